This is an optimization exercise on Yosys and OpenROAD, whose aim is small area, a short achievable clock period and few clock cycles per item, not a production implementation. RTL that was checked went through simulation tests only; none was proved equivalent to the original. The runs stand in the order in which they began. Some may have run side by side, so a run need not build on the results above it, and the first need not be the original design. Not every run is shown, and edits may drop behaviour that the tests do not exercise. For runs 2 to 8, 18, 19, 21, 22, 26, 30 to 37, 39, 40 and 44 to 47, only the layout was checked, not whether the RTL still works. Power figures rest on the tool's default switching activity, not on a simulated workload.

File: flow/config.mk
export PLATFORM = sky130hd
export DESIGN_NAME = divider
export DESIGN_NICKNAME = divider
export VERILOG_FILES = /design/flow/design.v
export SDC_FILE = /design/flow/constraint.sdc
export NUM_CORES = 4
export LEC_CHECK = 0
export CAP_MARGIN = 20
export CORE_MARGIN = 2
export CORE_UTILIZATION = 40
export PLACE_DENSITY = 0.6
export SLEW_MARGIN = 20
File: flow/constraint.sdc
create_clock -name core_clock -period 5.0 [get_ports {clk}]
set_input_delay 1.0000 -clock core_clock [delete_from_list [all_inputs] [get_ports {clk}]]
set_output_delay 1.0000 -clock core_clock [all_outputs]
set_load 0.01 [all_outputs]
File: flow/design.v
`timescale 1ns / 1ps
module divider(quotient, remainder, done, divisor, dividend, start, clk, rst);
    parameter WORD_SIZE     = 32;
    parameter COUNTER_SIZE  = 6;     
    parameter INIT          = 2'h0;
    parameter SHIFT_LEFT    = 2'h1;
    parameter LOAD          = 2'h2;
    parameter DONE          = 2'h3;
    output reg [WORD_SIZE - 1:0] quotient, remainder;
    input [WORD_SIZE - 1:0] divisor, dividend;
    input start, clk, rst;
    output done;                         
    reg [1:0] state, nextState;          
    reg [WORD_SIZE - 1:0] D;             
    reg [WORD_SIZE - 1:0] count;             
    reg initReg;                        
    wire N_GTE_D;                        
    reg shiftQuotient;                  
    reg enShiftLeft;                    
    reg enLoad;                         
    reg selDifference;                  
    wire cntDone;                        
    wire [WORD_SIZE - 1:0] T;            
    wire [WORD_SIZE - 1:0] difference;   
    always_ff @(posedge clk, negedge rst) begin
        if (~rst)
            state <= DONE;
        else
            state <= nextState;
    end
    always_ff @(posedge clk, negedge rst) begin
        if (~rst)
            D <= 0;
        else if (initReg)
            D <= divisor;
    end
    always_ff @(posedge clk, negedge rst) begin
        if (~rst)
            quotient <= 0;
        else if (initReg)
            quotient <= dividend;
        else if (shiftQuotient)
            quotient <= {quotient[WORD_SIZE - 2:0], N_GTE_D};
        else
            quotient <= quotient;
    end
    always_ff @(posedge clk, negedge rst) begin
        if (~rst)
            remainder <= 0;
        else if (enLoad) begin
            if (selDifference)
                remainder <= difference;
            else  
                remainder <= 0;
        end
        else if (enShiftLeft)
            remainder <= {remainder[WORD_SIZE - 2:0], quotient[WORD_SIZE - 1]};
        else
            remainder <= remainder;
    end
    always_ff @(posedge clk, negedge rst) begin
        if (~rst)
            count <= 0;
        else if (initReg)
            count <= WORD_SIZE;
        else if (count > 0)
            count <= count - 1;
    end
    assign cntDone = (count == 0)?1'b1:1'b0;
    assign done = (state == DONE);
    assign T = ~D + 1;
    assign {N_GTE_D, difference} = {remainder[WORD_SIZE - 2:0], quotient[WORD_SIZE - 1]} + T;
    always @(state, start, N_GTE_D, cntDone) begin
        case (state)
            INIT: begin
                if (!start && !N_GTE_D)     nextState = SHIFT_LEFT;
                else if (!start && N_GTE_D) nextState = LOAD;
                else                        nextState = INIT;
            end
            SHIFT_LEFT: begin
                if (!N_GTE_D && !cntDone)      nextState = SHIFT_LEFT;
                else if (!N_GTE_D && cntDone)  nextState = DONE;
                else if (N_GTE_D && !cntDone)  nextState = LOAD;
                else if (N_GTE_D && cntDone)   nextState = DONE;
                else                        nextState = DONE;
            end
            LOAD: begin
                if (!N_GTE_D && !cntDone)      nextState = SHIFT_LEFT;
                else if (!N_GTE_D && cntDone)  nextState = DONE;
                else if (N_GTE_D && !cntDone)  nextState = LOAD;
                else if (N_GTE_D && cntDone)   nextState = DONE;
                else                        nextState = DONE;
            end
            DONE: begin
                if (start)                  nextState = INIT;
                else             nextState = DONE;
            end
        endcase
    end
    always @ (nextState) begin
        case (nextState)
            INIT:       begin initReg = 1'b1; enShiftLeft = 1'b0;
                        enLoad = 1'b1; selDifference = 1'b0; shiftQuotient = 1'b0; end
            SHIFT_LEFT: begin initReg = 1'b0; enShiftLeft = 1'b1;
                        enLoad = 1'b0; selDifference = 1'b0; shiftQuotient = 1'b1; end
            LOAD:       begin initReg = 1'b0; enShiftLeft = 1'b0;
                        enLoad = 1'b1; selDifference = 1'b1; shiftQuotient = 1'b1; end
            DONE:       begin initReg = 1'b0; enShiftLeft = 1'b0;
                        enLoad = 1'b0; selDifference = 1'b0; shiftQuotient = 1'b0; end
        endcase
    end
endmodule
File: flow/run.sh
#!/bin/bash
# synth_recipe.tcl (not shown) runs the flow's synth.tcl, then flattens the netlist and writes it again
# the make line also repeats each setting of config.mk as NAME=value (left out here)
make -C /OpenROAD-flow-scripts/flow DESIGN_CONFIG=/design/flow/config.mk WORK_HOME=/design/flow/orfs CLKGATE_MAP_FILE= SYNTH_SCRIPT=/design/flow/synth_recipe.tcl finish
==> results of run 1 <==
[where the power goes]
group          internal, mW  switching, mW
combinational          1.14           1.28
sequential             1.40          0.350
clock                 0.733          0.483
total                  3.27           2.11
[per-stage QoR]
stage	setup WS (ns)	hold slack, ns	cell area (µm²)	util, %	std cells
6_report	0.301	0.523	10000	51.8	1281
5_1_grt	0.0187	0.562	10000	51.8	1281
4_1_cts	0.0686	0.525	10000	51.7	1281
3_5_place_dp	0.118	0.516	9470	48.8	1249
3_3_place_gp	0.268	0.510	9470	48.8	1249
2_1_floorplan	0.429	0.501	7890	-	880
[critical path, delay by kind of cell (launching register included)]
kind / cells / cell delay [ns]
AOI/OAI and AO/OA: 6 / 1.22
xor gates and xnor gates: 1 / 0.15
adders and majority gates: 1 / 0.33
DFF: 1 / 0.42
and+or+nand+nor: 7 / 2.43
[sequential cells by signal, summed over array words and instances (netlist names)]
signal     count
D             32
count         32
quotient      32
remainder     32
state          2
[cell type report]
class                   instances  area share, %
clock inverters                13           1.37
multi-input cells             691           43.9
repair buffers                142           13.9
clock buffers                  19           4.31
flip-flops and latches        130           32.4
inverters                      21          0.785
well taps                     265           3.30
[synthesized netlist by cell type, drive strengths merged, types with 15 or more instances]
cell | n | area share (%)
o31ai | 15 | 1.4
o21ai | 36 | 2.3
nor3 | 34 | 2.2
nor2 | 109 | 5.2
dfrtp | 128 | 41
xor2 | 29 | 3.2
a31oi | 36 | 2.9
nand2 | 129 | 6.1
xnor2 | 54 | 6.0
inv | 21 | 1.0
mux2 | 30 | 4.4
clkbuf | 25 | 1.2
ha | 36 | 5.7
a21oi | 39 | 2.5
[final timing paths]
path	startpoint	endpoint	slack, ns
min reg2reg	count[19]$_DFFE_PN0P_	count[19]$_DFFE_PN0P_	0.52
min in group asynchronous	rst	count[19]$_DFFE_PN0P_	0.67
max in group asynchronous	rst	remainder[12]$_DFFE_PN0P_	3.34
max reg2reg	D[8]$_DFFE_PN0N_	remainder[24]$_DFFE_PN0P_	0.30
max	D[8]$_DFFE_PN0N_	remainder[24]$_DFFE_PN0P_	0.30
min	count[19]$_DFFE_PN0P_	count[19]$_DFFE_PN0P_	0.52
[kinds of logic after synthesis]
family / after synthesis / share of synthesized area [%]
fa+ha+maj: 37 / 5.96
compound gates: 191 / 15.8
xor+xnor: 83 / 9.21
mux: 34 / 4.88
flops: 130 / 41.2
simple gates: 346 / 19.7
buf+inv: 59 / 3.20
[layer usage]
| metal | global-route usage, % | vias to the layer above | wire length, µm |
|---|---|---|---|
| li1 | - | 3390 | - |
| met1 | 28.3 | 3182 | 10000 |
| met2 | 31.6 | 131 | 9190 |
| met3 | 4.17 | 15 | 769 |
| met4 | 5.06 | 0 | 170 |
| met5 | 0 | - | 0 |
==> impl_results.md, run 1 <==
* Critical path launch point type: register
* TNS Setup at 0 ns
* Total power draw at 5.38 mW
* Sequential cell area at 3260 µm²
* Worst-path cell chain: or4_1 > or4_1 > or3_1 > or2_2 > nor3_1 > xnor2_1 > ha_1 > a21oi_1 > o21bai_1 > a21oi_1 > a2bb2oi_1 > o211a_1 > or2_1 > nor3_1 > a221o_1
* Footprint of the multi-input gates at 4420 µm²
* Final setup violation count at 0
* Initial Util at 40.7%
* Arrival time worst endpoint at 5.00 ns
* H-Tree Depth at 4
* Yosys reg bits at 130
* Inserted Clock Buffers at 17
* Skew-Pair Late Insertion Delay at 0.42 ns
* Crit-path max cell delay at 0.58 ns
* Min Tclk post-route at 4.70 ns
* Outcome: finished clean
* Most frequent cells in the layout: clkdlybuf4s50_1 (130), dfrtp_1 (128), nand2_1 (128), nor2_1 (107), xnor2_1 (54)
* Pwr Density at 536 nW/µm²
* DRT antenna net count at 0
* CTS tree: done
* Clk slew on worst S/H paths at 0.06 ns
* Slew Limit Fails at 0
* Period utilization at 94.0%
* R2r worst-path depth at 15
* Area grow syn2layout at 27.3%
* # DRC at 0
* Leak pwr at 4.33 nW
* PortBufs at 131
* Total gr overflow at 0
* Unrepaired setup endpoints after global routing: false
* Antenna cell count at 0
* Final Hold Vio Count at 0
* FP Rows at 51
* Share of layout cells above drive strength 1 at 8.86%
* Max_cap viols at 0
* Iteration-0 DRC Markers at 366
* Drt pass-1 iters at 4
* Antenna violations before repair at 0
* Hold Crit Depth at 2
* First-pass GRT wire length at 32900 µm
* Largest net degree at the start of global routing at 96
* Worst Clk Skew at 0.00864 ns
* Ys async rst share at 100%
* Sequential area share after synthesis at 41.2%
* Cells after Synth at 880
* Die W at 144 µm
* YS warnings at 1
* CTS Sinks at 130
* Kind of critical path: reg -> reg
* Vias in the first global route at 6416
* Mapped cell area at 7890 µm²
* Vert. Die Dim at 144 µm
* Yosys cell types at 60
* Leading cell type in the layout, fill and taps excluded: clkdlybuf4s50_1
* Final WL at 20200 µm
* Post-cts hold buffer count at 0
* Worst min path class: reg -> reg
* Final-layout fill cell count at 1884
* Total GRT Usage at 20.1%
* Tightest Pin Transition at 1.01 ns
* Ys flop type: dfrtp_1
* Post-CTS setup buffers at 0
* Die area at 20900 µm²
* Syn_nets at 984
* Ports at 132
* Vias at 6718
* CP Capture Type: register
* Detailed placer's ending HPWL at 14500 µm
* CTS max path bufs at 2
* Core area at 19400 µm²
* Fmax achieved at 0.213 GHz
* Avg Cell Area, Syn at 8.97 µm²
* Root buf cell: clkbuf_16
* Gpl congestion at 0.898
* Final #Nets at 1107
* Critical Path RT at 5.30 ns
* Post-CTS Resized at 0
* Max VDD drop at 0.273 mV
* Wire per inst at 15.7 µm
* Max-slew headroom at the worst pin at 32.5%
* EDFF count, synth at 0
* Crit path max fanout at 7
* Critical-path top delay cell: or4_1
* Drt via density at 5.24
Testbench counts, summed over its fixed seeds: cycles 69,632, items 2,048.
==> inputs of run 2 (changes only) <==
==> flow/design.v (replaced) <==
module divider(quotient, remainder, done, divisor, dividend, start, clk, rst);
    output reg [31:0] quotient, remainder;
    input [31:0] divisor, dividend;
    input start, clk, rst;
    output done;
    reg        busy;
    reg [31:0] B;        
    reg [4:0]  cnt;      
    function [5:0] clz;
        input [31:0] x;
        integer i;
        begin
            clz = 6'd32;
            for (i = 0; i < 32; i = i + 1)
                if (x[i]) clz = 6'd31 - i;
        end
    endfunction
    wire [5:0] za = clz(dividend);
    wire [5:0] zb = clz(divisor);
    wire [6:0] sd = {1'b0, zb} - {1'b0, za};
    wire       quick = sd[6] | zb[5];          
    wire [4:0] s = sd[4:0];
    wire [32:0] diff = {1'b0, remainder} - {1'b0, B};
    wire        qbit = ~diff[32];
    assign done = ~busy;
    always_ff @(posedge clk, negedge rst) begin
        if (~rst)
            busy <= 1'b0;
        else if (busy)
            busy <= (cnt != 5'd0);
        else
            busy <= start & ~quick;
    end
    always_ff @(posedge clk) begin
        if (busy) begin
            B <= B >> 1;
            cnt <= cnt - 5'd1;
            quotient <= {quotient[30:0], qbit};
            if (qbit) remainder <= diff[31:0];
        end else begin
            B <= divisor << s;
            cnt <= s;
            if (start) begin
                quotient <= 32'd0;
                remainder <= dividend;
            end
        end
    end
endmodule
==> run 2 against run 1 <==
  * Maximum frequency shrank 1.2%
  * Routed wire length grew 11%
  * Critical path type is now in -> reg
  * Worst hold slack lost 0.063 ns
  * Critical path depth grew 3
  * First-iteration DRC count grew 21%
  * Critical endpoint is now B[29]$_DFF_P_
  * Via count grew 7.3%
  * Largest cell class unchanged
  * Still clean on timing, DRC and antenna
  * Cell count grew 2.4%
  * Design area grew 4.7%
  * Clock power shrank about 40%
==> impl_results.md, run 2 <==
* Outcome: finished clean
* PortBufs at 131
* Yosys cell types at 67
* Largest net degree at the start of global routing at 82
* Avg Cell Area, Syn at 8.85 µm²
* CP Launch Point: dividend[5]
* Vias at 7208
* Max_cap viols at 0
* Switching power total at 3.02 mW
* CP Capture Type: register
* Ys flop type: edfxtp_1
* Gpl congestion at 0.898
* Die W at 142 µm
* Leading area contributor after synthesis: edfxtp_1
* Antenna violations before repair at 0
* Post-synth top area share at 25.2%
* Iteration-0 DRC Markers at 444
* Crit-path max cell delay at 0.60 ns
* Yosys reg bits at 102
* Core area at 18700 µm²
* Period utilization at 95.1%
* Power share of the clock group at 10.2%
* Final Util at 56.2%
* Worst Clk Skew at 0.0111 ns
* Critical-path top delay cell: fa_1
* Hold path startpoint: B[6]$_DFF_P_
* YS warnings at 1
* Vert. Die Dim at 142 µm
* Hold Crit Depth at 2
* Clk slew on worst S/H paths at 0.08 ns
* Tightest Pin Transition at 0.877 ns
* Slew Limit Fails at 0
* P_int at 4.16 mW
* Syn_nets at 970
* Kind of critical path: in -> reg
* Leading cell type in the layout, fill and taps excluded: clkdlybuf4s50_1
* Critical Path RT at 5.22 ns
* EDFF count, synth at 64
* TNS Setup at 0 ns
* Largest registers: B (32), quotient (32), remainder (32)
* Drt via density at 5.49
* Worst min path class: reg -> reg
* Most common cell on crit path: a21oi_1
* Critical R2R Launch: remainder[15]$_DFFE_PP_
* Max-slew headroom at the worst pin at 41.5%
* Final Hold Vio Count at 0
* WHS Endpoint: B[5]$_DFF_P_
* Pwr Density at 683 nW/µm²
* Final WL at 22500 µm
* H-Tree Depth at 3
* Sequential area share after synthesis at 35.3%
* Die area at 20200 µm²
* First-pass GRT wire length at 35400 µm
* Final setup violation count at 0
* Switching part of the total at 42.1%
* R2r worst-path depth at 11
* Max VDD drop at 0.391 mV
* DRT antenna net count at 0
* Reg2reg end: remainder[16]$_DFFE_PP_
* Worst-path cell chain: clkdlybuf4s50_1 > buf_4 > a21oi_1 > o21ai_0 > a21oi_1 > nor3_1 > o311ai_1 > a21oi_1 > nor3_2 > ha_2 > inv_1 > fa_1 > buf_6 > mux4_2 > mux2i_4 > mux2i_1 > a211oi_1 > a21oi_1
* Final-layout fill cell count at 1713
* Inserted Clock Buffers at 9
* Min Tclk post-route at 4.76 ns
* Worst R2R Setup Slack at 1.07 ns
* Vias in the first global route at 6854
* Top post-synthesis cells by area: edfxtp_1 (25%), dfxtp_1 (9.7%), ha_1 (6.6%)
* Sequential share of power at 25.3%
* Total GRT Usage at 22.3%
* CP endpoint: B[29]$_DFF_P_
* Detailed placer's ending HPWL at 17300 µm
* Ports at 132
* Cells after Synth at 861
* Crit path max fanout at 6
* Total gr overflow at 0
* Mapped cell area at 7620 µm²
* Initial Util at 40.8%
* Wire per inst at 17.1 µm
* Fmax achieved at 0.210 GHz
* Root buf cell: clkbuf_16
* # DRC at 0
* Final #Nets at 1182
* CTS Sinks at 102
* Area grow syn2layout at 38.0%
* Most frequent cells in the layout: clkdlybuf4s50_1 (124), buf_4 (98), nand2_1 (75), a21oi_1 (69), edfxtp_1 (64)
* CTS tree: done
* Combinational power share at 64.5%
* Antenna cell count at 0
* CTS max path bufs at 2
* FP Rows at 50
* Ys async rst share at 0.980%
* Min Hold Slack at 0.460 ns
* Post-synth top cells: a21oi_1 (75), nand2_1 (75), edfxtp_1 (64)
* Critical path launch point type: input port
* Leak pwr at 4.28 nW
* Arrival time worst endpoint at 4.98 ns
* Drt pass-1 iters at 6
* Skew-Pair Late Insertion Delay at 0.37 ns
* Share of layout cells above drive strength 1 at 18.9%
==> run 2: cell count changes after synthesis, sizes merged, moves of 35 or more <==
cell,before,now
a21oi,39,77
mux2i,4,42
inv,21,61
nor2,109,63
dfrtp,128,1
dfxtp,0,37
edfxtp,0,64
nand2,129,76
a211oi,6,41
==> run 2: power groups by stage <==
stage / sequential (mW) / combinational (mW) / clock (mW)
5_1_grt: 1.87 / 5.12 / 0.780
3_3_place_gp: 1.84 / 4.46 / 0
4_1_cts: 1.82 / 4.55 / 0.748
2_1_floorplan: 1.91 / 2.93 / 0
3_5_place_dp: 1.84 / 4.51 / 0
6_report: 1.82 / 4.64 / 0.734
==> run 2: worst max-delay path: cells and delay by family <==
kind	cells	cell delay, ns
AO/OA/AOI/OAI	7	1.12
multiplexers	3	0.92
buffers and inverters	4	0.86
adder cells (fa/ha/maj)	2	0.80
AND/OR/NAND/NOR	2	0.28
==> run 2: kinds of logic after synthesis <==
kind of cell / count (synthesis) / share of synthesized area (%)
multiplexers: 73 / 11.0
AO/OA/AOI/OAI: 261 / 22.0
adder cells (fa/ha/maj): 42 / 7.09
flip-flops: 102 / 35.3
AND/OR/NAND/NOR: 254 / 16.2
XOR/XNOR: 31 / 3.56
buffers and inverters: 98 / 4.91
==> run 2: metrics by stage <==
stage | worst slack (ns) | cell area [µm²] | instances | power (mW)
5_1_grt | -0.0237 | 10500 | 1312 | 7.77
2_1_floorplan | 0.593 | 7620 | 861 | 4.84
6_report | 0.244 | 10500 | 1312 | 7.19
3_5_place_dp | -0.542 | 9940 | 1290 | 6.35
3_3_place_gp | -0.405 | 9940 | 1290 | 6.30
4_1_cts | 0.0303 | 10300 | 1306 | 7.12
==> run 2: area by class of cell <==
class	count	area, µm²	share of cell area [%]
Multi-Input combinational cell	661	4770	45.4
Sequential cell	102	2690	25.6
Timing Repair Buffer	238	2220	21.1
Tap cell	234	293	2.78
Inverter	61	229	2.18
Clock buffer	9	225	2.14
Clock inverter	7	86.3	0.821
==> run 2: layer usage <==
metal	track usage (%)	share of wire [%]
met5	0	0
met1	29.9	46
met3	3.63	5.3
met4	6.05	1.4
met2	37.3	48
==> run 2: repair_timing <==
item / CTS / global route
cloned: 0 / 2
resized for setup: 4 / 51
setup endpoints to repair: 17 / 33
buffers inserted: 0 / 4
pin swaps: 0 / 22
hold buffers: 0 / 0
==> inputs of run 3 (changes only) <==
--- a/flow/config.mk
+++ b/flow/config.mk
@@ -10,3 +10,4 @@
 export CORE_UTILIZATION = 40
 export PLACE_DENSITY = 0.6
+export SETUP_SLACK_MARGIN = 1.0
 export SLEW_MARGIN = 20
==> run 3 against run 2 <==
  * Sequential share of layout area decreased by 1.4 points
  * Register-to-register slack improved by 0.21 ns
  * Synthesized cell count unchanged
  * Critical path type unchanged
  * Core utilization increased by 3.1 points
  * Sequential power about the same
  * Maximum frequency increased by 3.8%
==> impl_results.md, run 3 <==
* CTS Sinks at 102
* Die area at 20200 µm²
* Unrepaired setup endpoints after global routing: true
* Drt pass-1 iters at 5
* CTS tree: done
* Yosys reg bits at 102
* Reg2reg end: remainder[17]$_DFFE_PP_
* Ys async rst share at 0.980%
* Crit-path max cell delay at 0.50 ns
* Hold Crit Depth at 2
* YS warnings at 1
* Max VDD drop at 0.458 mV
* Cell Count, Final, Fillers Out at 1325
* Inserted Clock Buffers at 9
* Kind of critical path: in -> reg
* Die W at 142 µm
* Post-synth top cells: a21oi_1 (75), nand2_1 (75), edfxtp_1 (64)
* Total gr overflow at 0
* Final setup violation count at 0
* Pwr Density at 667 nW/µm²
* EDFF count, synth at 64
* Area grow syn2layout at 45.7%
* # DRC at 0
* Syn_nets at 970
* Avg Cell Area, Syn at 8.85 µm²
* Leading area contributor after synthesis: edfxtp_1
* Clk slew on worst S/H paths at 0.08 ns
* Max_cap viols at 0
* Detailed placer's ending HPWL at 17000 µm
* PortBufs at 131
* Skew-Pair Late Insertion Delay at 0.36 ns
* Initial Util at 40.8%
* Final Hold Vio Count at 0
* Critical Path RT at 5.22 ns
* Leading cell type in the layout, fill and taps excluded: clkdlybuf4s50_1
* Fmax achieved at 0.218 GHz
* Root buf cell: clkbuf_16
* Slew Limit Fails at 0
* Share of layout cells above drive strength 1 at 25.7%
* Total power draw at 7.41 mW
* Core area at 18700 µm²
* WHS Endpoint: B[7]$_DFF_P_
* Min Hold Slack at 0.456 ns
* Final #Nets at 1195
* Ys flop type: edfxtp_1
* Tightest Pin Transition at 1.01 ns
* Worst R2R Setup Slack at 1.28 ns
* Critical R2R Launch: remainder[15]$_DFFE_PP_
* Hold path startpoint: B[8]$_DFF_P_
* Dpl ws at -0.607 ns
* H-Tree Depth at 3
* Vert. Die Dim at 142 µm
* Antenna violations before repair at 0
* Worst-path cell chain: buf_6 > nor2_4 > o31ai_4 > buf_4 > a211oi_2 > o31ai_2 > buf_4 > a211oi_2 > o31ai_2 > a211oi_2 > nor3_2 > o31ai_2 > buf_4 > fa_2 > buf_6 > buf_6 > buf_6 > mux4_2 > buf_6 > mux2i_4 > a211oi_2 > a211oi_2 > a21oi_1
* Mapped cell area at 7620 µm²
* CTS max path bufs at 2
* Min Tclk post-route at 4.58 ns
* Dpl cells at 1283
* Crit path max fanout at 5
* Wire per inst at 17.3 µm
* Yosys cell types at 67
* CP Capture Type: register
* Outcome: finished clean
* Largest registers: B (32), quotient (32), remainder (32)
* Arrival time worst endpoint at 4.80 ns
* CP Launch Point: dividend[5]
* Top post-synthesis cells by area: edfxtp_1 (25%), dfxtp_1 (9.7%), ha_1 (6.6%)
* DRT antenna net count at 0
* Largest net degree at the start of global routing at 58
* Critical path launch point type: input port
* Max-slew headroom at the worst pin at 31.8%
* Ports at 132
* R2r worst-path depth at 11
* Sequential area share after synthesis at 35.3%
* Post-cts hold buffer count at 0
* Final WL at 22900 µm
* Critical-path top delay cell: fa_2
* FP Rows at 50
* Gpl congestion at 0.918
* Final worst setup slack at 0.420 ns
* Post-synth top area share at 25.2%
* Leak pwr at 4.44 nW
* Cells after Synth at 861
* First-pass GRT wire length at 36200 µm
* Vias at 7324
* Worst min path class: reg -> reg
* Antenna cell count at 0
* Iteration-0 DRC Markers at 462
* Dpl cell area at 9950 µm²
* Period utilization at 91.6%
* Vias in the first global route at 7089
* Most frequent cells in the layout: clkdlybuf4s50_1 (110), buf_4 (98), nand2_1 (73), edfxtp_1 (64), a21oi_1 (61)
* Drt via density at 5.53
* Final instance area at 11100 µm²
* Total GRT Usage at 22.6%
* Worst Clk Skew at 0.00629 ns
==> run 3: through the flow <==
step,setup TNS [ns],util (%)
floorplan,0,-
detailed placement,-10.62,53.2
finish,0,59.4
global placement,-11.59,53.2
global route,0,59.4
CTS,0,57.4
==> run 3: what timing repair did <==
action / in CTS / in global routing
buffers inserted: 17 / 5
pin swaps: 34 / 23
hold endpoints to repair: 0 / 0
cloned: 3 / 1
resized for setup: 118 / 78
endpoints found under the setup margin: 37 / 69
==> run 3: per-layer routing <==
layer,vias to the layer above,track usage (%),wire length (µm)
met5,-,0,0
met3,34,3.63,1140
met4,0,6.16,441
met1,3451,30.0,10200
met2,210,38.2,11000
li1,3629,-,-
==> run 3: logic make-up (layout without fill, tap and decap cells) <==
logic type | after synthesis | after routing | share of synthesized area (%)
simple gates | 254 | 254 | 16.2
compound gates | 261 | 261 | 22.0
xor+xnor | 31 | 31 | 3.56
fa+ha+maj | 42 | 42 | 7.09
buf+inv | 98 | 328 | 4.91
flops | 102 | 102 | 35.3
mux | 73 | 73 | 11.0
==> run 3: layout make-up <==
| type | instances | area (µm²) |
|---|---|---|
| timing repair inverter | 1 | 8.76 |
| clock inverter | 7 | 97.6 |
| clock buffer | 9 | 225 |
| sequential | 102 | 2690 |
| timing repair buffer | 250 | 2390 |
| multi-input combinational | 661 | 5160 |
| inverter | 61 | 241 |
| fill | 1665 | 7600 |
| tap | 234 | 293 |
==> run 3: how the worst max path moves through the flow <==
stage,to,slack (ns)
after floorplan,B[27]$_DFF_P_,0.83
after global placement,B[27]$_DFF_P_,-0.62
after detailed placement,B[27]$_DFF_P_,-0.61
after CTS,B[29]$_DFF_P_,0.31
after global routing,B[21]$_DFF_P_,0.19
final,B[27]$_DFF_P_,0.42
==> run 3: where the power goes <==
group | internal (mW) | switching (mW) | total [mW]
Clock | 0.406 | 0.364 | 0.771
Sequential | 1.60 | 0.248 | 1.85
Combinational | 2.32 | 2.47 | 4.79
Total | 4.32 | 3.08 | 7.40
==> run 3: critical path, delay by kind of cell <==
kind                       cells  cell delay (ns)
muxes                          2             0.48
and+or+nand+nor                2             0.21
buffers and inverters          8             1.08
adders and majority gates      1             0.50
AOI/OAI and AO/OA             10             1.55
==> inputs of run 4 (changes only) <==
--- a/flow/config.mk
+++ b/flow/config.mk
@@ -10,4 +10,4 @@
 export CORE_UTILIZATION = 40
 export PLACE_DENSITY = 0.6
-export SETUP_SLACK_MARGIN = 1.0
+export SETUP_SLACK_MARGIN = 2.0
 export SLEW_MARGIN = 20
==> run 4 against run 3 <==
  * Count of clock-buffer cells in the layout unchanged
  * Routed wire length up 9.4%
  * Sequential share of layout area down 1.8 points
  * Sequential cell count unchanged
  * Total power up 14%
  * Cell count up 5.2%
  * Via count up 4.6%
  * Highest routed layer unchanged
  * Critical path depth up 1
  * Maximum frequency up 0.64%
  * Clock power down about 10%
  * Largest cell class unchanged
  * Die area unchanged
  * Worst hold slack better by 0.015 ns
==> impl_results.md, run 4 <==
* Period utilization at 91.0%
* Die area at 20200 µm²
* Yosys cell types at 67
* Worst Clk Skew at 0.0132 ns
* Multiplexer area fraction after synthesis at 11.0%
* Ys async rst share at 0.980%
* Syn_nets at 970
* Antenna cell count at 0
* First-pass GRT wire length at 38400 µm
* Max_cap viols at 0
* CTS Sinks at 102
* YS warnings at 1
* Simple-gate share of the synthesized area at 16.2%
* Post-synthesis xor/xnor area fraction at 3.56%
* Initial Util at 40.8%
* Drt via density at 5.49
* Area grow syn2layout at 57.5%
* Drt pass-1 iters at 5
* DRT antenna net count at 0
* Final Util at 64.2%
* Kind of critical path: in -> reg
* Unrepaired setup endpoints after global routing: true
* Ys flop type: edfxtp_1
* PortBufs at 131
* CTS max path bufs at 2
* Total GRT Usage at 24.2%
* Critical path launch point type: input port
* CP Capture Type: register
* Tightest Pin Transition at 0.692 ns
* Total power draw at 8.44 mW
* Final instance area at 12000 µm²
* Leak pwr at 4.88 nW
* Crit path max fanout at 10
* Share of layout cells above drive strength 1 at 34.2%
* Leading cell type in the layout, fill and taps excluded: buf_4
* # DRC at 0
* Worst min path class: reg -> reg
* Post-synth top cells: a21oi_1 (75), nand2_1 (75), edfxtp_1 (64)
* Critical Path RT at 5.27 ns
* Skew-Pair Late Insertion Delay at 0.35 ns
* Root buf cell: clkbuf_16
* Final #Nets at 1264
* Gpl congestion at 0.892
* Arrival time worst endpoint at 4.83 ns
* Largest registers: B (32), quotient (32), remainder (32)
* Min Tclk post-route at 4.55 ns
* H-Tree Depth at 3
* EDFF count, synth at 64
* Max-slew headroom at the worst pin at 53.9%
* Clk slew on worst S/H paths at 0.07 ns
* Dpl ws at -0.492 ns
* Post-synth top area share at 25.2%
* Vias in the first global route at 7312
* Largest family of logic cells by synthesized area: compound AO/OA/AOI/OAI gates
* Outcome: finished clean
* Most frequent cells in the layout: buf_4 (159), clkdlybuf4s50_1 (109), nand2_1 (70), edfxtp_1 (64), inv_1 (57)
* Cell Count, Final, Fillers Out at 1394
* Pwr Density at 703 nW/µm²
* Vert. Die Dim at 142 µm
* Antenna violations before repair at 0
* Compound-gate portion of the synthesized area at 22.0%
* Iteration-0 DRC Markers at 469
* Vias at 7658
* CTS tree: done
* Post-cts hold buffer count at 0
* Final WL at 25000 µm
* Top post-synthesis cells by area: edfxtp_1 (25%), dfxtp_1 (9.7%), ha_1 (6.6%)
* Min Hold Slack at 0.471 ns
* Total gr overflow at 0
* Core area at 18700 µm²
* Post-Synth Adder-Cell Area at 7.09%
* Ports at 132
* Wire per inst at 17.9 µm
* Final setup violation count at 0
* Mapped cell area at 7620 µm²
* Leading area contributor after synthesis: edfxtp_1
* Yosys reg bits at 102
* Max VDD drop at 0.408 mV
* Dpl cell area at 10300 µm²
* Die W at 142 µm
* Slew Limit Fails at 0
* Sequential area share after synthesis at 35.3%
* TNS Setup at 0 ns
* Final Hold Vio Count at 0
* Inserted Clock Buffers at 9
* Dpl cells at 1309
* Cells after Synth at 861
* Avg Cell Area, Syn at 8.85 µm²
* Final worst setup slack at 0.449 ns
* Detailed placer's ending HPWL at 17700 µm
* Fmax achieved at 0.220 GHz
* Largest net degree at the start of global routing at 57
* FP Rows at 50
==> run 4: cell counts after synthesis <==
Identical to the previous run, type by type.
==> run 4: cell type report <==
class                           count  area, µm²
Tap cell                          234        293
Fill cell                        1529       6700
Multi-Input combinational cell    661       5500
Clock buffer                        9        225
Clock inverter                      7       62.6
Inverter                           61        236
Timing Repair Buffer              320       3000
Sequential cell                   102       2690
==> run 4: kinds of logic after synthesis <==
logic type,count (synthesis)
compound gates,261
simple gates,254
mux,73
xor+xnor,31
fa+ha+maj,42
flops,102
buf+inv,98
==> run 4: routing by layer <==
metal  GRT usage (%)  routed length (µm)  vias to the layer above  part of all wire [%]
met2            40.6               12200                      240                    49
met3            3.60                1350                       30                   5.4
met5               0                   0                        -                     0
met1            32.8               11000                     3633                    44
li1                -                   -                     3755                     -
met4            5.95                 490                        0                   2.0
==> run 4: what timing repair did <==
action	in CTS	in global routing
endpoints found under the hold margin	0	0
pin swaps	50	63
cloned	5	0
endpoints found under the setup margin	73	85
resized for setup	117	115
buffers inserted	41	23
==> run 4: where the power goes <==
group / internal, mW / switching, mW / leakage [nW] / total (mW)
Sequential: 1.60 / 0.263 / 1.00 / 1.86
Clock: 0.349 / 0.343 / 0.133 / 0.692
Combinational: 3.02 / 2.87 / 3.74 / 5.89
Total: 4.97 / 3.47 / 4.88 / 8.44
==> run 4: path summary, 6_finish.rpt <==
check / start / endpoint / slack (ns) / cells after the start
min in group asynchronous: rst / busy$_DFF_PN0_ / 0.79 / 1
worst min register to register: B[6]$_DFF_P_ / B[5]$_DFF_P_ / 0.47 / 2
worst max register to register: remainder[13]$_DFFE_PP_ / remainder[29]$_DFFE_PP_ / 1.57 / 13
worst min-delay path: B[6]$_DFF_P_ / B[5]$_DFF_P_ / 0.47 / 2
worst max-delay path: dividend[4] / B[23]$_DFF_P_ / 0.45 / 24
max in group asynchronous: rst / busy$_DFF_PN0_ / 4.10 / 1
==> run 4: critical path, stage by stage <==
cell and delay [ns]:
clkbuf_2 0.11, nor2_4 0.13, o31ai_1 0.09, buf_4 0.15
a211oi_4 0.28, o31ai_4 0.08, buf_6 0.14, a211oi_4 0.19
o31ai_2 0.09, a211oi_2 0.22, nor3_2 0.06, o31ai_2 0.21
buf_4 0.17, fa_2 0.48, buf_6 0.18, inv_8 0.08
nor2_1 0.05, a21oi_1 0.22, a21oi_1 0.10, buf_4 0.15
mux2_4 0.27, o22ai_2 0.16, nor2_1 0.05, a21oi_1 0.14
==> inputs of run 5 (changes only) <==
==> flow/design.v (replaced) <==
module divider(quotient, remainder, done, divisor, dividend, start, clk, rst);
    output reg [31:0] quotient, remainder;
    input [31:0] divisor, dividend;
    input start, clk, rst;
    output done;
    reg        busy, align;
    reg [4:0]  sh;       
    reg [31:0] B;        
    function [5:0] clz;
        input [31:0] x;
        integer i;
        begin
            clz = 6'd32;
            for (i = 0; i < 32; i = i + 1)
                if (x[i]) clz = 6'd31 - i;
        end
    endfunction
    wire [5:0] za = clz(dividend);
    wire [5:0] zb = clz(divisor);
    wire [6:0] sd = {1'b0, zb} - {1'b0, za};
    wire       quick = sd[6] | zb[5];          
    wire [32:0] diff = {1'b0, remainder} - {1'b0, B};
    wire        qbit = ~diff[32];
    assign done = ~busy;
    always_ff @(posedge clk, negedge rst) begin
        if (~rst) begin
            busy <= 1'b0;
            align <= 1'b0;
        end else if (busy) begin
            align <= 1'b0;
            busy <= align | (sh != 5'd0);
        end else begin
            busy <= start & ~quick;
            align <= start & ~quick;
        end
    end
    always_ff @(posedge clk) begin
        if (busy) begin
            if (align) begin
                B <= B << sh;
            end else begin
                B <= B >> 1;
                sh <= sh - 5'd1;
                quotient <= {quotient[30:0], qbit};
                if (qbit) remainder <= diff[31:0];
            end
        end else begin
            B <= divisor;
            sh <= sd[4:0];
            if (start) begin
                quotient <= 32'd0;
                remainder <= dividend;
            end
        end
    end
endmodule
--- a/flow/config.mk
+++ b/flow/config.mk
@@ -10,4 +10,3 @@
 export CORE_UTILIZATION = 40
 export PLACE_DENSITY = 0.6
-export SETUP_SLACK_MARGIN = 2.0
 export SLEW_MARGIN = 20
==> run 5 against run 4 <==
  * Sequential share of layout area increased by 5.2 points
  * Design area decreased by 16%
  * Core utilization decreased by 14 points
  * Register-to-register slack about the same
  * Sequential cell count increased by 1
  * Worst setup slack improved by 0.56 ns
  * Worst hold slack improved by 0.085 ns
  * Maximum frequency increased by 14%
  * Critical path depth decreased by 6
  * Critical path type unchanged
==> impl_results.md, run 5 <==
* Post-synthesis xor/xnor area fraction at 2.67%
* Top post-synthesis cells by area: edfxtp_1 (26%), dfxtp_1 (7.3%), ha_1 (6.1%)
* Critical Path RT at 5.26 ns
* FP Rows at 52
* Vias at 7507
* Root buf cell: clkbuf_16
* Yosys reg bits at 103
* Mapped cell area at 8190 µm²
* Leading area contributor after synthesis: edfxtp_1
* Period utilization at 79.7%
* Total gr overflow at 0
* Skew-Pair Late Insertion Delay at 0.37 ns
* Most frequent cells in the layout: clkdlybuf4s50_1 (131), nand2_1 (92), nor2_1 (75), edfxtp_1 (71), a21oi_1 (68)
* Most numerous cell in the Yosys netlist: nand2_1
* Crit path max fanout at 4
* Share of layout cells above drive strength 1 at 9.34%
* Inserted Clock Buffers at 9
* Post-CTS setup buffers at 0
* Outcome: finished clean
* CP endpoint: busy$_DFF_PN0_
* Drt via density at 5.77
* Compound-gate portion of the synthesized area at 21.4%
* Worst-path cell chain: clkdlybuf4s50_1 > nor2b_1 > o21bai_1 > a21oi_1 > o21ai_0 > a21oi_1 > o31a_1 > o21ai_0 > a221oi_1 > ha_1 > fa_1 > inv_1 > a21o_1 > a21oi_1 > o21bai_1 > a21oi_1 > nor3_1 > or2_1
* Clk slew on worst S/H paths at 0.09 ns
* Final #Nets at 1132
* Core area at 20200 µm²
* Worst min path class: reg -> reg
* DRT antenna net count at 0
* Final instance area at 10100 µm²
* Vias in the first global route at 7314
* Iteration-0 DRC Markers at 689
* Critical path launch point type: input port
* Post-synth top area share at 26.0%
* Largest registers: B (32), quotient (32), remainder (32)
* Area grow syn2layout at 23.2%
* Ys async rst share at 1.94%
* Sequential area share after synthesis at 34.0%
* TNS Setup at 0 ns
* Final WL at 25600 µm
* CTS max path bufs at 2
* Ys flop type: edfxtp_1
* Ports at 132
* Wire per inst at 19.7 µm
* Multiplexer area fraction after synthesis at 13.3%
* Drt pass-1 iters at 5
* Vert. Die Dim at 147 µm
* Slew Limit Fails at 0
* Tightest Pin Transition at 0.977 ns
* Most common cell on crit path: a21oi_1
* Die W at 147 µm
* First-pass GRT wire length at 40100 µm
* Largest net degree at the start of global routing at 68
* Post-CTS Resized at 0
* Dpl cell area at 9780 µm²
* Max-slew headroom at the worst pin at 34.9%
* Worst Clk Skew at 0.0136 ns
* EDFF count, synth at 71
* PortBufs at 131
* CP top delay family: compound AO/OA/AOI/OAI gates
* Avg Cell Area, Syn at 8.99 µm²
* CTS tree: done
* Simple-gate share of the synthesized area at 16.7%
* CP Launch Point: dividend[0]
* Fmax achieved at 0.251 GHz
* H-Tree Depth at 3
* Max_cap viols at 0
* Arrival time worst endpoint at 4.24 ns
* Crit path depth at 18
* Post-synth top cells: nand2_1 (92), nor2_1 (75), edfxtp_1 (71)
* Worst R2R Setup Slack at 1.57 ns
* Worst path bufs/invs at 2
* Initial Util at 40.6%
* Unrepaired setup endpoints after global routing: false
* R2r worst-path depth at 7
* Post-Synth Adder-Cell Area at 6.60%
* Final setup violation count at 0
* Critical R2R Launch: busy$_DFF_PN0_
* Detailed placer's ending HPWL at 19700 µm
* Largest family of logic cells by synthesized area: compound AO/OA/AOI/OAI gates
* CTS Sinks at 103
* # DRC at 0
* YS warnings at 1
* Critical-path top delay cell: clkdlybuf4s50_1
* Gpl congestion at 0.897
* Die area at 21600 µm²
* Total GRT Usage at 23.8%
* Cells after Synth at 911
* Antenna violations before repair at 2
* Final-layout fill cell count at 1964
* Post-cts hold buffer count at 0
* Kind of critical path: in -> reg
* Crit-path max cell delay at 0.53 ns
* CP Capture Type: register
* Reg2reg end: remainder[14]$_DFFE_PP_
* Syn_nets at 1020
* Min Tclk post-route at 3.99 ns
* Final Hold Vio Count at 0
* Yosys cell types at 73
* Leading cell type in the layout, fill and taps excluded: clkdlybuf4s50_1
-- run 5: cell types whose count changed after synthesis, sizes merged, moves of 7 or more --
cell / change
dfxtp: -7
o21ai: -9
nor2: +12
inv: +8
nand2: +16
o211ai: +22
mux2i: -11
o221ai: +9
mux4: +13
o21a: +8
a211oi: -25
edfxtp: +7
a21oi: -9
-- run 5: worst min-delay path by stage --
stage	start	end	slack, ns	cells past startpoint
after floorplan	B[11]$_DFF_P_	B[10]$_DFF_P_	0.50	2
after CTS	B[11]$_DFF_P_	B[10]$_DFF_P_	0.55	2
final	quotient[10]$_SDFFCE_PN0P_	quotient[11]$_SDFFCE_PN0P_	0.56	1
after global routing	quotient[4]$_SDFFCE_PN0P_	quotient[5]$_SDFFCE_PN0P_	0.57	1
after detailed placement	quotient[10]$_SDFFCE_PN0P_	quotient[11]$_SDFFCE_PN0P_	0.54	1
after global placement	quotient[10]$_SDFFCE_PN0P_	quotient[11]$_SDFFCE_PN0P_	0.53	1
-- run 5: per-stage QoR --
| stage | hold WS, ns | utilization (%) | worst slack (ns) | std cells |
|---|---|---|---|---|
| after CTS | 0.554 | 50.0 | 1.03 | 1298 |
| final | 0.556 | 50.0 | 1.01 | 1300 |
| after detailed placement | 0.542 | 48.5 | 0.663 | 1282 |
| after global routing | 0.570 | 50.0 | 0.726 | 1300 |
| after global placement | 0.533 | 48.5 | 0.718 | 1282 |
| after floorplan | 0.497 | - | 0.408 | 911 |
-- run 5: area by class of cell --
class | count | area [µm²] | area share (%)
Antenna cell | 2 | 5.00 | 0.0496
Clock buffer | 9 | 225 | 2.23
Clock inverter | 7 | 81.3 | 0.806
Inverter | 70 | 263 | 2.60
Multi-Input combinational cell | 695 | 4980 | 49.4
Sequential cell | 103 | 2790 | 27.6
Tap cell | 270 | 338 | 3.35
Timing Repair Buffer | 144 | 1410 | 14.0
-- run 5: kinds of logic after synthesis --
family / count (synthesis)
compound gates: 261
xor+xnor: 25
fa+ha+maj: 42
buf+inv: 113
flops: 103
mux: 81
simple gates: 286
-- run 5: layer usage --
layer	part of all wire, %	global-route usage [%]
met1	45	32.7
met4	2.9	9.04
met5	0	0
met3	5.7	3.42
met2	47	38.1
Power of run 5 is not shown: the default activity estimate is doubtful for this run.
==> inputs of run 6 (changes only) <==
--- a/flow/config.mk
+++ b/flow/config.mk
@@ -6,4 +6,5 @@
 export NUM_CORES = 4
 export LEC_CHECK = 0
+export ABC_CLOCK_PERIOD_IN_PS = 2500
 export CAP_MARGIN = 20
 export CORE_MARGIN = 2
==> run 6 against run 5 <==
  * Still clean
  * Die area did not move
  * Clock skew did not move
  * Worst setup slack unchanged
==> impl_results.md, run 6 <==
* Outcome: finished clean
* Post-synth top cells: nand2_1 (92), nor2_1 (75), edfxtp_1 (71)
* Die W at 147 µm
* Total gr overflow at 0
* Crit path depth at 18
* Critical Path RT at 5.26 ns
* Final setup violation count at 0
* Post-synth top area share at 26.0%
* Worst Clk Skew at 0.0136 ns
* Worst path bufs/invs at 2
* Total GRT Usage at 23.8%
* Skew-Pair Late Insertion Delay at 0.37 ns
* Inserted Clock Buffers at 9
* Top post-synthesis cells by area: edfxtp_1 (26%), dfxtp_1 (7.3%), ha_1 (6.1%)
* Clk slew on worst S/H paths at 0.09 ns
* # DRC at 0
* Crit-path max cell delay at 0.53 ns
* Tightest Pin Transition at 0.977 ns
* CTS tree: done
* Ports at 132
* Antenna violations before repair at 2
* Worst min path class: reg -> reg
* Die area at 21600 µm²
* Vias in the first global route at 7314
* Final #Nets at 1132
* Wire per inst at 19.7 µm
* Ys flop type: edfxtp_1
* Ys async rst share at 1.94%
* Yosys cell types at 73
* Avg Cell Area, Syn at 8.99 µm²
* Drt pass-1 iters at 5
* Critical R2R Launch: busy$_DFF_PN0_
* EDFF count, synth at 71
* First-pass GRT wire length at 40100 µm
* Vias at 7507
* Post-cts hold buffer count at 0
* CP top delay family: compound AO/OA/AOI/OAI gates
* Fmax achieved at 0.251 GHz
* CTS max path bufs at 2
* Min Tclk post-route at 3.99 ns
* Largest registers: B (32), quotient (32), remainder (32)
* Slew Limit Fails at 0
* Worst R2R Setup Slack at 1.57 ns
* Cells after Synth at 911
* Final Hold Vio Count at 0
* Max-slew headroom at the worst pin at 34.9%
* CP endpoint: busy$_DFF_PN0_
* Final-layout fill cell count at 1964
* YS warnings at 1
* CP Capture Type: register
* Detailed placer's ending HPWL at 19700 µm
* R2r worst-path depth at 7
* Post-CTS Resized at 0
* Dpl cells at 1282
* Unrepaired setup endpoints after global routing: false
* DRT antenna net count at 0
* Mapped cell area at 8190 µm²
* Yosys reg bits at 103
* FP Rows at 52
* Core area at 20200 µm²
* Area grow syn2layout at 23.2%
* CP Launch Point: dividend[0]
* Leading area contributor after synthesis: edfxtp_1
* Worst-path cell chain: clkdlybuf4s50_1 > nor2b_1 > o21bai_1 > a21oi_1 > o21ai_0 > a21oi_1 > o31a_1 > o21ai_0 > a221oi_1 > ha_1 > fa_1 > inv_1 > a21o_1 > a21oi_1 > o21bai_1 > a21oi_1 > nor3_1 > or2_1
* Arrival time worst endpoint at 4.24 ns
* Sequential area share after synthesis at 34.0%
* Largest net degree at the start of global routing at 68
* Vert. Die Dim at 147 µm
* TNS Setup at 0 ns
* Most frequent cells in the layout: clkdlybuf4s50_1 (131), nand2_1 (92), nor2_1 (75), edfxtp_1 (71), a21oi_1 (68)
* Reg2reg end: remainder[14]$_DFFE_PP_
* Leading cell type in the layout, fill and taps excluded: clkdlybuf4s50_1
* Critical path launch point type: input port
* Gpl congestion at 0.897
* Most numerous cell in the Yosys netlist: nand2_1
* Syn_nets at 1020
* Drt via density at 5.77
* H-Tree Depth at 3
* Share of layout cells above drive strength 1 at 9.34%
* Cell Count, Final, Fillers Out at 1300
* Final WL at 25600 µm
* Crit path max fanout at 4
* Iteration-0 DRC Markers at 689
* Critical-path top delay cell: clkdlybuf4s50_1
* Max_cap viols at 0
* Initial Util at 40.6%
* CTS Sinks at 103
* Period utilization at 79.7%
* Post-CTS setup buffers at 0
* Kind of critical path: in -> reg
* Root buf cell: clkbuf_16
* Most common cell on crit path: a21oi_1
* PortBufs at 131
-- run 6: cell counts after synthesis --
Identical to the previous run, type by type.
-- run 6: layout make-up --
class / instances / area (µm²) / area share, %
multi-input combinational: 695 / 4980 / 49.4
sequential: 103 / 2790 / 27.6
clock buffer: 9 / 225 / 2.23
clock inverter: 7 / 81.3 / 0.806
timing repair buffer: 144 / 1410 / 14.0
inverter: 70 / 263 / 2.60
tap: 270 / 338 / 3.35
antenna: 2 / 5.00 / 0.0496
-- run 6: cells by family after synthesis --
logic type	synth area share [%]
AND/OR/NAND/NOR	16.7
multiplexers	13.3
adder cells (fa/ha/maj)	6.60
AO/OA/AOI/OAI	21.4
XOR/XNOR	2.67
buffers and inverters	5.41
flip-flops	34.0
-- run 6: worst min path at each step --
stage,from,endpoint,cells past startpoint
after floorplan,B[11]$_DFF_P_,B[10]$_DFF_P_,2
after global placement,quotient[10]$_SDFFCE_PN0P_,quotient[11]$_SDFFCE_PN0P_,1
after detailed placement,quotient[10]$_SDFFCE_PN0P_,quotient[11]$_SDFFCE_PN0P_,1
after CTS,B[11]$_DFF_P_,B[10]$_DFF_P_,2
after global routing,quotient[4]$_SDFFCE_PN0P_,quotient[5]$_SDFFCE_PN0P_,1
final,quotient[10]$_SDFFCE_PN0P_,quotient[11]$_SDFFCE_PN0P_,1
-- run 6: per-stage QoR --
step | util, % | setup WS, ns | area [µm²] | hold slack (ns)
after floorplan | - | 0.408 | 8190 | 0.497
after global placement | 48.5 | 0.718 | 9780 | 0.533
after detailed placement | 48.5 | 0.663 | 9780 | 0.542
after CTS | 50.0 | 1.03 | 10100 | 0.554
after global routing | 50.0 | 0.726 | 10100 | 0.570
final | 50.0 | 1.01 | 10100 | 0.556
-- run 6: layer usage --
layer  GRT usage (%)  vias up  share of wire, %
met5               0        -                 0
met4            9.04        0               2.9
met3            3.42       47               5.7
met2            38.1      251                47
met1            32.7     3593                45
li1                -     3616                 -
Power of run 6 is not shown: the default activity estimate is doubtful for this run.
==> inputs of run 7 (changes only) <==
--- a/flow/config.mk
+++ b/flow/config.mk
@@ -11,3 +11,4 @@
 export CORE_UTILIZATION = 40
 export PLACE_DENSITY = 0.6
+export SETUP_SLACK_MARGIN = 1.5
 export SLEW_MARGIN = 20
==> run 7 against run 6 <==
  * Die area is the same
  * Critical path depth shrank 3
  * Register-to-register slack gained 0.18 ns
  * Synthesized cell count is the same
  * Largest cell class unchanged
==> impl_results.md, run 7 <==
* Core area at 20200 µm²
* Reg2reg end: remainder[17]$_DFFE_PP_
* Share of layout cells above drive strength 1 at 14.3%
* Drt via density at 5.77
* Multiplexer area fraction after synthesis at 13.3%
* Worst min path class: reg -> reg
* Unrepaired setup endpoints after global routing: true
* Total gr overflow at 0
* Root buf cell: clkbuf_16
* Min Tclk post-route at 3.57 ns
* EDFF count, synth at 71
* Leading cell type in the layout, fill and taps excluded: clkdlybuf4s50_1
* Most frequent cells in the layout: clkdlybuf4s50_1 (102), nand2_1 (92), edfxtp_1 (71), nor2_1 (69), inv_1 (66)
* Kind of critical path: in -> reg
* Mapped cell area at 8190 µm²
* Iteration-0 DRC Markers at 691
* Critical Path RT at 5.07 ns
* Final WL at 25700 µm
* Critical-path top delay cell: clkdlybuf4s50_1
* CP endpoint: sh[4]$_DFFE_PP_
* DRT antenna net count at 0
* Die W at 147 µm
* Die area at 21600 µm²
* Drt pass-1 iters at 5
* FP Rows at 52
* Top post-synthesis cells by area: edfxtp_1 (26%), dfxtp_1 (7.3%), ha_1 (6.1%)
* Slew Limit Fails at 0
* Area grow syn2layout at 26.0%
* Inserted Clock Buffers at 9
* Largest family of logic cells by synthesized area: compound AO/OA/AOI/OAI gates
* Critical R2R Launch: B[2]$_DFF_P_
* Largest net degree at the start of global routing at 107
* CP top delay family: compound AO/OA/AOI/OAI gates
* Crit path max fanout at 5
* Crit path depth at 15
* Skew-Pair Late Insertion Delay at 0.37 ns
* Initial Util at 40.6%
* CTS Sinks at 103
* Post-synth top area share at 26.0%
* Ys flop type: edfxtp_1
* Sequential area share after synthesis at 34.0%
* Post-Synth Adder-Cell Area at 6.60%
* Antenna violations before repair at 0
* Period utilization at 71.4%
* Ports at 132
* Leading area contributor after synthesis: edfxtp_1
* Final worst setup slack at 1.43 ns
* CP Capture Type: register
* Outcome: finished clean
* Final Util at 51.1%
* Detailed placer's ending HPWL at 19200 µm
* First-pass GRT wire length at 39000 µm
* CTS max path bufs at 2
* CTS tree: done
* Yosys reg bits at 103
* Arrival time worst endpoint at 3.64 ns
* Avg Cell Area, Syn at 8.99 µm²
* Wire per inst at 19.7 µm
* Gpl congestion at 0.961
* Post-synthesis xor/xnor area fraction at 2.67%
* Fmax achieved at 0.280 GHz
* Simple-gate share of the synthesized area at 16.7%
* Vias at 7535
* Post-synth top cells: nand2_1 (92), nor2_1 (75), edfxtp_1 (71)
* Dpl ws at 0.651 ns
* CP Launch Point: divisor[26]
* Crit-path max cell delay at 0.53 ns
* YS warnings at 1
* Final Hold Vio Count at 0
* Final-layout fill cell count at 1940
* Final #Nets at 1141
* Total GRT Usage at 23.2%
* # DRC at 0
* Ys async rst share at 1.94%
* Post-cts hold buffer count at 0
* Worst path bufs/invs at 3
* Tightest Pin Transition at 1.07 ns
* H-Tree Depth at 3
* Max_cap viols at 0
* Max-slew headroom at the worst pin at 28.5%
* Vert. Die Dim at 147 µm
* Yosys cell types at 73
* Syn_nets at 1020
* Worst Clk Skew at 0.0166 ns
* Critical path launch point type: input port
* Antenna cell count at 0
* Worst R2R Setup Slack at 1.75 ns
* Worst-path cell chain: clkdlybuf4s50_1 > nor3_2 > o221ai_1 > o221ai_1 > a21oi_1 > o311ai_1 > ha_2 > fa_2 > inv_2 > a21o_1 > a21oi_2 > buf_4 > xnor2_2 > nor2_1 > a21oi_1
* Vias in the first global route at 7092
* PortBufs at 131
* Largest registers: B (32), quotient (32), remainder (32)
* Most numerous cell in the Yosys netlist: nand2_1
* Compound-gate portion of the synthesized area at 21.4%
* Clk slew on worst S/H paths at 0.09 ns
* R2r worst-path depth at 12
* TNS Setup at 0 ns
* Final setup violation count at 0
* Cells after Synth at 911
==> run 7: cell type report <==
| type | count | area [µm²] | area share (%) |
|---|---|---|---|
| well taps | 270 | 338 | 3.28 |
| multi-input cells | 696 | 5150 | 50.0 |
| clock buffers | 9 | 225 | 2.18 |
| repair buffers | 152 | 1470 | 14.2 |
| flip-flops and latches | 103 | 2790 | 27.0 |
| inverters | 70 | 263 | 2.55 |
| clock inverters | 7 | 81.3 | 0.789 |
==> run 7: logic make-up (layout without fill, tap and decap cells) <==
family                     after synthesis  in the layout
AOI/OAI and AO/OA                      261            262
DFF                                    103            103
and+or+nand+nor                        286            286
muxes                                   81             81
buffers and inverters                  113            238
adders and majority gates               42             42
xor gates and xnor gates                25             25
==> run 7: timing repair <==
item	in CTS	in global routing
setup endpoints to repair	18	22
setup buffers	8	2
resized for setup	65	46
gates cloned	1	0
pin swaps	32	21
==> run 7: metal layers <==
metal / GRT usage, % / share of wire (%)
met5: 0 / 0
met4: 8.27 / 2.5
met3: 2.20 / 5.2
met2: 38.0 / 48
met1: 32.1 / 44
==> run 7: how the worst min path moves through the flow <==
stage	end	startpoint	slack (ns)	cells past startpoint
after CTS	quotient[26]$_SDFFCE_PN0P_	quotient[25]$_SDFFCE_PN0P_	0.56	1
after floorplan	B[10]$_DFF_P_	B[11]$_DFF_P_	0.50	2
after global routing	quotient[10]$_SDFFCE_PN0P_	quotient[9]$_SDFFCE_PN0P_	0.58	1
after detailed placement	quotient[26]$_SDFFCE_PN0P_	quotient[25]$_SDFFCE_PN0P_	0.54	1
final	quotient[5]$_SDFFCE_PN0P_	quotient[4]$_SDFFCE_PN0P_	0.56	1
after global placement	quotient[23]$_SDFFCE_PN0P_	quotient[22]$_SDFFCE_PN0P_	0.53	1
==> run 7: stage by stage <==
step           std cells  instance area [µm²]  hold WS [ns]
6_report            1307                10300         0.559
5_1_grt             1307                10300         0.581
2_1_floorplan        911                 8200         0.497
3_3_place_gp        1280                 9760         0.535
3_5_place_dp        1280                 9760         0.543
4_1_cts             1305                10200         0.564
Power of run 7 is not shown: the default activity estimate is doubtful for this run.
==> inputs of run 8 (changes only) <==
--- a/flow/config.mk
+++ b/flow/config.mk
@@ -6,9 +6,8 @@
 export NUM_CORES = 4
 export LEC_CHECK = 0
-export ABC_CLOCK_PERIOD_IN_PS = 2500
 export CAP_MARGIN = 20
 export CORE_MARGIN = 2
 export CORE_UTILIZATION = 40
+export GPL_TIMING_DRIVEN = 0
 export PLACE_DENSITY = 0.6
-export SETUP_SLACK_MARGIN = 1.5
 export SLEW_MARGIN = 20
==> run 8 against run 7 <==
  * Via count grew 3.6%
  * Cell count rose by 1.8%
  * Critical path depth increased by 1
  * Die area stayed put
==> impl_results.md, run 8 <==
* Total GRT Usage at 26.3%
* CTS Sinks at 103
* Post-cts hold buffer count at 0
* Top post-synthesis cells by area: edfxtp_1 (26%), dfxtp_1 (7.3%), ha_1 (6.1%)
* Gpl congestion at 0.953
* Detailed placer's ending HPWL at 22800 µm
* Met2 WL at 13400 µm
* First-pass GRT wire length at 43600 µm
* CTS max path bufs at 2
* Largest registers: B (32), quotient (32), remainder (32)
* Unrepaired setup endpoints after global routing: false
* CTS tree: done
* Arrival time worst endpoint at 4.30 ns
* Ys flop type: edfxtp_1
* Post-CTS Resized at 0
* EDFF count, synth at 71
* Inserted Clock Buffers at 9
* Yosys reg bits at 103
* CP Capture Type: register
* Vias at 7807
* Tightest Pin Transition at 0.821 ns
* Root buf cell: clkbuf_16
* PortBufs at 131
* Vias in the first global route at 7463
* Max-slew headroom at the worst pin at 45.3%
* Top sig layer: met4
* Clk slew on worst S/H paths at 0.08 ns
* Initial Util at 40.6%
* Skew-Pair Late Insertion Delay at 0.37 ns
* Mapped cell area at 8190 µm²
* Core area at 20200 µm²
* Wire per inst at 21.3 µm
* Vert. Die Dim at 147 µm
* Ys async rst share at 1.94%
* Drt pass-1 iters at 5
* Leading area contributor after synthesis: edfxtp_1
* Leading cell type in the layout, fill and taps excluded: clkdlybuf4s50_1
* Worst Clk Skew at 0.0171 ns
* YS warnings at 1
* Iteration-0 DRC Markers at 607
* Post-synth top area share at 26.0%
* Post-CTS setup buffers at 0
* Sequential area share after synthesis at 34.0%
* Critical path launch point type: input port
* Drt via density at 5.87
* Share of layout cells above drive strength 1 at 8.49%
* Max_cap viols at 0
* Fmax achieved at 0.238 GHz
* Avg Cell Area, Syn at 8.99 µm²
* DRT antenna net count at 0
* Antenna violations before repair at 0
* Final #Nets at 1164
* Most frequent cells in the layout: clkdlybuf4s50_1 (131), nand2_1 (92), nor2_1 (75), edfxtp_1 (71), a21oi_1 (68)
* # DRC at 0
* Syn_nets at 1020
* Antenna cell count at 0
* Final WL at 28400 µm
* Slew Limit Fails at 0
* Final Util at 50.7%
* H-Tree Depth at 3
* Crit path max fanout at 4
* Total gr overflow at 0
* Ports at 132
* Die area at 21600 µm²
* Most numerous cell in the Yosys netlist: nand2_1
* Die W at 147 µm
* FP Rows at 52
* Yosys cell types at 73
* Worst min path class: reg -> reg
* Min Tclk post-route at 4.21 ns
* Final setup violation count at 0
* Post-synth top cells: nand2_1 (92), nor2_1 (75), edfxtp_1 (71)
* Cells after Synth at 911
* WL met1 at 12400 µm
* Critical Path RT at 5.09 ns
* Kind of critical path: in -> reg
* Area grow syn2layout at 24.9%
* Largest net degree at the start of global routing at 23
* Outcome: finished clean
* Period utilization at 84.1%
* Met3 wire length at 1840 µm
* Final Hold Vio Count at 0
-- run 8: cell counts after synthesis --
No cell type changed its count.
-- run 8: area by class of cell --
| type | instances | area (µm²) |
|---|---|---|
| Buffer | 43 | 180 |
| Clock buffer | 9 | 225 |
| Clock inverter | 7 | 83.8 |
| Fill cell | 1943 | 9940 |
| Inverter | 70 | 263 |
| Multi-Input combinational cell | 695 | 4990 |
| Sequential cell | 103 | 2780 |
| Tap cell | 270 | 338 |
| Timing Repair Buffer | 133 | 1370 |
-- run 8: worst max-delay path, stage by stage --
cell,delay (ns)
clkdlybuf4s50_1,0.53
nor2_1,0.07
o31ai_1,0.28
a211oi_1,0.15
nor3_1,0.22
o31ai_1,0.11
a311oi_1,0.44
o31ai_1,0.16
a31o_2,0.28
fa_1,0.45
inv_1,0.07
a21o_1,0.10
a21oi_1,0.09
xnor2_1,0.14
nor2_1,0.12
a21oi_1,0.07
-- run 8: path summary, 6_finish.rpt --
check | from | end | slack (ns) | cells after the start
worst max-delay path | divisor[1] | sh[4]$_DFFE_PP_ | 0.79 | 16
max in group asynchronous | rst | align$_DFF_PN0_ | 3.98 | 1
worst min register to register | quotient[28]$_SDFFCE_PN0P_ | quotient[29]$_SDFFCE_PN0P_ | 0.56 | 1
min in group asynchronous | rst | busy$_DFF_PN0_ | 0.84 | 1
worst max register to register | remainder[0]$_DFFE_PP_ | remainder[13]$_DFFE_PP_ | 1.57 | 12
worst min-delay path | quotient[28]$_SDFFCE_PN0P_ | quotient[29]$_SDFFCE_PN0P_ | 0.56 | 1
-- run 8: through the flow --
step / setup TNS [ns] / hold WS (ns) / instance area, µm² / cells / setup slack [ns]
floorplan: 0 / 0.497 / 8190 / 911 / 0.408
detailed placement: 0 / 0.543 / 9920 / 1314 / 0.406
global placement: -56.97 / 0.535 / 9840 / 1312 / -1.78
finish: 0 / 0.559 / 10200 / 1330 / 0.794
global route: 0 / 0.587 / 10200 / 1330 / 0.600
CTS: 0 / 0.563 / 10200 / 1330 / 0.785
-- run 8: cells by family (layout without fill, tap and decap cells) --
logic type / Yosys count / after routing / synth area share [%]
fa+ha+maj: 42 / 42 / 6.60
buf+inv: 113 / 262 / 5.41
mux: 81 / 81 / 13.3
flops: 103 / 103 / 34.0
compound gates: 261 / 261 / 21.4
xor+xnor: 25 / 25 / 2.67
simple gates: 286 / 286 / 16.7
-- run 8: per-layer routing --
metal	global-route usage [%]	up-vias
li1	-	3665
met1	36.5	3777
met2	43.3	319
met3	2.76	46
met4	8.37	0
met5	0	-
Power of run 8 is not shown: the default activity estimate is doubtful for this run.
==> inputs of run 9 (changes only) <==
--- a/flow/design.v
+++ b/flow/design.v
@@ -7,17 +7,43 @@
     reg [4:0]  sh;       
     reg [31:0] B;        
-    function [5:0] clz;
+    function [4:0] lzc;
+        input [31:0] x;
+        reg [15:0] v0; reg [15:0] z0;
+        reg [7:0]  v1; reg [15:0] z1;
+        reg [3:0]  v2; reg [11:0] z2;
+        reg [1:0]  v3; reg [7:0]  z3;
+        integer i;
+        begin
+            for (i = 0; i < 16; i = i + 1) begin
+                v0[i] = x[2*i+1] | x[2*i];
+                z0[i] = ~x[2*i+1];
+            end
+            for (i = 0; i < 8; i = i + 1) begin
+                v1[i] = v0[2*i+1] | v0[2*i];
+                z1[2*i +: 2] = v0[2*i+1] ? {1'b0, z0[2*i+1]} : {1'b1, z0[2*i]};
+            end
+            for (i = 0; i < 4; i = i + 1) begin
+                v2[i] = v1[2*i+1] | v1[2*i];
+                z2[3*i +: 3] = v1[2*i+1] ? {1'b0, z1[4*i+2 +: 2]} : {1'b1, z1[4*i +: 2]};
+            end
+            for (i = 0; i < 2; i = i + 1) begin
+                v3[i] = v2[2*i+1] | v2[2*i];
+                z3[4*i +: 4] = v2[2*i+1] ? {1'b0, z2[6*i+3 +: 3]} : {1'b1, z2[6*i +: 3]};
+            end
+            lzc = v3[1] ? {1'b0, z3[7:4]} : {1'b1, z3[3:0]};
+        end
+    endfunction
+    function [31:0] smear;
         input [31:0] x;
         integer i;
         begin
-            clz = 6'd32;
-            for (i = 0; i < 32; i = i + 1)
-                if (x[i]) clz = 6'd31 - i;
+            smear = x;
+            for (i = 1; i < 32; i = i * 2)
+                smear = smear | (smear >> i);
         end
     endfunction
-    wire [5:0] za = clz(dividend);
-    wire [5:0] zb = clz(divisor);
-    wire [6:0] sd = {1'b0, zb} - {1'b0, za};
-    wire       quick = sd[6] | zb[5];          
+    wire [4:0] za = lzc(dividend);
+    wire [4:0] zb = lzc(divisor);
+    wire       quick = (|(divisor & ~smear(dividend))) | ~(|divisor);
     wire [32:0] diff = {1'b0, remainder} - {1'b0, B};
     wire        qbit = ~diff[32];
@@ -47,5 +73,5 @@
         end else begin
             B <= divisor;
-            sh <= sd[4:0];
+            sh <= zb - za;
             if (start) begin
                 quotient <= 32'd0;
--- a/flow/config.mk
+++ b/flow/config.mk
@@ -9,5 +9,4 @@
 export CORE_MARGIN = 2
 export CORE_UTILIZATION = 40
-export GPL_TIMING_DRIVEN = 0
 export PLACE_DENSITY = 0.6
 export SLEW_MARGIN = 20
==> run 9 against run 8 <==
  * Still clean
  * Sequential cell count is the same
  * Maximum frequency grew 2.4%
  * Cell count down 1.3%
  * Routed wire length down 4.5%
  * Global-route usage is 1.5 points lower
  * Area after synthesis decreased by 0.86%
  * Synthesized cell count up 1.8%
  * Die area fell by 0.83%
  * Critical path type unchanged
  * Critical endpoint unchanged
==> impl_results.md, run 9 <==
* Skew-Pair Late Insertion Delay at 0.37 ns
* CP Capture Type: register
* Met3 wire length at 1660 µm
* Vert. Die Dim at 146 µm
* R2r worst-path depth at 13
* Met2 WL at 11700 µm
* Multiplexer area fraction after synthesis at 10.9%
* Top post-synthesis cells by area: edfxtp_1 (26%), dfxtp_1 (7.4%), ha_1 (5.9%)
* Gpl congestion at 0.943
* Largest family of logic cells by synthesized area: compound AO/OA/AOI/OAI gates
* Vias at 7812
* Worst Clk Skew at 0.0147 ns
* Area grow syn2layout at 23.4%
* Fmax achieved at 0.243 GHz
* Reg2reg end: remainder[5]$_DFFE_PP_
* Clk slew on worst S/H paths at 0.08 ns
* Core area at 20100 µm²
* Yosys reg bits at 103
* Total gr overflow at 0
* Die area at 21500 µm²
* Crit path max fanout at 5
* Max_cap viols at 0
* Most numerous cell in the Yosys netlist: nand2_1
* Cells after Synth at 927
* First-pass GRT wire length at 41600 µm
* Post-synth top cells: nand2_1 (89), nor2_1 (82), a21oi_1 (78)
* Wire per inst at 20.6 µm
* Vias in the first global route at 7317
* Top sig layer: met4
* Sequential area share after synthesis at 34.3%
* YS warnings at 1
* Slew Limit Fails at 0
* Antenna cell count at 0
* Die W at 146 µm
* Largest registers: B (32), quotient (32), remainder (32)
* Kind of critical path: in -> reg
* Post-synthesis xor/xnor area fraction at 3.24%
* CP endpoint: sh[4]$_DFFE_PP_
* Critical R2R Launch: remainder[0]$_DFFE_PP_
* Drt pass-1 iters at 5
* Post-synth top area share at 26.3%
* Ports at 132
* Inserted Clock Buffers at 9
* Compound-gate portion of the synthesized area at 23.3%
* Share of layout cells above drive strength 1 at 8.34%
* Min Tclk post-route at 4.11 ns
* Drt via density at 5.95
* Critical-path top delay cell: clkdlybuf4s50_1
* Crit-path max cell delay at 0.48 ns
* Largest net degree at the start of global routing at 107
* Initial Util at 40.4%
* Worst R2R Setup Slack at 1.16 ns
* Arrival time worst endpoint at 4.22 ns
* Leading area contributor after synthesis: edfxtp_1
* Final-layout fill cell count at 1916
* Final setup violation count at 0
* Period utilization at 82.2%
* Yosys cell types at 70
* EDFF count, synth at 71
* Worst-path cell chain: clkdlybuf4s50_1 > nor4_1 > nor3b_1 > nand3_1 > o31ai_1 > ha_1 > inv_1 > fa_1 > a21o_1 > a21oi_1 > xor2_1 > xnor2_1 > o21ai_0
* Outcome: finished clean
* Worst min path class: reg -> reg
* FP Rows at 52
* Syn_nets at 1034
* TNS Setup at 0 ns
* DRT antenna net count at 0
* Total GRT Usage at 24.8%
* Root buf cell: clkbuf_16
* Post-CTS Resized at 0
* Detailed placer's ending HPWL at 21000 µm
* Mapped cell area at 8120 µm²
* Final #Nets at 1145
* WL met1 at 12900 µm
* CTS Sinks at 103
* Tightest Pin Transition at 1.02 ns
* Unrepaired setup endpoints after global routing: false
* PortBufs at 131
* Simple-gate share of the synthesized area at 16.8%
* H-Tree Depth at 3
* Final WL at 27100 µm
* Most frequent cells in the layout: clkdlybuf4s50_1 (131), nand2_1 (89), nor2_1 (82), a21oi_1 (78), edfxtp_1 (71)
* Antenna violations before repair at 0
* Ys flop type: edfxtp_1
* Ys async rst share at 1.94%
* CTS max path bufs at 2
* Critical Path RT at 5.11 ns
* Final Hold Vio Count at 0
* Post-Synth Adder-Cell Area at 6.35%
* Max-slew headroom at the worst pin at 31.9%
* Avg Cell Area, Syn at 8.76 µm²
* Critical path launch point type: input port
* Leading cell type in the layout, fill and taps excluded: clkdlybuf4s50_1
* Post-CTS setup buffers at 0
* CTS tree: done
* Post-cts hold buffer count at 0
* Iteration-0 DRC Markers at 839
* # DRC at 0
* CP Launch Point: dividend[23]
* Hold path startpoint: B[30]$_DFFE_PP_
==> run 9: worst min path at each step <==
stage | cells past startpoint | endpoint | slack [ns]
floorplan | 2 | B[29]$_DFF_P_ | 0.50
global placement | 2 | B[29]$_DFF_P_ | 0.51
detailed placement | 1 | quotient[2]$_SDFFCE_PN0P_ | 0.54
CTS | 2 | B[29]$_DFF_P_ | 0.55
global route | 1 | quotient[10]$_SDFFCE_PN0P_ | 0.58
finish | 2 | B[29]$_DFF_P_ | 0.55
==> run 9: layer usage <==
layer	track usage, %	up-vias
met5	0	-
met2	37.0	321
met4	8.69	0
li1	-	3666
met3	3.81	49
met1	36.7	3776
==> run 9: logic make-up after synthesis <==
family,after synthesis
flops,103
simple gates,291
fa+ha+maj,40
xor+xnor,30
compound gates,291
mux,63
buf+inv,109
==> run 9: critical path, delay by kind of cell <==
family / cells / cell delay, ns
simple gates: 3 / 1.06
compound gates: 4 / 0.68
fa+ha+maj: 2 / 0.59
buf+inv: 2 / 0.54
xor+xnor: 2 / 0.33
==> run 9: area by class of cell <==
class | instances | area (µm²) | share of cell area [%]
Tap cell | 270 | 338 | 3.37
Multi-Input combinational cell | 715 | 4920 | 49.2
Inverter | 67 | 251 | 2.51
Clock buffer | 9 | 225 | 2.25
Timing Repair Buffer | 142 | 1410 | 14.0
Clock inverter | 7 | 86.3 | 0.862
Sequential cell | 103 | 2790 | 27.8
==> run 9: stage by stage <==
step                setup slack [ns]  std cells  instance area [µm²]  hold WS, ns  util (%)
floorplan                       1.25        927                 8120        0.499         -
global placement               0.587       1297                 9700        0.511      48.3
detailed placement             0.537       1297                 9700        0.539      48.3
CTS                            0.930       1313                10000        0.552      49.8
global route                   0.561       1313                10000        0.576      49.8
finish                         0.892       1313                10000        0.549      49.8
Testbench counts for the RTL of run 9, summed over its fixed seeds: cycles 15,180, items 2,048.
Power of run 9 is not shown: the default activity estimate is doubtful for this run.
==> inputs of run 10 (changes only) <==
--- a/flow/config.mk
+++ b/flow/config.mk
@@ -10,3 +10,4 @@
 export CORE_UTILIZATION = 40
 export PLACE_DENSITY = 0.6
+export SETUP_SLACK_MARGIN = 1.5
 export SLEW_MARGIN = 20
==> run 10 against run 9 <==
  * Critical path depth rose by 1
  * Routed wire length rose by 2.2%
  * Sequential share of layout area fell by 1.3 points
  * Register-to-register slack improved by 0.48 ns
  * Cell count rose by 2.3%
  * Highest routed layer unchanged
  * Die area did not move
  * Non-clock buffer count rose by 28
  * Still clean
==> impl_results.md, run 10 <==
* Outcome: finished clean
* Worst-path cell chain: dlygate4sd2_1 > nor4_4 > nand2b_4 > a21oi_4 > a2111oi_2 > a21oi_1 > ha_2 > inv_2 > fa_2 > a21o_1 > a21oi_2 > xor2_1 > xnor2_1 > o21ai_1
* Final setup violation count at 0
* Antenna cell count at 0
* Crit path max fanout at 4
* CTS max path bufs at 2
* # DRC at 0
* Worst min path class: reg -> reg
* Final WL at 27700 µm
* Total GRT Usage at 25.1%
* Ys flop type: edfxtp_1
* Leading cell type in the layout, fill and taps excluded: nand2_1
* Kind of critical path: in -> reg
* Die W at 146 µm
* Worst Clk Skew at 0.0110 ns
* DRT antenna net count at 0
* CTS tree: done
* Ports at 132
* Critical-path top delay cell: fa_2
* Critical path launch point type: input port
* Post-synth top cells: nand2_1 (89), nor2_1 (82), a21oi_1 (78)
* CTS Sinks at 103
* Yosys reg bits at 103
* Critical Path RT at 5.10 ns
* Leading area contributor after synthesis: edfxtp_1
* Gpl congestion at 0.948
* Largest registers: B (32), quotient (32), remainder (32)
* Yosys cell types at 70
* Skew-Pair Late Insertion Delay at 0.37 ns
* Unrepaired setup endpoints after global routing: true
* Root buf cell: clkbuf_16
* Clk slew on worst S/H paths at 0.09 ns
* Vias at 8018
* Core area at 20100 µm²
* H-Tree Depth at 3
* Antenna violations before repair at 0
* Post-synth top area share at 26.3%
* Avg Cell Area, Syn at 8.76 µm²
* TNS Setup at 0 ns
* Min Tclk post-route at 3.43 ns
* Sequential area share after synthesis at 34.3%
* Most numerous cell in the Yosys netlist: nand2_1
* Arrival time worst endpoint at 3.53 ns
* EDFF count, synth at 71
* Area grow syn2layout at 29.4%
* Vias in the first global route at 7350
* Period utilization at 68.6%
* Mapped cell area at 8120 µm²
* Iteration-0 DRC Markers at 839
* Tightest Pin Transition at 1.05 ns
* Inserted Clock Buffers at 9
* Final #Nets at 1175
* Drt pass-1 iters at 5
* Drt via density at 5.97
* Syn_nets at 1034
* Crit-path max cell delay at 0.39 ns
* Vert. Die Dim at 146 µm
* Detailed placer's ending HPWL at 20400 µm
* Fmax achieved at 0.292 GHz
* Most frequent cells in the layout: nand2_1 (87), nor2_1 (77), clkdlybuf4s50_1 (75), a21oi_1 (74), edfxtp_1 (71)
* Ys async rst share at 1.94%
* Top post-synthesis cells by area: edfxtp_1 (26%), dfxtp_1 (7.4%), ha_1 (5.9%)
* Total gr overflow at 0
* Slew Limit Fails at 0
* Share of layout cells above drive strength 1 at 16.6%
* Wire per inst at 20.6 µm
* Initial Util at 40.4%
* Final Hold Vio Count at 0
* Die area at 21500 µm²
* CP Capture Type: register
* YS warnings at 1
* Max-slew headroom at the worst pin at 29.8%
* Largest net degree at the start of global routing at 76
* First-pass GRT wire length at 42000 µm
* PortBufs at 131
* FP Rows at 52
* Max_cap viols at 0
* Cells after Synth at 927
[run 10: cell counts after synthesis]
Identical to the previous run, type by type.
[run 10: metal layers]
| layer | vias up | share of wire (%) | track usage, % | routed length [µm] |
|---|---|---|---|---|
| li1 | 3741 | - | - | - |
| met1 | 3816 | 44 | 36.8 | 12200 |
| met2 | 412 | 45 | 39.6 | 12600 |
| met3 | 49 | 8.3 | 3.00 | 2300 |
| met4 | 0 | 2.2 | 6.41 | 605 |
| met5 | - | 0 | 0 | 0 |
[run 10: path summary, 6_finish.rpt]
path,slack (ns),start,cells after the start,endpoint
hold reg to reg,0.56,quotient[14]$_SDFFCE_PN0P_,1,quotient[15]$_SDFFCE_PN0P_
max in group asynchronous,4.08,rst,1,busy$_DFF_PN0_
setup / recovery,1.57,divisor[24],14,sh[4]$_DFFE_PP_
setup reg to reg,1.64,remainder[0]$_DFFE_PP_,14,remainder[22]$_DFFE_PP_
min in group asynchronous,0.79,rst,1,busy$_DFF_PN0_
hold / removal,0.56,quotient[14]$_SDFFCE_PN0P_,1,quotient[15]$_SDFFCE_PN0P_
[run 10: cell type report]
type,count,area [µm²]
clock buffers,9,225
repair buffers,170,1610
clock inverters,7,86.3
well taps,270,338
multi-input cells,717,5200
inverters,67,255
fillers,1916,9600
flip-flops and latches,103,2790
[run 10: critical path, delay by kind of cell]
family / cells / cell delay, ns
adder cells (fa/ha/maj): 2 / 0.58
buffers and inverters: 2 / 0.35
XOR/XNOR: 2 / 0.32
AO/OA/AOI/OAI: 6 / 0.77
AND/OR/NAND/NOR: 2 / 0.50
[run 10: metrics by stage]
step / cell area, µm² / hold WS, ns / cells / util [%] / worst slack [ns]
floorplan: 8140 / 0.499 / 927 / - / 1.43
global placement: 9690 / 0.533 / 1295 / 48.2 / 0.596
detailed placement: 9690 / 0.544 / 1295 / 48.2 / 0.558
CTS: 10300 / 0.565 / 1328 / 51.1 / 1.43
global route: 10500 / 0.581 / 1343 / 52.2 / 1.40
finish: 10500 / 0.558 / 1343 / 52.2 / 1.57
[run 10: cells by family (layout without fill, tap and decap cells)]
kind of cell | after synthesis | in the layout | synth area share [%]
buf+inv | 109 | 253 | 5.13
flops | 103 | 103 | 34.3
xor+xnor | 30 | 30 | 3.24
compound gates | 291 | 293 | 23.3
fa+ha+maj | 40 | 40 | 6.35
simple gates | 291 | 291 | 16.8
mux | 63 | 63 | 10.9
[run 10: what timing repair did]
item	in CTS	in global routing
gates resized for setup	72	95
hold buffers	0	0
setup buffers	15	15
pin swaps	17	29
cloned	2	0
setup endpoints to repair	36	38
Power of run 10 is not shown: the default activity estimate is doubtful for this run.
==> inputs of run 11 (changes only) <==
--- a/flow/config.mk
+++ b/flow/config.mk
@@ -10,4 +10,4 @@
 export CORE_UTILIZATION = 40
 export PLACE_DENSITY = 0.6
-export SETUP_SLACK_MARGIN = 1.5
+export SETUP_SLACK_MARGIN = 2.5
 export SLEW_MARGIN = 20
==> run 11 against run 10 <==
  * Count of clock-buffer cells in the layout unchanged
  * Global-route usage up 2.0 points
  * Critical path depth rose by 4
  * Critical endpoint unchanged
==> impl_results.md, run 11 <==
* CTS max path bufs at 2
* Unrepaired setup endpoints after global routing: true
* Post-synth top area share at 26.3%
* Wire per inst at 21.3 µm
* Final Hold Vio Count at 0
* Final setup violation count at 0
* Vias at 8371
* Final instance area at 11900 µm²
* Antenna violations before repair at 0
* Fmax achieved at 0.296 GHz
* Gpl congestion at 0.927
* Final worst setup slack at 1.62 ns
* Antenna cell count at 0
* Detailed placer's ending HPWL at 20600 µm
* DRT antenna net count at 0
* Total gr overflow at 0
* Final-layout fill cell count at 1783
* Worst R2R Setup Slack at 1.91 ns
* Mapped cell area at 8120 µm²
* Post-cts hold buffer count at 0
* WHS Endpoint: quotient[12]$_SDFFCE_PN0P_
* # DRC at 0
* Inserted Clock Buffers at 9
* Dpl cell area at 9910 µm²
* Ys flop type: edfxtp_1
* Critical Path RT at 5.11 ns
* Tightest Pin Transition at 0.776 ns
* Hold Crit Depth at 1
* Avg Cell Area, Syn at 8.76 µm²
* Period utilization at 67.7%
* Initial Util at 40.4%
* Arrival time worst endpoint at 3.49 ns
* Vert. Die Dim at 146 µm
* Dpl ws at 0.542 ns
* Max_cap viols at 0
* Final #Nets at 1248
* Skew-Pair Late Insertion Delay at 0.38 ns
* Total GRT Usage at 27.2%
* Share of layout cells above drive strength 1 at 33.4%
* Critical R2R Launch: remainder[0]$_DFFE_PP_
* Footprint of the multi-input gates at 5930 µm²
* Outcome: finished clean
* Worst min path class: reg -> reg
* Yosys cell types at 70
* Slew Limit Fails at 0
* R2r worst-path depth at 14
* Most numerous cell in the Yosys netlist: nand2_1
* Top post-synthesis cells by area: edfxtp_1 (26%), dfxtp_1 (7.4%), ha_1 (5.9%)
* Max-slew headroom at the worst pin at 48.2%
* Ys async rst share at 1.94%
* CP Capture Type: register
* Iteration-0 DRC Markers at 828
* Root buf cell: clkbuf_16
* H-Tree Depth at 3
* Die W at 146 µm
* Largest registers: B (32), quotient (32), remainder (32)
* Crit path max fanout at 5
* Core area at 20100 µm²
* Critical path launch point type: input port
* Min Tclk post-route at 3.38 ns
* Most frequent cells in the layout: buf_4 (91), nand2_1 (85), nor2_1 (72), edfxtp_1 (71), clkdlybuf4s50_1 (63)
* Sequential cell area at 2820 µm²
* Post-synth top cells: nand2_1 (89), nor2_1 (82), a21oi_1 (78)
* Leading area contributor after synthesis: edfxtp_1
* Worst Clk Skew at 0.0127 ns
* Leading cell type in the layout, fill and taps excluded: buf_4
* Yosys reg bits at 103
* Kind of critical path: in -> reg
* FP Rows at 52
* First-pass GRT wire length at 45200 µm
* Hold path startpoint: quotient[11]$_SDFFCE_PN0P_
* Final Util at 59.1%
* EDFF count, synth at 71
* Reg2reg end: remainder[5]$_DFFE_PP_
* CTS tree: done
* Cells after Synth at 927
* PortBufs at 131
* Final WL at 30100 µm
* TNS Setup at 0 ns
* Largest net degree at the start of global routing at 79
* Drt via density at 5.91
* Area grow syn2layout at 46.4%
* Drt pass-1 iters at 5
* CTS Sinks at 103
* Vias in the first global route at 7890
* Clk slew on worst S/H paths at 0.08 ns
* Syn_nets at 1034
* YS warnings at 1
* Sequential area share after synthesis at 34.3%
* Die area at 21500 µm²
* Ports at 132
## run 11: cell counts after synthesis
Identical to the previous run, type by type.
## run 11: area by class of cell
cell class	count	share of cell area (%)
Clock inverter	7	0.726
Tap cell	270	2.84
Sequential cell	103	23.7
Timing Repair Buffer	241	18.7
Timing Repair inverter	2	0.105
Multi-Input combinational cell	717	49.9
Inverter	67	2.18
Clock buffer	9	1.89
## run 11: logic make-up after synthesis
kind of cell / after synthesis / share of synthesized area [%]
AO/OA/AOI/OAI: 291 / 23.3
XOR/XNOR: 30 / 3.24
flip-flops: 103 / 34.3
AND/OR/NAND/NOR: 291 / 16.8
buffers and inverters: 109 / 5.13
multiplexers: 63 / 10.9
adder cells (fa/ha/maj): 40 / 6.35
## run 11: layer usage
layer | wire, µm | global-route usage [%] | up-vias
met5 | 0 | 0 | -
met4 | 922 | 10.1 | 0
met3 | 2150 | 3.66 | 62
met2 | 13800 | 42.7 | 377
met1 | 13300 | 38.4 | 4057
li1 | - | - | 3875
## run 11: worst max-delay path by stage
stage	slack, ns	from	end	cells after the start
floorplan	1.50	dividend[30]	sh[4]$_DFFE_PP_	13
global placement	0.61	dividend[30]	sh[4]$_DFFE_PP_	14
detailed placement	0.54	dividend[30]	sh[4]$_DFFE_PP_	14
CTS	1.65	dividend[30]	sh[4]$_DFFE_PP_	14
global route	1.42	dividend[2]	sh[4]$_DFFE_PP_	18
finish	1.62	dividend[17]	sh[4]$_DFFE_PP_	18
## run 11: metrics by stage
step           hold WS, ns  cells
2_1_floorplan        0.499    927
3_3_place_gp         0.533   1294
3_5_place_dp         0.545   1294
4_1_cts              0.564   1387
5_1_grt              0.581   1416
6_report             0.559   1416
## run 11: repair_timing
| action | 4_1_cts | 5_1_grt |
|---|---|---|
| cloned | 5 | 0 |
| buffers inserted | 72 | 29 |
| endpoints found under the setup margin | 125 | 84 |
| resized for setup | 316 | 86 |
| pin swaps | 71 | 58 |
## run 11: worst max-delay path, stage by stage
cell           delay [ns]
dlygate4sd2_1        0.30
inv_1                0.07
a21oi_1              0.05
nor2_1               0.09
nor2_1               0.05
nor2_1               0.10
nor2_1               0.07
o21ai_2              0.12
o211ai_1             0.15
o31ai_2              0.10
ha_2                 0.23
inv_2                0.05
fa_2                 0.33
a21o_1               0.19
a21oi_2              0.14
xor2_1               0.19
xnor2_1              0.16
o21ai_1              0.07
Power of run 11 is not shown: the default activity estimate is doubtful for this run.
==> inputs of run 12 (changes only) <==
==> flow/flow/run.sh (new file) <==
#!/bin/bash
# Own layout flow: the standard synthesis unchanged, then the standard ORFS
# steps with a few extra ORFS settings (flow/extra.mk) appended to config.mk
# after synthesis, so that synthesis is exactly the standard flow's.
set -euo pipefail
here="$(pwd)"
bash standard.sh synth > "$here/log_synth.txt" 2>&1
cat flow/extra.mk >> config.mk
bash standard.sh > "$here/log_layout.txt" 2>&1
==> flow/flow/extra.mk (new file) <==
export BUFFER_PORTS_ARGS = -buffer_cell sky130_fd_sc_hd__buf_2
==> flow/standard.sh (new file) <==
#!/bin/bash
# synth_recipe.tcl (not shown) runs the flow's synth.tcl, then flattens the netlist and writes it again
# the make line also repeats each setting of config.mk as NAME=value (left out here)
make -C /OpenROAD-flow-scripts/flow DESIGN_CONFIG=/design/flow/config.mk WORK_HOME=/design/flow/orfs CLKGATE_MAP_FILE= SYNTH_SCRIPT=/design/flow/synth_recipe.tcl "${@:-finish}"
--- a/flow/config.mk
+++ b/flow/config.mk
@@ -10,4 +10,5 @@
 export CORE_UTILIZATION = 40
 export PLACE_DENSITY = 0.6
-export SETUP_SLACK_MARGIN = 2.5
+export SETUP_SLACK_MARGIN = 1.5
 export SLEW_MARGIN = 20
+export BUFFER_PORTS_ARGS = -buffer_cell sky130_fd_sc_hd__buf_2
removed: flow/run.sh
==> run 12 against run 11 <==
  * Global-route usage decreased by 2.7 points
  * Worst setup slack got worse by 0.015 ns
  * Highest routed layer unchanged
  * Routed wire length decreased by 11%
  * Critical path depth unchanged
  * Worst hold slack got worse by 0.16 ns
  * Still clean
  * Synthesized cell count unchanged
  * Sequential cell count unchanged
  * Cell count decreased by 6.3%
  * Clock skew increased by 0.0025 ns
  * Area after synthesis unchanged
  * Register-to-register slack got worse by 0.29 ns
==> impl_results.md, run 12 <==
* Unrepaired setup endpoints after global routing: true
* Antenna violations before repair at 0
* TNS Setup at 0 ns
* Total GRT Usage at 24.5%
* YS warnings at 1
* Kind of critical path: in -> reg
* Post-synth top area share at 26.3%
* Final #Nets at 1159
* Grt met2 use at 37.5%
* Clk slew on worst S/H paths at 0.09 ns
* Drt via density at 5.91
* H-Tree Depth at 3
* Critical Path RT at 5.10 ns
* Final setup violation count at 0
* Cells after Synth at 927
* Wire per inst at 20.2 µm
* Final Hold Vio Count at 0
* Detailed placer's ending HPWL at 19600 µm
* GRT Max-Usage Layer: met2
* Worst min path class: in -> async
* Final-layout fill cell count at 1956
* Crit path max fanout at 4
* PortBufs at 131
* Initial Util at 40.4%
* Ys async rst share at 1.94%
* Met1 usage at 34.9%
* Grt met3 use at 3.88%
* Mapped cell area at 8120 µm²
* Ys flop type: edfxtp_1
* CP Capture Type: register
* Syn_nets at 1034
* Vias in the first global route at 7265
* Max-slew headroom at the worst pin at 31.4%
* Crit-path max cell delay at 0.35 ns
* CTS max path bufs at 2
* Most common cell on crit path: a21oi_2
* CTS tree: done
* Fmax achieved at 0.294 GHz
* Yosys reg bits at 103
* Root buf cell: clkbuf_16
* # DRC at 0
* Arrival time worst endpoint at 3.50 ns
* Largest net degree at the start of global routing at 95
* DRT antenna net count at 0
* Skew-Pair Late Insertion Delay at 0.37 ns
* Worst R2R Setup Slack at 1.62 ns
* Final WL at 26800 µm
* Sequential area share after synthesis at 34.3%
* Min Tclk post-route at 3.40 ns
* CP top delay family: compound AO/OA/AOI/OAI gates
* Avg Cell Area, Syn at 8.76 µm²
* Vert. Die Dim at 146 µm
* Core area at 20100 µm²
* Most frequent cells in the layout: buf_2 (129), nand2_1 (88), nor2_1 (81), a21oi_1 (73), edfxtp_1 (71)
* R2r worst-path depth at 14
* Slew Limit Fails at 0
* Critical path launch point type: input port
* Period utilization at 67.9%
* Share of layout cells above drive strength 1 at 24.4%
* Gpl congestion at 0.956
* Yosys cell types at 70
* Antenna cell count at 0
* Ports at 132
* Total gr overflow at 0
* Leading area contributor after synthesis: edfxtp_1
* Worst Clk Skew at 0.0153 ns
* FP Rows at 52
* Leading cell type in the layout, fill and taps excluded: buf_2
* Reg2reg end: remainder[12]$_DFFE_PP_
* Outcome: finished clean
* First-pass GRT wire length at 41200 µm
* Iteration-0 DRC Markers at 735
* Critical-path top delay cell: fa_2
* Die W at 146 µm
* Critical R2R Launch: remainder[0]$_DFFE_PP_
* Most numerous cell in the Yosys netlist: nand2_1
* Inserted Clock Buffers at 9
* Die area at 21500 µm²
* Area grow syn2layout at 19.9%
* Worst-path cell chain: buf_8 > nand2b_4 > a21oi_2 > o21bai_1 > a21oi_2 > o21bai_1 > a21oi_1 > nor2_1 > nor2_2 > o31ai_2 > ha_2 > inv_2 > fa_2 > a21o_1 > a21oi_2 > xor2_1 > xnor2_1 > o21ai_1
* Largest registers: B (32), quotient (32), remainder (32)
* Crit path depth at 18
* EDFF count, synth at 71
* Top post-synthesis cells by area: edfxtp_1 (26%), dfxtp_1 (7.4%), ha_1 (5.9%)
* Tightest Pin Transition at 1.03 ns
* Worst path bufs/invs at 2
* Drt pass-1 iters at 5
* Post-synth top cells: nand2_1 (89), nor2_1 (82), a21oi_1 (78)
* CTS Sinks at 103
* Max_cap viols at 0
* Vias at 7839
## run 12: cell counts after synthesis
Identical to the previous run, type by type.
## run 12: layer usage
metal  part of all wire [%]  vias to the layer above
met1                     44                     3720
li1                       -                     3697
met3                    7.3                       64
met4                    3.2                        0
met5                      0                        -
met2                     45                      358
## run 12: stage by stage
step | utilization (%) | setup slack [ns] | std cells | instance area (µm²) | hold WS (ns)
after floorplan | - | 1.43 | 927 | 8140 | 0.499
after global placement | 44.9 | 0.940 | 1294 | 9030 | 0.528
after detailed placement | 44.9 | 0.882 | 1294 | 9030 | 0.534
after CTS | 47.4 | 1.52 | 1321 | 9540 | 0.394
after global routing | 48.4 | 1.42 | 1327 | 9740 | 0.386
final | 48.4 | 1.60 | 1327 | 9740 | 0.399
## run 12: logic make-up after synthesis
| group | synth area share (%) |
|---|---|
| fa+ha+maj | 6.35 |
| mux | 10.9 |
| compound gates | 23.3 |
| simple gates | 16.8 |
| xor+xnor | 3.24 |
| flops | 34.3 |
| buf+inv | 5.13 |
## run 12: what timing repair did
item / 4_1_cts / 5_1_grt
pin swaps: 5 / 15
cloned: 2 / 0
setup buffers: 9 / 5
hold buffers: 0 / 0
endpoints found under the setup margin: 33 / 34
gates resized for setup: 11 / 30
## run 12: cell type report
type | count | area [µm²] | area share, %
Multi-Input combinational cell | 717 | 5160 | 53.0
Clock inverter | 7 | 86.3 | 0.887
Inverter | 67 | 251 | 2.58
Timing Repair Buffer | 154 | 886 | 9.10
Tap cell | 270 | 338 | 3.47
Clock buffer | 9 | 225 | 2.31
Sequential cell | 103 | 2790 | 28.6
## run 12: how the worst max path moves through the flow
stage / endpoint / startpoint
floorplan: sh[4]$_DFFE_PP_ / dividend[30]
global placement: sh[4]$_DFFE_PP_ / dividend[30]
detailed placement: sh[4]$_DFFE_PP_ / dividend[30]
CTS: sh[4]$_DFFE_PP_ / dividend[31]
global route: sh[4]$_DFFE_PP_ / dividend[2]
finish: sh[4]$_DFFE_PP_ / dividend[2]
## run 12: worst reg2reg max path: cells and delay by family, from the launching register on
kind,cells,cell delay [ns]
compound gates,8,1.56
fa+ha+maj,2,0.60
buf+inv,3,0.36
flops,1,0.34
simple gates,1,0.21
Power of run 12 is not shown: the default activity estimate is doubtful for this run.
==> inputs of run 13 (changes only) <==
==> flow/flow/extra.mk (replaced) <==
export BUFFER_PORTS_ARGS = -buffer_cell sky130_fd_sc_hd__buf_1
--- a/flow/config.mk
+++ b/flow/config.mk
@@ -12,3 +12,3 @@
 export SETUP_SLACK_MARGIN = 1.5
 export SLEW_MARGIN = 20
-export BUFFER_PORTS_ARGS = -buffer_cell sky130_fd_sc_hd__buf_2
+export BUFFER_PORTS_ARGS = -buffer_cell sky130_fd_sc_hd__buf_1
==> run 13 against run 12 <==
  * Global-route usage shrank 0.34 points
  * Cell count is essentially flat
  * Non-clock buffer count shrank 2
  * Count of clock-buffer cells in the layout is the same
  * Via count shrank 0.22%
  * Area after synthesis is the same
  * Worst setup slack lost 0.059 ns
  * Routed wire length shrank 1.7%
  * Maximum frequency shrank 1.7%
  * Critical path type unchanged
  * Critical endpoint unchanged
  * Highest routed layer unchanged
==> impl_results.md, run 13 <==
* Min Tclk post-route at 3.46 ns
* Avg Cell Area, Syn at 8.76 µm²
* Critical path launch point type: input port
* TNS Setup at 0 ns
* Outcome: finished clean
* Skew-Pair Late Insertion Delay at 0.37 ns
* Most frequent cells in the layout: buf_1 (124), nand2_1 (88), nor2_1 (81), a21oi_1 (76), edfxtp_1 (71)
* Final Hold Vio Count at 0
* Final Util at 47.2%
* Vias at 7822
* CTS tree: done
* Critical R2R Launch: remainder[0]$_DFFE_PP_
* DRT antenna net count at 0
* Final setup violation count at 0
* PortBufs at 131
* Initial Util at 40.4%
* Ys async rst share at 1.94%
* Antenna violations before repair at 1
* Worst Clk Skew at 0.0145 ns
* Total GRT Usage at 24.1%
* Mapped cell area at 8120 µm²
* Largest net degree at the start of global routing at 94
* EDFF count, synth at 71
* First-pass GRT wire length at 40300 µm
* Grt met3 use at 3.22%
* Inserted Clock Buffers at 9
* Leading cell type in the layout, fill and taps excluded: buf_1
* Crit path max fanout at 6
* Gpl congestion at 0.919
* Kind of critical path: in -> reg
* Leading area contributor after synthesis: edfxtp_1
* Post-synth top cells: nand2_1 (89), nor2_1 (82), a21oi_1 (78)
* YS warnings at 1
* Max_cap viols at 0
* H-Tree Depth at 3
* Top post-synthesis cells by area: edfxtp_1 (26%), dfxtp_1 (7.4%), ha_1 (5.9%)
* Worst-path cell chain: buf_4 > nor4_4 > nand2_2 > nor3_4 > nand3_2 > o31ai_2 > ha_2 > inv_2 > fa_2 > a21o_1 > a21oi_2 > xor2_1 > xnor2_1 > o21ai_1
* Yosys cell types at 70
* Largest registers: B (32), quotient (32), remainder (32)
* Area grow syn2layout at 16.9%
* Crit-path max cell delay at 0.35 ns
* CP top delay family: simple AND/OR/NAND/NOR gates
* Wire per inst at 19.8 µm
* Total gr overflow at 0
* Root buf cell: clkbuf_16
* R2r worst-path depth at 14
* Unrepaired setup endpoints after global routing: false
* Iteration-0 DRC Markers at 842
* Detailed placer's ending HPWL at 19500 µm
* Post-cts hold buffer count at 0
* Final #Nets at 1157
* CTS Sinks at 103
* CTS max path bufs at 2
* Arrival time worst endpoint at 3.55 ns
* CP Capture Type: register
* Grt met2 use at 37.8%
* Critical-path top delay cell: fa_2
* CP Launch Point: dividend[30]
* GRT Max-Usage Layer: met2
* Final WL at 26300 µm
* Die area at 21500 µm²
* Period utilization at 69.1%
* Tightest Pin Transition at 1.22 ns
* Reg2reg end: remainder[22]$_DFFE_PP_
* Critical Path RT at 5.10 ns
* Worst R2R Setup Slack at 1.69 ns
* Post-synth top area share at 26.3%
* Syn_nets at 1034
* Ys flop type: edfxtp_1
* Vias in the first global route at 7144
* Slew Limit Fails at 0
* Yosys reg bits at 103
* # DRC at 0
* Die W at 146 µm
* Most numerous cell in the Yosys netlist: nand2_1
* Max-slew headroom at the worst pin at 16.5%
* Worst min path class: in -> async
* Sequential area share after synthesis at 34.3%
* Drt via density at 5.90
* FP Rows at 52
* Drt pass-1 iters at 6
* Fmax achieved at 0.289 GHz
* Clk slew on worst S/H paths at 0.09 ns
* Cells after Synth at 927
* Core area at 20100 µm²
* Worst path bufs/invs at 2
* Ports at 132
* Met1 usage at 34.2%
* Share of layout cells above drive strength 1 at 12.0%
* Vert. Die Dim at 146 µm
==> run 13: worst max path at each step <==
stage | endpoint | slack (ns) | cells past startpoint
finish | sh[4]$_DFFE_PP_ | 1.54 | 14
global placement | sh[4]$_DFFE_PP_ | 0.93 | 14
detailed placement | sh[4]$_DFFE_PP_ | 0.89 | 14
CTS | sh[4]$_DFFE_PP_ | 1.50 | 14
floorplan | sh[4]$_DFFE_PP_ | 1.43 | 13
global route | sh[4]$_DFFE_PP_ | 1.39 | 14
==> run 13: layout make-up <==
type | instances | area [µm²]
diodes | 1 | 2.50
multi-input cells | 717 | 5100
repair buffers | 152 | 708
clock buffers | 9 | 225
well taps | 270 | 338
flip-flops and latches | 103 | 2790
fillers | 1982 | 10600
inverters | 67 | 251
clock inverters | 7 | 83.8
==> run 13: per-stage QoR <==
step / std cells / hold WS, ns / worst slack, ns / instance area (µm²)
6_report: 1326 / 0.397 / 1.54 / 9490
2_1_floorplan: 927 / 0.499 / 1.43 / 8140
3_5_place_dp: 1294 / 0.541 / 0.893 / 8870
3_3_place_gp: 1294 / 0.530 / 0.930 / 8870
4_1_cts: 1316 / 0.394 / 1.50 / 9340
5_1_grt: 1326 / 0.391 / 1.39 / 9490
==> run 13: timing repair <==
item                                    in CTS  in global routing
cloned                                       2                  0
endpoints found under the hold margin        0                  0
pin swaps                                    3                 20
buffers inserted                             4                  8
gates resized for setup                     12                 27
endpoints found under the setup margin      33                 34
==> run 13: cell families after synthesis <==
logic type | count (synthesis) | share of synthesized area (%)
AO/OA/AOI/OAI | 291 | 23.3
XOR/XNOR | 30 | 3.24
adder cells (fa/ha/maj) | 40 | 6.35
buffers and inverters | 109 | 5.13
flip-flops | 103 | 34.3
multiplexers | 63 | 10.9
AND/OR/NAND/NOR | 291 | 16.8
==> run 13: per-layer routing <==
layer / vias to the layer above / part of all wire, %
met2: 349 / 45
met1: 3719 / 45
met4: 0 / 3.2
li1: 3699 / -
met5: - / 0
met3: 55 / 7.2
Power of run 13 is not shown: the default activity estimate is doubtful for this run.
==> inputs of run 14 (changes only) <==
--- a/flow/config.mk
+++ b/flow/config.mk
@@ -10,5 +10,5 @@
 export CORE_UTILIZATION = 40
 export PLACE_DENSITY = 0.6
-export SETUP_SLACK_MARGIN = 1.5
+export SETUP_SLACK_MARGIN = 2.0
 export SLEW_MARGIN = 20
 export BUFFER_PORTS_ARGS = -buffer_cell sky130_fd_sc_hd__buf_1
==> run 14 against run 13 <==
  * Critical path type unchanged
  * Design area increased by 5.4%
  * Critical endpoint unchanged
  * Cell count increased by 1.2%
  * Die area unchanged
  * Via count increased by 1.6%
  * Critical path depth unchanged
  * Sequential share of layout area decreased by 1.3 points
  * Clock skew increased by 0.0023 ns
==> impl_results.md, run 14 <==
* Outcome: finished clean
* TNS Setup at 0 ns
* Post-cts hold buffer count at 0
* Detailed placer's ending HPWL at 19700 µm
* Sequential area share after synthesis at 34.3%
* Crit path max fanout at 4
* Simple-gate share of the synthesized area at 16.8%
* Period utilization at 66.4%
* Area grow syn2layout at 23.3%
* Critical path launch point type: input port
* Critical-path top delay cell: nor4_4
* CTS max path bufs at 2
* H-Tree Depth at 3
* Post-synth top cells: nand2_1 (89), nor2_1 (82), a21oi_1 (78)
* Arrival time worst endpoint at 3.43 ns
* Max_cap viols at 0
* # DRC at 0
* Unrepaired setup endpoints after global routing: true
* Ys flop type: edfxtp_1
* First-pass GRT wire length at 41800 µm
* Fmax achieved at 0.301 GHz
* Die W at 146 µm
* Iteration-0 DRC Markers at 800
* Worst R2R Setup Slack at 1.85 ns
* Largest net degree at the start of global routing at 89
* Post-synth top area share at 26.3%
* CP Capture Type: register
* Largest family of logic cells by synthesized area: compound AO/OA/AOI/OAI gates
* Post-synthesis xor/xnor area fraction at 3.24%
* Largest registers: B (32), quotient (32), remainder (32)
* Vert. Die Dim at 146 µm
* Root buf cell: clkbuf_16
* Inserted Clock Buffers at 9
* Clk slew on worst S/H paths at 0.09 ns
* Antenna violations before repair at 0
* YS warnings at 1
* FP Rows at 52
* Ys async rst share at 1.94%
* Post-Synth Adder-Cell Area at 6.35%
* Min Tclk post-route at 3.32 ns
* Critical Path RT at 5.11 ns
* Worst min path class: in -> async
* Drt pass-1 iters at 7
* Share of layout cells above drive strength 1 at 19.8%
* DRT antenna net count at 0
* Final-layout fill cell count at 1886
* Leading cell type in the layout, fill and taps excluded: buf_1
* Total gr overflow at 0
* Leading area contributor after synthesis: edfxtp_1
* Worst path bufs/invs at 2
* Vias in the first global route at 7471
* Tightest Pin Transition at 0.817 ns
* Total GRT Usage at 24.9%
* Slew Limit Fails at 0
* CTS tree: done
* Vias at 7945
* Ports at 132
* Antenna cell count at 0
* Skew-Pair Late Insertion Delay at 0.37 ns
* Yosys reg bits at 103
* Core area at 20100 µm²
* Most frequent cells in the layout: buf_1 (102), nand2_1 (87), nor2_1 (80), edfxtp_1 (71), a21oi_1 (70)
* Initial Util at 40.4%
* Final #Nets at 1174
* Gpl congestion at 0.929
* Crit-path max cell delay at 0.35 ns
* Avg Cell Area, Syn at 8.76 µm²
* Max-slew headroom at the worst pin at 45.5%
* Drt via density at 5.92
* Most numerous cell in the Yosys netlist: nand2_1
* Yosys cell types at 70
* CTS Sinks at 103
* CP top delay family: compound AO/OA/AOI/OAI gates
* Compound-gate portion of the synthesized area at 23.3%
* Mapped cell area at 8120 µm²
* Cells after Synth at 927
* Top post-synthesis cells by area: edfxtp_1 (26%), dfxtp_1 (7.4%), ha_1 (5.9%)
* Die area at 21500 µm²
* Final Hold Vio Count at 0
* Worst-path cell chain: buf_1 > nor4_4 > o21ai_1 > a21oi_2 > a2111oi_4 > a21oi_1 > ha_2 > inv_2 > fa_2 > a21o_1 > a21oi_2 > xor2_1 > xnor2_1 > o21ai_1
* Syn_nets at 1034
* Multiplexer area fraction after synthesis at 10.9%
* Wire per inst at 20.4 µm
* PortBufs at 131
* Kind of critical path: in -> reg
* Final setup violation count at 0
* EDFF count, synth at 71
* Worst Clk Skew at 0.0169 ns
* Final WL at 27300 µm
run 14: worst register-to-register path, cell delays in order, from the launching register on:
cell	delay, ns
dfxtp_2	0.40
inv_1	0.08
ha_1	0.40
o21ai_1	0.14
nor4_1	0.24
a21bo_2	0.29
a21oi_4	0.17
o21ai_4	0.09
o21ai_4	0.20
a21oi_4	0.10
o31ai_4	0.28
buf_6	0.18
a22o_4	0.16
buf_12	0.15
run 14: worst paths after layout:
kind	from	endpoint	cells past startpoint
min reg2reg	quotient[15]$_SDFFCE_PN0P_	quotient[16]$_SDFFCE_PN0P_	1
min in group core_clock	quotient[15]$_SDFFCE_PN0P_	quotient[16]$_SDFFCE_PN0P_	1
max	divisor[20]	sh[4]$_DFFE_PP_	14
min	rst	align$_DFF_PN0_	1
max in group asynchronous	rst	busy$_DFF_PN0_	1
max reg2reg	B[7]$_DFF_P_	remainder[20]$_DFFE_PP_	13
run 14: kinds of logic after synthesis:
logic type                 after synthesis
xor gates and xnor gates                30
adders and majority gates               40
and+or+nand+nor                        291
DFF                                    103
AOI/OAI and AO/OA                      291
buffers and inverters                  109
muxes                                   63
run 14: metrics by stage:
stage	utilization, %	cells	hold WS (ns)	worst slack, ns	cell area, µm²
final	49.8	1342	0.401	1.68	10000
after global routing	49.8	1342	0.390	1.50	10000
after CTS	48.7	1337	0.393	1.69	9780
after detailed placement	44.3	1293	0.539	0.917	8910
after global placement	44.3	1293	0.533	0.969	8910
after floorplan	-	927	0.499	1.50	8190
run 14: cell type report:
cell class / count / area [µm²] / area share, %
timing repair buffer: 168 / 916 / 9.15
multi-input combinational: 717 / 5370 / 53.6
timing repair inverter: 1 / 7.51 / 0.0750
clock buffer: 9 / 225 / 2.25
clock inverter: 7 / 88.8 / 0.888
inverter: 67 / 259 / 2.59
sequential: 103 / 2800 / 28.0
tap: 270 / 338 / 3.38
run 14: routing by layer:
metal / wire length, µm / vias to the layer above / part of all wire, % / global-route usage, %
li1: - / 3735 / - / -
met3: 1840 / 65 / 6.7 / 3.41
met1: 12100 / 3782 / 44 / 34.8
met4: 1020 / 0 / 3.7 / 10.1
met2: 12400 / 363 / 45 / 39.1
met5: 0 / - / 0 / 0
run 14: timing repair:
action | 4_1_cts | 5_1_grt
resized for setup | 90 | 60
pin swaps | 32 | 32
cloned | 2 | 1
endpoints found under the setup margin | 41 | 59
buffers inserted | 26 | 4
Power of run 14 is not shown: the default activity estimate is doubtful for this run.
==> inputs of run 15 (changes only) <==
==> flow/flow/extra.mk (replaced) <==
export BUFFER_PORTS_ARGS = -buffer_cell sky130_fd_sc_hd__buf_1
export RECOVER_POWER = 100
--- a/flow/config.mk
+++ b/flow/config.mk
@@ -10,5 +10,6 @@
 export CORE_UTILIZATION = 40
 export PLACE_DENSITY = 0.6
-export SETUP_SLACK_MARGIN = 2.0
+export SETUP_SLACK_MARGIN = 1.5
 export SLEW_MARGIN = 20
 export BUFFER_PORTS_ARGS = -buffer_cell sky130_fd_sc_hd__buf_1
+export RECOVER_POWER = 100
==> run 15 against run 14 <==
  * Now fails the layout checks on capacitance limit, slew limit
  * Count of clock-buffer cells in the layout unchanged
  * Core utilization shrank 2.8 points
  * Die area unchanged
  * Sequential cell count is the same
  * Via count shrank 2.1%
  * Non-clock buffer count down 16
  * Design area down 5.6%
  * Global-route usage decreased by 0.79 points
  * Largest cell class unchanged
==> impl_results.md, run 15 <==
* Yosys reg bits at 103
* Max-slew headroom at the worst pin at -14.9%
* Total GRT Usage at 24.1%
* # DRC at 0
* Met2 WL at 11900 µm
* CTS max path bufs at 2
* Final Hold Vio Count at 0
* Cells after Synth at 927
* Drt via density at 5.87
* YS warnings at 1
* CTS tree: done
* Skew-Pair Late Insertion Delay at 0.37 ns
* Gpl congestion at 0.919
* Drt pass-1 iters at 5
* Ports at 132
* Met3 wire length at 1760 µm
* First-pass GRT wire length at 40300 µm
* Sequential area share after synthesis at 34.3%
* Grt met3 use at 3.22%
* Arrival time worst endpoint at 4.15 ns
* Share of layout cells above drive strength 1 at 11.1%
* Grt met2 use at 37.8%
* Syn_nets at 1034
* Post-synth top area share at 26.3%
* Core area at 20100 µm²
* Total gr overflow at 0
* Most numerous cell in the Yosys netlist: nand2_1
* Avg Cell Area, Syn at 8.76 µm²
* Dpl cells at 1294
* FP Rows at 52
* Top post-synthesis cells by area: edfxtp_1 (26%), dfxtp_1 (7.4%), ha_1 (5.9%)
* Vias in the first global route at 7144
* WL met1 at 11900 µm
* Vert. Die Dim at 146 µm
* Antenna violations before repair at 1
* Die W at 146 µm
* Leading area contributor after synthesis: edfxtp_1
* Inserted Clock Buffers at 9
* Vias at 7779
* Iteration-0 DRC Markers at 851
* GRT Max-Usage Layer: met2
* Leading cell type in the layout, fill and taps excluded: buf_1
* Yosys cell types at 70
* Max_cap viols at 2
* TNS Setup at 0 ns
* EDFF count, synth at 71
* Top sig layer: met4
* Critical path launch point type: register
* H-Tree Depth at 3
* PortBufs at 131
* Clk slew on worst S/H paths at 0.09 ns
* Final WL at 26400 µm
* Final #Nets at 1157
* Period utilization at 81.1%
* Cell Count, Final, Fillers Out at 1326
* Ys flop type: edfxtp_1
* Most frequent cells in the layout: buf_1 (124), nand2_1 (88), nor2_1 (81), a21oi_1 (78), edfxtp_1 (71)
* Worst min path class: in -> async
* Violated checks: capacitance limit, slew limit
* Initial Util at 40.4%
* Final worst setup slack at 0.946 ns
* Worst Clk Skew at 0.0164 ns
* Area grow syn2layout at 16.3%
* Unrepaired setup endpoints after global routing: false
* Detailed placer's ending HPWL at 19500 µm
* Tightest Pin Transition at 1.72 ns
* Mapped cell area at 8120 µm²
* Largest registers: B (32), quotient (32), remainder (32)
* CP Capture Type: register
* Die area at 21500 µm²
* Dpl ws at 0.893 ns
* DRT antenna net count at 0
* Fmax achieved at 0.247 GHz
* Kind of critical path: reg -> reg
* Final-layout fill cell count at 1995
* Critical Path RT at 5.09 ns
* Met1 usage at 34.2%
* Outcome: finished with violations
* Post-synth top cells: nand2_1 (89), nor2_1 (82), a21oi_1 (78)
* Min Hold Slack at 0.398 ns
* Ys async rst share at 1.94%
* Slew Limit Fails at 127
* Root buf cell: clkbuf_16
* Min Tclk post-route at 4.05 ns
* CTS Sinks at 103
* Wire per inst at 19.9 µm
* Final setup violation count at 0
* Largest net degree at the start of global routing at 94
* Crit path max fanout at 10
## run 15: changes by cell type in the layout (fill, tap and decap cells not counted), sizes merged
cell,change
buf,-15
clkbuf,-1
clkinvlp,-3
diode,+1
inv,+2
## run 15: cells by family (layout without fill, tap and decap cells)
kind of cell             after synthesis  count (layout)  share of synthesized area (%)
AO/OA/AOI/OAI                        291             293                           23.3
adder cells (fa/ha/maj)               40              40                           6.35
buffers and inverters                109             235                           5.13
other                                  0               1                              0
XOR/XNOR                              30              30                           3.24
flip-flops                           103             103                           34.3
AND/OR/NAND/NOR                      291             291                           16.8
multiplexers                          63              63                           10.9
## run 15: final cells by class
type / instances / area [µm²] / share of cell area [%]
Multi-Input combinational cell: 717 / 5060 / 53.6
Sequential cell: 103 / 2780 / 29.5
Timing Repair Buffer: 152 / 702 / 7.43
Tap cell: 270 / 338 / 3.58
Inverter: 67 / 251 / 2.66
Clock buffer: 9 / 225 / 2.39
Clock inverter: 7 / 83.8 / 0.888
Antenna cell: 1 / 2.50 / 0.0265
## run 15: final timing paths
kind                                             from                    endpoint  slack [ns]  cells after the start
hold / removal                                    rst              busy$_DFF_PN0_        0.40                      1
setup reg to reg               remainder[0]$_DFFE_PP_     remainder[22]$_DFFE_PP_        0.95                     14
min in group core_clock    quotient[15]$_SDFFCE_PN0P_  quotient[16]$_SDFFCE_PN0P_        0.56                      1
max in group asynchronous                         rst             align$_DFF_PN0_        4.48                      1
setup / recovery               remainder[0]$_DFFE_PP_     remainder[22]$_DFFE_PP_        0.95                     14
hold reg to reg            quotient[15]$_SDFFCE_PN0P_  quotient[16]$_SDFFCE_PN0P_        0.56                      1
## run 15: critical path, stage by stage, from the launching register on
cell and delay (ns):
edfxtp_1 0.36, inv_1 0.05, ha_1 0.21, fa_1 0.42, nand2b_1 0.22, a21o_1 0.21
a21bo_2 0.21, a21oi_1 0.23, o21ai_0 0.20, o21ai_0 0.67, a21oi_1 0.27, o31ai_4 0.28
buf_12 0.16, a22o_4 0.15, buf_12 0.14
## run 15: through the flow
stage	utilization [%]	cell area (µm²)
final	47.0	9440
after global routing	47.0	9440
after CTS	46.4	9340
after detailed placement	44.1	8870
after global placement	44.1	8870
after floorplan	-	8140
## run 15: timing repair
action / CTS / global route
pin swaps: 3 / 20
hold buffers: 0 / 0
buffers inserted: 4 / 8
gates cloned: 2 / 0
endpoints found under the setup margin: 33 / 34
gates resized for setup: 12 / 27
Power of run 15 is not shown: the default activity estimate is doubtful for this run.
==> inputs of run 16 (changes only) <==
--- a/flow/design.v
+++ b/flow/design.v
@@ -5,4 +5,5 @@
     output done;
     reg        busy, align;
+    reg [4:0]  za_r;     
     reg [4:0]  sh;       
     reg [31:0] B;        
@@ -43,7 +44,11 @@
         end
     endfunction
-    wire [4:0] za = lzc(dividend);
-    wire [4:0] zb = lzc(divisor);
-    wire       quick = (|(divisor & ~smear(dividend))) | ~(|divisor);
+    wire quick = (|(divisor & ~smear(dividend))) | ~(|divisor);
+    wire [4:0] s = sh - za_r;
+    wire [31:0] B1 = s[0] ? {B[30:0], 1'b0} : B;
+    wire [31:0] B2 = s[1] ? {B1[29:0], 2'b0} : B1;
+    wire [31:0] B4 = s[2] ? {B2[27:0], 4'b0} : B2;
+    wire [31:0] B8 = s[3] ? {B4[23:0], 8'b0} : B4;
+    wire [31:0] Ba = s[4] ? {B8[15:0], 16'b0} : B8;
     wire [32:0] diff = {1'b0, remainder} - {1'b0, B};
     wire        qbit = ~diff[32];
@@ -64,5 +69,6 @@
         if (busy) begin
             if (align) begin
-                B <= B << sh;
+                B <= Ba;
+                sh <= s;
             end else begin
                 B <= B >> 1;
@@ -73,5 +79,6 @@
         end else begin
             B <= divisor;
-            sh <= zb - za;
+            sh <= lzc(divisor);
+            za_r <= lzc(dividend);
             if (start) begin
                 quotient <= 32'd0;
==> flow/flow/extra.mk (replaced) <==
export BUFFER_PORTS_ARGS = -buffer_cell sky130_fd_sc_hd__buf_1
--- a/flow/config.mk
+++ b/flow/config.mk
@@ -6,10 +6,10 @@
 export NUM_CORES = 4
 export LEC_CHECK = 0
+export ABC_AREA = 1
 export CAP_MARGIN = 20
 export CORE_MARGIN = 2
 export CORE_UTILIZATION = 40
 export PLACE_DENSITY = 0.6
-export SETUP_SLACK_MARGIN = 1.5
+export SETUP_SLACK_MARGIN = 2.2
 export SLEW_MARGIN = 20
 export BUFFER_PORTS_ARGS = -buffer_cell sky130_fd_sc_hd__buf_1
-export RECOVER_POWER = 100
==> run 16 against run 15 <==
  * Now clean on timing, DRC and antenna
  * Count of clock-buffer cells in the layout rose by 1
  * Area after synthesis increased by 13%
  * Worst hold slack improved by 0.0076 ns
  * Synthesized cell count grew 49%
  * Maximum frequency rose by 46%
  * Cell count rose by 34%
  * Global-route usage grew 4.0 points
  * Clock skew is 0.0048 ns lower
  * First-iteration DRC count rose by 100%
  * Register-to-register slack better by 1.3 ns
  * Worst setup slack better by 1.3 ns
==> impl_results.md, run 16 <==
* Mapped cell area at 9190 µm²
* Critical path launch point type: register
* Total GRT Usage at 28.1%
* Ys async rst share at 1.85%
* Final WL at 34800 µm
* Max-slew headroom at the worst pin at 36.2%
* Met2 WL at 15600 µm
* Antenna cell count at 0
* CTS max path bufs at 2
* Die W at 156 µm
* TNS Setup at 0 ns
* R2r worst-path depth at 10
* Total gr overflow at 0
* Area grow syn2layout at 11.6%
* Post-synth top cells: nand2_1 (391), inv_1 (205), nand3_1 (107)
* Min Tclk post-route at 2.77 ns
* Yosys cell types at 50
* Max_cap viols at 0
* CTS tree: done
* FP Rows at 55
* Worst Clk Skew at 0.0116 ns
* Arrival time worst endpoint at 3.09 ns
* Skew-Pair Late Insertion Delay at 0.37 ns
* Crit-path max cell delay at 0.40 ns
* Met3 wire length at 3200 µm
* CP Capture Type: register
* Largest net degree at the start of global routing at 85
* Worst-path cell chain: inv_1 > ha_1 > buf_6 > inv_2 > o21ai_0 > or2_1 > nand2_1 > nor2_1 > o211ai_1 > nand3b_1
* Tightest Pin Transition at 0.957 ns
* Outcome: finished clean
* Drt pass-1 iters at 12
* GRT Max-Usage Layer: met2
* Unrepaired setup endpoints after global routing: true
* Kind of critical path: reg -> reg
* Period utilization at 55.4%
* Drt via density at 5.65
* Detailed placer's ending HPWL at 26900 µm
* First-pass GRT wire length at 51800 µm
* Share of layout cells above drive strength 1 at 4.54%
* Top sig layer: met4
* Sequential area share after synthesis at 31.4%
* Ys flop type: edfxtp_1
* # DRC at 0
* Vias at 10100
* Clk slew on worst S/H paths at 0.09 ns
* Crit path max fanout at 60
* PortBufs at 131
* Vert. Die Dim at 156 µm
* Most frequent cells in the layout: nand2_1 (389), inv_1 (204), buf_1 (131), nand3_1 (107), nor2_1 (101)
* Antenna violations before repair at 0
* Critical Path RT at 5.31 ns
* Top post-synthesis cells by area: edfxtp_1 (23%), nand2_1 (16%), inv_1 (8.4%)
* Post-cts hold buffer count at 0
* Post-synth top area share at 23.2%
* Gpl congestion at 0.981
* Inserted Clock Buffers at 9
* EDFF count, synth at 71
* Avg Cell Area, Syn at 6.66 µm²
* Die area at 24200 µm²
* Wire per inst at 19.5 µm
* Yosys reg bits at 108
* Grt met2 use at 44.9%
* Root buf cell: clkbuf_16
* Post-CTS setup buffers at 0
* Post-CTS Resized at 3
* Final-layout fill cell count at 2406
* Grt met3 use at 3.89%
* Largest registers: B (32), quotient (32), remainder (32)
* Final Hold Vio Count at 0
* Critical-path top delay cell: o21ai_0
* Core area at 22600 µm²
* Leading area contributor after synthesis: edfxtp_1
* Vias in the first global route at 9343
* YS warnings at 1
* Slew Limit Fails at 0
* H-Tree Depth at 3
* Fmax achieved at 0.361 GHz
* Ports at 132
* Worst min path class: in -> async
* Final #Nets at 1600
* WL met1 at 14300 µm
* Syn_nets at 1488
* Critical R2R Launch: sh[0]$_DFF_P_
* Most numerous cell in the Yosys netlist: nand2_1
* Reg2reg end: B[27]$_DFF_P_
* DRT antenna net count at 0
* Cells after Synth at 1381
* Leading cell type in the layout, fill and taps excluded: nand2_1
* Initial Util at 40.7%
* CTS Sinks at 108
* Iteration-0 DRC Markers at 1718
* Met1 usage at 38.2%
* Worst R2R Setup Slack at 2.23 ns
* Final setup violation count at 0
## run 16: cell count changes in the layout (fill, tap and decap cells not counted), sizes merged, moves of 19 or more
cell / before / now
and2: 34 / 1
a21oi: 79 / 60
nand3: 9 / 107
mux2: 23 / 0
nor2: 82 / 107
nand2: 89 / 396
o211ai: 11 / 43
o21ai: 74 / 122
inv: 69 / 214
a21o: 23 / 1
## run 16: cell families (layout without fill, tap and decap cells)
| group | count (synthesis) | in the layout | share of synthesized area (%) |
|---|---|---|---|
| simple gates | 675 | 677 | 31.4 |
| flops | 108 | 108 | 31.4 |
| buf+inv | 259 | 374 | 11.6 |
| fa+ha+maj | 40 | 40 | 5.61 |
| mux | 11 | 11 | 1.20 |
| xor+xnor | 15 | 15 | 1.59 |
| compound gates | 273 | 273 | 17.3 |
## run 16: worst max-delay path: cells and delay by family (launching register included)
kind	cells	cell delay, ns
AO/OA/AOI/OAI	2	0.65
adder cells (fa/ha/maj)	1	0.30
buffers and inverters	3	0.66
flip-flops	1	0.31
AND/OR/NAND/NOR	4	0.78
## run 16: worst max-delay path by stage
stage                                       from                 endpoint
after detailed placement  remainder[0]$_DFFE_PP_  remainder[27]$_DFFE_PP_
after floorplan           remainder[0]$_DFFE_PP_   remainder[0]$_DFFE_PP_
final                              sh[0]$_DFF_P_            B[27]$_DFF_P_
after CTS                          sh[0]$_DFF_P_            B[27]$_DFF_P_
after global routing               sh[0]$_DFF_P_            B[27]$_DFF_P_
after global placement             sh[0]$_DFF_P_          B[31]$_DFFE_PP_
## run 16: area by class of cell
type | instances | area (µm²) | area share, %
flip-flops and latches | 108 | 2880 | 28.1
inverters | 212 | 807 | 7.87
multi-input cells | 1016 | 5310 | 51.7
repair inverters | 1 | 7.51 | 0.0732
clock inverters | 6 | 55.1 | 0.537
clock buffers | 10 | 229 | 2.23
well taps | 285 | 357 | 3.48
repair buffers | 145 | 614 | 5.99
## run 16: stage by stage
stage | util (%) | hold WS, ns | cell area [µm²] | instances | setup slack [ns]
3_3_place_gp | 43.6 | 0.484 | 9840 | 1758 | 2.09
5_1_grt | 45.4 | 0.415 | 10300 | 1783 | 2.16
6_report | 45.4 | 0.405 | 10300 | 1783 | 2.23
3_5_place_dp | 43.6 | 0.474 | 9840 | 1758 | 2.04
2_1_floorplan | - | 0.442 | 9200 | 1381 | 2.46
4_1_cts | 44.9 | 0.420 | 10100 | 1774 | 2.24
Testbench counts for the RTL of run 16, summed over its fixed seeds: cycles 15,180, items 2,048.
Power of run 16 is not shown: the default activity estimate is doubtful for this run.
==> inputs of run 17 (changes only) <==
--- a/flow/config.mk
+++ b/flow/config.mk
@@ -11,5 +11,5 @@
 export CORE_UTILIZATION = 40
 export PLACE_DENSITY = 0.6
-export SETUP_SLACK_MARGIN = 2.2
+export SETUP_SLACK_MARGIN = 3.0
 export SLEW_MARGIN = 20
 export BUFFER_PORTS_ARGS = -buffer_cell sky130_fd_sc_hd__buf_1
==> run 17 against run 16 <==
  * Routed wire length rose by 17%
  * Clock skew fell by 0.00086 ns
  * Synthesized cell count did not move
  * Worst hold slack improved by 0.013 ns
  * Design area rose by 29%
  * Via count rose by 10%
==> impl_results.md, run 17 <==
* Worst-path cell chain: inv_4 > ha_4 > inv_2 > fa_2 > buf_12 > inv_12 > mux2i_4 > buf_4 > o211ai_1 > nand3_1 > nand3b_1
* Tightest Pin Transition at 0.671 ns
* CP top delay family: adder cells
* FP Rows at 55
* Fmax achieved at 0.427 GHz
* Final WL at 40600 µm
* Worst path bufs/invs at 5
* Reg2reg end: B[26]$_DFF_P_
* CTS tree: done
* Largest net degree at the start of global routing at 85
* Largest registers: B (32), quotient (32), remainder (32)
* CTS Sinks at 108
* Detailed placer's ending HPWL at 27300 µm
* Arrival time worst endpoint at 2.65 ns
* Min Tclk post-route at 2.34 ns
* Leading cell type in the layout, fill and taps excluded: nand2_1
* Syn_nets at 1488
* Period utilization at 46.9%
* Drt via density at 5.85
* Critical-path top delay cell: fa_2
* Ys async rst share at 1.85%
* Antenna violations before repair at 0
* Mapped cell area at 9190 µm²
* CP Capture Type: register
* Root buf cell: clkbuf_16
* Yosys cell types at 50
* DRT antenna net count at 0
* Antenna cell count at 0
* Skew-Pair Late Insertion Delay at 0.37 ns
* Crit path max fanout at 7
* Cells after Synth at 1381
* Share of layout cells above drive strength 1 at 31.6%
* Post-synth top cells: nand2_1 (391), inv_1 (205), nand3_1 (107)
* CTS max path bufs at 2
* Area grow syn2layout at 43.5%
* Critical R2R Launch: sh[0]$_DFF_P_
* Ys flop type: edfxtp_1
* TNS Setup at 0 ns
* Final Hold Vio Count at 0
* Max_cap viols at 0
* Avg Cell Area, Syn at 6.66 µm²
* Iteration-0 DRC Markers at 1453
* First-pass GRT wire length at 56800 µm
* Worst R2R Setup Slack at 2.66 ns
* Initial Util at 40.7%
* Most numerous cell in the Yosys netlist: nand2_1
* Die area at 24200 µm²
* Vias in the first global route at 10000
* Drt pass-1 iters at 7
* EDFF count, synth at 71
* H-Tree Depth at 3
* PortBufs at 131
* Gpl congestion at 1.00
* Leading area contributor after synthesis: edfxtp_1
* Critical Path RT at 5.31 ns
* Sequential area share after synthesis at 31.4%
* Final #Nets at 1720
* Total GRT Usage at 30.8%
* Wire per inst at 21.3 µm
* Post-synth top area share at 23.2%
* Die W at 156 µm
* Most frequent cells in the layout: nand2_1 (318), inv_1 (170), buf_1 (99), buf_4 (83), nand3_1 (78)
* Worst min path class: in -> async
* Crit-path max cell delay at 0.58 ns
* # DRC at 0
* Inserted Clock Buffers at 9
* Slew Limit Fails at 0
* Unrepaired setup endpoints after global routing: true
* Outcome: finished clean
* Kind of critical path: reg -> reg
* Min Hold Slack at 0.418 ns
* Core area at 22600 µm²
* Yosys reg bits at 108
* Vert. Die Dim at 156 µm
* YS warnings at 1
* Post-cts hold buffer count at 0
* Top post-synthesis cells by area: edfxtp_1 (23%), nand2_1 (16%), inv_1 (8.4%)
* Vias at 11100
* Worst Clk Skew at 0.0107 ns
* Ports at 132
* Total gr overflow at 0
* R2r worst-path depth at 11
* Critical path launch point type: register
* Clk slew on worst S/H paths at 0.08 ns
* Max-slew headroom at the worst pin at 54.9%
* Final setup violation count at 0
==> run 17: cell counts after synthesis <==
No cell type changed its count.
==> run 17: logic make-up after synthesis <==
family	count (synthesis)	share of synthesized area (%)
and+or+nand+nor	675	31.4
buffers and inverters	259	11.6
DFF	108	31.4
muxes	11	1.20
xor gates and xnor gates	15	1.59
adders and majority gates	40	5.61
AOI/OAI and AO/OA	273	17.3
==> run 17: final cells by class <==
class / count / area [µm²]
flip-flops and latches: 108 / 2900
repair inverters: 9 / 85.1
clock buffers: 10 / 229
clock inverters: 5 / 45.0
repair buffers: 256 / 1850
well taps: 285 / 357
multi-input cells: 1017 / 6880
inverters: 212 / 850
fillers: 2067 / 9380
==> run 17: repair_timing <==
item / CTS / global route
cloned: 10 / 4
setup endpoints to repair: 133 / 155
resized for setup: 218 / 309
pin swaps: 61 / 104
buffers inserted: 61 / 56
==> run 17: metrics by stage <==
stage / cell area, µm² / cells / utilization (%) / worst slack [ns]
2_1_floorplan: 9300 / 1381 / - / 2.75
3_3_place_gp: 9910 / 1756 / 43.9 / 2.15
3_5_place_dp: 9910 / 1756 / 43.9 / 2.19
4_1_cts: 11700 / 1842 / 51.9 / 2.71
5_1_grt: 13200 / 1902 / 58.5 / 2.57
6_report: 13200 / 1902 / 58.5 / 2.66
==> run 17: worst max-delay path by stage <==
stage                      startpoint               to  depth (start not counted)
floorplan               sh[0]$_DFF_P_  B[30]$_DFFE_PP_                         12
global placement        sh[0]$_DFF_P_     B[6]$_DFF_P_                         10
detailed placement      sh[0]$_DFF_P_     B[6]$_DFF_P_                         10
CTS                 za_r[0]$_DFFE_PN_  B[30]$_DFFE_PP_                         10
global route        za_r[0]$_DFFE_PN_  B[31]$_DFFE_PP_                         11
finish                  sh[0]$_DFF_P_    B[26]$_DFF_P_                         11
==> run 17: layer usage <==
metal	global-route usage (%)	wire length (µm)	vias up
met3	6.14	3830	186
li1	-	-	5075
met5	0	0	-
met2	49.8	18600	647
met1	40.6	15800	5215
met4	12.1	2330	0
Power of run 17 is left out: the tool's default activity adds up to more than one toggle a clock period on the data nets, which glitch-free logic cannot reach.
==> inputs of run 18 (changes only) <==
--- a/flow/design.v
+++ b/flow/design.v
@@ -35,14 +35,17 @@
         end
     endfunction
-    function [31:0] smear;
-        input [31:0] x;
+    wire [4:0] za = lzc(dividend);
+    wire [4:0] zb = lzc(divisor);
+    function gt5;
+        input [4:0] x, y;
+        reg [4:0] g, e;
         integer i;
         begin
-            smear = x;
-            for (i = 1; i < 32; i = i * 2)
-                smear = smear | (smear >> i);
+            g = x & ~y;
+            e = ~(x ^ y);
+            gt5 = g[4] | (e[4] & (g[3] | (e[3] & (g[2] | (e[2] & (g[1] | (e[1] & g[0])))))));
         end
     endfunction
-    wire quick = (|(divisor & ~smear(dividend))) | ~(|divisor);
+    wire quick = gt5(za, zb) | ~(|divisor);
     wire [4:0] s = sh - za_r;
     wire [31:0] B1 = s[0] ? {B[30:0], 1'b0} : B;
@@ -79,6 +82,6 @@
         end else begin
             B <= divisor;
-            sh <= lzc(divisor);
-            za_r <= lzc(dividend);
+            sh <= zb;
+            za_r <= za;
             if (start) begin
                 quotient <= 32'd0;
--- a/flow/config.mk
+++ b/flow/config.mk
@@ -11,5 +11,5 @@
 export CORE_UTILIZATION = 40
 export PLACE_DENSITY = 0.6
-export SETUP_SLACK_MARGIN = 3.0
+export SETUP_SLACK_MARGIN = 2.2
 export SLEW_MARGIN = 20
 export BUFFER_PORTS_ARGS = -buffer_cell sky130_fd_sc_hd__buf_1
==> run 18 against run 17 <==
  * Die area is 7.5% lower
  * Via count is 22% lower
  * Worst setup slack worse by 0.32 ns
  * Critical endpoint is now B[9]$_DFF_P_
  * Worst hold slack worse by 0.015 ns
  * Sequential cell count stayed put
==> impl_results.md, run 18 <==
* Outcome: finished clean
* H-Tree Depth at 3
* Drt via density at 5.39
* Syn_nets at 1316
* Final #Nets at 1439
* Max-slew headroom at the worst pin at 53.8%
* Final instance area at 9860 µm²
* Wire per inst at 18.3 µm
* Area grow syn2layout at 16.2%
* Worst path bufs/invs at 3
* Largest registers: B (32), quotient (32), remainder (32)
* Iteration-0 DRC Markers at 755
* Final worst setup slack at 2.33 ns
* YS warnings at 1
* DRT antenna net count at 0
* Ys flop type: edfxtp_1
* TNS Setup at 0 ns
* Slew Limit Fails at 0
* Final Util at 47.2%
* Vias in the first global route at 8078
* Vert. Die Dim at 150 µm
* Cells after Synth at 1205
* Period utilization at 53.3%
* Most numerous cell in the Yosys netlist: nand2_1
* Crit-path max cell delay at 0.71 ns
* Clk slew on worst S/H paths at 0.08 ns
* CP Capture Type: register
* CTS tree: done
* Crit path max fanout at 14
* Arrival time worst endpoint at 2.93 ns
* Critical Path RT at 5.26 ns
* Mapped cell area at 8490 µm²
* Antenna violations before repair at 0
* Skew-Pair Late Insertion Delay at 0.38 ns
* CP top delay family: adder cells
* Avg Cell Area, Syn at 7.04 µm²
* Die area at 22400 µm²
* Kind of critical path: reg -> reg
* Gpl congestion at 0.943
* Min Tclk post-route at 2.67 ns
* Fmax achieved at 0.375 GHz
* # DRC at 0
* Leading area contributor after synthesis: edfxtp_1
* Core area at 20900 µm²
* Worst-path cell chain: inv_2 > ha_1 > inv_1 > fa_2 > buf_12 > nand2_1 > o21ai_1 > mux2i_1 > o21ai_1 > o22ai_1 > mux2_2
* Detailed placer's ending HPWL at 21900 µm
* Initial Util at 40.6%
* Worst Clk Skew at 0.0133 ns
* Dpl ws at 1.64 ns
* Most frequent cells in the layout: nand2_1 (312), inv_1 (155), buf_1 (130), nor2_1 (98), o21ai_1 (93)
* Ys async rst share at 1.85%
* Post-synth top area share at 25.1%
* FP Rows at 53
* Unrepaired setup endpoints after global routing: true
* Drt pass-1 iters at 5
* Max_cap viols at 0
* Total GRT Usage at 26.2%
* Share of layout cells above drive strength 1 at 8.70%
* Final setup violation count at 0
* Post-cts hold buffer count at 0
* EDFF count, synth at 71
* Post-synth top cells: nand2_1 (314), inv_1 (156), nor2_1 (100)
* Antenna cell count at 0
* Leading cell type in the layout, fill and taps excluded: nand2_1
* Worst min path class: in -> async
* Largest net degree at the start of global routing at 86
* First-pass GRT wire length at 45100 µm
* Critical-path top delay cell: fa_2
* Root buf cell: clkbuf_16
* Inserted Clock Buffers at 9
* Dpl cell area at 9180 µm²
* Die W at 150 µm
* CTS max path bufs at 2
* Most common cell on crit path: o21ai_1
* Vias at 8665
* Tightest Pin Transition at 0.693 ns
* Yosys cell types at 56
* CTS Sinks at 108
* Yosys reg bits at 108
* Total gr overflow at 0
* Final WL at 29400 µm
* Top post-synthesis cells by area: edfxtp_1 (25%), nand2_1 (14%), dfxtp_1 (8.3%)
* PortBufs at 131
* Sequential area share after synthesis at 34.0%
* Critical path launch point type: register
* Final Hold Vio Count at 0
* Ports at 132
[run 18: cell types whose count changed in the layout (fill, tap and decap cells not counted), sizes merged, moves of 13 or more]
cell	change
xor2	+13
o21bai	+13
nand4	-15
o211ai	-34
o21ai	+29
inv	-43
buf	-90
nand2	-80
nand3	-57
[run 18: worst paths after layout]
check                                    from  slack, ns               to  cells past startpoint
worst max-delay path            sh[0]$_DFF_P_       2.33     B[9]$_DFF_P_                     11
min in group core_clock         B[22]$_DFF_P_       0.53    B[21]$_DFF_P_                      2
worst max register to register  sh[0]$_DFF_P_       2.33     B[9]$_DFF_P_                     11
worst min register to register  B[22]$_DFF_P_       0.53    B[21]$_DFF_P_                      2
worst min-delay path                      rst       0.40  align$_DFF_PN0_                      1
max in group asynchronous                 rst       4.46   busy$_DFF_PN0_                      1
[run 18: cell families (layout without fill, tap and decap cells)]
kind of cell	Yosys count	count (layout)	synth area share [%]
AO/OA/AOI/OAI	296	297	20.6
XOR/XNOR	19	19	1.96
flip-flops	108	108	34.0
adder cells (fa/ha/maj)	44	44	6.66
multiplexers	15	15	1.78
buffers and inverters	217	344	10.2
AND/OR/NAND/NOR	506	506	24.8
[run 18: metrics by stage]
step / hold WS, ns / cells
after floorplan: 0.462 / 1205
after global placement: 0.494 / 1573
after detailed placement: 0.494 / 1573
after CTS: 0.395 / 1595
after global routing: 0.407 / 1608
final: 0.404 / 1608
[run 18: what timing repair did]
item,CTS,global route
gates resized for setup,7,49
pin swaps,2,7
setup endpoints to repair,36,54
cloned,1,3
setup buffers,5,10
[run 18: per-layer routing]
| layer | global-route usage (%) | vias to the layer above | routed length (µm) |
|---|---|---|---|
| met5 | 0 | - | 0 |
| met4 | 8.73 | 0 | 761 |
| met3 | 4.63 | 47 | 2000 |
| met2 | 40.9 | 327 | 13300 |
| met1 | 36.7 | 4024 | 13300 |
| li1 | - | 4267 | - |
[run 18: worst register-to-register path, delay by kind of cell (launching register included)]
kind / cells / cell delay [ns]
adder cells (fa/ha/maj): 2 / 0.87
multiplexers: 2 / 0.42
AND/OR/NAND/NOR: 1 / 0.06
buffers and inverters: 3 / 0.34
AO/OA/AOI/OAI: 3 / 0.56
flip-flops: 1 / 0.32
[run 18: cell type report]
class | count | area, µm²
clock buffers | 9 | 225
clock inverters | 7 | 57.6
fillers | 2170 | 11000
inverters | 172 | 653
multi-input cells | 881 | 4940
flip-flops and latches | 108 | 2880
well taps | 275 | 344
repair buffers | 154 | 748
repair inverters | 2 | 11.3
Power of run 18 is left out for the same reason.
==> inputs of run 19 (changes only) <==
--- a/flow/config.mk
+++ b/flow/config.mk
@@ -11,5 +11,5 @@
 export CORE_UTILIZATION = 40
 export PLACE_DENSITY = 0.6
-export SETUP_SLACK_MARGIN = 2.2
+export SETUP_SLACK_MARGIN = 2.6
 export SLEW_MARGIN = 20
 export BUFFER_PORTS_ARGS = -buffer_cell sky130_fd_sc_hd__buf_1
==> run 19 against run 18 <==
  * Clock skew down 0.0016 ns
  * Cell count grew 5.0%
  * Sequential share of layout area down 4.3 points
  * Design area grew 18%
  * Maximum frequency up 3.9%
  * Synthesized cell count unchanged
  * Register-to-register slack improved by 0.099 ns
  * Via count increased by 6.1%
  * Non-clock buffer count grew 81
  * Critical path type unchanged
  * Critical endpoint is now B[15]$_DFF_P_
  * Largest cell class unchanged
  * Highest routed layer unchanged
==> impl_results.md, run 19 <==
* Vias in the first global route at 8688
* Final-layout fill cell count at 1997
* Worst min path class: in -> async
* Ports at 132
* Yosys cell types at 56
* Final WL at 31500 µm
* Vert. Die Dim at 150 µm
* First-pass GRT wire length at 48000 µm
* Antenna violations before repair at 0
* CTS max path bufs at 2
* Min Tclk post-route at 2.57 ns
* Final #Nets at 1520
* Critical path launch point type: register
* CP top delay family: adder cells
* Final Hold Vio Count at 0
* EDFF count, synth at 71
* Post-synth top area share at 25.1%
* Vias at 9197
* Final setup violation count at 0
* Tightest Pin Transition at 0.708 ns
* Skew-Pair Late Insertion Delay at 0.38 ns
* Total GRT Usage at 28.0%
* Worst-path cell chain: ha_4 > inv_2 > fa_2 > buf_12 > buf_12 > o21a_1 > nand2_1 > nand2_1 > mux2i_1 > buf_4 > nor2_2 > a21oi_2 > o21ai_1
* Area grow syn2layout at 37.0%
* Sequential area share after synthesis at 34.0%
* Critical-path top delay cell: fa_2
* Leading cell type in the layout, fill and taps excluded: nand2_1
* Arrival time worst endpoint at 2.82 ns
* Root buf cell: clkbuf_16
* Initial Util at 40.6%
* Clk slew on worst S/H paths at 0.09 ns
* Crit-path max cell delay at 0.52 ns
* Outcome: finished clean
* Largest registers: B (32), quotient (32), remainder (32)
* Total gr overflow at 0
* Period utilization at 51.3%
* TNS Setup at 0 ns
* Largest net degree at the start of global routing at 86
* Cells after Synth at 1205
* Post-synth top cells: nand2_1 (314), inv_1 (156), nor2_1 (100)
* Antenna cell count at 0
* # DRC at 0
* Footprint of the multi-input gates at 5860 µm²
* Most numerous cell in the Yosys netlist: nand2_1
* Max-slew headroom at the worst pin at 52.8%
* CTS Sinks at 108
* Yosys reg bits at 108
* Syn_nets at 1316
* Ys flop type: edfxtp_1
* Kind of critical path: reg -> reg
* Worst path bufs/invs at 4
* Top post-synthesis cells by area: edfxtp_1 (25%), nand2_1 (14%), dfxtp_1 (8.3%)
* Avg Cell Area, Syn at 7.04 µm²
* DRT antenna net count at 0
* Mapped cell area at 8490 µm²
* Wire per inst at 18.7 µm
* Core area at 20900 µm²
* Iteration-0 DRC Markers at 906
* PortBufs at 131
* Die area at 22400 µm²
* Leading area contributor after synthesis: edfxtp_1
* Post-cts hold buffer count at 0
* CP Capture Type: register
* Share of layout cells above drive strength 1 at 26.5%
* Fmax achieved at 0.390 GHz
* Die W at 150 µm
* Drt pass-1 iters at 5
* Critical Path RT at 5.25 ns
* Crit path max fanout at 7
* Worst Clk Skew at 0.0117 ns
* Sequential cell area at 2900 µm²
* FP Rows at 53
* Ys async rst share at 1.85%
* Drt via density at 5.45
* Slew Limit Fails at 0
* YS warnings at 1
* Unrepaired setup endpoints after global routing: true
* H-Tree Depth at 3
* Most frequent cells in the layout: nand2_1 (279), inv_1 (138), buf_1 (117), nor2_1 (81)
* Max_cap viols at 0
* Detailed placer's ending HPWL at 22300 µm
* Gpl congestion at 0.928
* CTS tree: done
* Inserted Clock Buffers at 9
[run 19: cell counts after synthesis]
Identical to the previous run, type by type.
[run 19: logic make-up after synthesis]
group	synth area share, %
compound gates	20.6
xor+xnor	1.96
fa+ha+maj	6.66
buf+inv	10.2
flops	34.0
mux	1.78
simple gates	24.8
[run 19: final timing paths]
| check | start | depth (start not counted) | slack (ns) | end |
|---|---|---|---|---|
| min | rst | 1 | 0.42 | align$_DFF_PN0_ |
| max reg2reg | za_r[0]$_DFFE_PN_ | 13 | 2.43 | B[15]$_DFF_P_ |
| max | za_r[0]$_DFFE_PN_ | 13 | 2.43 | B[15]$_DFF_P_ |
| min reg2reg | B[19]$_DFF_P_ | 2 | 0.51 | B[18]$_DFF_P_ |
| min in group core_clock | B[19]$_DFF_P_ | 2 | 0.51 | B[18]$_DFF_P_ |
| max in group asynchronous | rst | 1 | 4.42 | busy$_DFF_PN0_ |
[run 19: final cells by class]
| class | instances | share of cell area (%) |
|---|---|---|
| inverters | 172 | 5.80 |
| repair inverters | 2 | 0.151 |
| well taps | 275 | 2.96 |
| repair buffers | 235 | 13.2 |
| clock inverters | 7 | 0.657 |
| flip-flops and latches | 108 | 25.0 |
| clock buffers | 9 | 1.94 |
| multi-input cells | 881 | 50.4 |
[run 19: repair_timing]
| item | 4_1_cts | 5_1_grt |
|---|---|---|
| pin swaps | 35 | 53 |
| cloned | 4 | 1 |
| resized for setup | 141 | 173 |
| setup buffers | 53 | 41 |
| hold endpoints to repair | 0 | 0 |
| endpoints found under the setup margin | 80 | 113 |
[run 19: metal layers]
metal	track usage, %	vias up	part of all wire [%]
met5	0	-	0
met4	10.2	0	3.1
met3	3.78	72	6.4
met2	44.9	388	47
met1	38.5	4293	44
li1	-	4444	-
[run 19: metrics by stage]
| step | cells | hold WS, ns | setup slack (ns) | instance area (µm²) | utilization (%) |
|---|---|---|---|---|---|
| CTS | 1647 | 0.430 | 2.47 | 10700 | 51.1 |
| global placement | 1574 | 0.484 | 1.82 | 9240 | 44.2 |
| finish | 1689 | 0.420 | 2.43 | 11600 | 55.7 |
| global route | 1689 | 0.436 | 2.34 | 11600 | 55.7 |
| floorplan | 1205 | 0.462 | 2.32 | 8550 | - |
| detailed placement | 1574 | 0.513 | 1.73 | 9240 | 44.2 |
Power of run 19 is left out for the same reason.
==> inputs of run 20 (changes only) <==
--- a/flow/design.v
+++ b/flow/design.v
@@ -35,17 +35,14 @@
         end
     endfunction
-    wire [4:0] za = lzc(dividend);
-    wire [4:0] zb = lzc(divisor);
-    function gt5;
-        input [4:0] x, y;
-        reg [4:0] g, e;
+    function [31:0] smear;
+        input [31:0] x;
         integer i;
         begin
-            g = x & ~y;
-            e = ~(x ^ y);
-            gt5 = g[4] | (e[4] & (g[3] | (e[3] & (g[2] | (e[2] & (g[1] | (e[1] & g[0])))))));
+            smear = x;
+            for (i = 1; i < 32; i = i * 2)
+                smear = smear | (smear >> i);
         end
     endfunction
-    wire quick = gt5(za, zb) | ~(|divisor);
+    wire quick = (|(divisor & ~smear(dividend))) | ~(|divisor);
     wire [4:0] s = sh - za_r;
     wire [31:0] B1 = s[0] ? {B[30:0], 1'b0} : B;
@@ -82,6 +79,6 @@
         end else begin
             B <= divisor;
-            sh <= zb;
-            za_r <= za;
+            sh <= lzc(divisor);
+            za_r <= lzc(dividend);
             if (start) begin
                 quotient <= 32'd0;
==> run 20 against run 19 <==
  * Design area fell by 6.0%
  * Still clean
  * Clock skew up 0.0020 ns
  * Critical endpoint is now B[30]$_DFFE_PP_
  * Synthesized cell count grew 15%
  * Sequential cell count is the same
  * First-iteration DRC count up 56%
  * Via count increased by 11%
  * Sequential share of layout area is 1.5 points higher
  * Cell count grew 6.9%
  * Core utilization down 7.2 points
  * Register-to-register slack better by 0.21 ns
==> impl_results.md, run 20 <==
* Leading cell type in the layout, fill and taps excluded: nand2_1
* Skew-Pair Late Insertion Delay at 0.38 ns
* Largest net degree at the start of global routing at 83
* Ports at 132
* Dpl cell area at 9850 µm²
* Period utilization at 47.2%
* Area grow syn2layout at 18.8%
* Syn_nets at 1488
* YS warnings at 1
* Share of layout cells above drive strength 1 at 10.2%
* Detailed placer's ending HPWL at 27100 µm
* Sequential area share after synthesis at 31.4%
* Final setup violation count at 0
* Drt pass-1 iters at 6
* R2r worst-path depth at 11
* Crit path depth at 11
* EDFF count, synth at 71
* Inserted Clock Buffers at 9
* Leading area contributor after synthesis: edfxtp_1
* PortBufs at 131
* CTS Sinks at 108
* Mapped cell area at 9190 µm²
* Vias in the first global route at 9245
* Antenna violations before repair at 0
* FP Rows at 55
* Iteration-0 DRC Markers at 1414
* Crit path max fanout at 14
* Most numerous cell in the Yosys netlist: nand2_1
* Worst path bufs/invs at 4
* Vias at 10200
* Core area at 22600 µm²
* H-Tree Depth at 3
* Top post-synthesis cells by area: edfxtp_1 (23%), nand2_1 (16%), inv_1 (8.4%)
* Clk slew on worst S/H paths at 0.09 ns
* Final #Nets at 1622
* Critical path launch point type: register
* Arrival time worst endpoint at 2.50 ns
* Worst min path class: in -> async
* Final Hold Vio Count at 0
* Min Tclk post-route at 2.36 ns
* Critical Path RT at 5.13 ns
* Yosys reg bits at 108
* Wire per inst at 19.7 µm
* Vert. Die Dim at 156 µm
* TNS Setup at 0 ns
* Initial Util at 40.7%
* Post-cts hold buffer count at 0
* Final instance area at 10900 µm²
* Ys flop type: edfxtp_1
* Yosys cell types at 50
* Total gr overflow at 0
* DRT antenna net count at 0
* Unrepaired setup endpoints after global routing: true
* Crit-path max cell delay at 0.60 ns
* Drt via density at 5.68
* Final WL at 35600 µm
* Avg Cell Area, Syn at 6.66 µm²
* CP top delay family: adder cells
* CTS max path bufs at 2
* Tightest Pin Transition at 1.01 ns
* Die area at 24200 µm²
* Ys async rst share at 1.85%
* Max-slew headroom at the worst pin at 32.8%
* Critical-path top delay cell: fa_2
* CP Capture Type: register
* First-pass GRT wire length at 52700 µm
* Post-synth top cells: nand2_1 (391), inv_1 (205), nand3_1 (107)
* Total GRT Usage at 28.7%
* CTS tree: done
* Worst Clk Skew at 0.0137 ns
* Largest registers: B (32), quotient (32), remainder (32)
* Root buf cell: clkbuf_16
* Slew Limit Fails at 0
* Cells after Synth at 1381
* Gpl congestion at 0.975
* Worst R2R Setup Slack at 2.64 ns
* Kind of critical path: reg -> reg
* Max_cap viols at 0
* Antenna cell count at 0
* Worst-path cell chain: inv_2 > ha_2 > inv_2 > fa_2 > buf_6 > inv_8 > or2_2 > o211ai_1 > o211ai_1 > nand3_1 > nand3b_1
* Outcome: finished clean
* Fmax achieved at 0.424 GHz
* Die W at 156 µm
* Most frequent cells in the layout: nand2_1 (381), inv_1 (200), buf_1 (131), nand3_1 (105), nor2_1 (95)
* Post-synth top area share at 23.2%
* # DRC at 0
run 20: changes by cell type in the layout (fill, tap and decap cells not counted), moves of 13 or more:
cell	delta
inv_2	-23
inv_1	+62
o21ai_0	+42
a21oi_1	+26
nor2_1	+14
buf_6	-13
nand2_1	+102
buf_1	+14
nand4_1	+15
nand3_1	+65
o21ai_1	-52
o211ai_1	+33
buf_4	-52
nand2_2	-25
run 20: worst register-to-register path, stage by stage (launching register included):
cell	delay, ns
dfxtp_1	0.31
inv_2	0.06
ha_2	0.16
inv_2	0.04
fa_2	0.60
buf_6	0.14
inv_8	0.07
or2_2	0.32
o211ai_1	0.11
o211ai_1	0.14
nand3_1	0.10
nand3b_1	0.09
run 20: repair_timing:
action / 4_1_cts / 5_1_grt
pin swaps: 10 / 21
endpoints found under the setup margin: 68 / 77
cloned: 5 / 0
gates resized for setup: 44 / 88
setup buffers: 10 / 15
run 20: layout make-up:
cell class | count | area, µm²
multi-input cells | 1017 | 5740
clock buffers | 9 | 225
well taps | 285 | 357
inverters | 212 | 823
fillers | 2356 | 11600
flip-flops and latches | 108 | 2890
clock inverters | 7 | 67.6
repair inverters | 2 | 23.8
repair buffers | 165 | 805
run 20: final timing paths:
path                               start              end
min reg2reg                B[12]$_DFF_P_    B[11]$_DFF_P_
min                                  rst  align$_DFF_PN0_
max reg2reg                sh[0]$_DFF_P_  B[30]$_DFFE_PP_
min in group core_clock    B[12]$_DFF_P_    B[11]$_DFF_P_
max                        sh[0]$_DFF_P_  B[30]$_DFFE_PP_
max in group asynchronous            rst   busy$_DFF_PN0_
run 20: kinds of logic (layout without fill, tap and decap cells):
group / Yosys count / count (layout) / share of synthesized area, %
buffers and inverters: 259 / 395 / 11.6
xor gates and xnor gates: 15 / 15 / 1.59
adders and majority gates: 40 / 40 / 5.61
DFF: 108 / 108 / 31.4
and+or+nand+nor: 675 / 678 / 31.4
AOI/OAI and AO/OA: 273 / 273 / 17.3
muxes: 11 / 11 / 1.20
run 20: routing by layer:
layer,global-route usage (%),up-vias,part of all wire (%)
li1,-,4880,-
met1,39.8,4723,42
met2,45.2,535,45
met5,0,-,0
met3,2.56,107,8.0
met4,13.8,0,4.8
run 20: metrics by stage:
stage	hold slack, ns	setup slack (ns)	cells	util, %
floorplan	0.442	2.63	1381	-
global placement	0.478	2.13	1759	43.6
detailed placement	0.475	2.13	1759	43.6
CTS	0.391	2.55	1790	46.5
global route	0.403	2.54	1805	48.4
finish	0.393	2.64	1805	48.4
Testbench counts for the RTL of run 20, summed over its fixed seeds: cycles 15,180, items 2,048.
Power of run 20 is not shown: the default activity estimate is doubtful for this run.
==> inputs of run 21 (changes only) <==
--- a/flow/design.v
+++ b/flow/design.v
@@ -35,14 +35,17 @@
         end
     endfunction
-    function [31:0] smear;
-        input [31:0] x;
+    wire [4:0] za = lzc(dividend);
+    wire [4:0] zb = lzc(divisor);
+    function gt5;
+        input [4:0] x, y;
+        reg [4:0] g, e;
         integer i;
         begin
-            smear = x;
-            for (i = 1; i < 32; i = i * 2)
-                smear = smear | (smear >> i);
+            g = x & ~y;
+            e = ~(x ^ y);
+            gt5 = g[4] | (e[4] & (g[3] | (e[3] & (g[2] | (e[2] & (g[1] | (e[1] & g[0])))))));
         end
     endfunction
-    wire quick = (|(divisor & ~smear(dividend))) | ~(|divisor);
+    wire quick = gt5(za, zb) | ~(|divisor);
     wire [4:0] s = sh - za_r;
     wire [31:0] B1 = s[0] ? {B[30:0], 1'b0} : B;
@@ -79,6 +82,6 @@
         end else begin
             B <= divisor;
-            sh <= lzc(divisor);
-            za_r <= lzc(dividend);
+            sh <= zb;
+            za_r <= za;
             if (start) begin
                 quotient <= 32'd0;
--- a/flow/config.mk
+++ b/flow/config.mk
@@ -11,5 +11,5 @@
 export CORE_UTILIZATION = 40
 export PLACE_DENSITY = 0.6
-export SETUP_SLACK_MARGIN = 2.6
+export SETUP_SLACK_MARGIN = 2.4
 export SLEW_MARGIN = 20
 export BUFFER_PORTS_ARGS = -buffer_cell sky130_fd_sc_hd__buf_1
==> run 21 against run 20 <==
  * Area after synthesis fell by 7.7%
  * Register-to-register slack got worse by 0.24 ns
  * Worst hold slack improved by 0.032 ns
  * Count of clock-buffer cells in the layout did not move
  * First-iteration DRC count fell by 43%
  * Clock skew fell by 0.0070 ns
  * Cell count fell by 9.4%
  * Core utilization rose by 2.3 points
==> impl_results.md, run 21 <==
* Outcome: finished clean
* Critical R2R Launch: B[13]$_DFF_P_
* Vias at 8858
* Inserted Clock Buffers at 9
* Gpl congestion at 0.960
* Antenna cell count at 0
* Post-cts hold buffer count at 0
* Max_cap viols at 0
* Period utilization at 51.9%
* Root buf cell: clkbuf_16
* CP Capture Type: register
* Final-layout fill cell count at 2126
* Max-slew headroom at the worst pin at 52.0%
* Yosys cell types at 56
* Worst Clk Skew at 0.00673 ns
* Avg Cell Area, Syn at 7.04 µm²
* Met1 usage at 36.1%
* Largest registers: B (32), quotient (32), remainder (32)
* Slew Limit Fails at 0
* Min Hold Slack at 0.425 ns
* GRT Max-Usage Layer: met2
* Grt met2 use at 41.0%
* Sequential cell area at 2890 µm²
* Leading area contributor after synthesis: edfxtp_1
* Core area at 20900 µm²
* Post-synth top cells: nand2_1 (314), inv_1 (156), nor2_1 (100)
* Grt met3 use at 3.90%
* Worst R2R Setup Slack at 2.40 ns
* Min Tclk post-route at 2.60 ns
* Yosys reg bits at 108
* Ports at 132
* Clk slew on worst S/H paths at 0.08 ns
* Die W at 150 µm
* Area grow syn2layout at 24.8%
* PortBufs at 131
* Skew-Pair Late Insertion Delay at 0.37 ns
* Top sig layer: met4
* Total GRT Usage at 26.3%
* Drt via density at 5.41
* Antenna violations before repair at 0
* Iteration-0 DRC Markers at 806
* CTS Sinks at 108
* EDFF count, synth at 71
* Wire per inst at 18.4 µm
* Final setup violation count at 0
* Sequential area share after synthesis at 34.0%
* Leading cell type in the layout, fill and taps excluded: nand2_1
* Final Hold Vio Count at 0
* Final #Nets at 1467
* Reg2reg end: remainder[29]$_DFFE_PP_
* Post-synth top area share at 25.1%
* Kind of critical path: reg -> reg
* Drt pass-1 iters at 5
* # DRC at 0
* First-pass GRT wire length at 45200 µm
* Ys async rst share at 1.85%
* DRT antenna net count at 0
* FP Rows at 53
* Largest net degree at the start of global routing at 86
* YS warnings at 1
* Total gr overflow at 0
* Ys flop type: edfxtp_1
* Syn_nets at 1316
* Worst min path class: in -> async
* Mapped cell area at 8490 µm²
* Footprint of the multi-input gates at 5290 µm²
* WL met1 at 13300 µm
* Most frequent cells in the layout: nand2_1 (303), inv_1 (145), buf_1 (126), nor2_1 (91), o21ai_1 (88)
* Initial Util at 40.6%
* Tightest Pin Transition at 0.720 ns
* H-Tree Depth at 3
* Fmax achieved at 0.385 GHz
* Critical Path RT at 5.08 ns
* CTS max path bufs at 2
* R2r worst-path depth at 14
* Top post-synthesis cells by area: edfxtp_1 (25%), nand2_1 (14%), dfxtp_1 (8.3%)
* Detailed placer's ending HPWL at 22000 µm
* Crit path max fanout at 4
* Share of layout cells above drive strength 1 at 15.1%
* TNS Setup at 0 ns
* Most numerous cell in the Yosys netlist: nand2_1
* CTS tree: done
* Critical path launch point type: register
* Die area at 22400 µm²
* Final WL at 30100 µm
* Vias in the first global route at 8250
* Cells after Synth at 1205
* Met2 WL at 13500 µm
* Met3 wire length at 2010 µm
* Arrival time worst endpoint at 2.68 ns
* Vert. Die Dim at 150 µm
* Unrepaired setup endpoints after global routing: true
## run 21: cell types whose count changed in the layout (fill, tap and decap cells not counted), moves of 11 or more
cell | previous run | this run
nand2_1 | 381 | 303
o21ai_1 | 28 | 88
xor2_1 | 0 | 12
o211ai_1 | 42 | 9
inv_1 | 200 | 145
nand3b_1 | 15 | 4
o21ai_0 | 88 | 49
nand4_1 | 16 | 1
o21bai_1 | 1 | 12
inv_2 | 6 | 23
nand3_1 | 105 | 46
## run 21: kinds of logic (layout without fill, tap and decap cells)
logic type      after synthesis  in the layout  share of synthesized area (%)
compound gates              296            297                           20.6
xor+xnor                     19             19                           1.96
fa+ha+maj                    44             44                           6.66
buf+inv                     217            372                           10.2
flops                       108            108                           34.0
mux                          15             15                           1.78
simple gates                506            506                           24.8
## run 21: repair_timing
action,in CTS,in global routing
buffers inserted,17,24
gates resized for setup,58,75
setup endpoints to repair,68,65
gates cloned,4,2
pin swaps,12,34
## run 21: per-stage QoR
step	setup WS, ns	instances	area, µm²	util [%]
floorplan	2.32	1205	8530	-
global placement	1.81	1573	9210	44.1
detailed placement	1.74	1573	9210	44.1
CTS	2.40	1610	10100	48.3
global route	2.31	1636	10600	50.7
finish	2.40	1636	10600	50.7
## run 21: worst max path at each step
stage / from / endpoint / slack [ns] / cells after the start
after floorplan: remainder[0]$_DFFE_PP_ / remainder[0]$_DFFE_PP_ / 2.32 / 12
after global placement: B[13]$_DFF_P_ / remainder[8]$_DFFE_PP_ / 1.81 / 12
after detailed placement: B[12]$_DFF_P_ / remainder[9]$_DFFE_PP_ / 1.74 / 12
after CTS: sh[0]$_DFF_P_ / B[31]$_DFFE_PP_ / 2.40 / 13
after global routing: B[15]$_DFF_P_ / remainder[25]$_DFFE_PP_ / 2.31 / 14
final: B[13]$_DFF_P_ / remainder[29]$_DFFE_PP_ / 2.40 / 14
## run 21: final cells by class
type                    instances  share of cell area, %
repair inverters                1                  0.106
flip-flops and latches        108                   27.3
multi-input cells             881                   49.9
clock buffers                   9                   2.13
inverters                     172                   6.42
repair buffers                183                   10.3
well taps                     275                   3.25
clock inverters                 7                  0.543
## run 21: worst max-delay path, stage by stage, from the launching register on
cell and delay (ns):
dfxtp_1 0.36, inv_1 0.11, ha_4 0.31, nand4_1 0.14, nor3_2 0.25, nand3_1 0.12
nand3_2 0.12, nand2_2 0.07, nand2_2 0.08, nand2_2 0.06, nand2_2 0.09, a21boi_4 0.08
buf_12 0.14, o21ai_4 0.20, buf_4 0.19
Power of run 21 is not shown: default switching activity piles up to over one toggle a cycle in this logic, so the estimate is an artifact.
==> inputs of run 22 (changes only) <==
--- a/flow/config.mk
+++ b/flow/config.mk
@@ -11,5 +11,5 @@
 export CORE_UTILIZATION = 40
 export PLACE_DENSITY = 0.6
-export SETUP_SLACK_MARGIN = 2.4
+export SETUP_SLACK_MARGIN = 2.5
 export SLEW_MARGIN = 20
 export BUFFER_PORTS_ARGS = -buffer_cell sky130_fd_sc_hd__buf_1
==> run 22 against run 21 <==
  * Sequential share of layout area down 1.3 points
  * Largest cell class unchanged
  * Critical path depth stayed put
  * Design area grew 5.2%
  * Worst setup slack worse by 0.0074 ns
  * Routed wire length rose by 2.8%
  * First-iteration DRC count rose by 14%
  * Maximum frequency decreased by 0.28%
  * Die area unchanged
  * Sequential cell count is the same
  * Area after synthesis did not move
==> impl_results.md, run 22 <==
* Total gr overflow at 0
* Skew-Pair Late Insertion Delay at 0.38 ns
* Leading area contributor after synthesis: edfxtp_1
* Min Tclk post-route at 2.60 ns
* Post-synth top cells: nand2_1 (314), inv_1 (156), nor2_1 (100)
* TNS Setup at 0 ns
* Largest registers: B (32), quotient (32), remainder (32)
* Clk slew on worst S/H paths at 0.09 ns
* Initial Util at 40.6%
* Final Hold Vio Count at 0
* Crit path max fanout at 6
* H-Tree Depth at 3
* Area grow syn2layout at 31.3%
* Wire per inst at 18.6 µm
* Yosys reg bits at 108
* Cells after Synth at 1205
* Tightest Pin Transition at 0.688 ns
* Kind of critical path: reg -> reg
* Arrival time worst endpoint at 2.71 ns
* PortBufs at 131
* Yosys cell types at 56
* Max_cap viols at 0
* Unrepaired setup endpoints after global routing: true
* Ports at 132
* CP Capture Type: register
* Ys flop type: edfxtp_1
* Max-slew headroom at the worst pin at 54.1%
* Vias at 9024
* Iteration-0 DRC Markers at 916
* Final #Nets at 1491
* # DRC at 0
* Post-cts hold buffer count at 0
* CTS max path bufs at 2
* Critical Path RT at 5.10 ns
* Sequential area share after synthesis at 34.0%
* Antenna violations before repair at 0
* Outcome: finished clean
* Vias in the first global route at 8507
* Drt via density at 5.44
* Top post-synthesis cells by area: edfxtp_1 (25%), nand2_1 (14%), dfxtp_1 (8.3%)
* DRT antenna net count at 0
* Worst Clk Skew at 0.0114 ns
* EDFF count, synth at 71
* Period utilization at 52.1%
* Crit-path max cell delay at 0.46 ns
* Post-synth top area share at 25.1%
* Leading cell type in the layout, fill and taps excluded: nand2_1
* Mapped cell area at 8490 µm²
* Total GRT Usage at 27.6%
* Critical-path top delay cell: edfxtp_1
* Core area at 20900 µm²
* Final WL at 30900 µm
* Drt pass-1 iters at 5
* Die area at 22400 µm²
* First-pass GRT wire length at 47200 µm
* Final setup violation count at 0
* Avg Cell Area, Syn at 7.04 µm²
* FP Rows at 53
* Die W at 150 µm
* Largest net degree at the start of global routing at 86
* Most numerous cell in the Yosys netlist: nand2_1
* YS warnings at 1
* Slew Limit Fails at 0
* Fmax achieved at 0.384 GHz
* CTS tree: done
* Detailed placer's ending HPWL at 22300 µm
* Worst-path cell chain: ha_4 > nand4_1 > nor3_2 > nand3_2 > nand3_2 > nand2_1 > nand2_2 > nand2_2 > nand2_4 > a21boi_4 > buf_6 > o21ai_4 > buf_6 > buf_16
* Share of layout cells above drive strength 1 at 21.6%
* Syn_nets at 1316
* CP top delay family: simple AND/OR/NAND/NOR gates
* Worst path bufs/invs at 3
* Gpl congestion at 0.928
* Critical path launch point type: register
* CTS Sinks at 108
* Most frequent cells in the layout: nand2_1 (293), inv_1 (141), buf_1 (120), nor2_1 (84), o21ai_1 (81)
* Root buf cell: clkbuf_16
* Ys async rst share at 1.85%
* Antenna cell count at 0
* Vert. Die Dim at 150 µm
* Worst min path class: in -> async
* Inserted Clock Buffers at 9
==> run 22: cell counts after synthesis <==
No cell type changed its count.
==> run 22: cell type report <==
type,instances,area (µm²)
Tap cell,275,344
Fill cell,2059,9750
Clock inverter,7,76.3
Clock buffer,9,225
Timing Repair Buffer,206,1310
Multi-Input combinational cell,881,5610
Timing Repair inverter,2,15.0
Inverter,172,667
Sequential cell,108,2900
==> run 22: metrics by stage <==
| stage | util [%] | std cells | cell area (µm²) | hold slack, ns | setup WS (ns) |
|---|---|---|---|---|---|
| floorplan | - | 1205 | 8550 | 0.462 | 2.32 |
| global placement | 44.2 | 1574 | 9240 | 0.484 | 1.82 |
| detailed placement | 44.2 | 1574 | 9240 | 0.513 | 1.73 |
| CTS | 50.1 | 1637 | 10500 | 0.430 | 2.46 |
| global route | 53.3 | 1660 | 11100 | 0.434 | 2.34 |
| finish | 53.3 | 1660 | 11100 | 0.421 | 2.40 |
==> run 22: cells by family after synthesis <==
logic type	synth area share, %
and+or+nand+nor	24.8
DFF	34.0
buffers and inverters	10.2
xor gates and xnor gates	1.96
muxes	1.78
adders and majority gates	6.66
AOI/OAI and AO/OA	20.6
==> run 22: layer usage <==
layer / part of all wire (%) / global-route usage [%] / vias to the layer above
li1: - / - / 4380
met1: 45 / 38.3 / 4216
met2: 46 / 44.1 / 361
met3: 6.2 / 3.60 / 67
met4: 2.8 / 9.86 / 0
met5: 0 / 0 / -
==> run 22: worst paths after layout <==
| kind | from | to | cells past startpoint | slack (ns) |
|---|---|---|---|---|
| worst max-delay path | remainder[13]$_DFFE_PP_ | remainder[12]$_DFFE_PP_ | 14 | 2.40 |
| worst min-delay path | rst | align$_DFF_PN0_ | 1 | 0.42 |
| worst max register to register | remainder[13]$_DFFE_PP_ | remainder[12]$_DFFE_PP_ | 14 | 2.40 |
| worst min register to register | B[22]$_DFF_P_ | B[21]$_DFF_P_ | 2 | 0.53 |
| max in group asynchronous | rst | busy$_DFF_PN0_ | 1 | 4.42 |
| min in group core_clock | B[22]$_DFF_P_ | B[21]$_DFF_P_ | 2 | 0.53 |
==> run 22: timing repair <==
item,4_1_cts,5_1_grt
setup buffers,42,22
endpoints found under the setup margin,74,70
cloned,5,1
pin swaps,15,62
gates resized for setup,104,135
Power of run 22 is left out for the same reason.
==> inputs of run 23 (changes only) <==
--- a/flow/design.v
+++ b/flow/design.v
@@ -35,17 +35,14 @@
         end
     endfunction
-    wire [4:0] za = lzc(dividend);
-    wire [4:0] zb = lzc(divisor);
-    function gt5;
-        input [4:0] x, y;
-        reg [4:0] g, e;
+    function [31:0] smear;
+        input [31:0] x;
         integer i;
         begin
-            g = x & ~y;
-            e = ~(x ^ y);
-            gt5 = g[4] | (e[4] & (g[3] | (e[3] & (g[2] | (e[2] & (g[1] | (e[1] & g[0])))))));
+            smear = x;
+            for (i = 1; i < 32; i = i * 2)
+                smear = smear | (smear >> i);
         end
     endfunction
-    wire quick = gt5(za, zb) | ~(|divisor);
+    wire quick = (|(divisor & ~smear(dividend))) | ~(|divisor);
     wire [4:0] s = sh - za_r;
     wire [31:0] B1 = s[0] ? {B[30:0], 1'b0} : B;
@@ -82,6 +79,6 @@
         end else begin
             B <= divisor;
-            sh <= zb;
-            za_r <= za;
+            sh <= lzc(divisor);
+            za_r <= lzc(dividend);
             if (start) begin
                 quotient <= 32'd0;
--- a/flow/config.mk
+++ b/flow/config.mk
@@ -11,5 +11,5 @@
 export CORE_UTILIZATION = 40
 export PLACE_DENSITY = 0.6
-export SETUP_SLACK_MARGIN = 2.5
+export SETUP_SLACK_MARGIN = 2.4
 export SLEW_MARGIN = 20
 export BUFFER_PORTS_ARGS = -buffer_cell sky130_fd_sc_hd__buf_1
==> run 23 against run 22 <==
  * Cell count up 7.5%
  * Register-to-register slack better by 0.03 ns
  * Critical path depth fell by 2
  * Sequential share of layout area rose by 1.6 points
  * Routed wire length is 13% higher
  * Synthesized cell count is 15% higher
  * Worst hold slack got worse by 0.011 ns
==> impl_results.md, run 23 <==
* Tightest Pin Transition at 0.952 ns
* Avg Cell Area, Syn at 6.66 µm²
* Unrepaired setup endpoints after global routing: true
* Drt pass-1 iters at 7
* Max-slew headroom at the worst pin at 36.6%
* Cells after Synth at 1381
* Vert. Die Dim at 156 µm
* Antenna cell count at 0
* DRT antenna net count at 0
* Drt via density at 5.64
* Total GRT Usage at 28.3%
* Worst-path cell chain: inv_1 > ha_1 > a21oi_1 > o21ai_4 > buf_4 > nand2_1 > nand2_1 > nand2_1 > nand2_1 > or2_2 > nand3_1 > o21ai_0
* Reg2reg end: remainder[14]$_DFFE_PP_
* Worst path bufs/invs at 2
* Antenna violations before repair at 0
* Period utilization at 51.5%
* Largest registers: B (32), quotient (32), remainder (32)
* Final Hold Vio Count at 0
* # DRC at 0
* Gpl congestion at 0.981
* Critical R2R Launch: B[3]$_DFF_P_
* Fmax achieved at 0.389 GHz
* CTS Sinks at 108
* Ports at 132
* Final-layout fill cell count at 2395
* Leading cell type in the layout, fill and taps excluded: nand2_1
* Final WL at 34800 µm
* Vias in the first global route at 9372
* Critical Path RT at 5.09 ns
* Final #Nets at 1602
* Kind of critical path: reg -> reg
* TNS Setup at 0 ns
* Leading area contributor after synthesis: edfxtp_1
* Final instance area at 10500 µm²
* Critical path launch point type: register
* First-pass GRT wire length at 52000 µm
* Worst Clk Skew at 0.00878 ns
* Worst R2R Setup Slack at 2.43 ns
* FP Rows at 55
* Most frequent cells in the layout: nand2_1 (389), inv_1 (202), buf_1 (131), nand3_1 (107), nor2_1 (99)
* EDFF count, synth at 71
* Outcome: finished clean
* Vias at 10100
* Skew-Pair Late Insertion Delay at 0.37 ns
* Largest net degree at the start of global routing at 85
* Yosys cell types at 50
* CTS max path bufs at 2
* Iteration-0 DRC Markers at 1513
* Ys flop type: edfxtp_1
* Post-synth top area share at 23.2%
* PortBufs at 131
* Top post-synthesis cells by area: edfxtp_1 (23%), nand2_1 (16%), inv_1 (8.4%)
* Detailed placer's ending HPWL at 26900 µm
* Slew Limit Fails at 0
* Ys async rst share at 1.85%
* Min Hold Slack at 0.411 ns
* CP top delay family: simple AND/OR/NAND/NOR gates
* YS warnings at 1
* Area grow syn2layout at 13.7%
* Die W at 156 µm
* Final setup violation count at 0
* Core area at 22600 µm²
* Most common cell on crit path: nand2_1
* Clk slew on worst S/H paths at 0.08 ns
* Inserted Clock Buffers at 9
* Mapped cell area at 9190 µm²
* Post-synth top cells: nand2_1 (391), inv_1 (205), nand3_1 (107)
* Dpl cell area at 9840 µm²
* Crit-path max cell delay at 0.39 ns
* Root buf cell: clkbuf_16
* Total gr overflow at 0
* Arrival time worst endpoint at 2.66 ns
* Most numerous cell in the Yosys netlist: nand2_1
* Wire per inst at 19.5 µm
* Share of layout cells above drive strength 1 at 6.07%
* Post-cts hold buffer count at 0
* Yosys reg bits at 108
* Die area at 24200 µm²
* Initial Util at 40.7%
* Max_cap viols at 0
* Sequential area share after synthesis at 31.4%
* Worst min path class: in -> async
* Critical-path top delay cell: ha_1
* Crit path max fanout at 5
* CTS tree: done
* R2r worst-path depth at 12
* CP Capture Type: register
* Min Tclk post-route at 2.57 ns
* H-Tree Depth at 3
* Syn_nets at 1488
## run 23: changes by cell type after synthesis, sizes merged, moves of 13 or more
| cell | delta |
|---|---|
| o211ai | +34 |
| xor2 | -13 |
| nand3 | +57 |
| o21bai | -13 |
| inv | +39 |
| o21ai | -28 |
| nand4 | +15 |
| nand2 | +77 |
## run 23: kinds of logic (layout without fill, tap and decap cells)
kind of cell    Yosys count  after routing  share of synthesized area, %
buf+inv                 259            377                          11.6
mux                      11             11                          1.20
flops                   108            108                          31.4
compound gates          273            273                          17.3
xor+xnor                 15             15                          1.59
fa+ha+maj                40             40                          5.61
simple gates            675            676                          31.4
## run 23: repair_timing
item | 4_1_cts | 5_1_grt
setup endpoints to repair | 64 | 65
pin swaps | 1 | 2
resized for setup | 12 | 35
gates cloned | 2 | 0
buffers inserted | 3 | 6
## run 23: how the worst max path moves through the flow
stage | start | endpoint | slack, ns | cells past startpoint
after floorplan | remainder[0]$_DFFE_PP_ | remainder[0]$_DFFE_PP_ | 2.46 | 12
after global placement | sh[0]$_DFF_P_ | B[31]$_DFFE_PP_ | 2.09 | 12
after detailed placement | remainder[0]$_DFFE_PP_ | remainder[27]$_DFFE_PP_ | 2.04 | 12
after CTS | remainder[0]$_DFFE_PP_ | remainder[26]$_DFFE_PP_ | 2.40 | 13
after global routing | B[3]$_DFF_P_ | remainder[14]$_DFFE_PP_ | 2.30 | 12
final | B[3]$_DFF_P_ | remainder[14]$_DFFE_PP_ | 2.43 | 12
## run 23: through the flow
| stage | cells | setup slack [ns] | utilization (%) |
|---|---|---|---|
| CTS | 1779 | 2.40 | 45.3 |
| global route | 1785 | 2.30 | 46.3 |
| detailed placement | 1758 | 2.04 | 43.6 |
| global placement | 1758 | 2.09 | 43.6 |
| floorplan | 1381 | 2.46 | - |
| finish | 1785 | 2.43 | 46.3 |
## run 23: routing by layer
layer	routed length, µm	vias up	GRT usage, %
met5	0	-	0
met4	1620	0	12.0
met3	2710	103	3.81
met2	15700	475	45.3
met1	14800	4659	38.4
li1	-	4823	-
## run 23: area by class of cell
cell class,instances,area [µm²],share of cell area [%]
clock buffer,10,229,2.19
clock inverter,6,55.1,0.526
inverter,212,817,7.81
multi-input combinational,1015,5450,52.2
sequential,108,2890,27.6
tap,285,357,3.41
timing repair buffer,148,653,6.25
timing repair inverter,1,7.51,0.0718
Testbench counts for the RTL of run 23, summed over its fixed seeds: cycles 15,180, items 2,048.
Power of run 23 is not shown: the default activity estimate is doubtful for this run.
==> inputs of run 24 (changes only) <==
--- a/flow/config.mk
+++ b/flow/config.mk
@@ -11,5 +11,5 @@
 export CORE_UTILIZATION = 40
 export PLACE_DENSITY = 0.6
-export SETUP_SLACK_MARGIN = 2.4
+export SETUP_SLACK_MARGIN = 2.5
 export SLEW_MARGIN = 20
 export BUFFER_PORTS_ARGS = -buffer_cell sky130_fd_sc_hd__buf_1
==> run 24 against run 23 <==
  * Critical path depth rose by 1
  * Routed wire length grew 2.1%
  * Highest routed layer unchanged
  * First-iteration DRC count is 4.5% lower
  * Cell count grew 0.73%
  * Still clean on timing, DRC and antenna
  * Sequential cell count unchanged
  * Area after synthesis is the same
  * Worst hold slack worse by 0.020 ns
  * Worst setup slack better by 0.081 ns
  * Non-clock buffer count increased by 11
==> impl_results.md, run 24 <==
* Total gr overflow at 0
* Area grow syn2layout at 16.5%
* Worst Clk Skew at 0.0137 ns
* Antenna violations before repair at 0
* Drt pass-1 iters at 6
* Reg2reg end: B[31]$_DFFE_PP_
* Yosys cell types at 50
* Cell Count, Final, Fillers Out at 1798
* Min Tclk post-route at 2.49 ns
* Ys async rst share at 1.85%
* Unrepaired setup endpoints after global routing: true
* Final Hold Vio Count at 0
* Grt met3 use at 2.83%
* Iteration-0 DRC Markers at 1445
* TNS Setup at 0 ns
* Skew-Pair Late Insertion Delay at 0.38 ns
* Crit path max fanout at 7
* Die area at 24200 µm²
* H-Tree Depth at 3
* Root buf cell: clkbuf_16
* YS warnings at 1
* Final Util at 47.5%
* Footprint of the multi-input gates at 5550 µm²
* Critical path launch point type: register
* Vias at 10200
* Ports at 132
* First-pass GRT wire length at 51900 µm
* Vert. Die Dim at 156 µm
* Tightest Pin Transition at 0.975 ns
* Clk slew on worst S/H paths at 0.09 ns
* Final #Nets at 1615
* Final setup violation count at 0
* Kind of critical path: reg -> reg
* Worst R2R Setup Slack at 2.51 ns
* EDFF count, synth at 71
* Top post-synthesis cells by area: edfxtp_1 (23%), nand2_1 (16%), inv_1 (8.4%)
* Arrival time worst endpoint at 2.64 ns
* Gpl congestion at 0.975
* Met1 usage at 39.4%
* PortBufs at 131
* Worst min path class: in -> async
* Ys flop type: edfxtp_1
* Antenna cell count at 0
* Grt met2 use at 44.7%
* Max_cap viols at 0
* Final WL at 35500 µm
* Post-synth top cells: nand2_1 (391), inv_1 (205), nand3_1 (107)
* Sequential area share after synthesis at 31.4%
* Slew Limit Fails at 0
* Outcome: finished clean
* Largest registers: B (32), quotient (32), remainder (32)
* Post-synth top area share at 23.2%
* Avg Cell Area, Syn at 6.66 µm²
* Total GRT Usage at 28.3%
* DRT antenna net count at 0
* Initial Util at 40.7%
* Leading cell type in the layout, fill and taps excluded: nand2_1
* Yosys reg bits at 108
* Die W at 156 µm
* Wire per inst at 19.8 µm
* Most numerous cell in the Yosys netlist: nand2_1
* Most frequent cells in the layout: nand2_1 (384), inv_1 (202), buf_1 (131), nand3_1 (105), nor2_1 (100)
* R2r worst-path depth at 13
* FP Rows at 55
* Post-cts hold buffer count at 0
* Mapped cell area at 9190 µm²
* Core area at 22600 µm²
* Syn_nets at 1488
* Fmax achieved at 0.401 GHz
* Detailed placer's ending HPWL at 27100 µm
* Max-slew headroom at the worst pin at 35.0%
* Critical Path RT at 5.15 ns
* CTS max path bufs at 2
* Inserted Clock Buffers at 9
* Sequential cell area at 2890 µm²
* Largest net degree at the start of global routing at 83
* # DRC at 0
* Vias in the first global route at 9172
* Leading area contributor after synthesis: edfxtp_1
* CP Capture Type: register
* Final-layout fill cell count at 2377
* Period utilization at 49.8%
* Dpl cells at 1759
* CTS Sinks at 108
* Drt via density at 5.67
* CP Launch Point: za_r[0]$_DFFE_PN_
* Cells after Synth at 1381
* GRT Max-Usage Layer: met2
* Share of layout cells above drive strength 1 at 8.00%
* Critical R2R Launch: za_r[0]$_DFFE_PN_
* CTS tree: done
## run 24: cell counts after synthesis
Identical to the previous run, type by type.
## run 24: timing repair
| action | CTS | global route |
|---|---|---|
| pin swaps | 2 | 13 |
| gates cloned | 3 | 2 |
| setup buffers | 4 | 14 |
| gates resized for setup | 17 | 69 |
| setup endpoints to repair | 67 | 68 |
## run 24: worst max-delay path by stage
stage,cells after the start,to,slack [ns]
after floorplan,12,B[30]$_DFFE_PP_,2.63
after global placement,11,B[27]$_DFF_P_,2.13
after detailed placement,12,B[31]$_DFFE_PP_,2.13
after CTS,10,B[25]$_DFF_P_,2.44
after global routing,13,B[31]$_DFFE_PP_,2.45
final,13,B[31]$_DFFE_PP_,2.51
## run 24: cell families (layout without fill, tap and decap cells)
| group | count (synthesis) | count (layout) | share of synthesized area [%] |
|---|---|---|---|
| compound gates | 273 | 273 | 17.3 |
| xor+xnor | 15 | 15 | 1.59 |
| fa+ha+maj | 40 | 40 | 5.61 |
| buf+inv | 259 | 389 | 11.6 |
| flops | 108 | 108 | 31.4 |
| mux | 11 | 11 | 1.20 |
| simple gates | 675 | 677 | 31.4 |
## run 24: layer usage
metal  routed length, µm  share of wire [%]
met1               14900                 42
met2               16100                 45
met3                2970                8.4
met4                1590                4.5
met5                   0                  0
## run 24: critical path, stage by stage, from the launching register on
cell,delay (ns)
edfxtp_1,0.43
ha_4,0.18
inv_2,0.05
fa_2,0.52
buf_6,0.17
buf_6,0.12
buf_12,0.14
or2_4,0.23
nand3_2,0.07
nand2_2,0.06
nand2_2,0.06
nand3b_1,0.08
nand3_1,0.08
nand2_1,0.05
## run 24: area by class of cell
type	instances	area share, %
flip-flops and latches	108	27.0
repair buffers	159	7.31
inverters	212	7.68
clock inverters	7	0.631
repair inverters	2	0.152
multi-input cells	1016	51.8
clock buffers	9	2.10
well taps	285	3.33
## run 24: stage by stage
step / instance area, µm² / setup WS, ns / hold WS, ns
2_1_floorplan: 9200 / 2.63 / 0.442
3_3_place_gp: 9850 / 2.13 / 0.478
3_5_place_dp: 9850 / 2.13 / 0.475
4_1_cts: 10300 / 2.44 / 0.391
5_1_grt: 10700 / 2.45 / 0.402
6_report: 10700 / 2.51 / 0.391
Power of run 24 is not shown: the default activity estimate is doubtful for this run.
==> inputs of run 25 (changes only) <==
--- a/flow/config.mk
+++ b/flow/config.mk
@@ -9,7 +9,8 @@
 export CAP_MARGIN = 20
 export CORE_MARGIN = 2
-export CORE_UTILIZATION = 40
-export PLACE_DENSITY = 0.6
-export SETUP_SLACK_MARGIN = 2.5
+export CORE_UTILIZATION = 60
+export CTS_BUF_LIST = sky130_fd_sc_hd__clkbuf_8
+export PLACE_DENSITY = 0.7
+export SETUP_SLACK_MARGIN = 2.6
 export SLEW_MARGIN = 20
 export BUFFER_PORTS_ARGS = -buffer_cell sky130_fd_sc_hd__buf_1
==> run 25 against run 24 <==
  * Design area is 0.98% higher
  * Non-clock buffer count increased by 7
  * Synthesized cell count stayed put
  * Global-route usage grew 12 points
  * Sequential share of layout area is 0.23 points lower
  * Register-to-register slack improved by 0.07 ns
  * Die area down 33%
  * Clock skew rose by 0.0055 ns
  * Highest routed layer unchanged
==> impl_results.md, run 25 <==
* Core area at 15100 µm²
* Footprint of the multi-input gates at 5770 µm²
* Ys async rst share at 1.85%
* Crit-path max cell delay at 0.75 ns
* Drt via density at 6.18
* Initial Util at 60.9%
* Unrepaired setup endpoints after global routing: true
* Vias at 10600
* Crit path depth at 10
* Yosys cell types at 50
* Period utilization at 48.4%
* Gpl congestion at 1.01
* Final setup violation count at 0
* Critical-path top delay cell: fa_2
* Mapped cell area at 9190 µm²
* TNS Setup at 0 ns
* Sequential area share after synthesis at 31.4%
* EDFF count, synth at 71
* Tightest Pin Transition at 0.843 ns
* Final Hold Vio Count at 0
* CTS max path bufs at 2
* Most common cell on crit path: inv_2
* Crit path max fanout at 7
* Post-synth top area share at 23.2%
* Worst-path cell chain: inv_2 > ha_4 > inv_2 > fa_2 > inv_4 > mux2i_2 > or2_2 > o211ai_1 > nand3_1 > nand3b_1
* Ys flop type: edfxtp_1
* CP Capture Type: register
* Top post-synthesis cells by area: edfxtp_1 (23%), nand2_1 (16%), inv_1 (8.4%)
* Area grow syn2layout at 17.6%
* Syn_nets at 1488
* Leading cell type in the layout, fill and taps excluded: nand2_1
* YS warnings at 1
* Final-layout fill cell count at 1290
* Iteration-0 DRC Markers at 1509
* CP top delay family: adder cells
* Min Tclk post-route at 2.42 ns
* Share of layout cells above drive strength 1 at 11.0%
* FP Rows at 45
* Avg Cell Area, Syn at 6.66 µm²
* Wire per inst at 20.0 µm
* Cells after Synth at 1381
* Most numerous cell in the Yosys netlist: nand2_1
* Vias in the first global route at 9568
* Antenna cell count at 0
* Final WL at 34100 µm
* Post-synth top cells: nand2_1 (391), inv_1 (205), nand3_1 (107)
* Critical path launch point type: register
* Kind of critical path: reg -> reg
* H-Tree Depth at 3
* Antenna violations before repair at 0
* Max-slew headroom at the worst pin at 43.3%
* Inserted Clock Buffers at 9
* First-pass GRT wire length at 50500 µm
* Die W at 128 µm
* Final #Nets at 1624
* Leading area contributor after synthesis: edfxtp_1
* CTS tree: done
* Clk slew on worst S/H paths at 0.12 ns
* Critical Path RT at 5.36 ns
* Worst min path class: in -> async
* R2r worst-path depth at 10
* # DRC at 0
* Most frequent cells in the layout: nand2_1 (380), inv_1 (197), buf_1 (131), nand3_1 (99), nor2_1 (95)
* DRT antenna net count at 0
* Worst path bufs/invs at 3
* CTS Sinks at 108
* Drt pass-1 iters at 6
* Vert. Die Dim at 128 µm
* Total gr overflow at 0
* Worst Clk Skew at 0.0192 ns
* Max_cap viols at 0
* Fmax achieved at 0.413 GHz
* Root buf cell: clkbuf_8
* Dpl ws at 2.13 ns
* Post-cts hold buffer count at 0
* Skew-Pair Late Insertion Delay at 0.41 ns
* Total GRT Usage at 40.5%
* Outcome: finished clean
* Die area at 16300 µm²
* Sequential cell area at 2890 µm²
* Slew Limit Fails at 0
* Largest net degree at the start of global routing at 85
* Ports at 132
* Arrival time worst endpoint at 2.78 ns
* Final worst setup slack at 2.58 ns
* PortBufs at 131
* Largest registers: B (32), quotient (32), remainder (32)
* Yosys reg bits at 108
* Detailed placer's ending HPWL at 25000 µm
## run 25: worst register-to-register path: stages (launching register included)
cell	delay (ns)
dfxtp_2	0.33
inv_2	0.07
ha_4	0.13
inv_2	0.04
fa_2	0.75
inv_4	0.13
mux2i_2	0.19
or2_2	0.31
o211ai_1	0.11
nand3_1	0.19
nand3b_1	0.14
## run 25: what timing repair did
action,CTS,global route
setup endpoints to repair,70,93
cloned,7,2
endpoints found under the hold margin,0,0
pin swaps,4,25
setup buffers,15,8
resized for setup,36,105
## run 25: cell families (layout without fill, tap and decap cells)
logic type                 count (synthesis)  after routing  share of synthesized area, %
DFF                                      108            108                          31.4
xor gates and xnor gates                  15             15                          1.59
adders and majority gates                 40             40                          5.61
buffers and inverters                    259            397                          11.6
and+or+nand+nor                          675            678                          31.4
muxes                                     11             11                          1.20
AOI/OAI and AO/OA                        273            273                          17.3
## run 25: path summary, 6_finish.rpt
| path | from | to | slack, ns |
|---|---|---|---|
| worst min register to register | B[11]$_DFF_P_ | B[10]$_DFF_P_ | 0.51 |
| worst max-delay path | sh[0]$_DFF_P_ | B[26]$_DFF_P_ | 2.58 |
| min in group core_clock | B[11]$_DFF_P_ | B[10]$_DFF_P_ | 0.51 |
| worst min-delay path | rst | busy$_DFF_PN0_ | 0.38 |
| max in group asynchronous | rst | busy$_DFF_PN0_ | 4.43 |
| worst max register to register | sh[0]$_DFF_P_ | B[26]$_DFF_P_ | 2.58 |
## run 25: cell type report
cell class	instances	share of cell area (%)
clock inverters	7	0.717
clock buffers	9	1.15
repair inverters	3	0.208
flip-flops and latches	108	26.7
repair buffers	166	8.12
inverters	212	7.60
well taps	188	2.17
multi-input cells	1017	53.3
## run 25: metrics by stage
stage                     std cells  area, µm²  hold WS [ns]  util, %
after floorplan                1381       9200         0.442        -
after global routing           1710      10800         0.393     71.7
after detailed placement       1662       9730         0.471     64.5
final                          1710      10800         0.385     71.7
after global placement         1662       9730         0.450     64.5
after CTS                      1700      10300         0.394     68.0
## run 25: metal layers
metal / wire, µm / up-vias / part of all wire, % / GRT usage (%)
met5: 0 / - / 0 / 0
li1: - / 4875 / - / -
met2: 15500 / 699 / 45 / 66.7
met4: 2140 / 0 / 6.3 / 20.4
met1: 13000 / 4835 / 38 / 52.4
met3: 3490 / 155 / 10 / 5.47
Power of run 25 is left out: the tool's default activity adds up to more than one toggle a clock period on the data nets, which glitch-free logic cannot reach.
==> inputs of run 26 (changes only) <==
--- a/flow/design.v
+++ b/flow/design.v
@@ -4,8 +4,8 @@
     input start, clk, rst;
     output done;
-    reg        busy, align;
+    reg        busy, idle, align;
     reg [4:0]  za_r;     
     reg [4:0]  sh;       
-    reg [31:0] B;        
+    reg [31:0] NB;       
     function [4:0] lzc;
         input [31:0] x;
@@ -35,33 +35,67 @@
         end
     endfunction
-    function [31:0] smear;
-        input [31:0] x;
-        integer i;
+    function longer4;
+        input [31:0] x, y;       
+        reg [7:0] nx, ny;
+        reg above;               
+        integer j;
         begin
-            smear = x;
-            for (i = 1; i < 32; i = i * 2)
-                smear = smear | (smear >> i);
+            for (j = 0; j < 8; j = j + 1) begin
+                nx[j] = |x[4*j +: 4];
+                ny[j] = |y[4*j +: 4];
+            end
+            longer4 = 1'b0;
+            above = 1'b0;
+            for (j = 7; j >= 0; j = j - 1) begin
+                above = above | nx[j];
+                longer4 = longer4 | (ny[j] & ~above);
+            end
         end
     endfunction
-    wire quick = (|(divisor & ~smear(dividend))) | ~(|divisor);
-    wire [4:0] s = sh - za_r;
-    wire [31:0] B1 = s[0] ? {B[30:0], 1'b0} : B;
-    wire [31:0] B2 = s[1] ? {B1[29:0], 2'b0} : B1;
-    wire [31:0] B4 = s[2] ? {B2[27:0], 4'b0} : B2;
-    wire [31:0] B8 = s[3] ? {B4[23:0], 8'b0} : B4;
-    wire [31:0] Ba = s[4] ? {B8[15:0], 16'b0} : B8;
-    wire [32:0] diff = {1'b0, remainder} - {1'b0, B};
-    wire        qbit = ~diff[32];
-    assign done = ~busy;
+    wire quick = longer4(dividend, divisor) | ~(|divisor);
+    wire [5:0] s = {1'b0, sh} - {1'b0, za_r};
+    wire [31:0] B1 = s[0] ? {NB[30:0], 1'b1} : NB;
+    wire [31:0] B2 = s[1] ? {B1[29:0], 2'b11} : B1;
+    wire [31:0] B4 = s[2] ? {B2[27:0], 4'hf} : B2;
+    wire [31:0] B8 = s[3] ? {B4[23:0], 8'hff} : B4;
+    wire [31:0] Ba = s[4] ? {B8[15:0], 16'hffff} : B8;
+    function [32:0] sub32;
+        input [31:0] x, ny;
+        reg [31:0] g, p, G, P, Gn, Pn;
+        integer i, d;
+        begin
+            g = x & ny;
+            p = x | ny;
+            g[0] = p[0];                     
+            G = g; P = p;
+            for (d = 1; d < 32; d = d * 2) begin
+                Gn = G; Pn = P;
+                for (i = 0; i < 32; i = i + 1)
+                    if (i % (2*d) >= d) begin
+                        Gn[i] = G[i] | (P[i] & G[i - (i % d) - 1]);
+                        Pn[i] = P[i] & P[i - (i % d) - 1];
+                    end
+                G = Gn; P = Pn;
+            end
+            sub32[32] = G[31];
+            sub32[0] = ~(x[0] ^ ny[0]);
+            for (i = 1; i < 32; i = i + 1)
+                sub32[i] = x[i] ^ ny[i] ^ G[i-1];
+        end
+    endfunction
+    wire [32:0] s32 = sub32(remainder, NB);
+    wire [31:0] diff = s32[31:0];
+    wire        qbit = s32[32];
+    wire busy_n = busy ? (align ? ~s[5] : (sh != 5'd0)) : (start & ~quick);
+    assign done = idle;
     always_ff @(posedge clk, negedge rst) begin
         if (~rst) begin
             busy <= 1'b0;
+            idle <= 1'b1;
             align <= 1'b0;
-        end else if (busy) begin
-            align <= 1'b0;
-            busy <= align | (sh != 5'd0);
         end else begin
-            busy <= start & ~quick;
-            align <= start & ~quick;
+            busy <= busy_n;
+            idle <= ~busy_n;
+            align <= ~busy & start & ~quick;
         end
     end
@@ -69,8 +103,8 @@
         if (busy) begin
             if (align) begin
-                B <= Ba;
-                sh <= s;
+                NB <= Ba;
+                sh <= s[4:0];
             end else begin
-                B <= B >> 1;
+                NB <= {1'b1, NB[31:1]};
                 sh <= sh - 5'd1;
                 quotient <= {quotient[30:0], qbit};
@@ -78,5 +112,5 @@
             end
         end else begin
-            B <= divisor;
+            NB <= ~divisor;
             sh <= lzc(divisor);
             za_r <= lzc(dividend);
--- a/flow/config.mk
+++ b/flow/config.mk
@@ -9,7 +9,7 @@
 export CAP_MARGIN = 20
 export CORE_MARGIN = 2
-export CORE_UTILIZATION = 60
+export CORE_UTILIZATION = 40
 export CTS_BUF_LIST = sky130_fd_sc_hd__clkbuf_8
-export PLACE_DENSITY = 0.7
+export PLACE_DENSITY = 0.6
 export SETUP_SLACK_MARGIN = 2.6
 export SLEW_MARGIN = 20
==> run 26 against run 25 <==
  * Critical path type unchanged
  * Area after synthesis shrank 3.2%
  * Critical endpoint is now NB[13]$_DFF_P_
  * Clock skew shrank 0.00092 ns
  * Count of clock-buffer cells in the layout is the same
  * Critical path depth grew 6
  * Still clean
  * First-iteration DRC count shrank 41%
  * Via count shrank 12%
  * Worst setup slack lost 0.051 ns
==> impl_results.md, run 26 <==
* Drt pass-1 iters at 6
* Area grow syn2layout at 20.7%
* Drt via density at 5.33
* Crit path max fanout at 6
* CP Capture Type: register
* Yosys reg bits at 109
* Leading cell type in the layout, fill and taps excluded: nand2_1
* Core area at 21800 µm²
* Iteration-0 DRC Markers at 890
* Most frequent cells in the layout: nand2_1 (344), inv_1 (215), buf_1 (131), o21ai_0 (84), nand3_1 (82)
* Final WL at 29800 µm
* Clk slew on worst S/H paths at 0.11 ns
* CTS tree: done
* Syn_nets at 1461
* Vias at 9263
* Mapped cell area at 8900 µm²
* Final Util at 49.2%
* Final-layout fill cell count at 2260
* Root buf cell: clkbuf_8
* Skew-Pair Late Insertion Delay at 0.41 ns
* PortBufs at 131
* FP Rows at 54
* Critical Path RT at 5.26 ns
* Final setup violation count at 0
* Wire per inst at 17.1 µm
* First-pass GRT wire length at 45900 µm
* Largest net degree at the start of global routing at 102
* Largest registers: NB (32), quotient (32), remainder (32)
* Sequential area share after synthesis at 32.7%
* Initial Util at 40.8%
* Antenna cell count at 0
* Leading area contributor after synthesis: edfxtp_1
* Worst min path class: in -> async
* Ports at 132
* Share of layout cells above drive strength 1 at 12.8%
* Min Hold Slack at 0.384 ns
* Critical path launch point type: register
* Detailed placer's ending HPWL at 21400 µm
* Ys async rst share at 2.75%
* Total GRT Usage at 24.7%
* CTS max path bufs at 2
* Tightest Pin Transition at 0.797 ns
* Vias in the first global route at 8608
* Post-cts hold buffer count at 0
* Min Tclk post-route at 2.47 ns
* Final #Nets at 1592
* # DRC at 0
* Max_cap viols at 0
* Worst-path cell chain: ha_4 > inv_2 > fa_2 > buf_12 > clkinvlp_4 > buf_8 > buf_6 > nand2_1 > nand2_1 > nand2_1 > nand2_1 > nand2_1 > nand2_1 > nand2_1 > nand2_1 > o21ai_1
* Most common cell on crit path: nand2_1
* Dpl cells at 1689
* Most numerous cell in the Yosys netlist: nand2_1
* Unrepaired setup endpoints after global routing: true
* Gpl congestion at 0.947
* Avg Cell Area, Syn at 6.74 µm²
* Total gr overflow at 0
* Slew Limit Fails at 0
* Arrival time worst endpoint at 2.74 ns
* Ys flop type: edfxtp_1
* Crit-path max cell delay at 0.46 ns
* Inserted Clock Buffers at 9
* Kind of critical path: reg -> reg
* Cells after Synth at 1321
* Final Hold Vio Count at 0
* Period utilization at 49.5%
* YS warnings at 1
* Die area at 23500 µm²
* Fmax achieved at 0.404 GHz
* Critical-path top delay cell: fa_2
* EDFF count, synth at 71
* Yosys cell types at 44
* Die W at 153 µm
* DRT antenna net count at 0
* Vert. Die Dim at 153 µm
* Antenna violations before repair at 0
* CTS Sinks at 109
* Post-synth top cells: nand2_1 (397), inv_1 (221), o21ai_0 (107)
* Outcome: finished clean
* Post-synth top area share at 23.9%
* H-Tree Depth at 3
* Cell Count, Final, Fillers Out at 1737
* TNS Setup at 0 ns
* Max-slew headroom at the worst pin at 46.8%
* Worst Clk Skew at 0.0183 ns
* Top post-synthesis cells by area: edfxtp_1 (24%), nand2_1 (17%), ha_1 (9.4%)
[run 26: cell types whose count changed after synthesis, moves of 10 or more]
cell,before,now
o211ai_1,42,18
nand3_1,107,97
ha_1,38,67
o21ai_1,20,3
nor2_1,102,75
nand4_1,16,6
inv_1,205,221
[run 26: cell type report]
cell class              count  area (µm²)  share of cell area (%)
repair inverters            3        22.5                   0.210
inverters                 224         857                    7.98
multi-input cells         940        5450                    50.7
clock buffers               9         124                    1.15
clock inverters             7        98.8                   0.920
repair buffers            165         926                    8.62
flip-flops and latches    109        2910                    27.1
well taps                 280         350                    3.26
[run 26: critical path, delay by kind of cell (launching register included)]
family	cells	cell delay (ns)
AO/OA/AOI/OAI	1	0.05
adder cells (fa/ha/maj)	2	0.64
buffers and inverters	5	0.57
flip-flops	1	0.43
AND/OR/NAND/NOR	8	0.64
[run 26: through the flow]
step	worst slack (ns)	area, µm²
floorplan	2.59	8930
global placement	1.91	9600
global route	2.43	10700
CTS	2.51	10300
finish	2.53	10700
detailed placement	1.87	9600
[run 26: kinds of logic (layout without fill, tap and decap cells)]
family | Yosys count | after routing | share of synthesized area (%)
flip-flops | 109 | 109 | 32.7
adder cells (fa/ha/maj) | 73 | 73 | 10.8
AND/OR/NAND/NOR | 616 | 617 | 28.5
buffers and inverters | 273 | 408 | 11.8
XOR/XNOR | 12 | 12 | 1.26
multiplexers | 2 | 2 | 0.225
AO/OA/AOI/OAI | 236 | 236 | 14.7
[run 26: layer usage]
layer  track usage (%)  wire length, µm
met5                 0                0
met3              3.94             2140
met2              40.3            13700
met1              33.8            13200
met4              7.10              700
[run 26: final timing paths]
kind | from | end | slack [ns] | cells past startpoint
max | za_r[0]$_DFFE_PN_ | NB[13]$_DFF_P_ | 2.53 | 16
min reg2reg | quotient[28]$_SDFFCE_PN0P_ | quotient[29]$_SDFFCE_PN0P_ | 0.55 | 2
max reg2reg | za_r[0]$_DFFE_PN_ | NB[13]$_DFF_P_ | 2.53 | 16
max in group asynchronous | rst | idle$_DFF_PN1_ | 4.39 | 1
min | rst | busy$_DFF_PN0_ | 0.38 | 1
min in group core_clock | quotient[28]$_SDFFCE_PN0P_ | quotient[29]$_SDFFCE_PN0P_ | 0.55 | 2
[run 26: what timing repair did]
action | in CTS | in global routing
pin swaps | 24 | 52
endpoints found under the setup margin | 119 | 115
gates cloned | 6 | 1
setup buffers | 15 | 10
gates resized for setup | 85 | 93
Power of run 26 is left out for the same reason.
==> inputs of run 27 (changes only) <==
--- a/flow/design.v
+++ b/flow/design.v
@@ -7,5 +7,5 @@
     reg [4:0]  za_r;     
     reg [4:0]  sh;       
-    reg [31:0] NB;       
+    reg [31:0] B;        
     function [4:0] lzc;
         input [31:0] x;
@@ -55,36 +55,11 @@
     wire quick = longer4(dividend, divisor) | ~(|divisor);
     wire [5:0] s = {1'b0, sh} - {1'b0, za_r};
-    wire [31:0] B1 = s[0] ? {NB[30:0], 1'b1} : NB;
-    wire [31:0] B2 = s[1] ? {B1[29:0], 2'b11} : B1;
-    wire [31:0] B4 = s[2] ? {B2[27:0], 4'hf} : B2;
-    wire [31:0] B8 = s[3] ? {B4[23:0], 8'hff} : B4;
-    wire [31:0] Ba = s[4] ? {B8[15:0], 16'hffff} : B8;
-    function [32:0] sub32;
-        input [31:0] x, ny;
-        reg [31:0] g, p, G, P, Gn, Pn;
-        integer i, d;
-        begin
-            g = x & ny;
-            p = x | ny;
-            g[0] = p[0];                     
-            G = g; P = p;
-            for (d = 1; d < 32; d = d * 2) begin
-                Gn = G; Pn = P;
-                for (i = 0; i < 32; i = i + 1)
-                    if (i % (2*d) >= d) begin
-                        Gn[i] = G[i] | (P[i] & G[i - (i % d) - 1]);
-                        Pn[i] = P[i] & P[i - (i % d) - 1];
-                    end
-                G = Gn; P = Pn;
-            end
-            sub32[32] = G[31];
-            sub32[0] = ~(x[0] ^ ny[0]);
-            for (i = 1; i < 32; i = i + 1)
-                sub32[i] = x[i] ^ ny[i] ^ G[i-1];
-        end
-    endfunction
-    wire [32:0] s32 = sub32(remainder, NB);
-    wire [31:0] diff = s32[31:0];
-    wire        qbit = s32[32];
+    wire [31:0] B1 = s[0] ? {B[30:0], 1'b0} : B;
+    wire [31:0] B2 = s[1] ? {B1[29:0], 2'b0} : B1;
+    wire [31:0] B4 = s[2] ? {B2[27:0], 4'b0} : B2;
+    wire [31:0] B8 = s[3] ? {B4[23:0], 8'b0} : B4;
+    wire [31:0] Ba = s[4] ? {B8[15:0], 16'b0} : B8;
+    wire [32:0] diff = {1'b0, remainder} - {1'b0, B};
+    wire        qbit = ~diff[32];
     wire busy_n = busy ? (align ? ~s[5] : (sh != 5'd0)) : (start & ~quick);
     assign done = idle;
@@ -103,8 +78,8 @@
         if (busy) begin
             if (align) begin
-                NB <= Ba;
+                B <= Ba;
                 sh <= s[4:0];
             end else begin
-                NB <= {1'b1, NB[31:1]};
+                B <= B >> 1;
                 sh <= sh - 5'd1;
                 quotient <= {quotient[30:0], qbit};
@@ -112,5 +87,5 @@
             end
         end else begin
-            NB <= ~divisor;
+            B <= divisor;
             sh <= lzc(divisor);
             za_r <= lzc(dividend);
--- a/flow/config.mk
+++ b/flow/config.mk
@@ -6,5 +6,4 @@
 export NUM_CORES = 4
 export LEC_CHECK = 0
-export ABC_AREA = 1
 export CAP_MARGIN = 20
 export CORE_MARGIN = 2
==> run 27 against run 26 <==
  * Area after synthesis shrank 5.0%
  * Worst setup slack lost 0.49 ns
  * Cell count shrank 17%
  * Clock skew shrank 0.0049 ns
  * Worst hold slack lost 0.0059 ns
  * Design area grew 6.1%
  * Critical path depth shrank 6
  * Still clean
  * Core utilization grew 5.3 points
  * Via count shrank 5.3%
  * Critical endpoint is now remainder[14]$_DFFE_PP_
==> impl_results.md, run 27 <==
* Final setup violation count at 0
* Skew-Pair Late Insertion Delay at 0.41 ns
* CTS max path bufs at 2
* Arrival time worst endpoint at 3.08 ns
* Max_cap viols at 0
* Critical R2R Launch: B[0]$_DFF_P_
* Root buf cell: clkbuf_8
* Fmax achieved at 0.337 GHz
* Tightest Pin Transition at 0.751 ns
* EDFF count, synth at 71
* Vert. Die Dim at 149 µm
* Max-slew headroom at the worst pin at 49.9%
* Area grow syn2layout at 34.7%
* Unrepaired setup endpoints after global routing: true
* Grt met2 use at 43.3%
* Met1 usage at 36.4%
* Vias in the first global route at 8181
* Kind of critical path: reg -> reg
* Final WL at 31100 µm
* CTS Sinks at 109
* Slew Limit Fails at 0
* Iteration-0 DRC Markers at 1027
* # DRC at 0
* Drt via density at 6.11
* Largest net degree at the start of global routing at 92
* PortBufs at 131
* Top post-synthesis cells by area: edfxtp_1 (25%), dfxtp_1 (8.3%), o21ai_0 (6.6%)
* Cells after Synth at 969
* Worst Clk Skew at 0.0134 ns
* Syn_nets at 1077
* Leading area contributor after synthesis: edfxtp_1
* Clk slew on worst S/H paths at 0.11 ns
* Crit path max fanout at 8
* Post-synth top cells: o21ai_0 (111), nand2_1 (84), a21oi_1 (77)
* Period utilization at 59.3%
* Total GRT Usage at 26.7%
* TNS Setup at 0 ns
* Avg Cell Area, Syn at 8.73 µm²
* YS warnings at 1
* Largest registers: B (32), quotient (32), remainder (32)
* Wire per inst at 21.7 µm
* CP Launch Point: B[0]$_DFF_P_
* Initial Util at 40.5%
* Most numerous cell in the Yosys netlist: o21ai_0
* Most frequent cells in the layout: buf_1 (127), o21ai_0 (82), edfxtp_1 (71), nand2_1 (69), buf_4 (66)
* Ys async rst share at 2.75%
* CP Capture Type: register
* Antenna cell count at 0
* Vias at 8768
* Leading cell type in the layout, fill and taps excluded: buf_1
* First-pass GRT wire length at 45700 µm
* Post-synth top area share at 25.2%
* Final worst setup slack at 2.04 ns
* Ports at 132
* Final-layout fill cell count at 1833
* Mapped cell area at 8460 µm²
* Yosys cell types at 69
* Core area at 20900 µm²
* Grt met3 use at 3.69%
* Share of layout cells above drive strength 1 at 29.7%
* Critical path launch point type: register
* Min Tclk post-route at 2.96 ns
* Drt pass-1 iters at 5
* Worst min path class: in -> async
* Dpl ws at 1.51 ns
* Gpl congestion at 0.946
* Outcome: finished clean
* Die area at 22300 µm²
* Total gr overflow at 0
* Final Hold Vio Count at 0
* Critical Path RT at 5.11 ns
* Sequential area share after synthesis at 34.4%
* CTS tree: done
* Die W at 149 µm
* Inserted Clock Buffers at 9
* Detailed placer's ending HPWL at 20900 µm
* Final #Nets at 1263
* GRT Max-Usage Layer: met2
* H-Tree Depth at 3
* Yosys reg bits at 109
* Antenna violations before repair at 0
* FP Rows at 53
* DRT antenna net count at 0
* Ys flop type: edfxtp_1
run 27: changes by cell type in the layout (fill, tap and decap cells not counted), sizes merged, moves of 17 or more:
cell	before	now
nand2	399	87
inv	224	65
nand3	97	16
buf	164	227
and2	1	33
ha	67	39
mux2i	2	28
mux2	0	20
o22ai	20	3
run 27: cell type report:
class                   count  area (µm²)  area share (%)
clock buffers               9         124            1.09
clock inverters             7        51.3           0.450
inverters                  63         243            2.13
multi-input cells         744        6300            55.3
flip-flops and latches    109        2940            25.8
well taps                 275         344            3.02
repair buffers            228        1390            12.2
run 27: cell families (layout without fill, tap and decap cells):
group	after synthesis	in the layout	share of synthesized area, %
AO/OA/AOI/OAI	315	315	23.1
XOR/XNOR	28	29	2.99
adder cells (fa/ha/maj)	41	41	6.24
buffers and inverters	120	307	5.50
flip-flops	109	109	34.4
multiplexers	64	64	10.2
AND/OR/NAND/NOR	292	295	17.5
run 27: path summary, 6_finish.rpt:
check	slack (ns)	cells past startpoint	endpoint
worst max-delay path	2.04	10	remainder[14]$_DFFE_PP_
worst min-delay path	0.38	1	busy$_DFF_PN0_
worst max register to register	2.04	10	remainder[14]$_DFFE_PP_
worst min register to register	0.54	2	B[8]$_DFF_P_
max in group asynchronous	4.40	1	idle$_DFF_PN1_
min in group core_clock	0.54	2	B[8]$_DFF_P_
run 27: timing repair:
| item | CTS | global route |
|---|---|---|
| pin swaps | 72 | 58 |
| buffers inserted | 57 | 31 |
| endpoints found under the setup margin | 95 | 126 |
| gates cloned | 4 | 0 |
| gates resized for setup | 183 | 96 |
| endpoints found under the hold margin | 0 | 0 |
| hold buffers | 0 | 0 |
run 27: metrics by stage:
step / cell area (µm²) / instances / hold slack (ns) / util (%)
finish: 11400 / 1435 / 0.378 / 54.5
global route: 11400 / 1435 / 0.371 / 54.5
CTS: 10700 / 1404 / 0.360 / 51.4
detailed placement: 9270 / 1327 / 0.543 / 44.4
global placement: 9270 / 1327 / 0.524 / 44.4
floorplan: 8610 / 969 / 0.494 / -
run 27: metal layers:
layer	wire length [µm]	share of wire (%)
met1	13000	42
met2	14500	47
met3	2340	7.5
met4	1230	3.9
met5	0	0
run 27: worst max-delay path, cell delays in order, from the launching register on:
cell and delay, ns:
dfxtp_2 0.38, ha_2 0.21, fa_2 0.36, nand2b_4 0.17
a21oi_4 0.14, o211ai_1 0.17, a2111oi_4 0.33, buf_4 0.19
o31ai_4 0.07, a211o_4 0.47, nand2_8 0.18
Testbench counts for the RTL of run 27, summed over its fixed seeds: cycles 15,277, items 2,048.
Power of run 27 is left out for the same reason.
==> inputs of run 28 (changes only) <==
--- a/flow/config.mk
+++ b/flow/config.mk
@@ -6,4 +6,5 @@
 export NUM_CORES = 4
 export LEC_CHECK = 0
+export ABC_AREA = 1
 export CAP_MARGIN = 20
 export CORE_MARGIN = 2
@@ -11,5 +12,5 @@
 export CTS_BUF_LIST = sky130_fd_sc_hd__clkbuf_8
 export PLACE_DENSITY = 0.6
-export SETUP_SLACK_MARGIN = 2.6
+export SETUP_SLACK_MARGIN = 2.5
 export SLEW_MARGIN = 20
 export BUFFER_PORTS_ARGS = -buffer_cell sky130_fd_sc_hd__buf_1
==> run 28 against run 27 <==
  * Synthesized cell count is 53% higher
  * Worst setup slack better by 0.56 ns
  * Maximum frequency grew 23%
  * Count of clock-buffer cells in the layout up 1
  * First-iteration DRC count rose by 2.1%
  * Register-to-register slack improved by 0.56 ns
  * Design area down 6.2%
  * Critical endpoint is now remainder[19]$_DFFE_PP_
==> impl_results.md, run 28 <==
* Cells after Synth at 1481
* # DRC at 0
* PortBufs at 131
* Vias at 10100
* Vias in the first global route at 9166
* Slew Limit Fails at 0
* Period utilization at 48.1%
* Worst Clk Skew at 0.0137 ns
* DRT antenna net count at 0
* CTS Sinks at 109
* Dpl cell area at 10100 µm²
* Gpl congestion at 0.940
* Critical path launch point type: register
* Top sig layer: met4
* Drt via density at 5.23
* Final Hold Vio Count at 0
* Min Tclk post-route at 2.41 ns
* Clk slew on worst S/H paths at 0.12 ns
* Core area at 23300 µm²
* Post-cts hold buffer count at 0
* Skew-Pair Late Insertion Delay at 0.40 ns
* CTS max path bufs at 2
* Sequential area share after synthesis at 30.9%
* Most frequent cells in the layout: nand2_1 (520), inv_1 (261), nand3_1 (147), buf_1 (131), nor2_1 (75)
* Crit path max fanout at 8
* Drt pass-1 iters at 5
* Worst-path cell chain: inv_1 > ha_2 > fa_1 > inv_2 > nand3_1 > nand3_2 > nand2_1 > nand3_2 > nand2_2 > nand2_2 > nand2_2 > nand2_2 > nand2_8 > nand2_8
* Final worst setup slack at 2.59 ns
* Met3 wire length at 2610 µm
* Top post-synthesis cells by area: edfxtp_1 (23%), nand2_1 (21%), inv_1 (11%)
* Iteration-0 DRC Markers at 1049
* Kind of critical path: reg -> reg
* Post-synth top cells: nand2_1 (529), inv_1 (265), nand3_1 (148)
* Crit-path max cell delay at 0.37 ns
* Final setup violation count at 0
* Tightest Pin Transition at 0.852 ns
* Critical-path top delay cell: fa_1
* FP Rows at 56
* Die area at 24800 µm²
* Yosys reg bits at 109
* EDFF count, synth at 71
* Most numerous cell in the Yosys netlist: nand2_1
* Syn_nets at 1589
* Antenna cell count at 0
* Detailed placer's ending HPWL at 25900 µm
* Vert. Die Dim at 157 µm
* Leading area contributor after synthesis: edfxtp_1
* Antenna violations before repair at 0
* Avg Cell Area, Syn at 6.35 µm²
* Ys flop type: edfxtp_1
* Ports at 132
* Leading cell type in the layout, fill and taps excluded: nand2_1
* Inserted Clock Buffers at 9
* First-pass GRT wire length at 49400 µm
* Final Util at 45.9%
* Mapped cell area at 9400 µm²
* WL met1 at 14300 µm
* CP Capture Type: register
* Yosys cell types at 48
* Final WL at 33800 µm
* Worst min path class: in -> async
* Unrepaired setup endpoints after global routing: false
* Fmax achieved at 0.416 GHz
* Share of layout cells above drive strength 1 at 6.59%
* Total GRT Usage at 26.4%
* YS warnings at 1
* Root buf cell: clkbuf_8
* Most common cell on crit path: nand2_2
* Final #Nets at 1711
* Critical Path RT at 5.11 ns
* Die W at 157 µm
* Max-slew headroom at the worst pin at 43.1%
* Largest net degree at the start of global routing at 66
* Post-synth top area share at 22.7%
* Dpl ws at 2.09 ns
* Final instance area at 10700 µm²
* H-Tree Depth at 3
* Outcome: finished clean
* Ys async rst share at 2.75%
* Max_cap viols at 0
* Total gr overflow at 0
* Initial Util at 40.4%
* Met2 WL at 15200 µm
* CTS tree: done
* Arrival time worst endpoint at 2.52 ns
* Largest registers: B (32), quotient (32), remainder (32)
* Area grow syn2layout at 13.6%
* Wire per inst at 17.5 µm
* TNS Setup at 0 ns
==> run 28: repair_timing <==
item | 4_1_cts | 5_1_grt
resized for setup | 12 | 47
endpoints found under the setup margin | 100 | 99
buffers inserted | 5 | 10
pin swaps | 2 | 9
hold endpoints to repair | 0 | 0
cloned | 1 | 4
==> run 28: metal layers <==
metal  GRT usage [%]  vias to the layer above
li1                -                     4980
met2            42.2                      431
met3            3.99                       83
met4            12.5                        0
met5               0                        -
met1            35.0                     4579
==> run 28: final timing paths <==
kind                                         from                      end  slack, ns  cells after the start
min                                           rst           busy$_DFF_PN0_       0.37                      1
max reg2reg                remainder[0]$_DFFE_PP_  remainder[19]$_DFFE_PP_       2.59                     14
max                        remainder[0]$_DFFE_PP_  remainder[19]$_DFFE_PP_       2.59                     14
min reg2reg                         B[12]$_DFF_P_            B[11]$_DFF_P_       0.50                      2
max in group asynchronous                     rst           idle$_DFF_PN1_       4.40                      1
min in group core_clock             B[12]$_DFF_P_            B[11]$_DFF_P_       0.50                      2
==> run 28: worst max-delay path, delay by kind of cell (launching register included) <==
| family | cells | cell delay, ns |
|---|---|---|
| buf+inv | 2 | 0.13 |
| fa+ha+maj | 2 | 0.56 |
| flops | 1 | 0.36 |
| simple gates | 10 | 1.05 |
==> run 28: layout make-up <==
cell class | count | area (µm²)
sequential | 109 | 2910
timing repair buffer | 154 | 713
multi-input combinational | 1059 | 5430
clock inverter | 6 | 53.8
fill | 2469 | 12600
clock buffer | 10 | 138
tap | 319 | 399
inverter | 270 | 1030
==> run 28: through the flow <==
step	hold WS, ns	std cells
after floorplan	0.456	1481
after global placement	0.473	1891
after detailed placement	0.480	1891
after CTS	0.356	1913
after global routing	0.372	1927
final	0.373	1927
==> run 28: kinds of logic (layout without fill, tap and decap cells) <==
group / Yosys count / in the layout / share of synthesized area, %
flip-flops: 109 / 109 / 30.9
multiplexers: 2 / 2 / 0.226
AND/OR/NAND/NOR: 810 / 814 / 36.0
adder cells (fa/ha/maj): 41 / 41 / 5.61
XOR/XNOR: 14 / 14 / 1.54
buffers and inverters: 317 / 440 / 14.0
AO/OA/AOI/OAI: 188 / 188 / 11.6
Power of run 28 is left out for the same reason.
==> inputs of run 29 (changes only) <==
--- a/flow/config.mk
+++ b/flow/config.mk
@@ -12,5 +12,5 @@
 export CTS_BUF_LIST = sky130_fd_sc_hd__clkbuf_8
 export PLACE_DENSITY = 0.6
-export SETUP_SLACK_MARGIN = 2.5
+export SETUP_SLACK_MARGIN = 2.6
 export SLEW_MARGIN = 20
 export BUFFER_PORTS_ARGS = -buffer_cell sky130_fd_sc_hd__buf_1
==> run 29 against run 28 <==
  * Critical endpoint is now remainder[30]$_DFFE_PP_
  * Count of clock-buffer cells in the layout is the same
  * Highest routed layer unchanged
  * Register-to-register slack better by 0.08 ns
  * Synthesized cell count unchanged
  * Sequential share of layout area down 0.46 points
  * Cell count increased by 0.36%
  * Worst hold slack gained 0.0027 ns
  * Critical path depth is the same
==> impl_results.md, run 29 <==
* Wire per inst at 17.7 µm
* Crit path max fanout at 8
* Sequential cell area at 2910 µm²
* Kind of critical path: reg -> reg
* Leading area contributor after synthesis: edfxtp_1
* Arrival time worst endpoint at 2.46 ns
* Tightest Pin Transition at 0.881 ns
* Final WL at 34300 µm
* Footprint of the multi-input gates at 5530 µm²
* Worst Clk Skew at 0.0102 ns
* DRT antenna net count at 0
* Most frequent cells in the layout: nand2_1 (517), inv_1 (259), nand3_1 (147), buf_1 (131), nor2_1 (73)
* CTS max path bufs at 2
* Cell Count, Final, Fillers Out at 1934
* Skew-Pair Late Insertion Delay at 0.40 ns
* Area grow syn2layout at 15.5%
* Total gr overflow at 0
* Slew Limit Fails at 0
* Syn_nets at 1589
* Outcome: finished clean
* YS warnings at 1
* Drt via density at 5.31
* Total GRT Usage at 27.0%
* Worst min path class: in -> async
* Min Tclk post-route at 2.33 ns
* Clk slew on worst S/H paths at 0.12 ns
* Unrepaired setup endpoints after global routing: true
* Critical path launch point type: register
* Fmax achieved at 0.429 GHz
* CP Capture Type: register
* Top post-synthesis cells by area: edfxtp_1 (23%), nand2_1 (21%), inv_1 (11%)
* Largest registers: B (32), quotient (32), remainder (32)
* Final setup violation count at 0
* Die area at 24800 µm²
* Root buf cell: clkbuf_8
* Final Hold Vio Count at 0
* Most numerous cell in the Yosys netlist: nand2_1
* Largest net degree at the start of global routing at 66
* Critical Path RT at 5.13 ns
* TNS Setup at 0 ns
* Antenna violations before repair at 0
* Post-synth top cells: nand2_1 (529), inv_1 (265), nand3_1 (148)
* Yosys cell types at 48
* Grt met3 use at 4.35%
* First-pass GRT wire length at 50400 µm
* Iteration-0 DRC Markers at 1117
* Ys async rst share at 2.75%
* Gpl congestion at 0.940
* Min Hold Slack at 0.376 ns
* Final #Nets at 1718
* Dpl cells at 1891
* Sequential area share after synthesis at 30.9%
* Drt pass-1 iters at 9
* Vert. Die Dim at 157 µm
* Leading cell type in the layout, fill and taps excluded: nand2_1
* Final worst setup slack at 2.67 ns
* Share of layout cells above drive strength 1 at 7.99%
* Detailed placer's ending HPWL at 25900 µm
* Cells after Synth at 1481
* Max_cap viols at 0
* Final-layout fill cell count at 2460
* Antenna cell count at 0
* Post-synth top area share at 22.7%
* Ports at 132
* CTS tree: done
* Grt met2 use at 43.3%
* Dpl ws at 2.09 ns
* Yosys reg bits at 109
* Period utilization at 46.6%
* Met1 usage at 35.4%
* EDFF count, synth at 71
* Die W at 157 µm
* Inserted Clock Buffers at 9
* Vias at 10300
* Initial Util at 40.4%
* Mapped cell area at 9400 µm²
* H-Tree Depth at 3
* Vias in the first global route at 9308
* # DRC at 0
* R2r worst-path depth at 14
* CTS Sinks at 109
* Ys flop type: edfxtp_1
* PortBufs at 131
* Max-slew headroom at the worst pin at 41.2%
* GRT Max-Usage Layer: met2
* Core area at 23300 µm²
* FP Rows at 56
* Avg Cell Area, Syn at 6.35 µm²
run 29: cell counts after synthesis:
No cell type changed its count.
run 29: per-stage QoR:
| step | instance area, µm² | util, % |
|---|---|---|
| 4_1_cts | 10600 | 45.5 |
| 3_5_place_dp | 10100 | 43.2 |
| 3_3_place_gp | 10100 | 43.2 |
| 5_1_grt | 10900 | 46.7 |
| 6_report | 10900 | 46.7 |
| 2_1_floorplan | 9410 | - |
run 29: routing by layer:
layer	vias up	share of wire (%)
met1	4717	42
met4	0	4.2
met2	462	46
met3	80	7.8
li1	5003	-
met5	-	0
run 29: worst paths after layout:
| kind | start | to | slack [ns] |
|---|---|---|---|
| worst max-delay path | B[5]$_DFF_P_ | remainder[30]$_DFFE_PP_ | 2.67 |
| worst min-delay path | rst | busy$_DFF_PN0_ | 0.38 |
| worst max register to register | B[5]$_DFF_P_ | remainder[30]$_DFFE_PP_ | 2.67 |
| worst min register to register | B[12]$_DFF_P_ | B[11]$_DFF_P_ | 0.50 |
| max in group asynchronous | rst | idle$_DFF_PN1_ | 4.40 |
| min in group core_clock | B[12]$_DFF_P_ | B[11]$_DFF_P_ | 0.50 |
run 29: kinds of logic (layout without fill, tap and decap cells):
kind of cell / after synthesis / after routing / synth area share (%)
xor gates and xnor gates: 14 / 14 / 1.54
DFF: 109 / 109 / 30.9
buffers and inverters: 317 / 446 / 14.0
adders and majority gates: 41 / 41 / 5.61
muxes: 2 / 2 / 0.226
AOI/OAI and AO/OA: 188 / 188 / 11.6
and+or+nand+nor: 810 / 815 / 36.0
run 29: worst max-delay path, stage by stage (launching register included):
cell and delay, ns:
dfxtp_1 0.35, inv_1 0.12, ha_1 0.39, nand2_1 0.10, inv_1 0.08, nand2_1 0.07
nor2_1 0.13, nand2_1 0.08, nand3_2 0.10, nand2_2 0.07, nand2_2 0.09, nand2_2 0.09
nand2_4 0.10, nand2_8 0.12, nand2_8 0.15
run 29: layout make-up:
class                   instances  share of cell area, %
multi-input cells            1060                   50.9
flip-flops and latches        109                   26.8
clock inverters                 6                  0.495
well taps                     319                   3.67
inverters                     270                   9.58
clock buffers                  10                   1.27
repair buffers                160                   7.25
run 29: timing repair:
item	4_1_cts	5_1_grt
hold buffers	0	0
setup buffers	11	10
pin swaps	7	9
gates cloned	4	2
gates resized for setup	43	36
setup endpoints to repair	101	99
Power of run 29 is left out for the same reason.
==> inputs of run 30 (changes only) <==
--- a/flow/design.v
+++ b/flow/design.v
@@ -7,5 +7,5 @@
     reg [4:0]  za_r;     
     reg [4:0]  sh;       
-    reg [31:0] B;        
+    reg [31:0] NB;       
     function [4:0] lzc;
         input [31:0] x;
@@ -35,32 +35,23 @@
         end
     endfunction
-    function longer4;
-        input [31:0] x, y;       
-        reg [7:0] nx, ny;
-        reg above;               
-        integer j;
+    function [31:0] smear;
+        input [31:0] x;
+        integer i;
         begin
-            for (j = 0; j < 8; j = j + 1) begin
-                nx[j] = |x[4*j +: 4];
-                ny[j] = |y[4*j +: 4];
-            end
-            longer4 = 1'b0;
-            above = 1'b0;
-            for (j = 7; j >= 0; j = j - 1) begin
-                above = above | nx[j];
-                longer4 = longer4 | (ny[j] & ~above);
-            end
+            smear = x;
+            for (i = 1; i < 32; i = i * 2)
+                smear = smear | (smear >> i);
         end
     endfunction
-    wire quick = longer4(dividend, divisor) | ~(|divisor);
-    wire [5:0] s = {1'b0, sh} - {1'b0, za_r};
-    wire [31:0] B1 = s[0] ? {B[30:0], 1'b0} : B;
-    wire [31:0] B2 = s[1] ? {B1[29:0], 2'b0} : B1;
-    wire [31:0] B4 = s[2] ? {B2[27:0], 4'b0} : B2;
-    wire [31:0] B8 = s[3] ? {B4[23:0], 8'b0} : B4;
-    wire [31:0] Ba = s[4] ? {B8[15:0], 16'b0} : B8;
-    wire [32:0] diff = {1'b0, remainder} - {1'b0, B};
+    wire quick = (|(divisor & ~smear(dividend))) | ~(|divisor);
+    wire [4:0] s = sh - za_r;
+    wire [31:0] B1 = s[0] ? {NB[30:0], 1'b1} : NB;
+    wire [31:0] B2 = s[1] ? {B1[29:0], 2'b11} : B1;
+    wire [31:0] B4 = s[2] ? {B2[27:0], 4'hf} : B2;
+    wire [31:0] B8 = s[3] ? {B4[23:0], 8'hff} : B4;
+    wire [31:0] Ba = s[4] ? {B8[15:0], 16'hffff} : B8;
+    wire [32:0] diff = {1'b0, remainder} - {1'b0, ~NB};
     wire        qbit = ~diff[32];
-    wire busy_n = busy ? (align ? ~s[5] : (sh != 5'd0)) : (start & ~quick);
+    wire busy_n = busy ? (align | (sh != 5'd0)) : (start & ~quick);
     assign done = idle;
     always_ff @(posedge clk, negedge rst) begin
@@ -76,10 +67,11 @@
     end
     always_ff @(posedge clk) begin
+        za_r <= lzc(dividend);           
         if (busy) begin
             if (align) begin
-                B <= Ba;
-                sh <= s[4:0];
+                NB <= Ba;
+                sh <= s;
             end else begin
-                B <= B >> 1;
+                NB <= {1'b1, NB[31:1]};
                 sh <= sh - 5'd1;
                 quotient <= {quotient[30:0], qbit};
@@ -87,7 +79,6 @@
             end
         end else begin
-            B <= divisor;
+            NB <= ~divisor;
             sh <= lzc(divisor);
-            za_r <= lzc(dividend);
             if (start) begin
                 quotient <= 32'd0;
--- a/flow/config.mk
+++ b/flow/config.mk
@@ -12,5 +12,5 @@
 export CTS_BUF_LIST = sky130_fd_sc_hd__clkbuf_8
 export PLACE_DENSITY = 0.6
-export SETUP_SLACK_MARGIN = 2.6
+export SETUP_SLACK_MARGIN = 2.5
 export SLEW_MARGIN = 20
 export BUFFER_PORTS_ARGS = -buffer_cell sky130_fd_sc_hd__buf_1
==> run 30 against run 29 <==
  * Still clean
  * Register-to-register slack lost 0.13 ns
  * Sequential cell count is the same
  * Count of clock-buffer cells in the layout grew 1
  * Synthesized cell count shrank 7.6%
  * Clock skew grew 0.0079 ns
  * Critical path depth shrank 2
  * First-iteration DRC count shrank 7.1%
  * Area after synthesis shrank 4.1%
  * Die area shrank 4.0%
  * Highest routed layer unchanged
==> impl_results.md, run 30 <==
* Outcome: finished clean
* CTS Sinks at 109
* Drt via density at 5.56
* Crit-path max cell delay at 0.49 ns
* Worst min path class: in -> async
* Dpl cells at 1741
* First-pass GRT wire length at 52200 µm
* Critical path launch point type: register
* Inserted Clock Buffers at 9
* PortBufs at 131
* FP Rows at 54
* Largest registers: NB (32), quotient (32), remainder (32)
* Wire per inst at 19.7 µm
* CTS max path bufs at 2
* Yosys cell types at 55
* R2r worst-path depth at 12
* Cells after Synth at 1368
* Post-cts hold buffer count at 0
* Area grow syn2layout at 17.4%
* Clk slew on worst S/H paths at 0.12 ns
* Sequential area share after synthesis at 31.7%
* Skew-Pair Late Insertion Delay at 0.41 ns
* Slew Limit Fails at 0
* Root buf cell: clkbuf_8
* Drt pass-1 iters at 9
* Fmax achieved at 0.407 GHz
* Final setup violation count at 0
* Mapped cell area at 9020 µm²
* Ys flop type: edfxtp_1
* Arrival time worst endpoint at 2.77 ns
* Most frequent cells in the layout: nand2_1 (431), inv_1 (154), buf_1 (131), nor2_1 (103), o21ai_0 (95)
* Initial Util at 41.1%
* Max-slew headroom at the worst pin at 45.4%
* CTS tree: done
* Detailed placer's ending HPWL at 26500 µm
* DRT antenna net count at 0
* Dpl cell area at 9660 µm²
* Final-layout fill cell count at 2347
* Worst-path cell chain: inv_4 > ha_4 > inv_2 > fa_2 > nand3_1 > nand2_2 > xnor2_4 > buf_4 > nor2_4 > buf_12 > buf_4 > a221o_1
* Syn_nets at 1475
* GRT Max-Usage Layer: met2
* Avg Cell Area, Syn at 6.59 µm²
* Critical-path top delay cell: fa_2
* Leading cell type in the layout, fill and taps excluded: nand2_1
* Top post-synthesis cells by area: edfxtp_1 (22%), nand2_1 (18%), dfxtp_1 (8.9%)
* Iteration-0 DRC Markers at 1038
* Core area at 22000 µm²
* Antenna cell count at 0
* Vias in the first global route at 9062
* Final WL at 35200 µm
* Crit path max fanout at 14
* YS warnings at 1
* Die area at 23800 µm²
* Final #Nets at 1611
* Largest net degree at the start of global routing at 78
* H-Tree Depth at 3
* Footprint of the multi-input gates at 5620 µm²
* Min Tclk post-route at 2.46 ns
* Max_cap viols at 0
* Tightest Pin Transition at 0.819 ns
* Post-synth top cells: nand2_1 (442), inv_1 (158), nor2_1 (108)
* Die W at 154 µm
* Met1 usage at 39.8%
* Cell Count, Final, Fillers Out at 1789
* Antenna violations before repair at 0
* Vert. Die Dim at 154 µm
* EDFF count, synth at 66
* Vias at 9941
* Final Hold Vio Count at 0
* Critical Path RT at 5.31 ns
* Total GRT Usage at 28.8%
* Grt met2 use at 43.3%
* Total gr overflow at 0
* Post-synth top area share at 22.0%
* Leading area contributor after synthesis: edfxtp_1
* Ys async rst share at 2.75%
* Period utilization at 49.2%
* Yosys reg bits at 109
* Most numerous cell in the Yosys netlist: nand2_1
* Share of layout cells above drive strength 1 at 10.0%
* Final instance area at 10600 µm²
* Sequential cell area at 2870 µm²
* Most common cell on crit path: buf_4
* TNS Setup at 0 ns
* Unrepaired setup endpoints after global routing: true
* Ports at 132
* # DRC at 0
* Grt met3 use at 6.54%
* Worst Clk Skew at 0.0181 ns
* Kind of critical path: reg -> reg
* Gpl congestion at 1.00
* CP Capture Type: register
-- run 30: timing repair --
action,in CTS,in global routing
cloned,4,1
setup endpoints to repair,98,71
resized for setup,36,59
setup buffers,14,13
pin swaps,10,8
-- run 30: routing by layer --
layer	wire length (µm)	part of all wire (%)	vias up
li1	-	-	4826
met1	15300	44	4521
met2	15000	42	507
met3	3460	9.8	87
met4	1440	4.1	0
met5	0	0	-
-- run 30: logic make-up after synthesis --
family	count (synthesis)	synth area share (%)
compound gates	281	17.7
xor+xnor	18	2.21
fa+ha+maj	40	5.72
buf+inv	213	10.0
flops	109	31.7
simple gates	707	32.7
-- run 30: layout make-up --
type	instances	share of cell area, %
sequential	109	27.1
tap	280	3.31
inverter	165	6.09
timing repair buffer	170	8.50
multi-input combinational	1049	53.1
clock inverter	5	0.544
clock buffer	11	1.43
-- run 30: worst paths after layout --
path | to | slack, ns | from
worst max-delay path | sh[4]$_DFF_P_ | 2.54 | sh[0]$_DFF_P_
worst min-delay path | align$_DFF_PN0_ | 0.38 | rst
worst max register to register | sh[4]$_DFF_P_ | 2.54 | sh[0]$_DFF_P_
worst min register to register | quotient[31]$_SDFFCE_PN0P_ | 0.54 | quotient[30]$_SDFFCE_PN0P_
max in group asynchronous | idle$_DFF_PN1_ | 4.40 | rst
min in group core_clock | quotient[31]$_SDFFCE_PN0P_ | 0.54 | quotient[30]$_SDFFCE_PN0P_
-- run 30: critical path: cells and delay by family (launching register included) --
family | cells | cell delay (ns)
AOI/OAI and AO/OA | 1 | 0.27
xor gates and xnor gates | 1 | 0.22
adders and majority gates | 2 | 0.61
buffers and inverters | 5 | 0.61
DFF | 1 | 0.35
and+or+nand+nor | 3 | 0.28
-- run 30: stage by stage --
stage,util [%],worst slack (ns),hold WS (ns)
3_5_place_dp,44.0,1.79,0.519
2_1_floorplan,-,2.53,0.474
3_3_place_gp,44.0,1.85,0.519
5_1_grt,48.2,2.46,0.396
6_report,48.2,2.54,0.376
4_1_cts,46.4,2.41,0.380
Power of run 30 is not shown: the default activity estimate is doubtful for this run.
==> inputs of run 31 (changes only) <==
--- a/flow/config.mk
+++ b/flow/config.mk
@@ -12,5 +12,5 @@
 export CTS_BUF_LIST = sky130_fd_sc_hd__clkbuf_8
 export PLACE_DENSITY = 0.6
-export SETUP_SLACK_MARGIN = 2.5
+export SETUP_SLACK_MARGIN = 2.6
 export SLEW_MARGIN = 20
 export BUFFER_PORTS_ARGS = -buffer_cell sky130_fd_sc_hd__buf_1
==> run 31 against run 30 <==
  * Critical path depth unchanged
  * Design area increased by 4.5%
  * Routed wire length increased by 3.0%
  * Area after synthesis unchanged
  * Sequential cell count unchanged
  * Via count increased by 3.5%
  * Sequential share of layout area decreased by 1.2 points
  * Worst hold slack improved by 0.012 ns
  * First-iteration DRC count increased by 9.2%
  * Core utilization increased by 2.2 points
  * Clock skew decreased by 0.0092 ns
  * Register-to-register slack got worse by 0.04 ns
  * Critical endpoint is now NB[29]$_DFF_P_
  * Largest cell class unchanged
  * Highest routed layer unchanged
==> impl_results.md, run 31 <==
* Critical path launch point type: register
* Root buf cell: clkbuf_8
* Min Tclk post-route at 2.50 ns
* Most numerous cell in the Yosys netlist: nand2_1
* Vias in the first global route at 9183
* Final-layout fill cell count at 2268
* Max-slew headroom at the worst pin at 37.2%
* EDFF count, synth at 66
* Total GRT Usage at 29.4%
* Avg Cell Area, Syn at 6.59 µm²
* Vert. Die Dim at 154 µm
* Yosys cell types at 55
* Gpl congestion at 0.955
* Final #Nets at 1628
* Reg2reg end: NB[29]$_DFF_P_
* PortBufs at 131
* Arrival time worst endpoint at 2.78 ns
* Period utilization at 49.9%
* First-pass GRT wire length at 53800 µm
* Outcome: finished clean
* Worst path bufs/invs at 5
* Cells after Synth at 1368
* Largest registers: NB (32), quotient (32), remainder (32)
* Post-synth top area share at 22.0%
* Leading cell type in the layout, fill and taps excluded: nand2_1
* Drt via density at 5.70
* CP Capture Type: register
* Critical-path top delay cell: fa_2
* Crit path max fanout at 7
* Max_cap viols at 0
* Antenna violations before repair at 1
* R2r worst-path depth at 12
* Multiplexer area fraction after synthesis at 0%
* Final WL at 36300 µm
* Vias at 10300
* Most frequent cells in the layout: nand2_1 (409), inv_1 (158), buf_1 (131), nor2_1 (98), o21ai_0 (87)
* Clk slew on worst S/H paths at 0.11 ns
* Ys flop type: edfxtp_1
* Worst-path cell chain: inv_2 > ha_4 > inv_4 > fa_2 > buf_6 > buf_12 > buf_16 > or2_4 > o21ai_4 > nand2_2 > a31oi_1 > o31ai_1
* Initial Util at 41.1%
* Worst Clk Skew at 0.00884 ns
* Tightest Pin Transition at 0.942 ns
* Final Hold Vio Count at 0
* Final setup violation count at 0
* Footprint of the multi-input gates at 5940 µm²
* Wire per inst at 20.1 µm
* Sequential cell area at 2870 µm²
* Sequential area share after synthesis at 31.7%
* DRT antenna net count at 0
* Core area at 22000 µm²
* Total gr overflow at 0
* Largest net degree at the start of global routing at 78
* TNS Setup at 0 ns
* Top post-synthesis cells by area: edfxtp_1 (22%), nand2_1 (18%), dfxtp_1 (8.9%)
* Die area at 23800 µm²
* Iteration-0 DRC Markers at 1134
* Skew-Pair Late Insertion Delay at 0.40 ns
* Area grow syn2layout at 22.6%
* Unrepaired setup endpoints after global routing: true
* Share of layout cells above drive strength 1 at 14.7%
* CTS tree: done
* Drt pass-1 iters at 5
* Simple-gate share of the synthesized area at 32.7%
* Slew Limit Fails at 0
* Post-synthesis xor/xnor area fraction at 2.21%
* Post-Synth Adder-Cell Area at 5.72%
* CP top delay family: adder cells
* Inserted Clock Buffers at 9
* YS warnings at 1
* Ys async rst share at 2.75%
* Detailed placer's ending HPWL at 26500 µm
* # DRC at 0
* Yosys reg bits at 109
* Mapped cell area at 9020 µm²
* Kind of critical path: reg -> reg
* Critical Path RT at 5.28 ns
* Syn_nets at 1475
* Critical R2R Launch: sh[0]$_DFF_P_
* Die W at 154 µm
* Worst min path class: in -> async
* Largest family of logic cells by synthesized area: simple AND/OR/NAND/NOR gates
* CTS max path bufs at 2
* Post-synth top cells: nand2_1 (442), inv_1 (158), nor2_1 (108)
* Worst R2R Setup Slack at 2.50 ns
* H-Tree Depth at 3
* CTS Sinks at 109
* Post-cts hold buffer count at 0
* Crit-path max cell delay at 0.56 ns
* Leading area contributor after synthesis: edfxtp_1
* Compound-gate portion of the synthesized area at 17.7%
* Ports at 132
* FP Rows at 54
* Fmax achieved at 0.401 GHz
[run 31: how the worst max path moves through the flow]
stage / startpoint / to / cells past startpoint
floorplan: sh[0]$_DFF_P_ / NB[31]$_DFFE_PP_ / 14
global placement: sh[0]$_DFF_P_ / NB[31]$_DFFE_PP_ / 12
detailed placement: sh[0]$_DFF_P_ / NB[31]$_DFFE_PP_ / 12
CTS: busy$_DFF_PN0_ / idle$_DFF_PN1_ / 10
global route: sh[0]$_DFF_P_ / NB[29]$_DFF_P_ / 12
finish: sh[0]$_DFF_P_ / NB[29]$_DFF_P_ / 12
[run 31: cell type report]
type / instances / area share (%)
Antenna cell: 1 / 0.0226
Clock buffer: 9 / 1.12
Clock inverter: 7 / 0.509
Inverter: 165 / 5.83
Multi-Input combinational cell: 1049 / 53.7
Sequential cell: 109 / 25.9
Tap cell: 280 / 3.17
Timing Repair Buffer: 185 / 9.60
Timing Repair inverter: 2 / 0.158
[run 31: through the flow]
stage	hold WS, ns	cells	util (%)	area, µm²	worst slack (ns)
finish	0.388	1807	50.4	11100	2.50
global route	0.393	1806	50.4	11100	2.44
CTS	0.389	1782	47.0	10300	2.44
detailed placement	0.521	1741	44.0	9670	1.86
global placement	0.517	1741	44.0	9670	1.89
floorplan	0.474	1368	-	9030	2.67
[run 31: layer usage]
layer	vias up	GRT usage (%)	share of wire, %
li1	4861	-	-
met4	0	11.2	4.3
met3	94	4.65	9.5
met2	591	44.5	42
met5	-	0	0
met1	4745	42.1	44
[run 31: worst reg2reg max path, cell delays in order, from the launching register on]
cell and delay, ns:
dfxtp_2 0.35, inv_2 0.05, ha_4 0.16, inv_4 0.05, fa_2 0.56, buf_6 0.19, buf_12 0.12, buf_16 0.13
or2_4 0.25, o21ai_4 0.18, nand2_2 0.07, a31oi_1 0.19, o31ai_1 0.10
[run 31: kinds of logic (layout without fill, tap and decap cells)]
family          count (synthesis)  count (layout)
simple gates                  707             709
compound gates                281             281
buf+inv                       213             368
flops                         109             109
fa+ha+maj                      40              40
xor+xnor                       18              19
other cells                     0               1
[run 31: repair_timing]
| action | 4_1_cts | 5_1_grt |
|---|---|---|
| setup endpoints to repair | 105 | 77 |
| gates resized for setup | 47 | 132 |
| setup buffers | 19 | 21 |
| cloned | 6 | 3 |
| pin swaps | 11 | 24 |
Power of run 31 is not shown: the default activity estimate is doubtful for this run.
==> inputs of run 32 (changes only) <==
--- a/flow/config.mk
+++ b/flow/config.mk
@@ -10,5 +10,4 @@
 export CORE_MARGIN = 2
 export CORE_UTILIZATION = 40
-export CTS_BUF_LIST = sky130_fd_sc_hd__clkbuf_8
 export PLACE_DENSITY = 0.6
 export SETUP_SLACK_MARGIN = 2.6
==> run 32 against run 31 <==
  * Sequential cell count did not move
  * Clock skew is 0.0024 ns higher
  * Via count decreased by 0.82%
  * Sequential share of layout area up 0.36 points
  * Routed wire length decreased by 0.72%
  * Synthesized cell count is the same
  * Register-to-register slack improved by 0.02 ns
  * Largest cell class unchanged
==> impl_results.md, run 32 <==
* Outcome: finished clean
* Leading cell type in the layout, fill and taps excluded: nand2_1
* Syn_nets at 1475
* Kind of critical path: reg -> reg
* Final setup violation count at 0
* Slew Limit Fails at 0
* Critical path launch point type: register
* Ys flop type: edfxtp_1
* First-pass GRT wire length at 53500 µm
* # DRC at 0
* Clk slew on worst S/H paths at 0.07 ns
* Crit path max fanout at 8
* Skew-Pair Late Insertion Delay at 0.37 ns
* Total gr overflow at 0
* Post-cts hold buffer count at 0
* Final #Nets at 1621
* Final-layout fill cell count at 2291
* Vias in the first global route at 9104
* Arrival time worst endpoint at 2.60 ns
* Critical R2R Launch: sh[0]$_DFF_P_
* Wire per inst at 20.0 µm
* Unrepaired setup endpoints after global routing: true
* PortBufs at 131
* Vias at 10200
* Antenna violations before repair at 0
* Ys async rst share at 2.75%
* EDFF count, synth at 66
* Top post-synthesis cells by area: edfxtp_1 (22%), nand2_1 (18%), dfxtp_1 (8.9%)
* Die area at 23800 µm²
* Total GRT Usage at 29.3%
* CP endpoint: NB[31]$_DFFE_PP_
* Post-synth top area share at 22.0%
* Largest family of logic cells by synthesized area: simple AND/OR/NAND/NOR gates
* CTS Sinks at 109
* Most frequent cells in the layout: nand2_1 (423), inv_1 (155), buf_1 (131), nor2_1 (99), o21ai_0 (88)
* Avg Cell Area, Syn at 6.59 µm²
* Min Hold Slack at 0.433 ns
* R2r worst-path depth at 14
* TNS Setup at 0 ns
* Min Tclk post-route at 2.47 ns
* Initial Util at 41.1%
* Ports at 132
* Largest registers: NB (32), quotient (32), remainder (32)
* Worst min path class: in -> async
* Inserted Clock Buffers at 9
* Post-Synth Adder-Cell Area at 5.72%
* Crit-path max cell delay at 0.75 ns
* Vert. Die Dim at 154 µm
* Worst R2R Setup Slack at 2.53 ns
* H-Tree Depth at 3
* Sequential area share after synthesis at 31.7%
* Final WL at 36000 µm
* Iteration-0 DRC Markers at 1257
* Post-synth top cells: nand2_1 (442), inv_1 (158), nor2_1 (108)
* Die W at 154 µm
* Fmax achieved at 0.404 GHz
* Root buf cell: clkbuf_16
* Most numerous cell in the Yosys netlist: nand2_1
* Reg2reg end: NB[31]$_DFFE_PP_
* Drt via density at 5.67
* Worst Clk Skew at 0.0112 ns
* Critical Path RT at 5.12 ns
* CP Capture Type: register
* Leading area contributor after synthesis: edfxtp_1
* Core area at 22000 µm²
* Max-slew headroom at the worst pin at 35.5%
* Drt pass-1 iters at 5
* Worst-path cell chain: inv_2 > ha_4 > inv_2 > fa_2 > clkinv_8 > buf_8 > nand2_1 > nand2_2 > nand2_2 > nand3_1 > nand2_1 > nor2_1 > o22ai_1 > inv_1
* Yosys cell types at 55
* Compound-gate portion of the synthesized area at 17.7%
* Period utilization at 49.5%
* Simple-gate share of the synthesized area at 32.7%
* Post-synthesis xor/xnor area fraction at 2.21%
* CTS max path bufs at 2
* YS warnings at 1
* CP Launch Point: sh[0]$_DFF_P_
* Mapped cell area at 9020 µm²
* Max_cap viols at 0
* CTS tree: done
* FP Rows at 54
* Detailed placer's ending HPWL at 26500 µm
* Share of layout cells above drive strength 1 at 12.5%
* Area grow syn2layout at 21.0%
* Multiplexer area fraction after synthesis at 0%
* Cells after Synth at 1368
* Gpl congestion at 0.955
* Tightest Pin Transition at 0.967 ns
* Yosys reg bits at 109
* DRT antenna net count at 0
* Final Hold Vio Count at 0
* Largest net degree at the start of global routing at 78
* Critical-path top delay cell: fa_2
[run 32: cell counts after synthesis]
Identical to the previous run, type by type.
[run 32: worst max-delay path: cells and delay by family (launching register included)]
kind	cells	cell delay, ns
AOI/OAI and AO/OA	1	0.10
adders and majority gates	2	0.88
buffers and inverters	5	0.47
DFF	1	0.32
and+or+nand+nor	6	0.44
[run 32: how the worst min path moves through the flow]
stage,start,to
6_report,rst,busy$_DFF_PN0_
5_1_grt,rst,align$_DFF_PN0_
4_1_cts,rst,align$_DFF_PN0_
3_5_place_dp,quotient[30]$_SDFFCE_PN0P_,quotient[31]$_SDFFCE_PN0P_
3_3_place_gp,quotient[16]$_SDFFCE_PN0P_,quotient[17]$_SDFFCE_PN0P_
2_1_floorplan,NB[29]$_DFF_P_,NB[28]$_DFF_P_
[run 32: layer usage]
metal	GRT usage, %	routed length [µm]
met3	4.37	3480
met1	41.9	15900
met5	0	0
met4	10.6	1390
met2	44.8	15300
[run 32: cell families (layout without fill, tap and decap cells)]
kind of cell	count (synthesis)	count (layout)
DFF	109	109
and+or+nand+nor	707	708
AOI/OAI and AO/OA	281	281
xor gates and xnor gates	18	19
other	0	1
adders and majority gates	40	40
buffers and inverters	213	362
[run 32: repair_timing]
item                       4_1_cts  5_1_grt
setup endpoints to repair      107      113
resized for setup               43       88
cloned                           4        2
buffers inserted                19       17
pin swaps                       11       17
[run 32: area by class of cell]
class | instances | area (µm²) | share of cell area [%]
Multi-Input combinational cell | 1048 | 5780 | 53.0
Inverter | 165 | 639 | 5.86
Tap cell | 280 | 350 | 3.21
Clock inverter | 2 | 11.3 | 0.103
Antenna cell | 1 | 2.50 | 0.0229
Clock buffer | 14 | 269 | 2.46
Timing Repair Buffer | 180 | 986 | 9.03
Timing Repair inverter | 1 | 8.76 | 0.0802
Sequential cell | 109 | 2870 | 26.3
[run 32: through the flow]
step | util, % | area (µm²) | setup slack, ns | instances
2_1_floorplan | - | 9030 | 2.67 | 1368
3_3_place_gp | 44.0 | 9670 | 1.89 | 1741
3_5_place_dp | 44.0 | 9670 | 1.86 | 1741
4_1_cts | 47.2 | 10400 | 2.52 | 1780
5_1_grt | 49.7 | 10900 | 2.46 | 1799
6_report | 49.7 | 10900 | 2.53 | 1800
Power of run 32 is not shown: the default activity estimate is doubtful for this run.
==> inputs of run 33 (changes only) <==
--- a/flow/design.v
+++ b/flow/design.v
@@ -45,5 +45,14 @@
     endfunction
     wire quick = (|(divisor & ~smear(dividend))) | ~(|divisor);
-    wire [4:0] s = sh - za_r;
+    wire [4:0] dt = sh ^ za_r;           
+    wire [4:0] dg = ~sh & za_r;          
+    wire [4:0] bw;                       
+    assign bw[0] = 1'b0;
+    assign bw[1] = dg[0];
+    assign bw[2] = dg[1] | (~dt[1] & dg[0]);
+    assign bw[3] = dg[2] | (~dt[2] & dg[1]) | (~dt[2] & ~dt[1] & dg[0]);
+    assign bw[4] = dg[3] | (~dt[3] & dg[2]) | (~dt[3] & ~dt[2] & dg[1])
+                 | (~dt[3] & ~dt[2] & ~dt[1] & dg[0]);
+    wire [4:0] s = dt ^ bw;
     wire [31:0] B1 = s[0] ? {NB[30:0], 1'b1} : NB;
     wire [31:0] B2 = s[1] ? {B1[29:0], 2'b11} : B1;
==> run 33 against run 32 <==
  * Critical endpoint is now NB[22]$_DFF_P_
  * Worst hold slack got worse by 0.00084 ns
  * Register-to-register slack improved by 0.06 ns
  * Critical path depth fell by 1
  * Sequential share of layout area fell by 1.3 points
  * Sequential cell count did not move
  * First-iteration DRC count fell by 8.1%
==> impl_results.md, run 33 <==
* Top post-synthesis cells by area: edfxtp_1 (21%), nand2_1 (20%), inv_1 (8.6%)
* CP top delay family: buffers and inverters
* Slew Limit Fails at 0
* Final Hold Vio Count at 0
* Kind of critical path: reg -> reg
* Clk slew on worst S/H paths at 0.09 ns
* Mapped cell area at 9390 µm²
* Post-synth top area share at 21.1%
* Worst R2R Setup Slack at 2.59 ns
* Ys async rst share at 2.75%
* CP Capture Type: register
* Most frequent cells in the layout: nand2_1 (457), inv_1 (210), nand3_1 (134), nor2_1 (133), buf_1 (131)
* Leading area contributor after synthesis: edfxtp_1
* H-Tree Depth at 3
* Vert. Die Dim at 157 µm
* Post-synth top cells: nand2_1 (488), inv_1 (215), nor2_1 (148)
* Critical R2R Launch: sh[0]$_DFF_P_
* Reg2reg end: NB[22]$_DFF_P_
* Total GRT Usage at 29.1%
* FP Rows at 56
* Detailed placer's ending HPWL at 27700 µm
* Yosys reg bits at 109
* # DRC at 0
* Critical Path RT at 5.25 ns
* TNS Setup at 0 ns
* Fmax achieved at 0.415 GHz
* Arrival time worst endpoint at 2.66 ns
* Crit path depth at 13
* Ports at 132
* Dpl cells at 1925
* Tightest Pin Transition at 0.592 ns
* Largest registers: NB (32), quotient (32), remainder (32)
* Iteration-0 DRC Markers at 1155
* Antenna cell count at 0
* Post-Synth Adder-Cell Area at 5.49%
* Worst path bufs/invs at 6
* DRT antenna net count at 0
* Post-synthesis xor/xnor area fraction at 1.20%
* Gpl congestion at 0.955
* PortBufs at 131
* CTS tree: done
* Ys flop type: edfxtp_1
* Core area at 23300 µm²
* Drt via density at 5.44
* Simple-gate share of the synthesized area at 37.1%
* Compound-gate portion of the synthesized area at 14.9%
* First-pass GRT wire length at 54100 µm
* Final-layout fill cell count at 2512
* Period utilization at 48.2%
* Sequential area share after synthesis at 30.5%
* Max-slew headroom at the worst pin at 60.1%
* Crit path max fanout at 14
* Drt pass-1 iters at 6
* Antenna violations before repair at 0
* CTS max path bufs at 2
* Critical-path top delay cell: fa_2
* Final #Nets at 1774
* Cell Count, Final, Fillers Out at 1991
* Vias in the first global route at 9493
* Outcome: finished clean
* Min Tclk post-route at 2.41 ns
* Vias at 10800
* Max_cap viols at 0
* Wire per inst at 18.9 µm
* Unrepaired setup endpoints after global routing: true
* Initial Util at 40.3%
* Worst min path class: in -> async
* Crit-path max cell delay at 0.46 ns
* Largest net degree at the start of global routing at 75
* Final setup violation count at 0
* YS warnings at 1
* Leading cell type in the layout, fill and taps excluded: nand2_1
* Share of layout cells above drive strength 1 at 11.5%
* EDFF count, synth at 66
* Dpl ws at 1.68 ns
* Die area at 24700 µm²
* Die W at 157 µm
* Worst-path cell chain: inv_4 > ha_4 > fa_2 > buf_12 > clkinvlp_4 > buf_12 > o211ai_1 > nand3_1 > nand2_1 > buf_4 > buf_4 > o2111ai_2 > nand2_1
* Most numerous cell in the Yosys netlist: nand2_1
* Largest family of logic cells by synthesized area: simple AND/OR/NAND/NOR gates
* R2r worst-path depth at 13
* Critical path launch point type: register
* Inserted Clock Buffers at 9
* Cells after Synth at 1514
* Area grow syn2layout at 22.7%
* Final worst setup slack at 2.59 ns
* Avg Cell Area, Syn at 6.20 µm²
* Min Hold Slack at 0.432 ns
* Worst Clk Skew at 0.00886 ns
* Syn_nets at 1621
* Multiplexer area fraction after synthesis at 0%
* Skew-Pair Late Insertion Delay at 0.37 ns
* Yosys cell types at 45
* Root buf cell: clkbuf_16
* CTS Sinks at 109
* Final WL at 37600 µm
* Post-cts hold buffer count at 0
* Total gr overflow at 0
-- run 33: cell count changes after synthesis, sizes merged, moves of 4 or more --
cell and change:
o211ai +8, xnor2 -7, and2 +7, o21ai -24, nor2 +37, nand2 +47
nand3 +47, a31oi -6, a22oi -15, o22ai +11, inv +54, nor4 -4
-- run 33: metal layers --
layer	wire length, µm	GRT usage [%]
met1	16600	41.7
met2	15500	42.8
met3	3680	3.41
met4	1890	14.6
met5	0	0
-- run 33: cells by family (layout without fill, tap and decap cells) --
group                      after synthesis  in the layout
AOI/OAI and AO/OA                      250            250
xor gates and xnor gates                12             12
adders and majority gates               40             40
buffers and inverters                  265            419
DFF                                    109            109
and+or+nand+nor                        838            842
-- run 33: timing repair --
item / 4_1_cts / 5_1_grt
gates cloned: 5 / 3
pin swaps: 23 / 38
setup endpoints to repair: 109 / 77
endpoints found under the hold margin: 0 / 0
setup buffers: 27 / 15
resized for setup: 66 / 94
-- run 33: cell type report --
class / instances / area, µm² / share of cell area, %
well taps: 319 / 399 / 3.47
repair buffers: 183 / 1070 / 9.31
clock inverters: 6 / 62.6 / 0.543
repair inverters: 1 / 7.51 / 0.0652
flip-flops and latches: 109 / 2870 / 25.0
inverters: 219 / 851 / 7.39
multi-input cells: 1144 / 6020 / 52.3
clock buffers: 10 / 229 / 1.99
-- run 33: worst reg2reg max path: stages (launching register included) --
cell and delay, ns:
dfxtp_2 0.33, inv_4 0.09, ha_4 0.15, fa_2 0.46, buf_12 0.16, clkinvlp_4 0.08, buf_12 0.14, o211ai_1 0.13
nand3_1 0.11, nand2_1 0.07, buf_4 0.13, buf_4 0.12, o2111ai_2 0.24, nand2_1 0.08
-- run 33: stage by stage --
stage                     cell area (µm²)  utilization [%]
after floorplan                      9390                -
after global placement              10100             43.6
after detailed placement            10100             43.6
after CTS                           11000             47.3
after global routing                11500             49.5
final                               11500             49.5
-- run 33: how the worst max path moves through the flow --
stage / startpoint / end / slack (ns)
global route: sh[0]$_DFF_P_ / NB[30]$_DFFE_PP_ / 2.48
floorplan: remainder[0]$_DFFE_PP_ / remainder[0]$_DFFE_PP_ / 2.62
CTS: sh[0]$_DFF_P_ / NB[29]$_DFF_P_ / 2.55
detailed placement: sh[0]$_DFF_P_ / NB[29]$_DFF_P_ / 1.68
finish: sh[0]$_DFF_P_ / NB[22]$_DFF_P_ / 2.59
global placement: sh[0]$_DFF_P_ / NB[29]$_DFF_P_ / 1.71
Power of run 33 is not shown: the default activity estimate is doubtful for this run.
==> inputs of run 34 (changes only) <==
--- a/flow/design.v
+++ b/flow/design.v
@@ -5,5 +5,5 @@
     output done;
     reg        busy, idle, align;
-    reg [4:0]  za_r;     
+    reg [4:0]  dt, dg;   
     reg [4:0]  sh;       
     reg [31:0] NB;       
@@ -45,6 +45,4 @@
     endfunction
     wire quick = (|(divisor & ~smear(dividend))) | ~(|divisor);
-    wire [4:0] dt = sh ^ za_r;           
-    wire [4:0] dg = ~sh & za_r;          
     wire [4:0] bw;                       
     assign bw[0] = 1'b0;
@@ -76,5 +74,6 @@
     end
     always_ff @(posedge clk) begin
-        za_r <= lzc(dividend);           
+        dt <= lzc(divisor) ^ lzc(dividend);      
+        dg <= ~lzc(divisor) & lzc(dividend);
         if (busy) begin
             if (align) begin
@@ -89,5 +88,4 @@
         end else begin
             NB <= ~divisor;
-            sh <= lzc(divisor);
             if (start) begin
                 quotient <= 32'd0;
--- a/flow/config.mk
+++ b/flow/config.mk
@@ -10,6 +10,7 @@
 export CORE_MARGIN = 2
 export CORE_UTILIZATION = 40
+export CTS_BUF_LIST = sky130_fd_sc_hd__clkbuf_8
 export PLACE_DENSITY = 0.6
-export SETUP_SLACK_MARGIN = 2.6
+export SETUP_SLACK_MARGIN = 2.5
 export SLEW_MARGIN = 20
 export BUFFER_PORTS_ARGS = -buffer_cell sky130_fd_sc_hd__buf_1
==> run 34 against run 33 <==
  * Worst setup slack gained 0.042 ns
  * Via count shrank 5.3%
  * Routed wire length shrank 5.9%
  * Register-to-register slack better by 0.04 ns
  * Non-clock buffer count fell by 35
  * Global-route usage shrank 0.60 points
  * Sequential cell count grew 4
  * Cell count is 3.0% lower
  * First-iteration DRC count down 4.9%
  * Critical path type unchanged
==> impl_results.md, run 34 <==
* Kind of critical path: reg -> reg
* Sequential area share after synthesis at 31.5%
* Pwr Density at 765 nW/µm²
* DRT antenna net count at 0
* PortBufs at 131
* R2r worst-path depth at 11
* Root buf cell: clkbuf_8
* Clk slew on worst S/H paths at 0.08 ns
* Post-synth top area share at 22.5%
* Max_cap viols at 0
* Arrival time worst endpoint at 2.53 ns
* Core area at 23400 µm²
* Final Hold Vio Count at 0
* Worst Clk Skew at 0.0230 ns
* CTS Sinks at 113
* EDFF count, synth at 71
* Worst R2R Setup Slack at 2.63 ns
* Final WL at 35400 µm
* Worst min path class: in -> async
* Final Util at 45.9%
* Final setup violation count at 0
* Ports at 132
* Largest family of logic cells by synthesized area: simple AND/OR/NAND/NOR gates
* Most numerous cell in the Yosys netlist: nand2_1
* Outcome: finished clean
* Critical path launch point type: register
* Tightest Pin Transition at 1.03 ns
* Crit path max fanout at 8
* Largest registers: NB (32), quotient (32), remainder (32)
* # DRC at 0
* Most frequent cells in the layout: nand2_1 (545), inv_1 (165), buf_1 (131), nor2_1 (121), nand3_1 (107)
* CP Capture Type: register
* Crit path depth at 11
* Max VDD drop at 0.250 mV
* Largest net degree at the start of global routing at 87
* Most common cell on crit path: nand2_1
* Yosys reg bits at 113
* Fmax achieved at 0.422 GHz
* Min Tclk post-route at 2.37 ns
* CP Launch Point: remainder[14]$_DFFE_PP_
* Final instance area at 10700 µm²
* Leading area contributor after synthesis: edfxtp_1
* Yosys cell types at 51
* Critical R2R Launch: remainder[14]$_DFFE_PP_
* Slew Limit Fails at 0
* Ys flop type: edfxtp_1
* Inserted Clock Buffers at 17
* Compound-gate portion of the synthesized area at 14.3%
* Total gr overflow at 0
* Total GRT Usage at 28.5%
* Final #Nets at 1705
* Mapped cell area at 9490 µm²
* Die area at 25000 µm²
* Ys async rst share at 2.65%
* YS warnings at 1
* Worst path bufs/invs at 1
* Leading cell type in the layout, fill and taps excluded: nand2_1
* Leak pwr at 5.05 nW
* CP top delay family: simple AND/OR/NAND/NOR gates
* Unrepaired setup endpoints after global routing: true
* FP Rows at 56
* Vias at 10300
* Critical-path top delay cell: edfxtp_1
* Antenna violations before repair at 1
* Dpl cell area at 10100 µm²
* Total power draw at 8.22 mW
* CTS max path bufs at 2
* TNS Setup at 0 ns
* Skew-Pair Late Insertion Delay at 0.48 ns
* Drt pass-1 iters at 6
* Simple-gate share of the synthesized area at 37.0%
* Critical Path RT at 5.16 ns
* Initial Util at 40.5%
* Top post-synthesis cells by area: edfxtp_1 (22%), nand2_1 (22%), dfxtp_1 (8.2%)
* Crit-path max cell delay at 0.42 ns
* Wire per inst at 18.3 µm
* Worst-path cell chain: ha_1 > nand2_1 > inv_1 > nand2_1 > nor3_1 > nand2_1 > nand2_2 > nand3_2 > nand2_2 > nand2_8 > nand2_8
* Area grow syn2layout at 13.2%
* Post-Synth Adder-Cell Area at 5.35%
* Vias in the first global route at 9540
* Multiplexer area fraction after synthesis at 0%
* Reg2reg end: remainder[28]$_DFFE_PP_
* Post-synth top cells: nand2_1 (550), inv_1 (167), nor2_1 (126)
* Max-slew headroom at the worst pin at 31.3%
* Post-synthesis xor/xnor area fraction at 1.29%
* Period utilization at 47.4%
* Detailed placer's ending HPWL at 27300 µm
* CTS tree: done
* CP endpoint: remainder[28]$_DFFE_PP_
* Drt via density at 5.31
* Avg Cell Area, Syn at 6.42 µm²
* Die W at 158 µm
* First-pass GRT wire length at 53500 µm
* Cells after Synth at 1478
* Gpl congestion at 0.944
* Vert. Die Dim at 158 µm
* Share of layout cells above drive strength 1 at 7.14%
* H-Tree Depth at 4
* Iteration-0 DRC Markers at 1098
* Syn_nets at 1585
[run 34: cell count changes in the layout (fill, tap and decap cells not counted), moves of 12 or more]
cell      change
clkbuf_8     +17
nand3_1      -27
nand2_2      -16
o21ai_0      -22
o22ai_1      -17
inv_1        -45
ha_1         +12
buf_4        -19
nand2_1      +88
a21oi_1      +19
nor2_1       -12
o21ai_1      +19
[run 34: per-layer routing]
layer	track usage, %	wire length [µm]	share of wire [%]
met2	45.3	15600	44
met3	5.72	3180	9.0
met4	10.1	1020	2.9
met1	38.4	15600	44
met5	0	0	0
[run 34: how the worst min path moves through the flow]
stage	from	end	slack (ns)
floorplan	NB[11]$_DFF_P_	NB[10]$_DFF_P_	0.48
global placement	quotient[15]$_SDFFCE_PN0P_	quotient[16]$_SDFFCE_PN0P_	0.52
detailed placement	quotient[26]$_SDFFCE_PN0P_	quotient[27]$_SDFFCE_PN0P_	0.52
CTS	rst	align$_DFF_PN0_	0.36
global route	rst	align$_DFF_PN0_	0.37
finish	rst	align$_DFF_PN0_	0.37
[run 34: cell type report]
type	instances	area [µm²]
tap	319	399
clock buffer	17	234
antenna	1	2.50
timing repair buffer	148	623
fill	2563	12700
multi-input combinational	1144	5650
inverter	174	679
sequential	113	2990
clock inverter	15	160
[run 34: stage by stage]
stage | hold slack, ns | cells | worst slack (ns)
finish | 0.375 | 1931 | 2.63
detailed placement | 0.521 | 1883 | 2.08
floorplan | 0.482 | 1478 | 2.54
CTS | 0.359 | 1918 | 2.49
global placement | 0.517 | 1883 | 2.03
global route | 0.371 | 1930 | 2.47
[run 34: logic make-up after synthesis]
group	count (synthesis)
buffers and inverters	224
XOR/XNOR	14
flip-flops	113
AND/OR/NAND/NOR	845
AO/OA/AOI/OAI	242
adder cells (fa/ha/maj)	40
[run 34: worst register-to-register path: stages (launching register included)]
cell	delay [ns]
edfxtp_1	0.42
ha_1	0.39
nand2_1	0.11
inv_1	0.07
nand2_1	0.12
nor3_1	0.27
nand2_1	0.11
nand2_2	0.11
nand3_2	0.09
nand2_2	0.12
nand2_8	0.13
nand2_8	0.14
[run 34: timing repair]
action,CTS,global route
pin swaps,1,6
buffers inserted,0,12
endpoints found under the setup margin,71,78
hold buffers,0,0
cloned,3,0
resized for setup,8,23
[run 34: power by group]
group | internal [mW] | switching, mW
Sequential | 1.71 | 0.420
Clock | 0.447 | 0.466
Combinational | 1.72 | 3.45
Total | 3.88 | 4.33
==> inputs of run 35 (changes only) <==
--- a/flow/config.mk
+++ b/flow/config.mk
@@ -12,5 +12,5 @@
 export CTS_BUF_LIST = sky130_fd_sc_hd__clkbuf_8
 export PLACE_DENSITY = 0.6
-export SETUP_SLACK_MARGIN = 2.5
+export SETUP_SLACK_MARGIN = 2.6
 export SLEW_MARGIN = 20
 export BUFFER_PORTS_ARGS = -buffer_cell sky130_fd_sc_hd__buf_1
==> run 35 against run 34 <==
  * Still clean
  * Combinational power up 2%
  * Total power grew 2.9%
  * Die area unchanged
  * Sequential power is 2% higher
  * Largest cell class unchanged
  * Largest power group unchanged
==> impl_results.md, run 35 <==
* R2r worst-path depth at 11
* CTS Sinks at 113
* Leading area contributor after synthesis: edfxtp_1
* Most common cell on crit path: nor2_1
* Cell Count, Final, Fillers Out at 1933
* Syn_nets at 1585
* Total gr overflow at 0
* TNS Setup at 0 ns
* Vias at 10200
* Die W at 158 µm
* FP Rows at 56
* Pwr Density at 774 nW/µm²
* Arrival time worst endpoint at 2.53 ns
* Total GRT Usage at 28.4%
* Largest registers: NB (32), quotient (32), remainder (32)
* Final-layout fill cell count at 2547
* Worst-path cell chain: ha_4 > a21oi_1 > nor2_1 > nor2_1 > nor2_1 > nor2_1 > o21ai_1 > a21oi_1 > nand2_2 > nand2_8 > nand2_8
* Final WL at 35500 µm
* Worst path bufs/invs at 0
* Yosys cell types at 51
* Critical Path RT at 5.20 ns
* Worst min path class: in -> async
* Critical-path top delay cell: dfxtp_1
* Area grow syn2layout at 15.1%
* Die area at 25000 µm²
* Vert. Die Dim at 158 µm
* YS warnings at 1
* Ports at 132
* Drt pass-1 iters at 6
* Unrepaired setup endpoints after global routing: true
* Detailed placer's ending HPWL at 27300 µm
* Dpl ws at 1.99 ns
* Final setup violation count at 0
* Crit-path max cell delay at 0.49 ns
* Slew Limit Fails at 0
* Critical path launch point type: register
* Top post-synthesis cells by area: edfxtp_1 (22%), nand2_1 (22%), dfxtp_1 (8.2%)
* Tightest Pin Transition at 0.802 ns
* Worst R2R Setup Slack at 2.66 ns
* Dpl cells at 1883
* CTS tree: done
* Final #Nets at 1708
* Most frequent cells in the layout: nand2_1 (539), inv_1 (164), buf_1 (131), nor2_1 (123), nand3_1 (108)
* Outcome: finished clean
* Leak pwr at 5.09 nW
* Skew-Pair Late Insertion Delay at 0.46 ns
* Final worst setup slack at 2.66 ns
* Drt via density at 5.29
* Core area at 23400 µm²
* CTS max path bufs at 2
* EDFF count, synth at 71
* Max VDD drop at 0.418 mV
* Ys async rst share at 2.65%
* Min Hold Slack at 0.378 ns
* CP top delay family: simple AND/OR/NAND/NOR gates
* CP Capture Type: register
* Cells after Synth at 1478
* Iteration-0 DRC Markers at 1051
* Final Util at 46.7%
* Leading cell type in the layout, fill and taps excluded: nand2_1
* Antenna cell count at 0
* Footprint of the multi-input gates at 5760 µm²
* Avg Cell Area, Syn at 6.42 µm²
* Antenna violations before repair at 0
* Final Hold Vio Count at 0
* Min Tclk post-route at 2.34 ns
* Root buf cell: clkbuf_8
* H-Tree Depth at 4
* Kind of critical path: reg -> reg
* Critical R2R Launch: NB[25]$_DFF_P_
* PortBufs at 131
* Sequential area share after synthesis at 31.5%
* Share of layout cells above drive strength 1 at 8.43%
* Post-synth top cells: nand2_1 (550), inv_1 (167), nor2_1 (126)
* Initial Util at 40.5%
* Ys flop type: edfxtp_1
* Fmax achieved at 0.428 GHz
* Mapped cell area at 9490 µm²
* Largest net degree at the start of global routing at 89
* Inserted Clock Buffers at 17
* Yosys reg bits at 113
* Max_cap viols at 0
* Clk slew on worst S/H paths at 0.10 ns
* DRT antenna net count at 0
* Most numerous cell in the Yosys netlist: nand2_1
* Max-slew headroom at the worst pin at 46.4%
* Post-synth top area share at 22.5%
* Crit path max fanout at 8
* Worst Clk Skew at 0.0205 ns
* Vias in the first global route at 9218
* Gpl congestion at 0.933
* # DRC at 0
* Wire per inst at 18.4 µm
* Reg2reg end: remainder[26]$_DFFE_PP_
* Period utilization at 46.8%
* First-pass GRT wire length at 53200 µm
* Sequential cell area at 2990 µm²
## run 35: metrics by stage
| step | power (mW) | area, µm² |
|---|---|---|
| after CTS | 8.12 | 10700 |
| final | 8.45 | 10900 |
| after detailed placement | 6.89 | 10100 |
| after global placement | 6.86 | 10100 |
| after global routing | 9.16 | 10900 |
| after floorplan | 5.49 | 9500 |
## run 35: final cells by class
| cell class | count | area share, % |
|---|---|---|
| inverter | 174 | 6.29 |
| sequential | 113 | 27.4 |
| multi-input combinational | 1144 | 52.7 |
| tap | 319 | 3.65 |
| clock buffer | 17 | 2.14 |
| timing repair buffer | 151 | 6.05 |
| clock inverter | 15 | 1.79 |
## run 35: routing by layer
layer / global-route usage [%] / up-vias / wire (µm)
met5: 0 / - / 0
met2: 42.4 / 446 / 15300
met3: 4.16 / 43 / 2730
li1: - / 5087 / -
met4: 9.31 / 0 / 777
met1: 41.8 / 4659 / 16800
## run 35: cell families after synthesis
group                    share of synthesized area [%]
adder cells (fa/ha/maj)                           5.35
flip-flops                                        31.5
XOR/XNOR                                          1.29
buffers and inverters                             10.5
AO/OA/AOI/OAI                                     14.3
AND/OR/NAND/NOR                                   37.0
## run 35: how the worst max path moves through the flow
| stage | startpoint | end | slack, ns | depth (start not counted) |
|---|---|---|---|---|
| after detailed placement | dividend[11] | dt[0]$_DFF_P_ | 1.99 | 10 |
| after CTS | dividend[15] | dt[0]$_DFF_P_ | 2.61 | 10 |
| after floorplan | start | quotient[0]$_SDFFCE_PN0P_ | 2.69 | 4 |
| after global routing | remainder[12]$_DFFE_PP_ | remainder[13]$_DFFE_PP_ | 2.52 | 11 |
| final | NB[25]$_DFF_P_ | remainder[26]$_DFFE_PP_ | 2.66 | 11 |
| after global placement | dividend[11] | dt[0]$_DFF_P_ | 1.93 | 10 |
## run 35: power breakdown
group          switching, mW  leakage [nW]  internal, mW  total (mW)
clock network          0.484         0.211         0.509       0.993
logic                   3.46          3.79          1.83        5.29
registers              0.454          1.09          1.71        2.17
total                   4.40          5.09          4.05        8.45
## run 35: what timing repair did
action / in CTS / in global routing
gates cloned: 3 / 0
buffers inserted: 5 / 10
endpoints found under the setup margin: 83 / 101
resized for setup: 18 / 40
hold buffers: 0 / 0
pin swaps: 7 / 8
==> inputs of run 36 (changes only) <==
--- a/flow/config.mk
+++ b/flow/config.mk
@@ -12,5 +12,5 @@
 export CTS_BUF_LIST = sky130_fd_sc_hd__clkbuf_8
 export PLACE_DENSITY = 0.6
-export SETUP_SLACK_MARGIN = 2.6
+export SETUP_SLACK_MARGIN = 2.7
 export SLEW_MARGIN = 20
 export BUFFER_PORTS_ARGS = -buffer_cell sky130_fd_sc_hd__buf_1
==> run 36 against run 35 <==
  * Critical path type unchanged
  * Maximum frequency increased by 2.0%
  * Highest routed layer unchanged
  * Synthesized cell count unchanged
  * Count of clock-buffer cells in the layout unchanged
  * Largest cell class unchanged
==> impl_results.md, run 36 <==
* Outcome: finished clean
* Most frequent cells in the layout: nand2_1 (527), inv_1 (164), buf_1 (131), nor2_1 (115), nand3_1 (107)
* Period utilization at 45.8%
* Core area at 23400 µm²
* Final-layout fill cell count at 2498
* R2r worst-path depth at 10
* Leading area contributor after synthesis: edfxtp_1
* H-Tree Depth at 4
* Antenna cell count at 0
* Worst min path class: in -> async
* Dpl cells at 1883
* CP Capture Type: register
* Worst R2R Setup Slack at 2.71 ns
* FP Rows at 56
* Final Hold Vio Count at 0
* Most numerous cell in the Yosys netlist: nand2_1
* Final WL at 36300 µm
* Tightest Pin Transition at 0.742 ns
* Leading cell type in the layout, fill and taps excluded: nand2_1
* Critical Path RT at 5.23 ns
* PortBufs at 131
* Clk slew on worst S/H paths at 0.09 ns
* Critical R2R Launch: remainder[12]$_DFFE_PP_
* CTS Sinks at 113
* Vias in the first global route at 9294
* Yosys cell types at 51
* Ports at 132
* YS warnings at 1
* Footprint of the multi-input gates at 6040 µm²
* Antenna violations before repair at 0
* Mapped cell area at 9490 µm²
* Post-synth top area share at 22.5%
* Total GRT Usage at 28.7%
* Yosys reg bits at 113
* Max_cap viols at 0
* Vias at 10400
* First-pass GRT wire length at 53800 µm
* TNS Setup at 0 ns
* EDFF count, synth at 71
* Top post-synthesis cells by area: edfxtp_1 (22%), nand2_1 (22%), dfxtp_1 (8.2%)
* Die W at 158 µm
* Sequential cell area at 3000 µm²
* Avg Cell Area, Syn at 6.42 µm²
* # DRC at 0
* Total gr overflow at 0
* Fmax achieved at 0.436 GHz
* Post-synth top cells: nand2_1 (550), inv_1 (167), nor2_1 (126)
* Root buf cell: clkbuf_8
* Drt via density at 5.39
* CTS tree: done
* Reg2reg end: quotient[0]$_SDFFCE_PN0P_
* Inserted Clock Buffers at 17
* Largest registers: NB (32), quotient (32), remainder (32)
* Detailed placer's ending HPWL at 27300 µm
* Cell Count, Final, Fillers Out at 1939
* Share of layout cells above drive strength 1 at 11.4%
* Skew-Pair Late Insertion Delay at 0.46 ns
* Final Util at 48.2%
* Slew Limit Fails at 0
* CP endpoint: quotient[0]$_SDFFCE_PN0P_
* Largest net degree at the start of global routing at 89
* Wire per inst at 18.7 µm
* Worst Clk Skew at 0.0202 ns
* Kind of critical path: reg -> reg
* Final setup violation count at 0
* Min Tclk post-route at 2.29 ns
* Max-slew headroom at the worst pin at 50.6%
* Cells after Synth at 1478
* Unrepaired setup endpoints after global routing: true
* Sequential area share after synthesis at 31.5%
* Ys async rst share at 2.65%
* Critical path launch point type: register
* Iteration-0 DRC Markers at 1169
* Drt pass-1 iters at 6
* CP Launch Point: remainder[12]$_DFFE_PP_
* Gpl congestion at 0.933
* Ys flop type: edfxtp_1
* Area grow syn2layout at 19.0%
* Arrival time worst endpoint at 2.52 ns
* Initial Util at 40.5%
* Die area at 25000 µm²
* Crit path max fanout at 5
* CTS max path bufs at 2
* Vert. Die Dim at 158 µm
* Final #Nets at 1714
* Syn_nets at 1585
* DRT antenna net count at 0
==> run 36: repair_timing <==
| item | 4_1_cts | 5_1_grt |
|---|---|---|
| pin swaps | 10 | 10 |
| hold buffers | 0 | 0 |
| setup endpoints to repair | 103 | 83 |
| cloned | 3 | 1 |
| resized for setup | 31 | 87 |
| setup buffers | 12 | 8 |
==> run 36: final cells by class <==
class	count	area share (%)
Sequential cell	113	26.6
Inverter	174	6.09
Timing Repair Buffer	157	6.46
Clock inverter	15	1.73
Clock buffer	17	2.07
Multi-Input combinational cell	1144	53.5
Tap cell	319	3.54
==> run 36: worst min-delay path by stage <==
| stage | startpoint | to | cells after the start |
|---|---|---|---|
| after global routing | rst | align$_DFF_PN0_ | 1 |
| final | rst | align$_DFF_PN0_ | 1 |
| after global placement | quotient[7]$_SDFFCE_PN0P_ | quotient[8]$_SDFFCE_PN0P_ | 2 |
| after detailed placement | quotient[7]$_SDFFCE_PN0P_ | quotient[8]$_SDFFCE_PN0P_ | 2 |
| after floorplan | NB[11]$_DFF_P_ | NB[10]$_DFF_P_ | 2 |
| after CTS | rst | align$_DFF_PN0_ | 1 |
==> run 36: routing by layer <==
metal	wire, µm	vias to the layer above	global-route usage, %
li1	-	5105	-
met1	16700	4754	41.8
met2	15600	523	42.9
met3	3070	65	4.35
met4	1040	0	9.95
met5	0	-	0
==> run 36: logic make-up after synthesis <==
family	after synthesis	share of synthesized area [%]
simple gates	845	37.0
compound gates	242	14.3
buf+inv	224	10.5
flops	113	31.5
fa+ha+maj	40	5.35
xor+xnor	14	1.29
==> run 36: worst max-delay path: stages, from the launching register on <==
cell	delay, ns
edfxtp_1	0.47
ha_4	0.32
nand2_1	0.09
inv_1	0.08
nand2_2	0.11
nor3_4	0.25
nand2_2	0.08
nand2_2	0.11
nand3_4	0.09
buf_4	0.15
a21oi_1	0.31
==> run 36: per-stage QoR <==
stage                     worst slack (ns)  cell area, µm²  hold WS [ns]
after global placement                1.93           10100         0.519
after floorplan                       2.69            9500         0.482
final                                 2.71           11300         0.384
after global routing                  2.64           11300         0.380
after CTS                             2.70           10800         0.368
after detailed placement              1.99           10100         0.523
Power of run 36 is not shown: the default activity estimate is doubtful for this run.
==> inputs of run 37 (changes only) <==
--- a/flow/config.mk
+++ b/flow/config.mk
@@ -10,7 +10,6 @@
 export CORE_MARGIN = 2
 export CORE_UTILIZATION = 40
-export CTS_BUF_LIST = sky130_fd_sc_hd__clkbuf_8
 export PLACE_DENSITY = 0.6
-export SETUP_SLACK_MARGIN = 2.7
+export SETUP_SLACK_MARGIN = 2.6
 export SLEW_MARGIN = 20
 export BUFFER_PORTS_ARGS = -buffer_cell sky130_fd_sc_hd__buf_1
==> run 37 against run 36 <==
  * Sequential cell count did not move
  * Cell count shrank 0.26%
  * Count of clock-buffer cells in the layout unchanged
  * Worst setup slack got worse by 0.059 ns
  * Synthesized cell count unchanged
  * Design area down 1.8%
  * Global-route usage decreased by 0.14 points
  * Core utilization fell by 0.87 points
  * Non-clock buffer count down 5
  * Die area unchanged
  * Clock skew decreased by 0.0068 ns
  * Largest cell class unchanged
==> impl_results.md, run 37 <==
* Final #Nets at 1709
* Leading area contributor after synthesis: edfxtp_1
* Max-slew headroom at the worst pin at 42.6%
* Syn_nets at 1585
* Grt met2 use at 43.1%
* Final setup violation count at 0
* Final WL at 35900 µm
* Post-synth top cells: nand2_1 (550), inv_1 (167), nor2_1 (126)
* Largest registers: NB (32), quotient (32), remainder (32)
* Mapped cell area at 9490 µm²
* Avg Cell Area, Syn at 6.42 µm²
* Top post-synthesis cells by area: edfxtp_1 (22%), nand2_1 (22%), dfxtp_1 (8.2%)
* Core area at 23400 µm²
* TNS Setup at 0 ns
* Tightest Pin Transition at 0.859 ns
* Footprint of the multi-input gates at 5730 µm²
* Inserted Clock Buffers at 17
* Crit path max fanout at 4
* Detailed placer's ending HPWL at 27300 µm
* Fmax achieved at 0.425 GHz
* Gpl congestion at 0.933
* Sequential cell area at 2990 µm²
* Sequential area share after synthesis at 31.5%
* Post-cts hold buffer count at 0
* DRT antenna net count at 0
* Drt pass-1 iters at 5
* Iteration-0 DRC Markers at 1099
* Final Hold Vio Count at 0
* CTS tree: done
* Max_cap viols at 0
* Most common cell on crit path: nand2_1
* Root buf cell: clkbuf_16
* Skew-Pair Late Insertion Delay at 0.43 ns
* Share of layout cells above drive strength 1 at 8.24%
* Slew Limit Fails at 0
* Ys flop type: edfxtp_1
* PortBufs at 131
* Arrival time worst endpoint at 2.53 ns
* Yosys reg bits at 113
* CTS Sinks at 113
* CP top delay family: simple AND/OR/NAND/NOR gates
* Die area at 25000 µm²
* Vias in the first global route at 9221
* Critical path launch point type: register
* CTS max path bufs at 2
* GRT Max-Usage Layer: met2
* Final-layout fill cell count at 2537
* Leak pwr at 5.18 nW
* Largest net degree at the start of global routing at 89
* Clk slew on worst S/H paths at 0.06 ns
* Cell Count, Final, Fillers Out at 1934
* Total gr overflow at 0
* Outcome: finished clean
* Post-synth top area share at 22.5%
* Crit-path max cell delay at 0.39 ns
* Yosys cell types at 51
* Min Tclk post-route at 2.35 ns
* Dpl cell area at 10100 µm²
* Critical Path RT at 5.18 ns
* Leading cell type in the layout, fill and taps excluded: nand2_1
* Worst path bufs/invs at 3
* Met1 usage at 41.5%
* Final instance area at 11100 µm²
* Vias at 10300
* Pwr Density at 791 nW/µm²
* Ports at 132
* Ys async rst share at 2.65%
* FP Rows at 56
* Period utilization at 47.0%
* H-Tree Depth at 4
* First-pass GRT wire length at 53400 µm
* Cells after Synth at 1478
* CP Capture Type: register
* Area grow syn2layout at 16.8%
* Most numerous cell in the Yosys netlist: nand2_1
* Vert. Die Dim at 158 µm
* Total GRT Usage at 28.5%
* Total power draw at 8.77 mW
* YS warnings at 1
* Drt via density at 5.32
* Antenna cell count at 0
* Initial Util at 40.5%
* Wire per inst at 18.6 µm
* Grt met3 use at 5.12%
* Max VDD drop at 0.399 mV
* Antenna violations before repair at 0
* Dpl cells at 1883
* Worst-path cell chain: inv_1 > ha_1 > inv_2 > fa_2 > nand2_2 > o21ai_4 > nand2_1 > nand2_2 > buf_4 > nand2_1 > nand2_1 > nand2_2 > nand3_1 > nand3_1 > nand2_1
* Critical-path top delay cell: edfxtp_1
* Worst min path class: in -> async
* Kind of critical path: reg -> reg
* # DRC at 0
* EDFF count, synth at 71
* Worst Clk Skew at 0.0135 ns
* Most frequent cells in the layout: nand2_1 (541), inv_1 (164), buf_1 (131), nor2_1 (122), nand3_1 (107)
* Unrepaired setup endpoints after global routing: true
* Die W at 158 µm
[run 37: cell counts after synthesis]
Identical to the previous run, type by type.
[run 37: report_power, final]
| group | internal, mW | switching, mW |
|---|---|---|
| clock | 0.800 | 0.522 |
| sequential | 1.72 | 0.447 |
| combinational | 1.80 | 3.48 |
[run 37: final cells by class]
class	count	area share [%]
flip-flops and latches	113	27.0
clock buffers	17	3.84
multi-input cells	1144	51.6
inverters	174	6.15
clock inverters	15	1.76
repair buffers	152	5.99
well taps	319	3.60
[run 37: kinds of logic after synthesis]
logic type | share of synthesized area [%]
compound gates | 14.3
xor+xnor | 1.29
fa+ha+maj | 5.35
buf+inv | 10.5
flops | 31.5
simple gates | 37.0
[run 37: worst register-to-register path: cells and delay by family (launching register included)]
family | cells | cell delay (ns)
and+or+nand+nor | 9 | 0.82
adders and majority gates | 2 | 0.54
DFF | 1 | 0.39
buffers and inverters | 3 | 0.27
AOI/OAI and AO/OA | 1 | 0.08
[run 37: final timing paths]
path	from	endpoint	slack, ns	cells past startpoint
max in group asynchronous	rst	idle$_DFF_PN1_	4.31	1
min reg2reg	quotient[15]$_SDFFCE_PN0P_	quotient[16]$_SDFFCE_PN0P_	0.54	2
min in group core_clock	quotient[15]$_SDFFCE_PN0P_	quotient[16]$_SDFFCE_PN0P_	0.54	2
max	remainder[0]$_DFFE_PP_	remainder[28]$_DFFE_PP_	2.65	15
max reg2reg	remainder[0]$_DFFE_PP_	remainder[28]$_DFFE_PP_	2.65	15
min	rst	align$_DFF_PN0_	0.42	1
[run 37: metal layers]
layer / vias to the layer above / part of all wire (%)
li1: 5096 / -
met1: 4655 / 46
met2: 495 / 43
met3: 47 / 8.9
met4: 0 / 2.2
met5: - / 0
[run 37: what timing repair did]
action	CTS	global route
buffers inserted	7	9
endpoints found under the setup margin	84	99
pin swaps	8	7
resized for setup	18	36
cloned	3	0
[run 37: metrics by stage]
| step | utilization (%) | hold WS (ns) | setup slack, ns |
|---|---|---|---|
| 2_1_floorplan | - | 0.482 | 2.69 |
| 3_3_place_gp | 43.1 | 0.519 | 1.93 |
| 3_5_place_dp | 43.1 | 0.523 | 1.99 |
| 4_1_cts | 46.5 | 0.404 | 2.61 |
| 5_1_grt | 47.4 | 0.414 | 2.51 |
| 6_report | 47.4 | 0.417 | 2.65 |
==> inputs of run 38 (changes only) <==
==> flow/design.v: back to that of run 27 <==
--- a/flow/config.mk
+++ b/flow/config.mk
@@ -10,6 +10,7 @@
 export CORE_MARGIN = 2
 export CORE_UTILIZATION = 40
+export CTS_BUF_LIST = sky130_fd_sc_hd__clkbuf_8
 export PLACE_DENSITY = 0.6
-export SETUP_SLACK_MARGIN = 2.6
+export SETUP_SLACK_MARGIN = 2.55
 export SLEW_MARGIN = 20
 export BUFFER_PORTS_ARGS = -buffer_cell sky130_fd_sc_hd__buf_1
==> run 38 against run 37 <==
  * Cell count fell by 0.26%
  * First-iteration DRC count is 5.0% lower
  * Register-to-register slack worse by 0.03 ns
  * Core utilization fell by 1.1 points
  * Worst setup slack worse by 0.028 ns
  * Synthesized cell count increased by 0.20%
==> impl_results.md, run 38 <==
* Avg Cell Area, Syn at 6.35 µm²
* Leading cell type in the layout, fill and taps excluded: nand2_1
* Total GRT Usage at 26.9%
* Drt via density at 5.22
* Post-synth top area share at 22.7%
* Leading area contributor after synthesis: edfxtp_1
* Critical path launch point type: register
* Core area at 23300 µm²
* YS warnings at 1
* Wire per inst at 17.5 µm
* FP Rows at 56
* Die W at 157 µm
* Final setup violation count at 0
* Final #Nets at 1713
* CP top delay family: simple AND/OR/NAND/NOR gates
* Antenna violations before repair at 0
* Worst R2R Setup Slack at 2.62 ns
* Mapped cell area at 9400 µm²
* CLK BUF at 10
* NonClk Buf Share at 7.00%
* Largest class: multi-input combinational cells
* CTS Sinks at 109
* Root buf cell: clkbuf_8
* Total gr overflow at 0
* Slew Limit Fails at 0
* PortBufs at 131
* Vert. Die Dim at 157 µm
* Drt pass-1 iters at 6
* Post-cts hold buffer count at 0
* First-pass GRT wire length at 50300 µm
* Yosys reg bits at 109
* CTS max path bufs at 2
* Tightest Pin Transition at 0.867 ns
* Final clock-cell share at 1.78%
* Cells after Synth at 1481
* Ys flop type: edfxtp_1
* R2r worst-path depth at 14
* Final Hold Vio Count at 0
* Outcome: finished clean
* Initial Util at 40.4%
* TNS Setup at 0 ns
* Skew-Pair Late Insertion Delay at 0.41 ns
* Ys async rst share at 2.75%
* Multi-input combinational area share at 50.8%
* Min Tclk post-route at 2.38 ns
* Arrival time worst endpoint at 2.51 ns
* Seq_cells at 109
* Worst path bufs/invs at 2
* Antenna cell count at 0
* Largest registers: B (32), quotient (32), remainder (32)
* Most frequent cells in the layout: nand2_1 (519), inv_1 (263), nand3_1 (147), buf_1 (131), nor2_1 (73)
* Post-synth top cells: nand2_1 (529), inv_1 (265), nand3_1 (148)
* Share of layout cells above drive strength 1 at 6.83%
* Final-layout fill cell count at 2474
* Worst min path class: in -> async
* Kind of critical path: reg -> reg
* Period utilization at 47.6%
* EDFF count, synth at 71
* Detailed placer's ending HPWL at 25900 µm
* Inserted Clock Buffers at 9
* Multi-input comb cells at 1059
* Top post-synthesis cells by area: edfxtp_1 (23%), nand2_1 (21%), inv_1 (11%)
* Final worst setup slack at 2.62 ns
* Ports at 132
* Max-slew headroom at the worst pin at 42.1%
* Critical-path top delay cell: dfxtp_1
* Critical R2R Launch: B[9]$_DFF_P_
* Most numerous cell in the Yosys netlist: nand2_1
* H-Tree Depth at 3
* Final WL at 33900 µm
* Crit path max fanout at 8
* Sequential area share after synthesis at 30.9%
* Unrepaired setup endpoints after global routing: true
* Critical Path RT at 5.13 ns
* Worst Clk Skew at 0.0119 ns
* Non-clk bufs at 156
* CTS tree: done
* Footprint of the multi-input gates at 5470 µm²
* Largest net degree at the start of global routing at 66
* Tap cell count at 319
* Vias in the first global route at 9259
* Worst-path cell chain: inv_1 > ha_4 > nand2_1 > inv_1 > nand2_1 > nor2_1 > nand2_1 > nand3_2 > nand2_2 > nand2_2 > nand2_2 > nand2_4 > nand2_8 > nand2_8
* Fraction of area in registers at 27.1%
* Crit-path max cell delay at 0.39 ns
* Area grow syn2layout at 14.5%
* Reg2reg end: remainder[14]$_DFFE_PP_
* Number of logic inverters in the finished layout at 270
* Iteration-0 DRC Markers at 1044
* Die area at 24800 µm²
* Vias at 10100
* Syn_nets at 1589
* DRT antenna net count at 0
* Clk slew on worst S/H paths at 0.12 ns
* Sequential cell area at 2910 µm²
* # DRC at 0
* Max_cap viols at 0
* Fmax achieved at 0.420 GHz
* Yosys cell types at 48
* Gpl congestion at 0.940
* CP Capture Type: register
* Dpl ws at 2.09 ns
==> run 38: cell count changes in the layout (fill, tap and decap cells not counted), sizes merged, moves of 5 or more <==
cell / previous run / this run
a21oi: 86 / 48
and2: 0 / 5
clkbuf: 17 / 11
inv: 178 / 272
nand2: 567 / 535
nand3: 113 / 154
nor2: 135 / 83
nor3: 10 / 16
o211ai: 15 / 31
o21ai: 114 / 78
o221ai: 9 / 3
o22ai: 7 / 15
==> run 38: repair_timing <==
item	CTS	global route
endpoints found under the setup margin	100	100
gates cloned	4	1
resized for setup	30	33
buffers inserted	10	7
pin swaps	6	6
==> run 38: worst max-delay path by stage <==
| stage | start | end | slack, ns | depth (start not counted) |
|---|---|---|---|---|
| after floorplan | remainder[0]$_DFFE_PP_ | remainder[0]$_DFFE_PP_ | 2.65 | 14 |
| after global placement | sh[0]$_DFF_P_ | B[30]$_DFFE_PP_ | 2.12 | 9 |
| after detailed placement | sh[0]$_DFF_P_ | B[31]$_DFFE_PP_ | 2.09 | 12 |
| after CTS | sh[0]$_DFF_P_ | B[31]$_DFFE_PP_ | 2.46 | 13 |
| after global routing | sh[0]$_DFF_P_ | B[31]$_DFFE_PP_ | 2.51 | 13 |
| final | B[9]$_DFF_P_ | remainder[14]$_DFFE_PP_ | 2.62 | 14 |
==> run 38: kinds of logic (layout without fill, tap and decap cells) <==
logic type                 Yosys count  count (layout)  synth area share [%]
xor gates and xnor gates            14              14                  1.54
muxes                                2               2                 0.226
AOI/OAI and AO/OA                  188             188                  11.6
DFF                                109             109                  30.9
buffers and inverters              317             442                  14.0
adders and majority gates           41              41                  5.61
and+or+nand+nor                    810             814                  36.0
==> run 38: stage by stage <==
stage / utilization [%] / cells / cell area (µm²) / hold slack (ns)
after floorplan: - / 1481 / 9410 / 0.456
after global placement: 43.2 / 1891 / 10100 / 0.473
after detailed placement: 43.2 / 1891 / 10100 / 0.480
after CTS: 45.2 / 1921 / 10500 / 0.356
after global routing: 46.3 / 1929 / 10800 / 0.372
final: 46.3 / 1929 / 10800 / 0.373
==> run 38: per-layer routing <==
metal	wire (µm)	share of wire, %	GRT usage (%)	vias to the layer above
met2	15500	46	43.2	417
met5	0	0	0	-
li1	-	-	-	4977
met3	2490	7.4	4.35	77
met4	1390	4.1	12.6	0
met1	14500	43	35.4	4593
Testbench counts for the RTL of run 38, summed over its fixed seeds: cycles 15,277, items 2,048.
Power of run 38 is left out: the tool's default activity adds up to more than one toggle a clock period on the data nets, which glitch-free logic cannot reach.
==> inputs of run 39 (changes only) <==
==> flow/design.v: back to that of run 34 <==
==> run 39 against run 38 <==
  * Sequential share of layout area increased by 0.66 points
  * Routed wire length increased by 4.6%
  * Global-route usage grew 1.5 points
  * Worst hold slack gained 0.014 ns
  * Critical path type unchanged
==> impl_results.md, run 39 <==
* Outcome: finished clean
* Drt pass-1 iters at 6
* Min Tclk post-route at 2.39 ns
* Final Hold Vio Count at 0
* Avg Cell Area, Syn at 6.42 µm²
* Total GRT Usage at 28.4%
* Post-cts hold buffer count at 0
* Top sig layer: met4
* Dpl ws at 1.99 ns
* Leading cell type in the layout, fill and taps excluded: nand2_1
* YS warnings at 1
* Vias at 10300
* Cells after Synth at 1478
* Pwr Density at 768 nW/µm²
* EDFF count, synth at 71
* Post-synth top cells: nand2_1 (550), inv_1 (167), nor2_1 (126)
* Grt met3 use at 4.19%
* # DRC at 0
* Total gr overflow at 0
* Die W at 158 µm
* Ys async rst share at 2.65%
* Total power draw at 8.29 mW
* Final WL at 35400 µm
* Post-synth top area share at 22.5%
* Worst R2R Setup Slack at 2.61 ns
* First-pass GRT wire length at 53100 µm
* Worst Clk Skew at 0.0215 ns
* FP Rows at 56
* Inserted Clock Buffers at 17
* Unrepaired setup endpoints after global routing: true
* Met2 WL at 15100 µm
* Ports at 132
* Min Hold Slack at 0.387 ns
* Slew Limit Fails at 0
* Antenna cell count at 0
* Kind of critical path: reg -> reg
* Critical Path RT at 5.16 ns
* Period utilization at 47.7%
* Met1 usage at 41.7%
* Ys flop type: edfxtp_1
* PortBufs at 131
* DRT antenna net count at 0
* Max VDD drop at 0.373 mV
* GRT Max-Usage Layer: met2
* Wire per inst at 18.3 µm
* Crit path max fanout at 8
* Grt met2 use at 42.0%
* CTS tree: done
* Arrival time worst endpoint at 2.55 ns
* Skew-Pair Late Insertion Delay at 0.46 ns
* Largest registers: NB (32), quotient (32), remainder (32)
* CTS max path bufs at 2
* Top post-synthesis cells by area: edfxtp_1 (22%), nand2_1 (22%), dfxtp_1 (8.2%)
* Most numerous cell in the Yosys netlist: nand2_1
* Fmax achieved at 0.419 GHz
* Post-CTS setup buffers at 2
* Detailed placer's ending HPWL at 27300 µm
* Final worst setup slack at 2.61 ns
* Vert. Die Dim at 158 µm
* Gpl congestion at 0.933
* Leak pwr at 5.08 nW
* Worst min path class: in -> async
* Max-slew headroom at the worst pin at 43.5%
* Die area at 25000 µm²
* Share of layout cells above drive strength 1 at 7.50%
* WL met1 at 16600 µm
* Core area at 23400 µm²
* Largest net degree at the start of global routing at 89
* Tightest Pin Transition at 0.846 ns
* Dpl cell area at 10100 µm²
* H-Tree Depth at 4
* Critical path launch point type: register
* Most frequent cells in the layout: nand2_1 (543), inv_1 (164), buf_1 (131), nor2_1 (123), nand3_1 (108)
* Met3 wire length at 2810 µm
* CTS Sinks at 113
* Max_cap viols at 0
* Post-CTS Resized at 14
* Iteration-0 DRC Markers at 1007
* Root buf cell: clkbuf_8
* Leading area contributor after synthesis: edfxtp_1
* Clk slew on worst S/H paths at 0.08 ns
* Final #Nets at 1707
* Sequential area share after synthesis at 31.5%
* Yosys reg bits at 113
* Cell Count, Final, Fillers Out at 1932
* Drt via density at 5.34
* TNS Setup at 0 ns
* Syn_nets at 1585
* Initial Util at 40.5%
* Dpl cells at 1883
* Mapped cell area at 9490 µm²
* Antenna violations before repair at 0
* Area grow syn2layout at 13.8%
* Final instance area at 10800 µm²
* Vias in the first global route at 9238
* CP Capture Type: register
* Final setup violation count at 0
* Yosys cell types at 51
* Final Util at 46.1%
==> run 39: cell types whose count changed in the layout (fill, tap and decap cells not counted), moves of 6 or more <==
| cell | change |
|---|---|
| o221ai_1 | +6 |
| o21ai_1 | +18 |
| nor2_1 | +50 |
| clkbuf_8 | +8 |
| ha_4 | -6 |
| o22ai_1 | -8 |
| nand2_2 | +6 |
| nand3_1 | -39 |
| o211ai_1 | -15 |
| nand2_1 | +24 |
| o21ai_0 | +15 |
| inv_1 | -99 |
| a21oi_1 | +34 |
==> run 39: cells by family (layout without fill, tap and decap cells) <==
| family | count (synthesis) | in the layout | synth area share [%] |
|---|---|---|---|
| xor gates and xnor gates | 14 | 14 | 1.29 |
| buffers and inverters | 224 | 356 | 10.5 |
| adders and majority gates | 40 | 40 | 5.35 |
| and+or+nand+nor | 845 | 848 | 37.0 |
| AOI/OAI and AO/OA | 242 | 242 | 14.3 |
| DFF | 113 | 113 | 31.5 |
==> run 39: area by class of cell <==
class | instances | area, µm²
fillers | 2570 | 12600
multi-input cells | 1144 | 5640
flip-flops and latches | 113 | 2990
inverters | 174 | 682
repair buffers | 150 | 653
well taps | 319 | 399
clock buffers | 17 | 234
clock inverters | 15 | 195
==> run 39: path summary, 6_finish.rpt <==
kind | from | to | cells after the start
max in group asynchronous | rst | idle$_DFF_PN1_ | 1
min in group core_clock | quotient[7]$_SDFFCE_PN0P_ | quotient[8]$_SDFFCE_PN0P_ | 2
max reg2reg | NB[0]$_DFF_P_ | remainder[26]$_DFFE_PP_ | 14
min reg2reg | quotient[7]$_SDFFCE_PN0P_ | quotient[8]$_SDFFCE_PN0P_ | 2
min | rst | align$_DFF_PN0_ | 1
max | NB[0]$_DFF_P_ | remainder[26]$_DFFE_PP_ | 14
==> run 39: where the power goes <==
| part | leakage, nW | switching [mW] | internal (mW) |
|---|---|---|---|
| registers | 1.09 | 0.435 | 1.71 |
| clock network | 0.211 | 0.478 | 0.509 |
| logic | 3.78 | 3.43 | 1.73 |
==> run 39: critical path, stage by stage, from the launching register on <==
cell     delay [ns]
dfxtp_1        0.35
inv_1          0.08
ha_1           0.19
inv_2          0.08
fa_2           0.20
nand2_1        0.09
o21ai_2        0.22
nand2_1        0.10
nand2_2        0.11
nand2_1        0.06
nand2_1        0.11
nand3_1        0.12
nand2_2        0.14
nand2_8        0.12
nand2_8        0.14
==> inputs of run 40 (changes only) <==
--- a/flow/config.mk
+++ b/flow/config.mk
@@ -12,5 +12,5 @@
 export CTS_BUF_LIST = sky130_fd_sc_hd__clkbuf_8
 export PLACE_DENSITY = 0.6
-export SETUP_SLACK_MARGIN = 2.55
+export SETUP_SLACK_MARGIN = 2.65
 export SLEW_MARGIN = 20
 export BUFFER_PORTS_ARGS = -buffer_cell sky130_fd_sc_hd__buf_1
==> run 40 against run 39 <==
  * Still clean on timing, DRC and antenna
  * Global-route usage grew 0.076 points
  * Worst hold slack lost 0.0013 ns
  * Maximum frequency grew 2.8%
  * Non-clock buffer count grew 3
  * Die area is the same
  * Cell count grew 0.16%
  * Routed wire length grew 1.9%
  * Critical path depth shrank 5
  * Register-to-register slack gained 0.06 ns
  * Synthesized cell count is the same
  * Clock skew shrank 0.0011 ns
  * Highest routed layer unchanged
==> impl_results.md, run 40 <==
* Yosys reg bits at 113
* Critical-path top delay cell: edfxtp_1
* Ports at 132
* Period utilization at 46.4%
* Largest net degree at the start of global routing at 89
* Total GRT Usage at 28.4%
* Gpl congestion at 0.933
* Vias in the first global route at 9249
* EDFF count, synth at 71
* Most common cell on crit path: nand2_8
* Clk slew on worst S/H paths at 0.08 ns
* Final setup violation count at 0
* Worst path bufs/invs at 1
* Cells after Synth at 1478
* H-Tree Depth at 4
* Die W at 158 µm
* Worst Clk Skew at 0.0204 ns
* Final Hold Vio Count at 0
* CTS tree: done
* PortBufs at 131
* Wire per inst at 18.7 µm
* Avg Cell Area, Syn at 6.42 µm²
* CTS max path bufs at 2
* Yosys cell types at 51
* Unrepaired setup endpoints after global routing: false
* Drt via density at 5.35
* TNS Setup at 0 ns
* Reg2reg end: remainder[26]$_DFFE_PP_
* Final-layout fill cell count at 2529
* Kind of critical path: reg -> reg
* Area grow syn2layout at 17.2%
* Most numerous cell in the Yosys netlist: nand2_1
* Most frequent cells in the layout: nand2_1 (538), inv_1 (164), buf_1 (131), nor2_1 (117), nand3_1 (107)
* Crit path max fanout at 8
* Final WL at 36100 µm
* Slew Limit Fails at 0
* Min Tclk post-route at 2.32 ns
* Detailed placer's ending HPWL at 27300 µm
* Ys flop type: edfxtp_1
* Share of layout cells above drive strength 1 at 9.96%
* Crit path depth at 9
* Top post-synthesis cells by area: edfxtp_1 (22%), nand2_1 (22%), dfxtp_1 (8.2%)
* Post-synth top cells: nand2_1 (550), inv_1 (167), nor2_1 (126)
* Sequential area share after synthesis at 31.5%
* Core area at 23400 µm²
* Ys async rst share at 2.65%
* Critical R2R Launch: remainder[23]$_DFFE_PP_
* CP top delay family: simple AND/OR/NAND/NOR gates
* CTS Sinks at 113
* Worst R2R Setup Slack at 2.68 ns
* Iteration-0 DRC Markers at 1105
* Max-slew headroom at the worst pin at 49.6%
* Total gr overflow at 0
* Critical Path RT at 5.19 ns
* Initial Util at 40.5%
* Skew-Pair Late Insertion Delay at 0.46 ns
* Largest registers: NB (32), quotient (32), remainder (32)
* Syn_nets at 1585
* Fmax achieved at 0.431 GHz
* Post-synth top area share at 22.5%
* Vert. Die Dim at 158 µm
* YS warnings at 1
* Final #Nets at 1710
* Max_cap viols at 0
* Tightest Pin Transition at 0.755 ns
* First-pass GRT wire length at 53300 µm
* Antenna cell count at 0
* Post-cts hold buffer count at 0
* Worst min path class: in -> async
* Root buf cell: clkbuf_8
* Leading area contributor after synthesis: edfxtp_1
* Drt pass-1 iters at 6
* DRT antenna net count at 0
* Vias at 10400
* Mapped cell area at 9490 µm²
* Worst-path cell chain: ha_2 > a21oi_1 > o21ai_0 > nor2_1 > inv_1 > a21oi_2 > nand2_4 > nand2_8 > nand2_8
* # DRC at 0
* CP Capture Type: register
* CP endpoint: remainder[26]$_DFFE_PP_
* FP Rows at 56
* Crit-path max cell delay at 0.47 ns
* Critical path launch point type: register
* Antenna violations before repair at 0
* Arrival time worst endpoint at 2.51 ns
* Inserted Clock Buffers at 17
* Outcome: finished clean
* CP Launch Point: remainder[23]$_DFFE_PP_
* Leading cell type in the layout, fill and taps excluded: nand2_1
* R2r worst-path depth at 9
* Die area at 25000 µm²
==> run 40: cell types whose count changed in the layout (fill, tap and decap cells not counted), sizes merged <==
cell | before | now
clkinv | 5 | 6
buf | 149 | 152
inv | 178 | 177
==> run 40: metrics by stage <==
step	setup slack [ns]	hold slack [ns]	std cells	utilization (%)	area, µm²
global route	2.60	0.380	1935	47.5	11100
detailed placement	1.99	0.523	1883	43.1	10100
finish	2.68	0.386	1935	47.5	11100
floorplan	2.69	0.482	1478	-	9500
global placement	1.93	0.519	1883	43.1	10100
CTS	2.67	0.368	1926	45.8	10700
==> run 40: worst min path at each step <==
stage                     depth (start not counted)  slack (ns)                        end                       from
after global placement                            2        0.52  quotient[8]$_SDFFCE_PN0P_  quotient[7]$_SDFFCE_PN0P_
final                                             1        0.39            align$_DFF_PN0_                        rst
after global routing                              1        0.38            align$_DFF_PN0_                        rst
after CTS                                         1        0.37            align$_DFF_PN0_                        rst
after detailed placement                          2        0.52  quotient[8]$_SDFFCE_PN0P_  quotient[7]$_SDFFCE_PN0P_
after floorplan                                   2        0.48             NB[10]$_DFF_P_             NB[11]$_DFF_P_
==> run 40: cells by family after synthesis <==
kind of cell	after synthesis	synth area share, %
AO/OA/AOI/OAI	242	14.3
XOR/XNOR	14	1.29
adder cells (fa/ha/maj)	40	5.35
buffers and inverters	224	10.5
flip-flops	113	31.5
AND/OR/NAND/NOR	845	37.0
==> run 40: area by class of cell <==
class                   instances  area, µm²  share of cell area (%)
repair buffers                153        694                    6.25
clock inverters                15        195                    1.76
flip-flops and latches        113       3000                    27.0
multi-input cells            1144       5910                    53.1
inverters                     174        687                    6.18
clock buffers                  17        234                    2.10
well taps                     319        399                    3.59
==> run 40: per-layer routing <==
layer | track usage [%] | share of wire [%]
met1 | 41.7 | 46
met2 | 42.5 | 43
met4 | 9.48 | 2.2
met5 | 0 | 0
met3 | 4.19 | 8.4
==> run 40: what timing repair did <==
| action | in CTS | in global routing |
|---|---|---|
| gates cloned | 3 | 1 |
| gates resized for setup | 23 | 66 |
| setup endpoints to repair | 96 | 68 |
| buffers inserted | 8 | 8 |
| pin swaps | 8 | 8 |
==> run 40: worst reg2reg max path: stages (launching register included) <==
cell and delay [ns]:
edfxtp_1 0.47, ha_2 0.37, a21oi_1 0.20, o21ai_0 0.16, nor2_1 0.20, inv_1 0.08, a21oi_2 0.20, nand2_4 0.09
nand2_8 0.17, nand2_8 0.12
Power of run 40 is not shown: the default activity estimate is doubtful for this run.
==> inputs of run 41 (changes only) <==
--- a/flow/design.v
+++ b/flow/design.v
@@ -35,14 +35,23 @@
         end
     endfunction
-    function [31:0] smear;
-        input [31:0] x;
-        integer i;
+    function longer4;
+        input [31:0] x, y;       
+        reg [7:0] nx, ny;
+        reg above;               
+        integer j;
         begin
-            smear = x;
-            for (i = 1; i < 32; i = i * 2)
-                smear = smear | (smear >> i);
+            for (j = 0; j < 8; j = j + 1) begin
+                nx[j] = |x[4*j +: 4];
+                ny[j] = |y[4*j +: 4];
+            end
+            longer4 = 1'b0;
+            above = 1'b0;
+            for (j = 7; j >= 0; j = j - 1) begin
+                above = above | nx[j];
+                longer4 = longer4 | (ny[j] & ~above);
+            end
         end
     endfunction
-    wire quick = (|(divisor & ~smear(dividend))) | ~(|divisor);
+    wire quick = longer4(dividend, divisor) | ~(|divisor);
     wire [4:0] bw;                       
     assign bw[0] = 1'b0;
@@ -53,4 +62,7 @@
                  | (~dt[3] & ~dt[2] & ~dt[1] & dg[0]);
     wire [4:0] s = dt ^ bw;
+    wire       neg = dg[4] | (~dt[4] & dg[3]) | (~dt[4] & ~dt[3] & dg[2])
+                   | (~dt[4] & ~dt[3] & ~dt[2] & dg[1])
+                   | (~dt[4] & ~dt[3] & ~dt[2] & ~dt[1] & dg[0]);
     wire [31:0] B1 = s[0] ? {NB[30:0], 1'b1} : NB;
     wire [31:0] B2 = s[1] ? {B1[29:0], 2'b11} : B1;
@@ -60,5 +72,5 @@
     wire [32:0] diff = {1'b0, remainder} - {1'b0, ~NB};
     wire        qbit = ~diff[32];
-    wire busy_n = busy ? (align | (sh != 5'd0)) : (start & ~quick);
+    wire busy_n = busy ? (align ? ~neg : (sh != 5'd0)) : (start & ~quick);
     assign done = idle;
     always_ff @(posedge clk, negedge rst) begin
--- a/flow/config.mk
+++ b/flow/config.mk
@@ -12,5 +12,5 @@
 export CTS_BUF_LIST = sky130_fd_sc_hd__clkbuf_8
 export PLACE_DENSITY = 0.6
-export SETUP_SLACK_MARGIN = 2.65
+export SETUP_SLACK_MARGIN = 2.55
 export SLEW_MARGIN = 20
 export BUFFER_PORTS_ARGS = -buffer_cell sky130_fd_sc_hd__buf_1
==> run 41 against run 40 <==
  * Largest cell class unchanged
  * Critical path type unchanged
  * Clock skew decreased by 0.0035 ns
  * Highest routed layer is now met5
  * Sequential cell count up 1
  * Via count down 0.23%
  * First-iteration DRC count up 0.36%
  * Die area increased by 0.36%
  * Still clean on timing, DRC and antenna
  * Worst hold slack worse by 0.058 ns
  * Area after synthesis grew 0.37%
  * Sequential share of layout area rose by 0.92 points
==> impl_results.md, run 41 <==
* Share of layout cells above drive strength 1 at 5.71%
* Syn_nets at 1649
* Dpl cell area at 10200 µm²
* Drt pass-1 iters at 6
* Area grow syn2layout at 13.5%
* Min Hold Slack at 0.328 ns
* Cells after Synth at 1541
* Largest registers: NB (32), quotient (32), remainder (32)
* Sequential area share after synthesis at 31.6%
* Footprint of the multi-input gates at 5580 µm²
* Final-layout fill cell count at 2581
* Top post-synthesis cells by area: nand2_1 (24%), edfxtp_1 (22%), nand3_1 (9.4%)
* Outcome: finished clean
* Detailed placer's ending HPWL at 25100 µm
* Largest net degree at the start of global routing at 103
* Tightest Pin Transition at 0.938 ns
* Die W at 158 µm
* TNS Setup at 0 ns
* Max-slew headroom at the worst pin at 37.3%
* Total GRT Usage at 26.3%
* Drt via density at 5.21
* Sequential cell area at 3020 µm²
* Final Hold Vio Count at 0
* CTS tree: done
* Crit-path max cell delay at 0.49 ns
* Critical-path top delay cell: dfxtp_1
* Gpl congestion at 0.944
* H-Tree Depth at 4
* Crit path max fanout at 4
* Avg Cell Area, Syn at 6.18 µm²
* Yosys cell types at 43
* Most frequent cells in the layout: nand2_1 (604), inv_1 (223), nand3_1 (175), buf_1 (131), nor2_1 (75)
* Clk slew on worst S/H paths at 0.09 ns
* Core area at 23400 µm²
* Slew Limit Fails at 0
* Arrival time worst endpoint at 2.57 ns
* PortBufs at 131
* Iteration-0 DRC Markers at 1109
* Most numerous cell in the Yosys netlist: nand2_1
* Period utilization at 47.4%
* Ports at 132
* Wire per inst at 16.6 µm
* Fmax achieved at 0.422 GHz
* Yosys reg bits at 114
* Max_cap viols at 0
* Final WL at 33000 µm
* Inserted Clock Buffers at 17
* DRT antenna net count at 0
* Worst Clk Skew at 0.0169 ns
* Ys flop type: edfxtp_1
* # DRC at 0
* Vias at 10300
* Vert. Die Dim at 158 µm
* CTS Sinks at 114
* First-pass GRT wire length at 50200 µm
* EDFF count, synth at 71
* Critical path launch point type: register
* Initial Util at 40.7%
* Skew-Pair Late Insertion Delay at 0.47 ns
* FP Rows at 56
* Antenna violations before repair at 1
* Leading area contributor after synthesis: nand2_1
* Root buf cell: clkbuf_8
* Unrepaired setup endpoints after global routing: true
* Final setup violation count at 0
* Worst min path class: in -> async
* Critical Path RT at 5.20 ns
* Antenna cell count at 0
* Post-synth top area share at 24.1%
* Total gr overflow at 0
* Die area at 25100 µm²
* Final #Nets at 1759
* Mapped cell area at 9520 µm²
* Worst R2R Setup Slack at 2.63 ns
* Post-synth top cells: nand2_1 (612), inv_1 (225), nand3_1 (178)
* Min Tclk post-route at 2.37 ns
* Final Util at 46.2%
* Kind of critical path: reg -> reg
* Vias in the first global route at 9340
* Final instance area at 10800 µm²
* Ys async rst share at 2.63%
* CTS max path bufs at 2
* Worst-path cell chain: ha_1 > nand2_1 > inv_1 > a21oi_2 > nand3_2 > buf_4 > or2_2 > nand3_1 > o21ai_0
* CP Capture Type: register
* Leading cell type in the layout, fill and taps excluded: nand2_1
* YS warnings at 1
run 41: repair_timing:
action | 4_1_cts | 5_1_grt
gates cloned | 3 | 0
setup buffers | 5 | 2
endpoints found under the setup margin | 62 | 96
pin swaps | 4 | 3
hold buffers | 0 | 0
gates resized for setup | 18 | 35
run 41: critical path, delay by kind of cell, from the launching register on:
kind | cells | cell delay [ns]
simple gates | 4 | 0.69
flops | 1 | 0.49
fa+ha+maj | 1 | 0.35
compound gates | 2 | 0.34
buf+inv | 2 | 0.24
run 41: logic make-up (layout without fill, tap and decap cells):
family,after synthesis,count (layout),share of synthesized area (%)
flops,114,114,31.6
simple gates,920,923,39.8
xor+xnor,10,10,0.920
buf+inv,284,404,12.2
fa+ha+maj,41,41,5.47
compound gates,172,172,10.0
run 41: area by class of cell:
type | instances | share of cell area, %
clock buffer | 17 | 2.16
clock inverter | 15 | 1.01
inverter | 229 | 8.10
multi-input combinational | 1146 | 51.6
sequential | 114 | 27.9
tap | 319 | 3.69
timing repair buffer | 143 | 5.52
run 41: final timing paths:
path,cells after the start,from,to
max in group asynchronous,1,rst,idle$_DFF_PN1_
hold reg to reg,2,quotient[2]$_SDFFCE_PN0P_,quotient[3]$_SDFFCE_PN0P_
setup reg to reg,9,NB[10]$_DFF_P_,remainder[12]$_DFFE_PP_
setup / recovery,9,NB[10]$_DFF_P_,remainder[12]$_DFFE_PP_
hold / removal,1,rst,busy$_DFF_PN0_
min in group core_clock,2,quotient[2]$_SDFFCE_PN0P_,quotient[3]$_SDFFCE_PN0P_
run 41: per-stage QoR:
step	cells	worst slack, ns
after global placement	1941	2.20
after global routing	1983	2.54
after detailed placement	1941	2.16
final	1983	2.63
after floorplan	1541	2.59
after CTS	1981	2.56
run 41: per-layer routing:
| metal | vias to the layer above | GRT usage, % | routed length [µm] |
|---|---|---|---|
| li1 | 5172 | - | - |
| met1 | 4612 | 37.0 | 15000 |
| met2 | 482 | 40.5 | 13900 |
| met3 | 61 | 4.87 | 3070 |
| met4 | 2 | 8.92 | 1010 |
| met5 | - | 0 | 13 |
Testbench counts for the RTL of run 41, summed over its fixed seeds: cycles 15,277, items 2,048.
Power of run 41 is not shown: the default activity estimate is doubtful for this run.
==> inputs of run 42 (changes only) <==
--- a/flow/config.mk
+++ b/flow/config.mk
@@ -12,5 +12,5 @@
 export CTS_BUF_LIST = sky130_fd_sc_hd__clkbuf_8
 export PLACE_DENSITY = 0.6
-export SETUP_SLACK_MARGIN = 2.55
+export SETUP_SLACK_MARGIN = 2.6
 export SLEW_MARGIN = 20
 export BUFFER_PORTS_ARGS = -buffer_cell sky130_fd_sc_hd__buf_1
==> run 42 against run 41 <==
  * Sequential share of layout area down 0.27 points
  * Maximum frequency up 1.1%
  * Cell count did not move
  * Via count decreased by 0.41%
  * Critical path depth grew 3
  * Global-route usage increased by 0.087 points
  * Worst setup slack better by 0.025 ns
  * Die area did not move
  * Register-to-register slack gained 0.03 ns
  * Area after synthesis stayed put
  * Synthesized cell count did not move
  * Count of clock-buffer cells in the layout is the same
  * Critical path type unchanged
  * Largest cell class unchanged
==> impl_results.md, run 42 <==
* Max_cap viols at 0
* Final WL at 33400 µm
* EDFF count, synth at 71
* Outcome: finished clean
* Yosys reg bits at 114
* PortBufs at 131
* Final Hold Vio Count at 0
* Area grow syn2layout at 14.9%
* Worst-path cell chain: inv_1 > ha_2 > inv_2 > fa_2 > nand3_2 > nand3_4 > nand3_2 > nand3_2 > buf_4 > or2_2 > nand3_1 > o21ai_0
* CP Launch Point: remainder[0]$_DFFE_PP_
* First-pass GRT wire length at 50100 µm
* Critical R2R Launch: remainder[0]$_DFFE_PP_
* Ys flop type: edfxtp_1
* # DRC at 0
* Core area at 23400 µm²
* Worst min path class: in -> async
* Share of layout cells above drive strength 1 at 6.86%
* TNS Setup at 0 ns
* Root buf cell: clkbuf_8
* Drt via density at 5.19
* FP Rows at 56
* Iteration-0 DRC Markers at 960
* Initial Util at 40.7%
* Total gr overflow at 0
* CTS tree: done
* Syn_nets at 1649
* Leading cell type in the layout, fill and taps excluded: nand2_1
* Final worst setup slack at 2.65 ns
* Mapped cell area at 9520 µm²
* Crit path max fanout at 4
* Leading area contributor after synthesis: nand2_1
* Vert. Die Dim at 158 µm
* Footprint of the multi-input gates at 5680 µm²
* Die W at 158 µm
* DRT antenna net count at 0
* Min Tclk post-route at 2.35 ns
* Crit-path max cell delay at 0.41 ns
* Critical Path RT at 5.18 ns
* Fmax achieved at 0.426 GHz
* Final #Nets at 1758
* Clk slew on worst S/H paths at 0.09 ns
* Drt pass-1 iters at 6
* Most common cell on crit path: nand3_2
* Wire per inst at 16.8 µm
* Critical path launch point type: register
* Post-cts hold buffer count at 0
* Detailed placer's ending HPWL at 25600 µm
* Yosys cell types at 43
* Period utilization at 46.9%
* Final-layout fill cell count at 2510
* Max-slew headroom at the worst pin at 35.0%
* Most frequent cells in the layout: nand2_1 (600), inv_1 (224), nand3_1 (172), buf_1 (131), nor2_1 (75)
* Unrepaired setup endpoints after global routing: true
* Ports at 132
* Dpl ws at 2.24 ns
* Skew-Pair Late Insertion Delay at 0.46 ns
* CTS max path bufs at 2
* Gpl congestion at 0.917
* Cells after Synth at 1541
* Min Hold Slack at 0.339 ns
* Cell Count, Final, Fillers Out at 1983
* Vias in the first global route at 9230
* Antenna violations before repair at 0
* YS warnings at 1
* Avg Cell Area, Syn at 6.18 µm²
* Total GRT Usage at 26.4%
* Tightest Pin Transition at 0.972 ns
* Sequential area share after synthesis at 31.6%
* CP Capture Type: register
* Ys async rst share at 2.63%
* Arrival time worst endpoint at 2.52 ns
* Top post-synthesis cells by area: nand2_1 (24%), edfxtp_1 (22%), nand3_1 (9.4%)
* Critical-path top delay cell: edfxtp_1
* Vias at 10300
* Worst R2R Setup Slack at 2.65 ns
* Largest registers: NB (32), quotient (32), remainder (32)
* Worst Clk Skew at 0.0152 ns
* Slew Limit Fails at 0
* Most numerous cell in the Yosys netlist: nand2_1
* Die area at 25100 µm²
* Sequential cell area at 3020 µm²
* CTS Sinks at 114
* Final setup violation count at 0
* Post-synth top cells: nand2_1 (612), inv_1 (225), nand3_1 (178)
* Post-synth top area share at 24.1%
* Kind of critical path: reg -> reg
* H-Tree Depth at 4
* Inserted Clock Buffers at 17
* Largest net degree at the start of global routing at 103
* Dpl cells at 1941
## run 42: changes by cell type in the layout (fill, tap and decap cells not counted), moves of 4 or more
cell        delta
clkinvlp_4     -6
nand2_1        -4
clkinv_4       +4
dfxtp_2        +6
dfxtp_1        -6
ha_1           -8
ha_2           +5
## run 42: kinds of logic after synthesis
group,Yosys count,synth area share (%)
compound gates,172,10.0
xor+xnor,10,0.920
fa+ha+maj,41,5.47
buf+inv,284,12.2
flops,114,31.6
simple gates,920,39.8
## run 42: layer usage
metal  vias up  wire [µm]  global-route usage (%)
met5         -          0                       0
met4         0       1050                    9.65
met3        64       2210                    3.65
met2       414      14100                    40.4
met1      4648      16000                    37.8
li1       5161          -                       -
## run 42: final cells by class
type	instances	share of cell area [%]
Timing Repair Buffer	142	5.37
Clock buffer	17	2.14
Sequential cell	114	27.6
Tap cell	319	3.65
Multi-Input combinational cell	1146	51.9
Inverter	229	7.95
Clock inverter	15	1.35
Antenna cell	1	0.0229
## run 42: critical path, delay by kind of cell (launching register included)
family	cells	cell delay [ns]
AND/OR/NAND/NOR	6	0.72
adder cells (fa/ha/maj)	2	0.54
flip-flops	1	0.41
buffers and inverters	3	0.30
AO/OA/AOI/OAI	1	0.11
## run 42: worst paths after layout
path	cells after the start	endpoint
worst max-delay path	12	remainder[12]$_DFFE_PP_
worst min-delay path	1	busy$_DFF_PN0_
worst max register to register	12	remainder[12]$_DFFE_PP_
worst min register to register	2	quotient[12]$_SDFFCE_PN0P_
max in group asynchronous	1	idle$_DFF_PN1_
min in group core_clock	2	quotient[12]$_SDFFCE_PN0P_
## run 42: through the flow
step	utilization (%)	cell area, µm²
finish	46.8	10900
global route	46.7	10900
CTS	45.8	10700
detailed placement	43.5	10200
global placement	43.5	10200
floorplan	-	9540
## run 42: repair_timing
item | in CTS | in global routing
setup buffers | 5 | 1
setup endpoints to repair | 99 | 98
pin swaps | 3 | 7
resized for setup | 20 | 56
cloned | 3 | 0
Power of run 42 is not shown: the default activity estimate is doubtful for this run.
==> inputs of run 43 (changes only) <==
--- a/flow/config.mk
+++ b/flow/config.mk
@@ -12,5 +12,5 @@
 export CTS_BUF_LIST = sky130_fd_sc_hd__clkbuf_8
 export PLACE_DENSITY = 0.6
-export SETUP_SLACK_MARGIN = 2.6
+export SETUP_SLACK_MARGIN = 2.7
 export SLEW_MARGIN = 20
 export BUFFER_PORTS_ARGS = -buffer_cell sky130_fd_sc_hd__buf_1
==> run 43 against run 42 <==
  * Still clean
  * Worst hold slack better by 0.012 ns
  * Routed wire length up 1.2%
  * Sequential cell count unchanged
  * Die area unchanged
  * Design area up 3.5%
  * Clock skew down 0.0031 ns
  * Critical path depth up 2
  * First-iteration DRC count up 10%
  * Count of clock-buffer cells in the layout unchanged
  * Largest cell class unchanged
==> impl_results.md, run 43 <==
* Final Hold Vio Count at 0
* Leading cell type in the layout, fill and taps excluded: nand2_1
* Critical path launch point type: register
* Critical Path RT at 5.20 ns
* Root buf cell: clkbuf_8
* Vias in the first global route at 9038
* R2r worst-path depth at 14
* Most common cell on crit path: nand3_2
* Yosys reg bits at 114
* Largest registers: NB (32), quotient (32), remainder (32)
* # DRC at 0
* Crit-path max cell delay at 0.40 ns
* Arrival time worst endpoint at 2.48 ns
* Max-slew headroom at the worst pin at 24.0%
* Area grow syn2layout at 18.9%
* Kind of critical path: reg -> reg
* Worst min path class: in -> async
* Sequential area share after synthesis at 31.6%
* Worst Clk Skew at 0.0121 ns
* Ports at 132
* Min Tclk post-route at 2.28 ns
* Inserted Clock Buffers at 17
* Vias at 10400
* Core area at 23400 µm²
* CTS max path bufs at 2
* Leading area contributor after synthesis: nand2_1
* Period utilization at 45.5%
* Mapped cell area at 9520 µm²
* Dpl cells at 1941
* Iteration-0 DRC Markers at 1060
* Final #Nets at 1768
* Post-synth top area share at 24.1%
* Antenna violations before repair at 0
* Cells after Synth at 1541
* Worst-path cell chain: inv_1 > ha_2 > inv_4 > fa_2 > nand3_2 > nand3_4 > nand3_2 > nand3_2 > nand2_2 > nand2_2 > nand2_4 > nand2_4 > nand2_8 > nand2_8
* Largest net degree at the start of global routing at 102
* Wire per inst at 17.0 µm
* PortBufs at 131
* Tightest Pin Transition at 1.14 ns
* Final WL at 33800 µm
* Post-synth top cells: nand2_1 (612), inv_1 (225), nand3_1 (178)
* Total gr overflow at 0
* Skew-Pair Late Insertion Delay at 0.46 ns
* CTS tree: done
* Critical R2R Launch: remainder[0]$_DFFE_PP_
* Ys async rst share at 2.63%
* Final setup violation count at 0
* TNS Setup at 0 ns
* Outcome: finished clean
* Yosys cell types at 43
* DRT antenna net count at 0
* First-pass GRT wire length at 50000 µm
* Fmax achieved at 0.439 GHz
* Max_cap viols at 0
* EDFF count, synth at 71
* Share of layout cells above drive strength 1 at 9.57%
* Vert. Die Dim at 158 µm
* Drt pass-1 iters at 5
* Die area at 25100 µm²
* CP Capture Type: register
* Most numerous cell in the Yosys netlist: nand2_1
* Antenna cell count at 0
* Critical-path top delay cell: edfxtp_1
* Ys flop type: edfxtp_1
* Total GRT Usage at 26.5%
* Post-cts hold buffer count at 0
* Initial Util at 40.7%
* Cell Count, Final, Fillers Out at 1991
* Avg Cell Area, Syn at 6.18 µm²
* Drt via density at 5.24
* Syn_nets at 1649
* Detailed placer's ending HPWL at 25500 µm
* Die W at 158 µm
* Worst R2R Setup Slack at 2.72 ns
* Top post-synthesis cells by area: nand2_1 (24%), edfxtp_1 (22%), nand3_1 (9.4%)
* Reg2reg end: remainder[19]$_DFFE_PP_
* Most frequent cells in the layout: nand2_1 (591), inv_1 (222), nand3_1 (169), buf_1 (131), edfxtp_1 (71)
* CTS Sinks at 114
* FP Rows at 56
* Crit path max fanout at 8
* Gpl congestion at 0.964
* Slew Limit Fails at 0
* YS warnings at 1
* H-Tree Depth at 4
* Clk slew on worst S/H paths at 0.08 ns
* Unrepaired setup endpoints after global routing: true
==> run 43: cell counts after synthesis <==
No cell type changed its count.
==> run 43: how the worst max path moves through the flow <==
stage | startpoint | to | cells past startpoint
3_5_place_dp | divisor[31] | idle$_DFF_PN1_ | 8
3_3_place_gp | divisor[31] | idle$_DFF_PN1_ | 8
6_report | remainder[0]$_DFFE_PP_ | remainder[19]$_DFFE_PP_ | 14
4_1_cts | remainder[0]$_DFFE_PP_ | remainder[24]$_DFFE_PP_ | 13
2_1_floorplan | busy$_DFF_PN0_ | quotient[0]$_SDFFCE_PN0P_ | 6
5_1_grt | dt[1]$_DFF_P_ | NB[30]$_DFFE_PP_ | 12
==> run 43: timing repair <==
| item | 4_1_cts | 5_1_grt |
|---|---|---|
| resized for setup | 42 | 88 |
| cloned | 3 | 0 |
| buffers inserted | 7 | 9 |
| endpoints found under the setup margin | 100 | 116 |
| pin swaps | 4 | 18 |
==> run 43: area by class of cell <==
| class | count | area [µm²] |
|---|---|---|
| clock inverters | 14 | 179 |
| repair buffers | 152 | 677 |
| inverters | 229 | 888 |
| clock buffers | 17 | 234 |
| well taps | 319 | 399 |
| multi-input cells | 1146 | 5920 |
| flip-flops and latches | 114 | 3030 |
| fillers | 2478 | 12100 |
==> run 43: stage by stage <==
step                hold slack (ns)  setup slack (ns)  instance area [µm²]  utilization [%]
finish                        0.351              2.72                11300             48.4
global route                  0.349              2.63                11300             48.4
global placement              0.512              2.24                10200             43.5
CTS                           0.338              2.67                10900             46.4
detailed placement            0.522              2.22                10200             43.5
floorplan                     0.499              2.69                 9550                -
==> run 43: worst max-delay path: cells and delay by family, from the launching register on <==
kind | cells | cell delay, ns
flip-flops | 1 | 0.40
adder cells (fa/ha/maj) | 2 | 0.54
buffers and inverters | 2 | 0.11
AND/OR/NAND/NOR | 10 | 0.96
==> run 43: per-layer routing <==
metal / vias to the layer above / wire length, µm / GRT usage (%)
met3: 45 / 2640 / 3.40
met2: 448 / 14300 / 40.0
met4: 0 / 1140 / 10.3
met1: 4744 / 15700 / 38.4
met5: - / 0 / 0
li1: 5193 / - / -
==> run 43: logic make-up after synthesis <==
family | after synthesis | synth area share, %
AOI/OAI and AO/OA | 172 | 10.0
xor gates and xnor gates | 10 | 0.920
adders and majority gates | 41 | 5.47
buffers and inverters | 284 | 12.2
DFF | 114 | 31.6
and+or+nand+nor | 920 | 39.8
Power of run 43 is not shown: the default activity estimate is doubtful for this run.
==> inputs of run 44 (changes only) <==
--- a/flow/design.v
+++ b/flow/design.v
@@ -35,23 +35,14 @@
         end
     endfunction
-    function longer4;
-        input [31:0] x, y;       
-        reg [7:0] nx, ny;
-        reg above;               
-        integer j;
+    function [31:0] smear;
+        input [31:0] x;
+        integer i;
         begin
-            for (j = 0; j < 8; j = j + 1) begin
-                nx[j] = |x[4*j +: 4];
-                ny[j] = |y[4*j +: 4];
-            end
-            longer4 = 1'b0;
-            above = 1'b0;
-            for (j = 7; j >= 0; j = j - 1) begin
-                above = above | nx[j];
-                longer4 = longer4 | (ny[j] & ~above);
-            end
+            smear = x;
+            for (i = 1; i < 32; i = i * 2)
+                smear = smear | (smear >> i);
         end
     endfunction
-    wire quick = longer4(dividend, divisor) | ~(|divisor);
+    wire quick = (|(divisor & ~smear(dividend))) | ~(|divisor);
     wire [4:0] bw;                       
     assign bw[0] = 1'b0;
@@ -62,7 +53,4 @@
                  | (~dt[3] & ~dt[2] & ~dt[1] & dg[0]);
     wire [4:0] s = dt ^ bw;
-    wire       neg = dg[4] | (~dt[4] & dg[3]) | (~dt[4] & ~dt[3] & dg[2])
-                   | (~dt[4] & ~dt[3] & ~dt[2] & dg[1])
-                   | (~dt[4] & ~dt[3] & ~dt[2] & ~dt[1] & dg[0]);
     wire [31:0] B1 = s[0] ? {NB[30:0], 1'b1} : NB;
     wire [31:0] B2 = s[1] ? {B1[29:0], 2'b11} : B1;
@@ -72,5 +60,7 @@
     wire [32:0] diff = {1'b0, remainder} - {1'b0, ~NB};
     wire        qbit = ~diff[32];
-    wire busy_n = busy ? (align ? ~neg : (sh != 5'd0)) : (start & ~quick);
+    wire szero = ~(|dt);
+    wire step = busy & (~align | szero);
+    wire busy_n = busy ? (align ? ~szero : (sh != 5'd0)) : (start & ~quick);
     assign done = idle;
     always_ff @(posedge clk, negedge rst) begin
@@ -88,4 +78,8 @@
         dt <= lzc(divisor) ^ lzc(dividend);      
         dg <= ~lzc(divisor) & lzc(dividend);
+        if (step) begin
+            quotient <= {quotient[30:0], qbit};
+            if (qbit) remainder <= diff[31:0];
+        end
         if (busy) begin
             if (align) begin
@@ -95,6 +89,4 @@
                 NB <= {1'b1, NB[31:1]};
                 sh <= sh - 5'd1;
-                quotient <= {quotient[30:0], qbit};
-                if (qbit) remainder <= diff[31:0];
             end
         end else begin
--- a/flow/config.mk
+++ b/flow/config.mk
@@ -12,5 +12,5 @@
 export CTS_BUF_LIST = sky130_fd_sc_hd__clkbuf_8
 export PLACE_DENSITY = 0.6
-export SETUP_SLACK_MARGIN = 2.7
+export SETUP_SLACK_MARGIN = 2.6
 export SLEW_MARGIN = 20
 export BUFFER_PORTS_ARGS = -buffer_cell sky130_fd_sc_hd__buf_1
==> run 44 against run 43 <==
  * Design area decreased by 0.18%
  * Via count increased by 8.3%
  * Count of clock-buffer cells in the layout is 2 higher
  * Cell count rose by 7.9%
  * Worst hold slack lost 0.017 ns
  * Non-clock buffer count rose by 4
  * Sequential cell count is 1 lower
  * Core utilization fell by 0.37 points
  * Largest cell class unchanged
==> impl_results.md, run 44 <==
* CTS Sinks at 113
* Max_cap viols at 0
* Area grow syn2layout at 17.6%
* Drt via density at 5.26
* Min Tclk post-route at 2.32 ns
* PortBufs at 131
* Met2 WL at 15900 µm
* Compound-gate portion of the synthesized area at 15.5%
* Avg Cell Area, Syn at 5.67 µm²
* Final #Nets at 1924
* Top post-synthesis cells by area: nand2_1 (21%), dfxtp_1 (21%), nor2_1 (9.4%)
* Post-synth top cells: nand2_1 (550), nor2_1 (242), inv_1 (226)
* Drt pass-1 iters at 6
* Worst min path class: in -> async
* First-pass GRT wire length at 59400 µm
* Outcome: finished clean
* CTS tree: done
* Post-synthesis xor/xnor area fraction at 1.46%
* Clk slew on worst S/H paths at 0.08 ns
* Unrepaired setup endpoints after global routing: false
* Vias at 11300
* YS warnings at 1
* Inserted Clock Buffers at 17
* Tightest Pin Transition at 0.680 ns
* Ys async rst share at 2.65%
* Sequential area share after synthesis at 24.4%
* Die area at 25300 µm²
* Core area at 23500 µm²
* Final setup violation count at 0
* Wire per inst at 18.0 µm
* Total GRT Usage at 30.2%
* WL met1 at 17500 µm
* Final WL at 38700 µm
* Post-Synth Adder-Cell Area at 5.28%
* Max-slew headroom at the worst pin at 54.6%
* Vert. Die Dim at 159 µm
* Kind of critical path: in -> reg
* Largest registers: NB (32), quotient (32), remainder (32)
* CP Capture Type: register
* Most numerous cell in the Yosys netlist: nand2_1
* Yosys reg bits at 113
* Largest family of logic cells by synthesized area: simple AND/OR/NAND/NOR gates
* Met3 wire length at 4050 µm
* Most frequent cells in the layout: nand2_1 (542), nor2_1 (231), inv_1 (219), o21ai_0 (138), buf_1 (131)
* Worst Clk Skew at 0.0220 ns
* CTS max path bufs at 2
* Leading cell type in the layout, fill and taps excluded: nand2_1
* Root buf cell: clkbuf_8
* DRT antenna net count at 0
* Ports at 132
* Simple-gate share of the synthesized area at 40.3%
* Top sig layer: met4
* Multiplexer area fraction after synthesis at 0.937%
* # DRC at 0
* Gpl congestion at 0.958
* Die W at 159 µm
* Total gr overflow at 0
* Yosys cell types at 48
* Post-synth top area share at 21.5%
* Period utilization at 46.4%
* Largest net degree at the start of global routing at 61
* Vias in the first global route at 10300
* Final Hold Vio Count at 0
* Leading area contributor after synthesis: nand2_1
* Post-cts hold buffer count at 0
* Initial Util at 40.8%
* Slew Limit Fails at 0
* Iteration-0 DRC Markers at 1120
* Arrival time worst endpoint at 2.65 ns
* Critical Path RT at 5.33 ns
* EDFF count, synth at 7
* Crit path max fanout at 4
* Share of layout cells above drive strength 1 at 8.63%
* Skew-Pair Late Insertion Delay at 0.47 ns
* Antenna cell count at 0
* TNS Setup at 0 ns
* Detailed placer's ending HPWL at 29500 µm
* Syn_nets at 1802
* Cells after Synth at 1695
* H-Tree Depth at 4
* Ys flop type: dfxtp_1
* Critical path launch point type: input port
* Fmax achieved at 0.431 GHz
* Mapped cell area at 9610 µm²
* FP Rows at 56
* Antenna violations before repair at 0
## run 44: changes by cell type after synthesis, sizes merged, moves of 20 or more
| cell | delta |
|---|---|
| nor2 | +167 |
| o21ai | +95 |
| nand3 | -84 |
| edfxtp | -64 |
| dfxtp | +63 |
| nand2 | -59 |
| clkbuf | +20 |
## run 44: worst max-delay path: stages
cell and delay, ns:
buf_1 0.12, nor2_1 0.24, inv_1 0.10, nor2_2 0.21, inv_1 0.10, o21ai_0 0.28, nand3_1 0.11, nand2_1 0.09
nor2_1 0.04, nand3_1 0.21, o21ai_0 0.14
## run 44: area by class of cell
class | instances | area [µm²]
multi-input combinational | 1292 | 6460
timing repair buffer | 156 | 727
fill | 2670 | 12200
timing repair inverter | 1 | 7.51
tap | 319 | 399
clock inverter | 13 | 173
sequential | 113 | 2360
inverter | 236 | 911
clock buffer | 19 | 262
## run 44: final timing paths
kind / from / end / slack (ns) / cells past startpoint
worst max-delay path: dividend[7] / busy$_DFF_PN0_ / 2.68 / 11
worst min-delay path: rst / busy$_DFF_PN0_ / 0.33 / 1
worst max register to register: dt[1]$_DFF_P_ / NB[30]$_DFFE_PP_ / 2.69 / 12
worst min register to register: quotient[29]$_DFF_P_ / quotient[30]$_DFF_P_ / 0.50 / 2
max in group asynchronous: rst / idle$_DFF_PN1_ / 4.43 / 1
min in group core_clock: quotient[29]$_DFF_P_ / quotient[30]$_DFF_P_ / 0.50 / 2
## run 44: per-stage QoR
step | setup slack [ns] | hold slack, ns | cell area (µm²) | std cells | util, %
final | 2.68 | 0.334 | 11300 | 2149 | 48.0
after global routing | 2.57 | 0.328 | 11300 | 2149 | 48.0
after CTS | 2.56 | 0.329 | 11000 | 2143 | 46.9
after detailed placement | 1.95 | 0.490 | 10300 | 2096 | 43.8
after global placement | 1.93 | 0.474 | 10300 | 2096 | 43.8
after floorplan | 2.76 | 0.501 | 9610 | 1695 | -
## run 44: layer usage
layer / up-vias / track usage (%)
li1: 5616 / -
met1: 5062 / 42.0
met2: 558 / 44.8
met3: 60 / 8.60
met4: 0 / 9.83
met5: - / 0
## run 44: cells by family (layout without fill, tap and decap cells)
family          after synthesis  count (layout)
flops                       113             113
mux                           9               9
fa+ha+maj                    40              40
buf+inv                     295             425
simple gates                950             955
compound gates              272             272
xor+xnor                     16              16
## run 44: repair_timing
item	in CTS	in global routing
buffers inserted	10	5
cloned	5	1
setup endpoints to repair	99	78
gates resized for setup	31	55
pin swaps	5	9
Power of run 44 is not shown: the default activity estimate is doubtful for this run.
==> inputs of run 45 (changes only) <==
--- a/flow/config.mk
+++ b/flow/config.mk
@@ -12,5 +12,5 @@
 export CTS_BUF_LIST = sky130_fd_sc_hd__clkbuf_8
 export PLACE_DENSITY = 0.6
-export SETUP_SLACK_MARGIN = 2.6
+export SETUP_SLACK_MARGIN = 2.65
 export SLEW_MARGIN = 20
 export BUFFER_PORTS_ARGS = -buffer_cell sky130_fd_sc_hd__buf_1
==> run 45 against run 44 <==
  * Sequential cell count did not move
  * Core utilization increased by 1.5 points
  * Highest routed layer unchanged
  * Sequential share of layout area shrank 0.38 points
  * Critical endpoint unchanged
  * Routed wire length is 1.2% higher
  * Count of clock-buffer cells in the layout unchanged
  * Die area unchanged
==> impl_results.md, run 45 <==
* FP Rows at 56
* Final WL at 39100 µm
* Final Util at 49.5%
* Final Hold Vio Count at 0
* Largest registers: NB (32), quotient (32), remainder (32)
* Ys async rst share at 2.65%
* Post-synth top cells: nand2_1 (550), nor2_1 (242), inv_1 (226)
* Antenna violations before repair at 0
* Min Hold Slack at 0.341 ns
* Root buf cell: clkbuf_8
* Dpl ws at 1.95 ns
* Gpl congestion at 0.958
* Unrepaired setup endpoints after global routing: true
* Avg Cell Area, Syn at 5.67 µm²
* EDFF count, synth at 7
* Largest net degree at the start of global routing at 61
* Drt via density at 5.25
* Most frequent cells in the layout: nand2_1 (538), nor2_1 (226), inv_1 (218), o21ai_0 (138), buf_1 (131)
* Initial Util at 40.8%
* Reg2reg end: remainder[24]$_DFF_P_
* # DRC at 0
* Worst Clk Skew at 0.0236 ns
* CTS tree: done
* Area grow syn2layout at 21.3%
* Detailed placer's ending HPWL at 29500 µm
* Crit path max fanout at 4
* TNS Setup at 0 ns
* Critical path launch point type: input port
* Inserted Clock Buffers at 17
* H-Tree Depth at 4
* Die area at 25300 µm²
* Post-cts hold buffer count at 0
* Period utilization at 47.0%
* R2r worst-path depth at 14
* Syn_nets at 1802
* Final-layout fill cell count at 2606
* Drt pass-1 iters at 6
* Max_cap viols at 0
* Core area at 23500 µm²
* Skew-Pair Late Insertion Delay at 0.47 ns
* Yosys reg bits at 113
* Worst R2R Setup Slack at 2.72 ns
* Slew Limit Fails at 0
* CP endpoint: busy$_DFF_PN0_
* Vias in the first global route at 10300
* Post-synth top area share at 21.5%
* Tightest Pin Transition at 0.625 ns
* Total GRT Usage at 30.2%
* Yosys cell types at 48
* Iteration-0 DRC Markers at 1200
* Sequential area share after synthesis at 24.4%
* Arrival time worst endpoint at 2.68 ns
* Final #Nets at 1934
* Die W at 159 µm
* YS warnings at 1
* Most numerous cell in the Yosys netlist: nand2_1
* Wire per inst at 18.1 µm
* Cells after Synth at 1695
* Leading area contributor after synthesis: nand2_1
* Leading cell type in the layout, fill and taps excluded: nand2_1
* Share of layout cells above drive strength 1 at 11.6%
* Vias at 11300
* Top post-synthesis cells by area: nand2_1 (21%), dfxtp_1 (21%), nor2_1 (9.4%)
* Vert. Die Dim at 159 µm
* Ports at 132
* Outcome: finished clean
* Ys flop type: dfxtp_1
* Critical R2R Launch: NB[27]$_DFF_P_
* Final worst setup slack at 2.65 ns
* Final setup violation count at 0
* First-pass GRT wire length at 59500 µm
* Mapped cell area at 9610 µm²
* Critical Path RT at 5.32 ns
* Total gr overflow at 0
* Fmax achieved at 0.425 GHz
* Max-slew headroom at the worst pin at 58.3%
* CP Capture Type: register
* DRT antenna net count at 0
* Min Tclk post-route at 2.35 ns
* CTS max path bufs at 2
* Clk slew on worst S/H paths at 0.08 ns
* Kind of critical path: in -> reg
* CTS Sinks at 113
* CP Launch Point: dividend[7]
* PortBufs at 131
* Worst min path class: in -> async
run 45: cell counts after synthesis:
Identical to the previous run, type by type.
run 45: kinds of logic after synthesis:
| kind of cell | Yosys count | share of synthesized area [%] |
|---|---|---|
| buf+inv | 295 | 12.1 |
| fa+ha+maj | 40 | 5.28 |
| mux | 9 | 0.937 |
| compound gates | 272 | 15.5 |
| simple gates | 950 | 40.3 |
| flops | 113 | 24.4 |
| xor+xnor | 16 | 1.46 |
run 45: per-layer routing:
| layer | part of all wire (%) | track usage (%) | up-vias | routed length (µm) |
|---|---|---|---|---|
| met4 | 3.0 | 10.1 | 0 | 1180 |
| li1 | - | - | 5651 | - |
| met2 | 41 | 44.7 | 568 | 16100 |
| met1 | 45 | 42.0 | 5065 | 17500 |
| met5 | 0 | 0 | - | 0 |
| met3 | 11 | 8.73 | 64 | 4340 |
run 45: worst max-delay path, stage by stage:
cell and delay, ns:
buf_1 0.12, nor2_1 0.24, inv_1 0.11, nor2_2 0.22, inv_1 0.10, o21ai_0 0.30
nand3_1 0.11, nand2_1 0.09, nor2_1 0.04, nand3_1 0.21, o21ai_0 0.13
run 45: worst min path at each step:
stage          slack [ns]             startpoint  cells after the start                     to
2_1_floorplan        0.50  remainder[11]$_DFF_P_                      2  remainder[11]$_DFF_P_
5_1_grt              0.33                    rst                      1         busy$_DFF_PN0_
6_report             0.34                    rst                      1         busy$_DFF_PN0_
3_5_place_dp         0.49   remainder[0]$_DFF_P_                      2   remainder[0]$_DFF_P_
3_3_place_gp         0.47   remainder[0]$_DFF_P_                      2   remainder[0]$_DFF_P_
4_1_cts              0.33                    rst                      1        align$_DFF_PN0_
run 45: what timing repair did:
item	in CTS	in global routing
gates resized for setup	36	110
cloned	5	3
buffers inserted	13	10
setup endpoints to repair	102	100
pin swaps	6	17
run 45: area by class of cell:
type                    instances  area, µm²  share of cell area [%]
clock buffers                  19        262                    2.24
multi-input cells            1292       6690                    57.3
flip-flops and latches        113       2390                    20.5
repair buffers                165        825                    7.07
repair inverters                2       12.5                   0.107
clock inverters                13        173                    1.48
well taps                     319        399                    3.42
diodes                          1       2.50                  0.0215
inverters                     236        911                    7.81
run 45: through the flow:
step	cells	instance area, µm²
3_3_place_gp	2096	10300
5_1_grt	2159	11700
6_report	2160	11700
3_5_place_dp	2096	10300
2_1_floorplan	1695	9610
4_1_cts	2146	11100
Power of run 45 is not shown: the default activity estimate is doubtful for this run.
==> inputs of run 46 (changes only) <==
--- a/flow/design.v
+++ b/flow/design.v
@@ -35,14 +35,23 @@
         end
     endfunction
-    function [31:0] smear;
-        input [31:0] x;
-        integer i;
+    function longer4;
+        input [31:0] x, y;       
+        reg [7:0] nx, ny;
+        reg above;               
+        integer j;
         begin
-            smear = x;
-            for (i = 1; i < 32; i = i * 2)
-                smear = smear | (smear >> i);
+            for (j = 0; j < 8; j = j + 1) begin
+                nx[j] = |x[4*j +: 4];
+                ny[j] = |y[4*j +: 4];
+            end
+            longer4 = 1'b0;
+            above = 1'b0;
+            for (j = 7; j >= 0; j = j - 1) begin
+                above = above | nx[j];
+                longer4 = longer4 | (ny[j] & ~above);
+            end
         end
     endfunction
-    wire quick = (|(divisor & ~smear(dividend))) | ~(|divisor);
+    wire quick = longer4(dividend, divisor) | ~(|divisor);
     wire [4:0] bw;                       
     assign bw[0] = 1'b0;
@@ -53,4 +62,7 @@
                  | (~dt[3] & ~dt[2] & ~dt[1] & dg[0]);
     wire [4:0] s = dt ^ bw;
+    wire       neg = dg[4] | (~dt[4] & dg[3]) | (~dt[4] & ~dt[3] & dg[2])
+                   | (~dt[4] & ~dt[3] & ~dt[2] & dg[1])
+                   | (~dt[4] & ~dt[3] & ~dt[2] & ~dt[1] & dg[0]);
     wire [31:0] B1 = s[0] ? {NB[30:0], 1'b1} : NB;
     wire [31:0] B2 = s[1] ? {B1[29:0], 2'b11} : B1;
@@ -62,5 +74,5 @@
     wire szero = ~(|dt);
     wire step = busy & (~align | szero);
-    wire busy_n = busy ? (align ? ~szero : (sh != 5'd0)) : (start & ~quick);
+    wire busy_n = busy ? (align ? ~(neg | szero) : (sh != 5'd0)) : (start & ~quick);
     assign done = idle;
     always_ff @(posedge clk, negedge rst) begin
--- a/flow/config.mk
+++ b/flow/config.mk
@@ -12,5 +12,5 @@
 export CTS_BUF_LIST = sky130_fd_sc_hd__clkbuf_8
 export PLACE_DENSITY = 0.6
-export SETUP_SLACK_MARGIN = 2.65
+export SETUP_SLACK_MARGIN = 2.6
 export SLEW_MARGIN = 20
 export BUFFER_PORTS_ARGS = -buffer_cell sky130_fd_sc_hd__buf_1
==> run 46 against run 45 <==
  * Still clean
  * Sequential share of layout area is 0.85 points higher
  * Critical path depth did not move
  * Die area is 2.4% lower
  * Cell count fell by 2.4%
  * Sequential cell count rose by 1
  * Design area fell by 4.0%
  * Via count fell by 4.5%
  * Count of clock-buffer cells in the layout fell by 1
  * Clock skew down 0.0077 ns
  * Critical endpoint is now NB[9]$_DFF_P_
  * Highest routed layer unchanged
==> impl_results.md, run 46 <==
* Final worst setup slack at 2.68 ns
* Critical Path RT at 5.38 ns
* CTS Sinks at 114
* Ys flop type: dfxtp_1
* First-pass GRT wire length at 55400 µm
* EDFF count, synth at 7
* Mapped cell area at 9380 µm²
* CP Capture Type: register
* Max-slew headroom at the worst pin at 40.0%
* Final Hold Vio Count at 0
* Largest registers: NB (32), quotient (32), remainder (32)
* Crit-path max cell delay at 0.40 ns
* Wire per inst at 17.4 µm
* Ys async rst share at 2.63%
* Yosys cell types at 48
* Largest net degree at the start of global routing at 60
* Unrepaired setup endpoints after global routing: true
* FP Rows at 56
* Period utilization at 46.4%
* Die W at 157 µm
* Slew Limit Fails at 0
* Post-synth top area share at 22.2%
* Gpl congestion at 0.995
* Cells after Synth at 1639
* Arrival time worst endpoint at 2.70 ns
* TNS Setup at 0 ns
* Syn_nets at 1747
* Leading cell type in the layout, fill and taps excluded: nand2_1
* Share of layout cells above drive strength 1 at 10.3%
* Most numerous cell in the Yosys netlist: nand2_1
* Sequential area share after synthesis at 25.2%
* Total GRT Usage at 29.7%
* Vias at 10800
* Core area at 23300 µm²
* H-Tree Depth at 4
* Final #Nets at 1885
* Leading area contributor after synthesis: dfxtp_1
* # DRC at 0
* Drt pass-1 iters at 6
* Iteration-0 DRC Markers at 962
* Vert. Die Dim at 157 µm
* Max_cap viols at 0
* Dpl ws at 2.12 ns
* DRT antenna net count at 0
* Worst-path cell chain: inv_1 > ha_4 > buf_12 > buf_4 > o21ai_0 > nand2_1 > o21ai_0 > nand2_1 > nand3_1 > o21ai_0 > a21boi_0
* R2r worst-path depth at 11
* Worst Clk Skew at 0.0159 ns
* Yosys reg bits at 114
* Critical-path top delay cell: o21ai_0
* CTS max path bufs at 2
* Antenna cell count at 0
* Total gr overflow at 0
* Antenna violations before repair at 0
* Vias in the first global route at 9799
* Detailed placer's ending HPWL at 27400 µm
* Tightest Pin Transition at 0.899 ns
* Top post-synthesis cells by area: dfxtp_1 (22%), nand2_1 (20%), inv_1 (9.3%)
* Final setup violation count at 0
* Fmax achieved at 0.431 GHz
* Most common cell on crit path: o21ai_0
* Skew-Pair Late Insertion Delay at 0.47 ns
* Die area at 24700 µm²
* Root buf cell: clkbuf_8
* CTS tree: done
* Clk slew on worst S/H paths at 0.08 ns
* Min Tclk post-route at 2.32 ns
* Inserted Clock Buffers at 17
* Critical path launch point type: register
* YS warnings at 1
* Min Hold Slack at 0.375 ns
* PortBufs at 131
* Kind of critical path: reg -> reg
* Drt via density at 5.14
* Outcome: finished clean
* Initial Util at 40.3%
* Most frequent cells in the layout: nand2_1 (503), inv_1 (225), nor2_1 (218), o21ai_0 (141), buf_1 (131)
* Final WL at 36600 µm
* Avg Cell Area, Syn at 5.72 µm²
* Worst min path class: in -> async
* Ports at 132
* Area grow syn2layout at 19.3%
* Post-synth top cells: nand2_1 (510), inv_1 (232), nor2_1 (226)
* Crit path max fanout at 9
[run 46: path summary, 6_finish.rpt]
kind                                         to  slack, ns                 start
max                               NB[9]$_DFF_P_       2.68         dt[1]$_DFF_P_
min                              busy$_DFF_PN0_       0.38                   rst
max reg2reg                       NB[9]$_DFF_P_       2.68         dt[1]$_DFF_P_
min reg2reg                remainder[0]$_DFF_P_       0.48  remainder[0]$_DFF_P_
max in group asynchronous        idle$_DFF_PN1_       4.37                   rst
min in group core_clock    remainder[0]$_DFF_P_       0.48  remainder[0]$_DFF_P_
[run 46: worst max-delay path: cells and delay by family (launching register included)]
kind	cells	cell delay, ns
fa+ha+maj	1	0.24
simple gates	3	0.40
buf+inv	3	0.43
flops	1	0.31
compound gates	4	0.87
[run 46: kinds of logic (layout without fill, tap and decap cells)]
group,count (synthesis),in the layout,share of synthesized area [%]
AOI/OAI and AO/OA,265,265,15.5
xor gates and xnor gates,13,13,1.21
adders and majority gates,41,41,5.55
buffers and inverters,297,443,12.5
DFF,114,114,25.2
muxes,3,3,0.320
and+or+nand+nor,906,910,39.7
[run 46: stage by stage]
step	std cells	instance area [µm²]	utilization, %
2_1_floorplan	1639	9380	-
3_3_place_gp	2037	10100	43.2
3_5_place_dp	2037	10100	43.2
4_1_cts	2090	10800	46.3
5_1_grt	2108	11200	48.1
6_report	2108	11200	48.1
[run 46: final cells by class]
| type | instances | area [µm²] |
|---|---|---|
| clock inverter | 13 | 163 |
| timing repair buffer | 169 | 860 |
| tap | 319 | 399 |
| clock buffer | 18 | 248 |
| timing repair inverter | 6 | 45.0 |
| inverter | 237 | 907 |
| sequential | 114 | 2390 |
| fill | 2578 | 12100 |
| multi-input combinational | 1232 | 6180 |
[run 46: timing repair]
item	in CTS	in global routing
gates cloned	9	2
setup endpoints to repair	97	103
hold buffers	0	0
pin swaps	3	10
buffers inserted	13	16
gates resized for setup	35	74
[run 46: metal layers]
metal / up-vias / track usage, % / part of all wire [%]
met3: 56 / 7.16 / 9.2
met2: 471 / 45.9 / 43
met1: 4838 / 40.6 / 45
met5: - / 0 / 0
li1: 5469 / - / -
met4: 0 / 10.3 / 2.8
Power of run 46 is not shown: the default activity estimate is doubtful for this run.
==> inputs of run 47 (changes only) <==
--- a/flow/config.mk
+++ b/flow/config.mk
@@ -12,5 +12,5 @@
 export CTS_BUF_LIST = sky130_fd_sc_hd__clkbuf_8
 export PLACE_DENSITY = 0.6
-export SETUP_SLACK_MARGIN = 2.6
+export SETUP_SLACK_MARGIN = 2.65
 export SLEW_MARGIN = 20
 export BUFFER_PORTS_ARGS = -buffer_cell sky130_fd_sc_hd__buf_1
==> run 47 against run 46 <==
  * Still clean
  * Design area rose by 0.83%
  * Die area did not move
  * Core utilization rose by 0.40 points
  * Global-route usage fell by 0.053 points
  * Cell count rose by 0.38%
  * Largest cell class unchanged
==> impl_results.md, run 47 <==
* Die area at 24700 µm²
* Critical Path RT at 5.38 ns
* Critical path launch point type: register
* Antenna cell count at 0
* Inserted Clock Buffers at 17
* Kind of critical path: reg -> reg
* CP Capture Type: register
* Total gr overflow at 0
* Vias at 10900
* EDFF count, synth at 7
* Final setup violation count at 0
* Wire per inst at 17.7 µm
* Root buf cell: clkbuf_8
* Die W at 157 µm
* Largest registers: NB (32), quotient (32), remainder (32)
* Critical R2R Launch: dt[1]$_DFF_P_
* Leading area contributor after synthesis: dfxtp_1
* Area grow syn2layout at 20.3%
* Most frequent cells in the layout: nand2_1 (502), inv_1 (223), nor2_1 (218), o21ai_0 (138), buf_1 (131)
* Tightest Pin Transition at 0.671 ns
* Max_cap viols at 0
* CTS Sinks at 114
* Final #Nets at 1893
* Core area at 23300 µm²
* Yosys cell types at 48
* Yosys reg bits at 114
* Max-slew headroom at the worst pin at 55.2%
* Drt via density at 5.16
* Total GRT Usage at 29.7%
* Most numerous cell in the Yosys netlist: nand2_1
* Largest net degree at the start of global routing at 60
* Ys async rst share at 2.63%
* Period utilization at 45.5%
* Post-synth top area share at 22.2%
* Top post-synthesis cells by area: dfxtp_1 (22%), nand2_1 (20%), inv_1 (9.3%)
* Gpl congestion at 0.995
* Antenna violations before repair at 0
* CP Launch Point: dt[1]$_DFF_P_
* CTS tree: done
* Post-synth top cells: nand2_1 (510), inv_1 (232), nor2_1 (226)
* Arrival time worst endpoint at 2.65 ns
* Drt pass-1 iters at 6
* Worst Clk Skew at 0.0142 ns
* Vert. Die Dim at 157 µm
* YS warnings at 1
* Share of layout cells above drive strength 1 at 10.8%
* FP Rows at 56
* Initial Util at 40.3%
* Outcome: finished clean
* Avg Cell Area, Syn at 5.72 µm²
* Final-layout fill cell count at 2579
* Iteration-0 DRC Markers at 919
* Clk slew on worst S/H paths at 0.08 ns
* # DRC at 0
* Ys flop type: dfxtp_1
* Detailed placer's ending HPWL at 27400 µm
* Sequential area share after synthesis at 25.2%
* PortBufs at 131
* Fmax achieved at 0.440 GHz
* H-Tree Depth at 4
* Skew-Pair Late Insertion Delay at 0.47 ns
* Mapped cell area at 9380 µm²
* Min Tclk post-route at 2.27 ns
* Cells after Synth at 1639
* Final WL at 37500 µm
* Syn_nets at 1747
* First-pass GRT wire length at 55300 µm
* CTS max path bufs at 2
* Vias in the first global route at 9782
* Unrepaired setup endpoints after global routing: true
* DRT antenna net count at 0
* Final Hold Vio Count at 0
* Worst min path class: in -> async
* Leading cell type in the layout, fill and taps excluded: nand2_1
* Slew Limit Fails at 0
* TNS Setup at 0 ns
* Crit path max fanout at 20
* Ports at 132
-- run 47: kinds of logic (layout without fill, tap and decap cells) --
logic type / after synthesis / count (layout) / share of synthesized area (%)
fa+ha+maj: 41 / 41 / 5.55
mux: 3 / 3 / 0.320
simple gates: 906 / 913 / 39.7
compound gates: 265 / 265 / 15.5
xor+xnor: 13 / 13 / 1.21
flops: 114 / 114 / 25.2
buf+inv: 297 / 448 / 12.5
-- run 47: final timing paths --
kind	slack (ns)	depth (start not counted)	endpoint
worst max-delay path	2.73	13	NB[13]$_DFF_P_
worst min-delay path	0.38	1	busy$_DFF_PN0_
worst max register to register	2.73	13	NB[13]$_DFF_P_
worst min register to register	0.49	2	remainder[0]$_DFF_P_
max in group asynchronous	4.36	1	idle$_DFF_PN1_
min in group core_clock	0.49	2	remainder[0]$_DFF_P_
-- run 47: what timing repair did --
action | 4_1_cts | 5_1_grt
gates cloned | 9 | 6
resized for setup | 40 | 75
hold buffers | 0 | 0
setup endpoints to repair | 97 | 105
setup buffers | 11 | 22
pin swaps | 4 | 13
-- run 47: final cells by class --
cell class | count | area, µm² | share of cell area (%)
tap | 319 | 399 | 3.54
timing repair inverter | 6 | 45.0 | 0.399
clock buffer | 18 | 248 | 2.20
timing repair buffer | 174 | 906 | 8.03
sequential | 114 | 2390 | 21.2
multi-input combinational | 1235 | 6230 | 55.2
inverter | 237 | 911 | 8.07
clock inverter | 13 | 163 | 1.44
-- run 47: worst max-delay path: stages (launching register included) --
cell        delay (ns)
dfxtp_1           0.32
inv_1             0.09
ha_4              0.17
nor2_1            0.10
nand2_1           0.08
nand2_2           0.16
buf_12            0.19
clkinvlp_4        0.17
buf_4             0.19
o21ai_1           0.22
nand2_1           0.08
nand3_1           0.16
o21ai_0           0.11
a22oi_1           0.16
-- run 47: metal layers --
layer  track usage [%]  wire [µm]
met1              40.4      16800
met2              45.6      15900
met3              7.43       3550
met4              10.5       1260
met5                 0          0
-- run 47: through the flow --
stage	cells	worst slack (ns)	area (µm²)	util, %	hold WS, ns
4_1_cts	2088	2.64	10800	46.3	0.361
2_1_floorplan	1639	2.66	9380	-	0.501
3_3_place_gp	2037	2.12	10100	43.2	0.477
6_report	2116	2.73	11300	48.5	0.376
3_5_place_dp	2037	2.12	10100	43.2	0.484
5_1_grt	2116	2.55	11300	48.5	0.368
Power of run 47 is not shown: the default activity estimate is doubtful for this run.
==> inputs of run 48 (changes only) <==
--- a/flow/design.v
+++ b/flow/design.v
@@ -72,7 +72,5 @@
     wire [32:0] diff = {1'b0, remainder} - {1'b0, ~NB};
     wire        qbit = ~diff[32];
-    wire szero = ~(|dt);
-    wire step = busy & (~align | szero);
-    wire busy_n = busy ? (align ? ~(neg | szero) : (sh != 5'd0)) : (start & ~quick);
+    wire busy_n = busy ? (align ? ~neg : (sh != 5'd0)) : (start & ~quick);
     assign done = idle;
     always_ff @(posedge clk, negedge rst) begin
@@ -90,8 +88,4 @@
         dt <= lzc(divisor) ^ lzc(dividend);      
         dg <= ~lzc(divisor) & lzc(dividend);
-        if (step) begin
-            quotient <= {quotient[30:0], qbit};
-            if (qbit) remainder <= diff[31:0];
-        end
         if (busy) begin
             if (align) begin
@@ -101,4 +95,6 @@
                 NB <= {1'b1, NB[31:1]};
                 sh <= sh - 5'd1;
+                quotient <= {quotient[30:0], qbit};
+                if (qbit) remainder <= diff[31:0];
             end
         end else begin
==> run 48 against run 47 <==
  * Still clean on timing, DRC and antenna
  * Register-to-register slack better by 0.02 ns
  * Worst hold slack got worse by 0.040 ns
  * Via count down 5.2%
  * Maximum frequency increased by 0.71%
  * Global-route usage down 3.2 points
  * Critical path depth did not move
  * Synthesized cell count down 6.0%
  * Clock skew is 0.0066 ns higher
  * Count of clock-buffer cells in the layout decreased by 1
  * Non-clock buffer count shrank 27
  * Sequential share of layout area increased by 5.8 points
==> impl_results.md, run 48 <==
* Outcome: finished clean
* PortBufs at 131
* CP Capture Type: register
* Skew-Pair Late Insertion Delay at 0.48 ns
* Final #Nets at 1763
* Die W at 158 µm
* Period utilization at 45.2%
* YS warnings at 1
* Min Tclk post-route at 2.26 ns
* Top post-synthesis cells by area: nand2_1 (24%), edfxtp_1 (22%), nand3_1 (9.4%)
* Yosys reg bits at 114
* Reg2reg end: remainder[14]$_DFFE_PP_
* Cells after Synth at 1541
* Most numerous cell in the Yosys netlist: nand2_1
* Leading cell type in the layout, fill and taps excluded: nand2_1
* Kind of critical path: reg -> reg
* Slew Limit Fails at 0
* Ys flop type: edfxtp_1
* Syn_nets at 1649
* Share of layout cells above drive strength 1 at 7.79%
* Final setup violation count at 0
* TNS Setup at 0 ns
* Initial Util at 40.7%
* Footprint of the multi-input gates at 5770 µm²
* Final-layout fill cell count at 2492
* Crit path max fanout at 4
* Most common cell on crit path: nand2_2
* Tightest Pin Transition at 0.670 ns
* H-Tree Depth at 4
* Area grow syn2layout at 17.6%
* Iteration-0 DRC Markers at 1107
* Worst Clk Skew at 0.0208 ns
* Post-synth top area share at 24.1%
* Clk slew on worst S/H paths at 0.09 ns
* Worst min path class: in -> async
* Ports at 132
* Most frequent cells in the layout: nand2_1 (596), inv_1 (224), nand3_1 (173), buf_1 (131), nor2_1 (72)
* Leading area contributor after synthesis: nand2_1
* Critical-path top delay cell: edfxtp_1
* Inserted Clock Buffers at 17
* Vias in the first global route at 9030
* Root buf cell: clkbuf_8
* Critical R2R Launch: remainder[0]$_DFFE_PP_
* Yosys cell types at 43
* Max-slew headroom at the worst pin at 55.3%
* Total gr overflow at 0
* CTS tree: done
* Total GRT Usage at 26.5%
* EDFF count, synth at 71
* Ys async rst share at 2.63%
* Antenna cell count at 0
* DRT antenna net count at 0
* Max_cap viols at 0
* Detailed placer's ending HPWL at 25600 µm
* Post-cts hold buffer count at 0
* Drt pass-1 iters at 7
* Final WL at 33600 µm
* Final Hold Vio Count at 0
* Critical Path RT at 5.19 ns
* Sequential cell area at 3020 µm²
* Worst R2R Setup Slack at 2.74 ns
* Largest registers: NB (32), quotient (32), remainder (32)
* Fmax achieved at 0.443 GHz
* Wire per inst at 16.9 µm
* Largest net degree at the start of global routing at 103
* First-pass GRT wire length at 50300 µm
* Sequential area share after synthesis at 31.6%
* Unrepaired setup endpoints after global routing: true
* Drt via density at 5.21
* Vias at 10400
* Die area at 25100 µm²
* CTS max path bufs at 2
* Critical path launch point type: register
* Crit-path max cell delay at 0.39 ns
* Antenna violations before repair at 0
* Worst-path cell chain: inv_1 > ha_1 > inv_2 > fa_2 > nand3_2 > nand3_4 > nand2_2 > nand2_2 > nand2_2 > nand2_4 > or2_2 > nand3_1 > o21ai_0
* CTS Sinks at 114
* Core area at 23400 µm²
* CP top delay family: simple AND/OR/NAND/NOR gates
* Vert. Die Dim at 158 µm
* # DRC at 0
* Arrival time worst endpoint at 2.45 ns
* Gpl congestion at 0.922
* Worst path bufs/invs at 2
* Post-synth top cells: nand2_1 (612), inv_1 (225), nand3_1 (178)
* FP Rows at 56
* R2r worst-path depth at 13
* Avg Cell Area, Syn at 6.18 µm²
* Mapped cell area at 9520 µm²
run 48: changes by cell type after synthesis, sizes merged, moves of 9 or more:
cell	change
nor2	-149
nand2	+98
o21ai	-93
nand3	+80
dfxtp	-64
edfxtp	+64
o22ai	+18
o211ai	-17
clkbuf	-14
or2	-10
xor2	-10
buf	+9
inv	-9
run 48: cells by family (layout without fill, tap and decap cells):
family	Yosys count	count (layout)	share of synthesized area [%]
buffers and inverters	284	408	12.2
adders and majority gates	41	41	5.47
and+or+nand+nor	920	923	39.8
AOI/OAI and AO/OA	172	172	10.0
DFF	114	114	31.6
xor gates and xnor gates	10	10	0.920
run 48: through the flow:
step / worst slack [ns] / hold slack [ns] / area, µm² / util [%] / instances
2_1_floorplan: 2.68 / 0.499 / 9550 / - / 1541
4_1_cts: 2.64 / 0.326 / 10800 / 46.3 / 1981
3_3_place_gp: 2.28 / 0.515 / 10200 / 43.5 / 1941
3_5_place_dp: 2.24 / 0.519 / 10200 / 43.5 / 1941
5_1_grt: 2.64 / 0.328 / 11200 / 47.8 / 1987
6_report: 2.74 / 0.336 / 11200 / 47.8 / 1987
run 48: metal layers:
metal / part of all wire [%] / track usage [%] / wire length [µm] / vias to the layer above
met4: 2.9 / 9.31 / 963 / 0
met2: 42 / 39.5 / 14100 / 505
met3: 8.8 / 5.14 / 2950 / 48
met5: 0 / 0 / 0 / -
met1: 46 / 38.1 / 15500 / 4628
li1: - / - / - / 5176
run 48: final cells by class:
type                            count  area share (%)
Clock buffer                       17            2.09
Clock inverter                     15            2.19
Inverter                          229            7.88
Multi-Input combinational cell   1146            51.6
Sequential cell                   114            27.0
Tap cell                          319            3.57
Timing Repair Buffer              147            5.71
run 48: worst max-delay path by stage:
| stage | startpoint | end | slack (ns) | cells after the start |
|---|---|---|---|---|
| finish | remainder[0]$_DFFE_PP_ | remainder[14]$_DFFE_PP_ | 2.74 | 13 |
| floorplan | remainder[0]$_DFFE_PP_ | remainder[0]$_DFFE_PP_ | 2.68 | 14 |
| global route | remainder[12]$_DFFE_PP_ | remainder[13]$_DFFE_PP_ | 2.64 | 10 |
| global placement | divisor[31] | idle$_DFF_PN1_ | 2.28 | 8 |
| detailed placement | divisor[31] | busy$_DFF_PN0_ | 2.24 | 9 |
| CTS | NB[7]$_DFF_P_ | remainder[18]$_DFFE_PP_ | 2.64 | 11 |
run 48: repair_timing:
action / 4_1_cts / 5_1_grt
pin swaps: 3 / 4
setup buffers: 5 / 6
endpoints found under the setup margin: 103 / 109
gates cloned: 3 / 0
gates resized for setup: 28 / 65
Testbench counts for the RTL of run 48, summed over its fixed seeds: cycles 15,277, items 2,048.
Power of run 48 is not shown: the default activity estimate is doubtful for this run.
==> inputs of run 49 (changes only) <==
--- a/flow/config.mk
+++ b/flow/config.mk
@@ -12,5 +12,5 @@
 export CTS_BUF_LIST = sky130_fd_sc_hd__clkbuf_8
 export PLACE_DENSITY = 0.6
-export SETUP_SLACK_MARGIN = 2.65
+export SETUP_SLACK_MARGIN = 2.68
 export SLEW_MARGIN = 20
 export BUFFER_PORTS_ARGS = -buffer_cell sky130_fd_sc_hd__buf_1
==> run 49 against run 48 <==
  * First-iteration DRC count decreased by 2.1%
  * Worst hold slack got worse by 0.0021 ns
  * Clock skew decreased by 0.0012 ns
  * Register-to-register slack about the same
  * Sequential cell count unchanged
  * Area after synthesis unchanged
  * Largest cell class unchanged
  * Routed wire length increased by 0.33%
==> impl_results.md, run 49 <==
* Area grow syn2layout at 18.8%
* Dpl cells at 1941
* DRT antenna net count at 0
* Leading area contributor after synthesis: nand2_1
* Antenna cell count at 0
* Vias in the first global route at 9047
* Max_cap viols at 0
* Leading cell type in the layout, fill and taps excluded: nand2_1
* H-Tree Depth at 4
* Avg Cell Area, Syn at 6.18 µm²
* Clk slew on worst S/H paths at 0.09 ns
* Period utilization at 45.3%
* Die W at 158 µm
* Largest registers: NB (32), quotient (32), remainder (32)
* Post-synth top area share at 24.1%
* Yosys reg bits at 114
* Drt via density at 5.20
* Ys flop type: edfxtp_1
* Initial Util at 40.7%
* Multiplexer area fraction after synthesis at 0%
* Crit path max fanout at 4
* Final instance area at 11300 µm²
* Wire per inst at 16.9 µm
* Post-synth top cells: nand2_1 (612), inv_1 (225), nand3_1 (178)
* CP top delay family: simple AND/OR/NAND/NOR gates
* Total GRT Usage at 26.6%
* Largest net degree at the start of global routing at 103
* Final setup violation count at 0
* R2r worst-path depth at 13
* Root buf cell: clkbuf_8
* Critical path launch point type: register
* Ports at 132
* Yosys cell types at 43
* Compound-gate portion of the synthesized area at 10.0%
* CP Capture Type: register
* EDFF count, synth at 71
* Crit-path max cell delay at 0.40 ns
* Core area at 23400 µm²
* Max-slew headroom at the worst pin at 59.7%
* Vert. Die Dim at 158 µm
* Simple-gate share of the synthesized area at 39.8%
* Die area at 25100 µm²
* Gpl congestion at 0.922
* Antenna violations before repair at 0
* CTS Sinks at 114
* Unrepaired setup endpoints after global routing: true
* Worst Clk Skew at 0.0196 ns
* Vias at 10400
* Kind of critical path: reg -> reg
* Sequential area share after synthesis at 31.6%
* Most numerous cell in the Yosys netlist: nand2_1
* # DRC at 0
* Critical Path RT at 5.20 ns
* Critical-path top delay cell: edfxtp_1
* Skew-Pair Late Insertion Delay at 0.47 ns
* Cells after Synth at 1541
* YS warnings at 1
* Dpl cell area at 10200 µm²
* Fmax achieved at 0.441 GHz
* Worst-path cell chain: inv_1 > ha_2 > inv_4 > fa_2 > nand3_2 > nand3_4 > nand2_2 > nand2_2 > nand2_2 > nand2_4 > or2_2 > nand3_1 > o21ai_0
* Final worst setup slack at 2.73 ns
* Share of layout cells above drive strength 1 at 8.60%
* Outcome: finished clean
* Worst path bufs/invs at 2
* TNS Setup at 0 ns
* CTS tree: done
* Post-Synth Adder-Cell Area at 5.47%
* Most common cell on crit path: nand2_2
* Iteration-0 DRC Markers at 1084
* FP Rows at 56
* CTS max path bufs at 2
* Most frequent cells in the layout: nand2_1 (596), inv_1 (223), nand3_1 (173), buf_1 (131), edfxtp_1 (71)
* Mapped cell area at 9520 µm²
* Ys async rst share at 2.63%
* Dpl ws at 2.24 ns
* Total gr overflow at 0
* Cell Count, Final, Fillers Out at 1994
* Largest family of logic cells by synthesized area: simple AND/OR/NAND/NOR gates
* Detailed placer's ending HPWL at 25600 µm
* Final Hold Vio Count at 0
* Top post-synthesis cells by area: nand2_1 (24%), edfxtp_1 (22%), nand3_1 (9.4%)
* PortBufs at 131
* Tightest Pin Transition at 0.603 ns
* Final #Nets at 1770
* Syn_nets at 1649
* Slew Limit Fails at 0
* Arrival time worst endpoint at 2.47 ns
* Min Tclk post-route at 2.27 ns
* Inserted Clock Buffers at 17
* First-pass GRT wire length at 50400 µm
* Drt pass-1 iters at 6
* Post-synthesis xor/xnor area fraction at 0.920%
* Crit path depth at 13
* Final WL at 33700 µm
* Worst min path class: in -> async
[run 49: cell type report]
class	instances	area [µm²]
well taps	319	399
repair buffers	154	697
clock inverters	15	245
inverters	229	888
fillers	2479	12100
flip-flops and latches	114	3020
multi-input cells	1146	5820
clock buffers	17	234
[run 49: metrics by stage]
| stage | utilization [%] | hold slack, ns |
|---|---|---|
| final | 48.3 | 0.334 |
| after global routing | 48.3 | 0.328 |
| after CTS | 46.7 | 0.326 |
| after detailed placement | 43.5 | 0.519 |
| after global placement | 43.5 | 0.515 |
| after floorplan | - | 0.499 |
[run 49: layer usage]
layer / wire [µm] / GRT usage [%] / part of all wire (%) / vias up
met4: 903 / 9.22 / 2.7 / 0
met2: 14200 / 39.7 / 42 / 502
met3: 2940 / 5.12 / 8.7 / 40
met5: 0 / 0 / 0 / -
met1: 15600 / 38.3 / 46 / 4631
li1: - / - / - / 5195
[run 49: repair_timing]
item / CTS / global route
cloned: 3 / 0
hold endpoints to repair: 0 / 0
endpoints found under the setup margin: 106 / 108
pin swaps: 5 / 9
buffers inserted: 7 / 11
gates resized for setup: 40 / 66
hold buffers: 0 / 0
[run 49: final timing paths]
path                                       startpoint                         end  slack, ns
min reg2reg                quotient[28]$_SDFFCE_PN0P_  quotient[29]$_SDFFCE_PN0P_       0.54
max                            remainder[0]$_DFFE_PP_     remainder[14]$_DFFE_PP_       2.73
min                                               rst              busy$_DFF_PN0_       0.33
max in group asynchronous                         rst              idle$_DFF_PN1_       4.43
max reg2reg                    remainder[0]$_DFFE_PP_     remainder[14]$_DFFE_PP_       2.73
min in group core_clock    quotient[28]$_SDFFCE_PN0P_  quotient[29]$_SDFFCE_PN0P_       0.54
[run 49: worst register-to-register path, delay by kind of cell, from the launching register on]
kind,cells,cell delay (ns)
buffers and inverters,2,0.11
AOI/OAI and AO/OA,1,0.10
and+or+nand+nor,8,0.87
adders and majority gates,2,0.53
DFF,1,0.40
[run 49: cell families after synthesis]
logic type	Yosys count
AO/OA/AOI/OAI	172
adder cells (fa/ha/maj)	41
buffers and inverters	284
XOR/XNOR	10
flip-flops	114
AND/OR/NAND/NOR	920
Power of run 49 is not shown: the default activity estimate is doubtful for this run.
==> inputs of run 50 (changes only) <==
--- a/flow/config.mk
+++ b/flow/config.mk
@@ -12,5 +12,5 @@
 export CTS_BUF_LIST = sky130_fd_sc_hd__clkbuf_8
 export PLACE_DENSITY = 0.6
-export SETUP_SLACK_MARGIN = 2.68
+export SETUP_SLACK_MARGIN = 2.62
 export SLEW_MARGIN = 20
 export BUFFER_PORTS_ARGS = -buffer_cell sky130_fd_sc_hd__buf_1
==> run 50 against run 49 <==
  * Worst setup slack got worse by 0.070 ns
  * Register-to-register slack got worse by 0.07 ns
  * Sequential cell count unchanged
  * Core utilization is 1.5 points lower
  * Critical path depth decreased by 1
  * Via count fell by 0.52%
  * Clock skew is 0.0051 ns lower
  * Sequential share of layout area rose by 0.88 points
  * Routed wire length is 0.89% lower
  * Largest cell class unchanged
==> impl_results.md, run 50 <==
* EDFF count, synth at 71
* Iteration-0 DRC Markers at 922
* CTS tree: done
* Total gr overflow at 0
* Share of layout cells above drive strength 1 at 7.16%
* Final setup violation count at 0
* Crit-path max cell delay at 0.40 ns
* Final Hold Vio Count at 0
* Root buf cell: clkbuf_8
* # DRC at 0
* CTS max path bufs at 2
* Worst-path cell chain: inv_1 > ha_2 > inv_2 > fa_2 > nand3_2 > nand3_4 > nand3_2 > nand3_2 > buf_4 > or2_2 > nand3_1 > o21ai_0
* Max-slew headroom at the worst pin at 54.9%
* Ys async rst share at 2.63%
* Clk slew on worst S/H paths at 0.09 ns
* First-pass GRT wire length at 50100 µm
* Period utilization at 46.7%
* H-Tree Depth at 4
* PortBufs at 131
* Antenna cell count at 0
* Yosys cell types at 43
* Final instance area at 11000 µm²
* Arrival time worst endpoint at 2.51 ns
* Kind of critical path: reg -> reg
* Inserted Clock Buffers at 17
* Fmax achieved at 0.428 GHz
* Tightest Pin Transition at 0.676 ns
* Dpl ws at 2.24 ns
* Worst path bufs/invs at 3
* Syn_nets at 1649
* Vias in the first global route at 9233
* Largest registers: NB (32), quotient (32), remainder (32)
* Top post-synthesis cells by area: nand2_1 (24%), edfxtp_1 (22%), nand3_1 (9.4%)
* Unrepaired setup endpoints after global routing: true
* Mapped cell area at 9520 µm²
* Post-synth top cells: nand2_1 (612), inv_1 (225), nand3_1 (178)
* Worst min path class: in -> async
* Area grow syn2layout at 15.1%
* Cells after Synth at 1541
* Most frequent cells in the layout: nand2_1 (598), inv_1 (224), nand3_1 (172), buf_1 (131), nor2_1 (73)
* Min Tclk post-route at 2.34 ns
* Leading area contributor after synthesis: nand2_1
* Largest net degree at the start of global routing at 103
* Total GRT Usage at 26.4%
* Post-synth top area share at 24.1%
* Final #Nets at 1758
* Sequential cell area at 3030 µm²
* Yosys reg bits at 114
* Critical Path RT at 5.17 ns
* TNS Setup at 0 ns
* Final-layout fill cell count at 2511
* CP Capture Type: register
* Detailed placer's ending HPWL at 25600 µm
* Drt pass-1 iters at 5
* Antenna violations before repair at 0
* Outcome: finished clean
* Leading cell type in the layout, fill and taps excluded: nand2_1
* Die W at 158 µm
* CTS Sinks at 114
* YS warnings at 1
* Skew-Pair Late Insertion Delay at 0.45 ns
* Die area at 25100 µm²
* Max_cap viols at 0
* Wire per inst at 16.8 µm
* Footprint of the multi-input gates at 5690 µm²
* DRT antenna net count at 0
* Final worst setup slack at 2.66 ns
* Gpl congestion at 0.917
* Ys flop type: edfxtp_1
* Crit path max fanout at 4
* Avg Cell Area, Syn at 6.18 µm²
* Dpl cell area at 10200 µm²
* Worst Clk Skew at 0.0145 ns
* Slew Limit Fails at 0
* Critical-path top delay cell: edfxtp_1
* Most common cell on crit path: nand3_2
* Final WL at 33400 µm
* Critical path launch point type: register
* FP Rows at 56
* Vert. Die Dim at 158 µm
* CP top delay family: simple AND/OR/NAND/NOR gates
* Initial Util at 40.7%
* Most numerous cell in the Yosys netlist: nand2_1
* Sequential area share after synthesis at 31.6%
* Post-cts hold buffer count at 0
* Vias at 10300
* Drt via density at 5.20
* Ports at 132
* Core area at 23400 µm²
## run 50: cell counts after synthesis
No cell type changed its count.
## run 50: final cells by class
cell class / instances / area share, %
clock buffers: 17 / 2.14
multi-input cells: 1146 / 52.0
well taps: 319 / 3.64
flip-flops and latches: 114 / 27.6
repair buffers: 142 / 5.38
inverters: 229 / 7.94
clock inverters: 15 / 1.35
## run 50: per-stage QoR
stage	utilization (%)	hold WS [ns]	instances
2_1_floorplan	-	0.499	1541
3_3_place_gp	43.5	0.513	1941
3_5_place_dp	43.5	0.519	1941
4_1_cts	45.8	0.329	1981
5_1_grt	46.8	0.333	1982
6_report	46.8	0.344	1982
## run 50: cells by family after synthesis
| logic type | share of synthesized area, % |
|---|---|
| AOI/OAI and AO/OA | 10.0 |
| xor gates and xnor gates | 0.920 |
| adders and majority gates | 5.47 |
| buffers and inverters | 12.2 |
| DFF | 31.6 |
| and+or+nand+nor | 39.8 |
## run 50: worst paths after layout
kind	startpoint	end	slack (ns)	cells after the start
min in group core_clock	quotient[11]$_SDFFCE_PN0P_	quotient[12]$_SDFFCE_PN0P_	0.54	2
max in group asynchronous	rst	idle$_DFF_PN1_	4.43	1
min	rst	busy$_DFF_PN0_	0.34	1
min reg2reg	quotient[11]$_SDFFCE_PN0P_	quotient[12]$_SDFFCE_PN0P_	0.54	2
max	remainder[0]$_DFFE_PP_	remainder[12]$_DFFE_PP_	2.66	12
max reg2reg	remainder[0]$_DFFE_PP_	remainder[12]$_DFFE_PP_	2.66	12
## run 50: layer usage
layer / wire (µm) / up-vias / track usage (%)
li1: - / 5158 / -
met1: 16000 / 4693 / 37.8
met2: 14200 / 406 / 40.4
met3: 2240 / 57 / 3.65
met4: 959 / 0 / 9.65
met5: 0 / - / 0
## run 50: repair_timing
item	in CTS	in global routing
endpoints found under the setup margin	103	106
gates resized for setup	22	61
setup buffers	5	1
pin swaps	3	8
gates cloned	3	0
## run 50: worst reg2reg max path, delay by kind of cell (launching register included)
kind / cells / cell delay [ns]
AND/OR/NAND/NOR: 6 / 0.73
adder cells (fa/ha/maj): 2 / 0.53
flip-flops: 1 / 0.40
buffers and inverters: 3 / 0.30
AO/OA/AOI/OAI: 1 / 0.11
Power of run 50 is not shown: the default activity estimate is doubtful for this run.
==> inputs of run 51 (changes only) <==
--- a/flow/config.mk
+++ b/flow/config.mk
@@ -10,7 +10,7 @@
 export CORE_MARGIN = 2
 export CORE_UTILIZATION = 40
-export CTS_BUF_LIST = sky130_fd_sc_hd__clkbuf_8
+export CTS_BUF_LIST = sky130_fd_sc_hd__clkbuf_8 sky130_fd_sc_hd__clkbuf_16
 export PLACE_DENSITY = 0.6
-export SETUP_SLACK_MARGIN = 2.62
+export SETUP_SLACK_MARGIN = 2.65
 export SLEW_MARGIN = 20
 export BUFFER_PORTS_ARGS = -buffer_cell sky130_fd_sc_hd__buf_1
==> run 51 against run 50 <==
  * Still clean on timing, DRC and antenna
  * Cell count rose by 0.45%
  * Routed wire length rose by 0.69%
  * Maximum frequency rose by 2.5%
  * First-iteration DRC count rose by 13%
  * Critical endpoint is now remainder[11]$_DFFE_PP_
==> impl_results.md, run 51 <==
* Outcome: finished clean
* Worst min path class: in -> async
* PortBufs at 131
* CTS tree: done
* Critical Path RT at 5.16 ns
* Most frequent cells in the layout: nand2_1 (595), inv_1 (224), nand3_1 (173), buf_1 (131), edfxtp_1 (71)
* Vias in the first global route at 9093
* Die W at 158 µm
* Tightest Pin Transition at 0.691 ns
* Final worst setup slack at 2.72 ns
* Leading cell type in the layout, fill and taps excluded: nand2_1
* Arrival time worst endpoint at 2.44 ns
* Drt pass-1 iters at 6
* Final Hold Vio Count at 0
* Kind of critical path: reg -> reg
* First-pass GRT wire length at 50500 µm
* Ys async rst share at 2.63%
* CTS max path bufs at 2
* Ys flop type: edfxtp_1
* H-Tree Depth at 4
* Slew Limit Fails at 0
* Grt met2 use at 40.1%
* Top post-synthesis cells by area: nand2_1 (24%), edfxtp_1 (22%), nand3_1 (9.4%)
* Crit path max fanout at 8
* Die area at 25100 µm²
* Wire per inst at 16.9 µm
* Iteration-0 DRC Markers at 1043
* Max_cap viols at 0
* Skew-Pair Late Insertion Delay at 0.43 ns
* Min Tclk post-route at 2.28 ns
* Met1 usage at 38.2%
* Root buf cell: clkbuf_16
* Area grow syn2layout at 20.4%
* Leading area contributor after synthesis: nand2_1
* YS warnings at 1
* Total GRT Usage at 26.7%
* Critical path launch point type: register
* Mapped cell area at 9520 µm²
* Avg Cell Area, Syn at 6.18 µm²
* Cells after Synth at 1541
* Min Hold Slack at 0.382 ns
* GRT Max-Usage Layer: met2
* Share of layout cells above drive strength 1 at 8.37%
* DRT antenna net count at 0
* Final #Nets at 1767
* Max-slew headroom at the worst pin at 53.9%
* Core area at 23400 µm²
* Yosys cell types at 43
* Sequential area share after synthesis at 31.6%
* Final setup violation count at 0
* Vert. Die Dim at 158 µm
* Clk slew on worst S/H paths at 0.07 ns
* Most numerous cell in the Yosys netlist: nand2_1
* Post-cts hold buffer count at 0
* Post-synth top cells: nand2_1 (612), inv_1 (225), nand3_1 (178)
* Detailed placer's ending HPWL at 25600 µm
* Antenna cell count at 0
* EDFF count, synth at 71
* Unrepaired setup endpoints after global routing: true
* Post-synth top area share at 24.1%
* Largest registers: NB (32), quotient (32), remainder (32)
* Vias at 10300
* Initial Util at 40.7%
* FP Rows at 56
* Fmax achieved at 0.439 GHz
* Dpl cell area at 10200 µm²
* CP Capture Type: register
* CTS Sinks at 114
* TNS Setup at 0 ns
* Largest net degree at the start of global routing at 103
* # DRC at 0
* Syn_nets at 1649
* Final instance area at 11500 µm²
* Final WL at 33600 µm
* Grt met3 use at 5.09%
* Antenna violations before repair at 0
* Gpl congestion at 0.922
* Total gr overflow at 0
* Ports at 132
* Worst Clk Skew at 0.0109 ns
* Final-layout fill cell count at 2461
* Inserted Clock Buffers at 17
* Dpl ws at 2.24 ns
* Yosys reg bits at 114
* Period utilization at 45.6%
* Drt via density at 5.19
[run 51: worst paths after layout]
check	startpoint	cells past startpoint	to	slack, ns
max in group asynchronous	rst	1	idle$_DFF_PN1_	4.38
hold reg to reg	quotient[10]$_SDFFCE_PN0P_	2	quotient[11]$_SDFFCE_PN0P_	0.54
setup / recovery	remainder[0]$_DFFE_PP_	15	remainder[11]$_DFFE_PP_	2.72
hold / removal	rst	1	busy$_DFF_PN0_	0.38
min in group core_clock	quotient[10]$_SDFFCE_PN0P_	2	quotient[11]$_SDFFCE_PN0P_	0.54
setup reg to reg	remainder[0]$_DFFE_PP_	15	remainder[11]$_DFFE_PP_	2.72
[run 51: critical path: stages (launching register included)]
cell      delay, ns
edfxtp_1       0.38
inv_1          0.07
ha_2           0.16
inv_2          0.06
fa_2           0.36
nand3_2        0.11
nand3_4        0.09
nand3_2        0.08
nand3_2        0.08
nand2_2        0.09
nand2_2        0.07
nand2_2        0.07
nand2_2        0.07
nand2_4        0.09
buf_12         0.15
nand2_8        0.09
[run 51: cell families (layout without fill, tap and decap cells)]
group / count (synthesis) / in the layout / synth area share [%]
and+or+nand+nor: 920 / 923 / 39.8
buffers and inverters: 284 / 412 / 12.2
AOI/OAI and AO/OA: 172 / 172 / 10.0
DFF: 114 / 114 / 31.6
adders and majority gates: 41 / 41 / 5.47
xor gates and xnor gates: 10 / 10 / 0.920
[run 51: layer usage]
metal  wire length, µm  up-vias
li1                  -     5195
met4               988        0
met1             15600     4624
met5                 0        -
met2             14100      463
met3              2890       51
[run 51: cell type report]
class	instances	area, µm²	share of cell area (%)
clock inverters	15	245	2.14
clock buffers	17	425	3.71
repair buffers	151	699	6.10
inverters	229	882	7.69
well taps	319	399	3.48
multi-input cells	1146	5800	50.5
flip-flops and latches	114	3020	26.4
[run 51: through the flow]
step                      util [%]  instances
after floorplan                  -       1541
after global placement        43.5       1941
after detailed placement      43.5       1941
after CTS                     47.5       1985
after global routing          49.0       1991
final                         49.0       1991
[run 51: repair_timing]
| action | 4_1_cts | 5_1_grt |
|---|---|---|
| pin swaps | 5 | 6 |
| resized for setup | 33 | 67 |
| endpoints found under the setup margin | 103 | 113 |
| buffers inserted | 9 | 6 |
| gates cloned | 3 | 0 |
Power of run 51 is not shown: the default activity estimate is doubtful for this run.
==> inputs of run 52 (changes only) <==
--- a/flow/config.mk
+++ b/flow/config.mk
@@ -10,6 +10,6 @@
 export CORE_MARGIN = 2
 export CORE_UTILIZATION = 40
-export CTS_BUF_LIST = sky130_fd_sc_hd__clkbuf_8 sky130_fd_sc_hd__clkbuf_16
-export PLACE_DENSITY = 0.6
+export CTS_BUF_LIST = sky130_fd_sc_hd__clkbuf_8
+export PLACE_DENSITY = 0.65
 export SETUP_SLACK_MARGIN = 2.65
 export SLEW_MARGIN = 20
==> run 52 against run 51 <==
  * Still clean
  * Clock skew is 0.0055 ns higher
  * Sequential cell count unchanged
  * Worst hold slack lost 0.037 ns
  * Maximum frequency decreased by 2.5%
  * Die area unchanged
  * Worst setup slack got worse by 0.057 ns
  * Sequential share of layout area grew 0.73 points
  * Global-route usage decreased by 0.75 points
  * Count of clock-buffer cells in the layout stayed put
  * Critical path type unchanged
  * Largest cell class unchanged
==> impl_results.md, run 52 <==
* Outcome: finished clean
* Iteration-0 DRC Markers at 1113
* Most numerous cell in the Yosys netlist: nand2_1
* Ys async rst share at 2.63%
* Ports at 132
* Total gr overflow at 0
* Dpl ws at 2.29 ns
* Final WL at 33200 µm
* Cell Count, Final, Fillers Out at 1994
* EDFF count, synth at 71
* Post-synth top cells: nand2_1 (612), inv_1 (225), nand3_1 (178)
* Unrepaired setup endpoints after global routing: false
* Vert. Die Dim at 158 µm
* Min Tclk post-route at 2.34 ns
* Leading cell type in the layout, fill and taps excluded: nand2_1
* Share of layout cells above drive strength 1 at 8.00%
* Skew-Pair Late Insertion Delay at 0.48 ns
* FP Rows at 56
* Drt pass-1 iters at 6
* Vias at 10600
* Gpl congestion at 0.988
* Period utilization at 46.7%
* Initial Util at 40.7%
* Avg Cell Area, Syn at 6.18 µm²
* Ys flop type: edfxtp_1
* # DRC at 0
* Dpl cells at 1942
* Final-layout fill cell count at 2465
* Yosys cell types at 43
* Die area at 25100 µm²
* Top post-synthesis cells by area: nand2_1 (24%), edfxtp_1 (22%), nand3_1 (9.4%)
* Max_cap viols at 0
* Footprint of the multi-input gates at 5750 µm²
* Wire per inst at 16.6 µm
* Slew Limit Fails at 0
* Critical path launch point type: register
* Drt via density at 5.32
* Antenna violations before repair at 0
* Yosys reg bits at 114
* Area grow syn2layout at 17.1%
* PortBufs at 131
* Kind of critical path: reg -> reg
* Sequential cell area at 3020 µm²
* Largest net degree at the start of global routing at 103
* Worst min path class: in -> async
* Tightest Pin Transition at 0.640 ns
* Syn_nets at 1649
* Detailed placer's ending HPWL at 25000 µm
* Leading area contributor after synthesis: nand2_1
* Arrival time worst endpoint at 2.52 ns
* Core area at 23400 µm²
* Max-slew headroom at the worst pin at 57.3%
* CTS tree: done
* Mapped cell area at 9520 µm²
* Antenna cell count at 0
* CP Capture Type: register
* YS warnings at 1
* Clk slew on worst S/H paths at 0.09 ns
* H-Tree Depth at 4
* CTS max path bufs at 2
* Crit path max fanout at 8
* Cells after Synth at 1541
* Sequential area share after synthesis at 31.6%
* Die W at 158 µm
* First-pass GRT wire length at 49900 µm
* Worst Clk Skew at 0.0164 ns
* Critical Path RT at 5.18 ns
* Final setup violation count at 0
* Inserted Clock Buffers at 17
* Root buf cell: clkbuf_8
* Final worst setup slack at 2.66 ns
* Fmax achieved at 0.428 GHz
* Final #Nets at 1770
* Vias in the first global route at 9309
* Post-synth top area share at 24.1%
* Most frequent cells in the layout: nand2_1 (595), inv_1 (221), nand3_1 (171), buf_1 (131), nor2_1 (74)
* TNS Setup at 0 ns
* Total GRT Usage at 25.9%
* Final Hold Vio Count at 0
* DRT antenna net count at 0
* Largest registers: NB (32), quotient (32), remainder (32)
* CTS Sinks at 114
-- run 52: kinds of logic (layout without fill, tap and decap cells) --
group,count (synthesis),after routing,share of synthesized area (%)
adders and majority gates,41,41,5.47
and+or+nand+nor,920,923,39.8
xor gates and xnor gates,10,10,0.920
buffers and inverters,284,415,12.2
DFF,114,114,31.6
AOI/OAI and AO/OA,172,172,10.0
-- run 52: metal layers --
layer / share of wire, % / GRT usage (%) / vias up / routed length [µm]
met2: 42 / 39.4 / 564 / 14100
met1: 45 / 37.2 / 4795 / 14800
met4: 2.9 / 8.15 / 0 / 945
met3: 9.9 / 4.74 / 57 / 3290
li1: - / - / 5199 / -
met5: 0 / 0 / - / 0
-- run 52: area by class of cell --
| cell class | count | share of cell area, % |
|---|---|---|
| sequential | 114 | 27.1 |
| clock buffer | 17 | 2.10 |
| tap | 319 | 3.58 |
| clock inverter | 15 | 1.46 |
| timing repair buffer | 154 | 6.21 |
| inverter | 229 | 7.97 |
| multi-input combinational | 1146 | 51.6 |
-- run 52: critical path: stages (launching register included) --
cell	delay, ns
edfxtp_1	0.54
ha_4	0.35
inv_1	0.07
nor3_2	0.27
inv_1	0.07
o21ai_1	0.26
nor2_2	0.10
nand2_4	0.09
nand2_8	0.12
nand2_8	0.16
-- run 52: worst paths after layout --
kind | from | to | slack, ns | cells after the start
min in group core_clock | quotient[30]$_SDFFCE_PN0P_ | quotient[31]$_SDFFCE_PN0P_ | 0.54 | 2
worst max register to register | NB[30]$_DFFE_PP_ | remainder[2]$_DFFE_PP_ | 2.66 | 9
max in group asynchronous | rst | idle$_DFF_PN1_ | 4.40 | 1
worst min register to register | quotient[30]$_SDFFCE_PN0P_ | quotient[31]$_SDFFCE_PN0P_ | 0.54 | 2
worst max-delay path | NB[30]$_DFFE_PP_ | remainder[2]$_DFFE_PP_ | 2.66 | 9
worst min-delay path | rst | align$_DFF_PN0_ | 0.34 | 1
-- run 52: metrics by stage --
| stage | cell area, µm² | utilization (%) | hold WS [ns] |
|---|---|---|---|
| after floorplan | 9550 | - | 0.499 |
| after global placement | 10200 | 43.5 | 0.517 |
| final | 11200 | 47.6 | 0.345 |
| after global routing | 11200 | 47.6 | 0.360 |
| after CTS | 10800 | 46.2 | 0.341 |
| after detailed placement | 10200 | 43.5 | 0.522 |
-- run 52: repair_timing --
item                       4_1_cts  5_1_grt
setup endpoints to repair       70      114
pin swaps                        8        6
gates resized for setup         35       59
cloned                           3        0
buffers inserted                 7       10
hold buffers                     0        0
Power of run 52 is not shown: the default activity estimate is doubtful for this run.

-- re-timing with driven ports --
No port has a modelled driver above. Below, the same layouts with a new extraction and two added sets of constraints. Step 1 sets driving cells, clkbuf_16 on the clock port and buf_2 on the other inputs (assumed; they add their load-dependent delay and slew). Step 2 also shifts input and output timing later by t, the mid clock arrival at the registers, as if the neighbouring blocks saw the same clock. Three values: ideal, step 1, step 2; two values: the first two.
| run | t, ns | setup slack, ns | worst setup path at the end |
|---|---|---|---|
| run 1 | 0.459 | 0.301 / 0.301 / 0.301 | register to register |
| run 2 | 0.407 | 0.244 / 0.266 / -0.141 | input to register |
| run 3 | 0.401 | 0.420 / 0.422 / 0.021 | input to register |
| run 4 | 0.391 | 0.449 / 0.449 / 0.059 | input to register |
| run 5 | 0.411 | 1.013 / 1.036 / 0.624 | input to register |
| run 6 | 0.411 | 1.013 / 1.036 / 0.624 | input to register |
| run 7 | 0.409 | 1.429 / 1.432 / 1.023 | input to register |
| run 8 | 0.406 | 0.794 / 0.812 / 0.405 | input to register |
| run 9 | 0.408 | 0.892 / 0.918 / 0.510 | input to register |
| run 10 | 0.407 | 1.571 / 1.592 / 1.184 | input to register |
| run 11 | 0.415 | 1.617 / 1.619 / 1.203 | input to register |
| run 12 | 0.412 | 1.603 / 1.593 / 1.181 | input to register |
| run 13 | 0.416 | 1.544 / 1.571 / 1.154 | input to register |
| run 14 | 0.410 | 1.678 / 1.658 / 1.248 | input to register |
| run 15 | 0.416 | 0.946 / 0.946 / 0.946 | register to register |
| run 16 | 0.417 | 2.229 / 2.229 / 2.204 | input to register |
| run 17 | 0.410 | 2.656 / 2.656 / 2.592 | input to register |
| run 18 | 0.413 | 2.335 / 2.335 / 1.954 | input to register |
| run 19 | 0.415 | 2.434 / 2.434 / 2.130 | input to register |
| run 20 | 0.415 | 2.639 / 2.606 / 2.302 | input to register |
| run 21 | 0.412 | 2.404 / 2.404 / 2.108 | input to register |
| run 22 | 0.414 | 2.396 / 2.396 / 2.077 | input to register |
| run 23 | 0.417 | 2.427 / 2.427 / 2.190 | input to register |
| run 24 | 0.418 | 2.508 / 2.508 / 2.221 | input to register |
| run 25 | 0.441 | 2.578 / 2.565 / 2.297 | input to register |
| run 26 | 0.441 | 2.527 / 2.527 / 2.215 | input to register |
| run 27 | 0.451 | 2.035 / 2.035 / 2.035 | register to register |
| run 28 | 0.441 | 2.593 / 2.593 / 2.327 | input to register |
| run 29 | 0.446 | 2.670 / 2.670 / 2.349 | input to register |
| run 30 | 0.443 | 2.542 / 2.542 / 2.110 | input to register |
| run 31 | 0.433 | 2.504 / 2.504 / 2.175 | input to register |
| run 32 | 0.408 | 2.527 / 2.527 / 2.230 | input to register |
| run 33 | 0.410 | 2.588 / 2.588 / 2.340 | input to register |
| run 34 | 0.510 | 2.630 / 2.630 / 2.139 | input to register |
| run 35 | 0.494 | 2.662 / 2.662 / 2.225 | input to register |
| run 36 | 0.493 | 2.708 / 2.708 / 2.294 | input to register |
| run 37 | 0.471 | 2.648 / 2.648 / 2.240 | input to register |
| run 38 | 0.446 | 2.620 / 2.620 / 2.334 | input to register |
| run 39 | 0.492 | 2.613 / 2.613 / 2.209 | input to register |
| run 40 | 0.493 | 2.678 / 2.678 / 2.258 | input to register |
| run 41 | 0.502 | 2.628 / 2.628 / 2.152 | input to register |
| run 42 | 0.491 | 2.653 / 2.653 / 2.296 | input to register |
| run 43 | 0.499 | 2.723 / 2.723 / 2.340 | input to register |
| run 44 | 0.505 | 2.682 / 2.683 / 2.178 | input to register |
| run 45 | 0.498 | 2.649 / 2.649 / 2.150 | input to register |
| run 46 | 0.504 | 2.678 / 2.678 / 2.255 | input to register |
| run 47 | 0.503 | 2.725 / 2.725 / 2.287 | input to register |
| run 48 | 0.508 | 2.741 / 2.725 / 2.322 | input to register |
| run 49 | 0.508 | 2.733 / 2.722 / 2.326 | input to register |
| run 50 | 0.486 | 2.664 / 2.664 / 2.293 | input to register |
| run 51 | 0.469 | 2.721 / 2.721 / 2.334 | input to register |
| run 52 | 0.513 | 2.664 / 2.664 / 2.273 | input to register |
With both steps, setup timing fails in run 2, where it was met with ideal ports. The setup slack of run 44, which loses most, moves by +0.001 ns with the drivers and by -0.504 ns with both steps.
